From an optimization exercise on the open Yosys and OpenROAD flow, aimed at small area; shortcuts taken in it are not production practice.
RTL that was checked went through simulation tests only; none was proved equivalent to the original.
The runs stand in the order in which they began. Some may have run side by side, so a run need not build on the results above it, and the first need not be the original design.
The series may have gaps, and a smaller design here may also do less where the tests do not look.
No functional check of the RTL was part of runs 2, 6 to 9, 11, 12, 15, 19, 21, 29 and 30.
No activity file was given, so power comes from the tool's default toggle rates.

==> flow/design.v <==
module rgb565_to_ycbcr422
(
    input   wire                    sys_clk         ,
    input   wire                    sys_rst_n       ,
    input   wire    [15:0]          rgb_data        ,
    output  reg     signed  [7:0]   img_out         ,
    output  reg     [1:0]           state           ,
    output  reg                     start_en        
);
reg             start_1             ;
reg             start               ;
reg     [1:0]   cnt_state           ;
wire    [7:0]   R0_8b               ;
wire    [7:0]   G0_8b               ;
wire    [7:0]   B0_8b               ;
reg     signed  [15:0]  RGB_mul[8:0]        ;
reg     signed  [15:0]  YCrCb_16b[2:0]      ;
reg     signed  [15:0]  Cb_delay            ;
assign R0_8b = {rgb_data[15:11],rgb_data[13:11]};  
assign G0_8b = {rgb_data[10: 5],rgb_data[ 6: 5]};  
assign B0_8b = {rgb_data[ 4: 0],rgb_data[ 2: 0]};  
always@(posedge sys_clk or negedge sys_rst_n)
    if(sys_rst_n==1'b0)
        begin
            RGB_mul[0]<=16'd0;
            RGB_mul[1]<=16'd0;
            RGB_mul[2]<=16'd0;
            RGB_mul[3]<=16'd0;
            RGB_mul[4]<=16'd0;
            RGB_mul[5]<=16'd0;
            RGB_mul[6]<=16'd0;
            RGB_mul[7]<=16'd0;
            RGB_mul[8]<=16'd0;
        end
    else
        begin
            RGB_mul[0]<=16'd77 * R0_8b;
            RGB_mul[1]<=16'd150* G0_8b;
            RGB_mul[2]<=16'd29 * B0_8b;
            RGB_mul[3]<=16'd43 * R0_8b;
            RGB_mul[4]<=16'd85 * G0_8b;
            RGB_mul[5]<=16'd128* B0_8b;
            RGB_mul[6]<=16'd128* R0_8b;
            RGB_mul[7]<=16'd107* G0_8b;
            RGB_mul[8]<=16'd21 * B0_8b;
        end
always@(posedge sys_clk or negedge sys_rst_n)
    if(sys_rst_n==1'b0)
        begin
            YCrCb_16b[0]<=16'd0;
            YCrCb_16b[1]<=16'd0;
            YCrCb_16b[2]<=16'd0;
        end
    else
        begin
            YCrCb_16b[0]<=RGB_mul[0]+RGB_mul[1]+RGB_mul[2]-16'd32768; 
            YCrCb_16b[1]<=RGB_mul[5]-RGB_mul[3]-RGB_mul[4]; 
            YCrCb_16b[2]<=RGB_mul[6]-RGB_mul[7]-RGB_mul[8]; 
        end
always@(posedge sys_clk or negedge sys_rst_n)
    if(sys_rst_n==1'b0)
        Cb_delay<=16'd0;
    else
        Cb_delay<=YCrCb_16b[2];
always@(posedge sys_clk or negedge sys_rst_n)
    if(sys_rst_n==1'b0)
        img_out<=8'd0;
    else if(cnt_state==2'd0 && start_1==1'b1)
        img_out<=YCrCb_16b[0][15:8];
    else if(cnt_state==2'd1 && start_1==1'b1)
        img_out<=YCrCb_16b[1][15:8];
    else if(cnt_state==2'd2 && start_1==1'b1)
        img_out<=Cb_delay[15:8];
    else if(cnt_state==2'd3 && start_1==1'b1)
        img_out<=YCrCb_16b[0][15:8];
    else
        img_out<=img_out;
always@(posedge sys_clk or negedge sys_rst_n)
    if(sys_rst_n==1'b0)
        begin
            start<=1'b0;
            start_1<=1'b0;
            start_en<=1'b0;
        end
    else
        begin
            start<=1'b1;
            start_1<=start;
            start_en<=start_1;
        end
always@(posedge sys_clk or negedge sys_rst_n)
    if(sys_rst_n==1'b0)
        cnt_state<=2'd0;
    else if(cnt_state==2'd3)
        cnt_state<=2'd0;
    else if(start_1==1'b1)
        cnt_state<=cnt_state+1'b1;
    else
        cnt_state<=cnt_state;
always@(posedge sys_clk or negedge sys_rst_n)
    if(sys_rst_n==1'b0)
        state<=2'd0;
    else
        state<=cnt_state;
endmodule
==> flow/run.sh <==
#!/bin/bash
# synth_recipe.tcl (not shown) runs the flow's synth.tcl, then flattens the netlist and writes it again
# the make line also repeats each setting of config.mk as NAME=value (left out here)
make -C /OpenROAD-flow-scripts/flow DESIGN_CONFIG=/design/flow/config.mk WORK_HOME=/design/flow/orfs CLKGATE_MAP_FILE= SYNTH_SCRIPT=/design/flow/synth_recipe.tcl finish
==> flow/config.mk <==
export PLATFORM = sky130hd
export DESIGN_NAME = rgb565_to_ycbcr422
export DESIGN_NICKNAME = rgb565_to_ycbcr422
export VERILOG_FILES = /design/flow/design.v
export SDC_FILE = /design/flow/constraint.sdc
export NUM_CORES = 4
export LEC_CHECK = 0
export CAP_MARGIN = 20
export CORE_MARGIN = 2
export CORE_UTILIZATION = 40
export SLEW_MARGIN = 20
==> flow/constraint.sdc <==
create_clock -name core_clock -period 5.0 [get_ports {sys_clk}]
set_input_delay 1.0000 -clock core_clock [delete_from_list [all_inputs] [get_ports {sys_clk}]]
set_output_delay 1.0000 -clock core_clock [all_outputs]
set_load 0.01 [all_outputs]
==> results of run 1 <==
[registers in the layout, summed over array words and instances, names as in the netlist]
register / flops
RGB_mul: 94
YCrCb_16b: 24
Cb_delay: 8
img_out: 8
cnt_state: 2
state: 2
start: 1
start_1: 1
start_en: 1
[through the flow]
step / hold slack [ps] / cells
after CTS: 345 / 1552
after floorplan: 331 / 1096
after detailed placement: 335 / 1522
after global placement: 332 / 1522
final: 337 / 1552
after global routing: 352 / 1552
[cell families after synthesis]
group	Yosys count
buffers and inverters	178
XOR/XNOR	84
adder cells (fa/ha/maj)	315
flip-flops	141
other	1
AO/OA/AOI/OAI	192
AND/OR/NAND/NOR	185
[cells in the final DEF (no fill, tap or decap), drive strengths merged, types with 4 or more instances in the layout]
master	netlist	routed
a2111oi	5	5
a21o	25	25
a21oi	59	59
a31oi	6	6
and3	6	6
buf	1	22
clkbuf	6	19
clkdlybuf4s50	0	27
clkinv	0	5
clkinvlp	0	5
dfrtp	141	141
fa	68	68
ha	247	247
inv	171	171
nand2	33	33
nand2b	7	7
nand3	15	15
nor2	70	70
nor2b	7	7
nor3	25	25
o211ai	7	7
o21a	8	8
o21ai	25	25
o21bai	6	6
o22ai	8	8
o31ai	16	16
o41ai	5	5
or3	4	4
xnor2	57	57
xor2	27	27
[power groups by stage]
stage / registers (mW) / clock network, mW / logic [mW]
CTS: 1.87 / 1.19 / 4.71
floorplan: 1.82 / 0 / 3.49
global route: 1.91 / 1.25 / 5.34
finish: 1.86 / 1.17 / 4.69
global placement: 1.88 / 0 / 4.60
detailed placement: 1.89 / 0 / 4.65
[final cells by class]
cell class / count / area share
multi-input cells: 777 / 0.567
flip-flops and latches: 141 / 0.271
inverters: 171 / 0.0493
well taps: 384 / 0.0369
clock buffers: 19 / 0.0348
repair buffers: 49 / 0.0337
clock inverters: 11 / 0.00739
[per-layer routing]
metal  share of wire  track usage
met5               0            0
met4           0.022       0.0476
met3           0.022       0.0249
met2            0.48        0.275
met1            0.48        0.221
[how the worst min path moves through the flow]
stage                               startpoint                endpoint  slack [ps]
finish              YCrCb_16b[2][10]$_DFF_PN0_  Cb_delay[10]$_DFF_PN0_         340
global route        YCrCb_16b[2][10]$_DFF_PN0_  Cb_delay[10]$_DFF_PN0_         350
CTS                 YCrCb_16b[2][10]$_DFF_PN0_  Cb_delay[10]$_DFF_PN0_         340
detailed placement  YCrCb_16b[2][12]$_DFF_PN0_  Cb_delay[12]$_DFF_PN0_         330
global placement    YCrCb_16b[2][12]$_DFF_PN0_  Cb_delay[12]$_DFF_PN0_         330
floorplan           YCrCb_16b[2][10]$_DFF_PN0_  Cb_delay[10]$_DFF_PN0_         330
==> flow_summary.toml, run 1 <==
[yosys]
gate_count_after_technology_mapping = 1096
ys.warnings.count = 3
yosys_register_bits = 141
synthXorXnorAreaFrac = 0.0635
synth-compound-area-share = 0.115
combinational_family_with_the_most_area_after_synthesis = "adder cells"
synthDistinctLibCells = 62
synth_fp_nets = 1429
synth_seq_area_share = 0.304
share_of_flip_flops_with_an_asynchronous_set_or_reset = 1.00
post_synth_most_frequent_cells = "sky130_fd_sc_hd__ha_1, sky130_fd_sc_hd__inv_1, sky130_fd_sc_hd__dfrtp_1"
avgSynthCellArea_um2 = 10.6
yosys_most_used_dff = "sky130_fd_sc_hd__dfrtp_1"
synthMostInstantiatedCell = "sky130_fd_sc_hd__ha_1"
netlist.top_cell.by_area = "sky130_fd_sc_hd__dfrtp_1"
synth_top_cells_by_area = "sky130_fd_sc_hd__dfrtp_1, sky130_fd_sc_hd__ha_1, sky130_fd_sc_hd__fa_1"
synth-adder-area-share = 0.384
yosys-mux-area-fraction = 0
simple_gate_share_of_the_synthesized_area = 0.0752
number_of_synthesized_flops_with_an_enable_pin = 0
syn_area_um2 = 11600
synth_top_area_share = 0.304

[clocking]
tritoncts_clock_tree = "done"
cts.reportedPaths.clkPinSlew_ps = 60
cts-htree-levels = 4
clk-insertion-delay-late_ps = 420
post_cts_resize_count = 0
clock_path_buffers = 2
cts_setup_buffers = 0
cts-buffers-inserted = 17
cts_root_buffer = "sky130_fd_sc_hd__clkbuf_16"
post_cts_hold_fix_bufs = 0
cts_sinks = 141

[pwr]
fin_total_pwr_mw = 7.72
power.share.switching = 0.434
logic_pwr_share = 0.608
power_density_nw_per_um2 = 592
power.share.clock = 0.151
seqPwrFrac = 0.241
internal_power_mw = 4.37
power.static_leakage_nw = 6.65
power.ir.vdd_worst_uv = 369
power_switching_mw = 3.35

[detailed_routing]
route.detailed.vias_per_inst = 4.91
wl_per_cell_um = 14.9
wirelength_routed_um = 23100
drt.antenna.violating_nets = 0
drt_drc = 0
routed-via-count = 7620
initial_detailed_routing_violation_count = 439
drt_pre_antenna_iters = 6

[place]
numPortBuffers = 28
placer_congestion = 0.850
detailedPlace.worstSlack_ps = 126
detailedPlacementHpwl_um = 19300
placed_area_um2 = 12500

[setup_path]
critPathMaxStageDelay_ps = 600
cell_by_cell_listing_of_the_critical_path = "clkdlybuf4s50_1, inv_1, ha_1, ha_1, inv_1, fa_1, inv_1, fa_1, ha_1, a21o_1, a21o_1, a2111oi_2, nor3_1, nand3b_1"
required_ps = 5280
setup.worst_path.end = "RGB_mul[7][14]$_DFF_PN0_"
cp_top_family = "adder cells"
timing.rr.start = "RGB_mul[0][1]$_DFF_PN0_"
critPathMaxFanout = 6
crit_slowest_cell = "sky130_fd_sc_hd__clkdlybuf4s50_1"
critical_path_type = "in -> reg"
r2r_setup_slack_ps = 2400
setup.worst_path.start_class = "input port"
critical_path_cell_count = 14
r2r-end = "YCrCb_16b[0][15]$_DFF_PN0_"
crit_path_end_kind = "flop"
rr_worst_depth = 8
worstSetupStartpoint = "rgb_data[6]"
cp_num_buf_inv = 4
cp.arrival_ps = 4720

[grt]
largest_net_degree_at_the_start_of_global_routing = 57
initial_antenna_violation_count = 1
grt.overflow.total = 0
global_route_wire_length_before_repair_um = 39300
first_global_vias = 7816
grt_util_all_layers = 0.164

[floorplanning]
rows = 62
design.die.area_um2 = 30400
io_pins = 29
initial_core_utilization = 0.405
die_height_um = 174
die_width_um = 174
core-area_um2 = 28600

[layout]
filler_cell_count = 2715
multiInputGateArea_um2 = 7390
finish.net_count = 1490
area_growth_pct = 12.4
utilization = 0.455
share_of_final_layout_standard_cells_stronger_than_drive_strength_1 = 0.0582
regArea_um2 = 3530
post-route-cell-area_um2 = 13000
n_antenna_cell = 0

[timing]
layout_min_cycle_time_ps = 4440
final.period_utilization = 0.887
setup-violations-final = 0
fin_worst_skew_ps = 8.83
rsz0062_at_grt = "no"
tightestPinTransition_ps = 632
timing_hold_violations_final = 0
max-slew-margin-rel = 0.578
timing.final.ws_setup_ps = 565
slew_violations = 0
timing.fmax_mhz = 225
final.setup.tns_ps = 0

[job]
drv.max_cap_violation_count = 0

[min_path]
hold_path_class = "reg -> reg"
holdPathStages = 0

[run_status]
run_status = "no timing/DRC/antenna violations"
==> run 2: changes to the inputs <==
==> flow/design.v (replaced) <==
module rgb565_to_ycbcr422
(
    input   wire                    sys_clk         ,
    input   wire                    sys_rst_n       ,
    input   wire    [15:0]          rgb_data        ,
    output  reg     signed  [7:0]   img_out         ,
    output  wire    [1:0]           state           ,
    output  wire                    start_en
);
reg     [1:0]   k       ;
reg             run     ;    
reg     [15:0]  x_q     ;
reg     [7:0]   a_q     ;
wire            sel_y   = ~k[1];
wire            sel_c1  = k[1] & ~k[0];
wire            sel_c2  = k[1] & k[0];
wire    [7:0]   f_top   ;
wire t_0;
wire t_1;
wire t_2;
wire t_3;
wire t_4;
wire t_5;
wire t_6;
wire t_7;
wire t_8;
wire t_9;
wire t_10;
wire t_11;
wire t_12;
wire t_13;
wire t_14;
wire t_15;
wire t_16;
wire t_17;
wire t_18;
wire t_19;
wire t_20;
wire t_21;
wire t_22;
wire t_23;
wire t_24;
wire t_25;
wire t_26;
wire t_27;
wire t_28;
wire t_29;
wire t_30;
wire t_31;
wire t_32;
wire t_33;
wire t_34;
wire t_35;
wire t_36;
wire t_37;
wire t_38;
wire t_39;
wire t_40;
wire t_41;
wire t_42;
wire t_43;
wire t_44;
wire t_45;
wire t_46;
wire t_47;
wire t_48;
wire t_49;
wire t_50;
wire t_51;
wire t_52;
wire t_53;
wire t_54;
wire t_55;
wire t_56;
wire t_57;
wire t_58;
wire t_59;
wire t_60;
wire t_61;
wire t_62;
wire t_63;
wire t_64;
wire t_65;
wire t_66;
wire t_67;
wire t_68;
wire t_69;
wire t_70;
wire t_71;
wire t_72;
wire t_73;
wire t_74;
wire t_75;
wire t_76;
wire t_77;
wire t_78;
wire t_79;
wire t_80;
wire t_81;
wire t_82;
wire t_83;
wire t_84;
wire t_85;
wire t_86;
wire t_87;
wire t_88;
wire t_89;
wire t_90;
wire t_91;
wire t_92;
wire t_93;
wire t_94;
wire t_95;
wire t_96;
wire t_97;
wire t_98;
wire t_99;
wire t_100;
wire t_101;
wire t_102;
wire t_103;
wire t_104;
wire t_105;
wire t_106;
wire t_107;
wire t_108;
wire t_109;
wire t_110;
wire t_111;
wire t_112;
wire t_113;
wire t_114;
wire t_115;
wire t_116;
wire t_117;
wire t_118;
wire t_119;
wire t_120;
wire t_121;
wire t_122;
wire t_123;
wire t_124;
wire t_125;
wire t_126;
wire t_127;
wire t_128;
wire t_129;
wire t_130;
wire t_131;
wire t_132;
wire t_133;
wire t_134;
wire t_135;
wire t_136;
wire t_137;
wire t_138;
wire t_139;
wire t_140;
wire t_141;
wire t_142;
wire t_143;
wire t_144;
wire t_145;
wire t_146;
wire t_147;
wire t_148;
wire t_149;
wire t_150;
wire t_151;
wire t_152;
wire t_153;
wire t_154;
wire t_155;
wire t_156;
wire t_157;
wire t_158;
wire t_159;
wire t_160;
wire t_161;
wire t_162;
wire t_163;
wire t_164;
wire t_165;
wire t_166;
wire t_167;
wire t_168;
wire t_169;
wire t_170;
wire t_171;
wire t_172;
wire t_173;
wire t_174;
wire t_175;
wire t_176;
wire t_177;
wire t_178;
wire t_179;
wire t_180;
wire t_181;
wire t_182;
wire t_183;
wire t_184;
wire t_185;
wire t_186;
wire t_187;
wire t_188;
wire t_189;
wire t_190;
wire t_191;
wire t_192;
wire t_193;
wire t_194;
wire t_195;
wire t_196;
wire t_197;
wire t_198;
wire t_199;
wire t_200;
wire t_201;
wire t_202;
wire t_203;
wire t_204;
wire t_205;
wire t_206;
wire t_207;
wire t_208;
wire t_209;
wire t_210;
wire t_211;
wire t_212;
wire t_213;
wire t_214;
wire t_215;
wire t_216;
wire t_217;
wire t_218;
wire t_219;
wire t_220;
wire t_221;
wire t_222;
wire t_223;
wire t_224;
wire t_225;
wire t_226;
wire t_227;
wire t_228;
wire t_229;
wire t_230;
wire t_231;
wire t_232;
wire t_233;
wire t_234;
wire t_235;
wire t_236;
wire t_237;
wire t_238;
wire t_239;
wire t_240;
wire t_241;
wire t_242;
wire t_243;
wire t_244;
wire t_245;
wire t_246;
wire t_247;
wire t_248;
wire t_249;
wire t_250;
wire t_251;
wire t_252;
wire t_253;
wire t_254;
wire t_255;
wire t_256;
wire t_257;
wire t_258;
wire t_259;
wire t_260;
wire t_261;
wire t_262;
wire t_263;
wire t_264;
wire t_265;
wire t_266;
wire t_267;
wire t_268;
wire t_269;
wire t_270;
wire t_271;
wire t_272;
wire t_273;
wire t_274;
wire t_275;
wire t_276;
wire t_277;
wire t_278;
wire t_279;
wire t_280;
wire t_281;
wire t_282;
wire t_283;
wire t_284;
wire t_285;
wire t_286;
wire t_287;
wire t_288;
wire t_289;
wire t_290;
wire t_291;
assign t_0 = (x_q[11] & (sel_y | sel_c1));
assign t_1 = ((sel_y | sel_c1) & (x_q[11] ^ (sel_y | sel_c1)));
assign t_2 = ((sel_y) & (x_q[11] ^ (sel_y)));
assign t_3 = (x_q[11] & (sel_y));
assign t_4 = ((sel_y | sel_c1) & (x_q[11] ^ (sel_y | sel_c1)));
assign t_5 = (x_q[11] & (sel_y | sel_c2));
assign t_6 = (x_q[12] & (sel_y | sel_c1));
assign t_7 = ((sel_y | sel_c1) & (x_q[12] ^ (sel_y | sel_c1)));
assign t_8 = ((sel_y) & (x_q[12] ^ (sel_y)));
assign t_9 = (x_q[12] & (sel_y));
assign t_10 = ((sel_y | sel_c1) & (x_q[12] ^ (sel_y | sel_c1)));
assign t_11 = (x_q[12] & (sel_y | sel_c2));
assign t_12 = (x_q[13] & (sel_y | sel_c1));
assign t_13 = ((sel_y | sel_c1) & (x_q[13] ^ (sel_y | sel_c1)));
assign t_14 = ((sel_y) & (x_q[13] ^ (sel_y)));
assign t_15 = (x_q[13] & (sel_y));
assign t_16 = ((sel_y | sel_c1) & (x_q[13] ^ (sel_y | sel_c1)));
assign t_17 = (x_q[13] & (sel_y | sel_c2));
assign t_18 = (x_q[14] & (sel_y | sel_c1));
assign t_19 = ((sel_y | sel_c1) & (x_q[14] ^ (sel_y)));
assign t_20 = (x_q[14] & (sel_y | sel_c1));
assign t_21 = ((sel_y | sel_c1) & (x_q[14] ^ (sel_y | sel_c1)));
assign t_22 = (x_q[14] & (sel_y | sel_c2));
assign t_23 = (x_q[15] & (sel_y | sel_c1));
assign t_24 = ((sel_y | sel_c1) & (x_q[15] ^ (sel_y)));
assign t_25 = (x_q[15] & (sel_y | sel_c1));
assign t_26 = ((sel_y | sel_c1) & (x_q[15] ^ (sel_y | sel_c1)));
assign t_27 = (x_q[15] & (sel_y | sel_c2));
assign t_28 = (x_q[5] & (sel_c1 | sel_c2));
assign t_29 = ((sel_y | sel_c1) & (x_q[5] ^ (sel_y | sel_c1)));
assign t_30 = ((sel_c1 | sel_c2) & (x_q[5] ^ (sel_c2)));
assign t_31 = (1'b1 & (x_q[5] ^ (sel_y | sel_c2)));
assign t_32 = (x_q[5] & (sel_c1));
assign t_33 = (x_q[5] & (sel_y));
assign t_34 = (1'b1 & (x_q[5] ^ (sel_c1 | sel_c2)));
assign t_35 = (x_q[6] & (sel_c1 | sel_c2));
assign t_36 = ((sel_y | sel_c1) & (x_q[6] ^ (sel_y | sel_c1)));
assign t_37 = ((sel_c1 | sel_c2) & (x_q[6] ^ (sel_c2)));
assign t_38 = (1'b1 & (x_q[6] ^ (sel_y | sel_c2)));
assign t_39 = (x_q[6] & (sel_c1));
assign t_40 = (x_q[6] & (sel_y));
assign t_41 = (1'b1 & (x_q[6] ^ (sel_c1 | sel_c2)));
assign t_42 = ((sel_c1 | sel_c2) & (x_q[7] ^ (sel_c2)));
assign t_43 = (1'b1 & (x_q[7] ^ (sel_y | sel_c2)));
assign t_44 = (1'b1 & (x_q[7] ^ (sel_y | sel_c2)));
assign t_45 = (1'b1 & (x_q[7] ^ (sel_c1 | sel_c2)));
assign t_46 = ((sel_c1 | sel_c2) & (x_q[8] ^ (sel_c2)));
assign t_47 = (1'b1 & (x_q[8] ^ (sel_y | sel_c2)));
assign t_48 = (1'b1 & (x_q[8] ^ (sel_y | sel_c2)));
assign t_49 = (1'b1 & (x_q[8] ^ (sel_c1 | sel_c2)));
assign t_50 = ((sel_c1 | sel_c2) & (x_q[9] ^ (sel_c2)));
assign t_51 = (1'b1 & (x_q[9] ^ (sel_y | sel_c2)));
assign t_52 = (1'b1 & (x_q[9] ^ (sel_y | sel_c2)));
assign t_53 = (1'b1 & (x_q[9] ^ (sel_c1 | sel_c2)));
assign t_54 = ((sel_c1 | sel_c2) & (x_q[10] ^ (sel_c2)));
assign t_55 = (1'b1 & (x_q[10] ^ (sel_y | sel_c2)));
assign t_56 = (1'b1 & (x_q[10] ^ (sel_y | sel_c2)));
assign t_57 = (1'b1 & (x_q[10] ^ (sel_c1 | sel_c2)));
assign t_58 = ((sel_y | sel_c2) & (x_q[0] ^ (sel_c2)));
assign t_59 = (x_q[0] & (sel_y | sel_c2));
assign t_60 = ((sel_c2) & (x_q[0] ^ (sel_c2)));
assign t_61 = ((sel_c1 | sel_c2) & (x_q[0] ^ (sel_c1 | sel_c2)));
assign t_62 = (x_q[0] & (sel_y | sel_c1));
assign t_63 = (x_q[0] & (sel_c1));
assign t_64 = ((sel_y | sel_c2) & (x_q[1] ^ (sel_c2)));
assign t_65 = (x_q[1] & (sel_y | sel_c2));
assign t_66 = ((sel_c2) & (x_q[1] ^ (sel_c2)));
assign t_67 = ((sel_c1 | sel_c2) & (x_q[1] ^ (sel_c1 | sel_c2)));
assign t_68 = (x_q[1] & (sel_y | sel_c1));
assign t_69 = (x_q[1] & (sel_c1));
assign t_70 = ((sel_y | sel_c2) & (x_q[2] ^ (sel_c2)));
assign t_71 = (x_q[2] & (sel_y | sel_c2));
assign t_72 = ((sel_c2) & (x_q[2] ^ (sel_c2)));
assign t_73 = ((sel_c1 | sel_c2) & (x_q[2] ^ (sel_c1 | sel_c2)));
assign t_74 = (x_q[2] & (sel_y | sel_c1));
assign t_75 = (x_q[2] & (sel_c1));
assign t_76 = ((sel_y | sel_c2) & (x_q[3] ^ (sel_c2)));
assign t_77 = ((sel_y | sel_c2) & (x_q[3] ^ (sel_y | sel_c2)));
assign t_78 = ((sel_c2) & (x_q[3] ^ (sel_c2)));
assign t_79 = (x_q[3] & (sel_y));
assign t_80 = (x_q[3] & (sel_c1));
assign t_81 = ((sel_y | sel_c2) & (x_q[4] ^ (sel_c2)));
assign t_82 = ((sel_y | sel_c2) & (x_q[4] ^ (sel_y | sel_c2)));
assign t_83 = ((sel_c2) & (x_q[4] ^ (sel_c2)));
assign t_84 = (x_q[4] & (sel_y));
assign t_85 = (x_q[4] & (sel_c1));
assign t_86 = (sel_c2);
assign t_87 = (sel_y | sel_c1);
assign t_88 = (sel_y | sel_c1);
assign t_89 = (sel_c1);
assign t_90 = (sel_y | sel_c1);
assign t_91 = (sel_c2);
assign t_92 = (sel_c1 | sel_c2);
assign t_93 = (sel_y | sel_c2);
assign t_94 = (sel_y);
assign t_95 = (sel_y | sel_c2);
assign t_96 = (sel_c1 | sel_c2);
csa_fa u_t_97 (.a(t_86), .b(t_0), .c(t_28), .s(t_97), .co(t_98));
csa_fa u_t_99 (.a(t_87), .b(t_6), .c(t_29), .s(t_99), .co(t_100));
csa_fa u_t_101 (.a(t_35), .b(t_64), .c(t_98), .s(t_101), .co(t_102));
csa_fa u_t_103 (.a(t_88), .b(t_1), .c(t_12), .s(t_103), .co(t_104));
csa_fa u_t_105 (.a(t_36), .b(t_59), .c(t_70), .s(t_105), .co(t_106));
csa_fa u_t_107 (.a(t_100), .b(t_103), .c(t_105), .s(t_107), .co(t_108));
csa_fa u_t_109 (.a(t_89), .b(t_2), .c(t_7), .s(t_109), .co(t_110));
csa_fa u_t_111 (.a(t_30), .b(t_65), .c(t_104), .s(t_111), .co(t_112));
csa_fa u_t_113 (.a(t_106), .b(t_109), .c(t_108), .s(t_113), .co(t_114));
csa_fa u_t_115 (.a(t_90), .b(t_8), .c(t_13), .s(t_115), .co(t_116));
csa_fa u_t_117 (.a(t_31), .b(t_37), .c(t_42), .s(t_117), .co(t_118));
csa_fa u_t_119 (.a(t_71), .b(t_110), .c(t_115), .s(t_119), .co(t_120));
csa_fa u_t_121 (.a(t_117), .b(t_112), .c(t_119), .s(t_121), .co(t_122));
csa_fa u_t_123 (.a(t_91), .b(t_14), .c(t_38), .s(t_123), .co(t_124));
csa_fa u_t_125 (.a(t_43), .b(t_46), .c(t_116), .s(t_125), .co(t_126));
csa_fa u_t_127 (.a(t_118), .b(t_123), .c(t_120), .s(t_127), .co(t_128));
csa_fa u_t_129 (.a(t_125), .b(t_122), .c(t_127), .s(t_129), .co(t_130));
csa_fa u_t_131 (.a(t_92), .b(t_3), .c(t_18), .s(t_131), .co(t_132));
csa_fa u_t_133 (.a(t_32), .b(t_47), .c(t_50), .s(t_133), .co(t_134));
csa_fa u_t_135 (.a(t_60), .b(t_76), .c(t_124), .s(t_135), .co(t_136));
csa_fa u_t_137 (.a(t_131), .b(t_133), .c(t_126), .s(t_137), .co(t_138));
csa_fa u_t_139 (.a(t_135), .b(t_128), .c(t_137), .s(t_139), .co(t_140));
csa_fa u_t_141 (.a(x_q[11]), .b(t_9), .c(t_23), .s(t_141), .co(t_142));
csa_fa u_t_143 (.a(t_39), .b(t_44), .c(t_51), .s(t_143), .co(t_144));
csa_fa u_t_145 (.a(t_54), .b(t_61), .c(t_66), .s(t_145), .co(t_146));
csa_fa u_t_147 (.a(t_81), .b(t_132), .c(t_134), .s(t_147), .co(t_148));
csa_fa u_t_149 (.a(t_141), .b(t_143), .c(t_145), .s(t_149), .co(t_150));
csa_fa u_t_151 (.a(t_136), .b(t_147), .c(t_149), .s(t_151), .co(t_152));
csa_fa u_t_153 (.a(t_138), .b(t_151), .c(t_140), .s(t_153), .co(t_154));
csa_fa u_t_155 (.a(x_q[12]), .b(t_15), .c(t_19), .s(t_155), .co(t_156));
csa_fa u_t_157 (.a(t_33), .b(t_48), .c(t_55), .s(t_157), .co(t_158));
csa_fa u_t_159 (.a(t_62), .b(t_67), .c(t_72), .s(t_159), .co(t_160));
csa_fa u_t_161 (.a(t_77), .b(t_142), .c(t_144), .s(t_161), .co(t_162));
csa_fa u_t_163 (.a(t_146), .b(t_155), .c(t_157), .s(t_163), .co(t_164));
csa_fa u_t_165 (.a(t_159), .b(t_148), .c(t_150), .s(t_165), .co(t_166));
csa_fa u_t_167 (.a(t_161), .b(t_163), .c(t_152), .s(t_167), .co(t_168));
csa_fa u_t_169 (.a(t_165), .b(t_167), .c(t_154), .s(t_169), .co(t_170));
csa_fa u_t_171 (.a(x_q[13]), .b(x_q[7]), .c(t_93), .s(t_171), .co(t_172));
csa_fa u_t_173 (.a(t_4), .b(t_24), .c(t_34), .s(t_173), .co(t_174));
csa_fa u_t_175 (.a(t_40), .b(t_52), .c(t_68), .s(t_175), .co(t_176));
csa_fa u_t_177 (.a(t_73), .b(t_82), .c(t_171), .s(t_177), .co(t_178));
csa_fa u_t_179 (.a(t_156), .b(t_158), .c(t_160), .s(t_179), .co(t_180));
csa_fa u_t_181 (.a(t_173), .b(t_175), .c(t_162), .s(t_181), .co(t_182));
csa_fa u_t_183 (.a(t_177), .b(t_164), .c(t_179), .s(t_183), .co(t_184));
csa_fa u_t_185 (.a(t_166), .b(t_181), .c(t_183), .s(t_185), .co(t_186));
csa_fa u_t_187 (.a(t_168), .b(t_185), .c(t_170), .s(t_187), .co(t_188));
csa_fa u_t_189 (.a(x_q[8]), .b(t_5), .c(t_10), .s(t_189), .co(t_190));
csa_fa u_t_191 (.a(t_20), .b(t_41), .c(t_56), .s(t_191), .co(t_192));
csa_fa u_t_193 (.a(t_63), .b(t_74), .c(t_78), .s(t_193), .co(t_194));
csa_fa u_t_195 (.a(t_172), .b(t_174), .c(t_176), .s(t_195), .co(t_196));
csa_fa u_t_197 (.a(t_189), .b(t_191), .c(t_193), .s(t_197), .co(t_198));
csa_fa u_t_199 (.a(t_178), .b(t_180), .c(t_195), .s(t_199), .co(t_200));
csa_fa u_t_201 (.a(t_197), .b(t_182), .c(t_184), .s(t_201), .co(t_202));
csa_fa u_t_203 (.a(t_199), .b(t_186), .c(t_201), .s(t_203), .co(t_204));
csa_fa u_t_205 (.a(x_q[9]), .b(t_11), .c(t_16), .s(t_205), .co(t_206));
csa_fa u_t_207 (.a(t_25), .b(t_45), .c(t_69), .s(t_207), .co(t_208));
csa_fa u_t_209 (.a(t_79), .b(t_83), .c(t_190), .s(t_209), .co(t_210));
csa_fa u_t_211 (.a(t_192), .b(t_194), .c(t_205), .s(t_211), .co(t_212));
csa_fa u_t_213 (.a(t_207), .b(t_196), .c(t_198), .s(t_213), .co(t_214));
csa_fa u_t_215 (.a(t_209), .b(t_211), .c(t_200), .s(t_215), .co(t_216));
csa_fa u_t_217 (.a(t_213), .b(t_202), .c(t_215), .s(t_217), .co(t_218));
csa_fa u_t_219 (.a(x_q[10]), .b(t_94), .c(t_17), .s(t_219), .co(t_220));
csa_fa u_t_221 (.a(t_21), .b(t_49), .c(t_75), .s(t_221), .co(t_222));
csa_fa u_t_223 (.a(t_84), .b(t_206), .c(t_208), .s(t_223), .co(t_224));
csa_fa u_t_225 (.a(t_219), .b(t_221), .c(t_210), .s(t_225), .co(t_226));
csa_fa u_t_227 (.a(t_212), .b(t_223), .c(t_214), .s(t_227), .co(t_228));
csa_fa u_t_229 (.a(t_225), .b(t_216), .c(t_227), .s(t_229), .co(t_230));
csa_fa u_t_231 (.a(t_95), .b(t_22), .c(t_26), .s(t_231), .co(t_232));
csa_fa u_t_233 (.a(t_53), .b(t_80), .c(t_220), .s(t_233), .co(t_234));
csa_fa u_t_235 (.a(t_222), .b(t_231), .c(t_224), .s(t_235), .co(t_236));
csa_fa u_t_237 (.a(t_233), .b(t_226), .c(t_235), .s(t_237), .co(t_238));
csa_fa u_t_239 (.a(t_228), .b(t_237), .c(t_230), .s(t_239), .co(t_240));
csa_fa u_t_241 (.a(t_96), .b(t_27), .c(t_57), .s(t_241), .co(t_242));
csa_fa u_t_243 (.a(t_85), .b(t_232), .c(t_241), .s(t_243), .co(t_244));
csa_fa u_t_245 (.a(t_234), .b(t_243), .c(t_236), .s(t_245), .co(t_246));
csa_fa u_t_247 (.a(t_238), .b(t_245), .c(t_240), .s(t_247), .co(t_248));
assign t_249 = t_242 ^ t_244 ^ t_246;
csa_ha u_t_250 (.a(t_58), .b(t_97), .s(t_250), .co(t_251));
csa_ha u_t_252 (.a(t_99), .b(t_101), .s(t_252), .co(t_253));
csa_ha u_t_254 (.a(t_102), .b(t_107), .s(t_254), .co(t_255));
csa_ha u_t_256 (.a(t_111), .b(t_113), .s(t_256), .co(t_257));
csa_ha u_t_258 (.a(t_114), .b(t_121), .s(t_258), .co(t_259));
csa_ha u_t_260 (.a(t_130), .b(t_139), .s(t_260), .co(t_261));
csa_ha u_t_262 (.a(t_203), .b(t_188), .s(t_262), .co(t_263));
csa_ha u_t_264 (.a(t_204), .b(t_217), .s(t_264), .co(t_265));
csa_ha u_t_266 (.a(t_218), .b(t_229), .s(t_266), .co(t_267));
csa_ha u_t_268 (.a(t_249), .b(t_248), .s(t_268), .co(t_269));
assign t_270 = t_253 | (t_252 & t_251);
assign t_271 = t_255 | (t_254 & t_270);
assign t_272 = t_257 | (t_256 & t_271);
assign t_273 = t_259 | (t_258 & t_272);
assign t_274 = t_129 & t_273;
assign t_275 = t_261 | (t_260 & t_274);
assign t_276 = t_153 & t_275;
assign t_277 = t_169 & t_276;
assign t_278 = t_187 & t_277;
assign t_279 = t_263 | (t_262 & t_278);
assign t_280 = t_265 | (t_264 & t_279);
assign t_281 = t_267 | (t_266 & t_280);
assign t_282 = t_239 & t_281;
assign t_283 = t_247 & t_282;
assign t_284 = t_169 ^ t_276;
assign t_285 = t_187 ^ t_277;
assign t_286 = t_262 ^ t_278;
assign t_287 = t_264 ^ t_279;
assign t_288 = t_266 ^ t_280;
assign t_289 = t_239 ^ t_281;
assign t_290 = t_247 ^ t_282;
assign t_291 = t_268 ^ t_283;
assign f_top = {t_291, t_290, t_289, t_288, t_287, t_286, t_285, t_284};
always @(posedge sys_clk) begin
    if (k != 2'd2)
        x_q <= rgb_data;
    a_q <= f_top;
end
always @(posedge sys_clk or negedge sys_rst_n)
    if (!sys_rst_n) begin
        k   <= 2'd0;
        run <= 1'b0;
    end else begin
        k   <= k + 2'd1;
        run <= run | (k == 2'd2);
    end
always @(posedge sys_clk or negedge sys_rst_n)
    if (!sys_rst_n)
        img_out <= 8'd0;
    else if (run || k == 2'd2)
        img_out <= a_q;
assign start_en = run;
assign state    = {run & (k[1] ^ k[0]), run & ~k[0]};
endmodule
module csa_fa (input wire a, input wire b, input wire c, output wire s, output wire co);
assign s  = a ^ b ^ c;
assign co = (a & b) | (a & c) | (b & c);
endmodule
module csa_ha (input wire a, input wire b, output wire s, output wire co);
assign s  = a ^ b;
assign co = a & b;
endmodule
--- a/flow/config.mk
+++ b/flow/config.mk
@@ -9,3 +9,4 @@
 export CORE_MARGIN = 2
 export CORE_UTILIZATION = 40
 export SLEW_MARGIN = 20
+export SYNTH_HIERARCHICAL = 1
==> flow_summary.toml, run 2 <==
[run_status]
run_status = "failed layout checks"
layout.failed_checks = "negative setup slack"

[pwr]
logic_pwr_share = 0.596
internal_power_mw = 0.927
power_switching_mw = 0.500
power.ir.vdd_worst_uv = 273
power.share.clock = 0.140
power.share.switching = 0.350
power_density_nw_per_um2 = 310
seqPwrFrac = 0.265
power.static_leakage_nw = 1.98

[clocking]
tritoncts_clock_tree = "done"
cts-htree-levels = 2
cts-buffers-inserted = 5
cts.reportedPaths.clkPinSlew_ps = 70
cts_root_buffer = "sky130_fd_sc_hd__clkbuf_8"
clk-insertion-delay-late_ps = 290
cts_sinks = 35
clock_path_buffers = 2

[setup_path]
setup.worst_path.start_class = "flop"
crit_path_end_kind = "flop"
required_ps = 5180
r2r_setup_slack_ps = -620
critPathMaxFanout = 10
critical_path_type = "reg -> reg"
cp.arrival_ps = 5790

[timing]
tightestPinTransition_ps = 521
timing.fmax_mhz = 178
max-slew-margin-rel = 0.651
final.period_utilization = 1.12
timing.final.ws_setup_ps = -616
rsz0062_at_grt = "yes"
layout_min_cycle_time_ps = 5620
setup-violations-final = 4
timing_hold_violations_final = 0
slew_violations = 0
fin_worst_skew_ps = 6.01

[grt]
first_global_vias = 2500
global_route_wire_length_before_repair_um = 13100
grt.overflow.total = 0
initial_antenna_violation_count = 0
grt_util_all_layers = 0.182
largest_net_degree_at_the_start_of_global_routing = 24

[place]
detailedPlacementHpwl_um = 6510
placer_congestion = 0.910
detailedPlace.worstSlack_ps = -721
numPortBuffers = 28
place.detailed.instances = 431

[min_path]
hold_path_class = "reg -> reg"

[layout]
post_layout_nonfiller_instances = 444
n_antenna_cell = 0
layout.cells.most_common = "sky130_fd_sc_hd__fa_1"
largest_register_ffs = 16
share_of_final_layout_standard_cells_stronger_than_drive_strength_1 = 0.313
layout_common_cells = "sky130_fd_sc_hd__fa_1, sky130_fd_sc_hd__buf_4, sky130_fd_sc_hd__nor2_1"
area_growth_pct = 31.7
finish.net_count = 462
filler_cell_count = 726
multiInputGateArea_um2 = 2700
largest-register = "x_q"
biggestRegsByFlops = "x_q x16, a_q x8, img_out x8"
regArea_um2 = 917

[detailed_routing]
initial_detailed_routing_violation_count = 73
drt.antenna.violating_nets = 0
drt_drc = 0
wirelength_routed_um = 7670
route.detailed.vias_per_inst = 4.72
drt_pre_antenna_iters = 4
wl_per_cell_um = 17.3
routed-via-count = 2097

[floorplanning]
die_width_um = 97.5
design.die.area_um2 = 9500
initial_core_utilization = 0.407
die_height_um = 97.5
core-area_um2 = 8590
io_pins = 29
rows = 34

[yosys]
syn_area_um2 = 3490
synth_top_cells_by_area = "sky130_fd_sc_hd__fa_1, sky130_fd_sc_hd__edfxtp_1, sky130_fd_sc_hd__ha_1"
post_synth_most_frequent_cells = "sky130_fd_sc_hd__fa_1, sky130_fd_sc_hd__ha_1, sky130_fd_sc_hd__nor2_1"
avgSynthCellArea_um2 = 13.9
synth_seq_area_share = 0.262
gate_count_after_technology_mapping = 252
yosys_most_used_dff = "sky130_fd_sc_hd__edfxtp_1"
synth_fp_nets = 379
number_of_synthesized_flops_with_an_enable_pin = 16
yosys_register_bits = 35
share_of_flip_flops_with_an_asynchronous_set_or_reset = 0.314
synth_top_area_share = 0.436
ys.warnings.count = 7
netlist.top_cell.by_area = "sky130_fd_sc_hd__fa_1"
synthMostInstantiatedCell = "sky130_fd_sc_hd__fa_1"
synthDistinctLibCells = 21

[job]
drv.max_cap_violation_count = 0
-- run 2: cell count changes after synthesis, moves of 24 or more --
cell	before	now
sky130_fd_sc_hd__a21oi_1	58	2
sky130_fd_sc_hd__o21ai_0	24	0
sky130_fd_sc_hd__nor2_1	70	33
sky130_fd_sc_hd__nor3_1	25	0
sky130_fd_sc_hd__inv_1	171	17
sky130_fd_sc_hd__dfrtp_1	141	11
sky130_fd_sc_hd__xor2_1	27	3
sky130_fd_sc_hd__ha_1	247	33
sky130_fd_sc_hd__xnor2_1	57	10
sky130_fd_sc_hd__a21o_1	25	0
sky130_fd_sc_hd__nand2_1	33	0
-- run 2: repair_timing --
action,CTS,global route
endpoints found under the setup margin,4,4
hold buffers,0,0
pin swaps,1,6
hold endpoints to repair,0,0
setup buffers,5,0
gates resized for setup,4,9
-- run 2: final cells by class --
class / instances / area share
Sequential cell: 35 / 0.199
Clock inverter: 2 / 0.00245
Timing Repair Buffer: 81 / 0.151
Tap cell: 108 / 0.0294
Clock buffer: 6 / 0.0158
Multi-Input combinational cell: 195 / 0.587
Inverter: 17 / 0.0152
-- run 2: stage by stage --
step	util	power [mW]	setup TNS (ps)	hold WS (ps)	cell area, um2
3_5_place_dp	0.513	1.26	-1990	448	4410
6_report	0.535	1.43	-1560	460	4600
2_1_floorplan	-	1.02	-2690	440	3650
4_1_cts	0.529	1.47	-1790	466	4540
5_1_grt	0.535	1.60	-2090	480	4600
3_3_place_gp	0.513	1.24	-1800	447	4410
-- run 2: cells by family (layout without fill, tap and decap cells) --
kind of cell / count (synthesis) / after routing / synth area share
multiplexers: 12 / 12 / 0.0387
AO/OA/AOI/OAI: 4 / 4 / 0.00752
XOR/XNOR: 13 / 13 / 0.0326
adder cells (fa/ha/maj): 109 / 109 / 0.554
buffers and inverters: 22 / 106 / 0.0265
AND/OR/NAND/NOR: 57 / 57 / 0.0788
flip-flops: 35 / 35 / 0.262
-- run 2: worst max-delay path, stage by stage (launching register included) --
cell	delay, ps
sky130_fd_sc_hd__dfrtp_1	440
sky130_fd_sc_hd__inv_2	80
sky130_fd_sc_hd__ha_4	180
sky130_fd_sc_hd__buf_12	150
sky130_fd_sc_hd__xnor2_4	150
sky130_fd_sc_hd__fa_1	600
sky130_fd_sc_hd__fa_1	460
sky130_fd_sc_hd__fa_2	380
sky130_fd_sc_hd__fa_1	480
sky130_fd_sc_hd__fa_2	350
sky130_fd_sc_hd__fa_2	440
sky130_fd_sc_hd__ha_4	180
sky130_fd_sc_hd__ha_4	140
sky130_fd_sc_hd__or2_4	230
sky130_fd_sc_hd__ha_4	150
sky130_fd_sc_hd__or2_4	250
sky130_fd_sc_hd__ha_4	150
sky130_fd_sc_hd__or2_4	230
sky130_fd_sc_hd__ha_4	170
sky130_fd_sc_hd__ha_4	150
sky130_fd_sc_hd__xor2_1	130
-- run 2: path summary, 6_finish.rpt --
check	startpoint	endpoint	cells after the start
max	k[0]$_DFF_PN0_	a_q[7]$_DFF_P_	20
min	a_q[5]$_DFF_P_	img_out[5]$_DFFE_PN0P_	1
max reg2reg	k[0]$_DFF_PN0_	a_q[7]$_DFF_P_	20
min reg2reg	a_q[5]$_DFF_P_	img_out[5]$_DFFE_PN0P_	1
max in group asynchronous	sys_rst_n	k[1]$_DFF_PN0_	1
min in group asynchronous	sys_rst_n	img_out[3]$_DFFE_PN0P_	1
-- run 2: modules after synthesis (local to each module, per instance) --
module / flip-flops and latches / cells / cell area [um2] / copies in the design
csa_ha: 0 / 1 / 12.5 / 10
csa_fa: 0 / 1 / 20.0 / 76
rgb565_to_ycbcr422: 35 / 166 / 1850 / 1
-- run 2: per-layer routing --
layer	track usage	vias to the layer above	wire length [um]
met1	0.243	1061	3300
met5	0	-	0
met4	0.0534	0	134
li1	-	974	-
met3	0.0302	11	276
met2	0.308	51	3960
-- run 2: power groups by stage --
stage               clock network, mW  registers (mW)  logic [mW]
floorplan                           0           0.379       0.643
global placement                    0           0.384       0.859
detailed placement                  0           0.383       0.880
CTS                             0.209           0.378       0.884
global route                    0.224           0.381       0.998
finish                          0.199           0.378       0.851
==> run 3: changes to the inputs <==
--- a/flow/design.v
+++ b/flow/design.v
@@ -307,6 +307,15 @@
 wire t_289;
 wire t_290;
 wire t_291;
+wire t_292;
+wire t_293;
+wire t_294;
+wire t_295;
+wire t_296;
+wire t_297;
+wire t_298;
+wire t_299;
+wire t_300;
 assign t_0 = (x_q[11] & (sel_y | sel_c1));
 assign t_1 = ((sel_y | sel_c1) & (x_q[11] ^ (sel_y | sel_c1)));
 assign t_2 = ((sel_y) & (x_q[11] ^ (sel_y)));
@@ -499,21 +508,30 @@
 assign t_275 = t_261 | (t_260 & t_274);
 assign t_276 = t_153 & t_275;
 assign t_277 = t_169 & t_276;
-assign t_278 = t_187 & t_277;
-assign t_279 = t_263 | (t_262 & t_278);
-assign t_280 = t_265 | (t_264 & t_279);
-assign t_281 = t_267 | (t_266 & t_280);
-assign t_282 = t_239 & t_281;
-assign t_283 = t_247 & t_282;
-assign t_284 = t_169 ^ t_276;
-assign t_285 = t_187 ^ t_277;
-assign t_286 = t_262 ^ t_278;
-assign t_287 = t_264 ^ t_279;
-assign t_288 = t_266 ^ t_280;
-assign t_289 = t_239 ^ t_281;
-assign t_290 = t_247 ^ t_282;
-assign t_291 = t_268 ^ t_283;
-assign f_top = {t_291, t_290, t_289, t_288, t_287, t_286, t_285, t_284};
+assign t_278 = t_262 & t_187;
+assign t_279 = t_267 | (t_266 & t_265);
+assign t_280 = t_266 & t_264;
+assign t_281 = t_247 & t_239;
+assign t_282 = t_187 & t_277;
+assign t_283 = t_263 | (t_278 & t_277);
+assign t_284 = t_239 & t_279;
+assign t_285 = t_239 & t_280;
+assign t_286 = t_281 & t_279;
+assign t_287 = t_281 & t_280;
+assign t_288 = t_265 | (t_264 & t_283);
+assign t_289 = t_279 | (t_280 & t_283);
+assign t_290 = t_284 | (t_285 & t_283);
+assign t_291 = t_286 | (t_287 & t_283);
+assign t_292 = t_269 | (t_268 & t_291);
+assign t_293 = t_169 ^ t_276;
+assign t_294 = t_187 ^ t_277;
+assign t_295 = t_262 ^ t_282;
+assign t_296 = t_264 ^ t_283;
+assign t_297 = t_266 ^ t_288;
+assign t_298 = t_239 ^ t_289;
+assign t_299 = t_247 ^ t_290;
+assign t_300 = t_268 ^ t_291;
+assign f_top = {t_300, t_299, t_298, t_297, t_296, t_295, t_294, t_293};
 always @(posedge sys_clk) begin
     if (k != 2'd2)
         x_q <= rgb_data;
==> flow_summary.toml, run 3 <==
[run_status]
run_status = "no timing/DRC/antenna violations"

[pwr]
power.static_leakage_nw = 1.79
power.share.clock = 0.151
power.share.switching = 0.377
power_density_nw_per_um2 = 353
logic_pwr_share = 0.596
internal_power_mw = 0.936
seqPwrFrac = 0.252
power_switching_mw = 0.566
power.ir.vdd_worst_uv = 325

[detailed_routing]
drt.antenna.violating_nets = 0
wl_per_cell_um = 17.0
routed-via-count = 2025
drt_drc = 0
initial_detailed_routing_violation_count = 56
drt_pre_antenna_iters = 4
wirelength_routed_um = 7000
route.detailed.vias_per_inst = 4.90

[clocking]
clock_path_buffers = 2
cts-htree-levels = 2
cts_setup_buffers = 0
tritoncts_clock_tree = "done"
post_cts_resize_count = 0
cts_root_buffer = "sky130_fd_sc_hd__clkbuf_8"
cts-buffers-inserted = 5
clk-insertion-delay-late_ps = 290
post_cts_hold_fix_bufs = 0
cts.reportedPaths.clkPinSlew_ps = 70
cts_sinks = 35

[yosys]
synthMostInstantiatedCell = "sky130_fd_sc_hd__fa_1"
avgSynthCellArea_um2 = 13.7
number_of_synthesized_flops_with_an_enable_pin = 16
synth_top_area_share = 0.428
gate_count_after_technology_mapping = 260
synth_fp_nets = 383
synthXorXnorAreaFrac = 0.0419
synthDistinctLibCells = 27
synth-compound-area-share = 0.0201
netlist.top_cell.by_area = "sky130_fd_sc_hd__fa_1"
share_of_flip_flops_with_an_asynchronous_set_or_reset = 0.314
combinational_family_with_the_most_area_after_synthesis = "adder cells"
syn_area_um2 = 3550
synth_top_cells_by_area = "sky130_fd_sc_hd__fa_1, sky130_fd_sc_hd__edfxtp_1, sky130_fd_sc_hd__ha_1"
synth-adder-area-share = 0.530
ys.warnings.count = 7
yosys_most_used_dff = "sky130_fd_sc_hd__edfxtp_1"
simple_gate_share_of_the_synthesized_area = 0.0859
post_synth_most_frequent_cells = "sky130_fd_sc_hd__fa_1, sky130_fd_sc_hd__nor2_1, sky130_fd_sc_hd__ha_1"
yosys_register_bits = 35
yosys-mux-area-fraction = 0.0380
synth_seq_area_share = 0.258

[job]
drv.max_cap_violation_count = 0

[grt]
largest_net_degree_at_the_start_of_global_routing = 23
initial_antenna_violation_count = 0
first_global_vias = 2312
global_route_wire_length_before_repair_um = 11800
grt.overflow.total = 0
grt_util_all_layers = 0.160

[timing]
max-slew-margin-rel = 0.664
timing_hold_violations_final = 0
timing.fmax_mhz = 208
final.setup.tns_ps = 0
slew_violations = 0
final.period_utilization = 0.960
fin_worst_skew_ps = 10.9
setup-violations-final = 0
layout_min_cycle_time_ps = 4800
rsz0062_at_grt = "no"
tightestPinTransition_ps = 502

[setup_path]
r2r-end = "a_q[6]$_DFF_P_"
worstSetupStartpoint = "k[1]$_DFF_PN0_"
rr_worst_depth = 13
critPathMaxFanout = 10
crit_path_end_kind = "flop"
cp.arrival_ps = 5020
required_ps = 5220
setup.worst_path.start_class = "flop"
r2r_setup_slack_ps = 200
timing.rr.start = "k[1]$_DFF_PN0_"
critical_path_type = "reg -> reg"

[layout]
share_of_final_layout_standard_cells_stronger_than_drive_strength_1 = 0.170
area_growth_pct = 19.6
largest-register = "x_q"
utilization = 0.490
largest_register_ffs = 16
n_antenna_cell = 0
layout.cells.most_common = "sky130_fd_sc_hd__fa_1"
layout_common_cells = "sky130_fd_sc_hd__fa_1, sky130_fd_sc_hd__nor2_1, sky130_fd_sc_hd__clkdlybuf4s50_1"
finish.net_count = 427
biggestRegsByFlops = "x_q x16, a_q x8, img_out x8"

[floorplanning]
die_height_um = 98.3
die_width_um = 98.3
initial_core_utilization = 0.409
io_pins = 29
design.die.area_um2 = 9650
core-area_um2 = 8680
rows = 34

[min_path]
hold_path_class = "reg -> reg"
worst_hold_startpoint = "a_q[5]$_DFF_P_"
holdPathStages = 1
worst_hold_endpoint = "img_out[5]$_DFFE_PN0P_"

[place]
placer_congestion = 0.915
numPortBuffers = 28
detailedPlacementHpwl_um = 5930
-- run 3: cell count changes after synthesis, sizes merged, moves of 2 or more --
cell / previous run / this run
nor2: 35 / 37
a2111oi: 0 / 2
xnor2: 10 / 12
ha: 33 / 29
nor3: 0 / 2
xor2: 3 / 5
or2: 3 / 0
-- run 3: stage by stage --
step / instances / worst slack, ps / power [mW] / hold slack (ps) / area [um2]
5_1_grt: 413 / 6.09 / 1.66 / 481 / 4250
3_5_place_dp: 405 / 37.3 / 1.20 / 448 / 4070
2_1_floorplan: 260 / 9.48 / 1.02 / 440 / 3580
3_3_place_gp: 405 / 120 / 1.18 / 447 / 4070
6_report: 413 / 201 / 1.50 / 463 / 4250
4_1_cts: 413 / 39.7 / 1.44 / 468 / 4170
-- run 3: power by group through the flow --
stage                     sequential (mW)  combinational [mW]  clock (mW)
after floorplan                     0.379               0.643           0
after global placement              0.387               0.794           0
after detailed placement            0.386               0.816           0
after CTS                           0.380               0.818       0.238
after global routing                0.383                1.02       0.252
final                               0.379               0.896       0.227
-- run 3: worst max path at each step --
stage	endpoint	slack [ps]	cells after the start
after floorplan	a_q[6]$_DFF_P_	9	16
after global placement	a_q[6]$_DFF_P_	120	15
after detailed placement	a_q[6]$_DFF_P_	40	14
after CTS	a_q[6]$_DFF_P_	40	14
after global routing	a_q[6]$_DFF_P_	6	14
final	a_q[6]$_DFF_P_	200	13
-- run 3: cells by family (layout without fill, tap and decap cells) --
| family | after synthesis | after routing |
|---|---|---|
| muxes | 12 | 12 |
| AOI/OAI and AO/OA | 8 | 8 |
| and+or+nand+nor | 60 | 60 |
| DFF | 35 | 35 |
| xor gates and xnor gates | 17 | 17 |
| adders and majority gates | 105 | 105 |
| buffers and inverters | 23 | 68 |
-- run 3: per-module statistics from Yosys (local to each module, per instance) --
module | flip-flops and latches | times used
rgb565_to_ycbcr422 | 35 | 1
csa_ha | 0 | 10
csa_fa | 0 | 76
-- run 3: worst max-delay path: stages, from the launching register on --
cell and delay, ps:
sky130_fd_sc_hd__dfrtp_2 450, sky130_fd_sc_hd__ha_4 220, sky130_fd_sc_hd__buf_4 190, sky130_fd_sc_hd__nor2b_1 270, sky130_fd_sc_hd__fa_1 500, sky130_fd_sc_hd__fa_1 580, sky130_fd_sc_hd__fa_2 460, sky130_fd_sc_hd__fa_1 410
sky130_fd_sc_hd__fa_1 390, sky130_fd_sc_hd__fa_2 360, sky130_fd_sc_hd__ha_4 290, sky130_fd_sc_hd__nand3_4 90, sky130_fd_sc_hd__a2111oi_4 370, sky130_fd_sc_hd__xor2_1 170
-- run 3: final cells by class --
| cell class | instances | area, um2 |
|---|---|---|
| clock buffers | 8 | 101 |
| fillers | 792 | 4430 |
| inverters | 18 | 73.8 |
| multi-input cells | 202 | 2640 |
| flip-flops and latches | 35 | 917 |
| well taps | 108 | 135 |
| repair buffers | 42 | 389 |
-- run 3: per-layer routing --
layer	vias up	track usage	wire [um]
li1	921	-	-
met1	1053	0.216	2960
met2	42	0.272	3660
met3	9	0.0215	269
met4	0	0.0443	110
met5	-	0	0
==> run 4: changes to the inputs <==
==> flow/flow/run.sh (new file) <==
#!/bin/bash
# Standard layout, but the port buffers are the smallest buffer cell.
set -euo pipefail
export BUFFER_PORTS_ARGS="-buffer_cell sky130_fd_sc_hd__buf_1"
bash standard.sh > standard_flow.log 2>&1
==> flow/standard.sh (new file) <==
#!/bin/bash
# synth_recipe.tcl (not shown) runs the flow's synth.tcl, then flattens the netlist and writes it again
# the make line also repeats each setting of config.mk as NAME=value (left out here)
make -C /OpenROAD-flow-scripts/flow DESIGN_CONFIG=/design/flow/config.mk WORK_HOME=/design/flow/orfs CLKGATE_MAP_FILE= SYNTH_SCRIPT=/design/flow/synth_recipe.tcl "${@:-finish}"
removed: flow/run.sh
==> flow_summary.toml, run 4 <==
[place]
numPortBuffers = 28
placer_congestion = 0.858
detailedPlacementHpwl_um = 5930
place.detailed.instances = 403

[timing]
tightestPinTransition_ps = 569
fin_worst_skew_ps = 6.04
whs_ps = 464
layout_min_cycle_time_ps = 4830
timing_hold_violations_final = 0
max-slew-margin-rel = 0.621
timing.fmax_mhz = 207
slew_violations = 0
final.period_utilization = 0.966
setup-violations-final = 0

[yosys]
synth_seq_area_share = 0.258
number_of_synthesized_flops_with_an_enable_pin = 16
synth_top_cells_by_area = "sky130_fd_sc_hd__fa_1, sky130_fd_sc_hd__edfxtp_1, sky130_fd_sc_hd__ha_1"
synthXorXnorAreaFrac = 0.0419
share_of_flip_flops_with_an_asynchronous_set_or_reset = 0.314
synth_fp_nets = 383
simple_gate_share_of_the_synthesized_area = 0.0859
combinational_family_with_the_most_area_after_synthesis = "adder cells"
synthMostInstantiatedCell = "sky130_fd_sc_hd__fa_1"
netlist.top_cell.by_area = "sky130_fd_sc_hd__fa_1"
avgSynthCellArea_um2 = 13.7
synth-adder-area-share = 0.530
synth-compound-area-share = 0.0201
gate_count_after_technology_mapping = 260
synthDistinctLibCells = 27
yosys-mux-area-fraction = 0.0380
syn_area_um2 = 3550
post_synth_most_frequent_cells = "sky130_fd_sc_hd__fa_1, sky130_fd_sc_hd__nor2_1, sky130_fd_sc_hd__ha_1"
synth_top_area_share = 0.428
ys.warnings.count = 7
yosys_register_bits = 35
yosys_most_used_dff = "sky130_fd_sc_hd__edfxtp_1"

[setup_path]
required_ps = 5220
cp.arrival_ps = 5050
crit_path_end_kind = "flop"
setup.worst_path.start_class = "flop"
critPathMaxFanout = 6
critical_path_type = "reg -> reg"

[clocking]
cts-buffers-inserted = 5
post_cts_hold_fix_bufs = 0
cts_sinks = 35
clk-insertion-delay-late_ps = 280
clock_path_buffers = 2
tritoncts_clock_tree = "done"
cts.reportedPaths.clkPinSlew_ps = 80
cts-htree-levels = 2
cts_root_buffer = "sky130_fd_sc_hd__clkbuf_8"

[detailed_routing]
routed-via-count = 2067
wirelength_routed_um = 7020
drt.antenna.violating_nets = 0
route.detailed.vias_per_inst = 4.97
drt_pre_antenna_iters = 4
drt_drc = 0
wl_per_cell_um = 16.9
initial_detailed_routing_violation_count = 123

[floorplanning]
design.die.area_um2 = 9650
die_width_um = 98.3
die_height_um = 98.3
io_pins = 29
core-area_um2 = 8680
initial_core_utilization = 0.409
rows = 34

[job]
drv.max_cap_violation_count = 0

[min_path]
hold_path_class = "reg -> reg"

[layout]
regArea_um2 = 917
filler_cell_count = 820
utilization = 0.476
largest-register = "x_q"
post_layout_nonfiller_instances = 416
biggestRegsByFlops = "x_q x16, a_q x8, img_out x8"
layout.cells.most_common = "sky130_fd_sc_hd__fa_1"
layout_common_cells = "sky130_fd_sc_hd__fa_1, sky130_fd_sc_hd__nor2_1, sky130_fd_sc_hd__buf_1"
n_antenna_cell = 0
largest_register_ffs = 16
share_of_final_layout_standard_cells_stronger_than_drive_strength_1 = 0.188
finish.net_count = 430
multiInputGateArea_um2 = 2640
area_growth_pct = 16.3

[pwr]
fin_total_pwr_mw = 1.49
power.static_leakage_nw = 1.76
power.ir.vdd_worst_uv = 272
power_density_nw_per_um2 = 360

[grt]
met3_usage = 0.0243
initial_antenna_violation_count = 0
first_global_vias = 2288
global_route_wire_length_before_repair_um = 11600
largest_net_degree_at_the_start_of_global_routing = 23
met2_usage = 0.275
grt_use_met1 = 0.203
busiest_layer = "met2"
grt_util_all_layers = 0.157
grt.overflow.total = 0

[run_status]
run_status = "no timing/DRC/antenna violations"
## run 4: cell count changes in the layout (fill, tap and decap cells not counted), sizes merged
cell | previous run | this run
buf | 14 | 44
clkdlybuf4s50 | 28 | 0
clkinv | 0 | 2
clkbuf | 8 | 7
## run 4: through the flow
stage / TNS (ps) / setup slack [ps] / instance area, um2
2_1_floorplan: 0 / 9.48 / 3580
3_3_place_gp: 0 / 93.2 / 3890
3_5_place_dp: -14.0 / -9.25 / 3890
4_1_cts: 0 / 22.1 / 4020
5_1_grt: -15.8 / -8.34 / 4130
6_report: 0 / 168 / 4130
## run 4: repair_timing
item | in CTS | in global routing
buffers inserted | 0 | 5
hold endpoints to repair | 0 | 0
pin swaps | 0 | 3
endpoints found under the setup margin | 2 | 4
gates resized for setup | 2 | 10
cloned | 0 | 0
## run 4: where the power goes
part | internal [mW] | total, mW | switching (mW)
Sequential | 0.361 | 0.380 | 0.0188
Clock | 0.128 | 0.232 | 0.104
Combinational | 0.435 | 0.877 | 0.442
## run 4: cells by family (layout without fill, tap and decap cells)
| kind of cell | Yosys count | after routing |
|---|---|---|
| buffers and inverters | 23 | 71 |
| XOR/XNOR | 17 | 17 |
| flip-flops | 35 | 35 |
| adder cells (fa/ha/maj) | 105 | 105 |
| AND/OR/NAND/NOR | 60 | 60 |
| multiplexers | 12 | 12 |
| AO/OA/AOI/OAI | 8 | 8 |
## run 4: critical path: stages (launching register included)
cell,delay [ps]
sky130_fd_sc_hd__dfrtp_2,450
sky130_fd_sc_hd__ha_4,180
sky130_fd_sc_hd__buf_12,140
sky130_fd_sc_hd__nor2_2,230
sky130_fd_sc_hd__fa_1,480
sky130_fd_sc_hd__fa_1,390
sky130_fd_sc_hd__fa_1,400
sky130_fd_sc_hd__fa_1,420
sky130_fd_sc_hd__fa_1,380
sky130_fd_sc_hd__fa_1,390
sky130_fd_sc_hd__fa_2,370
sky130_fd_sc_hd__ha_4,290
sky130_fd_sc_hd__nand3_4,90
sky130_fd_sc_hd__a2111oi_4,370
sky130_fd_sc_hd__xor2_1,170
## run 4: area by class of cell
class | instances | area share
multi-input cells | 202 | 0.639
flip-flops and latches | 35 | 0.222
repair buffers | 45 | 0.0623
well taps | 108 | 0.0327
clock buffers | 6 | 0.0227
inverters | 18 | 0.0179
clock inverters | 2 | 0.00333
## run 4: layer usage
layer  vias up  share of wire
met1      1080           0.43
li1        933              -
met4         0          0.015
met3        11          0.032
met5         -              0
met2        43           0.53
## run 4: modules after synthesis (local to each module, per instance)
module	copies in the design	area (um2)
csa_fa	76	20.0
rgb565_to_ycbcr422	1	1910
csa_ha	10	12.5
## run 4: worst paths after layout
kind	startpoint	endpoint	slack, ps	cells past startpoint
worst min-delay path	a_q[5]$_DFF_P_	img_out[5]$_DFFE_PN0P_	460	1
min in group asynchronous	sys_rst_n	img_out[3]$_DFFE_PN0P_	680	1
worst max-delay path	k[1]$_DFF_PN0_	a_q[6]$_DFF_P_	170	14
worst max register to register	k[1]$_DFF_PN0_	a_q[6]$_DFF_P_	170	14
worst min register to register	a_q[5]$_DFF_P_	img_out[5]$_DFFE_PN0P_	460	1
max in group asynchronous	sys_rst_n	k[1]$_DFF_PN0_	3920	1
==> run 5: changes to the inputs <==
==> flow/run.sh (new file) <==
#!/bin/bash
# synth_recipe.tcl (not shown) runs the flow's synth.tcl, then flattens the netlist and writes it again
# the make line also repeats each setting of config.mk as NAME=value (left out here)
make -C /OpenROAD-flow-scripts/flow DESIGN_CONFIG=/design/flow/config.mk WORK_HOME=/design/flow/orfs CLKGATE_MAP_FILE= SYNTH_SCRIPT=/design/flow/synth_recipe.tcl finish
--- a/flow/config.mk
+++ b/flow/config.mk
@@ -8,5 +8,6 @@
 export CAP_MARGIN = 20
 export CORE_MARGIN = 2
 export CORE_UTILIZATION = 40
+export CTS_BUF_LIST = sky130_fd_sc_hd__clkbuf_2 sky130_fd_sc_hd__clkbuf_4
 export SLEW_MARGIN = 20
 export SYNTH_HIERARCHICAL = 1
removed: flow/flow/run.sh
removed: flow/standard.sh
==> flow_summary.toml, run 5 <==
[layout]
finish.net_count = 427
post_layout_nonfiller_instances = 414
largest-register = "x_q"
biggestRegsByFlops = "x_q x16, a_q x8, img_out x8"
utilization = 0.488
layout_common_cells = "sky130_fd_sc_hd__fa_1, sky130_fd_sc_hd__nor2_1, sky130_fd_sc_hd__clkdlybuf4s50_1"
layout.cells.most_common = "sky130_fd_sc_hd__fa_1"
area_growth_pct = 19.2
post-route-cell-area_um2 = 4240
share_of_final_layout_standard_cells_stronger_than_drive_strength_1 = 0.177
largest_register_ffs = 16

[pwr]
fin_total_pwr_mw = 1.48
power.ir.vdd_worst_uv = 296
seqPwrFrac = 0.256
power_density_nw_per_um2 = 350
power.static_leakage_nw = 1.79
logic_pwr_share = 0.603
power.share.clock = 0.142
power_switching_mw = 0.559
internal_power_mw = 0.923
power.share.switching = 0.377

[timing]
layout_min_cycle_time_ps = 4800
slew_violations = 0
setup-violations-final = 0
max-slew-margin-rel = 0.665
fin_worst_skew_ps = 17.5
rsz0062_at_grt = "no"
final.period_utilization = 0.959
timing.fmax_mhz = 208
timing_hold_violations_final = 0
tightestPinTransition_ps = 501
final.setup.tns_ps = 0

[clocking]
clock_path_buffers = 2
cts-htree-levels = 2
cts-buffers-inserted = 5
post_cts_resize_count = 0
cts.reportedPaths.clkPinSlew_ps = 120
tritoncts_clock_tree = "done"
cts_sinks = 35
cts_root_buffer = "sky130_fd_sc_hd__clkbuf_4"
clk-insertion-delay-late_ps = 340
cts_setup_buffers = 0
post_cts_hold_fix_bufs = 0

[yosys]
share_of_flip_flops_with_an_asynchronous_set_or_reset = 0.314
ys.warnings.count = 7
number_of_synthesized_flops_with_an_enable_pin = 16
synth_top_cells_by_area = "sky130_fd_sc_hd__fa_1, sky130_fd_sc_hd__edfxtp_1, sky130_fd_sc_hd__ha_1"
synthMostInstantiatedCell = "sky130_fd_sc_hd__fa_1"
gate_count_after_technology_mapping = 260
post_synth_most_frequent_cells = "sky130_fd_sc_hd__fa_1, sky130_fd_sc_hd__nor2_1, sky130_fd_sc_hd__ha_1"
yosys_register_bits = 35
yosys_most_used_dff = "sky130_fd_sc_hd__edfxtp_1"
syn_area_um2 = 3550
synth_fp_nets = 383
avgSynthCellArea_um2 = 13.7
netlist.top_cell.by_area = "sky130_fd_sc_hd__fa_1"
synthDistinctLibCells = 27
synth_top_area_share = 0.428
synth_seq_area_share = 0.258

[grt]
met2_usage = 0.273
global_route_wire_length_before_repair_um = 11800
met3_usage = 0.0172
largest_net_degree_at_the_start_of_global_routing = 23
grt_util_all_layers = 0.159
busiest_layer = "met2"
grt_use_met1 = 0.217
initial_antenna_violation_count = 1
first_global_vias = 2313
grt.overflow.total = 0

[job]
drv.max_cap_violation_count = 0

[setup_path]
crit_slowest_cell = "sky130_fd_sc_hd__dfrtp_1"
critPathMaxFanout = 12
cell_by_cell_listing_of_the_critical_path = "ha_4, buf_4, nor2_1, fa_1, fa_1, fa_1, fa_1, fa_1, fa_1, fa_2, ha_4, nand3_4, a2111oi_4, xor2_1"
critical_path_type = "reg -> reg"
timing.critical_path.mode_cell = "sky130_fd_sc_hd__fa_1"
required_ps = 5280
rr_worst_depth = 14
crit_path_end_kind = "flop"
cp.arrival_ps = 5080
setup.worst_path.start_class = "flop"
critPathMaxStageDelay_ps = 430

[place]
detailedPlacementHpwl_um = 5930
placed_area_um2 = 4070
placer_congestion = 0.915
place.detailed.instances = 405
numPortBuffers = 28

[floorplanning]
rows = 34
io_pins = 29
core-area_um2 = 8680
die_width_um = 98.3
die_height_um = 98.3
design.die.area_um2 = 9650
initial_core_utilization = 0.409

[detailed_routing]
route.detailed.vias_per_inst = 4.87
wirelength_routed_um = 6990
routed-via-count = 2015
wl_per_cell_um = 16.9
drt_drc = 0
initial_detailed_routing_violation_count = 69
drt_pre_antenna_iters = 4
drt.antenna.violating_nets = 0

[min_path]
hold_path_class = "reg -> reg"
holdPathStages = 1

[run_status]
run_status = "no timing/DRC/antenna violations"
==> run 5: cell counts after synthesis <==
Identical to the previous run, type by type.
==> run 5: final timing paths <==
check / start / to / slack (ps)
setup / recovery: k[0]$_DFF_PN0_ / a_q[6]$_DFF_P_ / 200
hold / removal: a_q[5]$_DFF_P_ / img_out[5]$_DFFE_PN0P_ / 470
setup reg to reg: k[0]$_DFF_PN0_ / a_q[6]$_DFF_P_ / 200
hold reg to reg: a_q[5]$_DFF_P_ / img_out[5]$_DFFE_PN0P_ / 470
max in group asynchronous: sys_rst_n / k[1]$_DFF_PN0_ / 3640
min in group asynchronous: sys_rst_n / img_out[6]$_DFFE_PN0P_ / 980
==> run 5: metrics by stage <==
step / hold slack (ps) / setup WS (ps)
floorplan: 440 / 9.48
global placement: 447 / 120
detailed placement: 448 / 37.3
CTS: 476 / 47.6
global route: 492 / 3.66
finish: 473 / 203
==> run 5: metal layers <==
metal	vias up	part of all wire
met3	4	0.029
li1	926	-
met2	40	0.52
met4	0	0.012
met5	-	0
met1	1045	0.43
==> run 5: cells by family after synthesis <==
logic type               Yosys count  share of synthesized area
AND/OR/NAND/NOR                   60                     0.0859
AO/OA/AOI/OAI                      8                     0.0201
buffers and inverters             23                     0.0261
flip-flops                        35                      0.258
adder cells (fa/ha/maj)          105                      0.530
XOR/XNOR                          17                     0.0419
multiplexers                      12                     0.0380
==> run 5: power by group through the flow <==
stage          Combinational (mW)  Sequential [mW]  Clock [mW]
2_1_floorplan               0.643            0.379           0
3_3_place_gp                0.794            0.387           0
3_5_place_dp                0.816            0.386           0
4_1_cts                     0.818            0.379       0.221
5_1_grt                      1.02            0.383       0.234
6_report                    0.893            0.379       0.210
==> run 5: worst max-delay path, delay by kind of cell (launching register included) <==
kind                       cells  cell delay [ps]
and+or+nand+nor                2              210
buffers and inverters          1              220
xor gates and xnor gates       1              160
AOI/OAI and AO/OA              1              370
DFF                            1              430
adders and majority gates      9             3350
==> run 5: cell type report <==
| cell class | count | area (um2) |
|---|---|---|
| fillers | 798 | 4440 |
| multi-input cells | 202 | 2640 |
| flip-flops and latches | 35 | 917 |
| repair buffers | 42 | 389 |
| well taps | 108 | 135 |
| inverters | 18 | 73.8 |
| clock buffers | 7 | 52.6 |
| clock inverters | 1 | 30.0 |
| diodes | 1 | 2.50 |
==> run 5: Yosys stat by module, one instance, submodules excluded <==
module | cell area [um2] | times used | cells | flops+latches
csa_fa | 20.0 | 76 | 1 | 0
csa_ha | 12.5 | 10 | 1 | 0
rgb565_to_ycbcr422 | 1910 | 1 | 174 | 35
==> run 6: changes to the inputs <==
--- a/flow/design.v
+++ b/flow/design.v
@@ -317,89 +317,89 @@
 wire t_299;
 wire t_300;
 assign t_0 = (x_q[11] & (sel_y | sel_c1));
-assign t_1 = ((sel_y | sel_c1) & (x_q[11] ^ (sel_y | sel_c1)));
-assign t_2 = ((sel_y) & (x_q[11] ^ (sel_y)));
+assign t_1 = (x_q[11] ? 1'b0 : (sel_y | sel_c1));
+assign t_2 = (x_q[11] ? 1'b0 : (sel_y));
 assign t_3 = (x_q[11] & (sel_y));
-assign t_4 = ((sel_y | sel_c1) & (x_q[11] ^ (sel_y | sel_c1)));
+assign t_4 = (x_q[11] ? 1'b0 : (sel_y | sel_c1));
 assign t_5 = (x_q[11] & (sel_y | sel_c2));
 assign t_6 = (x_q[12] & (sel_y | sel_c1));
-assign t_7 = ((sel_y | sel_c1) & (x_q[12] ^ (sel_y | sel_c1)));
-assign t_8 = ((sel_y) & (x_q[12] ^ (sel_y)));
+assign t_7 = (x_q[12] ? 1'b0 : (sel_y | sel_c1));
+assign t_8 = (x_q[12] ? 1'b0 : (sel_y));
 assign t_9 = (x_q[12] & (sel_y));
-assign t_10 = ((sel_y | sel_c1) & (x_q[12] ^ (sel_y | sel_c1)));
+assign t_10 = (x_q[12] ? 1'b0 : (sel_y | sel_c1));
 assign t_11 = (x_q[12] & (sel_y | sel_c2));
 assign t_12 = (x_q[13] & (sel_y | sel_c1));
-assign t_13 = ((sel_y | sel_c1) & (x_q[13] ^ (sel_y | sel_c1)));
-assign t_14 = ((sel_y) & (x_q[13] ^ (sel_y)));
+assign t_13 = (x_q[13] ? 1'b0 : (sel_y | sel_c1));
+assign t_14 = (x_q[13] ? 1'b0 : (sel_y));
 assign t_15 = (x_q[13] & (sel_y));
-assign t_16 = ((sel_y | sel_c1) & (x_q[13] ^ (sel_y | sel_c1)));
+assign t_16 = (x_q[13] ? 1'b0 : (sel_y | sel_c1));
 assign t_17 = (x_q[13] & (sel_y | sel_c2));
 assign t_18 = (x_q[14] & (sel_y | sel_c1));
-assign t_19 = ((sel_y | sel_c1) & (x_q[14] ^ (sel_y)));
+assign t_19 = (x_q[14] ? (sel_c1) : (sel_y));
 assign t_20 = (x_q[14] & (sel_y | sel_c1));
-assign t_21 = ((sel_y | sel_c1) & (x_q[14] ^ (sel_y | sel_c1)));
+assign t_21 = (x_q[14] ? 1'b0 : (sel_y | sel_c1));
 assign t_22 = (x_q[14] & (sel_y | sel_c2));
 assign t_23 = (x_q[15] & (sel_y | sel_c1));
-assign t_24 = ((sel_y | sel_c1) & (x_q[15] ^ (sel_y)));
+assign t_24 = (x_q[15] ? (sel_c1) : (sel_y));
 assign t_25 = (x_q[15] & (sel_y | sel_c1));
-assign t_26 = ((sel_y | sel_c1) & (x_q[15] ^ (sel_y | sel_c1)));
+assign t_26 = (x_q[15] ? 1'b0 : (sel_y | sel_c1));
 assign t_27 = (x_q[15] & (sel_y | sel_c2));
 assign t_28 = (x_q[5] & (sel_c1 | sel_c2));
-assign t_29 = ((sel_y | sel_c1) & (x_q[5] ^ (sel_y | sel_c1)));
-assign t_30 = ((sel_c1 | sel_c2) & (x_q[5] ^ (sel_c2)));
-assign t_31 = (1'b1 & (x_q[5] ^ (sel_y | sel_c2)));
+assign t_29 = (x_q[5] ? 1'b0 : (sel_y | sel_c1));
+assign t_30 = (x_q[5] ? (sel_c1) : (sel_c2));
+assign t_31 = (x_q[5] ? (sel_c1) : (sel_y | sel_c2));
 assign t_32 = (x_q[5] & (sel_c1));
 assign t_33 = (x_q[5] & (sel_y));
-assign t_34 = (1'b1 & (x_q[5] ^ (sel_c1 | sel_c2)));
+assign t_34 = (x_q[5] ? (sel_y) : (sel_c1 | sel_c2));
 assign t_35 = (x_q[6] & (sel_c1 | sel_c2));
-assign t_36 = ((sel_y | sel_c1) & (x_q[6] ^ (sel_y | sel_c1)));
-assign t_37 = ((sel_c1 | sel_c2) & (x_q[6] ^ (sel_c2)));
-assign t_38 = (1'b1 & (x_q[6] ^ (sel_y | sel_c2)));
+assign t_36 = (x_q[6] ? 1'b0 : (sel_y | sel_c1));
+assign t_37 = (x_q[6] ? (sel_c1) : (sel_c2));
+assign t_38 = (x_q[6] ? (sel_c1) : (sel_y | sel_c2));
 assign t_39 = (x_q[6] & (sel_c1));
 assign t_40 = (x_q[6] & (sel_y));
-assign t_41 = (1'b1 & (x_q[6] ^ (sel_c1 | sel_c2)));
-assign t_42 = ((sel_c1 | sel_c2) & (x_q[7] ^ (sel_c2)));
-assign t_43 = (1'b1 & (x_q[7] ^ (sel_y | sel_c2)));
-assign t_44 = (1'b1 & (x_q[7] ^ (sel_y | sel_c2)));
-assign t_45 = (1'b1 & (x_q[7] ^ (sel_c1 | sel_c2)));
-assign t_46 = ((sel_c1 | sel_c2) & (x_q[8] ^ (sel_c2)));
-assign t_47 = (1'b1 & (x_q[8] ^ (sel_y | sel_c2)));
-assign t_48 = (1'b1 & (x_q[8] ^ (sel_y | sel_c2)));
-assign t_49 = (1'b1 & (x_q[8] ^ (sel_c1 | sel_c2)));
-assign t_50 = ((sel_c1 | sel_c2) & (x_q[9] ^ (sel_c2)));
-assign t_51 = (1'b1 & (x_q[9] ^ (sel_y | sel_c2)));
-assign t_52 = (1'b1 & (x_q[9] ^ (sel_y | sel_c2)));
-assign t_53 = (1'b1 & (x_q[9] ^ (sel_c1 | sel_c2)));
-assign t_54 = ((sel_c1 | sel_c2) & (x_q[10] ^ (sel_c2)));
-assign t_55 = (1'b1 & (x_q[10] ^ (sel_y | sel_c2)));
-assign t_56 = (1'b1 & (x_q[10] ^ (sel_y | sel_c2)));
-assign t_57 = (1'b1 & (x_q[10] ^ (sel_c1 | sel_c2)));
-assign t_58 = ((sel_y | sel_c2) & (x_q[0] ^ (sel_c2)));
+assign t_41 = (x_q[6] ? (sel_y) : (sel_c1 | sel_c2));
+assign t_42 = (x_q[7] ? (sel_c1) : (sel_c2));
+assign t_43 = (x_q[7] ? (sel_c1) : (sel_y | sel_c2));
+assign t_44 = (x_q[7] ? (sel_c1) : (sel_y | sel_c2));
+assign t_45 = (x_q[7] ? (sel_y) : (sel_c1 | sel_c2));
+assign t_46 = (x_q[8] ? (sel_c1) : (sel_c2));
+assign t_47 = (x_q[8] ? (sel_c1) : (sel_y | sel_c2));
+assign t_48 = (x_q[8] ? (sel_c1) : (sel_y | sel_c2));
+assign t_49 = (x_q[8] ? (sel_y) : (sel_c1 | sel_c2));
+assign t_50 = (x_q[9] ? (sel_c1) : (sel_c2));
+assign t_51 = (x_q[9] ? (sel_c1) : (sel_y | sel_c2));
+assign t_52 = (x_q[9] ? (sel_c1) : (sel_y | sel_c2));
+assign t_53 = (x_q[9] ? (sel_y) : (sel_c1 | sel_c2));
+assign t_54 = (x_q[10] ? (sel_c1) : (sel_c2));
+assign t_55 = (x_q[10] ? (sel_c1) : (sel_y | sel_c2));
+assign t_56 = (x_q[10] ? (sel_c1) : (sel_y | sel_c2));
+assign t_57 = (x_q[10] ? (sel_y) : (sel_c1 | sel_c2));
+assign t_58 = (x_q[0] ? (sel_y) : (sel_c2));
 assign t_59 = (x_q[0] & (sel_y | sel_c2));
-assign t_60 = ((sel_c2) & (x_q[0] ^ (sel_c2)));
-assign t_61 = ((sel_c1 | sel_c2) & (x_q[0] ^ (sel_c1 | sel_c2)));
+assign t_60 = (x_q[0] ? 1'b0 : (sel_c2));
+assign t_61 = (x_q[0] ? 1'b0 : (sel_c1 | sel_c2));
 assign t_62 = (x_q[0] & (sel_y | sel_c1));
 assign t_63 = (x_q[0] & (sel_c1));
-assign t_64 = ((sel_y | sel_c2) & (x_q[1] ^ (sel_c2)));
+assign t_64 = (x_q[1] ? (sel_y) : (sel_c2));
 assign t_65 = (x_q[1] & (sel_y | sel_c2));
-assign t_66 = ((sel_c2) & (x_q[1] ^ (sel_c2)));
-assign t_67 = ((sel_c1 | sel_c2) & (x_q[1] ^ (sel_c1 | sel_c2)));
+assign t_66 = (x_q[1] ? 1'b0 : (sel_c2));
+assign t_67 = (x_q[1] ? 1'b0 : (sel_c1 | sel_c2));
 assign t_68 = (x_q[1] & (sel_y | sel_c1));
 assign t_69 = (x_q[1] & (sel_c1));
-assign t_70 = ((sel_y | sel_c2) & (x_q[2] ^ (sel_c2)));
+assign t_70 = (x_q[2] ? (sel_y) : (sel_c2));
 assign t_71 = (x_q[2] & (sel_y | sel_c2));
-assign t_72 = ((sel_c2) & (x_q[2] ^ (sel_c2)));
-assign t_73 = ((sel_c1 | sel_c2) & (x_q[2] ^ (sel_c1 | sel_c2)));
+assign t_72 = (x_q[2] ? 1'b0 : (sel_c2));
+assign t_73 = (x_q[2] ? 1'b0 : (sel_c1 | sel_c2));
 assign t_74 = (x_q[2] & (sel_y | sel_c1));
 assign t_75 = (x_q[2] & (sel_c1));
-assign t_76 = ((sel_y | sel_c2) & (x_q[3] ^ (sel_c2)));
-assign t_77 = ((sel_y | sel_c2) & (x_q[3] ^ (sel_y | sel_c2)));
-assign t_78 = ((sel_c2) & (x_q[3] ^ (sel_c2)));
+assign t_76 = (x_q[3] ? (sel_y) : (sel_c2));
+assign t_77 = (x_q[3] ? 1'b0 : (sel_y | sel_c2));
+assign t_78 = (x_q[3] ? 1'b0 : (sel_c2));
 assign t_79 = (x_q[3] & (sel_y));
 assign t_80 = (x_q[3] & (sel_c1));
-assign t_81 = ((sel_y | sel_c2) & (x_q[4] ^ (sel_c2)));
-assign t_82 = ((sel_y | sel_c2) & (x_q[4] ^ (sel_y | sel_c2)));
-assign t_83 = ((sel_c2) & (x_q[4] ^ (sel_c2)));
+assign t_81 = (x_q[4] ? (sel_y) : (sel_c2));
+assign t_82 = (x_q[4] ? 1'b0 : (sel_y | sel_c2));
+assign t_83 = (x_q[4] ? 1'b0 : (sel_c2));
 assign t_84 = (x_q[4] & (sel_y));
 assign t_85 = (x_q[4] & (sel_c1));
 assign t_86 = (sel_c2);
@@ -548,8 +548,8 @@
 always @(posedge sys_clk or negedge sys_rst_n)
     if (!sys_rst_n)
         img_out <= 8'd0;
-    else if (run || k == 2'd2)
-        img_out <= a_q;
+    else
+        img_out <= a_q & {8{run | (k == 2'd2)}};
 assign start_en = run;
 assign state    = {run & (k[1] ^ k[0]), run & ~k[0]};
 endmodule
==> flow/flow/run.sh (new file) <==
#!/bin/bash
# Standard layout, but the port buffers are the smallest buffer cell.
set -euo pipefail
export BUFFER_PORTS_ARGS="-buffer_cell sky130_fd_sc_hd__buf_1"
bash standard.sh > standard_flow.log 2>&1
==> flow/standard.sh (new file) <==
#!/bin/bash
# synth_recipe.tcl (not shown) runs the flow's synth.tcl, then flattens the netlist and writes it again
# the make line also repeats each setting of config.mk as NAME=value (left out here)
make -C /OpenROAD-flow-scripts/flow DESIGN_CONFIG=/design/flow/config.mk WORK_HOME=/design/flow/orfs CLKGATE_MAP_FILE= SYNTH_SCRIPT=/design/flow/synth_recipe.tcl "${@:-finish}"
--- a/flow/config.mk
+++ b/flow/config.mk
@@ -8,6 +8,5 @@
 export CAP_MARGIN = 20
 export CORE_MARGIN = 2
 export CORE_UTILIZATION = 40
-export CTS_BUF_LIST = sky130_fd_sc_hd__clkbuf_2 sky130_fd_sc_hd__clkbuf_4
 export SLEW_MARGIN = 20
 export SYNTH_HIERARCHICAL = 1
removed: flow/run.sh
==> flow_summary.toml, run 6 <==
[clocking]
cts-buffers-inserted = 5
cts.reportedPaths.clkPinSlew_ps = 80
post_cts_hold_fix_bufs = 0
cts_sinks = 35
cts_setup_buffers = 0
tritoncts_clock_tree = "done"
cts-htree-levels = 2
clk-insertion-delay-late_ps = 290
clock_path_buffers = 2
post_cts_resize_count = 0
cts_root_buffer = "sky130_fd_sc_hd__clkbuf_8"

[run_status]
run_status = "no timing/DRC/antenna violations"

[pwr]
power.ir.vdd_worst_uv = 311
power.static_leakage_nw = 1.64
power_density_nw_per_um2 = 377
fin_total_pwr_mw = 1.50

[layout]
post_layout_nonfiller_instances = 419
area_growth_pct = 15.8
n_antenna_cell = 0
post-route-cell-area_um2 = 3970
share_of_final_layout_standard_cells_stronger_than_drive_strength_1 = 0.131
finish.net_count = 422
layout_common_cells = "sky130_fd_sc_hd__fa_1, sky130_fd_sc_hd__nor2_1, sky130_fd_sc_hd__nor2b_1"
biggestRegsByFlops = "x_q x16, a_q x8, img_out x8"
largest_register_ffs = 16
layout.cells.most_common = "sky130_fd_sc_hd__fa_1"
largest-register = "x_q"

[grt]
first_global_vias = 2192
grt_util_all_layers = 0.170
grt.overflow.total = 0
initial_antenna_violation_count = 0
global_route_wire_length_before_repair_um = 11200
largest_net_degree_at_the_start_of_global_routing = 20

[yosys]
yosys_most_used_dff = "sky130_fd_sc_hd__edfxtp_1"
yosys_register_bits = 35
ys.warnings.count = 7
share_of_flip_flops_with_an_asynchronous_set_or_reset = 0.314
synthMostInstantiatedCell = "sky130_fd_sc_hd__fa_1"
netlist.top_cell.by_area = "sky130_fd_sc_hd__fa_1"
avgSynthCellArea_um2 = 12.8
synth_top_cells_by_area = "sky130_fd_sc_hd__fa_1, sky130_fd_sc_hd__edfxtp_1, sky130_fd_sc_hd__dfrtp_1"
synth_fp_nets = 377
syn_area_um2 = 3430
gate_count_after_technology_mapping = 268
synth_seq_area_share = 0.267
number_of_synthesized_flops_with_an_enable_pin = 16
post_synth_most_frequent_cells = "sky130_fd_sc_hd__fa_1, sky130_fd_sc_hd__nor2_1, sky130_fd_sc_hd__nor2b_1"
synthDistinctLibCells = 28
synth_top_area_share = 0.444

[place]
placed_area_um2 = 3770
numPortBuffers = 28
detailedPlace.worstSlack_ps = 28.5
place.detailed.instances = 411
detailedPlacementHpwl_um = 5780
placer_congestion = 0.883

[detailed_routing]
initial_detailed_routing_violation_count = 149
wl_per_cell_um = 16.5
route.detailed.vias_per_inst = 5.02
drt_drc = 0
wirelength_routed_um = 6900
drt_pre_antenna_iters = 4
routed-via-count = 2104
drt.antenna.violating_nets = 0

[setup_path]
required_ps = 5220
cp.arrival_ps = 5040
setup.worst_path.start_class = "flop"
crit_path_end_kind = "flop"
critPathMaxFanout = 5
critical_path_type = "reg -> reg"

[timing]
timing_hold_violations_final = 0
final.setup.tns_ps = 0
fin_worst_skew_ps = 6.79
timing.fmax_mhz = 207
final.period_utilization = 0.964
timing.final.ws_setup_ps = 180
tightestPinTransition_ps = 573
layout_min_cycle_time_ps = 4820
setup-violations-final = 0
slew_violations = 0
max-slew-margin-rel = 0.617

[floorplanning]
io_pins = 29
design.die.area_um2 = 9320
initial_core_utilization = 0.415
die_width_um = 96.5
core-area_um2 = 8260
rows = 33
die_height_um = 96.5

[min_path]
hold_path_class = "reg -> reg"

[job]
drv.max_cap_violation_count = 0
==> run 6: cell types whose count changed after synthesis, moves of 3 or more <==
cell / previous run / this run
sky130_fd_sc_hd__nand2_1: 1 / 5
sky130_fd_sc_hd__inv_1: 17 / 10
sky130_fd_sc_hd__and2_1: 0 / 9
sky130_fd_sc_hd__clkbuf_1: 2 / 5
sky130_fd_sc_hd__o21ai_0: 0 / 4
sky130_fd_sc_hd__a21o_1: 1 / 4
sky130_fd_sc_hd__ha_1: 29 / 15
sky130_fd_sc_hd__mux2_2: 12 / 0
sky130_fd_sc_hd__nor2b_1: 17 / 29
sky130_fd_sc_hd__a21oi_1: 2 / 10
==> run 6: power breakdown <==
group	switching, mW	internal [mW]
Combinational	0.441	0.418
Sequential	0.0175	0.361
Clock	0.109	0.148
Total	0.568	0.928
==> run 6: final timing paths <==
check                                from              endpoint  slack (ps)  depth (start not counted)
setup / recovery           k[0]$_DFF_PN0_        a_q[7]$_DFF_P_         180                         16
hold / removal             a_q[5]$_DFF_P_  img_out[5]$_DFF_PN0_         440                          1
setup reg to reg           k[0]$_DFF_PN0_        a_q[7]$_DFF_P_         180                         16
hold reg to reg            a_q[5]$_DFF_P_  img_out[5]$_DFF_PN0_         440                          1
max in group asynchronous       sys_rst_n        k[1]$_DFF_PN0_        3960                          1
min in group asynchronous       sys_rst_n  img_out[6]$_DFF_PN0_         660                          1
==> run 6: stage by stage <==
step,util,hold slack (ps)
6_report,0.480,440
5_1_grt,0.480,460
4_1_cts,0.470,442
3_5_place_dp,0.456,431
3_3_place_gp,0.456,432
2_1_floorplan,-,423
==> run 6: logic make-up (layout without fill, tap and decap cells) <==
logic type / count (synthesis) / in the layout / share of synthesized area
fa+ha+maj: 91 / 91 / 0.499
simple gates: 84 / 84 / 0.128
buf+inv: 20 / 66 / 0.0234
compound gates: 25 / 25 / 0.0493
xor+xnor: 13 / 13 / 0.0332
flops: 35 / 35 / 0.267
==> run 6: area by class of cell <==
cell class / count / area [um2]
clock inverters: 3 / 43.8
clock buffers: 5 / 68.8
multi-input cells: 213 / 2510
flip-flops and latches: 35 / 916
repair buffers: 47 / 251
fillers: 758 / 4290
well taps: 105 / 131
inverters: 11 / 41.3
==> run 6: routing by layer <==
metal,up-vias,GRT usage,share of wire
met1,1097,0.234,0.42
met2,52,0.273,0.51
met5,-,0,0
li1,946,-,-
met3,9,0.0341,0.053
met4,0,0.0528,0.012
==> run 6: worst max-delay path: stages, from the launching register on <==
cell	delay (ps)
sky130_fd_sc_hd__dfrtp_1	420
sky130_fd_sc_hd__inv_1	110
sky130_fd_sc_hd__ha_4	200
sky130_fd_sc_hd__nor2_2	200
sky130_fd_sc_hd__inv_2	90
sky130_fd_sc_hd__nor2_1	110
sky130_fd_sc_hd__a21oi_1	70
sky130_fd_sc_hd__fa_1	490
sky130_fd_sc_hd__fa_1	420
sky130_fd_sc_hd__fa_1	390
sky130_fd_sc_hd__fa_1	460
sky130_fd_sc_hd__fa_1	390
sky130_fd_sc_hd__fa_1	390
sky130_fd_sc_hd__fa_1	530
sky130_fd_sc_hd__nand2_1	100
sky130_fd_sc_hd__a2111oi_4	210
sky130_fd_sc_hd__xor2_1	190
==> run 6: modules after synthesis, one instance, submodules excluded <==
module | cell area (um2) | copies in the design
rgb565_to_ycbcr422 | 1780 | 1
csa_fa | 20.0 | 76
csa_ha | 12.5 | 10
==> run 7: changes to the inputs <==
--- a/flow/design.v
+++ b/flow/design.v
@@ -11,9 +11,9 @@
 reg             run     ;    
 reg     [15:0]  x_q     ;
 reg     [7:0]   a_q     ;
-wire            sel_y   = ~k[1];
-wire            sel_c1  = k[1] & ~k[0];
-wire            sel_c2  = k[1] & k[0];
+reg             sel_y   ;
+reg             sel_c1  ;
+reg             sel_c2  ;
 wire    [7:0]   f_top   ;
 wire t_0;
 wire t_1;
@@ -533,17 +533,23 @@
 assign t_300 = t_268 ^ t_291;
 assign f_top = {t_300, t_299, t_298, t_297, t_296, t_295, t_294, t_293};
 always @(posedge sys_clk) begin
-    if (k != 2'd2)
+    if (!sel_c1)
         x_q <= rgb_data;
     a_q <= f_top;
 end
 always @(posedge sys_clk or negedge sys_rst_n)
     if (!sys_rst_n) begin
-        k   <= 2'd0;
-        run <= 1'b0;
+        k      <= 2'd0;
+        run    <= 1'b0;
+        sel_y  <= 1'b1;
+        sel_c1 <= 1'b0;
+        sel_c2 <= 1'b0;
     end else begin
-        k   <= k + 2'd1;
-        run <= run | (k == 2'd2);
+        k      <= k + 2'd1;
+        run    <= run | (k == 2'd2);
+        sel_y  <= k[1] == k[0];
+        sel_c1 <= k == 2'd1;
+        sel_c2 <= k == 2'd2;
     end
 always @(posedge sys_clk or negedge sys_rst_n)
     if (!sys_rst_n)
==> flow_summary.toml, run 7 <==
[run_status]
run_status = "no timing/DRC/antenna violations"

[setup_path]
cp.arrival_ps = 5040
crit_path_end_kind = "flop"
r2r-end = "a_q[7]$_DFF_P_"
rr_worst_depth = 14
timing.rr.start = "sel_y$_DFF_PN1_"
critPathMaxFanout = 9
required_ps = 5230
setup.worst_path.start_class = "flop"
r2r_setup_slack_ps = 190
critical_path_type = "reg -> reg"

[yosys]
synthDistinctLibCells = 29
gate_count_after_technology_mapping = 270
yosys_most_used_dff = "sky130_fd_sc_hd__edfxtp_1"
post_synth_most_frequent_cells = "sky130_fd_sc_hd__fa_1, sky130_fd_sc_hd__nor2_1, sky130_fd_sc_hd__nor2b_1"
synthMostInstantiatedCell = "sky130_fd_sc_hd__fa_1"
synth_seq_area_share = 0.281
avgSynthCellArea_um2 = 13.1
netlist.top_cell.by_area = "sky130_fd_sc_hd__fa_1"
synth_top_cells_by_area = "sky130_fd_sc_hd__fa_1, sky130_fd_sc_hd__edfxtp_1, sky130_fd_sc_hd__dfrtp_1"
synth_fp_nets = 379
number_of_synthesized_flops_with_an_enable_pin = 16
syn_area_um2 = 3530
ys.warnings.count = 7
yosys_register_bits = 38
synth_top_area_share = 0.430
share_of_flip_flops_with_an_asynchronous_set_or_reset = 0.368

[layout]
multiInputGateArea_um2 = 2530
finish.net_count = 427
post-route-cell-area_um2 = 4090
n_antenna_cell = 0
filler_cell_count = 787
layout.cells.most_common = "sky130_fd_sc_hd__fa_1"
biggestRegsByFlops = "x_q x16, a_q x8, img_out x8"
largest-register = "x_q"
layout_common_cells = "sky130_fd_sc_hd__fa_1, sky130_fd_sc_hd__buf_1, sky130_fd_sc_hd__nor2_1"
area_growth_pct = 15.6
regArea_um2 = 992
largest_register_ffs = 16
share_of_final_layout_standard_cells_stronger_than_drive_strength_1 = 0.163

[detailed_routing]
wirelength_routed_um = 7360
route.detailed.vias_per_inst = 4.98
wl_per_cell_um = 17.2
drt_pre_antenna_iters = 4
routed-via-count = 2128
initial_detailed_routing_violation_count = 149
drt_drc = 0
drt.antenna.violating_nets = 0

[pwr]
power_density_nw_per_um2 = 388
power.static_leakage_nw = 1.69
fin_total_pwr_mw = 1.59
power.ir.vdd_worst_uv = 253

[clocking]
clock_path_buffers = 2
clk-insertion-delay-late_ps = 290
cts.reportedPaths.clkPinSlew_ps = 90
tritoncts_clock_tree = "done"
cts_root_buffer = "sky130_fd_sc_hd__clkbuf_8"
cts_sinks = 38
post_cts_hold_fix_bufs = 0
cts-buffers-inserted = 5
cts-htree-levels = 2

[timing]
max-slew-margin-rel = 0.511
timing.fmax_mhz = 208
slew_violations = 0
setup-violations-final = 0
final.period_utilization = 0.962
tightestPinTransition_ps = 733
layout_min_cycle_time_ps = 4810
whs_ps = 444
timing_hold_violations_final = 0
fin_worst_skew_ps = 8.75

[grt]
initial_antenna_violation_count = 0
grt_util_all_layers = 0.162
first_global_vias = 2330
largest_net_degree_at_the_start_of_global_routing = 17
grt.overflow.total = 0
global_route_wire_length_before_repair_um = 11900

[floorplanning]
rows = 34
initial_core_utilization = 0.409
die_width_um = 98.0
io_pins = 29
die_height_um = 98.0
design.die.area_um2 = 9600
core-area_um2 = 8640

[place]
detailedPlacementHpwl_um = 6090
placer_congestion = 0.949
placed_area_um2 = 3870
numPortBuffers = 28

[min_path]
worst_hold_endpoint = "img_out[4]$_DFF_PN0_"
hold_path_class = "reg -> reg"
holdPathStages = 1
worst_hold_startpoint = "a_q[4]$_DFF_P_"

[job]
drv.max_cap_violation_count = 0
run 7: changes by cell type after synthesis, moves of 4 or more:
cell / previous run / this run
sky130_fd_sc_hd__and2_1: 9 / 20
sky130_fd_sc_hd__mux2_2: 0 / 8
sky130_fd_sc_hd__nor2_1: 34 / 26
sky130_fd_sc_hd__nor2b_1: 29 / 23
sky130_fd_sc_hd__xnor2_1: 10 / 4
sky130_fd_sc_hd__a21oi_1: 10 / 6
sky130_fd_sc_hd__o21ai_0: 4 / 8
run 7: worst max path at each step:
stage	startpoint	depth (start not counted)	endpoint	slack, ps
floorplan	sel_c1$_DFF_PN0_	14	a_q[6]$_DFF_P_	120
global placement	sel_c1$_DFF_PN0_	13	a_q[6]$_DFF_P_	120
detailed placement	sel_c1$_DFF_PN0_	13	a_q[7]$_DFF_P_	90
CTS	sel_y$_DFF_PN1_	14	a_q[7]$_DFF_P_	50
global route	sel_c1$_DFF_PN0_	15	a_q[7]$_DFF_P_	-50
finish	sel_y$_DFF_PN1_	14	a_q[7]$_DFF_P_	190
run 7: where the power goes:
part | switching, mW | leakage, nW | total, mW | internal (mW)
Combinational | 0.469 | 1.23 | 0.880 | 0.410
Sequential | 0.0205 | 0.401 | 0.406 | 0.385
Clock | 0.122 | 0.0665 | 0.302 | 0.180
Total | 0.611 | 1.69 | 1.59 | 0.976
run 7: through the flow:
stage               utilization  instances  worst slack, ps  TNS, ps
floorplan                     -        270              122        0
global placement          0.448        416              120        0
detailed placement        0.448        416             94.2        0
CTS                       0.463        424             46.1        0
global route              0.473        427            -51.4    -90.9
finish                    0.473        427              188        0
run 7: cell families (layout without fill, tap and decap cells):
kind of cell | after synthesis | count (layout) | synth area share
adder cells (fa/ha/maj) | 91 | 91 | 0.484
AND/OR/NAND/NOR | 84 | 84 | 0.128
multiplexers | 8 | 8 | 0.0255
AO/OA/AOI/OAI | 23 | 23 | 0.0435
flip-flops | 38 | 38 | 0.281
XOR/XNOR | 7 | 7 | 0.0173
buffers and inverters | 19 | 68 | 0.0212
run 7: final cells by class:
type / count / share of cell area
Timing Repair Buffer: 47 / 0.0609
Clock inverter: 2 / 0.00949
Multi-Input combinational cell: 213 / 0.619
Sequential cell: 38 / 0.243
Tap cell: 108 / 0.0331
Inverter: 13 / 0.0119
Clock buffer: 6 / 0.0230
run 7: per-layer routing:
layer / GRT usage / routed length, um / vias to the layer above
li1: - / - / 965
met1: 0.215 / 3060 / 1082
met5: 0 / 0 / -
met4: 0.0491 / 192 / 0
met2: 0.271 / 3750 / 62
met3: 0.0293 / 344 / 19
run 7: what timing repair did:
action                                  in CTS  in global routing
setup buffers                                0                  3
gates resized for setup                      0                 14
endpoints found under the setup margin       0                  5
run 7: modules after synthesis, one instance, submodules excluded:
module / copies in the design / area, um2
rgb565_to_ycbcr422: 1 / 1890
csa_fa: 76 / 20.0
csa_ha: 10 / 12.5
run 7: worst max-delay path, stage by stage (launching register included):
cell and delay, ps:
sky130_fd_sc_hd__dfstp_2 610, sky130_fd_sc_hd__nor2_1 90, sky130_fd_sc_hd__inv_2 150, sky130_fd_sc_hd__nor2_1 60, sky130_fd_sc_hd__a21oi_1 270, sky130_fd_sc_hd__fa_1 490
sky130_fd_sc_hd__fa_1 420, sky130_fd_sc_hd__fa_1 390, sky130_fd_sc_hd__fa_1 460, sky130_fd_sc_hd__fa_1 390, sky130_fd_sc_hd__fa_1 400, sky130_fd_sc_hd__fa_1 540
sky130_fd_sc_hd__nand2_1 100, sky130_fd_sc_hd__a2111oi_4 210, sky130_fd_sc_hd__xor2_1 170
==> run 8: changes to the inputs <==
--- a/flow/design.v
+++ b/flow/design.v
@@ -11,9 +11,9 @@
 reg             run     ;    
 reg     [15:0]  x_q     ;
 reg     [7:0]   a_q     ;
-reg             sel_y   ;
-reg             sel_c1  ;
-reg             sel_c2  ;
+wire            sel_y   = ~k[1];
+wire            sel_c1  = k[1] & ~k[0];
+wire            sel_c2  = k[1] & k[0];
 wire    [7:0]   f_top   ;
 wire t_0;
 wire t_1;
@@ -533,23 +533,17 @@
 assign t_300 = t_268 ^ t_291;
 assign f_top = {t_300, t_299, t_298, t_297, t_296, t_295, t_294, t_293};
 always @(posedge sys_clk) begin
-    if (!sel_c1)
+    if (k != 2'd2)
         x_q <= rgb_data;
     a_q <= f_top;
 end
 always @(posedge sys_clk or negedge sys_rst_n)
     if (!sys_rst_n) begin
-        k      <= 2'd0;
-        run    <= 1'b0;
-        sel_y  <= 1'b1;
-        sel_c1 <= 1'b0;
-        sel_c2 <= 1'b0;
+        k   <= 2'd0;
+        run <= 1'b0;
     end else begin
-        k      <= k + 2'd1;
-        run    <= run | (k == 2'd2);
-        sel_y  <= k[1] == k[0];
-        sel_c1 <= k == 2'd1;
-        sel_c2 <= k == 2'd2;
+        k   <= k + 2'd1;
+        run <= run | (k == 2'd2);
     end
 always @(posedge sys_clk or negedge sys_rst_n)
     if (!sys_rst_n)
--- a/flow/config.mk
+++ b/flow/config.mk
@@ -7,6 +7,7 @@
 export LEC_CHECK = 0
 export CAP_MARGIN = 20
 export CORE_MARGIN = 2
-export CORE_UTILIZATION = 40
+export CORE_UTILIZATION = 65
+export GPL_TIMING_DRIVEN = 0
 export SLEW_MARGIN = 20
 export SYNTH_HIERARCHICAL = 1
==> flow_summary.toml, run 8 <==
[setup_path]
r2r_setup_slack_ps = 150
worstSetupStartpoint = "k[0]$_DFF_PN0_"
required_ps = 5220
timing.rr.start = "k[0]$_DFF_PN0_"
cell_by_cell_listing_of_the_critical_path = "inv_2, ha_4, buf_12, clkbuf_8, nand2_1, o21ai_2, fa_1, fa_1, fa_2, fa_1, fa_2, fa_2, ha_4, nand3_4, a2111oi_4, xor2_1"
setup.worst_path.start_class = "flop"
critPathMaxStageDelay_ps = 520
critPathMaxFanout = 11
critical_path_type = "reg -> reg"
cp.arrival_ps = 5070
crit_path_end_kind = "flop"
crit_slowest_cell = "sky130_fd_sc_hd__fa_1"
cp_num_buf_inv = 3
cp_top_family = "adder cells"

[place]
place.detailed.instances = 366
placed_area_um2 = 3620
numPortBuffers = 28
detailedPlacementHpwl_um = 5410
placer_congestion = 0.905
detailedPlace.worstSlack_ps = -591

[floorplanning]
die_height_um = 76.6
rows = 26
core-area_um2 = 5110
io_pins = 29
die_width_um = 76.6
initial_core_utilization = 0.671
design.die.area_um2 = 5870

[detailed_routing]
drt_drc = 0
wirelength_routed_um = 6990
drt.antenna.violating_nets = 0
routed-via-count = 2160
initial_detailed_routing_violation_count = 170
wl_per_cell_um = 18.3
route.detailed.vias_per_inst = 5.65
drt_pre_antenna_iters = 4

[yosys]
synth_top_cells_by_area = "sky130_fd_sc_hd__fa_1, sky130_fd_sc_hd__edfxtp_1, sky130_fd_sc_hd__dfrtp_1"
syn_area_um2 = 3430
synth_seq_area_share = 0.267
netlist.top_cell.by_area = "sky130_fd_sc_hd__fa_1"
synth_top_area_share = 0.444
share_of_flip_flops_with_an_asynchronous_set_or_reset = 0.314
synthDistinctLibCells = 28
synth_fp_nets = 377
yosys_register_bits = 35
ys.warnings.count = 7
yosys_most_used_dff = "sky130_fd_sc_hd__edfxtp_1"
gate_count_after_technology_mapping = 268
post_synth_most_frequent_cells = "sky130_fd_sc_hd__fa_1, sky130_fd_sc_hd__nor2_1, sky130_fd_sc_hd__nor2b_1"
synthMostInstantiatedCell = "sky130_fd_sc_hd__fa_1"
number_of_synthesized_flops_with_an_enable_pin = 16
avgSynthCellArea_um2 = 12.8

[clocking]
cts_root_buffer = "sky130_fd_sc_hd__clkbuf_8"
cts.reportedPaths.clkPinSlew_ps = 70
cts-buffers-inserted = 5
cts_sinks = 35
tritoncts_clock_tree = "done"
clock_path_buffers = 2
post_cts_hold_fix_bufs = 0
cts-htree-levels = 2
clk-insertion-delay-late_ps = 290

[layout]
layout_common_cells = "sky130_fd_sc_hd__fa_1, sky130_fd_sc_hd__nor2b_1, sky130_fd_sc_hd__buf_1"
largest-register = "x_q"
finish.net_count = 420
area_growth_pct = 17.6
biggestRegsByFlops = "x_q x16, a_q x8, img_out x8"
layout.cells.most_common = "sky130_fd_sc_hd__fa_1"
largest_register_ffs = 16
n_antenna_cell = 0
post_layout_nonfiller_instances = 382
share_of_final_layout_standard_cells_stronger_than_drive_strength_1 = 0.167
post-route-cell-area_um2 = 4030
utilization = 0.789

[min_path]
worst_hold_startpoint = "a_q[4]$_DFF_P_"
hold_path_class = "reg -> reg"

[timing]
timing.final.ws_setup_ps = 154
max-slew-margin-rel = 0.593
timing.fmax_mhz = 206
layout_min_cycle_time_ps = 4850
tightestPinTransition_ps = 608
fin_worst_skew_ps = 6.02
timing_hold_violations_final = 0
final.period_utilization = 0.969
setup-violations-final = 0
slew_violations = 0

[grt]
grt.overflow.total = 0
initial_antenna_violation_count = 0
grt_util_all_layers = 0.273
global_route_wire_length_before_repair_um = 11900
largest_net_degree_at_the_start_of_global_routing = 18
first_global_vias = 2347

[pwr]
power_density_nw_per_um2 = 372
power.static_leakage_nw = 1.63
power.ir.vdd_worst_uv = 546
fin_total_pwr_mw = 1.50

[run_status]
run_status = "no timing/DRC/antenna violations"

[job]
drv.max_cap_violation_count = 0
## run 8: cell count changes after synthesis, sizes merged, moves of 2 or more
cell	before	now
a21oi	6	10
and2	20	9
clkbuf	3	5
dfrtp	13	11
inv	13	11
mux2	8	0
nand2	7	5
nor2	27	34
nor2b	23	29
o21ai	8	4
o21bai	0	2
xnor2	4	10
## run 8: cell type report
type / instances / area (um2)
Buffer: 9 / 91.3
Clock buffer: 6 / 72.6
Clock inverter: 2 / 11.3
Fill cell: 332 / 1080
Inverter: 11 / 47.5
Multi-Input combinational cell: 213 / 2620
Sequential cell: 35 / 918
Tap cell: 70 / 87.6
Timing Repair Buffer: 36 / 183
## run 8: worst register-to-register path: stages, from the launching register on
cell and delay (ps):
sky130_fd_sc_hd__dfrtp_2 440, sky130_fd_sc_hd__inv_2 90, sky130_fd_sc_hd__ha_4 190, sky130_fd_sc_hd__buf_12 150, sky130_fd_sc_hd__clkbuf_8 180, sky130_fd_sc_hd__nand2_1 80
sky130_fd_sc_hd__o21ai_2 100, sky130_fd_sc_hd__fa_1 470, sky130_fd_sc_hd__fa_1 520, sky130_fd_sc_hd__fa_2 420, sky130_fd_sc_hd__fa_1 470, sky130_fd_sc_hd__fa_2 370
sky130_fd_sc_hd__fa_2 360, sky130_fd_sc_hd__ha_4 300, sky130_fd_sc_hd__nand3_4 100, sky130_fd_sc_hd__a2111oi_4 370, sky130_fd_sc_hd__xor2_1 180
## run 8: power by group
part	internal, mW	leakage, nW	total (mW)	switching [mW]
clock network	0.0975	0.0455	0.199	0.101
registers	0.361	0.361	0.380	0.0185
logic	0.444	1.23	0.920	0.476
total	0.903	1.63	1.50	0.596
## run 8: final timing paths
kind                                             end  cells after the start
worst max-delay path                  a_q[6]$_DFF_P_                     16
worst min-delay path            img_out[4]$_DFF_PN0_                      1
worst max register to register        a_q[6]$_DFF_P_                     16
worst min register to register  img_out[4]$_DFF_PN0_                      1
max in group asynchronous             k[1]$_DFF_PN0_                      1
min in group asynchronous       img_out[6]$_DFF_PN0_                      1
## run 8: logic make-up (layout without fill, tap and decap cells)
family / Yosys count / after routing / synth area share
AOI/OAI and AO/OA: 25 / 25 / 0.0493
xor gates and xnor gates: 13 / 13 / 0.0332
adders and majority gates: 91 / 91 / 0.499
buffers and inverters: 20 / 64 / 0.0234
DFF: 35 / 35 / 0.267
and+or+nand+nor: 84 / 84 / 0.128
## run 8: layer usage
| metal | vias to the layer above | share of wire | routed length [um] | GRT usage |
|---|---|---|---|---|
| met4 | 0 | 0.022 | 153 | 0.100 |
| li1 | 946 | - | - | - |
| met5 | - | 0 | 0 | 0 |
| met3 | 15 | 0.060 | 417 | 0.0486 |
| met2 | 86 | 0.51 | 3580 | 0.434 |
| met1 | 1113 | 0.41 | 2840 | 0.385 |
## run 8: repair_timing
item,4_1_cts,5_1_grt
pin swaps,1,6
buffers inserted,4,3
resized for setup,33,23
endpoints found under the setup margin,5,4
gates cloned,0,1
## run 8: Yosys stat by module, one instance, submodules excluded
module | cell area, um2 | copies in the design
csa_ha | 12.5 | 10
rgb565_to_ycbcr422 | 1780 | 1
csa_fa | 20.0 | 76
## run 8: metrics by stage
stage,TNS [ps],hold slack [ps]
after global placement,-2020,427
final,0,440
after floorplan,0,423
after CTS,0,442
after global routing,-2.53,455
after detailed placement,-2140,432
==> run 9: changes to the inputs <==
--- a/flow/config.mk
+++ b/flow/config.mk
@@ -7,7 +7,7 @@
 export LEC_CHECK = 0
 export CAP_MARGIN = 20
 export CORE_MARGIN = 2
-export CORE_UTILIZATION = 65
+export CORE_UTILIZATION = 40
 export GPL_TIMING_DRIVEN = 0
 export SLEW_MARGIN = 20
 export SYNTH_HIERARCHICAL = 1
==> flow_summary.toml, run 9 <==
[grt]
initial_antenna_violation_count = 0
global_route_wire_length_before_repair_um = 11200
grt.overflow.total = 0
largest_net_degree_at_the_start_of_global_routing = 18
grt_util_all_layers = 0.166
first_global_vias = 2318

[place]
detailedPlace.worstSlack_ps = -610
detailedPlacementHpwl_um = 5650
place.detailed.instances = 401
placer_congestion = 0.868
placed_area_um2 = 3660
numPortBuffers = 28

[pwr]
power_switching_mw = 0.608
seqPwrFrac = 0.243
power.ir.vdd_worst_uv = 326
power.static_leakage_nw = 1.62
power.share.clock = 0.151
power.share.switching = 0.390
logic_pwr_share = 0.606
power_density_nw_per_um2 = 385
internal_power_mw = 0.952

[min_path]
hold_path_class = "reg -> reg"

[layout]
post-route-cell-area_um2 = 4060
share_of_final_layout_standard_cells_stronger_than_drive_strength_1 = 0.161
finish.net_count = 418
largest_register_ffs = 16
utilization = 0.492
n_antenna_cell = 0
layout_common_cells = "sky130_fd_sc_hd__fa_1, sky130_fd_sc_hd__nor2b_1, sky130_fd_sc_hd__nor2_1, sky130_fd_sc_hd__buf_1, sky130_fd_sc_hd__edfxtp_1"
layout.cells.most_common = "sky130_fd_sc_hd__fa_1"
area_growth_pct = 18.5
largest-register = "x_q"
biggestRegsByFlops = "x_q x16, a_q x8, img_out x8"
post_layout_nonfiller_instances = 415

[yosys]
yosys_most_used_dff = "sky130_fd_sc_hd__edfxtp_1"
number_of_synthesized_flops_with_an_enable_pin = 16
synth_seq_area_share = 0.267
synth_top_cells_by_area = "sky130_fd_sc_hd__fa_1, sky130_fd_sc_hd__edfxtp_1, sky130_fd_sc_hd__dfrtp_1"
synthDistinctLibCells = 28
netlist.top_cell.by_area = "sky130_fd_sc_hd__fa_1"
simple_gate_share_of_the_synthesized_area = 0.128
synth-adder-area-share = 0.499
combinational_family_with_the_most_area_after_synthesis = "adder cells"
synth_fp_nets = 377
synthMostInstantiatedCell = "sky130_fd_sc_hd__fa_1"
synthXorXnorAreaFrac = 0.0332
post_synth_most_frequent_cells = "sky130_fd_sc_hd__fa_1, sky130_fd_sc_hd__nor2_1, sky130_fd_sc_hd__nor2b_1"
synth_top_area_share = 0.444
yosys-mux-area-fraction = 0
ys.warnings.count = 7
avgSynthCellArea_um2 = 12.8
syn_area_um2 = 3430
share_of_flip_flops_with_an_asynchronous_set_or_reset = 0.314
yosys_register_bits = 35
gate_count_after_technology_mapping = 268
synth-compound-area-share = 0.0493

[detailed_routing]
drt_drc = 0
wirelength_routed_um = 6900
route.met3.wl_um = 383
wl_per_cell_um = 16.6
route.detailed.vias_per_inst = 4.98
dr.max_layer_used = "met4"
wl_met1_um = 2760
drt_pre_antenna_iters = 4
drt.antenna.violating_nets = 0
initial_detailed_routing_violation_count = 94
routed-via-count = 2068
met2RoutedLength_um = 3610

[setup_path]
cp.arrival_ps = 5050
crit_path_end_kind = "flop"
cp_num_buf_inv = 4
critPathMaxFanout = 10
cp_top_family = "adder cells"
setup.worst_path.start_class = "flop"
timing.critical_path.mode_cell = "sky130_fd_sc_hd__fa_1"
cell_by_cell_listing_of_the_critical_path = "inv_2, ha_4, buf_8, buf_12, buf_4, xnor2_1, fa_1, fa_1, fa_1, fa_2, fa_1, fa_2, ha_4, nand3_4, a2111oi_4, xor2_1"
required_ps = 5230
critical_path_type = "reg -> reg"
critPathMaxStageDelay_ps = 470
crit_slowest_cell = "sky130_fd_sc_hd__fa_1"

[timing]
max-slew-margin-rel = 0.627
timing_hold_violations_final = 0
final.period_utilization = 0.964
slew_violations = 0
timing.fmax_mhz = 207
final.setup.tns_ps = 0
tightestPinTransition_ps = 560
layout_min_cycle_time_ps = 4820
fin_worst_skew_ps = 7.92
timing.final.ws_setup_ps = 180
setup-violations-final = 0

[floorplanning]
io_pins = 29
rows = 33
die_height_um = 96.5
initial_core_utilization = 0.415
core-area_um2 = 8260
design.die.area_um2 = 9320
die_width_um = 96.5

[clocking]
cts_root_buffer = "sky130_fd_sc_hd__clkbuf_8"
clk-insertion-delay-late_ps = 290
cts.reportedPaths.clkPinSlew_ps = 80
cts-buffers-inserted = 5
post_cts_hold_fix_bufs = 0
tritoncts_clock_tree = "done"
cts-htree-levels = 2
cts_sinks = 35
clock_path_buffers = 2

[job]
drv.max_cap_violation_count = 0

[run_status]
run_status = "no timing/DRC/antenna violations"
-- run 9: cell counts after synthesis --
No cell type changed its count.
-- run 9: path summary, 6_finish.rpt --
kind                                             end  cells after the start  slack [ps]      startpoint
worst max-delay path                  a_q[6]$_DFF_P_                     16         180  k[0]$_DFF_PN0_
worst min-delay path            img_out[1]$_DFF_PN0_                      1         440  a_q[1]$_DFF_P_
worst max register to register        a_q[6]$_DFF_P_                     16         180  k[0]$_DFF_PN0_
worst min register to register  img_out[1]$_DFF_PN0_                      1         440  a_q[1]$_DFF_P_
max in group asynchronous             k[1]$_DFF_PN0_                      1        3940       sys_rst_n
min in group asynchronous       img_out[6]$_DFF_PN0_                      1         660       sys_rst_n
-- run 9: final cells by class --
cell class              count  area (um2)
fillers                   746        4200
inverters                  11        47.5
clock buffers               6        93.8
clock inverters             2        13.8
well taps                 105         131
plain buffers               8        83.8
flip-flops and latches     35         917
repair buffers             35         158
multi-input cells         213        2610
-- run 9: metal layers --
metal  GRT usage  vias up
met4      0.0669        0
met2       0.269       58
met1       0.221     1056
met3      0.0318       10
li1            -      944
met5           0        -
-- run 9: modules after synthesis, one instance, submodules excluded --
module,cells inside,copies in the design
rgb565_to_ycbcr422,182,1
csa_fa,1,76
csa_ha,1,10
-- run 9: timing repair --
item	in CTS	in global routing
endpoints found under the setup margin	6	5
pin swaps	1	10
setup buffers	2	5
resized for setup	30	25
-- run 9: power groups by stage --
| stage | logic (mW) | registers, mW | clock network, mW |
|---|---|---|---|
| after floorplan | 0.635 | 0.377 | 0 |
| after global placement | 0.763 | 0.383 | 0 |
| after detailed placement | 0.781 | 0.384 | 0 |
| after CTS | 0.927 | 0.379 | 0.245 |
| after global routing | 1.07 | 0.386 | 0.259 |
| final | 0.945 | 0.379 | 0.236 |
-- run 9: worst reg2reg max path: cells and delay by family (launching register included) --
family / cells / cell delay (ps)
compound gates: 1 / 380
fa+ha+maj: 8 / 2950
buf+inv: 4 / 530
xor+xnor: 2 / 370
simple gates: 1 / 100
flops: 1 / 420
-- run 9: kinds of logic (layout without fill, tap and decap cells) --
logic type,count (synthesis),count (layout)
buffers and inverters,20,62
flip-flops,35,35
AO/OA/AOI/OAI,25,25
XOR/XNOR,13,13
AND/OR/NAND/NOR,84,84
adder cells (fa/ha/maj),91,91
-- run 9: per-stage QoR --
step,power [mW],hold slack (ps)
after floorplan,1.01,423
after global placement,1.15,432
after detailed placement,1.17,434
after CTS,1.55,444
after global routing,1.72,461
final,1.56,440
==> run 10: changes to the inputs <==
==> flow/design.v (replaced) <==
module rgb565_to_ycbcr422
(
    input   wire                    sys_clk         ,
    input   wire                    sys_rst_n       ,
    input   wire    [15:0]          rgb_data        ,
    output  reg     signed  [7:0]   img_out         ,
    output  wire    [1:0]           state           ,
    output  wire                    start_en
);
reg     [1:0]   k       ;
reg             run     ;    
reg     [15:0]  x_q     ;
reg     [7:0]   a_q     ;
wire            sel_y   = ~k[1];
wire            sel_c1  = k[1] & ~k[0];
wire            sel_c2  = k[1] & k[0];
wire    [7:0]   f_top   ;
wire t_0;
wire t_1;
wire t_2;
wire t_3;
wire t_4;
wire t_5;
wire t_6;
wire t_7;
wire t_8;
wire t_9;
wire t_10;
wire t_11;
wire t_12;
wire t_13;
wire t_14;
wire t_15;
wire t_16;
wire t_17;
wire t_18;
wire t_19;
wire t_20;
wire t_21;
wire t_22;
wire t_23;
wire t_24;
wire t_25;
wire t_26;
wire t_27;
wire t_28;
wire t_29;
wire t_30;
wire t_31;
wire t_32;
wire t_33;
wire t_34;
wire t_35;
wire t_36;
wire t_37;
wire t_38;
wire t_39;
wire t_40;
wire t_41;
wire t_42;
wire t_43;
wire t_44;
wire t_45;
wire t_46;
wire t_47;
wire t_48;
wire t_49;
wire t_50;
wire t_51;
wire t_52;
wire t_53;
wire t_54;
wire t_55;
wire t_56;
wire t_57;
wire t_58;
wire t_59;
wire t_60;
wire t_61;
wire t_62;
wire t_63;
wire t_64;
wire t_65;
wire t_66;
wire t_67;
wire t_68;
wire t_69;
wire t_70;
wire t_71;
wire t_72;
wire t_73;
wire t_74;
wire t_75;
wire t_76;
wire t_77;
wire t_78;
wire t_79;
wire t_80;
wire t_81;
wire t_82;
wire t_83;
wire t_84;
wire t_85;
wire t_86;
wire t_87;
wire t_88;
wire t_89;
wire t_90;
wire t_91;
wire t_92;
wire t_93;
wire t_94;
wire t_95;
wire t_96;
wire t_97;
wire t_98;
wire t_99;
wire t_100;
wire t_101;
wire t_102;
wire t_103;
wire t_104;
wire t_105;
wire t_106;
wire t_107;
wire t_108;
wire t_109;
wire t_110;
wire t_111;
wire t_112;
wire t_113;
wire t_114;
wire t_115;
wire t_116;
wire t_117;
wire t_118;
wire t_119;
wire t_120;
wire t_121;
wire t_122;
wire t_123;
wire t_124;
wire t_125;
wire t_126;
wire t_127;
wire t_128;
wire t_129;
wire t_130;
wire t_131;
wire t_132;
wire t_133;
wire t_134;
wire t_135;
wire t_136;
wire t_137;
wire t_138;
wire t_139;
wire t_140;
wire t_141;
wire t_142;
wire t_143;
wire t_144;
wire t_145;
wire t_146;
wire t_147;
wire t_148;
wire t_149;
wire t_150;
wire t_151;
wire t_152;
wire t_153;
wire t_154;
wire t_155;
wire t_156;
wire t_157;
wire t_158;
wire t_159;
wire t_160;
wire t_161;
wire t_162;
wire t_163;
wire t_164;
wire t_165;
wire t_166;
wire t_167;
wire t_168;
wire t_169;
wire t_170;
wire t_171;
wire t_172;
wire t_173;
wire t_174;
wire t_175;
wire t_176;
wire t_177;
wire t_178;
wire t_179;
wire t_180;
wire t_181;
wire t_182;
wire t_183;
wire t_184;
wire t_185;
wire t_186;
wire t_187;
wire t_188;
wire t_189;
wire t_190;
wire t_191;
wire t_192;
wire t_193;
wire t_194;
wire t_195;
wire t_196;
wire t_197;
wire t_198;
wire t_199;
wire t_200;
wire t_201;
wire t_202;
wire t_203;
wire t_204;
wire t_205;
wire t_206;
wire t_207;
wire t_208;
wire t_209;
wire t_210;
wire t_211;
wire t_212;
wire t_213;
wire t_214;
wire t_215;
wire t_216;
wire t_217;
wire t_218;
wire t_219;
wire t_220;
wire t_221;
wire t_222;
wire t_223;
wire t_224;
wire t_225;
wire t_226;
wire t_227;
wire t_228;
wire t_229;
wire t_230;
wire t_231;
wire t_232;
wire t_233;
wire t_234;
wire t_235;
wire t_236;
wire t_237;
wire t_238;
wire t_239;
wire t_240;
wire t_241;
wire t_242;
wire t_243;
wire t_244;
wire t_245;
wire t_246;
wire t_247;
wire t_248;
wire t_249;
wire t_250;
wire t_251;
wire t_252;
wire t_253;
wire t_254;
wire t_255;
wire t_256;
wire t_257;
wire t_258;
wire t_259;
wire t_260;
wire t_261;
wire t_262;
wire t_263;
wire t_264;
wire t_265;
wire t_266;
wire t_267;
wire t_268;
wire t_269;
wire t_270;
wire t_271;
wire t_272;
wire t_273;
wire t_274;
wire t_275;
wire t_276;
wire t_277;
wire t_278;
wire t_279;
wire t_280;
wire t_281;
wire t_282;
assign t_0 = (x_q[11] & (sel_y | sel_c1));
assign t_1 = (x_q[11] ? (sel_y) : (sel_c1));
assign t_2 = (x_q[11] ? 1'b0 : (sel_y));
assign t_3 = (x_q[11] & (sel_y));
assign t_4 = (x_q[11] ? 1'b0 : (sel_y | sel_c1));
assign t_5 = (x_q[11] & (sel_y | sel_c2));
assign t_6 = (x_q[12] & (sel_y | sel_c1));
assign t_7 = (x_q[12] ? (sel_y) : (sel_c1));
assign t_8 = (x_q[12] ? 1'b0 : (sel_y));
assign t_9 = (x_q[12] & (sel_y));
assign t_10 = (x_q[12] ? 1'b0 : (sel_y | sel_c1));
assign t_11 = (x_q[12] & (sel_y | sel_c2));
assign t_12 = (x_q[13] & (sel_y | sel_c1));
assign t_13 = (x_q[13] ? 1'b0 : (sel_y | sel_c1));
assign t_14 = (x_q[13] ? 1'b0 : (sel_y));
assign t_15 = (x_q[13] & (sel_y));
assign t_16 = (x_q[13] ? 1'b0 : (sel_y | sel_c1));
assign t_17 = (x_q[13] & (sel_y | sel_c2));
assign t_18 = (x_q[14] & (sel_y | sel_c1));
assign t_19 = (x_q[14] ? (sel_c1) : (sel_y));
assign t_20 = (x_q[14] & (sel_y | sel_c1));
assign t_21 = (x_q[14] ? (sel_y) : (sel_c1));
assign t_22 = (x_q[14] & (sel_c2));
assign t_23 = (x_q[15] & (sel_y | sel_c1));
assign t_24 = (x_q[15] ? (sel_c1) : (sel_y));
assign t_25 = (x_q[15] & (sel_y | sel_c1));
assign t_26 = (x_q[15] ? 1'b0 : (sel_y | sel_c1));
assign t_27 = (x_q[15] & (sel_y | sel_c2));
assign t_28 = (x_q[5] ? (sel_c1) : (sel_c2));
assign t_29 = (x_q[5] ? (sel_y | sel_c1) : (sel_c2));
assign t_30 = (x_q[5] ? (sel_c1) : (sel_y | sel_c2));
assign t_31 = (x_q[5] ? (sel_c1) : (sel_y | sel_c2));
assign t_32 = (x_q[5] & (sel_c1));
assign t_33 = (x_q[5] & (sel_y));
assign t_34 = (x_q[5] ? (sel_y) : (sel_c1 | sel_c2));
assign t_35 = (x_q[6] ? (sel_c1) : (sel_c2));
assign t_36 = (x_q[6] ? (sel_y | sel_c1) : (sel_c2));
assign t_37 = (x_q[6] ? (sel_c1) : (sel_y | sel_c2));
assign t_38 = (x_q[6] ? (sel_c1) : (sel_y | sel_c2));
assign t_39 = (x_q[6] & (sel_c1));
assign t_40 = (x_q[6] & (sel_y));
assign t_41 = (x_q[6] ? (sel_y) : (sel_c1 | sel_c2));
assign t_42 = (x_q[7] ? (sel_c1) : (sel_c2));
assign t_43 = (x_q[7] ? (sel_y | sel_c1) : (sel_c2));
assign t_44 = (x_q[7] ? 1'b0 : (sel_y));
assign t_45 = (x_q[7] ? (sel_c1) : (sel_y | sel_c2));
assign t_46 = (x_q[7] ? (sel_y) : (sel_c1 | sel_c2));
assign t_47 = (x_q[8] ? (sel_c1) : (sel_c2));
assign t_48 = (x_q[8] ? (sel_c1) : (sel_y | sel_c2));
assign t_49 = (x_q[8] ? (sel_c1) : (sel_y | sel_c2));
assign t_50 = (x_q[8] ? (sel_y) : (sel_c1 | sel_c2));
assign t_51 = (x_q[9] & (sel_c1 | sel_c2));
assign t_52 = (x_q[9] & (sel_y | sel_c1));
assign t_53 = (x_q[9] ? 1'b0 : (sel_y | sel_c2));
assign t_54 = (x_q[9] ? (sel_c1) : (sel_y | sel_c2));
assign t_55 = (x_q[9] ? (sel_y) : (sel_c1 | sel_c2));
assign t_56 = (x_q[10] ? (sel_c1) : (sel_c2));
assign t_57 = (x_q[10] ? (sel_c1) : (sel_y | sel_c2));
assign t_58 = (x_q[10] ? (sel_c1) : (sel_y | sel_c2));
assign t_59 = (x_q[10] ? (sel_y) : (sel_c1 | sel_c2));
assign t_60 = (x_q[0] ? (sel_y) : (sel_c2));
assign t_61 = (x_q[0] & (sel_y | sel_c2));
assign t_62 = (x_q[0] & (sel_c2));
assign t_63 = (x_q[0] ? 1'b0 : (sel_c1));
assign t_64 = (x_q[0] ? (sel_y | sel_c1) : (sel_c2));
assign t_65 = (x_q[0] & (sel_c1));
assign t_66 = (x_q[1] ? (sel_y) : (sel_c2));
assign t_67 = (x_q[1] & (sel_y | sel_c2));
assign t_68 = (x_q[1] & (sel_c2));
assign t_69 = (x_q[1] & (sel_c1));
assign t_70 = (x_q[1] ? (sel_y) : (sel_c2));
assign t_71 = (x_q[1] & (sel_c1));
assign t_72 = (x_q[2] ? (sel_y) : (sel_c2));
assign t_73 = (x_q[2] & (sel_y | sel_c2));
assign t_74 = (x_q[2] ? 1'b0 : (sel_c2));
assign t_75 = (x_q[2] ? 1'b0 : (sel_c1 | sel_c2));
assign t_76 = (x_q[2] & (sel_y | sel_c1));
assign t_77 = (x_q[2] & (sel_c1));
assign t_78 = (x_q[3] ? (sel_y) : (sel_c2));
assign t_79 = (x_q[3] ? 1'b0 : (sel_y | sel_c2));
assign t_80 = (x_q[3] ? 1'b0 : (sel_c2));
assign t_81 = (x_q[3] & (sel_y));
assign t_82 = (x_q[3] & (sel_c1));
assign t_83 = (x_q[4] ? (sel_y) : (sel_c2));
assign t_84 = (x_q[4] ? 1'b0 : (sel_y | sel_c2));
assign t_85 = (x_q[4] ? 1'b0 : (sel_c2));
assign t_86 = (x_q[4] & (sel_y));
assign t_87 = (x_q[4] & (sel_c1));
assign t_88 = (sel_c2);
csa_fa u_t_89 (.a(t_0), .b(t_28), .c(t_60), .s(t_89), .co(t_90));
csa_fa u_t_91 (.a(t_6), .b(t_29), .c(t_35), .s(t_91), .co(t_92));
csa_fa u_t_93 (.a(t_66), .b(t_90), .c(t_91), .s(t_93), .co(t_94));
assign t_95 = ~(t_1 ^ t_12);
assign t_96 = t_1 | t_12;
csa_fa u_t_97 (.a(t_30), .b(t_36), .c(t_61), .s(t_97), .co(t_98));
csa_fa u_t_99 (.a(t_72), .b(t_92), .c(t_95), .s(t_99), .co(t_100));
csa_fa u_t_101 (.a(t_97), .b(t_94), .c(t_99), .s(t_101), .co(t_102));
csa_fa u_t_103 (.a(t_7), .b(t_37), .c(t_67), .s(t_103), .co(t_104));
csa_fa u_t_105 (.a(t_96), .b(t_98), .c(t_103), .s(t_105), .co(t_106));
csa_fa u_t_107 (.a(t_100), .b(t_105), .c(t_102), .s(t_107), .co(t_108));
csa_fa u_t_109 (.a(t_2), .b(t_13), .c(t_31), .s(t_109), .co(t_110));
csa_fa u_t_111 (.a(t_42), .b(t_73), .c(t_104), .s(t_111), .co(t_112));
csa_fa u_t_113 (.a(t_109), .b(t_106), .c(t_111), .s(t_113), .co(t_114));
assign t_115 = ~(t_8 ^ t_14);
assign t_116 = t_8 | t_14;
csa_fa u_t_117 (.a(t_38), .b(t_43), .c(t_47), .s(t_117), .co(t_118));
csa_fa u_t_119 (.a(t_110), .b(t_115), .c(t_117), .s(t_119), .co(t_120));
csa_fa u_t_121 (.a(t_112), .b(t_119), .c(t_114), .s(t_121), .co(t_122));
assign t_123 = ~(t_3 ^ t_18);
assign t_124 = t_3 | t_18;
csa_fa u_t_125 (.a(t_32), .b(t_44), .c(t_48), .s(t_125), .co(t_126));
csa_fa u_t_127 (.a(t_51), .b(t_62), .c(t_78), .s(t_127), .co(t_128));
csa_fa u_t_129 (.a(t_116), .b(t_118), .c(t_123), .s(t_129), .co(t_130));
csa_fa u_t_131 (.a(t_125), .b(t_127), .c(t_120), .s(t_131), .co(t_132));
csa_fa u_t_133 (.a(t_129), .b(t_131), .c(t_122), .s(t_133), .co(t_134));
csa_fa u_t_135 (.a(x_q[11]), .b(t_9), .c(t_23), .s(t_135), .co(t_136));
csa_fa u_t_137 (.a(t_39), .b(t_45), .c(t_52), .s(t_137), .co(t_138));
csa_fa u_t_139 (.a(t_56), .b(t_63), .c(t_68), .s(t_139), .co(t_140));
csa_fa u_t_141 (.a(t_83), .b(t_124), .c(t_126), .s(t_141), .co(t_142));
csa_fa u_t_143 (.a(t_128), .b(t_135), .c(t_137), .s(t_143), .co(t_144));
csa_fa u_t_145 (.a(t_139), .b(t_130), .c(t_141), .s(t_145), .co(t_146));
csa_fa u_t_147 (.a(t_143), .b(t_132), .c(t_145), .s(t_147), .co(t_148));
assign t_149 = ~(x_q[12] ^ t_15);
assign t_150 = x_q[12] | t_15;
csa_fa u_t_151 (.a(t_19), .b(t_33), .c(t_49), .s(t_151), .co(t_152));
csa_fa u_t_153 (.a(t_53), .b(t_57), .c(t_64), .s(t_153), .co(t_154));
csa_fa u_t_155 (.a(t_69), .b(t_74), .c(t_79), .s(t_155), .co(t_156));
csa_fa u_t_157 (.a(t_136), .b(t_138), .c(t_140), .s(t_157), .co(t_158));
csa_fa u_t_159 (.a(t_149), .b(t_151), .c(t_153), .s(t_159), .co(t_160));
csa_fa u_t_161 (.a(t_155), .b(t_142), .c(t_144), .s(t_161), .co(t_162));
csa_fa u_t_163 (.a(t_157), .b(t_159), .c(t_146), .s(t_163), .co(t_164));
csa_fa u_t_165 (.a(t_161), .b(t_148), .c(t_163), .s(t_165), .co(t_166));
csa_fa u_t_167 (.a(x_q[13]), .b(x_q[7]), .c(t_4), .s(t_167), .co(t_168));
csa_fa u_t_169 (.a(t_24), .b(t_34), .c(t_40), .s(t_169), .co(t_170));
csa_fa u_t_171 (.a(t_54), .b(t_70), .c(t_75), .s(t_171), .co(t_172));
csa_fa u_t_173 (.a(t_84), .b(t_150), .c(t_152), .s(t_173), .co(t_174));
csa_fa u_t_175 (.a(t_154), .b(t_156), .c(t_167), .s(t_175), .co(t_176));
csa_fa u_t_177 (.a(t_169), .b(t_171), .c(t_158), .s(t_177), .co(t_178));
csa_fa u_t_179 (.a(t_160), .b(t_173), .c(t_175), .s(t_179), .co(t_180));
csa_fa u_t_181 (.a(t_162), .b(t_177), .c(t_179), .s(t_181), .co(t_182));
csa_fa u_t_183 (.a(t_164), .b(t_181), .c(t_166), .s(t_183), .co(t_184));
csa_fa u_t_185 (.a(x_q[8]), .b(t_5), .c(t_10), .s(t_185), .co(t_186));
csa_fa u_t_187 (.a(t_20), .b(t_41), .c(t_58), .s(t_187), .co(t_188));
csa_fa u_t_189 (.a(t_65), .b(t_76), .c(t_80), .s(t_189), .co(t_190));
csa_fa u_t_191 (.a(t_168), .b(t_170), .c(t_172), .s(t_191), .co(t_192));
csa_fa u_t_193 (.a(t_185), .b(t_187), .c(t_189), .s(t_193), .co(t_194));
csa_fa u_t_195 (.a(t_174), .b(t_176), .c(t_191), .s(t_195), .co(t_196));
csa_fa u_t_197 (.a(t_193), .b(t_178), .c(t_180), .s(t_197), .co(t_198));
csa_fa u_t_199 (.a(t_195), .b(t_182), .c(t_197), .s(t_199), .co(t_200));
csa_fa u_t_201 (.a(x_q[9]), .b(t_11), .c(t_16), .s(t_201), .co(t_202));
csa_fa u_t_203 (.a(t_25), .b(t_46), .c(t_71), .s(t_203), .co(t_204));
csa_fa u_t_205 (.a(t_81), .b(t_85), .c(t_186), .s(t_205), .co(t_206));
csa_fa u_t_207 (.a(t_188), .b(t_190), .c(t_201), .s(t_207), .co(t_208));
csa_fa u_t_209 (.a(t_203), .b(t_192), .c(t_194), .s(t_209), .co(t_210));
csa_fa u_t_211 (.a(t_205), .b(t_207), .c(t_196), .s(t_211), .co(t_212));
csa_fa u_t_213 (.a(t_209), .b(t_198), .c(t_211), .s(t_213), .co(t_214));
csa_fa u_t_215 (.a(x_q[10]), .b(t_17), .c(t_21), .s(t_215), .co(t_216));
csa_fa u_t_217 (.a(t_50), .b(t_77), .c(t_86), .s(t_217), .co(t_218));
csa_fa u_t_219 (.a(t_202), .b(t_204), .c(t_215), .s(t_219), .co(t_220));
csa_fa u_t_221 (.a(t_217), .b(t_206), .c(t_208), .s(t_221), .co(t_222));
csa_fa u_t_223 (.a(t_219), .b(t_210), .c(t_221), .s(t_223), .co(t_224));
csa_fa u_t_225 (.a(t_212), .b(t_223), .c(t_214), .s(t_225), .co(t_226));
csa_fa u_t_227 (.a(t_88), .b(t_22), .c(t_26), .s(t_227), .co(t_228));
csa_fa u_t_229 (.a(t_55), .b(t_82), .c(t_216), .s(t_229), .co(t_230));
csa_fa u_t_231 (.a(t_218), .b(t_227), .c(t_220), .s(t_231), .co(t_232));
csa_fa u_t_233 (.a(t_229), .b(t_222), .c(t_231), .s(t_233), .co(t_234));
csa_fa u_t_235 (.a(t_224), .b(t_233), .c(t_226), .s(t_235), .co(t_236));
assign t_237 = ~(t_27 ^ t_59);
assign t_238 = t_27 | t_59;
csa_fa u_t_239 (.a(t_87), .b(t_228), .c(t_237), .s(t_239), .co(t_240));
csa_fa u_t_241 (.a(t_230), .b(t_239), .c(t_232), .s(t_241), .co(t_242));
csa_fa u_t_243 (.a(t_234), .b(t_241), .c(t_236), .s(t_243), .co(t_244));
assign t_245 = t_238 ^ t_240 ^ t_242;
csa_ha u_t_246 (.a(t_113), .b(t_108), .s(t_246), .co(t_247));
csa_ha u_t_248 (.a(t_147), .b(t_134), .s(t_248), .co(t_249));
csa_ha u_t_250 (.a(t_199), .b(t_184), .s(t_250), .co(t_251));
csa_ha u_t_252 (.a(t_200), .b(t_213), .s(t_252), .co(t_253));
csa_ha u_t_254 (.a(t_245), .b(t_244), .s(t_254), .co(t_255));
assign t_256 = t_121 & t_247;
assign t_257 = t_133 & t_256;
assign t_258 = t_249 | (t_248 & t_257);
assign t_259 = t_165 & t_258;
assign t_260 = t_250 & t_183;
assign t_261 = t_225 & t_253;
assign t_262 = t_225 & t_252;
assign t_263 = t_243 & t_235;
assign t_264 = t_183 & t_259;
assign t_265 = t_251 | (t_260 & t_259);
assign t_266 = t_235 & t_261;
assign t_267 = t_235 & t_262;
assign t_268 = t_263 & t_261;
assign t_269 = t_263 & t_262;
assign t_270 = t_253 | (t_252 & t_265);
assign t_271 = t_261 | (t_262 & t_265);
assign t_272 = t_266 | (t_267 & t_265);
assign t_273 = t_268 | (t_269 & t_265);
assign t_274 = t_255 | (t_254 & t_273);
assign t_275 = t_165 ^ t_258;
assign t_276 = t_183 ^ t_259;
assign t_277 = t_250 ^ t_264;
assign t_278 = t_252 ^ t_265;
assign t_279 = t_225 ^ t_270;
assign t_280 = t_235 ^ t_271;
assign t_281 = t_243 ^ t_272;
assign t_282 = t_254 ^ t_273;
assign f_top = {t_282, t_281, t_280, t_279, t_278, t_277, t_276, t_275};
always @(posedge sys_clk) begin
    if (k != 2'd2)
        x_q <= rgb_data;
    a_q <= f_top;
end
always @(posedge sys_clk or negedge sys_rst_n)
    if (!sys_rst_n) begin
        k   <= 2'd0;
        run <= 1'b0;
    end else begin
        k   <= k + 2'd1;
        run <= run | (k == 2'd2);
    end
always @(posedge sys_clk or negedge sys_rst_n)
    if (!sys_rst_n)
        img_out <= 8'd0;
    else
        img_out <= a_q & {8{run | (k == 2'd2)}};
assign start_en = run;
assign state    = {run & (k[1] ^ k[0]), run & ~k[0]};
endmodule
module csa_fa (input wire a, input wire b, input wire c, output wire s, output wire co);
assign s  = a ^ b ^ c;
assign co = (a & b) | (a & c) | (b & c);
endmodule
module csa_ha (input wire a, input wire b, output wire s, output wire co);
assign s  = a ^ b;
assign co = a & b;
endmodule
--- a/flow/config.mk
+++ b/flow/config.mk
@@ -8,6 +8,5 @@
 export CAP_MARGIN = 20
 export CORE_MARGIN = 2
 export CORE_UTILIZATION = 40
-export GPL_TIMING_DRIVEN = 0
 export SLEW_MARGIN = 20
 export SYNTH_HIERARCHICAL = 1
==> flow_summary.toml, run 10 <==
[run_status]
run_status = "no timing/DRC/antenna violations"

[grt]
largest_net_degree_at_the_start_of_global_routing = 24
grt_util_all_layers = 0.164
grt.overflow.total = 0
global_route_wire_length_before_repair_um = 11200
initial_antenna_violation_count = 0
first_global_vias = 2289

[timing]
slew_violations = 0
rsz0062_at_grt = "yes"
timing.fmax_mhz = 208
timing.final.ws_setup_ps = 201
fin_worst_skew_ps = 7.73
tightestPinTransition_ps = 652
max-slew-margin-rel = 0.565
setup-violations-final = 0
timing_hold_violations_final = 0
whs_ps = 438
layout_min_cycle_time_ps = 4800
final.period_utilization = 0.960
final.setup.tns_ps = 0

[place]
numPortBuffers = 28
placed_area_um2 = 3710
place.detailed.instances = 406
placer_congestion = 0.948
detailedPlace.worstSlack_ps = 23.4
detailedPlacementHpwl_um = 5630

[setup_path]
worstSetupStartpoint = "k[0]$_DFF_PN0_"
cp.arrival_ps = 5020
rr_worst_depth = 16
required_ps = 5220
timing.rr.start = "k[0]$_DFF_PN0_"
setup.worst_path.start_class = "flop"
r2r-end = "a_q[7]$_DFF_P_"
critPathMaxFanout = 8
critical_path_type = "reg -> reg"
r2r_setup_slack_ps = 200
setup.worst_path.end = "a_q[7]$_DFF_P_"
crit_path_end_kind = "flop"

[layout]
share_of_final_layout_standard_cells_stronger_than_drive_strength_1 = 0.126
largest_register_ffs = 16
area_growth_pct = 12.2
biggestRegsByFlops = "x_q x16, a_q x8, img_out x8"
layout.cells.most_common = "sky130_fd_sc_hd__fa_1"
n_antenna_cell = 0
post_layout_nonfiller_instances = 415
layout_common_cells = "sky130_fd_sc_hd__fa_1, sky130_fd_sc_hd__buf_1, sky130_fd_sc_hd__nor2_1"
post-route-cell-area_um2 = 3840
largest-register = "x_q"
utilization = 0.465
finish.net_count = 415

[pwr]
power.share.switching = 0.371
power_switching_mw = 0.502
internal_power_mw = 0.850
fin_total_pwr_mw = 1.35
power_density_nw_per_um2 = 352
power.ir.vdd_worst_uv = 295
seqPwrFrac = 0.284
power.share.clock = 0.146
power.static_leakage_nw = 1.61
logic_pwr_share = 0.570

[yosys]
synth_seq_area_share = 0.268
synth_fp_nets = 378
synth_top_cells_by_area = "sky130_fd_sc_hd__fa_1, sky130_fd_sc_hd__edfxtp_1, sky130_fd_sc_hd__dfrtp_1"
avgSynthCellArea_um2 = 12.6
post_synth_most_frequent_cells = "sky130_fd_sc_hd__fa_1, sky130_fd_sc_hd__nor2_1, sky130_fd_sc_hd__nor2b_1"
synthDistinctLibCells = 32
synth_top_area_share = 0.427
syn_area_um2 = 3420
number_of_synthesized_flops_with_an_enable_pin = 16
synthMostInstantiatedCell = "sky130_fd_sc_hd__fa_1"
ys.warnings.count = 7
netlist.top_cell.by_area = "sky130_fd_sc_hd__fa_1"
yosys_most_used_dff = "sky130_fd_sc_hd__edfxtp_1"
share_of_flip_flops_with_an_asynchronous_set_or_reset = 0.314
yosys_register_bits = 35
gate_count_after_technology_mapping = 272

[min_path]
hold_path_class = "reg -> reg"
holdPathStages = 1

[detailed_routing]
wirelength_routed_um = 6820
wl_per_cell_um = 16.4
routed-via-count = 2011
initial_detailed_routing_violation_count = 80
route.detailed.vias_per_inst = 4.85
drt_drc = 0
drt.antenna.violating_nets = 0
drt_pre_antenna_iters = 4

[clocking]
cts_root_buffer = "sky130_fd_sc_hd__clkbuf_8"
cts-htree-levels = 2
cts.reportedPaths.clkPinSlew_ps = 70
tritoncts_clock_tree = "done"
cts-buffers-inserted = 5
cts_sinks = 35
clk-insertion-delay-late_ps = 290
clock_path_buffers = 2

[floorplanning]
die_height_um = 96.5
design.die.area_um2 = 9310
die_width_um = 96.5
initial_core_utilization = 0.414
rows = 33
core-area_um2 = 8260
io_pins = 29

[job]
drv.max_cap_violation_count = 0
run 10: cell count changes in the layout (fill, tap and decap cells not counted), moves of 5 or more:
cell and delta:
sky130_fd_sc_hd__buf_4 +6, sky130_fd_sc_hd__inv_1 +6, sky130_fd_sc_hd__fa_1 -5, sky130_fd_sc_hd__and2b_1 +5, sky130_fd_sc_hd__nor2b_1 -11, sky130_fd_sc_hd__xor2_1 +6
run 10: timing repair:
item | 4_1_cts | 5_1_grt
hold buffers | 0 | 0
pin swaps | 0 | 0
setup endpoints to repair | 1 | 3
buffers inserted | 0 | 1
gates resized for setup | 2 | 8
run 10: modules after synthesis, one instance, submodules excluded:
module              cells inside  flops+latches  copies in the design
csa_fa                         1              0                    73
csa_ha                         1              0                     5
rgb565_to_ycbcr422           194             35                     1
run 10: kinds of logic after synthesis:
logic type / synth area share
adder cells (fa/ha/maj): 0.482
multiplexers: 0.00585
AND/OR/NAND/NOR: 0.118
flip-flops: 0.268
buffers and inverters: 0.0413
AO/OA/AOI/OAI: 0.0413
XOR/XNOR: 0.0435
run 10: cell type report:
type / count / area (um2)
fillers: 779 / 4420
multi-input cells: 209 / 2420
flip-flops and latches: 35 / 916
repair buffers: 42 / 223
well taps: 105 / 131
clock buffers: 7 / 76.3
inverters: 16 / 63.8
clock inverters: 1 / 5.00
run 10: worst max-delay path, cell delays in order (launching register included):
cell	delay [ps]
sky130_fd_sc_hd__dfrtp_1	430
sky130_fd_sc_hd__inv_2	80
sky130_fd_sc_hd__ha_4	210
sky130_fd_sc_hd__or2_1	250
sky130_fd_sc_hd__buf_4	170
sky130_fd_sc_hd__nor2_1	80
sky130_fd_sc_hd__a21oi_1	70
sky130_fd_sc_hd__fa_1	440
sky130_fd_sc_hd__fa_1	450
sky130_fd_sc_hd__fa_1	500
sky130_fd_sc_hd__fa_1	450
sky130_fd_sc_hd__fa_2	380
sky130_fd_sc_hd__fa_2	350
sky130_fd_sc_hd__fa_1	530
sky130_fd_sc_hd__nand3_1	90
sky130_fd_sc_hd__a21oi_2	130
sky130_fd_sc_hd__xor2_1	150
run 10: per-layer routing:
metal / global-route usage / up-vias / share of wire
li1: - / 923 / -
met4: 0.0458 / 0 / 0.014
met2: 0.295 / 43 / 0.54
met5: 0 / - / 0
met1: 0.209 / 1037 / 0.41
met3: 0.0225 / 8 / 0.036
run 10: worst min-delay path by stage:
| stage | start | to | slack, ps |
|---|---|---|---|
| final | a_q[1]$_DFF_P_ | img_out[1]$_DFF_PN0_ | 440 |
| after floorplan | a_q[2]$_DFF_P_ | img_out[2]$_DFF_PN0_ | 420 |
| after global placement | a_q[5]$_DFF_P_ | img_out[5]$_DFF_PN0_ | 420 |
| after detailed placement | a_q[4]$_DFF_P_ | img_out[4]$_DFF_PN0_ | 430 |
| after global routing | a_q[2]$_DFF_P_ | img_out[2]$_DFF_PN0_ | 450 |
| after CTS | a_q[1]$_DFF_P_ | img_out[1]$_DFF_PN0_ | 440 |
run 10: power groups by stage:
stage | combinational (mW) | clock, mW | sequential (mW)
2_1_floorplan | 0.618 | 0 | 0.379
3_3_place_gp | 0.769 | 0 | 0.390
3_5_place_dp | 0.780 | 0 | 0.390
4_1_cts | 0.787 | 0.205 | 0.384
5_1_grt | 0.895 | 0.218 | 0.387
6_report | 0.770 | 0.197 | 0.384
==> run 11: changes to the inputs <==
--- a/flow/design.v
+++ b/flow/design.v
@@ -11,9 +11,9 @@
 reg             run     ;    
 reg     [15:0]  x_q     ;
 reg     [7:0]   a_q     ;
+reg             sel_c1  ;    
+reg             sel_c2  ;    
 wire            sel_y   = ~k[1];
-wire            sel_c1  = k[1] & ~k[0];
-wire            sel_c2  = k[1] & k[0];
 wire    [7:0]   f_top   ;
 wire t_0;
 wire t_1;
@@ -298,91 +298,91 @@
 wire t_280;
 wire t_281;
 wire t_282;
-assign t_0 = (x_q[11] & (sel_y | sel_c1));
+assign t_0 = (x_q[11] & ~sel_c2);
 assign t_1 = (x_q[11] ? (sel_y) : (sel_c1));
 assign t_2 = (x_q[11] ? 1'b0 : (sel_y));
 assign t_3 = (x_q[11] & (sel_y));
-assign t_4 = (x_q[11] ? 1'b0 : (sel_y | sel_c1));
-assign t_5 = (x_q[11] & (sel_y | sel_c2));
-assign t_6 = (x_q[12] & (sel_y | sel_c1));
+assign t_4 = (x_q[11] ? 1'b0 : ~sel_c2);
+assign t_5 = (x_q[11] & ~sel_c1);
+assign t_6 = (x_q[12] & ~sel_c2);
 assign t_7 = (x_q[12] ? (sel_y) : (sel_c1));
 assign t_8 = (x_q[12] ? 1'b0 : (sel_y));
 assign t_9 = (x_q[12] & (sel_y));
-assign t_10 = (x_q[12] ? 1'b0 : (sel_y | sel_c1));
-assign t_11 = (x_q[12] & (sel_y | sel_c2));
-assign t_12 = (x_q[13] & (sel_y | sel_c1));
-assign t_13 = (x_q[13] ? 1'b0 : (sel_y | sel_c1));
+assign t_10 = (x_q[12] ? 1'b0 : ~sel_c2);
+assign t_11 = (x_q[12] & ~sel_c1);
+assign t_12 = (x_q[13] & ~sel_c2);
+assign t_13 = (x_q[13] ? 1'b0 : ~sel_c2);
 assign t_14 = (x_q[13] ? 1'b0 : (sel_y));
 assign t_15 = (x_q[13] & (sel_y));
-assign t_16 = (x_q[13] ? 1'b0 : (sel_y | sel_c1));
-assign t_17 = (x_q[13] & (sel_y | sel_c2));
-assign t_18 = (x_q[14] & (sel_y | sel_c1));
+assign t_16 = (x_q[13] ? 1'b0 : ~sel_c2);
+assign t_17 = (x_q[13] & ~sel_c1);
+assign t_18 = (x_q[14] & ~sel_c2);
 assign t_19 = (x_q[14] ? (sel_c1) : (sel_y));
-assign t_20 = (x_q[14] & (sel_y | sel_c1));
+assign t_20 = (x_q[14] & ~sel_c2);
 assign t_21 = (x_q[14] ? (sel_y) : (sel_c1));
 assign t_22 = (x_q[14] & (sel_c2));
-assign t_23 = (x_q[15] & (sel_y | sel_c1));
+assign t_23 = (x_q[15] & ~sel_c2);
 assign t_24 = (x_q[15] ? (sel_c1) : (sel_y));
-assign t_25 = (x_q[15] & (sel_y | sel_c1));
-assign t_26 = (x_q[15] ? 1'b0 : (sel_y | sel_c1));
-assign t_27 = (x_q[15] & (sel_y | sel_c2));
+assign t_25 = (x_q[15] & ~sel_c2);
+assign t_26 = (x_q[15] ? 1'b0 : ~sel_c2);
+assign t_27 = (x_q[15] & ~sel_c1);
 assign t_28 = (x_q[5] ? (sel_c1) : (sel_c2));
-assign t_29 = (x_q[5] ? (sel_y | sel_c1) : (sel_c2));
-assign t_30 = (x_q[5] ? (sel_c1) : (sel_y | sel_c2));
-assign t_31 = (x_q[5] ? (sel_c1) : (sel_y | sel_c2));
+assign t_29 = (x_q[5] ? ~sel_c2 : (sel_c2));
+assign t_30 = (x_q[5] ? (sel_c1) : ~sel_c1);
+assign t_31 = (x_q[5] ? (sel_c1) : ~sel_c1);
 assign t_32 = (x_q[5] & (sel_c1));
 assign t_33 = (x_q[5] & (sel_y));
-assign t_34 = (x_q[5] ? (sel_y) : (sel_c1 | sel_c2));
+assign t_34 = (x_q[5] ? (sel_y) : k[1]);
 assign t_35 = (x_q[6] ? (sel_c1) : (sel_c2));
-assign t_36 = (x_q[6] ? (sel_y | sel_c1) : (sel_c2));
-assign t_37 = (x_q[6] ? (sel_c1) : (sel_y | sel_c2));
-assign t_38 = (x_q[6] ? (sel_c1) : (sel_y | sel_c2));
+assign t_36 = (x_q[6] ? ~sel_c2 : (sel_c2));
+assign t_37 = (x_q[6] ? (sel_c1) : ~sel_c1);
+assign t_38 = (x_q[6] ? (sel_c1) : ~sel_c1);
 assign t_39 = (x_q[6] & (sel_c1));
 assign t_40 = (x_q[6] & (sel_y));
-assign t_41 = (x_q[6] ? (sel_y) : (sel_c1 | sel_c2));
+assign t_41 = (x_q[6] ? (sel_y) : k[1]);
 assign t_42 = (x_q[7] ? (sel_c1) : (sel_c2));
-assign t_43 = (x_q[7] ? (sel_y | sel_c1) : (sel_c2));
+assign t_43 = (x_q[7] ? ~sel_c2 : (sel_c2));
 assign t_44 = (x_q[7] ? 1'b0 : (sel_y));
-assign t_45 = (x_q[7] ? (sel_c1) : (sel_y | sel_c2));
-assign t_46 = (x_q[7] ? (sel_y) : (sel_c1 | sel_c2));
+assign t_45 = (x_q[7] ? (sel_c1) : ~sel_c1);
+assign t_46 = (x_q[7] ? (sel_y) : k[1]);
 assign t_47 = (x_q[8] ? (sel_c1) : (sel_c2));
-assign t_48 = (x_q[8] ? (sel_c1) : (sel_y | sel_c2));
-assign t_49 = (x_q[8] ? (sel_c1) : (sel_y | sel_c2));
-assign t_50 = (x_q[8] ? (sel_y) : (sel_c1 | sel_c2));
-assign t_51 = (x_q[9] & (sel_c1 | sel_c2));
-assign t_52 = (x_q[9] & (sel_y | sel_c1));
-assign t_53 = (x_q[9] ? 1'b0 : (sel_y | sel_c2));
-assign t_54 = (x_q[9] ? (sel_c1) : (sel_y | sel_c2));
-assign t_55 = (x_q[9] ? (sel_y) : (sel_c1 | sel_c2));
+assign t_48 = (x_q[8] ? (sel_c1) : ~sel_c1);
+assign t_49 = (x_q[8] ? (sel_c1) : ~sel_c1);
+assign t_50 = (x_q[8] ? (sel_y) : k[1]);
+assign t_51 = (x_q[9] & k[1]);
+assign t_52 = (x_q[9] & ~sel_c2);
+assign t_53 = (x_q[9] ? 1'b0 : ~sel_c1);
+assign t_54 = (x_q[9] ? (sel_c1) : ~sel_c1);
+assign t_55 = (x_q[9] ? (sel_y) : k[1]);
 assign t_56 = (x_q[10] ? (sel_c1) : (sel_c2));
-assign t_57 = (x_q[10] ? (sel_c1) : (sel_y | sel_c2));
-assign t_58 = (x_q[10] ? (sel_c1) : (sel_y | sel_c2));
-assign t_59 = (x_q[10] ? (sel_y) : (sel_c1 | sel_c2));
+assign t_57 = (x_q[10] ? (sel_c1) : ~sel_c1);
+assign t_58 = (x_q[10] ? (sel_c1) : ~sel_c1);
+assign t_59 = (x_q[10] ? (sel_y) : k[1]);
 assign t_60 = (x_q[0] ? (sel_y) : (sel_c2));
-assign t_61 = (x_q[0] & (sel_y | sel_c2));
+assign t_61 = (x_q[0] & ~sel_c1);
 assign t_62 = (x_q[0] & (sel_c2));
 assign t_63 = (x_q[0] ? 1'b0 : (sel_c1));
-assign t_64 = (x_q[0] ? (sel_y | sel_c1) : (sel_c2));
+assign t_64 = (x_q[0] ? ~sel_c2 : (sel_c2));
 assign t_65 = (x_q[0] & (sel_c1));
 assign t_66 = (x_q[1] ? (sel_y) : (sel_c2));
-assign t_67 = (x_q[1] & (sel_y | sel_c2));
+assign t_67 = (x_q[1] & ~sel_c1);
 assign t_68 = (x_q[1] & (sel_c2));
 assign t_69 = (x_q[1] & (sel_c1));
 assign t_70 = (x_q[1] ? (sel_y) : (sel_c2));
 assign t_71 = (x_q[1] & (sel_c1));
 assign t_72 = (x_q[2] ? (sel_y) : (sel_c2));
-assign t_73 = (x_q[2] & (sel_y | sel_c2));
+assign t_73 = (x_q[2] & ~sel_c1);
 assign t_74 = (x_q[2] ? 1'b0 : (sel_c2));
-assign t_75 = (x_q[2] ? 1'b0 : (sel_c1 | sel_c2));
-assign t_76 = (x_q[2] & (sel_y | sel_c1));
+assign t_75 = (x_q[2] ? 1'b0 : k[1]);
+assign t_76 = (x_q[2] & ~sel_c2);
 assign t_77 = (x_q[2] & (sel_c1));
 assign t_78 = (x_q[3] ? (sel_y) : (sel_c2));
-assign t_79 = (x_q[3] ? 1'b0 : (sel_y | sel_c2));
+assign t_79 = (x_q[3] ? 1'b0 : ~sel_c1);
 assign t_80 = (x_q[3] ? 1'b0 : (sel_c2));
 assign t_81 = (x_q[3] & (sel_y));
 assign t_82 = (x_q[3] & (sel_c1));
 assign t_83 = (x_q[4] ? (sel_y) : (sel_c2));
-assign t_84 = (x_q[4] ? 1'b0 : (sel_y | sel_c2));
+assign t_84 = (x_q[4] ? 1'b0 : ~sel_c1);
 assign t_85 = (x_q[4] ? 1'b0 : (sel_c2));
 assign t_86 = (x_q[4] & (sel_y));
 assign t_87 = (x_q[4] & (sel_c1));
@@ -505,23 +505,27 @@
 assign t_282 = t_254 ^ t_273;
 assign f_top = {t_282, t_281, t_280, t_279, t_278, t_277, t_276, t_275};
 always @(posedge sys_clk) begin
-    if (k != 2'd2)
+    if (!sel_c1)
         x_q <= rgb_data;
     a_q <= f_top;
 end
 always @(posedge sys_clk or negedge sys_rst_n)
     if (!sys_rst_n) begin
-        k   <= 2'd0;
-        run <= 1'b0;
+        k      <= 2'd0;
+        run    <= 1'b0;
+        sel_c1 <= 1'b0;
+        sel_c2 <= 1'b0;
     end else begin
-        k   <= k + 2'd1;
-        run <= run | (k == 2'd2);
+        k      <= k + 2'd1;
+        run    <= run | (k == 2'd2);
+        sel_c1 <= k == 2'd1;
+        sel_c2 <= k == 2'd2;
     end
 always @(posedge sys_clk or negedge sys_rst_n)
     if (!sys_rst_n)
         img_out <= 8'd0;
     else
-        img_out <= a_q & {8{run | (k == 2'd2)}};
+        img_out <= a_q & {8{run | sel_c1}};
 assign start_en = run;
 assign state    = {run & (k[1] ^ k[0]), run & ~k[0]};
 endmodule
==> flow_summary.toml, run 11 <==
[run_status]
run_status = "no timing/DRC/antenna violations"

[layout]
post-route-cell-area_um2 = 3900
filler_cell_count = 763
largest-register = "x_q"
biggestRegsByFlops = "x_q x16, a_q x8, img_out x8"
largest_register_ffs = 16
utilization = 0.472
share_of_final_layout_standard_cells_stronger_than_drive_strength_1 = 0.104
finish.net_count = 420
area_growth_pct = 13.9
n_antenna_cell = 0
layout_common_cells = "sky130_fd_sc_hd__fa_1, sky130_fd_sc_hd__buf_1, sky130_fd_sc_hd__ha_1"
layout.cells.most_common = "sky130_fd_sc_hd__fa_1"

[pwr]
power.static_leakage_nw = 1.72
power_density_nw_per_um2 = 358
fin_total_pwr_mw = 1.40
power.ir.vdd_worst_uv = 175

[timing]
layout_min_cycle_time_ps = 4750
fin_worst_skew_ps = 4.02
final.setup.tns_ps = 0
rsz0062_at_grt = "no"
max-slew-margin-rel = 0.511
timing_hold_violations_final = 0
tightestPinTransition_ps = 734
timing.fmax_mhz = 210
final.period_utilization = 0.950
timing.final.ws_setup_ps = 249
slew_violations = 0
setup-violations-final = 0

[grt]
global_route_wire_length_before_repair_um = 11600
grt_util_all_layers = 0.174
initial_antenna_violation_count = 0
first_global_vias = 2205
largest_net_degree_at_the_start_of_global_routing = 17
grt.overflow.total = 0

[floorplanning]
design.die.area_um2 = 9320
die_height_um = 96.5
rows = 33
initial_core_utilization = 0.415
die_width_um = 96.5
core-area_um2 = 8260
io_pins = 29

[place]
detailedPlacementHpwl_um = 5930
numPortBuffers = 28
placed_area_um2 = 3730
placer_congestion = 0.969
detailedPlace.worstSlack_ps = 152

[detailed_routing]
route.detailed.vias_per_inst = 4.72
drt_pre_antenna_iters = 4
wl_per_cell_um = 16.9
drt_drc = 0
routed-via-count = 1944
initial_detailed_routing_violation_count = 58
wirelength_routed_um = 6980
drt.antenna.violating_nets = 0

[yosys]
synth_top_area_share = 0.427
synth_top_cells_by_area = "sky130_fd_sc_hd__fa_1, sky130_fd_sc_hd__edfxtp_1, sky130_fd_sc_hd__dfrtp_1"
avgSynthCellArea_um2 = 13.1
synth_seq_area_share = 0.282
yosys_most_used_dff = "sky130_fd_sc_hd__edfxtp_1"
gate_count_after_technology_mapping = 261
synth_fp_nets = 375
synthDistinctLibCells = 28
syn_area_um2 = 3430
number_of_synthesized_flops_with_an_enable_pin = 16
synthMostInstantiatedCell = "sky130_fd_sc_hd__fa_1"
ys.warnings.count = 7
netlist.top_cell.by_area = "sky130_fd_sc_hd__fa_1"
post_synth_most_frequent_cells = "sky130_fd_sc_hd__fa_1, sky130_fd_sc_hd__ha_1, sky130_fd_sc_hd__inv_1"
share_of_flip_flops_with_an_asynchronous_set_or_reset = 0.351
yosys_register_bits = 37

[clocking]
cts-htree-levels = 2
cts_root_buffer = "sky130_fd_sc_hd__clkbuf_8"
clk-insertion-delay-late_ps = 290
cts-buffers-inserted = 5
cts_sinks = 37
clock_path_buffers = 2
cts.reportedPaths.clkPinSlew_ps = 70
tritoncts_clock_tree = "done"

[setup_path]
required_ps = 5220
critPathMaxFanout = 12
setup.worst_path.start_class = "flop"
critical_path_type = "reg -> reg"
crit_path_end_kind = "flop"
cp.arrival_ps = 4980

[job]
drv.max_cap_violation_count = 0

[min_path]
hold_path_class = "reg -> reg"
## run 11: cell types whose count changed after synthesis, moves of 3 or more
| cell | delta |
|---|---|
| sky130_fd_sc_hd__inv_1 | +6 |
| sky130_fd_sc_hd__and2_1 | -4 |
| sky130_fd_sc_hd__a21oi_1 | -7 |
| sky130_fd_sc_hd__nor2_1 | -6 |
| sky130_fd_sc_hd__buf_2 | -3 |
| sky130_fd_sc_hd__and2b_1 | +3 |
| sky130_fd_sc_hd__nor2b_1 | -6 |
| sky130_fd_sc_hd__ha_1 | +8 |
| sky130_fd_sc_hd__nand2_1 | +4 |
## run 11: area by class of cell
class                           count  area [um2]  share of cell area
Inverter                           23        88.8              0.0228
Sequential cell                    37         967               0.248
Timing Repair Buffer               43         218              0.0558
Clock buffer                        8         111              0.0285
Tap cell                          105         131              0.0337
Multi-Input combinational cell    196        2380               0.611
## run 11: final timing paths
path                                              to  slack (ps)              from  cells after the start
worst max-delay path                  a_q[7]$_DFF_P_         250  sel_c1$_DFF_PN0_                     13
worst min-delay path            img_out[7]$_DFF_PN0_         440    a_q[7]$_DFF_P_                      1
worst max register to register        a_q[7]$_DFF_P_         250  sel_c1$_DFF_PN0_                     13
worst min register to register  img_out[7]$_DFF_PN0_         440    a_q[7]$_DFF_P_                      1
max in group asynchronous           sel_c2$_DFF_PN0_        3760         sys_rst_n                      1
min in group asynchronous              run$_DFF_PN0_         740         sys_rst_n                      1
## run 11: timing repair
action                     4_1_cts  5_1_grt
hold endpoints to repair         0        0
setup endpoints to repair        0        1
buffers inserted                 0        1
gates resized for setup          0        9
hold buffers                     0        0
## run 11: metal layers
layer	vias to the layer above	GRT usage	wire, um
li1	908	-	-
met1	987	0.241	2970
met2	43	0.291	3600
met3	6	0.0248	330
met4	0	0.0446	70
met5	-	0	0
## run 11: power breakdown
part / switching [mW] / internal, mW
combinational: 0.385 / 0.365
clock: 0.109 / 0.143
sequential: 0.0173 / 0.379
total: 0.511 / 0.886
## run 11: metrics by stage
step	instances	hold slack [ps]
after global placement	403	421
after global routing	412	455
after floorplan	261	418
final	412	439
after CTS	411	441
after detailed placement	403	427
## run 11: kinds of logic (layout without fill, tap and decap cells)
kind of cell	after synthesis	in the layout	synth area share
fa+ha+maj	96	96	0.511
simple gates	66	66	0.0990
flops	37	37	0.282
buf+inv	28	74	0.0347
compound gates	18	18	0.0325
xor+xnor	15	15	0.0384
mux	1	1	0.00292
## run 11: worst max-delay path: stages (launching register included)
cell and delay [ps]:
sky130_fd_sc_hd__dfrtp_1 410, sky130_fd_sc_hd__buf_4 220, sky130_fd_sc_hd__and2_1 200, sky130_fd_sc_hd__fa_1 480, sky130_fd_sc_hd__fa_1 430, sky130_fd_sc_hd__fa_1 420, sky130_fd_sc_hd__fa_1 460, sky130_fd_sc_hd__fa_1 380
sky130_fd_sc_hd__fa_1 380, sky130_fd_sc_hd__fa_1 400, sky130_fd_sc_hd__fa_1 530, sky130_fd_sc_hd__nand3_1 100, sky130_fd_sc_hd__a21oi_2 130, sky130_fd_sc_hd__xor2_1 140
## run 11: Yosys stat by module, one instance, submodules excluded
module	cells	flops+latches
rgb565_to_ycbcr422	183	37
csa_fa	1	0
csa_ha	1	0
==> run 12: changes to the inputs <==
--- a/flow/design.v
+++ b/flow/design.v
@@ -11,9 +11,9 @@
 reg             run     ;    
 reg     [15:0]  x_q     ;
 reg     [7:0]   a_q     ;
-reg             sel_c1  ;    
-reg             sel_c2  ;    
 wire            sel_y   = ~k[1];
+wire            sel_c1  = k[1] & ~k[0];
+wire            sel_c2  = k[1] & k[0];
 wire    [7:0]   f_top   ;
 wire t_0;
 wire t_1;
@@ -289,100 +289,91 @@
 wire t_271;
 wire t_272;
 wire t_273;
-wire t_274;
-wire t_275;
-wire t_276;
-wire t_277;
-wire t_278;
-wire t_279;
-wire t_280;
-wire t_281;
-wire t_282;
-assign t_0 = (x_q[11] & ~sel_c2);
+assign t_0 = (x_q[11] & (sel_y | sel_c1));
 assign t_1 = (x_q[11] ? (sel_y) : (sel_c1));
 assign t_2 = (x_q[11] ? 1'b0 : (sel_y));
 assign t_3 = (x_q[11] & (sel_y));
-assign t_4 = (x_q[11] ? 1'b0 : ~sel_c2);
-assign t_5 = (x_q[11] & ~sel_c1);
-assign t_6 = (x_q[12] & ~sel_c2);
+assign t_4 = (x_q[11] ? 1'b0 : (sel_y | sel_c1));
+assign t_5 = (x_q[11] & (sel_y | sel_c2));
+assign t_6 = (x_q[12] & (sel_y | sel_c1));
 assign t_7 = (x_q[12] ? (sel_y) : (sel_c1));
 assign t_8 = (x_q[12] ? 1'b0 : (sel_y));
 assign t_9 = (x_q[12] & (sel_y));
-assign t_10 = (x_q[12] ? 1'b0 : ~sel_c2);
-assign t_11 = (x_q[12] & ~sel_c1);
-assign t_12 = (x_q[13] & ~sel_c2);
-assign t_13 = (x_q[13] ? 1'b0 : ~sel_c2);
+assign t_10 = (x_q[12] ? 1'b0 : (sel_y | sel_c1));
+assign t_11 = (x_q[12] & (sel_y | sel_c2));
+assign t_12 = (x_q[13] & (sel_y | sel_c1));
+assign t_13 = (x_q[13] ? 1'b0 : (sel_y | sel_c1));
 assign t_14 = (x_q[13] ? 1'b0 : (sel_y));
 assign t_15 = (x_q[13] & (sel_y));
-assign t_16 = (x_q[13] ? 1'b0 : ~sel_c2);
-assign t_17 = (x_q[13] & ~sel_c1);
-assign t_18 = (x_q[14] & ~sel_c2);
+assign t_16 = (x_q[13] ? 1'b0 : (sel_y | sel_c1));
+assign t_17 = (x_q[13] & (sel_y | sel_c2));
+assign t_18 = (x_q[14] & (sel_y | sel_c1));
 assign t_19 = (x_q[14] ? (sel_c1) : (sel_y));
-assign t_20 = (x_q[14] & ~sel_c2);
+assign t_20 = (x_q[14] & (sel_y | sel_c1));
 assign t_21 = (x_q[14] ? (sel_y) : (sel_c1));
 assign t_22 = (x_q[14] & (sel_c2));
-assign t_23 = (x_q[15] & ~sel_c2);
+assign t_23 = (x_q[15] & (sel_y | sel_c1));
 assign t_24 = (x_q[15] ? (sel_c1) : (sel_y));
-assign t_25 = (x_q[15] & ~sel_c2);
-assign t_26 = (x_q[15] ? 1'b0 : ~sel_c2);
-assign t_27 = (x_q[15] & ~sel_c1);
+assign t_25 = (x_q[15] & (sel_y | sel_c1));
+assign t_26 = (x_q[15] ? 1'b0 : (sel_y | sel_c1));
+assign t_27 = (x_q[15] & (sel_y | sel_c2));
 assign t_28 = (x_q[5] ? (sel_c1) : (sel_c2));
-assign t_29 = (x_q[5] ? ~sel_c2 : (sel_c2));
-assign t_30 = (x_q[5] ? (sel_c1) : ~sel_c1);
-assign t_31 = (x_q[5] ? (sel_c1) : ~sel_c1);
+assign t_29 = (x_q[5] ? (sel_y | sel_c1) : (sel_c2));
+assign t_30 = (x_q[5] ? (sel_c1) : (sel_y | sel_c2));
+assign t_31 = (x_q[5] ? (sel_c1) : (sel_y | sel_c2));
 assign t_32 = (x_q[5] & (sel_c1));
 assign t_33 = (x_q[5] & (sel_y));
-assign t_34 = (x_q[5] ? (sel_y) : k[1]);
+assign t_34 = (x_q[5] ? (sel_y) : (sel_c1 | sel_c2));
 assign t_35 = (x_q[6] ? (sel_c1) : (sel_c2));
-assign t_36 = (x_q[6] ? ~sel_c2 : (sel_c2));
-assign t_37 = (x_q[6] ? (sel_c1) : ~sel_c1);
-assign t_38 = (x_q[6] ? (sel_c1) : ~sel_c1);
+assign t_36 = (x_q[6] ? (sel_y | sel_c1) : (sel_c2));
+assign t_37 = (x_q[6] ? (sel_c1) : (sel_y | sel_c2));
+assign t_38 = (x_q[6] ? (sel_c1) : (sel_y | sel_c2));
 assign t_39 = (x_q[6] & (sel_c1));
 assign t_40 = (x_q[6] & (sel_y));
-assign t_41 = (x_q[6] ? (sel_y) : k[1]);
+assign t_41 = (x_q[6] ? (sel_y) : (sel_c1 | sel_c2));
 assign t_42 = (x_q[7] ? (sel_c1) : (sel_c2));
-assign t_43 = (x_q[7] ? ~sel_c2 : (sel_c2));
+assign t_43 = (x_q[7] ? (sel_y | sel_c1) : (sel_c2));
 assign t_44 = (x_q[7] ? 1'b0 : (sel_y));
-assign t_45 = (x_q[7] ? (sel_c1) : ~sel_c1);
-assign t_46 = (x_q[7] ? (sel_y) : k[1]);
+assign t_45 = (x_q[7] ? (sel_c1) : (sel_y | sel_c2));
+assign t_46 = (x_q[7] ? (sel_y) : (sel_c1 | sel_c2));
 assign t_47 = (x_q[8] ? (sel_c1) : (sel_c2));
-assign t_48 = (x_q[8] ? (sel_c1) : ~sel_c1);
-assign t_49 = (x_q[8] ? (sel_c1) : ~sel_c1);
-assign t_50 = (x_q[8] ? (sel_y) : k[1]);
-assign t_51 = (x_q[9] & k[1]);
-assign t_52 = (x_q[9] & ~sel_c2);
-assign t_53 = (x_q[9] ? 1'b0 : ~sel_c1);
-assign t_54 = (x_q[9] ? (sel_c1) : ~sel_c1);
-assign t_55 = (x_q[9] ? (sel_y) : k[1]);
+assign t_48 = (x_q[8] ? (sel_c1) : (sel_y | sel_c2));
+assign t_49 = (x_q[8] ? (sel_c1) : (sel_y | sel_c2));
+assign t_50 = (x_q[8] ? (sel_y) : (sel_c1 | sel_c2));
+assign t_51 = (x_q[9] & (sel_c1 | sel_c2));
+assign t_52 = (x_q[9] & (sel_y | sel_c1));
+assign t_53 = (x_q[9] ? 1'b0 : (sel_y | sel_c2));
+assign t_54 = (x_q[9] ? (sel_c1) : (sel_y | sel_c2));
+assign t_55 = (x_q[9] ? (sel_y) : (sel_c1 | sel_c2));
 assign t_56 = (x_q[10] ? (sel_c1) : (sel_c2));
-assign t_57 = (x_q[10] ? (sel_c1) : ~sel_c1);
-assign t_58 = (x_q[10] ? (sel_c1) : ~sel_c1);
-assign t_59 = (x_q[10] ? (sel_y) : k[1]);
+assign t_57 = (x_q[10] ? (sel_c1) : (sel_y | sel_c2));
+assign t_58 = (x_q[10] ? (sel_c1) : (sel_y | sel_c2));
+assign t_59 = (x_q[10] ? (sel_y) : (sel_c1 | sel_c2));
 assign t_60 = (x_q[0] ? (sel_y) : (sel_c2));
-assign t_61 = (x_q[0] & ~sel_c1);
+assign t_61 = (x_q[0] & (sel_y | sel_c2));
 assign t_62 = (x_q[0] & (sel_c2));
 assign t_63 = (x_q[0] ? 1'b0 : (sel_c1));
-assign t_64 = (x_q[0] ? ~sel_c2 : (sel_c2));
+assign t_64 = (x_q[0] ? (sel_y | sel_c1) : (sel_c2));
 assign t_65 = (x_q[0] & (sel_c1));
 assign t_66 = (x_q[1] ? (sel_y) : (sel_c2));
-assign t_67 = (x_q[1] & ~sel_c1);
+assign t_67 = (x_q[1] & (sel_y | sel_c2));
 assign t_68 = (x_q[1] & (sel_c2));
 assign t_69 = (x_q[1] & (sel_c1));
 assign t_70 = (x_q[1] ? (sel_y) : (sel_c2));
 assign t_71 = (x_q[1] & (sel_c1));
 assign t_72 = (x_q[2] ? (sel_y) : (sel_c2));
-assign t_73 = (x_q[2] & ~sel_c1);
+assign t_73 = (x_q[2] & (sel_y | sel_c2));
 assign t_74 = (x_q[2] ? 1'b0 : (sel_c2));
-assign t_75 = (x_q[2] ? 1'b0 : k[1]);
-assign t_76 = (x_q[2] & ~sel_c2);
+assign t_75 = (x_q[2] ? 1'b0 : (sel_c1 | sel_c2));
+assign t_76 = (x_q[2] & (sel_y | sel_c1));
 assign t_77 = (x_q[2] & (sel_c1));
 assign t_78 = (x_q[3] ? (sel_y) : (sel_c2));
-assign t_79 = (x_q[3] ? 1'b0 : ~sel_c1);
+assign t_79 = (x_q[3] ? 1'b0 : (sel_y | sel_c2));
 assign t_80 = (x_q[3] ? 1'b0 : (sel_c2));
 assign t_81 = (x_q[3] & (sel_y));
 assign t_82 = (x_q[3] & (sel_c1));
 assign t_83 = (x_q[4] ? (sel_y) : (sel_c2));
-assign t_84 = (x_q[4] ? 1'b0 : ~sel_c1);
+assign t_84 = (x_q[4] ? 1'b0 : (sel_y | sel_c2));
 assign t_85 = (x_q[4] ? 1'b0 : (sel_c2));
 assign t_86 = (x_q[4] & (sel_y));
 assign t_87 = (x_q[4] & (sel_c1));
@@ -480,52 +471,39 @@
 assign t_257 = t_133 & t_256;
 assign t_258 = t_249 | (t_248 & t_257);
 assign t_259 = t_165 & t_258;
-assign t_260 = t_250 & t_183;
-assign t_261 = t_225 & t_253;
-assign t_262 = t_225 & t_252;
-assign t_263 = t_243 & t_235;
-assign t_264 = t_183 & t_259;
-assign t_265 = t_251 | (t_260 & t_259);
-assign t_266 = t_235 & t_261;
-assign t_267 = t_235 & t_262;
-assign t_268 = t_263 & t_261;
-assign t_269 = t_263 & t_262;
-assign t_270 = t_253 | (t_252 & t_265);
-assign t_271 = t_261 | (t_262 & t_265);
-assign t_272 = t_266 | (t_267 & t_265);
-assign t_273 = t_268 | (t_269 & t_265);
-assign t_274 = t_255 | (t_254 & t_273);
-assign t_275 = t_165 ^ t_258;
-assign t_276 = t_183 ^ t_259;
-assign t_277 = t_250 ^ t_264;
-assign t_278 = t_252 ^ t_265;
-assign t_279 = t_225 ^ t_270;
-assign t_280 = t_235 ^ t_271;
-assign t_281 = t_243 ^ t_272;
-assign t_282 = t_254 ^ t_273;
-assign f_top = {t_282, t_281, t_280, t_279, t_278, t_277, t_276, t_275};
+assign t_260 = t_183 & t_259;
+assign t_261 = t_251 | (t_250 & t_260);
+assign t_262 = t_253 | (t_252 & t_261);
+assign t_263 = t_225 & t_262;
+assign t_264 = t_235 & t_263;
+assign t_265 = t_243 & t_264;
+assign t_266 = t_165 ^ t_258;
+assign t_267 = t_183 ^ t_259;
+assign t_268 = t_250 ^ t_260;
+assign t_269 = t_252 ^ t_261;
+assign t_270 = t_225 ^ t_262;
+assign t_271 = t_235 ^ t_263;
+assign t_272 = t_243 ^ t_264;
+assign t_273 = t_254 ^ t_265;
+assign f_top = {t_273, t_272, t_271, t_270, t_269, t_268, t_267, t_266};
 always @(posedge sys_clk) begin
-    if (!sel_c1)
+    if (k != 2'd2)
         x_q <= rgb_data;
     a_q <= f_top;
 end
 always @(posedge sys_clk or negedge sys_rst_n)
     if (!sys_rst_n) begin
-        k      <= 2'd0;
-        run    <= 1'b0;
-        sel_c1 <= 1'b0;
-        sel_c2 <= 1'b0;
+        k   <= 2'd0;
+        run <= 1'b0;
     end else begin
-        k      <= k + 2'd1;
-        run    <= run | (k == 2'd2);
-        sel_c1 <= k == 2'd1;
-        sel_c2 <= k == 2'd2;
+        k   <= k + 2'd1;
+        run <= run | (k == 2'd2);
     end
 always @(posedge sys_clk or negedge sys_rst_n)
     if (!sys_rst_n)
         img_out <= 8'd0;
     else
-        img_out <= a_q & {8{run | sel_c1}};
+        img_out <= a_q & {8{run | (k == 2'd2)}};
 assign start_en = run;
 assign state    = {run & (k[1] ^ k[0]), run & ~k[0]};
 endmodule
==> flow_summary.toml, run 12 <==
[floorplanning]
rows = 34
die_width_um = 97.4
initial_core_utilization = 0.406
die_height_um = 97.4
core-area_um2 = 8590
design.die.area_um2 = 9480
io_pins = 29

[layout]
area_growth_pct = 24.0
largest-register = "x_q"
largest_register_ffs = 16
biggestRegsByFlops = "x_q x16, a_q x8, img_out x8"
layout.cells.most_common = "sky130_fd_sc_hd__fa_1"
post_layout_nonfiller_instances = 438
finish.net_count = 439
n_antenna_cell = 0
filler_cell_count = 778
share_of_final_layout_standard_cells_stronger_than_drive_strength_1 = 0.324
post-route-cell-area_um2 = 4320
layout_common_cells = "sky130_fd_sc_hd__fa_1, sky130_fd_sc_hd__buf_4, sky130_fd_sc_hd__buf_1"

[yosys]
synth_top_cells_by_area = "sky130_fd_sc_hd__fa_1, sky130_fd_sc_hd__edfxtp_1, sky130_fd_sc_hd__dfrtp_1"
syn_area_um2 = 3490
gate_count_after_technology_mapping = 261
yosys_most_used_dff = "sky130_fd_sc_hd__edfxtp_1"
avgSynthCellArea_um2 = 13.4
netlist.top_cell.by_area = "sky130_fd_sc_hd__fa_1"
number_of_synthesized_flops_with_an_enable_pin = 16
post_synth_most_frequent_cells = "sky130_fd_sc_hd__fa_1, sky130_fd_sc_hd__nor2b_1, sky130_fd_sc_hd__ha_1"
synthMostInstantiatedCell = "sky130_fd_sc_hd__fa_1"
synthDistinctLibCells = 28
synth_fp_nets = 371
ys.warnings.count = 7
share_of_flip_flops_with_an_asynchronous_set_or_reset = 0.314
yosys_register_bits = 35
synth_seq_area_share = 0.263
synth_top_area_share = 0.419

[setup_path]
critPathMaxFanout = 6
cp.arrival_ps = 5390
critical_path_type = "reg -> reg"
critPathMaxStageDelay_ps = 480
cell_by_cell_listing_of_the_critical_path = "buf_6, ha_4, buf_6, mux2_4, fa_2, fa_2, fa_2, fa_2, fa_2, fa_2, ha_4, ha_4, or2_4, ha_4, or2_4, ha_4, ha_4, ha_4, xor2_1"
timing.rr.start = "k[1]$_DFF_PN0_"
crit_path_end_kind = "flop"
rr_worst_depth = 19
r2r_setup_slack_ps = -210
required_ps = 5180
r2r-end = "a_q[7]$_DFF_P_"
crit_slowest_cell = "sky130_fd_sc_hd__fa_2"
setup.worst_path.start_class = "flop"
timing.critical_path.mode_cell = "sky130_fd_sc_hd__ha_4"

[detailed_routing]
drt_drc = 0
drt.antenna.violating_nets = 0
routed-via-count = 2073
route.detailed.vias_per_inst = 4.73
drt_pre_antenna_iters = 4
wirelength_routed_um = 7280
initial_detailed_routing_violation_count = 88
wl_per_cell_um = 16.6

[clocking]
cts_root_buffer = "sky130_fd_sc_hd__clkbuf_8"
clk-insertion-delay-late_ps = 290
cts.reportedPaths.clkPinSlew_ps = 70
cts-buffers-inserted = 5
cts_sinks = 35
cts-htree-levels = 2
clock_path_buffers = 2
tritoncts_clock_tree = "done"

[grt]
initial_antenna_violation_count = 0
grt_util_all_layers = 0.175
global_route_wire_length_before_repair_um = 12500
first_global_vias = 2465
grt.overflow.total = 0
largest_net_degree_at_the_start_of_global_routing = 19

[place]
placer_congestion = 0.854
placed_area_um2 = 4130
place.detailed.instances = 427
detailedPlacementHpwl_um = 6140
numPortBuffers = 28

[timing]
whs_ps = 441
timing.fmax_mhz = 192
layout_min_cycle_time_ps = 5210
fin_worst_skew_ps = 6.33
tightestPinTransition_ps = 650
max-slew-margin-rel = 0.567
rsz0062_at_grt = "yes"
setup-violations-final = 2
timing.final.ws_setup_ps = -210
slew_violations = 0
final.period_utilization = 1.04
timing_hold_violations_final = 0

[min_path]
worst_hold_endpoint = "img_out[6]$_DFF_PN0_"
worst_hold_startpoint = "a_q[6]$_DFF_P_"
hold_path_class = "reg -> reg"
holdPathStages = 1

[job]
drv.max_cap_violation_count = 0

[pwr]
fin_total_pwr_mw = 1.46
power.ir.vdd_worst_uv = 235
power_density_nw_per_um2 = 337
power.static_leakage_nw = 1.81

[run_status]
layout.failed_checks = "negative setup slack"
run_status = "failed layout checks"
==> run 12: cell count changes after synthesis, moves of 5 or more <==
| cell | previous run | this run |
|---|---|---|
| sky130_fd_sc_hd__mux2_4 | 0 | 5 |
| sky130_fd_sc_hd__nand2_1 | 12 | 1 |
| sky130_fd_sc_hd__inv_1 | 22 | 15 |
| sky130_fd_sc_hd__and2b_1 | 8 | 0 |
| sky130_fd_sc_hd__nor2b_1 | 12 | 28 |
| sky130_fd_sc_hd__o21ai_0 | 5 | 0 |
| sky130_fd_sc_hd__buf_6 | 0 | 7 |
==> run 12: what timing repair did <==
action                                  CTS  global route
hold buffers                              0             0
gates resized for setup                  21             1
endpoints found under the setup margin    3             3
pin swaps                                15             0
buffers inserted                          3             0
==> run 12: final cells by class <==
cell class | count | area [um2] | share of cell area
Clock buffer | 7 | 86.3 | 0.0200
Clock inverter | 1 | 5.00 | 0.00116
Inverter | 15 | 60.1 | 0.0139
Multi-Input combinational cell | 198 | 2650 | 0.612
Sequential cell | 35 | 916 | 0.212
Tap cell | 108 | 135 | 0.0313
Timing Repair Buffer | 74 | 474 | 0.110
==> run 12: stage by stage <==
| step | utilization | setup TNS (ps) | worst slack [ps] |
|---|---|---|---|
| 3_3_place_gp | 0.480 | -638 | -303 |
| 6_report | 0.503 | -360 | -210 |
| 4_1_cts | 0.502 | -433 | -241 |
| 5_1_grt | 0.503 | -770 | -349 |
| 3_5_place_dp | 0.480 | -726 | -336 |
| 2_1_floorplan | - | -520 | -261 |
==> run 12: how the worst max path moves through the flow <==
| stage | startpoint | endpoint | cells after the start |
|---|---|---|---|
| 2_1_floorplan | k[1]$_DFF_PN0_ | a_q[7]$_DFF_P_ | 21 |
| 3_3_place_gp | k[1]$_DFF_PN0_ | a_q[7]$_DFF_P_ | 18 |
| 4_1_cts | k[1]$_DFF_PN0_ | a_q[7]$_DFF_P_ | 19 |
| 5_1_grt | k[1]$_DFF_PN0_ | a_q[7]$_DFF_P_ | 19 |
| 6_report | k[1]$_DFF_PN0_ | a_q[7]$_DFF_P_ | 19 |
| 3_5_place_dp | k[1]$_DFF_PN0_ | a_q[7]$_DFF_P_ | 18 |
==> run 12: where the power goes <==
part / internal [mW] / total [mW] / switching [mW]
logic: 0.467 / 0.858 / 0.391
clock network: 0.111 / 0.214 / 0.103
registers: 0.363 / 0.383 / 0.0202
total: 0.941 / 1.46 / 0.514
==> run 12: cell families (layout without fill, tap and decap cells) <==
family / after synthesis / in the layout / share of synthesized area
compound gates: 12 / 12 / 0.0201
xor+xnor: 13 / 13 / 0.0327
fa+ha+maj: 92 / 92 / 0.487
buf+inv: 28 / 97 / 0.0481
flops: 35 / 35 / 0.263
mux: 8 / 8 / 0.0305
simple gates: 73 / 73 / 0.118
==> run 12: routing by layer <==
| layer | wire, um | GRT usage | vias to the layer above |
|---|---|---|---|
| met4 | 161 | 0.0684 | 0 |
| met1 | 2900 | 0.216 | 1074 |
| met5 | 0 | 0 | - |
| li1 | - | - | 952 |
| met3 | 221 | 0.0245 | 10 |
| met2 | 4000 | 0.311 | 37 |
==> run 12: worst max-delay path: cells and delay by family (launching register included) <==
family | cells | cell delay, ps
adders and majority gates | 13 | 3500
and+or+nand+nor | 2 | 470
DFF | 1 | 420
buffers and inverters | 2 | 290
muxes | 1 | 280
xor gates and xnor gates | 1 | 130
==> run 12: modules after synthesis (local to each module, per instance) <==
module	times used	cells inside	area, um2
csa_ha	5	1	12.5
rgb565_to_ycbcr422	1	183	1960
csa_fa	73	1	20.0
==> run 13: changes to the inputs <==
--- a/flow/design.v
+++ b/flow/design.v
@@ -289,6 +289,15 @@
 wire t_271;
 wire t_272;
 wire t_273;
+wire t_274;
+wire t_275;
+wire t_276;
+wire t_277;
+wire t_278;
+wire t_279;
+wire t_280;
+wire t_281;
+wire t_282;
 assign t_0 = (x_q[11] & (sel_y | sel_c1));
 assign t_1 = (x_q[11] ? (sel_y) : (sel_c1));
 assign t_2 = (x_q[11] ? 1'b0 : (sel_y));
@@ -471,21 +480,30 @@
 assign t_257 = t_133 & t_256;
 assign t_258 = t_249 | (t_248 & t_257);
 assign t_259 = t_165 & t_258;
-assign t_260 = t_183 & t_259;
-assign t_261 = t_251 | (t_250 & t_260);
-assign t_262 = t_253 | (t_252 & t_261);
-assign t_263 = t_225 & t_262;
-assign t_264 = t_235 & t_263;
-assign t_265 = t_243 & t_264;
-assign t_266 = t_165 ^ t_258;
-assign t_267 = t_183 ^ t_259;
-assign t_268 = t_250 ^ t_260;
-assign t_269 = t_252 ^ t_261;
-assign t_270 = t_225 ^ t_262;
-assign t_271 = t_235 ^ t_263;
-assign t_272 = t_243 ^ t_264;
-assign t_273 = t_254 ^ t_265;
-assign f_top = {t_273, t_272, t_271, t_270, t_269, t_268, t_267, t_266};
+assign t_260 = t_250 & t_183;
+assign t_261 = t_225 & t_253;
+assign t_262 = t_225 & t_252;
+assign t_263 = t_243 & t_235;
+assign t_264 = t_183 & t_259;
+assign t_265 = t_251 | (t_260 & t_259);
+assign t_266 = t_235 & t_261;
+assign t_267 = t_235 & t_262;
+assign t_268 = t_263 & t_261;
+assign t_269 = t_263 & t_262;
+assign t_270 = t_253 | (t_252 & t_265);
+assign t_271 = t_261 | (t_262 & t_265);
+assign t_272 = t_266 | (t_267 & t_265);
+assign t_273 = t_268 | (t_269 & t_265);
+assign t_274 = t_255 | (t_254 & t_273);
+assign t_275 = t_165 ^ t_258;
+assign t_276 = t_183 ^ t_259;
+assign t_277 = t_250 ^ t_264;
+assign t_278 = t_252 ^ t_265;
+assign t_279 = t_225 ^ t_270;
+assign t_280 = t_235 ^ t_271;
+assign t_281 = t_243 ^ t_272;
+assign t_282 = t_254 ^ t_273;
+assign f_top = {t_282, t_281, t_280, t_279, t_278, t_277, t_276, t_275};
 always @(posedge sys_clk) begin
     if (k != 2'd2)
         x_q <= rgb_data;
--- a/flow/config.mk
+++ b/flow/config.mk
@@ -8,5 +8,7 @@
 export CAP_MARGIN = 20
 export CORE_MARGIN = 2
 export CORE_UTILIZATION = 40
+export CTS_CLUSTER_DIAMETER = 150
+export CTS_CLUSTER_SIZE = 50
 export SLEW_MARGIN = 20
 export SYNTH_HIERARCHICAL = 1
==> flow_summary.toml, run 13 <==
[place]
placer_congestion = 0.948
placed_area_um2 = 3710
detailedPlacementHpwl_um = 5630
detailedPlace.worstSlack_ps = 23.4
numPortBuffers = 28

[setup_path]
crit_path_end_kind = "flop"
cp.arrival_ps = 5020
critPathMaxFanout = 8
critical_path_type = "reg -> reg"
setup.worst_path.start_class = "flop"
required_ps = 5220

[grt]
first_global_vias = 2289
grt.overflow.total = 0
global_route_wire_length_before_repair_um = 11200
largest_net_degree_at_the_start_of_global_routing = 24
grt_util_all_layers = 0.164
initial_antenna_violation_count = 0

[yosys]
gate_count_after_technology_mapping = 272
number_of_synthesized_flops_with_an_enable_pin = 16
synthDistinctLibCells = 32
synth_seq_area_share = 0.268
share_of_flip_flops_with_an_asynchronous_set_or_reset = 0.314
ys.warnings.count = 7
post_synth_most_frequent_cells = "sky130_fd_sc_hd__fa_1, sky130_fd_sc_hd__nor2_1, sky130_fd_sc_hd__nor2b_1"
synth_top_cells_by_area = "sky130_fd_sc_hd__fa_1, sky130_fd_sc_hd__edfxtp_1, sky130_fd_sc_hd__dfrtp_1"
synthMostInstantiatedCell = "sky130_fd_sc_hd__fa_1"
netlist.top_cell.by_area = "sky130_fd_sc_hd__fa_1"
synth_top_area_share = 0.427
avgSynthCellArea_um2 = 12.6
synth_fp_nets = 378
yosys_most_used_dff = "sky130_fd_sc_hd__edfxtp_1"
yosys_register_bits = 35
syn_area_um2 = 3420

[layout]
layout_common_cells = "sky130_fd_sc_hd__fa_1, sky130_fd_sc_hd__buf_1, sky130_fd_sc_hd__nor2_1"
largest_register_ffs = 16
biggestRegsByFlops = "x_q x16, a_q x8, img_out x8"
share_of_final_layout_standard_cells_stronger_than_drive_strength_1 = 0.126
n_antenna_cell = 0
layout.cells.most_common = "sky130_fd_sc_hd__fa_1"
largest-register = "x_q"
post-route-cell-area_um2 = 3840
area_growth_pct = 12.2
finish.net_count = 415

[detailed_routing]
drt.antenna.violating_nets = 0
initial_detailed_routing_violation_count = 80
wl_per_cell_um = 16.4
drt_pre_antenna_iters = 4
routed-via-count = 2011
route.detailed.vias_per_inst = 4.85
drt_drc = 0
wirelength_routed_um = 6820

[timing]
whs_ps = 438
max-slew-margin-rel = 0.565
tightestPinTransition_ps = 652
final.setup.tns_ps = 0
rsz0062_at_grt = "yes"
fin_worst_skew_ps = 7.73
timing.fmax_mhz = 208
final.period_utilization = 0.960
setup-violations-final = 0
timing_hold_violations_final = 0
slew_violations = 0
timing.final.ws_setup_ps = 201
layout_min_cycle_time_ps = 4800

[floorplanning]
design.die.area_um2 = 9310
die_height_um = 96.5
io_pins = 29
initial_core_utilization = 0.414
core-area_um2 = 8260
rows = 33
die_width_um = 96.5

[clocking]
cts-buffers-inserted = 5
cts_sinks = 35
cts_root_buffer = "sky130_fd_sc_hd__clkbuf_8"
cts.reportedPaths.clkPinSlew_ps = 70
tritoncts_clock_tree = "done"
clock_path_buffers = 2
post_cts_hold_fix_bufs = 0
clk-insertion-delay-late_ps = 290
cts-htree-levels = 2

[pwr]
power_density_nw_per_um2 = 352
fin_total_pwr_mw = 1.35
power.ir.vdd_worst_uv = 295
power.static_leakage_nw = 1.61

[min_path]
hold_path_class = "reg -> reg"

[run_status]
run_status = "no timing/DRC/antenna violations"

[job]
drv.max_cap_violation_count = 0
run 13: cell count changes in the layout (fill, tap and decap cells not counted), sizes merged, moves of 5 or more:
cell   before  now
and2b       0    5
mux2        6    0
nand2       1    8
nor3        5    0
nor2       19   27
nor2b      28   18
buf        74   42
run 13: through the flow:
step | utilization | cells
floorplan | - | 272
global placement | 0.449 | 406
detailed placement | 0.449 | 406
CTS | 0.460 | 414
global route | 0.465 | 415
finish | 0.465 | 415
run 13: critical path: stages (launching register included):
cell and delay (ps):
sky130_fd_sc_hd__dfrtp_1 430, sky130_fd_sc_hd__inv_2 80, sky130_fd_sc_hd__ha_4 210, sky130_fd_sc_hd__or2_1 250
sky130_fd_sc_hd__buf_4 170, sky130_fd_sc_hd__nor2_1 80, sky130_fd_sc_hd__a21oi_1 70, sky130_fd_sc_hd__fa_1 440
sky130_fd_sc_hd__fa_1 450, sky130_fd_sc_hd__fa_1 500, sky130_fd_sc_hd__fa_1 450, sky130_fd_sc_hd__fa_2 380
sky130_fd_sc_hd__fa_2 350, sky130_fd_sc_hd__fa_1 530, sky130_fd_sc_hd__nand3_1 90, sky130_fd_sc_hd__a21oi_2 130
sky130_fd_sc_hd__xor2_1 150
run 13: what timing repair did:
item | in CTS | in global routing
gates resized for setup | 2 | 8
setup buffers | 0 | 1
pin swaps | 0 | 0
endpoints found under the setup margin | 1 | 3
run 13: routing by layer:
metal / global-route usage / vias to the layer above / part of all wire
met3: 0.0225 / 8 / 0.036
met2: 0.295 / 43 / 0.54
met1: 0.209 / 1037 / 0.41
met4: 0.0458 / 0 / 0.014
met5: 0 / - / 0
li1: - / 923 / -
run 13: cell type report:
| cell class | count | area (um2) |
|---|---|---|
| inverters | 16 | 63.8 |
| repair buffers | 42 | 223 |
| multi-input cells | 209 | 2420 |
| clock inverters | 1 | 5.00 |
| flip-flops and latches | 35 | 916 |
| fillers | 779 | 4420 |
| clock buffers | 7 | 76.3 |
| well taps | 105 | 131 |
run 13: worst paths after layout:
path | startpoint | to | slack (ps) | cells after the start
setup reg to reg | k[0]$_DFF_PN0_ | a_q[7]$_DFF_P_ | 200 | 16
hold reg to reg | a_q[1]$_DFF_P_ | img_out[1]$_DFF_PN0_ | 440 | 1
max in group asynchronous | sys_rst_n | img_out[3]$_DFF_PN0_ | 3870 | 1
hold / removal | a_q[1]$_DFF_P_ | img_out[1]$_DFF_PN0_ | 440 | 1
setup / recovery | k[0]$_DFF_PN0_ | a_q[7]$_DFF_P_ | 200 | 16
min in group asynchronous | sys_rst_n | img_out[7]$_DFF_PN0_ | 700 | 1
run 13: modules after synthesis (local to each module, per instance):
module | cells | flops+latches | area (um2) | times used
rgb565_to_ycbcr422 | 194 | 35 | 1900 | 1
csa_fa | 1 | 0 | 20.0 | 73
csa_ha | 1 | 0 | 12.5 | 5
run 13: cell families after synthesis:
kind of cell / Yosys count / share of synthesized area
fa+ha+maj: 88 / 0.482
simple gates: 78 / 0.118
flops: 35 / 0.268
buf+inv: 28 / 0.0413
compound gates: 24 / 0.0413
xor+xnor: 17 / 0.0435
mux: 2 / 0.00585
run 13: power breakdown:
group | internal (mW) | switching, mW
combinational | 0.389 | 0.381
clock | 0.0977 | 0.0995
sequential | 0.363 | 0.0211
total | 0.850 | 0.502
==> run 14: changes to the inputs <==
--- a/flow/config.mk
+++ b/flow/config.mk
@@ -8,6 +8,7 @@
 export CAP_MARGIN = 20
 export CORE_MARGIN = 2
 export CORE_UTILIZATION = 40
+export CTS_BUF_LIST = sky130_fd_sc_hd__clkbuf_4 sky130_fd_sc_hd__clkbuf_8
 export CTS_CLUSTER_DIAMETER = 150
 export CTS_CLUSTER_SIZE = 50
 export SLEW_MARGIN = 20
==> flow_summary.toml, run 14 <==
[run_status]
run_status = "no timing/DRC/antenna violations"

[job]
drv.max_cap_violation_count = 0

[detailed_routing]
drt.antenna.violating_nets = 0
initial_detailed_routing_violation_count = 79
wl_per_cell_um = 16.4
routed-via-count = 1998
wirelength_routed_um = 6810
drt_drc = 0
drt_pre_antenna_iters = 4
route.detailed.vias_per_inst = 4.81

[timing]
final.setup.tns_ps = 0
rsz0062_at_grt = "yes"
setup-violations-final = 0
final.period_utilization = 0.961
tightestPinTransition_ps = 652
layout_min_cycle_time_ps = 4800
max-slew-margin-rel = 0.565
slew_violations = 0
timing.final.ws_setup_ps = 197
fin_worst_skew_ps = 7.87
timing.fmax_mhz = 208
timing_hold_violations_final = 0

[grt]
initial_antenna_violation_count = 0
grt_util_all_layers = 0.165
largest_net_degree_at_the_start_of_global_routing = 24
grt.overflow.total = 0
first_global_vias = 2289
global_route_wire_length_before_repair_um = 11200

[clocking]
clock_path_buffers = 2
cts.reportedPaths.clkPinSlew_ps = 70
cts-buffers-inserted = 5
cts_sinks = 35
tritoncts_clock_tree = "done"
cts-htree-levels = 2
cts_root_buffer = "sky130_fd_sc_hd__clkbuf_8"
clk-insertion-delay-late_ps = 290

[pwr]
fin_total_pwr_mw = 1.36
power_density_nw_per_um2 = 354
power.ir.vdd_worst_uv = 295
power.static_leakage_nw = 1.61

[yosys]
number_of_synthesized_flops_with_an_enable_pin = 16
ys.warnings.count = 7
synth_fp_nets = 378
gate_count_after_technology_mapping = 272
netlist.top_cell.by_area = "sky130_fd_sc_hd__fa_1"
synth_seq_area_share = 0.268
yosys_most_used_dff = "sky130_fd_sc_hd__edfxtp_1"
avgSynthCellArea_um2 = 12.6
yosys_register_bits = 35
synthMostInstantiatedCell = "sky130_fd_sc_hd__fa_1"
synth_top_cells_by_area = "sky130_fd_sc_hd__fa_1, sky130_fd_sc_hd__edfxtp_1, sky130_fd_sc_hd__dfrtp_1"
post_synth_most_frequent_cells = "sky130_fd_sc_hd__fa_1, sky130_fd_sc_hd__nor2_1, sky130_fd_sc_hd__nor2b_1"
synthDistinctLibCells = 32
share_of_flip_flops_with_an_asynchronous_set_or_reset = 0.314
synth_top_area_share = 0.427
syn_area_um2 = 3420

[layout]
largest_register_ffs = 16
n_antenna_cell = 0
layout_common_cells = "sky130_fd_sc_hd__fa_1, sky130_fd_sc_hd__buf_1, sky130_fd_sc_hd__nor2_1"
area_growth_pct = 12.4
share_of_final_layout_standard_cells_stronger_than_drive_strength_1 = 0.132
filler_cell_count = 778
largest-register = "x_q"
layout.cells.most_common = "sky130_fd_sc_hd__fa_1"
biggestRegsByFlops = "x_q x16, a_q x8, img_out x8"
finish.net_count = 415

[setup_path]
critical_path_type = "reg -> reg"
timing.critical_path.mode_cell = "sky130_fd_sc_hd__fa_1"
crit_path_end_kind = "flop"
cp.arrival_ps = 5030
required_ps = 5230
setup.worst_path.start_class = "flop"
crit_slowest_cell = "sky130_fd_sc_hd__fa_1"
critPathMaxFanout = 8
cell_by_cell_listing_of_the_critical_path = "inv_2, ha_4, or2_1, buf_4, nor2_1, a21oi_1, fa_1, fa_1, fa_1, fa_1, fa_2, fa_2, fa_1, nand3_1, a21oi_2, xor2_1"
cp_num_buf_inv = 2
critPathMaxStageDelay_ps = 530
cp_top_family = "adder cells"

[floorplanning]
io_pins = 29
core-area_um2 = 8260
die_height_um = 96.5
rows = 33
initial_core_utilization = 0.414
die_width_um = 96.5
design.die.area_um2 = 9310

[place]
numPortBuffers = 28
detailedPlace.worstSlack_ps = 23.4
placer_congestion = 0.948
detailedPlacementHpwl_um = 5630

[min_path]
hold_path_class = "reg -> reg"
run 14: cell counts after synthesis:
No cell type changed its count.
run 14: cell type report:
type | instances | area [um2] | share of cell area
Inverter | 16 | 63.8 | 0.0166
Timing Repair Buffer | 42 | 223 | 0.0579
Clock inverter | 1 | 5.00 | 0.00130
Multi-Input combinational cell | 209 | 2420 | 0.630
Sequential cell | 35 | 916 | 0.238
Tap cell | 105 | 131 | 0.0341
Clock buffer | 7 | 83.8 | 0.0218
run 14: stage by stage:
stage          area (um2)  hold slack, ps  instances  utilization
3_5_place_dp         3710             428        406        0.449
2_1_floorplan        3450             418        272            -
6_report             3850             438        415        0.466
3_3_place_gp         3710             422        406        0.449
4_1_cts              3810             442        414        0.461
5_1_grt              3850             454        415        0.466
run 14: final timing paths:
| check | depth (start not counted) | startpoint | slack [ps] | to |
|---|---|---|---|---|
| max | 16 | k[0]$_DFF_PN0_ | 200 | a_q[7]$_DFF_P_ |
| min | 1 | a_q[1]$_DFF_P_ | 440 | img_out[1]$_DFF_PN0_ |
| max reg2reg | 16 | k[0]$_DFF_PN0_ | 200 | a_q[7]$_DFF_P_ |
| min reg2reg | 1 | a_q[1]$_DFF_P_ | 440 | img_out[1]$_DFF_PN0_ |
| max in group asynchronous | 1 | sys_rst_n | 3870 | img_out[3]$_DFF_PN0_ |
| min in group asynchronous | 1 | sys_rst_n | 700 | img_out[7]$_DFF_PN0_ |
run 14: metal layers:
layer  vias to the layer above  part of all wire  routed length, um  global-route usage
met3                         8             0.026                179              0.0248
met5                         -                 0                  0                   0
met2                        35              0.54               3670               0.296
li1                        923                 -                  -                   -
met1                      1032              0.42               2870               0.209
met4                         0             0.014                 93              0.0458
run 14: report_power, final:
group          switching [mW]  total [mW]  internal [mW]
clock                   0.100       0.209          0.109
sequential             0.0211       0.384          0.363
combinational           0.381       0.771          0.389
run 14: cells by family after synthesis:
group / synth area share
simple gates: 0.118
buf+inv: 0.0413
xor+xnor: 0.0435
flops: 0.268
mux: 0.00585
compound gates: 0.0413
fa+ha+maj: 0.482
run 14: Yosys stat by module, one instance, submodules excluded:
module,cells inside,flip-flops and latches
rgb565_to_ycbcr422,194,35
csa_fa,1,0
csa_ha,1,0
run 14: worst reg2reg max path, stage by stage, from the launching register on:
cell and delay, ps:
sky130_fd_sc_hd__dfrtp_1 430, sky130_fd_sc_hd__inv_2 80, sky130_fd_sc_hd__ha_4 210, sky130_fd_sc_hd__or2_1 250, sky130_fd_sc_hd__buf_4 170, sky130_fd_sc_hd__nor2_1 80
sky130_fd_sc_hd__a21oi_1 70, sky130_fd_sc_hd__fa_1 440, sky130_fd_sc_hd__fa_1 450, sky130_fd_sc_hd__fa_1 500, sky130_fd_sc_hd__fa_1 450, sky130_fd_sc_hd__fa_2 380
sky130_fd_sc_hd__fa_2 350, sky130_fd_sc_hd__fa_1 530, sky130_fd_sc_hd__nand3_1 90, sky130_fd_sc_hd__a21oi_2 130, sky130_fd_sc_hd__xor2_1 150
run 14: repair_timing:
item,4_1_cts,5_1_grt
gates cloned,0,0
setup endpoints to repair,1,3
gates resized for setup,2,8
hold buffers,0,0
buffers inserted,0,1
==> run 15: changes to the inputs <==
==> flow/design.v: back to that of run 11 <==
==> flow/flow/run.sh (replaced) <==
#!/bin/bash
# Standard layout, but the port buffers are the smallest buffer cell and
# non-critical cells are downsized after global routing.
set -euo pipefail
export BUFFER_PORTS_ARGS="-buffer_cell sky130_fd_sc_hd__buf_1"
export RECOVER_POWER=100
bash standard.sh > standard_flow.log 2>&1
--- a/flow/config.mk
+++ b/flow/config.mk
@@ -8,8 +8,5 @@
 export CAP_MARGIN = 20
 export CORE_MARGIN = 2
 export CORE_UTILIZATION = 40
-export CTS_BUF_LIST = sky130_fd_sc_hd__clkbuf_4 sky130_fd_sc_hd__clkbuf_8
-export CTS_CLUSTER_DIAMETER = 150
-export CTS_CLUSTER_SIZE = 50
 export SLEW_MARGIN = 20
 export SYNTH_HIERARCHICAL = 1
==> flow_summary.toml, run 15 <==
[run_status]
run_status = "no timing/DRC/antenna violations"

[layout]
layout.cells.most_common = "sky130_fd_sc_hd__fa_1"
finish.net_count = 420
share_of_final_layout_standard_cells_stronger_than_drive_strength_1 = 0.101
biggestRegsByFlops = "x_q x16, a_q x8, img_out x8"
largest-register = "x_q"
area_growth_pct = 13.8
layout_common_cells = "sky130_fd_sc_hd__fa_1, sky130_fd_sc_hd__buf_1, sky130_fd_sc_hd__ha_1"
n_antenna_cell = 0
largest_register_ffs = 16

[place]
detailedPlace.worstSlack_ps = 152
detailedPlacementHpwl_um = 5930
numPortBuffers = 28
placer_congestion = 0.969

[yosys]
synth_fp_nets = 375
netlist.top_cell.by_area = "sky130_fd_sc_hd__fa_1"
yosys_most_used_dff = "sky130_fd_sc_hd__edfxtp_1"
synthMostInstantiatedCell = "sky130_fd_sc_hd__fa_1"
post_synth_most_frequent_cells = "sky130_fd_sc_hd__fa_1, sky130_fd_sc_hd__ha_1, sky130_fd_sc_hd__inv_1"
gate_count_after_technology_mapping = 261
synth_seq_area_share = 0.282
ys.warnings.count = 7
avgSynthCellArea_um2 = 13.1
yosys_register_bits = 37
synthDistinctLibCells = 28
share_of_flip_flops_with_an_asynchronous_set_or_reset = 0.351
synth_top_area_share = 0.427
synth_top_cells_by_area = "sky130_fd_sc_hd__fa_1, sky130_fd_sc_hd__edfxtp_1, sky130_fd_sc_hd__dfrtp_1"
syn_area_um2 = 3430
number_of_synthesized_flops_with_an_enable_pin = 16

[pwr]
fin_total_pwr_mw = 1.39
power_switching_mw = 0.507
power.static_leakage_nw = 1.72
power.ir.vdd_worst_uv = 174
internal_power_mw = 0.884
logic_pwr_share = 0.535
seqPwrFrac = 0.285
power_density_nw_per_um2 = 357
power.share.switching = 0.364
power.share.clock = 0.180

[timing]
fin_worst_skew_ps = 4.20
whs_ps = 439
rsz0062_at_grt = "no"
slew_violations = 0
tightestPinTransition_ps = 887
timing.final.ws_setup_ps = 260
final.period_utilization = 0.948
max-slew-margin-rel = 0.409
timing_hold_violations_final = 0
setup-violations-final = 0
layout_min_cycle_time_ps = 4740
timing.fmax_mhz = 211
final.setup.tns_ps = 0

[detailed_routing]
routed-via-count = 1954
initial_detailed_routing_violation_count = 70
drt.antenna.violating_nets = 0
wl_per_cell_um = 16.9
drt_pre_antenna_iters = 4
drt_drc = 0
wirelength_routed_um = 6960
route.detailed.vias_per_inst = 4.74

[clocking]
clock_path_buffers = 2
cts.reportedPaths.clkPinSlew_ps = 70
cts_sinks = 37
cts-buffers-inserted = 5
tritoncts_clock_tree = "done"
cts_root_buffer = "sky130_fd_sc_hd__clkbuf_8"
cts-htree-levels = 2
clk-insertion-delay-late_ps = 290

[floorplanning]
core-area_um2 = 8260
io_pins = 29
rows = 33
die_width_um = 96.5
die_height_um = 96.5
initial_core_utilization = 0.415
design.die.area_um2 = 9320

[setup_path]
crit_path_end_kind = "flop"
timing.rr.start = "sel_c1$_DFF_PN0_"
worstSetupStartpoint = "sel_c1$_DFF_PN0_"
critical_path_type = "reg -> reg"
required_ps = 5220
critPathMaxFanout = 12
setup.worst_path.start_class = "flop"
cp.arrival_ps = 4960

[grt]
grt.overflow.total = 0
initial_antenna_violation_count = 0
global_route_wire_length_before_repair_um = 11600
grt_util_all_layers = 0.174
first_global_vias = 2205
largest_net_degree_at_the_start_of_global_routing = 17

[min_path]
hold_path_class = "reg -> reg"
worst_hold_startpoint = "a_q[7]$_DFF_P_"

[job]
drv.max_cap_violation_count = 0
[run 15: area by class of cell]
class / count / area [um2]
Clock buffer: 8 / 111
Fill cell: 763 / 4360
Inverter: 23 / 88.8
Multi-Input combinational cell: 196 / 2380
Sequential cell: 37 / 967
Tap cell: 105 / 131
Timing Repair Buffer: 43 / 214
[run 15: power by group through the flow]
stage / Clock, mW / Sequential, mW / Combinational (mW)
finish: 0.250 / 0.396 / 0.745
global route: 0.271 / 0.401 / 0.899
CTS: 0.259 / 0.396 / 0.757
detailed placement: 0 / 0.402 / 0.755
global placement: 0 / 0.402 / 0.733
floorplan: 0 / 0.397 / 0.596
[run 15: what timing repair did]
| action | CTS | global route |
|---|---|---|
| endpoints found under the hold margin | 0 | 0 |
| hold buffers | 0 | 0 |
| endpoints found under the setup margin | 0 | 1 |
| setup buffers | 0 | 1 |
| gates resized for setup | 0 | 9 |
[run 15: path summary, 6_finish.rpt]
path	to	slack (ps)	depth (start not counted)
setup / recovery	a_q[7]$_DFF_P_	260	13
hold / removal	img_out[7]$_DFF_PN0_	440	1
setup reg to reg	a_q[7]$_DFF_P_	260	13
hold reg to reg	img_out[7]$_DFF_PN0_	440	1
max in group asynchronous	sel_c2$_DFF_PN0_	3750	1
min in group asynchronous	run$_DFF_PN0_	740	1
[run 15: kinds of logic after synthesis]
kind of cell,share of synthesized area
AND/OR/NAND/NOR,0.0990
AO/OA/AOI/OAI,0.0325
adder cells (fa/ha/maj),0.511
buffers and inverters,0.0347
flip-flops,0.282
multiplexers,0.00292
XOR/XNOR,0.0384
[run 15: stage by stage]
step | cell area, um2 | utilization | cells
2_1_floorplan | 3430 | - | 261
3_3_place_gp | 3730 | 0.452 | 403
3_5_place_dp | 3730 | 0.452 | 403
4_1_cts | 3850 | 0.466 | 411
5_1_grt | 3900 | 0.472 | 412
6_report | 3900 | 0.472 | 412
[run 15: per-module statistics from Yosys (local to each module, per instance)]
module              cell area (um2)  cells
rgb565_to_ycbcr422             1900    183
csa_fa                         20.0      1
csa_ha                         12.5      1
[run 15: metal layers]
layer  up-vias  part of all wire  global-route usage
li1        907                 -                   -
met1       991              0.43               0.241
met2        46              0.51               0.291
met3        10             0.048              0.0248
met4         0             0.014              0.0446
met5         -                 0                   0
[run 15: critical path: stages, from the launching register on]
cell and delay, ps:
sky130_fd_sc_hd__dfrtp_1 410, sky130_fd_sc_hd__buf_4 220, sky130_fd_sc_hd__and2_1 200, sky130_fd_sc_hd__fa_1 470, sky130_fd_sc_hd__fa_1 430, sky130_fd_sc_hd__fa_1 420, sky130_fd_sc_hd__fa_1 460, sky130_fd_sc_hd__fa_1 380
sky130_fd_sc_hd__fa_1 380, sky130_fd_sc_hd__fa_1 400, sky130_fd_sc_hd__fa_1 530, sky130_fd_sc_hd__nand3_1 100, sky130_fd_sc_hd__a21oi_2 130, sky130_fd_sc_hd__xor2_1 140
==> run 16: changes to the inputs <==
==> flow/design.v: back to that of run 10 <==
==> flow_summary.toml, run 16 <==
[setup_path]
setup.worst_path.start_class = "flop"
crit_path_end_kind = "flop"
critPathMaxFanout = 8
cp.arrival_ps = 5030
critical_path_type = "reg -> reg"
timing.critical_path.mode_cell = "sky130_fd_sc_hd__fa_1"
required_ps = 5220
crit_slowest_cell = "sky130_fd_sc_hd__fa_1"
worstSetupStartpoint = "k[0]$_DFF_PN0_"
cell_by_cell_listing_of_the_critical_path = "inv_2, ha_4, or2_1, buf_4, nor2_1, a21oi_1, fa_1, fa_1, fa_1, fa_1, fa_2, fa_2, fa_1, nand3_1, a21oi_2, xor2_1"
critPathMaxStageDelay_ps = 530
timing.rr.start = "k[0]$_DFF_PN0_"

[floorplanning]
core-area_um2 = 8260
rows = 33
initial_core_utilization = 0.414
design.die.area_um2 = 9310
die_height_um = 96.5
die_width_um = 96.5
io_pins = 29

[yosys]
synthXorXnorAreaFrac = 0.0435
avgSynthCellArea_um2 = 12.6
gate_count_after_technology_mapping = 272
share_of_flip_flops_with_an_asynchronous_set_or_reset = 0.314
combinational_family_with_the_most_area_after_synthesis = "adder cells"
synth-adder-area-share = 0.482
number_of_synthesized_flops_with_an_enable_pin = 16
synth_fp_nets = 378
ys.warnings.count = 7
synth_top_area_share = 0.427
syn_area_um2 = 3420
yosys_register_bits = 35
synth_top_cells_by_area = "sky130_fd_sc_hd__fa_1, sky130_fd_sc_hd__edfxtp_1, sky130_fd_sc_hd__dfrtp_1"
synth_seq_area_share = 0.268
synth-compound-area-share = 0.0413
post_synth_most_frequent_cells = "sky130_fd_sc_hd__fa_1, sky130_fd_sc_hd__nor2_1, sky130_fd_sc_hd__nor2b_1"
yosys_most_used_dff = "sky130_fd_sc_hd__edfxtp_1"
synthMostInstantiatedCell = "sky130_fd_sc_hd__fa_1"
simple_gate_share_of_the_synthesized_area = 0.118
synthDistinctLibCells = 32
netlist.top_cell.by_area = "sky130_fd_sc_hd__fa_1"
yosys-mux-area-fraction = 0.00585

[timing]
fin_worst_skew_ps = 7.87
timing_hold_violations_final = 0
tightestPinTransition_ps = 929
timing.fmax_mhz = 208
final.setup.tns_ps = 0
final.period_utilization = 0.961
timing.final.ws_setup_ps = 197
setup-violations-final = 0
whs_ps = 438
max-slew-margin-rel = 0.381
layout_min_cycle_time_ps = 4800
rsz0062_at_grt = "yes"
slew_violations = 0

[layout]
biggestRegsByFlops = "x_q x16, a_q x8, img_out x8"
utilization = 0.464
post_layout_nonfiller_instances = 415
multiInputGateArea_um2 = 2420
layout_common_cells = "sky130_fd_sc_hd__fa_1, sky130_fd_sc_hd__nor2_1, sky130_fd_sc_hd__buf_1"
regArea_um2 = 916
area_growth_pct = 12.0
share_of_final_layout_standard_cells_stronger_than_drive_strength_1 = 0.119
filler_cell_count = 780
largest_register_ffs = 16
largest-register = "x_q"
post-route-cell-area_um2 = 3830
n_antenna_cell = 0
layout.cells.most_common = "sky130_fd_sc_hd__fa_1"
finish.net_count = 415

[min_path]
worst_hold_startpoint = "a_q[1]$_DFF_P_"
hold_path_class = "reg -> reg"

[detailed_routing]
routed-via-count = 2008
drt.antenna.violating_nets = 0
route.detailed.vias_per_inst = 4.84
drt_drc = 0
wl_per_cell_um = 16.4
initial_detailed_routing_violation_count = 77
wirelength_routed_um = 6790
drt_pre_antenna_iters = 4

[pwr]
power.static_leakage_nw = 1.60
power_density_nw_per_um2 = 351
fin_total_pwr_mw = 1.35
power.ir.vdd_worst_uv = 294

[place]
numPortBuffers = 28
detailedPlacementHpwl_um = 5630
placed_area_um2 = 3710
detailedPlace.worstSlack_ps = 23.4
place.detailed.instances = 406
placer_congestion = 0.948

[grt]
grt.overflow.total = 0
first_global_vias = 2289
initial_antenna_violation_count = 0
global_route_wire_length_before_repair_um = 11200
grt_util_all_layers = 0.164
largest_net_degree_at_the_start_of_global_routing = 24

[clocking]
cts-buffers-inserted = 5
clock_path_buffers = 2
cts.reportedPaths.clkPinSlew_ps = 70
clk-insertion-delay-late_ps = 290
cts_root_buffer = "sky130_fd_sc_hd__clkbuf_8"
cts-htree-levels = 2
cts_sinks = 35
tritoncts_clock_tree = "done"

[run_status]
run_status = "no timing/DRC/antenna violations"

[job]
drv.max_cap_violation_count = 0
run 16: cell types whose count changed after synthesis, moves of 3 or more:
cell,change
sky130_fd_sc_hd__a21oi_1,+7
sky130_fd_sc_hd__nand2_1,-4
sky130_fd_sc_hd__and2b_1,-3
sky130_fd_sc_hd__nor2b_1,+6
sky130_fd_sc_hd__buf_2,+3
sky130_fd_sc_hd__and2_1,+4
sky130_fd_sc_hd__inv_1,-6
sky130_fd_sc_hd__nor2_1,+6
sky130_fd_sc_hd__ha_1,-8
run 16: kinds of logic after synthesis:
family | after synthesis
fa+ha+maj | 88
flops | 35
xor+xnor | 17
simple gates | 78
compound gates | 24
mux | 2
buf+inv | 28
run 16: cell type report:
type	count	share of cell area
Clock inverter	1	0.00131
Timing Repair Buffer	42	0.0562
Sequential cell	35	0.239
Tap cell	105	0.0343
Inverter	16	0.0167
Clock buffer	7	0.0199
Multi-Input combinational cell	209	0.633
run 16: what timing repair did:
action / 4_1_cts / 5_1_grt
setup endpoints to repair: 1 / 3
hold buffers: 0 / 0
pin swaps: 0 / 0
buffers inserted: 0 / 1
gates resized for setup: 2 / 8
hold endpoints to repair: 0 / 0
run 16: metal layers:
layer | GRT usage | vias up | part of all wire
li1 | - | 924 | -
met1 | 0.209 | 1044 | 0.42
met2 | 0.295 | 30 | 0.53
met3 | 0.0225 | 10 | 0.027
met4 | 0.0458 | 0 | 0.016
met5 | 0 | - | 0
run 16: final timing paths:
kind                                              to  slack (ps)  cells past startpoint
max in group asynchronous       img_out[3]$_DFF_PN0_        3880                      1
worst max register to register        a_q[7]$_DFF_P_         200                     16
worst min register to register  img_out[1]$_DFF_PN0_         440                      1
min in group asynchronous       img_out[7]$_DFF_PN0_         700                      1
worst min-delay path            img_out[1]$_DFF_PN0_         440                      1
worst max-delay path                  a_q[7]$_DFF_P_         200                     16
run 16: report_power, final:
part / switching [mW] / leakage (nW) / internal, mW
clock network: 0.0997 / 0.0422 / 0.0977
registers: 0.0211 / 0.363 / 0.363
logic: 0.379 / 1.20 / 0.385
total: 0.500 / 1.60 / 0.846
run 16: modules after synthesis (local to each module, per instance):
| module | cells inside | flops+latches | cell area [um2] | times used |
|---|---|---|---|---|
| csa_ha | 1 | 0 | 12.5 | 5 |
| rgb565_to_ycbcr422 | 194 | 35 | 1900 | 1 |
| csa_fa | 1 | 0 | 20.0 | 73 |
run 16: critical path: cells and delay by family, from the launching register on:
family,cells,cell delay (ps)
DFF,1,430
buffers and inverters,2,250
AOI/OAI and AO/OA,2,200
and+or+nand+nor,3,420
adders and majority gates,8,3310
xor gates and xnor gates,1,150
==> run 17: changes to the inputs <==
==> flow/flow/run.sh (replaced) <==
#!/bin/bash
# Standard layout, but the port buffers are the smallest buffer cell.
set -euo pipefail
export BUFFER_PORTS_ARGS="-buffer_cell sky130_fd_sc_hd__buf_1"
bash standard.sh > standard_flow.log 2>&1
--- a/flow/config.mk
+++ b/flow/config.mk
@@ -7,6 +7,6 @@
 export LEC_CHECK = 0
 export CAP_MARGIN = 20
 export CORE_MARGIN = 2
-export CORE_UTILIZATION = 40
+export CORE_UTILIZATION = 60
 export SLEW_MARGIN = 20
 export SYNTH_HIERARCHICAL = 1
==> flow_summary.toml, run 17 <==
[run_status]
run_status = "no timing/DRC/antenna violations"

[setup_path]
timing.rr.start = "k[0]$_DFF_PN0_"
rr_worst_depth = 16
r2r-end = "a_q[7]$_DFF_P_"
crit_path_end_kind = "flop"
setup.worst_path.start_class = "flop"
cp.arrival_ps = 5070
critical_path_type = "reg -> reg"
r2r_setup_slack_ps = 160
required_ps = 5220
critPathMaxFanout = 7

[clocking]
clk-insertion-delay-late_ps = 290
clock_path_buffers = 2
cts.reportedPaths.clkPinSlew_ps = 70
cts_sinks = 35
cts-htree-levels = 2
post_cts_hold_fix_bufs = 0
tritoncts_clock_tree = "done"
cts_root_buffer = "sky130_fd_sc_hd__clkbuf_8"
cts-buffers-inserted = 5

[layout]
layout.cells.most_common = "sky130_fd_sc_hd__fa_1"
finish.net_count = 414
filler_cell_count = 410
utilization = 0.698
n_antenna_cell = 0
area_growth_pct = 12.2
largest-register = "x_q"
post_layout_nonfiller_instances = 381
biggestRegsByFlops = "x_q x16, a_q x8, img_out x8"
layout_common_cells = "sky130_fd_sc_hd__fa_1, sky130_fd_sc_hd__buf_1, sky130_fd_sc_hd__nor2_1"
post-route-cell-area_um2 = 3840
share_of_final_layout_standard_cells_stronger_than_drive_strength_1 = 0.146
largest_register_ffs = 16

[yosys]
synthXorXnorAreaFrac = 0.0435
synthDistinctLibCells = 32
synth-adder-area-share = 0.482
number_of_synthesized_flops_with_an_enable_pin = 16
yosys-mux-area-fraction = 0.00585
gate_count_after_technology_mapping = 272
synth_top_area_share = 0.427
combinational_family_with_the_most_area_after_synthesis = "adder cells"
yosys_register_bits = 35
synth_seq_area_share = 0.268
post_synth_most_frequent_cells = "sky130_fd_sc_hd__fa_1, sky130_fd_sc_hd__nor2_1, sky130_fd_sc_hd__nor2b_1"
netlist.top_cell.by_area = "sky130_fd_sc_hd__fa_1"
yosys_most_used_dff = "sky130_fd_sc_hd__edfxtp_1"
synth_top_cells_by_area = "sky130_fd_sc_hd__fa_1, sky130_fd_sc_hd__edfxtp_1, sky130_fd_sc_hd__dfrtp_1"
ys.warnings.count = 7
simple_gate_share_of_the_synthesized_area = 0.118
share_of_flip_flops_with_an_asynchronous_set_or_reset = 0.314
avgSynthCellArea_um2 = 12.6
synth_fp_nets = 378
syn_area_um2 = 3420
synthMostInstantiatedCell = "sky130_fd_sc_hd__fa_1"
synth-compound-area-share = 0.0413

[min_path]
hold_path_class = "reg -> reg"
holdPathStages = 1
worst_hold_endpoint = "img_out[4]$_DFF_PN0_"
worst_hold_startpoint = "a_q[4]$_DFF_P_"

[timing]
fin_worst_skew_ps = 6.24
whs_ps = 442
max-slew-margin-rel = 0.581
timing.fmax_mhz = 206
slew_violations = 0
timing.final.ws_setup_ps = 155
layout_min_cycle_time_ps = 4840
timing_hold_violations_final = 0
final.period_utilization = 0.969
final.setup.tns_ps = 0
tightestPinTransition_ps = 628
setup-violations-final = 0

[place]
numPortBuffers = 28
placer_congestion = 0.887
detailedPlace.worstSlack_ps = -24.9
detailedPlacementHpwl_um = 5300
placed_area_um2 = 3650
place.detailed.instances = 371

[pwr]
power.static_leakage_nw = 1.62
power_density_nw_per_um2 = 367
fin_total_pwr_mw = 1.41
power.ir.vdd_worst_uv = 315

[detailed_routing]
wl_per_cell_um = 16.9
route.detailed.vias_per_inst = 5.35
drt_drc = 0
wirelength_routed_um = 6450
drt.antenna.violating_nets = 0
drt_pre_antenna_iters = 4
routed-via-count = 2038
initial_detailed_routing_violation_count = 101

[floorplanning]
io_pins = 29
die_width_um = 79.5
design.die.area_um2 = 6320
die_height_um = 79.5
core-area_um2 = 5510
rows = 27
initial_core_utilization = 0.621

[grt]
grt_util_all_layers = 0.232
global_route_wire_length_before_repair_um = 10700
initial_antenna_violation_count = 0
largest_net_degree_at_the_start_of_global_routing = 24
first_global_vias = 2209
grt.overflow.total = 0

[job]
drv.max_cap_violation_count = 0
-- run 17: cell counts after synthesis --
No cell type changed its count.
-- run 17: logic make-up (layout without fill, tap and decap cells) --
| family | Yosys count | in the layout |
|---|---|---|
| XOR/XNOR | 17 | 17 |
| buffers and inverters | 28 | 65 |
| multiplexers | 2 | 2 |
| AND/OR/NAND/NOR | 78 | 78 |
| AO/OA/AOI/OAI | 24 | 24 |
| adder cells (fa/ha/maj) | 88 | 88 |
| flip-flops | 35 | 35 |
-- run 17: repair_timing --
item | CTS | global route
cloned | 0 | 0
endpoints found under the setup margin | 1 | 3
setup buffers | 2 | 0
resized for setup | 2 | 13
pin swaps | 1 | 2
-- run 17: cell type report --
type	count	area [um2]	share of cell area
Tap cell	72	90.1	0.0235
Inverter	16	67.6	0.0176
Clock inverter	1	5.00	0.00130
Clock buffer	7	108	0.0280
Multi-Input combinational cell	209	2440	0.635
Timing Repair Buffer	41	215	0.0560
Sequential cell	35	917	0.239
-- run 17: worst max path at each step --
stage	startpoint	endpoint	slack [ps]	cells after the start
2_1_floorplan	k[0]$_DFF_PN0_	a_q[7]$_DFF_P_	10	15
3_3_place_gp	k[0]$_DFF_PN0_	a_q[7]$_DFF_P_	30	14
3_5_place_dp	k[0]$_DFF_PN0_	a_q[7]$_DFF_P_	-20	15
4_1_cts	k[1]$_DFF_PN0_	a_q[7]$_DFF_P_	2	15
5_1_grt	k[0]$_DFF_PN0_	a_q[7]$_DFF_P_	-4	16
6_report	k[0]$_DFF_PN0_	a_q[7]$_DFF_P_	160	16
-- run 17: worst max-delay path: stages, from the launching register on --
cell	delay (ps)
sky130_fd_sc_hd__dfrtp_1	420
sky130_fd_sc_hd__inv_2	80
sky130_fd_sc_hd__ha_4	190
sky130_fd_sc_hd__or2_1	260
sky130_fd_sc_hd__buf_4	170
sky130_fd_sc_hd__nor2_1	80
sky130_fd_sc_hd__a21oi_1	70
sky130_fd_sc_hd__fa_1	450
sky130_fd_sc_hd__fa_1	480
sky130_fd_sc_hd__fa_1	510
sky130_fd_sc_hd__fa_1	440
sky130_fd_sc_hd__fa_2	370
sky130_fd_sc_hd__fa_2	350
sky130_fd_sc_hd__fa_1	530
sky130_fd_sc_hd__nand3_1	90
sky130_fd_sc_hd__a21oi_2	130
sky130_fd_sc_hd__xor2_1	140
-- run 17: routing by layer --
layer,vias to the layer above,part of all wire,global-route usage
met5,-,0,0
met4,0,0.028,0.0776
met3,19,0.040,0.0317
met2,63,0.50,0.375
met1,1035,0.43,0.328
li1,921,-,-
-- run 17: where the power goes --
group	internal, mW	switching (mW)
Sequential	0.363	0.0213
Clock	0.141	0.103
Combinational	0.389	0.392
-- run 17: per-module statistics from Yosys (local to each module, per instance) --
module	times used	cells inside
csa_fa	73	1
csa_ha	5	1
rgb565_to_ycbcr422	1	194
==> run 18: changes to the inputs <==
--- a/flow/config.mk
+++ b/flow/config.mk
@@ -7,6 +7,7 @@
 export LEC_CHECK = 0
 export CAP_MARGIN = 20
 export CORE_MARGIN = 2
-export CORE_UTILIZATION = 60
+export CORE_UTILIZATION = 40
+export PLACE_DENSITY = 0.8
 export SLEW_MARGIN = 20
 export SYNTH_HIERARCHICAL = 1
==> flow_summary.toml, run 18 <==
[min_path]
worst_hold_startpoint = "a_q[2]$_DFF_P_"
hold_path_class = "reg -> reg"

[grt]
grt_util_all_layers = 0.168
first_global_vias = 2338
met2_usage = 0.301
grt_use_met1 = 0.213
met3_usage = 0.0209
grt.overflow.total = 0
global_route_wire_length_before_repair_um = 11500
initial_antenna_violation_count = 0
busiest_layer = "met2"
largest_net_degree_at_the_start_of_global_routing = 24

[setup_path]
critPathMaxFanout = 14
critical_path_type = "reg -> reg"
cell_by_cell_listing_of_the_critical_path = "ha_2, buf_4, nor2_1, a21oi_1, fa_1, fa_1, fa_1, fa_1, fa_2, fa_2, fa_2, fa_1, nand3_1, a21oi_2, xor2_1"
setup.worst_path.start_class = "flop"
worstSetupStartpoint = "k[1]$_DFF_PN0_"
timing.critical_path.mode_cell = "sky130_fd_sc_hd__fa_1"
critPathMaxStageDelay_ps = 550
timing.rr.start = "k[1]$_DFF_PN0_"
crit_slowest_cell = "sky130_fd_sc_hd__fa_1"
required_ps = 5220
cp_top_family = "adder cells"
cp_num_buf_inv = 1
cp.arrival_ps = 5150
crit_path_end_kind = "flop"

[layout]
finish.net_count = 413
layout_common_cells = "sky130_fd_sc_hd__fa_1, sky130_fd_sc_hd__buf_1, sky130_fd_sc_hd__nor2_1"
layout.cells.most_common = "sky130_fd_sc_hd__fa_1"
n_antenna_cell = 0
filler_cell_count = 747
area_growth_pct = 12.5
largest_register_ffs = 16
share_of_final_layout_standard_cells_stronger_than_drive_strength_1 = 0.120
largest-register = "x_q"
biggestRegsByFlops = "x_q x16, a_q x8, img_out x8"

[yosys]
synth_top_area_share = 0.427
share_of_flip_flops_with_an_asynchronous_set_or_reset = 0.314
synthDistinctLibCells = 32
yosys_register_bits = 35
yosys_most_used_dff = "sky130_fd_sc_hd__edfxtp_1"
avgSynthCellArea_um2 = 12.6
netlist.top_cell.by_area = "sky130_fd_sc_hd__fa_1"
gate_count_after_technology_mapping = 272
synthMostInstantiatedCell = "sky130_fd_sc_hd__fa_1"
number_of_synthesized_flops_with_an_enable_pin = 16
post_synth_most_frequent_cells = "sky130_fd_sc_hd__fa_1, sky130_fd_sc_hd__nor2_1, sky130_fd_sc_hd__nor2b_1"
synth_seq_area_share = 0.268
synth_top_cells_by_area = "sky130_fd_sc_hd__fa_1, sky130_fd_sc_hd__edfxtp_1, sky130_fd_sc_hd__dfrtp_1"
ys.warnings.count = 7
synth_fp_nets = 378
syn_area_um2 = 3420

[clocking]
cts-buffers-inserted = 5
cts_sinks = 35
cts-htree-levels = 2
clk-insertion-delay-late_ps = 290
cts_root_buffer = "sky130_fd_sc_hd__clkbuf_8"
cts_setup_buffers = 0
post_cts_hold_fix_bufs = 0
cts.reportedPaths.clkPinSlew_ps = 70
clock_path_buffers = 2
tritoncts_clock_tree = "done"

[timing]
fin_worst_skew_ps = 2.29
slew_violations = 0
timing_hold_violations_final = 0
setup-violations-final = 0
timing.fmax_mhz = 203
final.setup.tns_ps = 0
final.period_utilization = 0.987
tightestPinTransition_ps = 574
max-slew-margin-rel = 0.617
timing.final.ws_setup_ps = 65.8
layout_min_cycle_time_ps = 4930
rsz0062_at_grt = "yes"

[pwr]
power_density_nw_per_um2 = 371
power.static_leakage_nw = 1.62
power.ir.vdd_worst_uv = 272

[detailed_routing]
routed-via-count = 2046
initial_detailed_routing_violation_count = 147
drt.antenna.violating_nets = 0
drt_drc = 0
wirelength_routed_um = 6940
route.detailed.vias_per_inst = 4.95
drt_pre_antenna_iters = 4
wl_per_cell_um = 16.8

[floorplanning]
io_pins = 29
die_width_um = 96.5
design.die.area_um2 = 9310
rows = 33
die_height_um = 96.5
core-area_um2 = 8260
initial_core_utilization = 0.414

[place]
placer_congestion = 0.904
numPortBuffers = 28
detailedPlacementHpwl_um = 5770
detailedPlace.worstSlack_ps = 11.4

[run_status]
run_status = "no timing/DRC/antenna violations"

[job]
drv.max_cap_violation_count = 0
-- run 18: cell types whose count changed in the layout (fill, tap and decap cells not counted), sizes merged --
cell,change
buf,-1
clkinvlp,-1
inv,+1
-- run 18: worst paths after layout --
kind                                             end  slack, ps  depth (start not counted)
worst max-delay path                  a_q[7]$_DFF_P_         70                         15
worst min-delay path            img_out[2]$_DFF_PN0_        440                          1
worst max register to register        a_q[7]$_DFF_P_         70                         15
worst min register to register  img_out[2]$_DFF_PN0_        440                          1
max in group asynchronous             k[0]$_DFF_PN0_       3950                          1
min in group asynchronous       img_out[3]$_DFF_PN0_        670                          1
-- run 18: power by group --
part	total (mW)	switching, mW	internal, mW	leakage, nW
registers	0.385	0.0223	0.363	0.363
clock network	0.249	0.108	0.141	0.0594
logic	0.794	0.403	0.391	1.20
total	1.43	0.533	0.896	1.62
-- run 18: final cells by class --
class / instances / area (um2) / area share
inverters: 16 / 63.8 / 0.0166
clock buffers: 7 / 108 / 0.0280
flip-flops and latches: 35 / 916 / 0.238
repair buffers: 40 / 208 / 0.0540
well taps: 105 / 131 / 0.0341
multi-input cells: 209 / 2420 / 0.628
clock inverters: 1 / 5.00 / 0.00130
-- run 18: cells by family after synthesis --
logic type | after synthesis | synth area share
adders and majority gates | 88 | 0.482
and+or+nand+nor | 78 | 0.118
DFF | 35 | 0.268
buffers and inverters | 28 | 0.0413
AOI/OAI and AO/OA | 24 | 0.0413
xor gates and xnor gates | 17 | 0.0435
muxes | 2 | 0.00585
-- run 18: modules after synthesis (local to each module, per instance) --
module | flip-flops and latches | cells inside
csa_fa | 0 | 1
rgb565_to_ycbcr422 | 35 | 194
csa_ha | 0 | 1
-- run 18: worst register-to-register path: stages, from the launching register on --
cell and delay [ps]:
sky130_fd_sc_hd__dfrtp_1 430, sky130_fd_sc_hd__ha_2 240, sky130_fd_sc_hd__buf_4 200, sky130_fd_sc_hd__nor2_1 120
sky130_fd_sc_hd__a21oi_1 80, sky130_fd_sc_hd__fa_1 440, sky130_fd_sc_hd__fa_1 460, sky130_fd_sc_hd__fa_1 390
sky130_fd_sc_hd__fa_1 470, sky130_fd_sc_hd__fa_2 360, sky130_fd_sc_hd__fa_2 360, sky130_fd_sc_hd__fa_2 350
sky130_fd_sc_hd__fa_1 550, sky130_fd_sc_hd__nand3_1 100, sky130_fd_sc_hd__a21oi_2 140, sky130_fd_sc_hd__xor2_1 170
-- run 18: repair_timing --
action                     in CTS  in global routing
gates resized for setup         2                  5
setup endpoints to repair       1                  3
gates cloned                    0                  0
-- run 18: routing by layer --
layer / routed length (um) / vias to the layer above
met5: 0 / -
met4: 146 / 0
met3: 288 / 19
met2: 3780 / 58
met1: 2730 / 1049
li1: - / 920
-- run 18: metrics by stage --
stage / hold WS [ps] / utilization / cell area, um2 / cells / power (mW)
after floorplan: 418 / - / 3450 / 272 / 0.997
after global placement: 427 / 0.448 / 3700 / 405 / 1.14
after detailed placement: 434 / 0.448 / 3700 / 405 / 1.19
after CTS: 450 / 0.462 / 3820 / 413 / 1.44
after global routing: 464 / 0.466 / 3850 / 413 / 1.57
final: 444 / 0.466 / 3850 / 413 / 1.43
==> run 19: changes to the inputs <==
==> flow/design.v (replaced) <==
module rgb565_to_ycbcr422
(
    input   wire                    sys_clk         ,
    input   wire                    sys_rst_n       ,
    input   wire    [15:0]          rgb_data        ,
    output  reg     signed  [7:0]   img_out         ,
    output  wire    [1:0]           state           ,
    output  wire                    start_en
);
reg     [1:0]   k       ;
reg             run     ;    
reg     [15:0]  x_q     ;
reg     [7:0]   a_q     ;
reg             sel_c1  ;    
reg             sel_c2  ;    
wire            sel_y   = ~k[1];
wire    [7:0]   f_top   ;
wire t_0;
wire t_1;
wire t_2;
wire t_3;
wire t_4;
wire t_5;
wire t_6;
wire t_7;
wire t_8;
wire t_9;
wire t_10;
wire t_11;
wire t_12;
wire t_13;
wire t_14;
wire t_15;
wire t_16;
wire t_17;
wire t_18;
wire t_19;
wire t_20;
wire t_21;
wire t_22;
wire t_23;
wire t_24;
wire t_25;
wire t_26;
wire t_27;
wire t_28;
wire t_29;
wire t_30;
wire t_31;
wire t_32;
wire t_33;
wire t_34;
wire t_35;
wire t_36;
wire t_37;
wire t_38;
wire t_39;
wire t_40;
wire t_41;
wire t_42;
wire t_43;
wire t_44;
wire t_45;
wire t_46;
wire t_47;
wire t_48;
wire t_49;
wire t_50;
wire t_51;
wire t_52;
wire t_53;
wire t_54;
wire t_55;
wire t_56;
wire t_57;
wire t_58;
wire t_59;
wire t_60;
wire t_61;
wire t_62;
wire t_63;
wire t_64;
wire t_65;
wire t_66;
wire t_67;
wire t_68;
wire t_69;
wire t_70;
wire t_71;
wire t_72;
wire t_73;
wire t_74;
wire t_75;
wire t_76;
wire t_77;
wire t_78;
wire t_79;
wire t_80;
wire t_81;
wire t_82;
wire t_83;
wire t_84;
wire t_85;
wire t_86;
wire t_87;
wire t_88;
wire t_89;
wire t_90;
wire t_91;
wire t_92;
wire t_93;
wire t_94;
wire t_95;
wire t_96;
wire t_97;
wire t_98;
wire t_99;
wire t_100;
wire t_101;
wire t_102;
wire t_103;
wire t_104;
wire t_105;
wire t_106;
wire t_107;
wire t_108;
wire t_109;
wire t_110;
wire t_111;
wire t_112;
wire t_113;
wire t_114;
wire t_115;
wire t_116;
wire t_117;
wire t_118;
wire t_119;
wire t_120;
wire t_121;
wire t_122;
wire t_123;
wire t_124;
wire t_125;
wire t_126;
wire t_127;
wire t_128;
wire t_129;
wire t_130;
wire t_131;
wire t_132;
wire t_133;
wire t_134;
wire t_135;
wire t_136;
wire t_137;
wire t_138;
wire t_139;
wire t_140;
wire t_141;
wire t_142;
wire t_143;
wire t_144;
wire t_145;
wire t_146;
wire t_147;
wire t_148;
wire t_149;
wire t_150;
wire t_151;
wire t_152;
wire t_153;
wire t_154;
wire t_155;
wire t_156;
wire t_157;
wire t_158;
wire t_159;
wire t_160;
wire t_161;
wire t_162;
wire t_163;
wire t_164;
wire t_165;
wire t_166;
wire t_167;
wire t_168;
wire t_169;
wire t_170;
wire t_171;
wire t_172;
wire t_173;
wire t_174;
wire t_175;
wire t_176;
wire t_177;
wire t_178;
wire t_179;
wire t_180;
wire t_181;
wire t_182;
wire t_183;
wire t_184;
wire t_185;
wire t_186;
wire t_187;
wire t_188;
wire t_189;
wire t_190;
wire t_191;
wire t_192;
wire t_193;
wire t_194;
wire t_195;
wire t_196;
wire t_197;
wire t_198;
wire t_199;
wire t_200;
wire t_201;
wire t_202;
wire t_203;
wire t_204;
wire t_205;
wire t_206;
wire t_207;
wire t_208;
wire t_209;
wire t_210;
wire t_211;
wire t_212;
wire t_213;
wire t_214;
wire t_215;
wire t_216;
wire t_217;
wire t_218;
wire t_219;
wire t_220;
wire t_221;
wire t_222;
wire t_223;
wire t_224;
wire t_225;
wire t_226;
wire t_227;
wire t_228;
wire t_229;
wire t_230;
wire t_231;
wire t_232;
wire t_233;
wire t_234;
wire t_235;
wire t_236;
wire t_237;
wire t_238;
wire t_239;
wire t_240;
wire t_241;
wire t_242;
wire t_243;
wire t_244;
wire t_245;
wire t_246;
wire t_247;
wire t_248;
wire t_249;
wire t_250;
wire t_251;
wire t_252;
wire t_253;
wire t_254;
wire t_255;
wire t_256;
wire t_257;
wire t_258;
wire t_259;
wire t_260;
wire t_261;
wire t_262;
wire t_263;
wire t_264;
wire t_265;
wire t_266;
wire t_267;
wire t_268;
wire t_269;
wire t_270;
wire t_271;
wire t_272;
wire t_273;
wire t_274;
wire t_275;
wire t_276;
wire t_277;
wire t_278;
wire t_279;
wire t_280;
wire t_281;
wire t_282;
wire t_283;
wire t_284;
wire t_285;
wire t_286;
wire t_287;
assign t_0 = (x_q[11] & ~sel_c2);
assign t_1 = (x_q[11] ? (sel_y) : (sel_c1));
assign t_2 = (x_q[11] ? 1'b0 : (sel_y));
assign t_3 = (x_q[11] & (sel_y));
assign t_4 = (x_q[11] ? 1'b0 : ~sel_c2);
assign t_5 = (x_q[11] & ~sel_c1);
assign t_6 = (x_q[12] & ~sel_c2);
assign t_7 = (x_q[12] ? 1'b0 : ~sel_c2);
assign t_8 = (x_q[12] ? 1'b0 : (sel_y));
assign t_9 = (x_q[12] ? 1'b0 : (sel_y));
assign t_10 = (x_q[12] ? 1'b0 : k[1]);
assign t_11 = (x_q[12] ? (sel_c2) : ~sel_c2);
assign t_12 = (x_q[12] & ~sel_c1);
assign t_13 = (x_q[13] & ~sel_c2);
assign t_14 = (x_q[13] ? 1'b0 : ~sel_c2);
assign t_15 = (x_q[13] ? 1'b0 : (sel_y));
assign t_16 = (x_q[13] & (sel_y));
assign t_17 = (x_q[13] ? (sel_c2) : ~sel_c2);
assign t_18 = (x_q[13] ? 1'b0 : ~sel_c2);
assign t_19 = (x_q[13] & ~sel_c1);
assign t_20 = (x_q[14] & ~sel_c2);
assign t_21 = (x_q[14] ? (sel_c1) : (sel_y));
assign t_22 = (x_q[14] & ~sel_c2);
assign t_23 = (x_q[14] ? 1'b0 : ~sel_c2);
assign t_24 = (x_q[14] & ~sel_c1);
assign t_25 = (x_q[15] & ~sel_c2);
assign t_26 = (x_q[15] ? (sel_c1) : (sel_y));
assign t_27 = (x_q[15] & ~sel_c2);
assign t_28 = (x_q[15] ? (sel_y) : (sel_c1));
assign t_29 = (x_q[15] & (sel_c2));
assign t_30 = (x_q[5] ? (sel_c1) : (sel_c2));
assign t_31 = (x_q[5] ? (sel_c1) : ~sel_c1);
assign t_32 = (x_q[5] ? (sel_c1) : (sel_c2));
assign t_33 = (x_q[5] ? (sel_c1) : ~sel_c1);
assign t_34 = (x_q[5] & (sel_c1));
assign t_35 = (x_q[5] & (sel_y));
assign t_36 = (x_q[5] ? (sel_y) : k[1]);
assign t_37 = (x_q[6] ? (sel_c2) : (sel_c1));
assign t_38 = (x_q[6] ? 1'b0 : (sel_y));
assign t_39 = (x_q[6] ? (sel_c2) : (sel_c1));
assign t_40 = (x_q[6] ? 1'b0 : (sel_y));
assign t_41 = (x_q[6] ? 1'b0 : k[1]);
assign t_42 = (x_q[6] ? 1'b0 : (sel_c1));
assign t_43 = (x_q[6] & ~sel_c2);
assign t_44 = (x_q[6] ? (sel_y) : k[1]);
assign t_45 = (x_q[7] ? (sel_c1) : (sel_c2));
assign t_46 = (x_q[7] ? (sel_c1) : ~sel_c1);
assign t_47 = (x_q[7] ? (sel_c1) : ~sel_c1);
assign t_48 = (x_q[7] ? (sel_y) : k[1]);
assign t_49 = (x_q[8] ? (sel_c1) : (sel_c2));
assign t_50 = (x_q[8] ? (sel_c1) : ~sel_c1);
assign t_51 = (x_q[8] ? (sel_c1) : ~sel_c1);
assign t_52 = (x_q[8] ? (sel_y) : k[1]);
assign t_53 = (x_q[9] ? (sel_c1) : (sel_c2));
assign t_54 = (x_q[9] ? (sel_c1) : ~sel_c1);
assign t_55 = (x_q[9] ? (sel_c1) : ~sel_c1);
assign t_56 = (x_q[9] ? (sel_y) : k[1]);
assign t_57 = (x_q[10] ? (sel_c1) : (sel_c2));
assign t_58 = (x_q[10] ? (sel_c1) : ~sel_c1);
assign t_59 = (x_q[10] ? (sel_c1) : ~sel_c1);
assign t_60 = (x_q[10] ? (sel_y) : k[1]);
assign t_61 = (x_q[0] ? (sel_y) : (sel_c2));
assign t_62 = (x_q[0] & ~sel_c1);
assign t_63 = (x_q[0] & (sel_c2));
assign t_64 = (x_q[0] & (sel_c1));
assign t_65 = (x_q[0] ? (sel_y) : (sel_c2));
assign t_66 = (x_q[0] & (sel_c1));
assign t_67 = (x_q[1] ? (sel_y) : (sel_c2));
assign t_68 = (x_q[1] & ~sel_c1);
assign t_69 = (x_q[1] & (sel_c2));
assign t_70 = (x_q[1] & (sel_c1));
assign t_71 = (x_q[1] ? (sel_y) : (sel_c2));
assign t_72 = (x_q[1] & (sel_c1));
assign t_73 = (x_q[2] ? (sel_y) : (sel_c2));
assign t_74 = (x_q[2] & ~sel_c1);
assign t_75 = (x_q[2] & (sel_c2));
assign t_76 = (x_q[2] & (sel_c1));
assign t_77 = (x_q[2] ? (sel_y) : (sel_c2));
assign t_78 = (x_q[2] & (sel_c1));
assign t_79 = (x_q[3] ? (sel_y) : (sel_c2));
assign t_80 = (x_q[3] ? 1'b0 : ~sel_c1);
assign t_81 = (x_q[3] & (sel_c2));
assign t_82 = (x_q[3] ? (sel_y) : (sel_c2));
assign t_83 = (x_q[3] & (sel_c1));
assign t_84 = (x_q[4] ? (sel_y) : (sel_c2));
assign t_85 = (x_q[4] ? (sel_c2) : (sel_y));
assign t_86 = (x_q[4] & (sel_c2));
assign t_87 = (x_q[4] ? (sel_y) : (sel_c2));
assign t_88 = (x_q[4] & (sel_c1));
assign t_89 = ~sel_c1;
csa_fa u_t_90 (.a(t_0), .b(t_30), .c(t_61), .s(t_90), .co(t_91));
assign t_92 = ~(t_6 ^ t_31);
assign t_93 = t_6 | t_31;
csa_fa u_t_94 (.a(t_37), .b(t_67), .c(t_91), .s(t_94), .co(t_95));
csa_fa u_t_96 (.a(t_1), .b(t_13), .c(t_32), .s(t_96), .co(t_97));
csa_fa u_t_98 (.a(t_38), .b(t_62), .c(t_73), .s(t_98), .co(t_99));
csa_fa u_t_100 (.a(t_93), .b(t_96), .c(t_98), .s(t_100), .co(t_101));
csa_fa u_t_102 (.a(t_7), .b(t_68), .c(t_97), .s(t_102), .co(t_103));
csa_fa u_t_104 (.a(t_99), .b(t_101), .c(t_102), .s(t_104), .co(t_105));
assign t_106 = ~(t_2 ^ t_8);
assign t_107 = t_2 | t_8;
csa_fa u_t_108 (.a(t_14), .b(t_33), .c(t_39), .s(t_108), .co(t_109));
csa_fa u_t_110 (.a(t_45), .b(t_74), .c(t_106), .s(t_110), .co(t_111));
csa_fa u_t_112 (.a(t_108), .b(t_103), .c(t_110), .s(t_112), .co(t_113));
csa_fa u_t_114 (.a(t_15), .b(t_40), .c(t_46), .s(t_114), .co(t_115));
csa_fa u_t_116 (.a(t_49), .b(t_107), .c(t_109), .s(t_116), .co(t_117));
csa_fa u_t_118 (.a(t_114), .b(t_111), .c(t_116), .s(t_118), .co(t_119));
csa_fa u_t_120 (.a(t_3), .b(t_20), .c(t_34), .s(t_120), .co(t_121));
csa_fa u_t_122 (.a(t_41), .b(t_50), .c(t_53), .s(t_122), .co(t_123));
csa_fa u_t_124 (.a(t_63), .b(t_79), .c(t_115), .s(t_124), .co(t_125));
csa_fa u_t_126 (.a(t_120), .b(t_122), .c(t_117), .s(t_126), .co(t_127));
csa_fa u_t_128 (.a(t_124), .b(t_119), .c(t_126), .s(t_128), .co(t_129));
assign t_130 = ~(x_q[11] ^ t_9);
assign t_131 = x_q[11] | t_9;
csa_fa u_t_132 (.a(t_25), .b(t_47), .c(t_54), .s(t_132), .co(t_133));
csa_fa u_t_134 (.a(t_57), .b(t_64), .c(t_69), .s(t_134), .co(t_135));
csa_fa u_t_136 (.a(t_84), .b(t_121), .c(t_123), .s(t_136), .co(t_137));
csa_fa u_t_138 (.a(t_130), .b(t_132), .c(t_134), .s(t_138), .co(t_139));
csa_fa u_t_140 (.a(t_125), .b(t_136), .c(t_138), .s(t_140), .co(t_141));
csa_fa u_t_142 (.a(t_127), .b(t_140), .c(t_129), .s(t_142), .co(t_143));
assign t_144 = ~(t_10 ^ t_16);
assign t_145 = t_10 | t_16;
csa_fa u_t_146 (.a(t_21), .b(t_35), .c(t_42), .s(t_146), .co(t_147));
csa_fa u_t_148 (.a(t_51), .b(t_58), .c(t_65), .s(t_148), .co(t_149));
csa_fa u_t_150 (.a(t_70), .b(t_75), .c(t_80), .s(t_150), .co(t_151));
csa_fa u_t_152 (.a(t_131), .b(t_133), .c(t_135), .s(t_152), .co(t_153));
csa_fa u_t_154 (.a(t_144), .b(t_146), .c(t_148), .s(t_154), .co(t_155));
csa_fa u_t_156 (.a(t_150), .b(t_137), .c(t_139), .s(t_156), .co(t_157));
csa_fa u_t_158 (.a(t_152), .b(t_154), .c(t_141), .s(t_158), .co(t_159));
csa_fa u_t_160 (.a(t_156), .b(t_158), .c(t_143), .s(t_160), .co(t_161));
csa_fa u_t_162 (.a(x_q[7]), .b(t_4), .c(t_11), .s(t_162), .co(t_163));
csa_fa u_t_164 (.a(t_17), .b(t_26), .c(t_36), .s(t_164), .co(t_165));
csa_fa u_t_166 (.a(t_43), .b(t_55), .c(t_71), .s(t_166), .co(t_167));
csa_fa u_t_168 (.a(t_76), .b(t_85), .c(t_145), .s(t_168), .co(t_169));
csa_fa u_t_170 (.a(t_147), .b(t_149), .c(t_151), .s(t_170), .co(t_171));
csa_fa u_t_172 (.a(t_162), .b(t_164), .c(t_166), .s(t_172), .co(t_173));
csa_fa u_t_174 (.a(t_153), .b(t_155), .c(t_168), .s(t_174), .co(t_175));
csa_fa u_t_176 (.a(t_170), .b(t_172), .c(t_157), .s(t_176), .co(t_177));
csa_fa u_t_178 (.a(t_174), .b(t_159), .c(t_176), .s(t_178), .co(t_179));
assign t_180 = ~(x_q[8] ^ t_5);
assign t_181 = x_q[8] | t_5;
csa_fa u_t_182 (.a(t_18), .b(t_22), .c(t_44), .s(t_182), .co(t_183));
csa_fa u_t_184 (.a(t_59), .b(t_66), .c(t_77), .s(t_184), .co(t_185));
csa_fa u_t_186 (.a(t_81), .b(t_86), .c(t_163), .s(t_186), .co(t_187));
csa_fa u_t_188 (.a(t_165), .b(t_167), .c(t_180), .s(t_188), .co(t_189));
csa_fa u_t_190 (.a(t_182), .b(t_184), .c(t_169), .s(t_190), .co(t_191));
csa_fa u_t_192 (.a(t_171), .b(t_173), .c(t_186), .s(t_192), .co(t_193));
csa_fa u_t_194 (.a(t_188), .b(t_175), .c(t_190), .s(t_194), .co(t_195));
csa_fa u_t_196 (.a(t_192), .b(t_177), .c(t_194), .s(t_196), .co(t_197));
csa_fa u_t_198 (.a(x_q[9]), .b(t_12), .c(t_27), .s(t_198), .co(t_199));
csa_fa u_t_200 (.a(t_48), .b(t_72), .c(t_82), .s(t_200), .co(t_201));
csa_fa u_t_202 (.a(t_181), .b(t_183), .c(t_185), .s(t_202), .co(t_203));
csa_fa u_t_204 (.a(t_198), .b(t_200), .c(t_187), .s(t_204), .co(t_205));
csa_fa u_t_206 (.a(t_189), .b(t_202), .c(t_191), .s(t_206), .co(t_207));
csa_fa u_t_208 (.a(t_193), .b(t_204), .c(t_195), .s(t_208), .co(t_209));
csa_fa u_t_210 (.a(t_206), .b(t_197), .c(t_208), .s(t_210), .co(t_211));
csa_fa u_t_212 (.a(x_q[10]), .b(t_89), .c(t_19), .s(t_212), .co(t_213));
csa_fa u_t_214 (.a(t_23), .b(t_52), .c(t_78), .s(t_214), .co(t_215));
csa_fa u_t_216 (.a(t_87), .b(t_199), .c(t_201), .s(t_216), .co(t_217));
csa_fa u_t_218 (.a(t_212), .b(t_214), .c(t_203), .s(t_218), .co(t_219));
csa_fa u_t_220 (.a(t_216), .b(t_205), .c(t_218), .s(t_220), .co(t_221));
csa_fa u_t_222 (.a(t_207), .b(t_220), .c(t_209), .s(t_222), .co(t_223));
csa_fa u_t_224 (.a(t_24), .b(t_28), .c(t_56), .s(t_224), .co(t_225));
csa_fa u_t_226 (.a(t_83), .b(t_213), .c(t_215), .s(t_226), .co(t_227));
csa_fa u_t_228 (.a(t_224), .b(t_217), .c(t_226), .s(t_228), .co(t_229));
csa_fa u_t_230 (.a(t_219), .b(t_228), .c(t_221), .s(t_230), .co(t_231));
assign t_232 = ~(t_29 ^ t_60);
assign t_233 = t_29 | t_60;
csa_fa u_t_234 (.a(t_88), .b(t_225), .c(t_232), .s(t_234), .co(t_235));
csa_fa u_t_236 (.a(t_227), .b(t_234), .c(t_229), .s(t_236), .co(t_237));
assign t_238 = t_233 ^ t_235 ^ t_237;
csa_ha u_t_239 (.a(t_92), .b(t_94), .s(t_239), .co(t_240));
csa_ha u_t_241 (.a(t_95), .b(t_100), .s(t_241), .co(t_242));
csa_ha u_t_243 (.a(t_105), .b(t_112), .s(t_243), .co(t_244));
csa_ha u_t_245 (.a(t_113), .b(t_118), .s(t_245), .co(t_246));
csa_ha u_t_247 (.a(t_178), .b(t_161), .s(t_247), .co(t_248));
csa_ha u_t_249 (.a(t_179), .b(t_196), .s(t_249), .co(t_250));
csa_ha u_t_251 (.a(t_211), .b(t_222), .s(t_251), .co(t_252));
csa_ha u_t_253 (.a(t_230), .b(t_223), .s(t_253), .co(t_254));
csa_ha u_t_255 (.a(t_236), .b(t_231), .s(t_255), .co(t_256));
assign t_257 = t_242 | (t_241 & t_240);
assign t_258 = t_104 & t_257;
assign t_259 = t_244 | (t_243 & t_258);
assign t_260 = t_246 | (t_245 & t_259);
assign t_261 = t_128 & t_260;
assign t_262 = t_142 & t_261;
assign t_263 = t_160 & t_262;
assign t_264 = t_250 | (t_249 & t_248);
assign t_265 = t_249 & t_247;
assign t_266 = t_251 & t_210;
assign t_267 = t_256 | (t_255 & t_254);
assign t_268 = t_255 & t_253;
assign t_269 = t_248 | (t_247 & t_263);
assign t_270 = t_264 | (t_265 & t_263);
assign t_271 = t_254 | (t_253 & t_252);
assign t_272 = t_253 & t_266;
assign t_273 = t_267 | (t_268 & t_252);
assign t_274 = t_268 & t_266;
assign t_275 = t_210 & t_270;
assign t_276 = t_252 | (t_266 & t_270);
assign t_277 = t_271 | (t_272 & t_270);
assign t_278 = t_273 | (t_274 & t_270);
assign t_279 = t_238 & t_278;
assign t_280 = t_160 ^ t_262;
assign t_281 = t_247 ^ t_263;
assign t_282 = t_249 ^ t_269;
assign t_283 = t_210 ^ t_270;
assign t_284 = t_251 ^ t_275;
assign t_285 = t_253 ^ t_276;
assign t_286 = t_255 ^ t_277;
assign t_287 = t_238 ^ t_278;
assign f_top = {t_287, t_286, t_285, t_284, t_283, t_282, t_281, t_280};
always @(posedge sys_clk) begin
    if (!sel_c1)
        x_q <= rgb_data;
    a_q <= f_top;
end
always @(posedge sys_clk or negedge sys_rst_n)
    if (!sys_rst_n) begin
        k      <= 2'd0;
        run    <= 1'b0;
        sel_c1 <= 1'b0;
        sel_c2 <= 1'b0;
    end else begin
        k      <= k + 2'd1;
        run    <= run | (k == 2'd2);
        sel_c1 <= k == 2'd1;
        sel_c2 <= k == 2'd2;
    end
always @(posedge sys_clk or negedge sys_rst_n)
    if (!sys_rst_n)
        img_out <= 8'd0;
    else
        img_out <= a_q & {8{run | sel_c1}};
assign start_en = run;
assign state    = {run & (k[1] ^ k[0]), run & ~k[0]};
endmodule
module csa_fa (input wire a, input wire b, input wire c, output wire s, output wire co);
assign s  = a ^ b ^ c;
assign co = (a & b) | (a & c) | (b & c);
endmodule
module csa_ha (input wire a, input wire b, output wire s, output wire co);
assign s  = a ^ b;
assign co = a & b;
endmodule
--- a/flow/config.mk
+++ b/flow/config.mk
@@ -8,6 +8,5 @@
 export CAP_MARGIN = 20
 export CORE_MARGIN = 2
 export CORE_UTILIZATION = 40
-export PLACE_DENSITY = 0.8
 export SLEW_MARGIN = 20
 export SYNTH_HIERARCHICAL = 1
==> flow_summary.toml, run 19 <==
[run_status]
run_status = "no timing/DRC/antenna violations"

[pwr]
logic_pwr_share = 0.519
seqPwrFrac = 0.282
power_switching_mw = 0.493
power.share.switching = 0.353
fin_total_pwr_mw = 1.40
internal_power_mw = 0.903
power.share.clock = 0.199
power.ir.vdd_worst_uv = 252
power.static_leakage_nw = 1.68
power_density_nw_per_um2 = 370

[grt]
first_global_vias = 2145
initial_antenna_violation_count = 0
largest_net_degree_at_the_start_of_global_routing = 20
grt.overflow.total = 0
global_route_wire_length_before_repair_um = 11000
grt_util_all_layers = 0.165

[detailed_routing]
drt_drc = 0
initial_detailed_routing_violation_count = 147
routed-via-count = 1943
drt_pre_antenna_iters = 4
route.detailed.vias_per_inst = 4.77
drt.antenna.violating_nets = 0
wirelength_routed_um = 6630
wl_per_cell_um = 16.3

[setup_path]
critPathMaxStageDelay_ps = 500
cp.arrival_ps = 4900
critical_path_type = "reg -> reg"
setup.worst_path.start_class = "flop"
timing.critical_path.mode_cell = "sky130_fd_sc_hd__fa_1"
crit_path_end_kind = "flop"
crit_slowest_cell = "sky130_fd_sc_hd__fa_1"
required_ps = 5190
critPathMaxFanout = 14
cell_by_cell_listing_of_the_critical_path = "buf_4, xnor2_1, fa_1, fa_1, fa_1, fa_1, fa_1, fa_1, ha_1, o211ai_1, o21bai_2, a21oi_1, xnor2_1"

[floorplanning]
design.die.area_um2 = 9240
core-area_um2 = 8220
rows = 33
io_pins = 29
die_width_um = 96.1
initial_core_utilization = 0.413
die_height_um = 96.1

[yosys]
synth_seq_area_share = 0.284
yosys_register_bits = 37
avgSynthCellArea_um2 = 12.8
gate_count_after_technology_mapping = 265
share_of_flip_flops_with_an_asynchronous_set_or_reset = 0.351
synth_top_area_share = 0.401
yosys_most_used_dff = "sky130_fd_sc_hd__edfxtp_1"
ys.warnings.count = 7
post_synth_most_frequent_cells = "sky130_fd_sc_hd__fa_1, sky130_fd_sc_hd__ha_1, sky130_fd_sc_hd__inv_1"
synthDistinctLibCells = 27
syn_area_um2 = 3400
synth_top_cells_by_area = "sky130_fd_sc_hd__fa_1, sky130_fd_sc_hd__edfxtp_1, sky130_fd_sc_hd__ha_1"
number_of_synthesized_flops_with_an_enable_pin = 16
netlist.top_cell.by_area = "sky130_fd_sc_hd__fa_1"
synthMostInstantiatedCell = "sky130_fd_sc_hd__fa_1"
synth_fp_nets = 378

[layout]
layout.cells.most_common = "sky130_fd_sc_hd__fa_1"
biggestRegsByFlops = "x_q x16, a_q x8, img_out x8"
finish.net_count = 414
post_layout_nonfiller_instances = 407
share_of_final_layout_standard_cells_stronger_than_drive_strength_1 = 0.0662
layout_common_cells = "sky130_fd_sc_hd__fa_1, sky130_fd_sc_hd__buf_1, sky130_fd_sc_hd__ha_1"
post-route-cell-area_um2 = 3780
largest_register_ffs = 16
area_growth_pct = 11.2
filler_cell_count = 774
largest-register = "x_q"
n_antenna_cell = 0

[timing]
final.period_utilization = 0.942
fin_worst_skew_ps = 5.09
layout_min_cycle_time_ps = 4710
slew_violations = 0
rsz0062_at_grt = "no"
timing.fmax_mhz = 212
max-slew-margin-rel = 0.513
tightestPinTransition_ps = 730
timing.final.ws_setup_ps = 289
setup-violations-final = 0
final.setup.tns_ps = 0
timing_hold_violations_final = 0

[clocking]
post_cts_resize_count = 0
cts_root_buffer = "sky130_fd_sc_hd__clkbuf_8"
cts_sinks = 37
cts.reportedPaths.clkPinSlew_ps = 80
tritoncts_clock_tree = "done"
cts_setup_buffers = 0
post_cts_hold_fix_bufs = 0
clock_path_buffers = 2
clk-insertion-delay-late_ps = 290
cts-htree-levels = 2
cts-buffers-inserted = 5

[place]
placed_area_um2 = 3660
placer_congestion = 0.898
detailedPlacementHpwl_um = 5650
detailedPlace.worstSlack_ps = 293
numPortBuffers = 28
place.detailed.instances = 399

[min_path]
hold_path_class = "reg -> reg"

[job]
drv.max_cap_violation_count = 0
run 19: cell count changes after synthesis, moves of 4 or more:
cell / before / now
sky130_fd_sc_hd__nor2b_1: 18 / 14
sky130_fd_sc_hd__fa_1: 73 / 68
sky130_fd_sc_hd__buf_4: 4 / 0
sky130_fd_sc_hd__and2b_1: 5 / 0
sky130_fd_sc_hd__ha_1: 15 / 27
sky130_fd_sc_hd__inv_1: 16 / 26
sky130_fd_sc_hd__nor2_1: 27 / 21
run 19: logic make-up after synthesis:
family,synth area share
flops,0.284
fa+ha+maj,0.500
mux,0.00884
simple gates,0.0833
compound gates,0.0479
xor+xnor,0.0387
buf+inv,0.0365
run 19: Yosys stat by module (local to each module, per instance):
| module | cells inside | times used | cell area, um2 | flip-flops and latches |
|---|---|---|---|---|
| rgb565_to_ycbcr422 | 188 | 1 | 1920 | 37 |
| csa_ha | 1 | 9 | 12.5 | 0 |
| csa_fa | 1 | 68 | 20.0 | 0 |
run 19: routing by layer:
| metal | global-route usage | part of all wire | up-vias |
|---|---|---|---|
| li1 | - | - | 907 |
| met2 | 0.273 | 0.51 | 47 |
| met3 | 0.0321 | 0.039 | 14 |
| met1 | 0.218 | 0.43 | 975 |
| met5 | 0 | 0 | - |
| met4 | 0.0560 | 0.025 | 0 |
run 19: power groups by stage:
| stage | registers (mW) | logic [mW] | clock network [mW] |
|---|---|---|---|
| after floorplan | 0.394 | 0.599 | 0 |
| after global placement | 0.400 | 0.729 | 0 |
| after detailed placement | 0.401 | 0.738 | 0 |
| after CTS | 0.394 | 0.745 | 0.289 |
| after global routing | 0.397 | 0.845 | 0.297 |
| final | 0.393 | 0.725 | 0.278 |
run 19: layout make-up:
cell class | instances | area [um2] | area share
multi-input combinational | 196 | 2310 | 0.610
timing repair buffer | 35 | 158 | 0.0417
clock buffer | 6 | 82.6 | 0.0219
inverter | 26 | 97.6 | 0.0258
clock inverter | 2 | 36.3 | 0.00961
tap | 105 | 131 | 0.0348
sequential | 37 | 966 | 0.256
run 19: final timing paths:
| path | from | endpoint | slack (ps) | cells after the start |
|---|---|---|---|---|
| max in group asynchronous | sys_rst_n | img_out[7]$_DFF_PN0_ | 3810 | 1 |
| hold reg to reg | a_q[3]$_DFF_P_ | img_out[3]$_DFF_PN0_ | 440 | 1 |
| hold / removal | a_q[3]$_DFF_P_ | img_out[3]$_DFF_PN0_ | 440 | 1 |
| setup / recovery | sel_c1$_DFF_PN0_ | a_q[6]$_DFF_P_ | 290 | 13 |
| setup reg to reg | sel_c1$_DFF_PN0_ | a_q[6]$_DFF_P_ | 290 | 13 |
| min in group asynchronous | sys_rst_n | img_out[3]$_DFF_PN0_ | 730 | 1 |
run 19: critical path, delay by kind of cell, from the launching register on:
| kind | cells | cell delay (ps) |
|---|---|---|
| buffers and inverters | 1 | 240 |
| adder cells (fa/ha/maj) | 7 | 2970 |
| AO/OA/AOI/OAI | 3 | 450 |
| flip-flops | 1 | 480 |
| XOR/XNOR | 2 | 480 |
run 19: through the flow:
step                      utilization  hold WS (ps)
after detailed placement        0.445           432
after global routing            0.460           450
final                           0.460           438
after global placement          0.445           428
after floorplan                     -           423
after CTS                       0.460           441
==> run 20: changes to the inputs <==
--- a/flow/design.v
+++ b/flow/design.v
@@ -11,9 +11,9 @@
 reg             run     ;    
 reg     [15:0]  x_q     ;
 reg     [7:0]   a_q     ;
-reg             sel_c1  ;    
-reg             sel_c2  ;    
 wire            sel_y   = ~k[1];
+wire            sel_c1  = k[1] & ~k[0];
+wire            sel_c2  = k[1] & k[0];
 wire    [7:0]   f_top   ;
 wire t_0;
 wire t_1;
@@ -303,87 +303,87 @@
 wire t_285;
 wire t_286;
 wire t_287;
-assign t_0 = (x_q[11] & ~sel_c2);
+assign t_0 = (x_q[11] & (sel_y | sel_c1));
 assign t_1 = (x_q[11] ? (sel_y) : (sel_c1));
 assign t_2 = (x_q[11] ? 1'b0 : (sel_y));
 assign t_3 = (x_q[11] & (sel_y));
-assign t_4 = (x_q[11] ? 1'b0 : ~sel_c2);
-assign t_5 = (x_q[11] & ~sel_c1);
-assign t_6 = (x_q[12] & ~sel_c2);
-assign t_7 = (x_q[12] ? 1'b0 : ~sel_c2);
+assign t_4 = (x_q[11] ? 1'b0 : (sel_y | sel_c1));
+assign t_5 = (x_q[11] & (sel_y | sel_c2));
+assign t_6 = (x_q[12] & (sel_y | sel_c1));
+assign t_7 = (x_q[12] ? 1'b0 : (sel_y | sel_c1));
 assign t_8 = (x_q[12] ? 1'b0 : (sel_y));
 assign t_9 = (x_q[12] ? 1'b0 : (sel_y));
-assign t_10 = (x_q[12] ? 1'b0 : k[1]);
-assign t_11 = (x_q[12] ? (sel_c2) : ~sel_c2);
-assign t_12 = (x_q[12] & ~sel_c1);
-assign t_13 = (x_q[13] & ~sel_c2);
-assign t_14 = (x_q[13] ? 1'b0 : ~sel_c2);
+assign t_10 = (x_q[12] ? 1'b0 : (sel_c1 | sel_c2));
+assign t_11 = (x_q[12] ? (sel_c2) : (sel_y | sel_c1));
+assign t_12 = (x_q[12] & (sel_y | sel_c2));
+assign t_13 = (x_q[13] & (sel_y | sel_c1));
+assign t_14 = (x_q[13] ? 1'b0 : (sel_y | sel_c1));
 assign t_15 = (x_q[13] ? 1'b0 : (sel_y));
 assign t_16 = (x_q[13] & (sel_y));
-assign t_17 = (x_q[13] ? (sel_c2) : ~sel_c2);
-assign t_18 = (x_q[13] ? 1'b0 : ~sel_c2);
-assign t_19 = (x_q[13] & ~sel_c1);
-assign t_20 = (x_q[14] & ~sel_c2);
+assign t_17 = (x_q[13] ? (sel_c2) : (sel_y | sel_c1));
+assign t_18 = (x_q[13] ? 1'b0 : (sel_y | sel_c1));
+assign t_19 = (x_q[13] & (sel_y | sel_c2));
+assign t_20 = (x_q[14] & (sel_y | sel_c1));
 assign t_21 = (x_q[14] ? (sel_c1) : (sel_y));
-assign t_22 = (x_q[14] & ~sel_c2);
-assign t_23 = (x_q[14] ? 1'b0 : ~sel_c2);
-assign t_24 = (x_q[14] & ~sel_c1);
-assign t_25 = (x_q[15] & ~sel_c2);
+assign t_22 = (x_q[14] & (sel_y | sel_c1));
+assign t_23 = (x_q[14] ? 1'b0 : (sel_y | sel_c1));
+assign t_24 = (x_q[14] & (sel_y | sel_c2));
+assign t_25 = (x_q[15] & (sel_y | sel_c1));
 assign t_26 = (x_q[15] ? (sel_c1) : (sel_y));
-assign t_27 = (x_q[15] & ~sel_c2);
+assign t_27 = (x_q[15] & (sel_y | sel_c1));
 assign t_28 = (x_q[15] ? (sel_y) : (sel_c1));
 assign t_29 = (x_q[15] & (sel_c2));
 assign t_30 = (x_q[5] ? (sel_c1) : (sel_c2));
-assign t_31 = (x_q[5] ? (sel_c1) : ~sel_c1);
+assign t_31 = (x_q[5] ? (sel_c1) : (sel_y | sel_c2));
 assign t_32 = (x_q[5] ? (sel_c1) : (sel_c2));
-assign t_33 = (x_q[5] ? (sel_c1) : ~sel_c1);
+assign t_33 = (x_q[5] ? (sel_c1) : (sel_y | sel_c2));
 assign t_34 = (x_q[5] & (sel_c1));
 assign t_35 = (x_q[5] & (sel_y));
-assign t_36 = (x_q[5] ? (sel_y) : k[1]);
+assign t_36 = (x_q[5] ? (sel_y) : (sel_c1 | sel_c2));
 assign t_37 = (x_q[6] ? (sel_c2) : (sel_c1));
 assign t_38 = (x_q[6] ? 1'b0 : (sel_y));
 assign t_39 = (x_q[6] ? (sel_c2) : (sel_c1));
 assign t_40 = (x_q[6] ? 1'b0 : (sel_y));
-assign t_41 = (x_q[6] ? 1'b0 : k[1]);
+assign t_41 = (x_q[6] ? 1'b0 : (sel_c1 | sel_c2));
 assign t_42 = (x_q[6] ? 1'b0 : (sel_c1));
-assign t_43 = (x_q[6] & ~sel_c2);
-assign t_44 = (x_q[6] ? (sel_y) : k[1]);
+assign t_43 = (x_q[6] & (sel_y | sel_c1));
+assign t_44 = (x_q[6] ? (sel_y) : (sel_c1 | sel_c2));
 assign t_45 = (x_q[7] ? (sel_c1) : (sel_c2));
-assign t_46 = (x_q[7] ? (sel_c1) : ~sel_c1);
-assign t_47 = (x_q[7] ? (sel_c1) : ~sel_c1);
-assign t_48 = (x_q[7] ? (sel_y) : k[1]);
+assign t_46 = (x_q[7] ? (sel_c1) : (sel_y | sel_c2));
+assign t_47 = (x_q[7] ? (sel_c1) : (sel_y | sel_c2));
+assign t_48 = (x_q[7] ? (sel_y) : (sel_c1 | sel_c2));
 assign t_49 = (x_q[8] ? (sel_c1) : (sel_c2));
-assign t_50 = (x_q[8] ? (sel_c1) : ~sel_c1);
-assign t_51 = (x_q[8] ? (sel_c1) : ~sel_c1);
-assign t_52 = (x_q[8] ? (sel_y) : k[1]);
+assign t_50 = (x_q[8] ? (sel_c1) : (sel_y | sel_c2));
+assign t_51 = (x_q[8] ? (sel_c1) : (sel_y | sel_c2));
+assign t_52 = (x_q[8] ? (sel_y) : (sel_c1 | sel_c2));
 assign t_53 = (x_q[9] ? (sel_c1) : (sel_c2));
-assign t_54 = (x_q[9] ? (sel_c1) : ~sel_c1);
-assign t_55 = (x_q[9] ? (sel_c1) : ~sel_c1);
-assign t_56 = (x_q[9] ? (sel_y) : k[1]);
+assign t_54 = (x_q[9] ? (sel_c1) : (sel_y | sel_c2));
+assign t_55 = (x_q[9] ? (sel_c1) : (sel_y | sel_c2));
+assign t_56 = (x_q[9] ? (sel_y) : (sel_c1 | sel_c2));
 assign t_57 = (x_q[10] ? (sel_c1) : (sel_c2));
-assign t_58 = (x_q[10] ? (sel_c1) : ~sel_c1);
-assign t_59 = (x_q[10] ? (sel_c1) : ~sel_c1);
-assign t_60 = (x_q[10] ? (sel_y) : k[1]);
+assign t_58 = (x_q[10] ? (sel_c1) : (sel_y | sel_c2));
+assign t_59 = (x_q[10] ? (sel_c1) : (sel_y | sel_c2));
+assign t_60 = (x_q[10] ? (sel_y) : (sel_c1 | sel_c2));
 assign t_61 = (x_q[0] ? (sel_y) : (sel_c2));
-assign t_62 = (x_q[0] & ~sel_c1);
+assign t_62 = (x_q[0] & (sel_y | sel_c2));
 assign t_63 = (x_q[0] & (sel_c2));
 assign t_64 = (x_q[0] & (sel_c1));
 assign t_65 = (x_q[0] ? (sel_y) : (sel_c2));
 assign t_66 = (x_q[0] & (sel_c1));
 assign t_67 = (x_q[1] ? (sel_y) : (sel_c2));
-assign t_68 = (x_q[1] & ~sel_c1);
+assign t_68 = (x_q[1] & (sel_y | sel_c2));
 assign t_69 = (x_q[1] & (sel_c2));
 assign t_70 = (x_q[1] & (sel_c1));
 assign t_71 = (x_q[1] ? (sel_y) : (sel_c2));
 assign t_72 = (x_q[1] & (sel_c1));
 assign t_73 = (x_q[2] ? (sel_y) : (sel_c2));
-assign t_74 = (x_q[2] & ~sel_c1);
+assign t_74 = (x_q[2] & (sel_y | sel_c2));
 assign t_75 = (x_q[2] & (sel_c2));
 assign t_76 = (x_q[2] & (sel_c1));
 assign t_77 = (x_q[2] ? (sel_y) : (sel_c2));
 assign t_78 = (x_q[2] & (sel_c1));
 assign t_79 = (x_q[3] ? (sel_y) : (sel_c2));
-assign t_80 = (x_q[3] ? 1'b0 : ~sel_c1);
+assign t_80 = (x_q[3] ? 1'b0 : (sel_y | sel_c2));
 assign t_81 = (x_q[3] & (sel_c2));
 assign t_82 = (x_q[3] ? (sel_y) : (sel_c2));
 assign t_83 = (x_q[3] & (sel_c1));
@@ -392,7 +392,7 @@
 assign t_86 = (x_q[4] & (sel_c2));
 assign t_87 = (x_q[4] ? (sel_y) : (sel_c2));
 assign t_88 = (x_q[4] & (sel_c1));
-assign t_89 = ~sel_c1;
+assign t_89 = (sel_y | sel_c2);
 csa_fa u_t_90 (.a(t_0), .b(t_30), .c(t_61), .s(t_90), .co(t_91));
 assign t_92 = ~(t_6 ^ t_31);
 assign t_93 = t_6 | t_31;
@@ -516,27 +516,23 @@
 assign t_287 = t_238 ^ t_278;
 assign f_top = {t_287, t_286, t_285, t_284, t_283, t_282, t_281, t_280};
 always @(posedge sys_clk) begin
-    if (!sel_c1)
+    if (k != 2'd2)
         x_q <= rgb_data;
     a_q <= f_top;
 end
 always @(posedge sys_clk or negedge sys_rst_n)
     if (!sys_rst_n) begin
-        k      <= 2'd0;
-        run    <= 1'b0;
-        sel_c1 <= 1'b0;
-        sel_c2 <= 1'b0;
+        k   <= 2'd0;
+        run <= 1'b0;
     end else begin
-        k      <= k + 2'd1;
-        run    <= run | (k == 2'd2);
-        sel_c1 <= k == 2'd1;
-        sel_c2 <= k == 2'd2;
+        k   <= k + 2'd1;
+        run <= run | (k == 2'd2);
     end
 always @(posedge sys_clk or negedge sys_rst_n)
     if (!sys_rst_n)
         img_out <= 8'd0;
     else
-        img_out <= a_q & {8{run | sel_c1}};
+        img_out <= a_q & {8{run | (k == 2'd2)}};
 assign start_en = run;
 assign state    = {run & (k[1] ^ k[0]), run & ~k[0]};
 endmodule
==> flow_summary.toml, run 20 <==
[run_status]
run_status = "no timing/DRC/antenna violations"

[grt]
largest_net_degree_at_the_start_of_global_routing = 25
grt.overflow.total = 0
first_global_vias = 2196
grt_util_all_layers = 0.162
global_route_wire_length_before_repair_um = 10800
initial_antenna_violation_count = 0

[clocking]
cts-htree-levels = 2
cts.reportedPaths.clkPinSlew_ps = 70
clock_path_buffers = 2
cts-buffers-inserted = 5
cts_root_buffer = "sky130_fd_sc_hd__clkbuf_8"
tritoncts_clock_tree = "done"
post_cts_hold_fix_bufs = 0
clk-insertion-delay-late_ps = 290
cts_sinks = 35

[detailed_routing]
initial_detailed_routing_violation_count = 109
route.detailed.vias_per_inst = 4.78
drt_pre_antenna_iters = 4
wirelength_routed_um = 6440
drt.antenna.violating_nets = 0
wl_per_cell_um = 15.5
routed-via-count = 1984
drt_drc = 0

[yosys]
synth_top_cells_by_area = "sky130_fd_sc_hd__fa_1, sky130_fd_sc_hd__edfxtp_1, sky130_fd_sc_hd__dfrtp_1"
syn_area_um2 = 3330
synthMostInstantiatedCell = "sky130_fd_sc_hd__fa_1"
synth-adder-area-share = 0.483
synth_top_area_share = 0.408
yosys-mux-area-fraction = 0.00601
synthXorXnorAreaFrac = 0.0368
synth_fp_nets = 376
netlist.top_cell.by_area = "sky130_fd_sc_hd__fa_1"
number_of_synthesized_flops_with_an_enable_pin = 16
post_synth_most_frequent_cells = "sky130_fd_sc_hd__fa_1, sky130_fd_sc_hd__nor2_1, sky130_fd_sc_hd__ha_1, sky130_fd_sc_hd__inv_1, sky130_fd_sc_hd__nor2b_1"
avgSynthCellArea_um2 = 12.3
yosys_most_used_dff = "sky130_fd_sc_hd__edfxtp_1"
combinational_family_with_the_most_area_after_synthesis = "adder cells"
gate_count_after_technology_mapping = 270
synthDistinctLibCells = 26
synth-compound-area-share = 0.0601
ys.warnings.count = 7
share_of_flip_flops_with_an_asynchronous_set_or_reset = 0.314
synth_seq_area_share = 0.275
yosys_register_bits = 35
simple_gate_share_of_the_synthesized_area = 0.107

[min_path]
hold_path_class = "reg -> reg"
holdPathStages = 1
worst_hold_endpoint = "img_out[6]$_DFF_PN0_"
worst_hold_startpoint = "a_q[6]$_DFF_P_"

[place]
detailedPlacementHpwl_um = 5580
numPortBuffers = 28
placed_area_um2 = 3620
detailedPlace.worstSlack_ps = 51.4
placer_congestion = 0.916

[layout]
post-route-cell-area_um2 = 3770
finish.net_count = 415
share_of_final_layout_standard_cells_stronger_than_drive_strength_1 = 0.113
largest_register_ffs = 16
area_growth_pct = 13.0
n_antenna_cell = 0
layout_common_cells = "sky130_fd_sc_hd__fa_1, sky130_fd_sc_hd__buf_1, sky130_fd_sc_hd__nor2_1"
layout.cells.most_common = "sky130_fd_sc_hd__fa_1"
filler_cell_count = 753
biggestRegsByFlops = "x_q x16, a_q x8, img_out x8"
largest-register = "x_q"

[floorplanning]
die_height_um = 95.3
rows = 33
io_pins = 29
initial_core_utilization = 0.410
design.die.area_um2 = 9080
die_width_um = 95.3
core-area_um2 = 8130

[setup_path]
critPathMaxFanout = 5
timing.critical_path.mode_cell = "sky130_fd_sc_hd__fa_1"
setup.worst_path.start_class = "flop"
r2r-end = "a_q[7]$_DFF_P_"
crit_slowest_cell = "sky130_fd_sc_hd__fa_1"
critPathMaxStageDelay_ps = 460
cp.arrival_ps = 4950
required_ps = 5170
rr_worst_depth = 16
cell_by_cell_listing_of_the_critical_path = "inv_1, ha_2, clkinvlp_4, nor2_2, a21o_1, fa_1, fa_1, fa_1, fa_1, fa_1, fa_1, ha_1, a211oi_2, o21bai_2, o31ai_2, xnor2_1"
crit_path_end_kind = "flop"
timing.rr.start = "k[0]$_DFF_PN0_"
r2r_setup_slack_ps = 230
critical_path_type = "reg -> reg"

[timing]
whs_ps = 439
fin_worst_skew_ps = 3.13
setup-violations-final = 0
final.setup.tns_ps = 0
layout_min_cycle_time_ps = 4770
tightestPinTransition_ps = 601
timing_hold_violations_final = 0
max-slew-margin-rel = 0.599
rsz0062_at_grt = "no"
final.period_utilization = 0.955
timing.fmax_mhz = 209
timing.final.ws_setup_ps = 227
slew_violations = 0

[pwr]
power_density_nw_per_um2 = 349
power.static_leakage_nw = 1.61
power.ir.vdd_worst_uv = 247
fin_total_pwr_mw = 1.31

[job]
drv.max_cap_violation_count = 0
==> run 20: changes by cell type after synthesis, moves of 3 or more <==
cell and delta:
sky130_fd_sc_hd__xor2_1 -3, sky130_fd_sc_hd__a21oi_1 +6, sky130_fd_sc_hd__nor2_1 +5, sky130_fd_sc_hd__nor2b_1 +5, sky130_fd_sc_hd__inv_1 -6, sky130_fd_sc_hd__ha_1 -7
==> run 20: cell type report <==
type / count / area, um2 / share of cell area
clock buffers: 5 / 68.8 / 0.0183
inverters: 20 / 78.8 / 0.0209
multi-input cells: 208 / 2360 / 0.626
flip-flops and latches: 35 / 916 / 0.243
clock inverters: 3 / 15.0 / 0.00399
repair buffers: 39 / 200 / 0.0532
well taps: 105 / 131 / 0.0349
==> run 20: modules after synthesis, one instance, submodules excluded <==
module,copies in the design,cells
csa_fa,68,1
csa_ha,9,1
rgb565_to_ycbcr422,1,193
==> run 20: power breakdown <==
part | switching (mW) | internal, mW
combinational | 0.370 | 0.366
sequential | 0.0172 | 0.362
clock | 0.104 | 0.0953
total | 0.491 | 0.823
==> run 20: per-layer routing <==
layer	share of wire	GRT usage
met5	0	0
met2	0.50	0.265
met1	0.44	0.227
met3	0.037	0.0206
met4	0.022	0.0495
==> run 20: cells by family (layout without fill, tap and decap cells) <==
logic type               Yosys count  in the layout
AO/OA/AOI/OAI                     32             32
XOR/XNOR                          14             14
adder cells (fa/ha/maj)           88             88
buffers and inverters             27             67
flip-flops                        35             35
multiplexers                       2              2
AND/OR/NAND/NOR                   72             72
==> run 20: how the worst max path moves through the flow <==
stage	startpoint	to	slack [ps]	depth (start not counted)
after floorplan	k[0]$_DFF_PN0_	a_q[7]$_DFF_P_	180	16
after global placement	k[0]$_DFF_PN0_	a_q[6]$_DFF_P_	190	15
after detailed placement	k[0]$_DFF_PN0_	a_q[6]$_DFF_P_	50	15
after CTS	k[0]$_DFF_PN0_	a_q[7]$_DFF_P_	40	15
after global routing	k[0]$_DFF_PN0_	a_q[7]$_DFF_P_	40	17
final	k[0]$_DFF_PN0_	a_q[7]$_DFF_P_	230	16
==> run 20: critical path, delay by kind of cell, from the launching register on <==
| family | cells | cell delay (ps) |
|---|---|---|
| fa+ha+maj | 8 | 3040 |
| compound gates | 4 | 850 |
| flops | 1 | 390 |
| buf+inv | 2 | 220 |
| xor+xnor | 1 | 100 |
| simple gates | 1 | 70 |
==> run 20: timing repair <==
| item | in CTS | in global routing |
|---|---|---|
| setup buffers | 0 | 2 |
| endpoints found under the setup margin | 0 | 5 |
| gates resized for setup | 0 | 10 |
==> run 20: per-stage QoR <==
| stage | utilization | cells |
|---|---|---|
| 2_1_floorplan | - | 270 |
| 3_3_place_gp | 0.445 | 405 |
| 3_5_place_dp | 0.445 | 405 |
| 4_1_cts | 0.456 | 413 |
| 5_1_grt | 0.463 | 415 |
| 6_report | 0.463 | 415 |
==> run 21: changes to the inputs <==
==> flow/design.v (replaced) <==
module rgb565_to_ycbcr422
(
    input   wire                    sys_clk         ,
    input   wire                    sys_rst_n       ,
    input   wire    [15:0]          rgb_data        ,
    output  reg     signed  [7:0]   img_out         ,
    output  wire    [1:0]           state           ,
    output  wire                    start_en
);
reg     [1:0]   k       ;
reg             run     ;    
reg     [15:0]  x_q     ;
reg     [7:0]   a_q     ;
wire            sel_y   = ~k[1];
wire            sel_c1  = k[1] & ~k[0];
wire            sel_c2  = k[1] & k[0];
wire    [7:0]   f_top   ;
wire t_0;
wire t_1;
wire t_2;
wire t_3;
wire t_4;
wire t_5;
wire t_6;
wire t_7;
wire t_8;
wire t_9;
wire t_10;
wire t_11;
wire t_12;
wire t_13;
wire t_14;
wire t_15;
wire t_16;
wire t_17;
wire t_18;
wire t_19;
wire t_20;
wire t_21;
wire t_22;
wire t_23;
wire t_24;
wire t_25;
wire t_26;
wire t_27;
wire t_28;
wire t_29;
wire t_30;
wire t_31;
wire t_32;
wire t_33;
wire t_34;
wire t_35;
wire t_36;
wire t_37;
wire t_38;
wire t_39;
wire t_40;
wire t_41;
wire t_42;
wire t_43;
wire t_44;
wire t_45;
wire t_46;
wire t_47;
wire t_48;
wire t_49;
wire t_50;
wire t_51;
wire t_52;
wire t_53;
wire t_54;
wire t_55;
wire t_56;
wire t_57;
wire t_58;
wire t_59;
wire t_60;
wire t_61;
wire t_62;
wire t_63;
wire t_64;
wire t_65;
wire t_66;
wire t_67;
wire t_68;
wire t_69;
wire t_70;
wire t_71;
wire t_72;
wire t_73;
wire t_74;
wire t_75;
wire t_76;
wire t_77;
wire t_78;
wire t_79;
wire t_80;
wire t_81;
wire t_82;
wire t_83;
wire t_84;
wire t_85;
wire t_86;
wire t_87;
wire t_88;
wire t_89;
wire t_90;
wire t_91;
wire t_92;
wire t_93;
wire t_94;
wire t_95;
wire t_96;
wire t_97;
wire t_98;
wire t_99;
wire t_100;
wire t_101;
wire t_102;
wire t_103;
wire t_104;
wire t_105;
wire t_106;
wire t_107;
wire t_108;
wire t_109;
wire t_110;
wire t_111;
wire t_112;
wire t_113;
wire t_114;
wire t_115;
wire t_116;
wire t_117;
wire t_118;
wire t_119;
wire t_120;
wire t_121;
wire t_122;
wire t_123;
wire t_124;
wire t_125;
wire t_126;
wire t_127;
wire t_128;
wire t_129;
wire t_130;
wire t_131;
wire t_132;
wire t_133;
wire t_134;
wire t_135;
wire t_136;
wire t_137;
wire t_138;
wire t_139;
wire t_140;
wire t_141;
wire t_142;
wire t_143;
wire t_144;
wire t_145;
wire t_146;
wire t_147;
wire t_148;
wire t_149;
wire t_150;
wire t_151;
wire t_152;
wire t_153;
wire t_154;
wire t_155;
wire t_156;
wire t_157;
wire t_158;
wire t_159;
wire t_160;
wire t_161;
wire t_162;
wire t_163;
wire t_164;
wire t_165;
wire t_166;
wire t_167;
wire t_168;
wire t_169;
wire t_170;
wire t_171;
wire t_172;
wire t_173;
wire t_174;
wire t_175;
wire t_176;
wire t_177;
wire t_178;
wire t_179;
wire t_180;
wire t_181;
wire t_182;
wire t_183;
wire t_184;
wire t_185;
wire t_186;
wire t_187;
wire t_188;
wire t_189;
wire t_190;
wire t_191;
wire t_192;
wire t_193;
wire t_194;
wire t_195;
wire t_196;
wire t_197;
wire t_198;
wire t_199;
wire t_200;
wire t_201;
wire t_202;
wire t_203;
wire t_204;
wire t_205;
wire t_206;
wire t_207;
wire t_208;
wire t_209;
wire t_210;
wire t_211;
wire t_212;
wire t_213;
wire t_214;
wire t_215;
wire t_216;
wire t_217;
wire t_218;
wire t_219;
wire t_220;
wire t_221;
wire t_222;
wire t_223;
wire t_224;
wire t_225;
wire t_226;
wire t_227;
wire t_228;
wire t_229;
wire t_230;
wire t_231;
wire t_232;
wire t_233;
wire t_234;
wire t_235;
wire t_236;
wire t_237;
wire t_238;
wire t_239;
wire t_240;
wire t_241;
wire t_242;
wire t_243;
wire t_244;
wire t_245;
wire t_246;
wire t_247;
wire t_248;
wire t_249;
wire t_250;
wire t_251;
wire t_252;
wire t_253;
wire t_254;
wire t_255;
wire t_256;
wire t_257;
wire t_258;
wire t_259;
wire t_260;
wire t_261;
wire t_262;
wire t_263;
wire t_264;
wire t_265;
wire t_266;
wire t_267;
wire t_268;
wire t_269;
wire t_270;
wire t_271;
wire t_272;
wire t_273;
wire t_274;
wire t_275;
wire t_276;
wire t_277;
wire t_278;
wire t_279;
wire t_280;
wire t_281;
wire t_282;
wire t_283;
wire t_284;
wire t_285;
wire t_286;
wire t_287;
assign t_0 = (x_q[11] & (sel_y | sel_c1));
assign t_1 = (x_q[11] ? (sel_y) : (sel_c1));
assign t_2 = (x_q[11] ? 1'b0 : (sel_y));
assign t_3 = (x_q[11] & (sel_y));
assign t_4 = (x_q[11] ? 1'b0 : (sel_y | sel_c1));
assign t_5 = (x_q[11] & (sel_y | sel_c2));
assign t_6 = (x_q[12] ? 1'b0 : (sel_y | sel_c1));
assign t_7 = (x_q[12] ? 1'b0 : (sel_y | sel_c1));
assign t_8 = (x_q[12] ? 1'b0 : (sel_y));
assign t_9 = (x_q[12] & (sel_y));
assign t_10 = (x_q[12] ? 1'b0 : (sel_y | sel_c1));
assign t_11 = (x_q[12] & (sel_y | sel_c2));
assign t_12 = (x_q[13] & (sel_y | sel_c1));
assign t_13 = (x_q[13] ? (sel_y) : (sel_c1));
assign t_14 = (x_q[13] & (sel_y));
assign t_15 = (x_q[13] & (sel_y));
assign t_16 = (x_q[13] ? (sel_c1) : (sel_y));
assign t_17 = (x_q[13] ? (sel_y | sel_c2) : (sel_c1));
assign t_18 = (x_q[14] & (sel_y | sel_c1));
assign t_19 = (x_q[14] ? (sel_c1) : (sel_y));
assign t_20 = (x_q[14] & (sel_y | sel_c1));
assign t_21 = (x_q[14] ? 1'b0 : (sel_y | sel_c1));
assign t_22 = (x_q[14] & (sel_y | sel_c2));
assign t_23 = (x_q[15] & (sel_y | sel_c1));
assign t_24 = (x_q[15] ? (sel_c1) : (sel_y));
assign t_25 = (x_q[15] ? 1'b0 : (sel_y | sel_c1));
assign t_26 = (x_q[15] ? 1'b0 : (sel_y | sel_c1));
assign t_27 = (x_q[15] & (sel_y | sel_c2));
assign t_28 = (x_q[5] ? (sel_c1) : (sel_c2));
assign t_29 = (x_q[5] ? (sel_c2) : (sel_y | sel_c1));
assign t_30 = (x_q[5] ? (sel_c1) : (sel_c2));
assign t_31 = (x_q[5] ? (sel_c1) : (sel_y | sel_c2));
assign t_32 = (x_q[5] & (sel_c1));
assign t_33 = (x_q[5] & (sel_y));
assign t_34 = (x_q[5] ? (sel_y) : (sel_c1 | sel_c2));
assign t_35 = (x_q[6] & (sel_c1 | sel_c2));
assign t_36 = (x_q[6] ? 1'b0 : (sel_y | sel_c1));
assign t_37 = (x_q[6] ? 1'b0 : (sel_c1 | sel_c2));
assign t_38 = (x_q[6] ? (sel_y) : (sel_c2));
assign t_39 = (x_q[6] ? 1'b0 : (sel_y | sel_c1));
assign t_40 = (x_q[6] ? 1'b0 : (sel_c1));
assign t_41 = (x_q[6] ? (sel_y) : (sel_c1));
assign t_42 = (x_q[6] ? (sel_y) : (sel_c2));
assign t_43 = (x_q[7] ? 1'b0 : (sel_c1 | sel_c2));
assign t_44 = (x_q[7] & (sel_y | sel_c2));
assign t_45 = (x_q[7] ? (sel_y | sel_c2) : (sel_c1));
assign t_46 = (x_q[7] ? (sel_y | sel_c2) : (sel_c1));
assign t_47 = (x_q[7] & (sel_c1));
assign t_48 = (x_q[7] ? (sel_y) : (sel_c1 | sel_c2));
assign t_49 = (x_q[8] ? (sel_c1) : (sel_c2));
assign t_50 = (x_q[8] ? (sel_c1) : (sel_y | sel_c2));
assign t_51 = (x_q[8] ? (sel_c1) : (sel_y | sel_c2));
assign t_52 = (x_q[8] ? (sel_y) : (sel_c1 | sel_c2));
assign t_53 = (x_q[9] ? (sel_c1) : (sel_c2));
assign t_54 = (x_q[9] ? (sel_c1) : (sel_y | sel_c2));
assign t_55 = (x_q[9] ? (sel_c1) : (sel_y | sel_c2));
assign t_56 = (x_q[9] ? (sel_y) : (sel_c1 | sel_c2));
assign t_57 = (x_q[10] ? (sel_c1) : (sel_c2));
assign t_58 = (x_q[10] ? (sel_c1) : (sel_y | sel_c2));
assign t_59 = (x_q[10] & (sel_y | sel_c2));
assign t_60 = (x_q[10] & (sel_c1));
assign t_61 = (x_q[10] ? (sel_y) : (sel_c1 | sel_c2));
assign t_62 = (x_q[0] ? (sel_y) : (sel_c2));
assign t_63 = (x_q[0] & (sel_y | sel_c2));
assign t_64 = (x_q[0] & (sel_c2));
assign t_65 = (x_q[0] & (sel_c1));
assign t_66 = (x_q[0] ? (sel_y) : (sel_c2));
assign t_67 = (x_q[0] & (sel_c1));
assign t_68 = (x_q[1] ? (sel_y) : (sel_c2));
assign t_69 = (x_q[1] & (sel_y | sel_c2));
assign t_70 = (x_q[1] ? 1'b0 : (sel_c2));
assign t_71 = (x_q[1] ? 1'b0 : (sel_c1 | sel_c2));
assign t_72 = (x_q[1] & (sel_y | sel_c1));
assign t_73 = (x_q[1] & (sel_c1));
assign t_74 = (x_q[2] ? 1'b0 : (sel_y | sel_c2));
assign t_75 = (x_q[2] & (sel_y));
assign t_76 = (x_q[2] & (sel_y | sel_c2));
assign t_77 = (x_q[2] & (sel_c2));
assign t_78 = (x_q[2] ? 1'b0 : (sel_c1));
assign t_79 = (x_q[2] ? (sel_y | sel_c1) : (sel_c2));
assign t_80 = (x_q[2] & (sel_c1));
assign t_81 = (x_q[3] ? (sel_y) : (sel_c2));
assign t_82 = (x_q[3] ? (sel_y) : (sel_c2));
assign t_83 = (x_q[3] & (sel_y));
assign t_84 = (x_q[3] ? (sel_y) : (sel_c2));
assign t_85 = (x_q[3] & (sel_c1));
assign t_86 = (x_q[4] ? (sel_c2) : (sel_y));
assign t_87 = (x_q[4] ? (sel_c2) : (sel_y));
assign t_88 = (x_q[4] & (sel_c2));
assign t_89 = (x_q[4] ? (sel_y) : (sel_c2));
assign t_90 = (x_q[4] & (sel_c1));
assign t_91 = (sel_c2);
csa_fa u_t_92 (.a(t_0), .b(t_28), .c(t_62), .s(t_92), .co(t_93));
csa_fa u_t_94 (.a(t_6), .b(t_29), .c(t_35), .s(t_94), .co(t_95));
csa_fa u_t_96 (.a(t_68), .b(t_93), .c(t_94), .s(t_96), .co(t_97));
csa_fa u_t_98 (.a(t_1), .b(t_7), .c(t_12), .s(t_98), .co(t_99));
csa_fa u_t_100 (.a(t_36), .b(t_63), .c(t_74), .s(t_100), .co(t_101));
csa_fa u_t_102 (.a(t_95), .b(t_98), .c(t_100), .s(t_102), .co(t_103));
csa_fa u_t_104 (.a(t_30), .b(t_69), .c(t_75), .s(t_104), .co(t_105));
csa_fa u_t_106 (.a(t_99), .b(t_101), .c(t_104), .s(t_106), .co(t_107));
csa_fa u_t_108 (.a(t_2), .b(t_8), .c(t_13), .s(t_108), .co(t_109));
csa_fa u_t_110 (.a(t_31), .b(t_37), .c(t_43), .s(t_110), .co(t_111));
csa_fa u_t_112 (.a(t_76), .b(t_105), .c(t_108), .s(t_112), .co(t_113));
csa_fa u_t_114 (.a(t_110), .b(t_107), .c(t_112), .s(t_114), .co(t_115));
csa_fa u_t_116 (.a(t_38), .b(t_44), .c(t_49), .s(t_116), .co(t_117));
csa_fa u_t_118 (.a(t_109), .b(t_111), .c(t_116), .s(t_118), .co(t_119));
csa_fa u_t_120 (.a(t_113), .b(t_118), .c(t_115), .s(t_120), .co(t_121));
assign t_122 = ~(t_3 ^ t_14);
assign t_123 = t_3 | t_14;
csa_fa u_t_124 (.a(t_18), .b(t_32), .c(t_39), .s(t_124), .co(t_125));
csa_fa u_t_126 (.a(t_45), .b(t_50), .c(t_53), .s(t_126), .co(t_127));
csa_fa u_t_128 (.a(t_64), .b(t_81), .c(t_117), .s(t_128), .co(t_129));
csa_fa u_t_130 (.a(t_122), .b(t_124), .c(t_126), .s(t_130), .co(t_131));
csa_fa u_t_132 (.a(t_119), .b(t_128), .c(t_130), .s(t_132), .co(t_133));
csa_fa u_t_134 (.a(x_q[11]), .b(t_9), .c(t_15), .s(t_134), .co(t_135));
csa_fa u_t_136 (.a(t_23), .b(t_54), .c(t_57), .s(t_136), .co(t_137));
csa_fa u_t_138 (.a(t_65), .b(t_70), .c(t_86), .s(t_138), .co(t_139));
csa_fa u_t_140 (.a(t_123), .b(t_125), .c(t_127), .s(t_140), .co(t_141));
csa_fa u_t_142 (.a(t_134), .b(t_136), .c(t_138), .s(t_142), .co(t_143));
csa_fa u_t_144 (.a(t_129), .b(t_131), .c(t_140), .s(t_144), .co(t_145));
csa_fa u_t_146 (.a(t_142), .b(t_133), .c(t_144), .s(t_146), .co(t_147));
csa_fa u_t_148 (.a(x_q[12]), .b(t_19), .c(t_33), .s(t_148), .co(t_149));
csa_fa u_t_150 (.a(t_40), .b(t_46), .c(t_51), .s(t_150), .co(t_151));
csa_fa u_t_152 (.a(t_58), .b(t_66), .c(t_71), .s(t_152), .co(t_153));
csa_fa u_t_154 (.a(t_77), .b(t_82), .c(t_87), .s(t_154), .co(t_155));
csa_fa u_t_156 (.a(t_135), .b(t_137), .c(t_139), .s(t_156), .co(t_157));
csa_fa u_t_158 (.a(t_148), .b(t_150), .c(t_152), .s(t_158), .co(t_159));
csa_fa u_t_160 (.a(t_154), .b(t_141), .c(t_143), .s(t_160), .co(t_161));
csa_fa u_t_162 (.a(t_156), .b(t_158), .c(t_145), .s(t_162), .co(t_163));
csa_fa u_t_164 (.a(t_160), .b(t_147), .c(t_162), .s(t_164), .co(t_165));
csa_fa u_t_166 (.a(x_q[13]), .b(t_4), .c(t_24), .s(t_166), .co(t_167));
csa_fa u_t_168 (.a(t_34), .b(t_41), .c(t_55), .s(t_168), .co(t_169));
csa_fa u_t_170 (.a(t_72), .b(t_78), .c(t_83), .s(t_170), .co(t_171));
csa_fa u_t_172 (.a(t_149), .b(t_151), .c(t_153), .s(t_172), .co(t_173));
csa_fa u_t_174 (.a(t_155), .b(t_166), .c(t_168), .s(t_174), .co(t_175));
csa_fa u_t_176 (.a(t_170), .b(t_157), .c(t_159), .s(t_176), .co(t_177));
csa_fa u_t_178 (.a(t_172), .b(t_174), .c(t_161), .s(t_178), .co(t_179));
csa_fa u_t_180 (.a(t_176), .b(t_163), .c(t_178), .s(t_180), .co(t_181));
csa_fa u_t_182 (.a(x_q[8]), .b(x_q[10]), .c(t_5), .s(t_182), .co(t_183));
csa_fa u_t_184 (.a(t_10), .b(t_20), .c(t_42), .s(t_184), .co(t_185));
csa_fa u_t_186 (.a(t_47), .b(t_67), .c(t_79), .s(t_186), .co(t_187));
csa_fa u_t_188 (.a(t_84), .b(t_88), .c(t_167), .s(t_188), .co(t_189));
csa_fa u_t_190 (.a(t_169), .b(t_171), .c(t_182), .s(t_190), .co(t_191));
csa_fa u_t_192 (.a(t_184), .b(t_186), .c(t_173), .s(t_192), .co(t_193));
csa_fa u_t_194 (.a(t_175), .b(t_188), .c(t_190), .s(t_194), .co(t_195));
csa_fa u_t_196 (.a(t_177), .b(t_192), .c(t_194), .s(t_196), .co(t_197));
csa_fa u_t_198 (.a(t_179), .b(t_196), .c(t_181), .s(t_198), .co(t_199));
csa_fa u_t_200 (.a(x_q[9]), .b(t_11), .c(t_16), .s(t_200), .co(t_201));
csa_fa u_t_202 (.a(t_25), .b(t_48), .c(t_59), .s(t_202), .co(t_203));
csa_fa u_t_204 (.a(t_73), .b(t_183), .c(t_185), .s(t_204), .co(t_205));
csa_fa u_t_206 (.a(t_187), .b(t_200), .c(t_202), .s(t_206), .co(t_207));
csa_fa u_t_208 (.a(t_189), .b(t_191), .c(t_204), .s(t_208), .co(t_209));
csa_fa u_t_210 (.a(t_206), .b(t_193), .c(t_195), .s(t_210), .co(t_211));
csa_fa u_t_212 (.a(t_208), .b(t_197), .c(t_210), .s(t_212), .co(t_213));
csa_fa u_t_214 (.a(t_17), .b(t_21), .c(t_26), .s(t_214), .co(t_215));
csa_fa u_t_216 (.a(t_52), .b(t_60), .c(t_80), .s(t_216), .co(t_217));
csa_fa u_t_218 (.a(t_89), .b(t_201), .c(t_203), .s(t_218), .co(t_219));
csa_fa u_t_220 (.a(t_214), .b(t_216), .c(t_205), .s(t_220), .co(t_221));
csa_fa u_t_222 (.a(t_207), .b(t_218), .c(t_209), .s(t_222), .co(t_223));
csa_fa u_t_224 (.a(t_220), .b(t_211), .c(t_222), .s(t_224), .co(t_225));
csa_fa u_t_226 (.a(t_91), .b(t_22), .c(t_56), .s(t_226), .co(t_227));
csa_fa u_t_228 (.a(t_85), .b(t_215), .c(t_217), .s(t_228), .co(t_229));
csa_fa u_t_230 (.a(t_226), .b(t_219), .c(t_228), .s(t_230), .co(t_231));
csa_fa u_t_232 (.a(t_221), .b(t_230), .c(t_223), .s(t_232), .co(t_233));
assign t_234 = ~(t_27 ^ t_61);
assign t_235 = t_27 | t_61;
csa_fa u_t_236 (.a(t_90), .b(t_227), .c(t_234), .s(t_236), .co(t_237));
csa_fa u_t_238 (.a(t_229), .b(t_236), .c(t_231), .s(t_238), .co(t_239));
assign t_240 = t_235 ^ t_237 ^ t_239;
csa_ha u_t_241 (.a(t_97), .b(t_102), .s(t_241), .co(t_242));
csa_ha u_t_243 (.a(t_103), .b(t_106), .s(t_243), .co(t_244));
csa_ha u_t_245 (.a(t_132), .b(t_121), .s(t_245), .co(t_246));
csa_ha u_t_247 (.a(t_165), .b(t_180), .s(t_247), .co(t_248));
csa_ha u_t_249 (.a(t_212), .b(t_199), .s(t_249), .co(t_250));
csa_ha u_t_251 (.a(t_213), .b(t_224), .s(t_251), .co(t_252));
csa_ha u_t_253 (.a(t_225), .b(t_232), .s(t_253), .co(t_254));
csa_ha u_t_255 (.a(t_238), .b(t_233), .s(t_255), .co(t_256));
assign t_257 = t_244 | (t_243 & t_242);
assign t_258 = t_114 & t_257;
assign t_259 = t_120 & t_258;
assign t_260 = t_246 | (t_245 & t_259);
assign t_261 = t_146 & t_260;
assign t_262 = t_164 & t_261;
assign t_263 = t_198 & t_248;
assign t_264 = t_198 & t_247;
assign t_265 = t_252 | (t_251 & t_250);
assign t_266 = t_251 & t_249;
assign t_267 = t_256 | (t_255 & t_254);
assign t_268 = t_255 & t_253;
assign t_269 = t_248 | (t_247 & t_262);
assign t_270 = t_263 | (t_264 & t_262);
assign t_271 = t_254 | (t_253 & t_265);
assign t_272 = t_253 & t_266;
assign t_273 = t_267 | (t_268 & t_265);
assign t_274 = t_268 & t_266;
assign t_275 = t_250 | (t_249 & t_270);
assign t_276 = t_265 | (t_266 & t_270);
assign t_277 = t_271 | (t_272 & t_270);
assign t_278 = t_273 | (t_274 & t_270);
assign t_279 = t_240 & t_278;
assign t_280 = t_164 ^ t_261;
assign t_281 = t_247 ^ t_262;
assign t_282 = t_198 ^ t_269;
assign t_283 = t_249 ^ t_270;
assign t_284 = t_251 ^ t_275;
assign t_285 = t_253 ^ t_276;
assign t_286 = t_255 ^ t_277;
assign t_287 = t_240 ^ t_278;
assign f_top = {t_287, t_286, t_285, t_284, t_283, t_282, t_281, t_280};
always @(posedge sys_clk) begin
    if (k != 2'd2)
        x_q <= rgb_data;
    a_q <= f_top;
end
always @(posedge sys_clk or negedge sys_rst_n)
    if (!sys_rst_n) begin
        k   <= 2'd0;
        run <= 1'b0;
    end else begin
        k   <= k + 2'd1;
        run <= run | (k == 2'd2);
    end
always @(posedge sys_clk or negedge sys_rst_n)
    if (!sys_rst_n)
        img_out <= 8'd0;
    else
        img_out <= a_q & {8{run | (k == 2'd2)}};
assign start_en = run;
assign state    = {run & (k[1] ^ k[0]), run & ~k[0]};
endmodule
module csa_fa (input wire a, input wire b, input wire c, output wire s, output wire co);
assign s  = a ^ b ^ c;
assign co = (a & b) | (a & c) | (b & c);
endmodule
module csa_ha (input wire a, input wire b, output wire s, output wire co);
assign s  = a ^ b;
assign co = a & b;
endmodule
==> flow_summary.toml, run 21 <==
[layout]
area_growth_pct = 11.1
biggestRegsByFlops = "x_q x16, a_q x8, img_out x8"
n_antenna_cell = 0
share_of_final_layout_standard_cells_stronger_than_drive_strength_1 = 0.0676
layout_common_cells = "sky130_fd_sc_hd__fa_1, sky130_fd_sc_hd__nor2_1, sky130_fd_sc_hd__buf_1"
layout.cells.most_common = "sky130_fd_sc_hd__fa_1"
finish.net_count = 400
largest-register = "x_q"
largest_register_ffs = 16

[clocking]
clk-insertion-delay-late_ps = 280
cts-htree-levels = 2
cts_sinks = 35
cts.reportedPaths.clkPinSlew_ps = 70
clock_path_buffers = 2
cts_root_buffer = "sky130_fd_sc_hd__clkbuf_8"
post_cts_hold_fix_bufs = 0
tritoncts_clock_tree = "done"
cts-buffers-inserted = 5

[yosys]
avgSynthCellArea_um2 = 12.8
ys.warnings.count = 7
gate_count_after_technology_mapping = 262
number_of_synthesized_flops_with_an_enable_pin = 16
yosys_register_bits = 35
synthDistinctLibCells = 28
share_of_flip_flops_with_an_asynchronous_set_or_reset = 0.314
syn_area_um2 = 3350
netlist.top_cell.by_area = "sky130_fd_sc_hd__fa_1"
post_synth_most_frequent_cells = "sky130_fd_sc_hd__fa_1, sky130_fd_sc_hd__nor2_1, sky130_fd_sc_hd__nor2b_1"
yosys_most_used_dff = "sky130_fd_sc_hd__edfxtp_1"
synth_fp_nets = 367
synth_top_area_share = 0.430
synthMostInstantiatedCell = "sky130_fd_sc_hd__fa_1"
synth_top_cells_by_area = "sky130_fd_sc_hd__fa_1, sky130_fd_sc_hd__edfxtp_1, sky130_fd_sc_hd__dfrtp_1"
synth_seq_area_share = 0.273

[setup_path]
timing.rr.start = "k[0]$_DFF_PN0_"
required_ps = 5170
r2r_setup_slack_ps = 280
critical_path_type = "reg -> reg"
rr_worst_depth = 16
setup.worst_path.start_class = "flop"
r2r-end = "a_q[7]$_DFF_P_"
crit_path_end_kind = "flop"
critPathMaxFanout = 28
cp.arrival_ps = 4890

[timing]
layout_min_cycle_time_ps = 4720
fin_worst_skew_ps = 4.32
rsz0062_at_grt = "no"
final.setup.tns_ps = 0
timing.fmax_mhz = 212
setup-violations-final = 0
slew_violations = 0
final.period_utilization = 0.944
max-slew-margin-rel = 0.605
tightestPinTransition_ps = 593
timing_hold_violations_final = 0

[job]
drv.max_cap_violation_count = 0

[floorplanning]
die_height_um = 95.5
core-area_um2 = 8180
rows = 33
io_pins = 29
initial_core_utilization = 0.410
design.die.area_um2 = 9130
die_width_um = 95.5

[detailed_routing]
initial_detailed_routing_violation_count = 60
route.detailed.vias_per_inst = 4.95
drt_drc = 0
routed-via-count = 1984
wl_per_cell_um = 15.9
drt_pre_antenna_iters = 4
wirelength_routed_um = 6400
drt.antenna.violating_nets = 0

[grt]
first_global_vias = 2190
largest_net_degree_at_the_start_of_global_routing = 29
global_route_wire_length_before_repair_um = 10600
grt_use_met1 = 0.210
busiest_layer = "met2"
met3_usage = 0.0221
grt_util_all_layers = 0.158
met2_usage = 0.256
grt.overflow.total = 0
initial_antenna_violation_count = 0

[min_path]
hold_path_class = "reg -> reg"
worst_hold_endpoint = "img_out[4]$_DFF_PN0_"
worst_hold_startpoint = "a_q[4]$_DFF_P_"
holdPathStages = 1

[pwr]
power.ir.vdd_worst_uv = 246
fin_total_pwr_mw = 1.42
power.static_leakage_nw = 1.54
power_density_nw_per_um2 = 381

[place]
numPortBuffers = 28
detailedPlacementHpwl_um = 5290
placer_congestion = 0.871

[run_status]
run_status = "no timing/DRC/antenna violations"
-- run 21: cell count changes after synthesis, moves of 4 or more --
| cell | previous run | this run |
|---|---|---|
| sky130_fd_sc_hd__a21oi_1 | 16 | 12 |
| sky130_fd_sc_hd__fa_1 | 68 | 72 |
| sky130_fd_sc_hd__ha_1 | 20 | 15 |
| sky130_fd_sc_hd__inv_1 | 20 | 10 |
| sky130_fd_sc_hd__nand2_1 | 11 | 5 |
| sky130_fd_sc_hd__nor2b_1 | 19 | 27 |
-- run 21: cell families after synthesis --
| group | share of synthesized area |
|---|---|
| fa+ha+maj | 0.486 |
| simple gates | 0.117 |
| flops | 0.273 |
| compound gates | 0.0530 |
| buf+inv | 0.0254 |
| xor+xnor | 0.0366 |
| mux | 0.00896 |
-- run 21: metal layers --
layer  share of wire  vias to the layer above
met1            0.41                     1013
met3           0.037                       18
met2            0.52                       57
met5               0                        -
li1                -                      896
met4           0.034                        0
-- run 21: worst max-delay path, cell delays in order (launching register included) --
cell and delay [ps]:
sky130_fd_sc_hd__dfrtp_1 400, sky130_fd_sc_hd__inv_1 80, sky130_fd_sc_hd__ha_1 230, sky130_fd_sc_hd__buf_12 200
sky130_fd_sc_hd__and2_1 200, sky130_fd_sc_hd__o21bai_1 150, sky130_fd_sc_hd__fa_1 480, sky130_fd_sc_hd__fa_1 420
sky130_fd_sc_hd__fa_1 390, sky130_fd_sc_hd__fa_1 450, sky130_fd_sc_hd__fa_1 380, sky130_fd_sc_hd__fa_1 370
sky130_fd_sc_hd__ha_1 310, sky130_fd_sc_hd__nand3_1 130, sky130_fd_sc_hd__o211ai_2 200, sky130_fd_sc_hd__a21oi_2 80
sky130_fd_sc_hd__xnor2_1 120
-- run 21: per-module statistics from Yosys, one instance, submodules excluded --
module	cells	area [um2]	times used
csa_fa	1	20.0	72
csa_ha	1	12.5	8
rgb565_to_ycbcr422	182	1810	1
-- run 21: power breakdown --
part	switching, mW	internal, mW	leakage (nW)
combinational	0.407	0.383	1.11
sequential	0.0212	0.362	0.362
clock	0.101	0.141	0.0594
total	0.530	0.886	1.54
-- run 21: through the flow --
| stage | cell area, um2 | util | instances | setup WS, ps | hold slack [ps] |
|---|---|---|---|---|---|
| detailed placement | 3600 | 0.440 | 393 | 281 | 433 |
| CTS | 3710 | 0.454 | 401 | 247 | 438 |
| floorplan | 3350 | - | 262 | 338 | 423 |
| global route | 3720 | 0.455 | 401 | 24.9 | 456 |
| finish | 3720 | 0.455 | 401 | 282 | 437 |
| global placement | 3600 | 0.440 | 393 | 308 | 432 |
-- run 21: worst max-delay path by stage --
| stage | slack [ps] | from | endpoint | cells past startpoint |
|---|---|---|---|---|
| global placement | 310 | k[0]$_DFF_PN0_ | a_q[7]$_DFF_P_ | 16 |
| detailed placement | 280 | k[0]$_DFF_PN0_ | a_q[7]$_DFF_P_ | 16 |
| CTS | 250 | k[0]$_DFF_PN0_ | a_q[4]$_DFF_P_ | 19 |
| global route | 20 | k[0]$_DFF_PN0_ | a_q[4]$_DFF_P_ | 19 |
| finish | 280 | k[0]$_DFF_PN0_ | a_q[7]$_DFF_P_ | 16 |
| floorplan | 340 | k[0]$_DFF_PN0_ | a_q[6]$_DFF_P_ | 16 |
-- run 21: cell type report --
class	count	area [um2]
repair buffers	34	163
fillers	763	4450
inverters	11	41.3
well taps	105	131
clock inverters	1	5.00
multi-input cells	208	2360
clock buffers	7	108
flip-flops and latches	35	916
-- run 21: what timing repair did --
action	CTS	global route
resized for setup	0	1
endpoints found under the setup margin	0	1
buffers inserted	0	0
==> run 22: changes to the inputs <==
==> flow/design.v (replaced) <==
module rgb565_to_ycbcr422
(
    input   wire                    sys_clk         ,
    input   wire                    sys_rst_n       ,
    input   wire    [15:0]          rgb_data        ,
    output  reg     signed  [7:0]   img_out         ,
    output  wire    [1:0]           state           ,
    output  wire                    start_en
);
reg     [1:0]   k       ;
reg             run     ;    
reg     [15:0]  x_q     ;
reg     [7:0]   a_q     ;
wire            sel_y   = ~k[1];
wire            sel_c1  = k[1] & ~k[0];
wire            sel_c2  = k[1] & k[0];
wire    [7:0]   f_top   ;
wire t_0;
wire t_1;
wire t_2;
wire t_3;
wire t_4;
wire t_5;
wire t_6;
wire t_7;
wire t_8;
wire t_9;
wire t_10;
wire t_11;
wire t_12;
wire t_13;
wire t_14;
wire t_15;
wire t_16;
wire t_17;
wire t_18;
wire t_19;
wire t_20;
wire t_21;
wire t_22;
wire t_23;
wire t_24;
wire t_25;
wire t_26;
wire t_27;
wire t_28;
wire t_29;
wire t_30;
wire t_31;
wire t_32;
wire t_33;
wire t_34;
wire t_35;
wire t_36;
wire t_37;
wire t_38;
wire t_39;
wire t_40;
wire t_41;
wire t_42;
wire t_43;
wire t_44;
wire t_45;
wire t_46;
wire t_47;
wire t_48;
wire t_49;
wire t_50;
wire t_51;
wire t_52;
wire t_53;
wire t_54;
wire t_55;
wire t_56;
wire t_57;
wire t_58;
wire t_59;
wire t_60;
wire t_61;
wire t_62;
wire t_63;
wire t_64;
wire t_65;
wire t_66;
wire t_67;
wire t_68;
wire t_69;
wire t_70;
wire t_71;
wire t_72;
wire t_73;
wire t_74;
wire t_75;
wire t_76;
wire t_77;
wire t_78;
wire t_79;
wire t_80;
wire t_81;
wire t_82;
wire t_83;
wire t_84;
wire t_85;
wire t_86;
wire t_87;
wire t_88;
wire t_89;
wire t_90;
wire t_91;
wire t_92;
wire t_93;
wire t_94;
wire t_95;
wire t_96;
wire t_97;
wire t_98;
wire t_99;
wire t_100;
wire t_101;
wire t_102;
wire t_103;
wire t_104;
wire t_105;
wire t_106;
wire t_107;
wire t_108;
wire t_109;
wire t_110;
wire t_111;
wire t_112;
wire t_113;
wire t_114;
wire t_115;
wire t_116;
wire t_117;
wire t_118;
wire t_119;
wire t_120;
wire t_121;
wire t_122;
wire t_123;
wire t_124;
wire t_125;
wire t_126;
wire t_127;
wire t_128;
wire t_129;
wire t_130;
wire t_131;
wire t_132;
wire t_133;
wire t_134;
wire t_135;
wire t_136;
wire t_137;
wire t_138;
wire t_139;
wire t_140;
wire t_141;
wire t_142;
wire t_143;
wire t_144;
wire t_145;
wire t_146;
wire t_147;
wire t_148;
wire t_149;
wire t_150;
wire t_151;
wire t_152;
wire t_153;
wire t_154;
wire t_155;
wire t_156;
wire t_157;
wire t_158;
wire t_159;
wire t_160;
wire t_161;
wire t_162;
wire t_163;
wire t_164;
wire t_165;
wire t_166;
wire t_167;
wire t_168;
wire t_169;
wire t_170;
wire t_171;
wire t_172;
wire t_173;
wire t_174;
wire t_175;
wire t_176;
wire t_177;
wire t_178;
wire t_179;
wire t_180;
wire t_181;
wire t_182;
wire t_183;
wire t_184;
wire t_185;
wire t_186;
wire t_187;
wire t_188;
wire t_189;
wire t_190;
wire t_191;
wire t_192;
wire t_193;
wire t_194;
wire t_195;
wire t_196;
wire t_197;
wire t_198;
wire t_199;
wire t_200;
wire t_201;
wire t_202;
wire t_203;
wire t_204;
wire t_205;
wire t_206;
wire t_207;
wire t_208;
wire t_209;
wire t_210;
wire t_211;
wire t_212;
wire t_213;
wire t_214;
wire t_215;
wire t_216;
wire t_217;
wire t_218;
wire t_219;
wire t_220;
wire t_221;
wire t_222;
wire t_223;
wire t_224;
wire t_225;
wire t_226;
wire t_227;
wire t_228;
wire t_229;
wire t_230;
wire t_231;
wire t_232;
wire t_233;
wire t_234;
wire t_235;
wire t_236;
wire t_237;
wire t_238;
wire t_239;
wire t_240;
wire t_241;
wire t_242;
wire t_243;
wire t_244;
wire t_245;
wire t_246;
wire t_247;
wire t_248;
wire t_249;
wire t_250;
wire t_251;
wire t_252;
wire t_253;
wire t_254;
wire t_255;
wire t_256;
wire t_257;
wire t_258;
wire t_259;
wire t_260;
wire t_261;
wire t_262;
wire t_263;
wire t_264;
wire t_265;
wire t_266;
wire t_267;
wire t_268;
wire t_269;
wire t_270;
wire t_271;
wire t_272;
wire t_273;
wire t_274;
wire t_275;
wire t_276;
wire t_277;
wire t_278;
wire t_279;
wire t_280;
assign t_0 = (x_q[11] & (sel_y | sel_c1));
assign t_1 = (x_q[11] ? (sel_y) : (sel_c1));
assign t_2 = (x_q[11] & (sel_y));
assign t_3 = (x_q[11] & (sel_y));
assign t_4 = (x_q[11] ? 1'b0 : (sel_y | sel_c1));
assign t_5 = (x_q[11] & (sel_y | sel_c2));
assign t_6 = (x_q[12] & (sel_y | sel_c1));
assign t_7 = (x_q[12] ? 1'b0 : (sel_y | sel_c1));
assign t_8 = (x_q[12] ? 1'b0 : (sel_y));
assign t_9 = (x_q[12] & (sel_y));
assign t_10 = (x_q[12] & (sel_y | sel_c1));
assign t_11 = (x_q[12] ? (sel_c2) : (sel_c1));
assign t_12 = (x_q[13] & (sel_y | sel_c1));
assign t_13 = (x_q[13] ? 1'b0 : (sel_y | sel_c1));
assign t_14 = (x_q[13] ? 1'b0 : (sel_y));
assign t_15 = (x_q[13] & (sel_y));
assign t_16 = (x_q[13] ? (sel_y) : (sel_c1));
assign t_17 = (x_q[13] & (sel_c2));
assign t_18 = (x_q[14] & (sel_y | sel_c1));
assign t_19 = (x_q[14] ? (sel_c1) : (sel_y));
assign t_20 = (x_q[14] ? 1'b0 : (sel_y | sel_c1));
assign t_21 = (x_q[14] ? 1'b0 : (sel_y | sel_c1));
assign t_22 = (x_q[14] & (sel_y | sel_c2));
assign t_23 = (x_q[15] & (sel_y | sel_c1));
assign t_24 = (x_q[15] ? (sel_c1) : (sel_y));
assign t_25 = (x_q[15] & (sel_y | sel_c1));
assign t_26 = (x_q[15] ? 1'b0 : (sel_y | sel_c1));
assign t_27 = (x_q[15] & (sel_y | sel_c2));
assign t_28 = (x_q[5] ? (sel_c1) : (sel_c2));
assign t_29 = (x_q[5] ? (sel_y | sel_c1) : (sel_c2));
assign t_30 = (x_q[5] ? (sel_c1) : (sel_y | sel_c2));
assign t_31 = (x_q[5] ? (sel_c1) : (sel_y | sel_c2));
assign t_32 = (x_q[5] & (sel_c1));
assign t_33 = (x_q[5] & (sel_y));
assign t_34 = (x_q[5] ? (sel_y) : (sel_c1 | sel_c2));
assign t_35 = (x_q[6] ? (sel_c1) : (sel_c2));
assign t_36 = (x_q[6] ? (sel_c2) : (sel_y | sel_c1));
assign t_37 = (x_q[6] ? (sel_c1) : (sel_c2));
assign t_38 = (x_q[6] ? (sel_c1) : (sel_y | sel_c2));
assign t_39 = (x_q[6] & (sel_c1));
assign t_40 = (x_q[6] & (sel_y));
assign t_41 = (x_q[6] ? (sel_y) : (sel_c1 | sel_c2));
assign t_42 = (x_q[7] ? (sel_c1) : (sel_c2));
assign t_43 = (x_q[7] ? (sel_c1) : (sel_y | sel_c2));
assign t_44 = (x_q[7] ? (sel_c1) : (sel_y | sel_c2));
assign t_45 = (x_q[7] ? (sel_y) : (sel_c1 | sel_c2));
assign t_46 = (x_q[8] ? (sel_c1) : (sel_c2));
assign t_47 = (x_q[8] ? (sel_c1) : (sel_y | sel_c2));
assign t_48 = (x_q[8] ? (sel_c1) : (sel_y | sel_c2));
assign t_49 = (x_q[8] ? (sel_y) : (sel_c1 | sel_c2));
assign t_50 = (x_q[9] ? (sel_c2) : (sel_c1));
assign t_51 = (x_q[9] ? 1'b0 : (sel_y));
assign t_52 = (x_q[9] ? (sel_c1) : (sel_c2));
assign t_53 = (x_q[9] ? (sel_c1) : (sel_y | sel_c2));
assign t_54 = (x_q[9] ? (sel_y) : (sel_c1 | sel_c2));
assign t_55 = (x_q[10] ? (sel_c1) : (sel_c2));
assign t_56 = (x_q[10] ? (sel_c1) : (sel_y | sel_c2));
assign t_57 = (x_q[10] ? (sel_c1) : (sel_y | sel_c2));
assign t_58 = (x_q[10] ? (sel_y) : (sel_c1 | sel_c2));
assign t_59 = (x_q[0] ? (sel_y) : (sel_c2));
assign t_60 = (x_q[0] & (sel_y | sel_c2));
assign t_61 = (x_q[0] ? 1'b0 : (sel_c2));
assign t_62 = (x_q[0] ? 1'b0 : (sel_c1 | sel_c2));
assign t_63 = (x_q[0] & (sel_y | sel_c1));
assign t_64 = (x_q[0] & (sel_c1));
assign t_65 = (x_q[1] ? (sel_y) : (sel_c2));
assign t_66 = (x_q[1] & (sel_y | sel_c2));
assign t_67 = (x_q[1] ? 1'b0 : (sel_c2));
assign t_68 = (x_q[1] ? 1'b0 : (sel_c1 | sel_c2));
assign t_69 = (x_q[1] & (sel_y | sel_c1));
assign t_70 = (x_q[1] & (sel_c1));
assign t_71 = (x_q[2] ? (sel_y) : (sel_c2));
assign t_72 = (x_q[2] & (sel_y | sel_c2));
assign t_73 = (x_q[2] ? 1'b0 : (sel_c2));
assign t_74 = (x_q[2] ? (sel_c2) : (sel_c1));
assign t_75 = (x_q[2] ? (sel_c1) : (sel_y | sel_c2));
assign t_76 = (x_q[2] & (sel_y));
assign t_77 = (x_q[2] & (sel_c1));
assign t_78 = (x_q[3] ? (sel_y) : (sel_c2));
assign t_79 = (x_q[3] ? 1'b0 : (sel_y | sel_c2));
assign t_80 = (x_q[3] ? 1'b0 : (sel_c2));
assign t_81 = (x_q[3] & (sel_y));
assign t_82 = (x_q[3] & (sel_c1));
assign t_83 = (x_q[4] ? (sel_y) : (sel_c2));
assign t_84 = (x_q[4] ? (sel_y) : (sel_c2));
assign t_85 = (x_q[4] & (sel_y));
assign t_86 = (x_q[4] ? (sel_y) : (sel_c2));
assign t_87 = (x_q[4] & (sel_c1));
assign t_88 = (sel_c2);
csa_fa u_t_89 (.a(t_0), .b(t_28), .c(t_59), .s(t_89), .co(t_90));
csa_fa u_t_91 (.a(t_6), .b(t_29), .c(t_35), .s(t_91), .co(t_92));
csa_fa u_t_93 (.a(t_65), .b(t_90), .c(t_91), .s(t_93), .co(t_94));
csa_fa u_t_95 (.a(t_1), .b(t_12), .c(t_30), .s(t_95), .co(t_96));
csa_fa u_t_97 (.a(t_36), .b(t_60), .c(t_71), .s(t_97), .co(t_98));
csa_fa u_t_99 (.a(t_92), .b(t_95), .c(t_97), .s(t_99), .co(t_100));
csa_fa u_t_101 (.a(t_7), .b(t_66), .c(t_96), .s(t_101), .co(t_102));
csa_fa u_t_103 (.a(t_98), .b(t_100), .c(t_101), .s(t_103), .co(t_104));
csa_fa u_t_105 (.a(t_2), .b(t_8), .c(t_13), .s(t_105), .co(t_106));
csa_fa u_t_107 (.a(t_31), .b(t_37), .c(t_42), .s(t_107), .co(t_108));
csa_fa u_t_109 (.a(t_72), .b(t_105), .c(t_107), .s(t_109), .co(t_110));
csa_fa u_t_111 (.a(t_102), .b(t_109), .c(t_104), .s(t_111), .co(t_112));
assign t_113 = ~(t_3 ^ t_14);
assign t_114 = t_3 | t_14;
csa_fa u_t_115 (.a(t_38), .b(t_43), .c(t_46), .s(t_115), .co(t_116));
csa_fa u_t_117 (.a(t_106), .b(t_108), .c(t_113), .s(t_117), .co(t_118));
csa_fa u_t_119 (.a(t_115), .b(t_110), .c(t_117), .s(t_119), .co(t_120));
csa_fa u_t_121 (.a(t_18), .b(t_32), .c(t_47), .s(t_121), .co(t_122));
csa_fa u_t_123 (.a(t_50), .b(t_61), .c(t_78), .s(t_123), .co(t_124));
csa_fa u_t_125 (.a(t_114), .b(t_116), .c(t_121), .s(t_125), .co(t_126));
csa_fa u_t_127 (.a(t_123), .b(t_118), .c(t_125), .s(t_127), .co(t_128));
csa_fa u_t_129 (.a(x_q[11]), .b(t_9), .c(t_23), .s(t_129), .co(t_130));
csa_fa u_t_131 (.a(t_39), .b(t_44), .c(t_51), .s(t_131), .co(t_132));
csa_fa u_t_133 (.a(t_55), .b(t_62), .c(t_67), .s(t_133), .co(t_134));
csa_fa u_t_135 (.a(t_83), .b(t_122), .c(t_124), .s(t_135), .co(t_136));
csa_fa u_t_137 (.a(t_129), .b(t_131), .c(t_133), .s(t_137), .co(t_138));
csa_fa u_t_139 (.a(t_126), .b(t_135), .c(t_137), .s(t_139), .co(t_140));
csa_fa u_t_141 (.a(x_q[12]), .b(t_15), .c(t_19), .s(t_141), .co(t_142));
csa_fa u_t_143 (.a(t_33), .b(t_48), .c(t_52), .s(t_143), .co(t_144));
csa_fa u_t_145 (.a(t_56), .b(t_63), .c(t_68), .s(t_145), .co(t_146));
csa_fa u_t_147 (.a(t_73), .b(t_79), .c(t_130), .s(t_147), .co(t_148));
csa_fa u_t_149 (.a(t_132), .b(t_134), .c(t_141), .s(t_149), .co(t_150));
csa_fa u_t_151 (.a(t_143), .b(t_145), .c(t_136), .s(t_151), .co(t_152));
csa_fa u_t_153 (.a(t_138), .b(t_147), .c(t_149), .s(t_153), .co(t_154));
csa_fa u_t_155 (.a(t_151), .b(t_140), .c(t_153), .s(t_155), .co(t_156));
csa_fa u_t_157 (.a(x_q[13]), .b(x_q[7]), .c(t_4), .s(t_157), .co(t_158));
csa_fa u_t_159 (.a(t_24), .b(t_34), .c(t_40), .s(t_159), .co(t_160));
csa_fa u_t_161 (.a(t_53), .b(t_69), .c(t_74), .s(t_161), .co(t_162));
csa_fa u_t_163 (.a(t_84), .b(t_142), .c(t_144), .s(t_163), .co(t_164));
csa_fa u_t_165 (.a(t_146), .b(t_157), .c(t_159), .s(t_165), .co(t_166));
csa_fa u_t_167 (.a(t_161), .b(t_148), .c(t_150), .s(t_167), .co(t_168));
csa_fa u_t_169 (.a(t_163), .b(t_165), .c(t_152), .s(t_169), .co(t_170));
csa_fa u_t_171 (.a(t_154), .b(t_167), .c(t_169), .s(t_171), .co(t_172));
csa_fa u_t_173 (.a(x_q[8]), .b(t_5), .c(t_10), .s(t_173), .co(t_174));
csa_fa u_t_175 (.a(t_20), .b(t_41), .c(t_57), .s(t_175), .co(t_176));
csa_fa u_t_177 (.a(t_64), .b(t_75), .c(t_80), .s(t_177), .co(t_178));
csa_fa u_t_179 (.a(t_85), .b(t_158), .c(t_160), .s(t_179), .co(t_180));
csa_fa u_t_181 (.a(t_162), .b(t_173), .c(t_175), .s(t_181), .co(t_182));
csa_fa u_t_183 (.a(t_177), .b(t_164), .c(t_166), .s(t_183), .co(t_184));
csa_fa u_t_185 (.a(t_179), .b(t_181), .c(t_168), .s(t_185), .co(t_186));
csa_fa u_t_187 (.a(t_183), .b(t_170), .c(t_185), .s(t_187), .co(t_188));
csa_fa u_t_189 (.a(x_q[9]), .b(t_11), .c(t_16), .s(t_189), .co(t_190));
csa_fa u_t_191 (.a(t_21), .b(t_25), .c(t_45), .s(t_191), .co(t_192));
csa_fa u_t_193 (.a(t_70), .b(t_76), .c(t_81), .s(t_193), .co(t_194));
csa_fa u_t_195 (.a(t_86), .b(t_174), .c(t_176), .s(t_195), .co(t_196));
csa_fa u_t_197 (.a(t_178), .b(t_189), .c(t_191), .s(t_197), .co(t_198));
csa_fa u_t_199 (.a(t_193), .b(t_180), .c(t_182), .s(t_199), .co(t_200));
csa_fa u_t_201 (.a(t_195), .b(t_197), .c(t_184), .s(t_201), .co(t_202));
csa_fa u_t_203 (.a(t_199), .b(t_186), .c(t_201), .s(t_203), .co(t_204));
csa_fa u_t_205 (.a(x_q[10]), .b(t_17), .c(t_49), .s(t_205), .co(t_206));
csa_fa u_t_207 (.a(t_77), .b(t_190), .c(t_192), .s(t_207), .co(t_208));
csa_fa u_t_209 (.a(t_194), .b(t_205), .c(t_196), .s(t_209), .co(t_210));
csa_fa u_t_211 (.a(t_198), .b(t_207), .c(t_200), .s(t_211), .co(t_212));
csa_fa u_t_213 (.a(t_209), .b(t_202), .c(t_211), .s(t_213), .co(t_214));
csa_fa u_t_215 (.a(t_88), .b(t_22), .c(t_26), .s(t_215), .co(t_216));
csa_fa u_t_217 (.a(t_54), .b(t_82), .c(t_206), .s(t_217), .co(t_218));
csa_fa u_t_219 (.a(t_215), .b(t_208), .c(t_217), .s(t_219), .co(t_220));
csa_fa u_t_221 (.a(t_210), .b(t_219), .c(t_212), .s(t_221), .co(t_222));
assign t_223 = ~(t_27 ^ t_58);
assign t_224 = t_27 | t_58;
csa_fa u_t_225 (.a(t_87), .b(t_216), .c(t_223), .s(t_225), .co(t_226));
csa_fa u_t_227 (.a(t_218), .b(t_225), .c(t_220), .s(t_227), .co(t_228));
assign t_229 = t_224 ^ t_226 ^ t_228;
csa_ha u_t_230 (.a(t_94), .b(t_99), .s(t_230), .co(t_231));
csa_ha u_t_232 (.a(t_119), .b(t_112), .s(t_232), .co(t_233));
csa_ha u_t_234 (.a(t_120), .b(t_127), .s(t_234), .co(t_235));
csa_ha u_t_236 (.a(t_128), .b(t_139), .s(t_236), .co(t_237));
csa_ha u_t_238 (.a(t_156), .b(t_171), .s(t_238), .co(t_239));
csa_ha u_t_240 (.a(t_172), .b(t_187), .s(t_240), .co(t_241));
csa_ha u_t_242 (.a(t_188), .b(t_203), .s(t_242), .co(t_243));
csa_ha u_t_244 (.a(t_204), .b(t_213), .s(t_244), .co(t_245));
csa_ha u_t_246 (.a(t_214), .b(t_221), .s(t_246), .co(t_247));
csa_ha u_t_248 (.a(t_227), .b(t_222), .s(t_248), .co(t_249));
assign t_250 = t_103 & t_231;
assign t_251 = t_111 & t_250;
assign t_252 = t_233 | (t_232 & t_251);
assign t_253 = t_235 | (t_234 & t_252);
assign t_254 = t_237 | (t_236 & t_253);
assign t_255 = t_155 & t_254;
assign t_256 = t_241 | (t_240 & t_239);
assign t_257 = t_240 & t_238;
assign t_258 = t_245 | (t_244 & t_243);
assign t_259 = t_244 & t_242;
assign t_260 = t_249 | (t_248 & t_247);
assign t_261 = t_248 & t_246;
assign t_262 = t_239 | (t_238 & t_255);
assign t_263 = t_256 | (t_257 & t_255);
assign t_264 = t_247 | (t_246 & t_258);
assign t_265 = t_246 & t_259;
assign t_266 = t_260 | (t_261 & t_258);
assign t_267 = t_261 & t_259;
assign t_268 = t_243 | (t_242 & t_263);
assign t_269 = t_258 | (t_259 & t_263);
assign t_270 = t_264 | (t_265 & t_263);
assign t_271 = t_266 | (t_267 & t_263);
assign t_272 = t_229 & t_271;
assign t_273 = t_155 ^ t_254;
assign t_274 = t_238 ^ t_255;
assign t_275 = t_240 ^ t_262;
assign t_276 = t_242 ^ t_263;
assign t_277 = t_244 ^ t_268;
assign t_278 = t_246 ^ t_269;
assign t_279 = t_248 ^ t_270;
assign t_280 = t_229 ^ t_271;
assign f_top = {t_280, t_279, t_278, t_277, t_276, t_275, t_274, t_273};
always @(posedge sys_clk) begin
    if (k != 2'd2)
        x_q <= rgb_data;
    a_q <= f_top;
end
always @(posedge sys_clk or negedge sys_rst_n)
    if (!sys_rst_n) begin
        k   <= 2'd0;
        run <= 1'b0;
    end else begin
        k   <= k + 2'd1;
        run <= run | (k == 2'd2);
    end
always @(posedge sys_clk or negedge sys_rst_n)
    if (!sys_rst_n)
        img_out <= 8'd0;
    else
        img_out <= a_q & {8{run | (k == 2'd2)}};
assign start_en = run;
assign state    = {run & (k[1] ^ k[0]), run & ~k[0]};
endmodule
module csa_fa (input wire a, input wire b, input wire c, output wire s, output wire co);
assign s  = a ^ b ^ c;
assign co = (a & b) | (a & c) | (b & c);
endmodule
module csa_ha (input wire a, input wire b, output wire s, output wire co);
assign s  = a ^ b;
assign co = a & b;
endmodule
==> flow_summary.toml, run 22 <==
[run_status]
run_status = "no timing/DRC/antenna violations"

[floorplanning]
rows = 33
die_width_um = 95.3
initial_core_utilization = 0.410
die_height_um = 95.3
io_pins = 29
core-area_um2 = 8130
design.die.area_um2 = 9080

[yosys]
syn_area_um2 = 3330
yosys_most_used_dff = "sky130_fd_sc_hd__edfxtp_1"
netlist.top_cell.by_area = "sky130_fd_sc_hd__fa_1"
post_synth_most_frequent_cells = "sky130_fd_sc_hd__fa_1, sky130_fd_sc_hd__nor2_1, sky130_fd_sc_hd__nor2b_1"
synth_top_cells_by_area = "sky130_fd_sc_hd__fa_1, sky130_fd_sc_hd__edfxtp_1, sky130_fd_sc_hd__dfrtp_1"
share_of_flip_flops_with_an_asynchronous_set_or_reset = 0.314
synth_fp_nets = 371
synth-compound-area-share = 0.0653
synthMostInstantiatedCell = "sky130_fd_sc_hd__fa_1"
avgSynthCellArea_um2 = 12.4
synthDistinctLibCells = 30
synth-adder-area-share = 0.472
synth_seq_area_share = 0.275
yosys-mux-area-fraction = 0.00300
synthXorXnorAreaFrac = 0.0420
yosys_register_bits = 35
synth_top_area_share = 0.408
ys.warnings.count = 7
gate_count_after_technology_mapping = 268
number_of_synthesized_flops_with_an_enable_pin = 16
simple_gate_share_of_the_synthesized_area = 0.117
combinational_family_with_the_most_area_after_synthesis = "adder cells"

[timing]
whs_ps = 438
timing.final.ws_setup_ps = 272
fin_worst_skew_ps = 9.24
tightestPinTransition_ps = 570
timing.fmax_mhz = 212
slew_violations = 0
final.setup.tns_ps = 0
timing_hold_violations_final = 0
rsz0062_at_grt = "no"
layout_min_cycle_time_ps = 4730
setup-violations-final = 0
final.period_utilization = 0.946
max-slew-margin-rel = 0.620

[job]
drv.max_cap_violation_count = 0

[grt]
grt.overflow.total = 0
initial_antenna_violation_count = 0
met3_usage = 0.0348
largest_net_degree_at_the_start_of_global_routing = 23
global_route_wire_length_before_repair_um = 11000
first_global_vias = 2185
met2_usage = 0.271
grt_util_all_layers = 0.166
busiest_layer = "met2"
grt_use_met1 = 0.219

[place]
detailedPlace.worstSlack_ps = 179
place.detailed.instances = 400
placed_area_um2 = 3600
numPortBuffers = 28
placer_congestion = 0.914
detailedPlacementHpwl_um = 5560

[pwr]
power.ir.vdd_worst_uv = 224
fin_total_pwr_mw = 1.34
power_density_nw_per_um2 = 362
power.static_leakage_nw = 1.55

[detailed_routing]
route.detailed.vias_per_inst = 5.00
drt_pre_antenna_iters = 4
routed-via-count = 2041
wirelength_routed_um = 6680
wl_per_cell_um = 16.4
drt.antenna.violating_nets = 0
initial_detailed_routing_violation_count = 128
drt_drc = 0

[setup_path]
r2r_setup_slack_ps = 270
required_ps = 5230
r2r-end = "a_q[4]$_DFF_P_"
cell_by_cell_listing_of_the_critical_path = "ha_1, buf_4, nor2b_2, fa_1, fa_1, fa_1, fa_1, ha_1, a41o_1, a21o_1, a21o_1, ha_1, a21o_2, a21o_1, ha_1, nor2_1, xnor2_1"
timing.rr.start = "k[0]$_DFF_PN0_"
crit_path_end_kind = "flop"
crit_slowest_cell = "sky130_fd_sc_hd__fa_1"
critPathMaxStageDelay_ps = 470
rr_worst_depth = 17
setup.worst_path.start_class = "flop"
cp.arrival_ps = 4960
critical_path_type = "reg -> reg"
critPathMaxFanout = 22

[min_path]
hold_path_class = "reg -> reg"
worst_hold_startpoint = "a_q[3]$_DFF_P_"
worst_hold_endpoint = "img_out[3]$_DFF_PN0_"
holdPathStages = 1

[clocking]
tritoncts_clock_tree = "done"
cts.reportedPaths.clkPinSlew_ps = 80
cts-htree-levels = 2
post_cts_hold_fix_bufs = 0
cts-buffers-inserted = 5
post_cts_resize_count = 0
clock_path_buffers = 2
cts_root_buffer = "sky130_fd_sc_hd__clkbuf_8"
cts_sinks = 35
cts_setup_buffers = 0
clk-insertion-delay-late_ps = 290

[layout]
largest_register_ffs = 16
share_of_final_layout_standard_cells_stronger_than_drive_strength_1 = 0.0924
largest-register = "x_q"
utilization = 0.456
post-route-cell-area_um2 = 3710
filler_cell_count = 739
area_growth_pct = 11.3
post_layout_nonfiller_instances = 408
finish.net_count = 405
biggestRegsByFlops = "x_q x16, a_q x8, img_out x8"
layout.cells.most_common = "sky130_fd_sc_hd__fa_1"
layout_common_cells = "sky130_fd_sc_hd__fa_1, sky130_fd_sc_hd__buf_1, sky130_fd_sc_hd__nor2_1"
n_antenna_cell = 0
-- run 22: changes by cell type in the layout (fill, tap and decap cells not counted), sizes merged, moves of 3 or more --
cell / previous run / this run
fa: 72 / 68
a21o: 0 / 4
buf: 34 / 38
a21oi: 15 / 10
o21ai: 6 / 11
or2: 0 / 3
and2: 11 / 8
nand2: 5 / 10
xnor2: 9 / 13
-- run 22: cell families after synthesis --
group,after synthesis
AOI/OAI and AO/OA,33
DFF,35
adders and majority gates,85
xor gates and xnor gates,16
and+or+nand+nor,77
buffers and inverters,21
muxes,1
-- run 22: modules after synthesis, one instance, submodules excluded --
module	cell area, um2	cells inside	flops+latches	times used
csa_fa	20.0	1	0	68
csa_ha	12.5	1	0	10
rgb565_to_ycbcr422	1850	190	35	1
-- run 22: layer usage --
metal,vias to the layer above,wire [um]
met5,-,0
met4,0,160
met3,13,377
met2,63,3420
met1,1044,2730
li1,921,-
-- run 22: how the worst max path moves through the flow --
stage              startpoint              to  slack, ps
5_1_grt        k[1]$_DFF_PN0_  a_q[4]$_DFF_P_         40
2_1_floorplan  k[0]$_DFF_PN0_  a_q[4]$_DFF_P_        240
3_5_place_dp   k[0]$_DFF_PN0_  a_q[4]$_DFF_P_        180
6_report       k[0]$_DFF_PN0_  a_q[4]$_DFF_P_        270
3_3_place_gp   k[1]$_DFF_PN0_  a_q[4]$_DFF_P_        260
4_1_cts        k[0]$_DFF_PN0_  a_q[4]$_DFF_P_        150
-- run 22: layout make-up --
type	instances	area, um2	share of cell area
timing repair buffer	38	180	0.0486
clock buffer	6	93.8	0.0253
clock inverter	2	13.8	0.00371
multi-input combinational	212	2340	0.630
inverter	10	37.5	0.0101
tap	105	131	0.0354
sequential	35	916	0.247
-- run 22: power by group --
group / switching, mW / internal (mW) / total (mW)
clock network: 0.110 / 0.128 / 0.238
logic: 0.362 / 0.364 / 0.726
registers: 0.0183 / 0.360 / 0.379
-- run 22: critical path: cells and delay by family (launching register included) --
kind                       cells  cell delay, ps
xor gates and xnor gates       1             120
AOI/OAI and AO/OA              5             970
buffers and inverters          1             230
DFF                            1             400
adders and majority gates      8            2570
and+or+nand+nor                2             360
==> run 23: changes to the inputs <==
==> flow/flow/run.sh (replaced) <==
#!/bin/bash
# Standard layout, with the smallest buffer cell on the ports and a clock
# tree without dummy balancing loads.
set -euo pipefail
export BUFFER_PORTS_ARGS="-buffer_cell sky130_fd_sc_hd__buf_1"
export CTS_ARGS="-sink_clustering_enable -repair_clock_nets -dont_use_dummy_load"
bash standard.sh > standard_flow.log 2>&1
==> flow_summary.toml, run 23 <==
[pwr]
power_density_nw_per_um2 = 350
power.static_leakage_nw = 1.53
seqPwrFrac = 0.295
power.ir.vdd_worst_uv = 215
power.share.clock = 0.141
power.share.switching = 0.366
power_switching_mw = 0.470
logic_pwr_share = 0.564
fin_total_pwr_mw = 1.28
internal_power_mw = 0.814

[setup_path]
crit_path_end_kind = "flop"
cp.arrival_ps = 4970
required_ps = 5230
r2r-end = "a_q[4]$_DFF_P_"
r2r_setup_slack_ps = 260
timing.rr.start = "k[0]$_DFF_PN0_"
rr_worst_depth = 17
critPathMaxFanout = 22
setup.worst_path.start_class = "flop"
critical_path_type = "reg -> reg"

[grt]
initial_antenna_violation_count = 0
grt.overflow.total = 0
global_route_wire_length_before_repair_um = 11000
first_global_vias = 2174
largest_net_degree_at_the_start_of_global_routing = 23
grt_util_all_layers = 0.166

[detailed_routing]
drt.antenna.violating_nets = 0
drt_pre_antenna_iters = 4
routed-via-count = 2041
initial_detailed_routing_violation_count = 109
wl_per_cell_um = 16.5
drt_drc = 0
wirelength_routed_um = 6680
route.detailed.vias_per_inst = 5.04

[floorplanning]
die_width_um = 95.3
initial_core_utilization = 0.410
io_pins = 29
design.die.area_um2 = 9080
core-area_um2 = 8130
rows = 33
die_height_um = 95.3

[yosys]
yosys_most_used_dff = "sky130_fd_sc_hd__edfxtp_1"
synth_fp_nets = 371
number_of_synthesized_flops_with_an_enable_pin = 16
gate_count_after_technology_mapping = 268
synth_top_cells_by_area = "sky130_fd_sc_hd__fa_1, sky130_fd_sc_hd__edfxtp_1, sky130_fd_sc_hd__dfrtp_1"
synthDistinctLibCells = 30
syn_area_um2 = 3330
synthMostInstantiatedCell = "sky130_fd_sc_hd__fa_1"
avgSynthCellArea_um2 = 12.4
synth_seq_area_share = 0.275
yosys_register_bits = 35
ys.warnings.count = 7
post_synth_most_frequent_cells = "sky130_fd_sc_hd__fa_1, sky130_fd_sc_hd__nor2_1, sky130_fd_sc_hd__nor2b_1"
netlist.top_cell.by_area = "sky130_fd_sc_hd__fa_1"
synth_top_area_share = 0.408
share_of_flip_flops_with_an_asynchronous_set_or_reset = 0.314

[clocking]
cts-htree-levels = 2
tritoncts_clock_tree = "done"
cts_root_buffer = "sky130_fd_sc_hd__clkbuf_8"
cts_sinks = 35
cts-buffers-inserted = 5
post_cts_hold_fix_bufs = 0
cts.reportedPaths.clkPinSlew_ps = 80
clk-insertion-delay-late_ps = 290
cts_setup_buffers = 0
clock_path_buffers = 2

[layout]
n_antenna_cell = 0
finish.net_count = 405
share_of_final_layout_standard_cells_stronger_than_drive_strength_1 = 0.0833
largest-register = "x_q"
post_layout_nonfiller_instances = 405
biggestRegsByFlops = "x_q x16, a_q x8, img_out x8"
filler_cell_count = 742
area_growth_pct = 10.1
layout_common_cells = "sky130_fd_sc_hd__fa_1, sky130_fd_sc_hd__buf_1, sky130_fd_sc_hd__nor2_1"
largest_register_ffs = 16
layout.cells.most_common = "sky130_fd_sc_hd__fa_1"

[place]
placer_congestion = 0.914
numPortBuffers = 28
detailedPlace.worstSlack_ps = 179
place.detailed.instances = 400
detailedPlacementHpwl_um = 5560

[timing]
final.period_utilization = 0.948
timing.fmax_mhz = 211
final.setup.tns_ps = 0
max-slew-margin-rel = 0.619
tightestPinTransition_ps = 571
timing.final.ws_setup_ps = 261
timing_hold_violations_final = 0
whs_ps = 427
slew_violations = 0
rsz0062_at_grt = "no"
layout_min_cycle_time_ps = 4740
fin_worst_skew_ps = 26.6
setup-violations-final = 0

[min_path]
worst_hold_endpoint = "img_out[3]$_DFF_PN0_"
worst_hold_startpoint = "a_q[3]$_DFF_P_"
holdPathStages = 1
hold_path_class = "reg -> reg"

[run_status]
run_status = "no timing/DRC/antenna violations"

[job]
drv.max_cap_violation_count = 0
-- run 23: cell types whose count changed in the layout (fill, tap and decap cells not counted) --
cell and delta:
sky130_fd_sc_hd__clkinv_2 -1, sky130_fd_sc_hd__clkbuf_16 -1, sky130_fd_sc_hd__clkinv_4 -1
-- run 23: worst max path at each step --
stage | from | end | slack (ps) | depth (start not counted)
2_1_floorplan | k[0]$_DFF_PN0_ | a_q[4]$_DFF_P_ | 240 | 19
3_3_place_gp | k[1]$_DFF_PN0_ | a_q[4]$_DFF_P_ | 260 | 17
3_5_place_dp | k[0]$_DFF_PN0_ | a_q[4]$_DFF_P_ | 180 | 17
4_1_cts | k[0]$_DFF_PN0_ | a_q[4]$_DFF_P_ | 150 | 17
5_1_grt | k[1]$_DFF_PN0_ | a_q[4]$_DFF_P_ | 40 | 17
6_report | k[0]$_DFF_PN0_ | a_q[4]$_DFF_P_ | 260 | 17
-- run 23: logic make-up after synthesis --
| logic type | Yosys count | share of synthesized area |
|---|---|---|
| mux | 1 | 0.00300 |
| fa+ha+maj | 85 | 0.472 |
| compound gates | 33 | 0.0653 |
| xor+xnor | 16 | 0.0420 |
| simple gates | 77 | 0.117 |
| flops | 35 | 0.275 |
| buf+inv | 21 | 0.0255 |
-- run 23: worst max-delay path: stages (launching register included) --
cell	delay (ps)
sky130_fd_sc_hd__dfrtp_1	400
sky130_fd_sc_hd__ha_1	230
sky130_fd_sc_hd__buf_4	230
sky130_fd_sc_hd__nor2b_2	240
sky130_fd_sc_hd__fa_1	470
sky130_fd_sc_hd__fa_1	430
sky130_fd_sc_hd__fa_1	410
sky130_fd_sc_hd__fa_1	370
sky130_fd_sc_hd__ha_1	280
sky130_fd_sc_hd__a41o_1	240
sky130_fd_sc_hd__a21o_1	170
sky130_fd_sc_hd__a21o_1	170
sky130_fd_sc_hd__ha_1	210
sky130_fd_sc_hd__a21o_2	220
sky130_fd_sc_hd__a21o_1	170
sky130_fd_sc_hd__ha_1	170
sky130_fd_sc_hd__nor2_1	130
sky130_fd_sc_hd__xnor2_1	120
-- run 23: metal layers --
layer | GRT usage | routed length (um) | vias up | share of wire
li1 | - | - | 917 | -
met1 | 0.218 | 2730 | 1048 | 0.41
met2 | 0.270 | 3440 | 65 | 0.51
met3 | 0.0348 | 372 | 11 | 0.056
met4 | 0.0616 | 146 | 0 | 0.022
met5 | 0 | 0 | - | 0
-- run 23: per-stage QoR --
stage | instance area, um2 | util
floorplan | 3330 | -
global placement | 3600 | 0.442
detailed placement | 3600 | 0.442
CTS | 3670 | 0.451
global route | 3670 | 0.451
finish | 3670 | 0.451
-- run 23: what timing repair did --
item                                   4_1_cts  5_1_grt
endpoints found under the hold margin        0        0
setup endpoints to repair                    0        3
gates resized for setup                      0        3
-- run 23: per-module statistics from Yosys (local to each module, per instance) --
module	cells inside	area, um2
csa_fa	1	20.0
csa_ha	1	12.5
rgb565_to_ycbcr422	190	1850
-- run 23: area by class of cell --
| type | count | area [um2] | share of cell area |
|---|---|---|---|
| multi-input combinational | 212 | 2340 | 0.637 |
| sequential | 35 | 916 | 0.249 |
| clock buffer | 5 | 68.8 | 0.0187 |
| tap | 105 | 131 | 0.0358 |
| timing repair buffer | 38 | 180 | 0.0491 |
| inverter | 10 | 37.5 | 0.0102 |
-- run 23: power by group through the flow --
stage | clock network, mW | logic [mW] | registers, mW
after floorplan | 0 | 0.597 | 0.377
after global placement | 0 | 0.727 | 0.385
after detailed placement | 0 | 0.736 | 0.386
after CTS | 0.191 | 0.740 | 0.380
after global routing | 0.202 | 0.838 | 0.383
final | 0.181 | 0.724 | 0.379
==> run 24: changes to the inputs <==
==> flow/flow/run.sh (replaced) <==
#!/bin/bash
# Standard layout, with the smallest buffer cell on the ports and a clock
# tree without dummy balancing loads.
set -euo pipefail
export BUFFER_PORTS_ARGS="-buffer_cell sky130_fd_sc_hd__buf_1"
export CTS_ARGS="-sink_clustering_enable -repair_clock_nets -dont_use_dummy_load -buf_list sky130_fd_sc_hd__clkbuf_8 -root_buf sky130_fd_sc_hd__clkbuf_4"
bash standard.sh > standard_flow.log 2>&1
==> flow_summary.toml, run 24 <==
[yosys]
gate_count_after_technology_mapping = 268
netlist.top_cell.by_area = "sky130_fd_sc_hd__fa_1"
synthDistinctLibCells = 30
avgSynthCellArea_um2 = 12.4
synth_top_cells_by_area = "sky130_fd_sc_hd__fa_1, sky130_fd_sc_hd__edfxtp_1, sky130_fd_sc_hd__dfrtp_1"
yosys_most_used_dff = "sky130_fd_sc_hd__edfxtp_1"
number_of_synthesized_flops_with_an_enable_pin = 16
syn_area_um2 = 3330
post_synth_most_frequent_cells = "sky130_fd_sc_hd__fa_1, sky130_fd_sc_hd__nor2_1, sky130_fd_sc_hd__nor2b_1"
ys.warnings.count = 7
synth_fp_nets = 371
synth_seq_area_share = 0.275
yosys_register_bits = 35
synthMostInstantiatedCell = "sky130_fd_sc_hd__fa_1"
share_of_flip_flops_with_an_asynchronous_set_or_reset = 0.314
synth_top_area_share = 0.408

[layout]
area_growth_pct = 9.19
largest_register_ffs = 16
share_of_final_layout_standard_cells_stronger_than_drive_strength_1 = 0.0833
biggestRegsByFlops = "x_q x16, a_q x8, img_out x8"
filler_cell_count = 739
regArea_um2 = 916
utilization = 0.448
n_antenna_cell = 0
finish.net_count = 405
layout.cells.most_common = "sky130_fd_sc_hd__fa_1"
layout_common_cells = "sky130_fd_sc_hd__fa_1, sky130_fd_sc_hd__buf_1, sky130_fd_sc_hd__nor2_1"
multiInputGateArea_um2 = 2340
largest-register = "x_q"

[grt]
first_global_vias = 2153
global_route_wire_length_before_repair_um = 10900
grt_util_all_layers = 0.164
initial_antenna_violation_count = 0
grt.overflow.total = 0
largest_net_degree_at_the_start_of_global_routing = 23

[pwr]
fin_total_pwr_mw = 1.23
power.static_leakage_nw = 1.52
power_density_nw_per_um2 = 339
power.ir.vdd_worst_uv = 199

[run_status]
run_status = "no timing/DRC/antenna violations"

[setup_path]
cp.arrival_ps = 5030
critical_path_type = "reg -> reg"
critPathMaxFanout = 22
required_ps = 5290
rr_worst_depth = 17
r2r-end = "a_q[4]$_DFF_P_"
r2r_setup_slack_ps = 260
timing.rr.start = "k[0]$_DFF_PN0_"
setup.worst_path.start_class = "flop"
crit_path_end_kind = "flop"

[timing]
final.period_utilization = 0.948
setup-violations-final = 0
max-slew-margin-rel = 0.621
timing_hold_violations_final = 0
layout_min_cycle_time_ps = 4740
rsz0062_at_grt = "no"
fin_worst_skew_ps = 36.4
timing.fmax_mhz = 211
slew_violations = 0
final.setup.tns_ps = 0
tightestPinTransition_ps = 569

[clocking]
clock_path_buffers = 2
post_cts_resize_count = 0
post_cts_hold_fix_bufs = 0
clk-insertion-delay-late_ps = 350
tritoncts_clock_tree = "done"
cts_sinks = 35
cts-htree-levels = 2
cts_root_buffer = "sky130_fd_sc_hd__clkbuf_4"
cts.reportedPaths.clkPinSlew_ps = 120
cts-buffers-inserted = 5
cts_setup_buffers = 0

[job]
drv.max_cap_violation_count = 0

[detailed_routing]
routed-via-count = 2037
wl_per_cell_um = 16.3
route.detailed.vias_per_inst = 5.03
initial_detailed_routing_violation_count = 134
drt.antenna.violating_nets = 0
drt_drc = 0
wirelength_routed_um = 6590
drt_pre_antenna_iters = 4

[min_path]
hold_path_class = "reg -> reg"
worst_hold_endpoint = "img_out[3]$_DFF_PN0_"
holdPathStages = 1
worst_hold_startpoint = "a_q[3]$_DFF_P_"

[floorplanning]
die_width_um = 95.3
core-area_um2 = 8130
die_height_um = 95.3
rows = 33
io_pins = 29
initial_core_utilization = 0.410
design.die.area_um2 = 9080

[place]
detailedPlacementHpwl_um = 5560
numPortBuffers = 28
placer_congestion = 0.914
## run 24: cell counts after synthesis
No cell type changed its count.
## run 24: critical path, stage by stage, from the launching register on
cell and delay, ps:
sky130_fd_sc_hd__dfrtp_1 420, sky130_fd_sc_hd__ha_1 240, sky130_fd_sc_hd__buf_4 230, sky130_fd_sc_hd__nor2b_2 230, sky130_fd_sc_hd__fa_1 470, sky130_fd_sc_hd__fa_1 430, sky130_fd_sc_hd__fa_1 410, sky130_fd_sc_hd__fa_1 370
sky130_fd_sc_hd__ha_1 280, sky130_fd_sc_hd__a41o_1 240, sky130_fd_sc_hd__a21o_1 170, sky130_fd_sc_hd__a21o_1 170, sky130_fd_sc_hd__ha_1 210, sky130_fd_sc_hd__a21o_2 220, sky130_fd_sc_hd__a21o_1 170, sky130_fd_sc_hd__ha_1 170
sky130_fd_sc_hd__nor2_1 130, sky130_fd_sc_hd__xnor2_1 120
## run 24: how the worst max path moves through the flow
stage                        start              to  slack, ps  depth (start not counted)
floorplan           k[0]$_DFF_PN0_  a_q[4]$_DFF_P_        240                         19
global placement    k[1]$_DFF_PN0_  a_q[4]$_DFF_P_        260                         17
detailed placement  k[0]$_DFF_PN0_  a_q[4]$_DFF_P_        180                         17
CTS                 k[0]$_DFF_PN0_  a_q[4]$_DFF_P_        140                         17
global route        k[1]$_DFF_PN0_  a_q[4]$_DFF_P_         30                         17
finish              k[0]$_DFF_PN0_  a_q[4]$_DFF_P_        260                         17
## run 24: Yosys stat by module (local to each module, per instance)
module	cell area [um2]	flops+latches
csa_fa	20.0	0
csa_ha	12.5	0
rgb565_to_ycbcr422	1850	35
## run 24: where the power goes
group	internal (mW)	total (mW)	leakage, nW	switching [mW]
sequential	0.360	0.379	0.363	0.0183
combinational	0.362	0.720	1.13	0.358
clock	0.0470	0.134	0.0230	0.0867
## run 24: area by class of cell
type / instances / share of cell area
Inverter: 10 / 0.0103
Multi-Input combinational cell: 212 / 0.642
Clock buffer: 5 / 0.0103
Tap cell: 105 / 0.0361
Sequential cell: 35 / 0.252
Timing Repair Buffer: 38 / 0.0495
## run 24: logic make-up after synthesis
family | share of synthesized area
AO/OA/AOI/OAI | 0.0653
XOR/XNOR | 0.0420
adder cells (fa/ha/maj) | 0.472
buffers and inverters | 0.0255
flip-flops | 0.275
multiplexers | 0.00300
AND/OR/NAND/NOR | 0.117
## run 24: metrics by stage
step | cell area [um2] | hold slack, ps | instances | worst slack [ps]
after floorplan | 3330 | 423 | 268 | 242
after global placement | 3600 | 431 | 400 | 260
after detailed placement | 3600 | 434 | 400 | 179
after CTS | 3640 | 425 | 405 | 137
after global routing | 3640 | 438 | 405 | 28.7
final | 3640 | 428 | 405 | 259
## run 24: metal layers
| layer | part of all wire | global-route usage | vias up |
|---|---|---|---|
| met4 | 0.023 | 0.0495 | 0 |
| met2 | 0.51 | 0.268 | 67 |
| met5 | 0 | 0 | - |
| li1 | - | - | 917 |
| met1 | 0.40 | 0.215 | 1041 |
| met3 | 0.067 | 0.0411 | 12 |
==> run 25: changes to the inputs <==
==> flow/flow/run.sh (replaced) <==
#!/bin/bash
# Standard layout, with the smallest buffer cell on the ports and a clock
# tree without dummy balancing loads.
set -euo pipefail
export BUFFER_PORTS_ARGS="-buffer_cell sky130_fd_sc_hd__buf_1"
export CTS_ARGS="-sink_clustering_enable -repair_clock_nets -dont_use_dummy_load -buf_list sky130_fd_sc_hd__clkbuf_4 -root_buf sky130_fd_sc_hd__clkbuf_8"
bash standard.sh > standard_flow.log 2>&1
==> flow_summary.toml, run 25 <==
[run_status]
run_status = "no timing/DRC/antenna violations"

[job]
drv.max_cap_violation_count = 0

[grt]
grt.overflow.total = 0
grt_util_all_layers = 0.166
first_global_vias = 2174
global_route_wire_length_before_repair_um = 11000
largest_net_degree_at_the_start_of_global_routing = 23
initial_antenna_violation_count = 0

[pwr]
power.share.switching = 0.366
power.share.clock = 0.141
logic_pwr_share = 0.564
power.ir.vdd_worst_uv = 215
internal_power_mw = 0.814
fin_total_pwr_mw = 1.28
power_switching_mw = 0.470
seqPwrFrac = 0.295
power.static_leakage_nw = 1.53
power_density_nw_per_um2 = 350

[yosys]
combinational_family_with_the_most_area_after_synthesis = "adder cells"
number_of_synthesized_flops_with_an_enable_pin = 16
yosys_register_bits = 35
yosys-mux-area-fraction = 0.00300
simple_gate_share_of_the_synthesized_area = 0.117
synth-compound-area-share = 0.0653
synth_fp_nets = 371
synth_seq_area_share = 0.275
synthXorXnorAreaFrac = 0.0420
gate_count_after_technology_mapping = 268
yosys_most_used_dff = "sky130_fd_sc_hd__edfxtp_1"
synthMostInstantiatedCell = "sky130_fd_sc_hd__fa_1"
netlist.top_cell.by_area = "sky130_fd_sc_hd__fa_1"
synth_top_cells_by_area = "sky130_fd_sc_hd__fa_1, sky130_fd_sc_hd__edfxtp_1, sky130_fd_sc_hd__dfrtp_1"
avgSynthCellArea_um2 = 12.4
synthDistinctLibCells = 30
synth_top_area_share = 0.408
synth-adder-area-share = 0.472
post_synth_most_frequent_cells = "sky130_fd_sc_hd__fa_1, sky130_fd_sc_hd__nor2_1, sky130_fd_sc_hd__nor2b_1"
ys.warnings.count = 7
share_of_flip_flops_with_an_asynchronous_set_or_reset = 0.314
syn_area_um2 = 3330

[layout]
n_antenna_cell = 0
finish.net_count = 405
filler_cell_count = 742
largest-register = "x_q"
area_growth_pct = 10.1
utilization = 0.451
post-route-cell-area_um2 = 3670
layout_common_cells = "sky130_fd_sc_hd__fa_1, sky130_fd_sc_hd__buf_1, sky130_fd_sc_hd__nor2_1"
share_of_final_layout_standard_cells_stronger_than_drive_strength_1 = 0.0833
biggestRegsByFlops = "x_q x16, a_q x8, img_out x8"
largest_register_ffs = 16
layout.cells.most_common = "sky130_fd_sc_hd__fa_1"

[timing]
tightestPinTransition_ps = 571
slew_violations = 0
layout_min_cycle_time_ps = 4740
max-slew-margin-rel = 0.619
timing_hold_violations_final = 0
setup-violations-final = 0
timing.fmax_mhz = 211
final.period_utilization = 0.948
final.setup.tns_ps = 0
rsz0062_at_grt = "no"
fin_worst_skew_ps = 26.6

[setup_path]
r2r_setup_slack_ps = 260
worstSetupStartpoint = "k[0]$_DFF_PN0_"
setup.worst_path.end = "a_q[4]$_DFF_P_"
setup.worst_path.start_class = "flop"
crit_path_end_kind = "flop"
critPathMaxFanout = 22
rr_worst_depth = 17
critical_path_type = "reg -> reg"
cp.arrival_ps = 4970
timing.rr.start = "k[0]$_DFF_PN0_"
required_ps = 5230
r2r-end = "a_q[4]$_DFF_P_"

[floorplanning]
die_height_um = 95.3
io_pins = 29
rows = 33
initial_core_utilization = 0.410
die_width_um = 95.3
core-area_um2 = 8130
design.die.area_um2 = 9080

[place]
placed_area_um2 = 3600
detailedPlacementHpwl_um = 5560
numPortBuffers = 28
placer_congestion = 0.914

[clocking]
clock_path_buffers = 2
cts.reportedPaths.clkPinSlew_ps = 80
cts_setup_buffers = 0
cts_root_buffer = "sky130_fd_sc_hd__clkbuf_8"
cts-htree-levels = 2
cts_sinks = 35
tritoncts_clock_tree = "done"
clk-insertion-delay-late_ps = 290
cts-buffers-inserted = 5

[min_path]
hold_path_class = "reg -> reg"

[detailed_routing]
drt_drc = 0
drt_pre_antenna_iters = 4
routed-via-count = 2041
wl_per_cell_um = 16.5
drt.antenna.violating_nets = 0
initial_detailed_routing_violation_count = 109
wirelength_routed_um = 6680
route.detailed.vias_per_inst = 5.04
## run 25: worst min-delay path by stage
stage | startpoint | depth (start not counted) | endpoint | slack (ps)
floorplan | a_q[0]$_DFF_P_ | 1 | img_out[0]$_DFF_PN0_ | 420
global placement | a_q[0]$_DFF_P_ | 1 | img_out[0]$_DFF_PN0_ | 430
detailed placement | a_q[3]$_DFF_P_ | 1 | img_out[3]$_DFF_PN0_ | 430
CTS | a_q[3]$_DFF_P_ | 1 | img_out[3]$_DFF_PN0_ | 430
global route | a_q[3]$_DFF_P_ | 1 | img_out[3]$_DFF_PN0_ | 450
finish | a_q[3]$_DFF_P_ | 1 | img_out[3]$_DFF_PN0_ | 430
## run 25: area by class of cell
type                    instances  area, um2  area share
clock buffers                   5       68.8      0.0187
inverters                      10       37.5      0.0102
multi-input cells             212       2340       0.637
flip-flops and latches         35        916       0.249
well taps                     105        131      0.0358
repair buffers                 38        180      0.0491
## run 25: what timing repair did
item | CTS | global route
hold buffers | 0 | 0
setup endpoints to repair | 0 | 3
gates resized for setup | 0 | 3
## run 25: per-module statistics from Yosys (local to each module, per instance)
module,cell area (um2),cells inside,flip-flops and latches,copies in the design
csa_ha,12.5,1,0,10
rgb565_to_ycbcr422,1850,190,35,1
csa_fa,20.0,1,0,68
## run 25: logic make-up after synthesis
| logic type | after synthesis |
|---|---|
| simple gates | 77 |
| compound gates | 33 |
| mux | 1 |
| flops | 35 |
| fa+ha+maj | 85 |
| buf+inv | 21 |
| xor+xnor | 16 |
## run 25: routing by layer
metal,up-vias,GRT usage,wire [um]
li1,917,-,-
met1,1048,0.218,2730
met2,65,0.270,3440
met3,11,0.0348,372
met4,0,0.0616,146
met5,-,0,0
## run 25: through the flow
stage	setup slack, ps	hold WS (ps)	cells
after floorplan	242	423	268
after global placement	260	431	400
after detailed placement	179	434	400
after CTS	149	432	405
after global routing	41.5	445	405
final	261	427	405
## run 25: power by group through the flow
stage	Combinational [mW]	Clock (mW)	Sequential, mW
2_1_floorplan	0.597	0	0.377
3_3_place_gp	0.727	0	0.385
3_5_place_dp	0.736	0	0.386
4_1_cts	0.740	0.191	0.380
5_1_grt	0.838	0.202	0.383
6_report	0.724	0.181	0.379
## run 25: critical path, stage by stage (launching register included)
cell and delay [ps]:
sky130_fd_sc_hd__dfrtp_1 400, sky130_fd_sc_hd__ha_1 230, sky130_fd_sc_hd__buf_4 230, sky130_fd_sc_hd__nor2b_2 240, sky130_fd_sc_hd__fa_1 470, sky130_fd_sc_hd__fa_1 430, sky130_fd_sc_hd__fa_1 410, sky130_fd_sc_hd__fa_1 370
sky130_fd_sc_hd__ha_1 280, sky130_fd_sc_hd__a41o_1 240, sky130_fd_sc_hd__a21o_1 170, sky130_fd_sc_hd__a21o_1 170, sky130_fd_sc_hd__ha_1 210, sky130_fd_sc_hd__a21o_2 220, sky130_fd_sc_hd__a21o_1 170, sky130_fd_sc_hd__ha_1 170
sky130_fd_sc_hd__nor2_1 130, sky130_fd_sc_hd__xnor2_1 120
==> run 26: changes to the inputs <==
==> flow/flow/run.sh (replaced) <==
#!/bin/bash
# Standard layout, with the smallest buffer cell on the ports and a clock
# tree without dummy balancing loads.
set -euo pipefail
export BUFFER_PORTS_ARGS="-buffer_cell sky130_fd_sc_hd__buf_1"
export CTS_ARGS="-sink_clustering_enable -repair_clock_nets -dont_use_dummy_load -buf_list sky130_fd_sc_hd__clkbuf_4 -root_buf sky130_fd_sc_hd__clkbuf_4"
bash standard.sh > standard_flow.log 2>&1
==> flow_summary.toml, run 26 <==
[setup_path]
cp.arrival_ps = 5030
critical_path_type = "reg -> reg"
rr_worst_depth = 17
r2r_setup_slack_ps = 260
cell_by_cell_listing_of_the_critical_path = "ha_1, buf_4, nor2b_2, fa_1, fa_1, fa_1, fa_1, ha_1, a41o_1, a21o_1, a21o_1, ha_1, a21o_2, a21o_1, ha_1, nor2_1, xnor2_1"
worstSetupStartpoint = "k[0]$_DFF_PN0_"
critical_path_cell_count = 17
timing.rr.start = "k[0]$_DFF_PN0_"
setup.worst_path.end = "a_q[4]$_DFF_P_"
crit_path_end_kind = "flop"
cp_top_family = "adder cells"
cp_num_buf_inv = 1
r2r-end = "a_q[4]$_DFF_P_"
critPathMaxFanout = 22
required_ps = 5290
crit_slowest_cell = "sky130_fd_sc_hd__fa_1"
critPathMaxStageDelay_ps = 470
setup.worst_path.start_class = "flop"

[pwr]
power.share.clock = 0.108
logic_pwr_share = 0.584
internal_power_mw = 0.769
seqPwrFrac = 0.307
power.ir.vdd_worst_uv = 199
power.share.switching = 0.376
power_switching_mw = 0.463
power_density_nw_per_um2 = 339
power.static_leakage_nw = 1.52

[timing]
timing.fmax_mhz = 211
timing.final.ws_setup_ps = 259
setup-violations-final = 0
rsz0062_at_grt = "no"
max-slew-margin-rel = 0.621
layout_min_cycle_time_ps = 4740
slew_violations = 0
final.period_utilization = 0.948
final.setup.tns_ps = 0
fin_worst_skew_ps = 36.4
timing_hold_violations_final = 0
tightestPinTransition_ps = 569

[layout]
layout_common_cells = "sky130_fd_sc_hd__fa_1, sky130_fd_sc_hd__buf_1, sky130_fd_sc_hd__nor2_1"
largest_register_ffs = 16
area_growth_pct = 9.19
biggestRegsByFlops = "x_q x16, a_q x8, img_out x8"
post_layout_nonfiller_instances = 405
share_of_final_layout_standard_cells_stronger_than_drive_strength_1 = 0.0833
finish.net_count = 405
n_antenna_cell = 0
layout.cells.most_common = "sky130_fd_sc_hd__fa_1"
largest-register = "x_q"

[detailed_routing]
wirelength_routed_um = 6590
drt_drc = 0
initial_detailed_routing_violation_count = 134
wl_per_cell_um = 16.3
routed-via-count = 2037
route.detailed.vias_per_inst = 5.03
drt_pre_antenna_iters = 4
drt.antenna.violating_nets = 0

[clocking]
tritoncts_clock_tree = "done"
post_cts_hold_fix_bufs = 0
clk-insertion-delay-late_ps = 350
clock_path_buffers = 2
cts_root_buffer = "sky130_fd_sc_hd__clkbuf_4"
cts_sinks = 35
cts-buffers-inserted = 5
cts-htree-levels = 2
cts.reportedPaths.clkPinSlew_ps = 120

[floorplanning]
design.die.area_um2 = 9080
core-area_um2 = 8130
die_width_um = 95.3
die_height_um = 95.3
rows = 33
io_pins = 29
initial_core_utilization = 0.410

[run_status]
run_status = "no timing/DRC/antenna violations"

[place]
numPortBuffers = 28
place.detailed.instances = 400
detailedPlacementHpwl_um = 5560
detailedPlace.worstSlack_ps = 179
placer_congestion = 0.914

[grt]
grt_util_all_layers = 0.164
largest_net_degree_at_the_start_of_global_routing = 23
initial_antenna_violation_count = 0
first_global_vias = 2153
grt.overflow.total = 0
global_route_wire_length_before_repair_um = 10900

[min_path]
worst_hold_startpoint = "a_q[3]$_DFF_P_"
hold_path_class = "reg -> reg"

[yosys]
post_synth_most_frequent_cells = "sky130_fd_sc_hd__fa_1, sky130_fd_sc_hd__nor2_1, sky130_fd_sc_hd__nor2b_1"
netlist.top_cell.by_area = "sky130_fd_sc_hd__fa_1"
synth_seq_area_share = 0.275
number_of_synthesized_flops_with_an_enable_pin = 16
syn_area_um2 = 3330
yosys_most_used_dff = "sky130_fd_sc_hd__edfxtp_1"
synth_top_cells_by_area = "sky130_fd_sc_hd__fa_1, sky130_fd_sc_hd__edfxtp_1, sky130_fd_sc_hd__dfrtp_1"
share_of_flip_flops_with_an_asynchronous_set_or_reset = 0.314
yosys_register_bits = 35
synth_top_area_share = 0.408
gate_count_after_technology_mapping = 268
synthMostInstantiatedCell = "sky130_fd_sc_hd__fa_1"
avgSynthCellArea_um2 = 12.4
ys.warnings.count = 7
synth_fp_nets = 371
synthDistinctLibCells = 30

[job]
drv.max_cap_violation_count = 0
[run 26: what timing repair did]
item / 4_1_cts / 5_1_grt
hold endpoints to repair: 0 / 0
endpoints found under the setup margin: 0 / 3
resized for setup: 0 / 3
setup buffers: 0 / 0
[run 26: worst reg2reg max path: cells and delay by family, from the launching register on]
kind	cells	cell delay, ps
flip-flops	1	420
adder cells (fa/ha/maj)	8	2580
buffers and inverters	1	230
AO/OA/AOI/OAI	5	970
AND/OR/NAND/NOR	2	370
XOR/XNOR	1	120
[run 26: metal layers]
metal / part of all wire / vias to the layer above / GRT usage / routed length, um
met2: 0.51 / 67 / 0.268 / 3370
met5: 0 / - / 0 / 0
li1: - / 917 / - / -
met3: 0.067 / 12 / 0.0411 / 442
met4: 0.023 / 0 / 0.0495 / 154
met1: 0.40 / 1041 / 0.215 / 2620
[run 26: kinds of logic after synthesis]
group | share of synthesized area
compound gates | 0.0653
xor+xnor | 0.0420
fa+ha+maj | 0.472
buf+inv | 0.0255
flops | 0.275
mux | 0.00300
simple gates | 0.117
[run 26: area by class of cell]
cell class	instances	area, um2
clock buffers	5	37.5
fillers	739	4490
inverters	10	37.5
multi-input cells	212	2340
flip-flops and latches	35	916
well taps	105	131
repair buffers	38	180
[run 26: worst min-delay path by stage]
stage | end | cells after the start | slack [ps]
detailed placement | img_out[3]$_DFF_PN0_ | 1 | 430
global route | img_out[3]$_DFF_PN0_ | 1 | 440
CTS | img_out[3]$_DFF_PN0_ | 1 | 420
global placement | img_out[0]$_DFF_PN0_ | 1 | 430
floorplan | img_out[0]$_DFF_PN0_ | 1 | 420
finish | img_out[3]$_DFF_PN0_ | 1 | 430
[run 26: power by group through the flow]
stage	clock network (mW)	registers, mW	logic [mW]
floorplan	0	0.377	0.597
global placement	0	0.385	0.727
detailed placement	0	0.386	0.736
finish	0.134	0.379	0.720
CTS	0.144	0.379	0.739
global route	0.156	0.383	0.838
[run 26: metrics by stage]
stage / power, mW / util / area, um2 / hold slack, ps
floorplan: 0.974 / - / 3330 / 423
global placement: 1.11 / 0.442 / 3600 / 431
detailed placement: 1.12 / 0.442 / 3600 / 434
CTS: 1.26 / 0.447 / 3640 / 425
global route: 1.38 / 0.448 / 3640 / 438
finish: 1.23 / 0.448 / 3640 / 428
[run 26: per-module statistics from Yosys, one instance, submodules excluded]
module,flip-flops and latches,area (um2),copies in the design
rgb565_to_ycbcr422,35,1850,1
csa_fa,0,20.0,68
csa_ha,0,12.5,10
==> run 27: changes to the inputs <==
--- a/flow/config.mk
+++ b/flow/config.mk
@@ -7,6 +7,6 @@
 export LEC_CHECK = 0
 export CAP_MARGIN = 20
 export CORE_MARGIN = 2
-export CORE_UTILIZATION = 40
+export CORE_UTILIZATION = 50
 export SLEW_MARGIN = 20
 export SYNTH_HIERARCHICAL = 1
==> flow_summary.toml, run 27 <==
[yosys]
netlist.top_cell.by_area = "sky130_fd_sc_hd__fa_1"
yosys_register_bits = 35
syn_area_um2 = 3330
synthDistinctLibCells = 30
synth_top_area_share = 0.408
share_of_flip_flops_with_an_asynchronous_set_or_reset = 0.314
number_of_synthesized_flops_with_an_enable_pin = 16
gate_count_after_technology_mapping = 268
synth_top_cells_by_area = "sky130_fd_sc_hd__fa_1, sky130_fd_sc_hd__edfxtp_1, sky130_fd_sc_hd__dfrtp_1"
synthMostInstantiatedCell = "sky130_fd_sc_hd__fa_1"
yosys_most_used_dff = "sky130_fd_sc_hd__edfxtp_1"
synth_seq_area_share = 0.275
avgSynthCellArea_um2 = 12.4
ys.warnings.count = 7
synth_fp_nets = 371
post_synth_most_frequent_cells = "sky130_fd_sc_hd__fa_1, sky130_fd_sc_hd__nor2_1, sky130_fd_sc_hd__nor2b_1"

[setup_path]
cell_by_cell_listing_of_the_critical_path = "buf_4, ha_1, inv_1, nor2_2, or2_1, fa_1, fa_1, fa_1, fa_1, ha_1, a41o_1, a21o_1, a21o_1, ha_1, a21o_2, a21o_1, ha_1, nor2_2, xnor2_1"
critPathMaxFanout = 6
crit_path_end_kind = "flop"
required_ps = 5270
cp_num_buf_inv = 2
crit_slowest_cell = "sky130_fd_sc_hd__fa_1"
critical_path_cell_count = 19
cp.arrival_ps = 5070
critPathMaxStageDelay_ps = 450
rr_worst_depth = 19
setup.worst_path.start_class = "flop"
critical_path_type = "reg -> reg"
cp_top_family = "adder cells"

[place]
numPortBuffers = 28
place.detailed.instances = 374
detailedPlace.worstSlack_ps = 185
placer_congestion = 0.886
detailedPlacementHpwl_um = 5560
placed_area_um2 = 3580

[layout]
finish.net_count = 407
biggestRegsByFlops = "x_q x16, a_q x8, img_out x8"
largest-register = "x_q"
layout_common_cells = "sky130_fd_sc_hd__fa_1, sky130_fd_sc_hd__buf_1, sky130_fd_sc_hd__nor2b_1"
post-route-cell-area_um2 = 3650
area_growth_pct = 9.42
largest_register_ffs = 16
layout.cells.most_common = "sky130_fd_sc_hd__fa_1"
utilization = 0.571
share_of_final_layout_standard_cells_stronger_than_drive_strength_1 = 0.113
post_layout_nonfiller_instances = 379
n_antenna_cell = 0

[timing]
max-slew-margin-rel = 0.580
whs_ps = 444
layout_min_cycle_time_ps = 4800
final.period_utilization = 0.960
slew_violations = 0
setup-violations-final = 0
tightestPinTransition_ps = 630
timing.fmax_mhz = 208
timing.final.ws_setup_ps = 201
rsz0062_at_grt = "yes"
fin_worst_skew_ps = 34.7
timing_hold_violations_final = 0
final.setup.tns_ps = 0

[grt]
largest_net_degree_at_the_start_of_global_routing = 21
grt_util_all_layers = 0.206
global_route_wire_length_before_repair_um = 11200
initial_antenna_violation_count = 0
grt.overflow.total = 0
first_global_vias = 2175

[min_path]
holdPathStages = 1
hold_path_class = "reg -> reg"

[detailed_routing]
routed-via-count = 2003
wirelength_routed_um = 6640
initial_detailed_routing_violation_count = 117
drt.antenna.violating_nets = 0
route.detailed.vias_per_inst = 5.28
drt_drc = 0
drt_pre_antenna_iters = 4
wl_per_cell_um = 17.5

[clocking]
cts-htree-levels = 2
cts_root_buffer = "sky130_fd_sc_hd__clkbuf_4"
clock_path_buffers = 2
clk-insertion-delay-late_ps = 330
cts-buffers-inserted = 5
cts_sinks = 35
cts.reportedPaths.clkPinSlew_ps = 120
tritoncts_clock_tree = "done"

[floorplanning]
die_height_um = 85.7
core-area_um2 = 6390
die_width_um = 85.7
rows = 29
design.die.area_um2 = 7340
initial_core_utilization = 0.522
io_pins = 29

[job]
drv.max_cap_violation_count = 0

[pwr]
power.ir.vdd_worst_uv = 338
power_density_nw_per_um2 = 341
fin_total_pwr_mw = 1.25
power.static_leakage_nw = 1.53

[run_status]
run_status = "no timing/DRC/antenna violations"
[run 27: cell types whose count changed in the layout (fill, tap and decap cells not counted), moves of 2 or more]
cell and delta:
sky130_fd_sc_hd__a21oi_2 +2, sky130_fd_sc_hd__nor2_1 -3, sky130_fd_sc_hd__a21oi_1 -2, sky130_fd_sc_hd__fa_2 +2, sky130_fd_sc_hd__fa_1 -2, sky130_fd_sc_hd__nor2_2 +3
sky130_fd_sc_hd__buf_4 +2
[run 27: cell type report]
type,count,area [um2]
sequential,35,916
tap,77,96.3
timing repair buffer,40,195
inverter,10,37.5
fill,537,2740
multi-input combinational,212,2370
clock buffer,5,37.5
[run 27: per-module statistics from Yosys (local to each module, per instance)]
module | cells inside | times used | flops+latches
rgb565_to_ycbcr422 | 190 | 1 | 35
csa_fa | 1 | 68 | 0
csa_ha | 1 | 10 | 0
[run 27: cells by family after synthesis]
family,count (synthesis),synth area share
buf+inv,21,0.0255
simple gates,77,0.117
mux,1,0.00300
xor+xnor,16,0.0420
compound gates,33,0.0653
fa+ha+maj,85,0.472
flops,35,0.275
[run 27: layer usage]
layer / GRT usage / up-vias / routed length (um)
li1: - / 926 / -
met1: 0.296 / 1004 / 2850
met2: 0.329 / 61 / 3380
met3: 0.0318 / 12 / 291
met4: 0.0620 / 0 / 117
met5: 0 / - / 0
[run 27: where the power goes]
| group | total [mW] | switching [mW] | internal [mW] |
|---|---|---|---|
| Clock | 0.130 | 0.0830 | 0.0470 |
| Combinational | 0.736 | 0.370 | 0.367 |
| Sequential | 0.379 | 0.0185 | 0.360 |
[run 27: what timing repair did]
action | CTS | global route
setup buffers | 0 | 0
gates resized for setup | 0 | 10
hold buffers | 0 | 0
endpoints found under the setup margin | 0 | 4
[run 27: path summary, 6_finish.rpt]
| check | to | slack (ps) | from |
|---|---|---|---|
| min | img_out[5]$_DFF_PN0_ | 440 | a_q[5]$_DFF_P_ |
| max in group asynchronous | img_out[3]$_DFF_PN0_ | 3930 | sys_rst_n |
| max reg2reg | a_q[4]$_DFF_P_ | 200 | k[1]$_DFF_PN0_ |
| min reg2reg | img_out[5]$_DFF_PN0_ | 440 | a_q[5]$_DFF_P_ |
| min in group asynchronous | img_out[4]$_DFF_PN0_ | 640 | sys_rst_n |
| max | a_q[4]$_DFF_P_ | 200 | k[1]$_DFF_PN0_ |
==> run 28: changes to the inputs <==
--- a/flow/config.mk
+++ b/flow/config.mk
@@ -7,6 +7,7 @@
 export LEC_CHECK = 0
 export CAP_MARGIN = 20
 export CORE_MARGIN = 2
-export CORE_UTILIZATION = 50
+export CORE_UTILIZATION = 40
+export PLACE_DENSITY = 0.5
 export SLEW_MARGIN = 20
 export SYNTH_HIERARCHICAL = 1
==> flow_summary.toml, run 28 <==
[layout]
post-route-cell-area_um2 = 3690
post_layout_nonfiller_instances = 411
area_growth_pct = 10.7
finish.net_count = 411
utilization = 0.454
largest_register_ffs = 16
n_antenna_cell = 0
share_of_final_layout_standard_cells_stronger_than_drive_strength_1 = 0.0948
layout.cells.most_common = "sky130_fd_sc_hd__fa_1"
biggestRegsByFlops = "x_q x16, a_q x8, img_out x8"
largest-register = "x_q"
layout_common_cells = "sky130_fd_sc_hd__fa_1, sky130_fd_sc_hd__buf_1, sky130_fd_sc_hd__nor2_1, sky130_fd_sc_hd__nor2b_1"
filler_cell_count = 759

[timing]
max-slew-margin-rel = 0.611
timing.fmax_mhz = 212
layout_min_cycle_time_ps = 4720
setup-violations-final = 0
final.setup.tns_ps = 0
tightestPinTransition_ps = 584
final.period_utilization = 0.944
timing_hold_violations_final = 0
fin_worst_skew_ps = 45.1
slew_violations = 0

[grt]
first_global_vias = 2156
grt.overflow.total = 0
global_route_wire_length_before_repair_um = 11300
largest_net_degree_at_the_start_of_global_routing = 22
grt_util_all_layers = 0.173
initial_antenna_violation_count = 0

[setup_path]
critical_path_type = "reg -> reg"
critPathMaxFanout = 4
crit_path_end_kind = "flop"
cp.arrival_ps = 5000
r2r_setup_slack_ps = 280
required_ps = 5280
setup.worst_path.start_class = "flop"

[detailed_routing]
wl_per_cell_um = 16.7
drt.antenna.violating_nets = 0
route.detailed.vias_per_inst = 4.82
drt_pre_antenna_iters = 4
wirelength_routed_um = 6850
drt_drc = 0
routed-via-count = 1983
initial_detailed_routing_violation_count = 106

[clocking]
cts_sinks = 35
clk-insertion-delay-late_ps = 340
post_cts_resize_count = 0
cts.reportedPaths.clkPinSlew_ps = 120
cts-htree-levels = 2
clock_path_buffers = 2
post_cts_hold_fix_bufs = 0
cts-buffers-inserted = 5
tritoncts_clock_tree = "done"
cts_root_buffer = "sky130_fd_sc_hd__clkbuf_4"
cts_setup_buffers = 0

[pwr]
power.share.switching = 0.376
power.static_leakage_nw = 1.55
logic_pwr_share = 0.586
power_switching_mw = 0.465
seqPwrFrac = 0.304
internal_power_mw = 0.771
power.ir.vdd_worst_uv = 235
power.share.clock = 0.110
fin_total_pwr_mw = 1.24
power_density_nw_per_um2 = 335

[floorplanning]
die_height_um = 95.3
rows = 33
initial_core_utilization = 0.410
die_width_um = 95.3
io_pins = 29
core-area_um2 = 8130
design.die.area_um2 = 9080

[yosys]
synth_top_area_share = 0.408
syn_area_um2 = 3330
gate_count_after_technology_mapping = 268
synth_seq_area_share = 0.275
synthMostInstantiatedCell = "sky130_fd_sc_hd__fa_1"
avgSynthCellArea_um2 = 12.4
ys.warnings.count = 7
number_of_synthesized_flops_with_an_enable_pin = 16
post_synth_most_frequent_cells = "sky130_fd_sc_hd__fa_1, sky130_fd_sc_hd__nor2_1, sky130_fd_sc_hd__nor2b_1"
synth_top_cells_by_area = "sky130_fd_sc_hd__fa_1, sky130_fd_sc_hd__edfxtp_1, sky130_fd_sc_hd__dfrtp_1"
netlist.top_cell.by_area = "sky130_fd_sc_hd__fa_1"
yosys_register_bits = 35
share_of_flip_flops_with_an_asynchronous_set_or_reset = 0.314
yosys_most_used_dff = "sky130_fd_sc_hd__edfxtp_1"
synth_fp_nets = 371
synthDistinctLibCells = 30

[place]
placer_congestion = 0.815
placed_area_um2 = 3640
detailedPlacementHpwl_um = 5850
place.detailed.instances = 406
numPortBuffers = 28

[min_path]
hold_path_class = "reg -> reg"

[run_status]
run_status = "no timing/DRC/antenna violations"

[job]
drv.max_cap_violation_count = 0
==> run 28: changes by cell type in the layout (fill, tap and decap cells not counted), sizes merged <==
cell / before / now
buf: 40 / 44
==> run 28: worst max-delay path, cell delays in order (launching register included) <==
cell and delay (ps):
sky130_fd_sc_hd__dfrtp_1 440, sky130_fd_sc_hd__ha_1 220, sky130_fd_sc_hd__inv_1 110, sky130_fd_sc_hd__nor2_1 90, sky130_fd_sc_hd__or2_1 250, sky130_fd_sc_hd__fa_1 470, sky130_fd_sc_hd__fa_1 400, sky130_fd_sc_hd__fa_1 420
sky130_fd_sc_hd__fa_1 370, sky130_fd_sc_hd__ha_1 280, sky130_fd_sc_hd__a41o_1 240, sky130_fd_sc_hd__a21o_1 170, sky130_fd_sc_hd__a21o_1 170, sky130_fd_sc_hd__ha_1 220, sky130_fd_sc_hd__a21o_2 220, sky130_fd_sc_hd__a21o_1 170
sky130_fd_sc_hd__ha_1 170, sky130_fd_sc_hd__nor2_1 120, sky130_fd_sc_hd__xnor2_1 120
==> run 28: metrics by stage <==
step	hold slack (ps)	worst slack, ps
floorplan	423	242
global placement	430	297
detailed placement	431	222
CTS	430	186
global route	425	-2.45
finish	427	282
==> run 28: modules after synthesis, one instance, submodules excluded <==
module / times used / flops+latches / area, um2
csa_fa: 68 / 0 / 20.0
csa_ha: 10 / 0 / 12.5
rgb565_to_ycbcr422: 1 / 35 / 1850
==> run 28: logic make-up (layout without fill, tap and decap cells) <==
kind of cell    Yosys count  after routing  share of synthesized area
simple gates             77             77                      0.117
fa+ha+maj                85             85                      0.472
flops                    35             35                      0.275
xor+xnor                 16             16                     0.0420
buf+inv                  21             59                     0.0255
mux                       1              1                    0.00300
compound gates           33             33                     0.0653
==> run 28: power by group through the flow <==
| stage | Sequential, mW | Clock, mW | Combinational (mW) |
|---|---|---|---|
| floorplan | 0.377 | 0 | 0.597 |
| global placement | 0.383 | 0 | 0.751 |
| detailed placement | 0.383 | 0 | 0.745 |
| CTS | 0.377 | 0.143 | 0.750 |
| global route | 0.381 | 0.151 | 0.849 |
| finish | 0.376 | 0.135 | 0.725 |
==> run 28: cell type report <==
type                            count  area [um2]  share of cell area
Multi-Input combinational cell    212        2340               0.633
Sequential cell                    35         916               0.248
Timing Repair Buffer               44         233              0.0631
Tap cell                          105         131              0.0356
Clock buffer                        5        37.5              0.0102
Inverter                           10        37.5              0.0102
==> run 28: final timing paths <==
check	from	to	cells past startpoint
setup / recovery	k[1]$_DFF_PN0_	a_q[4]$_DFF_P_	18
hold / removal	a_q[3]$_DFF_P_	img_out[3]$_DFF_PN0_	1
setup reg to reg	k[1]$_DFF_PN0_	a_q[4]$_DFF_P_	18
hold reg to reg	a_q[3]$_DFF_P_	img_out[3]$_DFF_PN0_	1
max in group asynchronous	sys_rst_n	img_out[6]$_DFF_PN0_	1
min in group asynchronous	sys_rst_n	img_out[3]$_DFF_PN0_	1
==> run 28: routing by layer <==
| metal | track usage | wire (um) |
|---|---|---|
| met1 | 0.250 | 3200 |
| met2 | 0.271 | 3370 |
| met3 | 0.0229 | 150 |
| met4 | 0.0543 | 129 |
| met5 | 0 | 0 |
==> run 29: changes to the inputs <==
==> flow/design.v (replaced) <==
module rgb565_to_ycbcr422
(
    input   wire                    sys_clk         ,
    input   wire                    sys_rst_n       ,
    input   wire    [15:0]          rgb_data        ,
    output  reg     signed  [7:0]   img_out         ,
    output  wire    [1:0]           state           ,
    output  wire                    start_en
);
reg     [1:0]   k       ;
reg             run     ;    
reg     [15:0]  x_q     ;
reg     [7:0]   a_q     ;
wire            sel_y   = ~k[1];
wire            sel_c1  = k[1] & ~k[0];
wire            sel_c2  = k[1] & k[0];
wire    [7:0]   f_top   ;
wire t_0;
wire t_1;
wire t_2;
wire t_3;
wire t_4;
wire t_5;
wire t_6;
wire t_7;
wire t_8;
wire t_9;
wire t_10;
wire t_11;
wire t_12;
wire t_13;
wire t_14;
wire t_15;
wire t_16;
wire t_17;
wire t_18;
wire t_19;
wire t_20;
wire t_21;
wire t_22;
wire t_23;
wire t_24;
wire t_25;
wire t_26;
wire t_27;
wire t_28;
wire t_29;
wire t_30;
wire t_31;
wire t_32;
wire t_33;
wire t_34;
wire t_35;
wire t_36;
wire t_37;
wire t_38;
wire t_39;
wire t_40;
wire t_41;
wire t_42;
wire t_43;
wire t_44;
wire t_45;
wire t_46;
wire t_47;
wire t_48;
wire t_49;
wire t_50;
wire t_51;
wire t_52;
wire t_53;
wire t_54;
wire t_55;
wire t_56;
wire t_57;
wire t_58;
wire t_59;
wire t_60;
wire t_61;
wire t_62;
wire t_63;
wire t_64;
wire t_65;
wire t_66;
wire t_67;
wire t_68;
wire t_69;
wire t_70;
wire t_71;
wire t_72;
wire t_73;
wire t_74;
wire t_75;
wire t_76;
wire t_77;
wire t_78;
wire t_79;
wire t_80;
wire t_81;
wire t_82;
wire t_83;
wire t_84;
wire t_85;
wire t_86;
wire t_87;
wire t_88;
wire t_89;
wire t_90;
wire t_91;
wire t_92;
wire t_93;
wire t_94;
wire t_95;
wire t_96;
wire t_97;
wire t_98;
wire t_99;
wire t_100;
wire t_101;
wire t_102;
wire t_103;
wire t_104;
wire t_105;
wire t_106;
wire t_107;
wire t_108;
wire t_109;
wire t_110;
wire t_111;
wire t_112;
wire t_113;
wire t_114;
wire t_115;
wire t_116;
wire t_117;
wire t_118;
wire t_119;
wire t_120;
wire t_121;
wire t_122;
wire t_123;
wire t_124;
wire t_125;
wire t_126;
wire t_127;
wire t_128;
wire t_129;
wire t_130;
wire t_131;
wire t_132;
wire t_133;
wire t_134;
wire t_135;
wire t_136;
wire t_137;
wire t_138;
wire t_139;
wire t_140;
wire t_141;
wire t_142;
wire t_143;
wire t_144;
wire t_145;
wire t_146;
wire t_147;
wire t_148;
wire t_149;
wire t_150;
wire t_151;
wire t_152;
wire t_153;
wire t_154;
wire t_155;
wire t_156;
wire t_157;
wire t_158;
wire t_159;
wire t_160;
wire t_161;
wire t_162;
wire t_163;
wire t_164;
wire t_165;
wire t_166;
wire t_167;
wire t_168;
wire t_169;
wire t_170;
wire t_171;
wire t_172;
wire t_173;
wire t_174;
wire t_175;
wire t_176;
wire t_177;
wire t_178;
wire t_179;
wire t_180;
wire t_181;
wire t_182;
wire t_183;
wire t_184;
wire t_185;
wire t_186;
wire t_187;
wire t_188;
wire t_189;
wire t_190;
wire t_191;
wire t_192;
wire t_193;
wire t_194;
wire t_195;
wire t_196;
wire t_197;
wire t_198;
wire t_199;
wire t_200;
wire t_201;
wire t_202;
wire t_203;
wire t_204;
wire t_205;
wire t_206;
wire t_207;
wire t_208;
wire t_209;
wire t_210;
wire t_211;
wire t_212;
wire t_213;
wire t_214;
wire t_215;
wire t_216;
wire t_217;
wire t_218;
wire t_219;
wire t_220;
wire t_221;
wire t_222;
wire t_223;
wire t_224;
wire t_225;
wire t_226;
wire t_227;
wire t_228;
wire t_229;
wire t_230;
wire t_231;
wire t_232;
wire t_233;
wire t_234;
wire t_235;
wire t_236;
wire t_237;
wire t_238;
wire t_239;
wire t_240;
wire t_241;
wire t_242;
wire t_243;
wire t_244;
wire t_245;
wire t_246;
wire t_247;
wire t_248;
wire t_249;
wire t_250;
wire t_251;
wire t_252;
wire t_253;
wire t_254;
wire t_255;
wire t_256;
wire t_257;
wire t_258;
wire t_259;
wire t_260;
wire t_261;
wire t_262;
wire t_263;
wire t_264;
wire t_265;
wire t_266;
wire t_267;
wire t_268;
wire t_269;
wire t_270;
wire t_271;
wire t_272;
wire t_273;
wire t_274;
wire t_275;
wire t_276;
wire t_277;
wire t_278;
wire t_279;
wire t_280;
wire t_281;
wire t_282;
wire t_283;
wire t_284;
wire t_285;
wire t_286;
wire t_287;
wire t_288;
wire t_289;
assign t_0 = (x_q[11] & (sel_y | sel_c1));
assign t_1 = (x_q[11] ? (sel_y) : (sel_c1));
assign t_2 = (x_q[11] & (sel_y));
assign t_3 = (x_q[11] & (sel_y));
assign t_4 = (x_q[11] & (sel_y | sel_c1));
assign t_5 = (x_q[11] ? (sel_c2) : (sel_c1));
assign t_6 = (x_q[12] & (sel_y | sel_c1));
assign t_7 = (x_q[12] ? 1'b0 : (sel_y | sel_c1));
assign t_8 = (x_q[12] ? 1'b0 : (sel_y));
assign t_9 = (x_q[12] & (sel_y));
assign t_10 = (x_q[12] ? 1'b0 : (sel_y | sel_c1));
assign t_11 = (x_q[12] & (sel_y | sel_c2));
assign t_12 = (x_q[13] & (sel_y | sel_c1));
assign t_13 = (x_q[13] ? (sel_c1) : (sel_y));
assign t_14 = (x_q[13] ? 1'b0 : (sel_y | sel_c1));
assign t_15 = (x_q[13] ? 1'b0 : (sel_y));
assign t_16 = (x_q[13] ? 1'b0 : (sel_c1 | sel_c2));
assign t_17 = (x_q[13] ? (sel_c2) : (sel_y | sel_c1));
assign t_18 = (x_q[13] & (sel_y | sel_c2));
assign t_19 = (x_q[14] & (sel_y | sel_c1));
assign t_20 = (x_q[14] ? (sel_c1) : (sel_y));
assign t_21 = (x_q[14] & (sel_y | sel_c1));
assign t_22 = (x_q[14] ? 1'b0 : (sel_y | sel_c1));
assign t_23 = (x_q[14] & (sel_y | sel_c2));
assign t_24 = (x_q[15] & (sel_y | sel_c1));
assign t_25 = (x_q[15] ? (sel_c1) : (sel_y));
assign t_26 = (x_q[15] ? 1'b0 : (sel_y | sel_c1));
assign t_27 = (x_q[15] ? 1'b0 : (sel_y | sel_c1));
assign t_28 = (x_q[15] & (sel_y | sel_c2));
assign t_29 = (x_q[5] ? (sel_c1) : (sel_c2));
assign t_30 = (x_q[5] ? (sel_c1) : (sel_y | sel_c2));
assign t_31 = (x_q[5] ? (sel_c1) : (sel_c2));
assign t_32 = (x_q[5] ? (sel_c1) : (sel_y | sel_c2));
assign t_33 = (x_q[5] & (sel_c1));
assign t_34 = (x_q[5] & (sel_y));
assign t_35 = (x_q[5] ? (sel_y) : (sel_c1 | sel_c2));
assign t_36 = (x_q[6] ? (sel_c2) : (sel_c1));
assign t_37 = (x_q[6] ? 1'b0 : (sel_y));
assign t_38 = (x_q[6] ? 1'b0 : (sel_c1 | sel_c2));
assign t_39 = (x_q[6] & (sel_y | sel_c2));
assign t_40 = ~x_q[6];
assign t_41 = (x_q[6] & (sel_c1));
assign t_42 = (x_q[6] & (sel_y));
assign t_43 = (x_q[6] ? (sel_y) : (sel_c1 | sel_c2));
assign t_44 = (x_q[7] ? (sel_c1) : (sel_c2));
assign t_45 = (x_q[7] ? (sel_c1) : (sel_y | sel_c2));
assign t_46 = (x_q[7] ? (sel_c1) : (sel_y | sel_c2));
assign t_47 = (x_q[7] ? 1'b0 : (sel_c1 | sel_c2));
assign t_48 = (x_q[8] ? (sel_c1) : (sel_c2));
assign t_49 = (x_q[8] ? (sel_c1) : (sel_y | sel_c2));
assign t_50 = (x_q[8] ? (sel_c1) : (sel_y | sel_c2));
assign t_51 = (x_q[8] ? (sel_y) : (sel_c1 | sel_c2));
assign t_52 = (x_q[9] ? (sel_c1) : (sel_c2));
assign t_53 = (x_q[9] ? (sel_c1) : (sel_y | sel_c2));
assign t_54 = (x_q[9] ? (sel_c1) : (sel_y | sel_c2));
assign t_55 = (x_q[9] ? (sel_y) : (sel_c1 | sel_c2));
assign t_56 = (x_q[10] ? (sel_c1) : (sel_c2));
assign t_57 = (x_q[10] ? (sel_c1) : (sel_y | sel_c2));
assign t_58 = (x_q[10] ? (sel_c1) : (sel_y | sel_c2));
assign t_59 = (x_q[10] ? (sel_y) : (sel_c1 | sel_c2));
assign t_60 = (x_q[0] ? (sel_y) : (sel_c2));
assign t_61 = (x_q[0] & (sel_y | sel_c2));
assign t_62 = (x_q[0] & (sel_c2));
assign t_63 = (x_q[0] & (sel_c1));
assign t_64 = (x_q[0] ? (sel_y) : (sel_c2));
assign t_65 = (x_q[0] & (sel_c1));
assign t_66 = (x_q[1] ? (sel_y) : (sel_c2));
assign t_67 = (x_q[1] & (sel_y | sel_c2));
assign t_68 = (x_q[1] ? 1'b0 : (sel_c2));
assign t_69 = (x_q[1] ? 1'b0 : (sel_c1 | sel_c2));
assign t_70 = (x_q[1] & (sel_y | sel_c1));
assign t_71 = (x_q[1] & (sel_c1));
assign t_72 = (x_q[2] ? (sel_y) : (sel_c2));
assign t_73 = (x_q[2] & (sel_y | sel_c2));
assign t_74 = (x_q[2] & (sel_c2));
assign t_75 = (x_q[2] ? 1'b0 : (sel_c1));
assign t_76 = (x_q[2] ? (sel_y | sel_c1) : (sel_c2));
assign t_77 = (x_q[2] & (sel_c1));
assign t_78 = (x_q[3] ? (sel_y) : (sel_c2));
assign t_79 = (x_q[3] & (sel_y | sel_c2));
assign t_80 = (x_q[3] ? (sel_y) : (sel_c2));
assign t_81 = (x_q[3] ? (sel_y) : (sel_c2));
assign t_82 = (x_q[3] & (sel_c1));
assign t_83 = (x_q[4] ? (sel_c2) : (sel_y));
assign t_84 = (x_q[4] ? (sel_c2) : (sel_y));
assign t_85 = (x_q[4] & (sel_c2));
assign t_86 = (x_q[4] & (sel_y | sel_c2));
assign t_87 = (x_q[4] ? 1'b0 : (sel_c2));
assign t_88 = (x_q[4] & (sel_c1));
csa_fa u_t_89 (.a(t_0), .b(t_29), .c(t_60), .s(t_89), .co(t_90));
assign t_91 = ~(t_6 ^ t_30);
assign t_92 = t_6 | t_30;
csa_fa u_t_93 (.a(t_36), .b(t_66), .c(t_90), .s(t_93), .co(t_94));
csa_fa u_t_95 (.a(t_1), .b(t_12), .c(t_31), .s(t_95), .co(t_96));
csa_fa u_t_97 (.a(t_37), .b(t_61), .c(t_72), .s(t_97), .co(t_98));
csa_fa u_t_99 (.a(t_92), .b(t_95), .c(t_97), .s(t_99), .co(t_100));
csa_fa u_t_101 (.a(t_7), .b(t_67), .c(t_96), .s(t_101), .co(t_102));
csa_fa u_t_103 (.a(t_98), .b(t_100), .c(t_101), .s(t_103), .co(t_104));
csa_fa u_t_105 (.a(t_2), .b(t_8), .c(t_13), .s(t_105), .co(t_106));
csa_fa u_t_107 (.a(t_32), .b(t_38), .c(t_44), .s(t_107), .co(t_108));
csa_fa u_t_109 (.a(t_73), .b(t_105), .c(t_107), .s(t_109), .co(t_110));
csa_ha u_t_111 (.a(t_102), .b(t_109), .s(t_111), .co(t_112));
csa_fa u_t_113 (.a(t_3), .b(t_14), .c(t_39), .s(t_113), .co(t_114));
csa_fa u_t_115 (.a(t_45), .b(t_48), .c(t_106), .s(t_115), .co(t_116));
csa_fa u_t_117 (.a(t_108), .b(t_113), .c(t_110), .s(t_117), .co(t_118));
csa_fa u_t_119 (.a(t_115), .b(t_112), .c(t_117), .s(t_119), .co(t_120));
csa_fa u_t_121 (.a(t_19), .b(t_33), .c(t_40), .s(t_121), .co(t_122));
csa_fa u_t_123 (.a(t_49), .b(t_52), .c(t_62), .s(t_123), .co(t_124));
csa_fa u_t_125 (.a(t_78), .b(t_114), .c(t_121), .s(t_125), .co(t_126));
csa_fa u_t_127 (.a(t_123), .b(t_116), .c(t_125), .s(t_127), .co(t_128));
csa_ha u_t_129 (.a(t_118), .b(t_127), .s(t_129), .co(t_130));
assign t_131 = ~(x_q[11] ^ t_9);
assign t_132 = x_q[11] | t_9;
csa_fa u_t_133 (.a(t_24), .b(t_46), .c(t_53), .s(t_133), .co(t_134));
csa_fa u_t_135 (.a(t_56), .b(t_63), .c(t_68), .s(t_135), .co(t_136));
csa_fa u_t_137 (.a(t_83), .b(t_122), .c(t_124), .s(t_137), .co(t_138));
csa_fa u_t_139 (.a(t_131), .b(t_133), .c(t_135), .s(t_139), .co(t_140));
csa_fa u_t_141 (.a(t_126), .b(t_137), .c(t_139), .s(t_141), .co(t_142));
csa_fa u_t_143 (.a(t_128), .b(t_141), .c(t_130), .s(t_143), .co(t_144));
csa_fa u_t_145 (.a(x_q[12]), .b(t_15), .c(t_20), .s(t_145), .co(t_146));
csa_fa u_t_147 (.a(t_34), .b(t_41), .c(t_50), .s(t_147), .co(t_148));
csa_fa u_t_149 (.a(t_57), .b(t_64), .c(t_69), .s(t_149), .co(t_150));
csa_fa u_t_151 (.a(t_74), .b(t_79), .c(t_84), .s(t_151), .co(t_152));
csa_fa u_t_153 (.a(t_132), .b(t_134), .c(t_136), .s(t_153), .co(t_154));
csa_fa u_t_155 (.a(t_145), .b(t_147), .c(t_149), .s(t_155), .co(t_156));
csa_fa u_t_157 (.a(t_151), .b(t_138), .c(t_140), .s(t_157), .co(t_158));
csa_fa u_t_159 (.a(t_153), .b(t_155), .c(t_142), .s(t_159), .co(t_160));
csa_fa u_t_161 (.a(t_157), .b(t_159), .c(t_144), .s(t_161), .co(t_162));
csa_fa u_t_163 (.a(x_q[7]), .b(t_4), .c(t_16), .s(t_163), .co(t_164));
csa_fa u_t_165 (.a(t_25), .b(t_35), .c(t_42), .s(t_165), .co(t_166));
csa_fa u_t_167 (.a(t_54), .b(t_70), .c(t_75), .s(t_167), .co(t_168));
csa_fa u_t_169 (.a(t_80), .b(t_146), .c(t_148), .s(t_169), .co(t_170));
csa_fa u_t_171 (.a(t_150), .b(t_152), .c(t_163), .s(t_171), .co(t_172));
csa_fa u_t_173 (.a(t_165), .b(t_167), .c(t_154), .s(t_173), .co(t_174));
csa_fa u_t_175 (.a(t_156), .b(t_169), .c(t_171), .s(t_175), .co(t_176));
csa_fa u_t_177 (.a(t_158), .b(t_173), .c(t_175), .s(t_177), .co(t_178));
csa_ha u_t_179 (.a(t_160), .b(t_177), .s(t_179), .co(t_180));
csa_fa u_t_181 (.a(x_q[8]), .b(t_5), .c(t_10), .s(t_181), .co(t_182));
csa_fa u_t_183 (.a(t_17), .b(t_21), .c(t_43), .s(t_183), .co(t_184));
csa_fa u_t_185 (.a(t_58), .b(t_65), .c(t_76), .s(t_185), .co(t_186));
csa_fa u_t_187 (.a(t_81), .b(t_85), .c(t_164), .s(t_187), .co(t_188));
csa_fa u_t_189 (.a(t_166), .b(t_168), .c(t_181), .s(t_189), .co(t_190));
csa_fa u_t_191 (.a(t_183), .b(t_185), .c(t_170), .s(t_191), .co(t_192));
csa_fa u_t_193 (.a(t_172), .b(t_187), .c(t_189), .s(t_193), .co(t_194));
csa_fa u_t_195 (.a(t_174), .b(t_191), .c(t_176), .s(t_195), .co(t_196));
csa_fa u_t_197 (.a(t_193), .b(t_178), .c(t_195), .s(t_197), .co(t_198));
csa_fa u_t_199 (.a(x_q[7]), .b(x_q[9]), .c(t_11), .s(t_199), .co(t_200));
csa_fa u_t_201 (.a(t_26), .b(t_71), .c(t_182), .s(t_201), .co(t_202));
csa_fa u_t_203 (.a(t_184), .b(t_186), .c(t_199), .s(t_203), .co(t_204));
csa_fa u_t_205 (.a(t_188), .b(t_190), .c(t_201), .s(t_205), .co(t_206));
csa_fa u_t_207 (.a(t_203), .b(t_192), .c(t_194), .s(t_207), .co(t_208));
csa_fa u_t_209 (.a(t_205), .b(t_196), .c(t_207), .s(t_209), .co(t_210));
csa_fa u_t_211 (.a(x_q[10]), .b(t_18), .c(t_22), .s(t_211), .co(t_212));
csa_fa u_t_213 (.a(t_27), .b(t_47), .c(t_51), .s(t_213), .co(t_214));
csa_fa u_t_215 (.a(t_77), .b(t_86), .c(t_200), .s(t_215), .co(t_216));
csa_fa u_t_217 (.a(t_211), .b(t_213), .c(t_202), .s(t_217), .co(t_218));
csa_fa u_t_219 (.a(t_204), .b(t_215), .c(t_206), .s(t_219), .co(t_220));
csa_fa u_t_221 (.a(t_217), .b(t_208), .c(t_219), .s(t_221), .co(t_222));
csa_fa u_t_223 (.a(t_23), .b(t_55), .c(t_82), .s(t_223), .co(t_224));
csa_fa u_t_225 (.a(t_87), .b(t_212), .c(t_214), .s(t_225), .co(t_226));
csa_fa u_t_227 (.a(t_223), .b(t_216), .c(t_225), .s(t_227), .co(t_228));
csa_fa u_t_229 (.a(t_218), .b(t_227), .c(t_220), .s(t_229), .co(t_230));
assign t_231 = ~(t_28 ^ t_59);
assign t_232 = t_28 | t_59;
csa_fa u_t_233 (.a(t_88), .b(t_224), .c(t_231), .s(t_233), .co(t_234));
csa_fa u_t_235 (.a(t_226), .b(t_233), .c(t_228), .s(t_235), .co(t_236));
assign t_237 = t_232 ^ t_234 ^ t_236;
csa_ha u_t_238 (.a(t_91), .b(t_93), .s(t_238), .co(t_239));
csa_ha u_t_240 (.a(t_94), .b(t_99), .s(t_240), .co(t_241));
csa_ha u_t_242 (.a(t_111), .b(t_104), .s(t_242), .co(t_243));
csa_ha u_t_244 (.a(t_129), .b(t_120), .s(t_244), .co(t_245));
csa_ha u_t_246 (.a(t_179), .b(t_162), .s(t_246), .co(t_247));
csa_ha u_t_248 (.a(t_180), .b(t_197), .s(t_248), .co(t_249));
csa_ha u_t_250 (.a(t_198), .b(t_209), .s(t_250), .co(t_251));
csa_ha u_t_252 (.a(t_210), .b(t_221), .s(t_252), .co(t_253));
csa_ha u_t_254 (.a(t_222), .b(t_229), .s(t_254), .co(t_255));
csa_ha u_t_256 (.a(t_235), .b(t_230), .s(t_256), .co(t_257));
assign t_258 = t_241 | (t_240 & t_239);
assign t_259 = t_103 & t_258;
assign t_260 = t_243 | (t_242 & t_259);
assign t_261 = t_119 & t_260;
assign t_262 = t_245 | (t_244 & t_261);
assign t_263 = t_143 & t_262;
assign t_264 = t_161 & t_263;
assign t_265 = t_249 | (t_248 & t_247);
assign t_266 = t_248 & t_246;
assign t_267 = t_253 | (t_252 & t_251);
assign t_268 = t_252 & t_250;
assign t_269 = t_257 | (t_256 & t_255);
assign t_270 = t_256 & t_254;
assign t_271 = t_247 | (t_246 & t_264);
assign t_272 = t_265 | (t_266 & t_264);
assign t_273 = t_255 | (t_254 & t_267);
assign t_274 = t_254 & t_268;
assign t_275 = t_269 | (t_270 & t_267);
assign t_276 = t_270 & t_268;
assign t_277 = t_251 | (t_250 & t_272);
assign t_278 = t_267 | (t_268 & t_272);
assign t_279 = t_273 | (t_274 & t_272);
assign t_280 = t_275 | (t_276 & t_272);
assign t_281 = t_237 & t_280;
assign t_282 = t_161 ^ t_263;
assign t_283 = t_246 ^ t_264;
assign t_284 = t_248 ^ t_271;
assign t_285 = t_250 ^ t_272;
assign t_286 = t_252 ^ t_277;
assign t_287 = t_254 ^ t_278;
assign t_288 = t_256 ^ t_279;
assign t_289 = t_237 ^ t_280;
assign f_top = {t_289, t_288, t_287, t_286, t_285, t_284, t_283, t_282};
always @(posedge sys_clk) begin
    if (k != 2'd2)
        x_q <= rgb_data;
    a_q <= f_top;
end
always @(posedge sys_clk or negedge sys_rst_n)
    if (!sys_rst_n) begin
        k   <= 2'd0;
        run <= 1'b0;
    end else begin
        k   <= k + 2'd1;
        run <= run | (k == 2'd2);
    end
always @(posedge sys_clk or negedge sys_rst_n)
    if (!sys_rst_n)
        img_out <= 8'd0;
    else
        img_out <= a_q & {8{run | (k == 2'd2)}};
assign start_en = run;
assign state    = {run & (k[1] ^ k[0]), run & ~k[0]};
endmodule
module csa_fa (input wire a, input wire b, input wire c, output wire s, output wire co);
assign s  = a ^ b ^ c;
assign co = (a & b) | (a & c) | (b & c);
endmodule
module csa_ha (input wire a, input wire b, output wire s, output wire co);
assign s  = a ^ b;
assign co = a & b;
endmodule
--- a/flow/config.mk
+++ b/flow/config.mk
@@ -8,6 +8,5 @@
 export CAP_MARGIN = 20
 export CORE_MARGIN = 2
 export CORE_UTILIZATION = 40
-export PLACE_DENSITY = 0.5
 export SLEW_MARGIN = 20
 export SYNTH_HIERARCHICAL = 1
==> flow_summary.toml, run 29 <==
[timing]
fin_worst_skew_ps = 33.2
timing_hold_violations_final = 0
final.period_utilization = 0.946
tightestPinTransition_ps = 660
whs_ps = 407
max-slew-margin-rel = 0.548
timing.fmax_mhz = 212
setup-violations-final = 0
layout_min_cycle_time_ps = 4730
final.setup.tns_ps = 0
rsz0062_at_grt = "no"
slew_violations = 0

[detailed_routing]
drt.antenna.violating_nets = 0
drt_drc = 0
wirelength_routed_um = 6450
drt_pre_antenna_iters = 4
wl_per_cell_um = 16.0
route.detailed.vias_per_inst = 4.94
initial_detailed_routing_violation_count = 118
routed-via-count = 1996

[yosys]
syn_area_um2 = 3350
simple_gate_share_of_the_synthesized_area = 0.111
synth_seq_area_share = 0.273
synthMostInstantiatedCell = "sky130_fd_sc_hd__fa_1"
synth-compound-area-share = 0.0467
yosys-mux-area-fraction = 0.0183
synthXorXnorAreaFrac = 0.0366
synth_top_cells_by_area = "sky130_fd_sc_hd__fa_1, sky130_fd_sc_hd__edfxtp_1, sky130_fd_sc_hd__dfrtp_1"
share_of_flip_flops_with_an_asynchronous_set_or_reset = 0.314
synth_top_area_share = 0.406
gate_count_after_technology_mapping = 268
post_synth_most_frequent_cells = "sky130_fd_sc_hd__fa_1, sky130_fd_sc_hd__nor2_1, sky130_fd_sc_hd__ha_1"
ys.warnings.count = 7
yosys_most_used_dff = "sky130_fd_sc_hd__edfxtp_1"
yosys_register_bits = 35
netlist.top_cell.by_area = "sky130_fd_sc_hd__fa_1"
avgSynthCellArea_um2 = 12.5
synth-adder-area-share = 0.485
number_of_synthesized_flops_with_an_enable_pin = 16
synthDistinctLibCells = 29
synth_fp_nets = 375
combinational_family_with_the_most_area_after_synthesis = "adder cells"

[layout]
utilization = 0.446
regArea_um2 = 916
post_layout_nonfiller_instances = 404
layout.cells.most_common = "sky130_fd_sc_hd__fa_1"
filler_cell_count = 765
largest_register_ffs = 16
layout_common_cells = "sky130_fd_sc_hd__fa_1, sky130_fd_sc_hd__nor2_1, sky130_fd_sc_hd__buf_1"
biggestRegsByFlops = "x_q x16, a_q x8, img_out x8"
largest-register = "x_q"
finish.net_count = 408
n_antenna_cell = 0
multiInputGateArea_um2 = 2340
area_growth_pct = 8.88
share_of_final_layout_standard_cells_stronger_than_drive_strength_1 = 0.0602

[grt]
grt_util_all_layers = 0.161
grt.overflow.total = 0
global_route_wire_length_before_repair_um = 10900
largest_net_degree_at_the_start_of_global_routing = 30
initial_antenna_violation_count = 0
first_global_vias = 2135

[run_status]
run_status = "no timing/DRC/antenna violations"

[floorplanning]
io_pins = 29
design.die.area_um2 = 9130
core-area_um2 = 8180
die_width_um = 95.5
initial_core_utilization = 0.410
die_height_um = 95.5
rows = 33

[setup_path]
setup.worst_path.start_class = "flop"
cp.arrival_ps = 4980
critPathMaxFanout = 20
critical_path_type = "reg -> reg"
crit_path_end_kind = "flop"
required_ps = 5250

[pwr]
power.static_leakage_nw = 1.55
power_density_nw_per_um2 = 355
power.ir.vdd_worst_uv = 241

[clocking]
cts_setup_buffers = 0
tritoncts_clock_tree = "done"
cts-htree-levels = 2
post_cts_hold_fix_bufs = 0
cts_sinks = 35
clk-insertion-delay-late_ps = 350
cts.reportedPaths.clkPinSlew_ps = 120
cts-buffers-inserted = 5
clock_path_buffers = 2
cts_root_buffer = "sky130_fd_sc_hd__clkbuf_4"

[min_path]
hold_path_class = "reg -> reg"

[job]
drv.max_cap_violation_count = 0

[place]
placer_congestion = 0.892
detailedPlacementHpwl_um = 5450
place.detailed.instances = 399
numPortBuffers = 28
==> run 29: metal layers <==
metal  global-route usage  part of all wire  wire, um
met1                0.226              0.42      2730
met2                0.253              0.50      3230
met3               0.0237             0.050       324
met4               0.0619             0.026       165
met5                    0                 0         0
==> run 29: cell families (layout without fill, tap and decap cells) <==
| family | after synthesis | in the layout |
|---|---|---|
| simple gates | 76 | 76 |
| mux | 6 | 6 |
| buf+inv | 24 | 55 |
| compound gates | 24 | 24 |
| xor+xnor | 14 | 14 |
| flops | 35 | 35 |
| fa+ha+maj | 89 | 89 |
==> run 29: through the flow <==
step | power, mW | area (um2) | worst slack [ps]
global route | 1.46 | 3650 | 4.38
global placement | 1.17 | 3610 | 315
CTS | 1.33 | 3640 | 207
finish | 1.29 | 3650 | 272
floorplan | 1.03 | 3350 | 327
detailed placement | 1.19 | 3610 | 272
==> run 29: per-module statistics from Yosys (local to each module, per instance) <==
| module | flip-flops and latches | cells inside | times used | cell area [um2] |
|---|---|---|---|---|
| csa_fa | 0 | 1 | 68 | 20.0 |
| csa_ha | 0 | 1 | 13 | 12.5 |
| rgb565_to_ycbcr422 | 35 | 187 | 1 | 1830 |
==> run 29: layout make-up <==
type                    instances  area share
multi-input cells             209       0.642
flip-flops and latches         35       0.251
repair buffers                 34      0.0446
well taps                     105      0.0360
inverters                      16      0.0165
clock buffers                   5      0.0103
==> run 29: final timing paths <==
path,start,cells after the start,slack [ps],endpoint
min in group asynchronous,sys_rst_n,1,610,run$_DFF_PN0_
worst max-delay path,k[1]$_DFF_PN0_,15,270,a_q[4]$_DFF_P_
worst max register to register,k[1]$_DFF_PN0_,15,270,a_q[4]$_DFF_P_
max in group asynchronous,sys_rst_n,1,3960,img_out[7]$_DFF_PN0_
worst min register to register,a_q[4]$_DFF_P_,1,410,img_out[4]$_DFF_PN0_
worst min-delay path,a_q[4]$_DFF_P_,1,410,img_out[4]$_DFF_PN0_
==> run 29: power breakdown <==
| group | switching (mW) | internal [mW] |
|---|---|---|
| sequential | 0.0183 | 0.362 |
| clock | 0.0864 | 0.0470 |
| combinational | 0.387 | 0.394 |
==> run 29: what timing repair did <==
item,CTS,global route
resized for setup,0,2
hold endpoints to repair,0,0
setup endpoints to repair,0,4
==> run 29: worst max-delay path, cell delays in order (launching register included) <==
cell	delay [ps]
sky130_fd_sc_hd__dfrtp_1	430
sky130_fd_sc_hd__ha_1	220
sky130_fd_sc_hd__buf_4	220
sky130_fd_sc_hd__nor2_1	340
sky130_fd_sc_hd__fa_1	480
sky130_fd_sc_hd__fa_1	510
sky130_fd_sc_hd__fa_1	410
sky130_fd_sc_hd__ha_1	210
sky130_fd_sc_hd__fa_1	390
sky130_fd_sc_hd__fa_1	440
sky130_fd_sc_hd__ha_1	240
sky130_fd_sc_hd__a21oi_2	210
sky130_fd_sc_hd__o21bai_1	90
sky130_fd_sc_hd__ha_1	180
sky130_fd_sc_hd__nor2_1	130
sky130_fd_sc_hd__xnor2_1	120
==> run 30: changes to the inputs <==
--- a/flow/design.v
+++ b/flow/design.v
@@ -300,11 +300,6 @@
 wire t_282;
 wire t_283;
 wire t_284;
-wire t_285;
-wire t_286;
-wire t_287;
-wire t_288;
-wire t_289;
 assign t_0 = (x_q[11] & (sel_y | sel_c1));
 assign t_1 = (x_q[11] ? (sel_y) : (sel_c1));
 assign t_2 = (x_q[11] & (sel_y));
@@ -406,11 +401,11 @@
 csa_fa u_t_105 (.a(t_2), .b(t_8), .c(t_13), .s(t_105), .co(t_106));
 csa_fa u_t_107 (.a(t_32), .b(t_38), .c(t_44), .s(t_107), .co(t_108));
 csa_fa u_t_109 (.a(t_73), .b(t_105), .c(t_107), .s(t_109), .co(t_110));
-csa_ha u_t_111 (.a(t_102), .b(t_109), .s(t_111), .co(t_112));
+csa_fa u_t_111 (.a(t_102), .b(t_109), .c(t_104), .s(t_111), .co(t_112));
 csa_fa u_t_113 (.a(t_3), .b(t_14), .c(t_39), .s(t_113), .co(t_114));
 csa_fa u_t_115 (.a(t_45), .b(t_48), .c(t_106), .s(t_115), .co(t_116));
 csa_fa u_t_117 (.a(t_108), .b(t_113), .c(t_110), .s(t_117), .co(t_118));
-csa_fa u_t_119 (.a(t_115), .b(t_112), .c(t_117), .s(t_119), .co(t_120));
+csa_fa u_t_119 (.a(t_115), .b(t_117), .c(t_112), .s(t_119), .co(t_120));
 csa_fa u_t_121 (.a(t_19), .b(t_33), .c(t_40), .s(t_121), .co(t_122));
 csa_fa u_t_123 (.a(t_49), .b(t_52), .c(t_62), .s(t_123), .co(t_124));
 csa_fa u_t_125 (.a(t_78), .b(t_114), .c(t_121), .s(t_125), .co(t_126));
@@ -441,7 +436,7 @@
 csa_fa u_t_173 (.a(t_165), .b(t_167), .c(t_154), .s(t_173), .co(t_174));
 csa_fa u_t_175 (.a(t_156), .b(t_169), .c(t_171), .s(t_175), .co(t_176));
 csa_fa u_t_177 (.a(t_158), .b(t_173), .c(t_175), .s(t_177), .co(t_178));
-csa_ha u_t_179 (.a(t_160), .b(t_177), .s(t_179), .co(t_180));
+csa_fa u_t_179 (.a(t_160), .b(t_177), .c(t_162), .s(t_179), .co(t_180));
 csa_fa u_t_181 (.a(x_q[8]), .b(t_5), .c(t_10), .s(t_181), .co(t_182));
 csa_fa u_t_183 (.a(t_17), .b(t_21), .c(t_43), .s(t_183), .co(t_184));
 csa_fa u_t_185 (.a(t_58), .b(t_65), .c(t_76), .s(t_185), .co(t_186));
@@ -474,47 +469,44 @@
 assign t_237 = t_232 ^ t_234 ^ t_236;
 csa_ha u_t_238 (.a(t_91), .b(t_93), .s(t_238), .co(t_239));
 csa_ha u_t_240 (.a(t_94), .b(t_99), .s(t_240), .co(t_241));
-csa_ha u_t_242 (.a(t_111), .b(t_104), .s(t_242), .co(t_243));
-csa_ha u_t_244 (.a(t_129), .b(t_120), .s(t_244), .co(t_245));
-csa_ha u_t_246 (.a(t_179), .b(t_162), .s(t_246), .co(t_247));
-csa_ha u_t_248 (.a(t_180), .b(t_197), .s(t_248), .co(t_249));
-csa_ha u_t_250 (.a(t_198), .b(t_209), .s(t_250), .co(t_251));
-csa_ha u_t_252 (.a(t_210), .b(t_221), .s(t_252), .co(t_253));
-csa_ha u_t_254 (.a(t_222), .b(t_229), .s(t_254), .co(t_255));
-csa_ha u_t_256 (.a(t_235), .b(t_230), .s(t_256), .co(t_257));
-assign t_258 = t_241 | (t_240 & t_239);
-assign t_259 = t_103 & t_258;
-assign t_260 = t_243 | (t_242 & t_259);
-assign t_261 = t_119 & t_260;
-assign t_262 = t_245 | (t_244 & t_261);
-assign t_263 = t_143 & t_262;
-assign t_264 = t_161 & t_263;
-assign t_265 = t_249 | (t_248 & t_247);
-assign t_266 = t_248 & t_246;
-assign t_267 = t_253 | (t_252 & t_251);
-assign t_268 = t_252 & t_250;
-assign t_269 = t_257 | (t_256 & t_255);
-assign t_270 = t_256 & t_254;
-assign t_271 = t_247 | (t_246 & t_264);
-assign t_272 = t_265 | (t_266 & t_264);
-assign t_273 = t_255 | (t_254 & t_267);
-assign t_274 = t_254 & t_268;
-assign t_275 = t_269 | (t_270 & t_267);
-assign t_276 = t_270 & t_268;
-assign t_277 = t_251 | (t_250 & t_272);
-assign t_278 = t_267 | (t_268 & t_272);
-assign t_279 = t_273 | (t_274 & t_272);
-assign t_280 = t_275 | (t_276 & t_272);
-assign t_281 = t_237 & t_280;
-assign t_282 = t_161 ^ t_263;
-assign t_283 = t_246 ^ t_264;
-assign t_284 = t_248 ^ t_271;
-assign t_285 = t_250 ^ t_272;
-assign t_286 = t_252 ^ t_277;
-assign t_287 = t_254 ^ t_278;
-assign t_288 = t_256 ^ t_279;
-assign t_289 = t_237 ^ t_280;
-assign f_top = {t_289, t_288, t_287, t_286, t_285, t_284, t_283, t_282};
+csa_ha u_t_242 (.a(t_129), .b(t_120), .s(t_242), .co(t_243));
+csa_ha u_t_244 (.a(t_197), .b(t_180), .s(t_244), .co(t_245));
+csa_ha u_t_246 (.a(t_198), .b(t_209), .s(t_246), .co(t_247));
+csa_ha u_t_248 (.a(t_210), .b(t_221), .s(t_248), .co(t_249));
+csa_ha u_t_250 (.a(t_222), .b(t_229), .s(t_250), .co(t_251));
+csa_ha u_t_252 (.a(t_235), .b(t_230), .s(t_252), .co(t_253));
+assign t_254 = t_241 | (t_240 & t_239);
+assign t_255 = t_103 & t_254;
+assign t_256 = t_111 & t_255;
+assign t_257 = t_119 & t_256;
+assign t_258 = t_243 | (t_242 & t_257);
+assign t_259 = t_143 & t_258;
+assign t_260 = t_161 & t_259;
+assign t_261 = t_244 & t_179;
+assign t_262 = t_249 | (t_248 & t_247);
+assign t_263 = t_248 & t_246;
+assign t_264 = t_253 | (t_252 & t_251);
+assign t_265 = t_252 & t_250;
+assign t_266 = t_179 & t_260;
+assign t_267 = t_245 | (t_261 & t_260);
+assign t_268 = t_251 | (t_250 & t_262);
+assign t_269 = t_250 & t_263;
+assign t_270 = t_264 | (t_265 & t_262);
+assign t_271 = t_265 & t_263;
+assign t_272 = t_247 | (t_246 & t_267);
+assign t_273 = t_262 | (t_263 & t_267);
+assign t_274 = t_268 | (t_269 & t_267);
+assign t_275 = t_270 | (t_271 & t_267);
+assign t_276 = t_237 & t_275;
+assign t_277 = t_161 ^ t_259;
+assign t_278 = t_179 ^ t_260;
+assign t_279 = t_244 ^ t_266;
+assign t_280 = t_246 ^ t_267;
+assign t_281 = t_248 ^ t_272;
+assign t_282 = t_250 ^ t_273;
+assign t_283 = t_252 ^ t_274;
+assign t_284 = t_237 ^ t_275;
+assign f_top = {t_284, t_283, t_282, t_281, t_280, t_279, t_278, t_277};
 always @(posedge sys_clk) begin
     if (k != 2'd2)
         x_q <= rgb_data;
==> flow_summary.toml, run 30 <==
[clocking]
tritoncts_clock_tree = "done"
cts-htree-levels = 2
cts_sinks = 35
clock_path_buffers = 2
cts-buffers-inserted = 5
cts.reportedPaths.clkPinSlew_ps = 110
cts_root_buffer = "sky130_fd_sc_hd__clkbuf_4"
clk-insertion-delay-late_ps = 340

[place]
placed_area_um2 = 3710
detailedPlace.worstSlack_ps = -12.0
detailedPlacementHpwl_um = 5770
placer_congestion = 0.922
numPortBuffers = 28

[setup_path]
critical_path_cell_count = 15
setup.worst_path.start_class = "flop"
cp_num_buf_inv = 2
crit_slowest_cell = "sky130_fd_sc_hd__fa_1"
required_ps = 5220
cp.arrival_ps = 5040
cp_top_family = "adder cells"
timing.critical_path.mode_cell = "sky130_fd_sc_hd__fa_1"
cell_by_cell_listing_of_the_critical_path = "ha_2, buf_4, buf_4, and2_1, o21bai_2, fa_2, fa_1, fa_1, fa_1, fa_1, ha_4, a31o_1, o22a_2, a31oi_4, xnor2_1"
critical_path_type = "reg -> reg"
timing.rr.start = "k[1]$_DFF_PN0_"
critPathMaxFanout = 12
worstSetupStartpoint = "k[1]$_DFF_PN0_"
crit_path_end_kind = "flop"
critPathMaxStageDelay_ps = 580
rr_worst_depth = 15

[timing]
fin_worst_skew_ps = 22.2
slew_violations = 0
max-slew-margin-rel = 0.599
timing.final.ws_setup_ps = 178
final.period_utilization = 0.964
final.setup.tns_ps = 0
timing.fmax_mhz = 207
setup-violations-final = 0
tightestPinTransition_ps = 600
whs_ps = 421
layout_min_cycle_time_ps = 4820
timing_hold_violations_final = 0
rsz0062_at_grt = "no"

[layout]
largest_register_ffs = 16
share_of_final_layout_standard_cells_stronger_than_drive_strength_1 = 0.190
utilization = 0.477
layout.cells.most_common = "sky130_fd_sc_hd__fa_1"
layout_common_cells = "sky130_fd_sc_hd__fa_1, sky130_fd_sc_hd__buf_1, sky130_fd_sc_hd__buf_4"
largest-register = "x_q"
area_growth_pct = 16.9
n_antenna_cell = 0
biggestRegsByFlops = "x_q x16, a_q x8, img_out x8"
finish.net_count = 417
post-route-cell-area_um2 = 3860

[yosys]
synth_seq_area_share = 0.277
share_of_flip_flops_with_an_asynchronous_set_or_reset = 0.314
synth_top_cells_by_area = "sky130_fd_sc_hd__fa_1, sky130_fd_sc_hd__edfxtp_1, sky130_fd_sc_hd__dfrtp_1"
netlist.top_cell.by_area = "sky130_fd_sc_hd__fa_1"
post_synth_most_frequent_cells = "sky130_fd_sc_hd__fa_1, sky130_fd_sc_hd__nor2_1, sky130_fd_sc_hd__nor2b_1"
synthDistinctLibCells = 29
synthMostInstantiatedCell = "sky130_fd_sc_hd__fa_1"
number_of_synthesized_flops_with_an_enable_pin = 16
yosys_register_bits = 35
yosys_most_used_dff = "sky130_fd_sc_hd__edfxtp_1"
synth_top_area_share = 0.425
syn_area_um2 = 3300
avgSynthCellArea_um2 = 12.8
gate_count_after_technology_mapping = 257
synth_fp_nets = 362
ys.warnings.count = 7

[pwr]
power.ir.vdd_worst_uv = 259
power.static_leakage_nw = 1.64
power_density_nw_per_um2 = 347

[grt]
first_global_vias = 2173
grt.overflow.total = 0
global_route_wire_length_before_repair_um = 11100
initial_antenna_violation_count = 0
grt_util_all_layers = 0.170
largest_net_degree_at_the_start_of_global_routing = 19

[min_path]
worst_hold_startpoint = "a_q[3]$_DFF_P_"
holdPathStages = 1
hold_path_class = "reg -> reg"

[floorplanning]
io_pins = 29
initial_core_utilization = 0.408
die_width_um = 94.8
rows = 33
design.die.area_um2 = 8990
core-area_um2 = 8090
die_height_um = 94.8

[detailed_routing]
drt_pre_antenna_iters = 4
drt_drc = 0
drt.antenna.violating_nets = 0
wirelength_routed_um = 6680
initial_detailed_routing_violation_count = 102
route.detailed.vias_per_inst = 4.84
routed-via-count = 2010
wl_per_cell_um = 16.1

[run_status]
run_status = "no timing/DRC/antenna violations"

[job]
drv.max_cap_violation_count = 0
[run 30: per-module statistics from Yosys, one instance, submodules excluded]
module,cells,times used,flops+latches,cell area [um2]
csa_ha,1,9,0,12.5
csa_fa,1,70,0,20.0
rgb565_to_ycbcr422,178,1,35,1790
[run 30: through the flow]
step,instances,total power [mW]
2_1_floorplan,257,0.965
3_3_place_gp,410,1.16
3_5_place_dp,410,1.18
4_1_cts,415,1.33
5_1_grt,415,1.49
6_report,415,1.34
[run 30: power breakdown]
group | internal (mW) | leakage, nW | switching (mW)
Sequential | 0.361 | 0.363 | 0.0152
Clock | 0.0470 | 0.0230 | 0.0859
Combinational | 0.440 | 1.25 | 0.391
[run 30: timing repair]
action | 4_1_cts | 5_1_grt
endpoints found under the hold margin | 0 | 0
pin swaps | 0 | 7
hold buffers | 0 | 0
endpoints found under the setup margin | 2 | 5
buffers inserted | 0 | 0
resized for setup | 7 | 21
[run 30: cells by family after synthesis]
| family | synth area share |
|---|---|
| adders and majority gates | 0.489 |
| buffers and inverters | 0.0273 |
| muxes | 0.0186 |
| and+or+nand+nor | 0.105 |
| DFF | 0.277 |
| xor gates and xnor gates | 0.0371 |
| AOI/OAI and AO/OA | 0.0455 |
[run 30: worst register-to-register path: cells and delay by family, from the launching register on]
| family | cells | cell delay (ps) |
|---|---|---|
| fa+ha+maj | 7 | 2690 |
| compound gates | 4 | 950 |
| flops | 1 | 440 |
| buf+inv | 2 | 380 |
| simple gates | 1 | 170 |
| xor+xnor | 1 | 80 |
[run 30: layout make-up]
class                           count  area [um2]
Sequential cell                    35         916
Fill cell                         775        4240
Multi-Input combinational cell    199        2390
Inverter                           15        56.3
Tap cell                          105         131
Timing Repair Buffer               56         327
Clock buffer                        5        37.5
[run 30: final timing paths]
check,endpoint,slack [ps]
setup / recovery,a_q[7]$_DFF_P_,180
hold / removal,img_out[3]$_DFF_PN0_,420
setup reg to reg,a_q[7]$_DFF_P_,180
hold reg to reg,img_out[3]$_DFF_PN0_,420
max in group asynchronous,run$_DFF_PN0_,3970
min in group asynchronous,img_out[1]$_DFF_PN0_,620
[run 30: layer usage]
layer | track usage | wire [um]
met5 | 0 | 0
met4 | 0.0737 | 219
met3 | 0.0239 | 297
met2 | 0.282 | 3530
met1 | 0.223 | 2630
==> run 31: changes to the inputs <==
==> flow/design.v (replaced) <==
module rgb565_to_ycbcr422
(
    input   wire                    sys_clk         ,
    input   wire                    sys_rst_n       ,
    input   wire    [15:0]          rgb_data        ,
    output  reg     signed  [7:0]   img_out         ,
    output  wire    [1:0]           state           ,
    output  wire                    start_en
);
reg     [1:0]   k       ;
reg             run     ;    
reg     [15:0]  x_q     ;
reg     [7:0]   a_q     ;
reg             sel_c1  ;    
reg             sel_c2  ;    
wire            sel_y   = ~k[1];
wire    [7:0]   f_top   ;
wire t_0;
wire t_1;
wire t_2;
wire t_3;
wire t_4;
wire t_5;
wire t_6;
wire t_7;
wire t_8;
wire t_9;
wire t_10;
wire t_11;
wire t_12;
wire t_13;
wire t_14;
wire t_15;
wire t_16;
wire t_17;
wire t_18;
wire t_19;
wire t_20;
wire t_21;
wire t_22;
wire t_23;
wire t_24;
wire t_25;
wire t_26;
wire t_27;
wire t_28;
wire t_29;
wire t_30;
wire t_31;
wire t_32;
wire t_33;
wire t_34;
wire t_35;
wire t_36;
wire t_37;
wire t_38;
wire t_39;
wire t_40;
wire t_41;
wire t_42;
wire t_43;
wire t_44;
wire t_45;
wire t_46;
wire t_47;
wire t_48;
wire t_49;
wire t_50;
wire t_51;
wire t_52;
wire t_53;
wire t_54;
wire t_55;
wire t_56;
wire t_57;
wire t_58;
wire t_59;
wire t_60;
wire t_61;
wire t_62;
wire t_63;
wire t_64;
wire t_65;
wire t_66;
wire t_67;
wire t_68;
wire t_69;
wire t_70;
wire t_71;
wire t_72;
wire t_73;
wire t_74;
wire t_75;
wire t_76;
wire t_77;
wire t_78;
wire t_79;
wire t_80;
wire t_81;
wire t_82;
wire t_83;
wire t_84;
wire t_85;
wire t_86;
wire t_87;
wire t_88;
wire t_89;
wire t_90;
wire t_91;
wire t_92;
wire t_93;
wire t_94;
wire t_95;
wire t_96;
wire t_97;
wire t_98;
wire t_99;
wire t_100;
wire t_101;
wire t_102;
wire t_103;
wire t_104;
wire t_105;
wire t_106;
wire t_107;
wire t_108;
wire t_109;
wire t_110;
wire t_111;
wire t_112;
wire t_113;
wire t_114;
wire t_115;
wire t_116;
wire t_117;
wire t_118;
wire t_119;
wire t_120;
wire t_121;
wire t_122;
wire t_123;
wire t_124;
wire t_125;
wire t_126;
wire t_127;
wire t_128;
wire t_129;
wire t_130;
wire t_131;
wire t_132;
wire t_133;
wire t_134;
wire t_135;
wire t_136;
wire t_137;
wire t_138;
wire t_139;
wire t_140;
wire t_141;
wire t_142;
wire t_143;
wire t_144;
wire t_145;
wire t_146;
wire t_147;
wire t_148;
wire t_149;
wire t_150;
wire t_151;
wire t_152;
wire t_153;
wire t_154;
wire t_155;
wire t_156;
wire t_157;
wire t_158;
wire t_159;
wire t_160;
wire t_161;
wire t_162;
wire t_163;
wire t_164;
wire t_165;
wire t_166;
wire t_167;
wire t_168;
wire t_169;
wire t_170;
wire t_171;
wire t_172;
wire t_173;
wire t_174;
wire t_175;
wire t_176;
wire t_177;
wire t_178;
wire t_179;
wire t_180;
wire t_181;
wire t_182;
wire t_183;
wire t_184;
wire t_185;
wire t_186;
wire t_187;
wire t_188;
wire t_189;
wire t_190;
wire t_191;
wire t_192;
wire t_193;
wire t_194;
wire t_195;
wire t_196;
wire t_197;
wire t_198;
wire t_199;
wire t_200;
wire t_201;
wire t_202;
wire t_203;
wire t_204;
wire t_205;
wire t_206;
wire t_207;
wire t_208;
wire t_209;
wire t_210;
wire t_211;
wire t_212;
wire t_213;
wire t_214;
wire t_215;
wire t_216;
wire t_217;
wire t_218;
wire t_219;
wire t_220;
wire t_221;
wire t_222;
wire t_223;
wire t_224;
wire t_225;
wire t_226;
wire t_227;
wire t_228;
wire t_229;
wire t_230;
wire t_231;
wire t_232;
wire t_233;
wire t_234;
wire t_235;
wire t_236;
wire t_237;
wire t_238;
wire t_239;
wire t_240;
wire t_241;
wire t_242;
wire t_243;
wire t_244;
wire t_245;
wire t_246;
wire t_247;
wire t_248;
wire t_249;
wire t_250;
wire t_251;
wire t_252;
wire t_253;
wire t_254;
wire t_255;
wire t_256;
wire t_257;
wire t_258;
wire t_259;
wire t_260;
wire t_261;
wire t_262;
wire t_263;
wire t_264;
wire t_265;
wire t_266;
wire t_267;
wire t_268;
wire t_269;
wire t_270;
wire t_271;
wire t_272;
wire t_273;
wire t_274;
wire t_275;
wire t_276;
wire t_277;
wire t_278;
wire t_279;
wire t_280;
assign t_0 = (x_q[11] & ~sel_c2);
assign t_1 = (x_q[11] ? (sel_y) : (sel_c1));
assign t_2 = (x_q[11] & (sel_y));
assign t_3 = (x_q[11] & (sel_y));
assign t_4 = (x_q[11] ? 1'b0 : ~sel_c2);
assign t_5 = (x_q[11] & ~sel_c1);
assign t_6 = (x_q[12] & ~sel_c2);
assign t_7 = (x_q[12] ? 1'b0 : ~sel_c2);
assign t_8 = (x_q[12] ? 1'b0 : (sel_y));
assign t_9 = (x_q[12] & (sel_y));
assign t_10 = (x_q[12] & ~sel_c2);
assign t_11 = (x_q[12] ? (sel_c2) : (sel_c1));
assign t_12 = (x_q[13] & ~sel_c2);
assign t_13 = (x_q[13] ? 1'b0 : ~sel_c2);
assign t_14 = (x_q[13] ? 1'b0 : (sel_y));
assign t_15 = (x_q[13] & (sel_y));
assign t_16 = (x_q[13] ? (sel_y) : (sel_c1));
assign t_17 = (x_q[13] & (sel_c2));
assign t_18 = (x_q[14] & ~sel_c2);
assign t_19 = (x_q[14] ? (sel_c1) : (sel_y));
assign t_20 = (x_q[14] ? 1'b0 : ~sel_c2);
assign t_21 = (x_q[14] ? 1'b0 : ~sel_c2);
assign t_22 = (x_q[14] & ~sel_c1);
assign t_23 = (x_q[15] & ~sel_c2);
assign t_24 = (x_q[15] ? (sel_c1) : (sel_y));
assign t_25 = (x_q[15] & ~sel_c2);
assign t_26 = (x_q[15] ? 1'b0 : ~sel_c2);
assign t_27 = (x_q[15] & ~sel_c1);
assign t_28 = (x_q[5] ? (sel_c1) : (sel_c2));
assign t_29 = (x_q[5] ? ~sel_c2 : (sel_c2));
assign t_30 = (x_q[5] ? (sel_c1) : ~sel_c1);
assign t_31 = (x_q[5] ? (sel_c1) : ~sel_c1);
assign t_32 = (x_q[5] & (sel_c1));
assign t_33 = (x_q[5] & (sel_y));
assign t_34 = (x_q[5] ? (sel_y) : k[1]);
assign t_35 = (x_q[6] ? (sel_c1) : (sel_c2));
assign t_36 = (x_q[6] ? (sel_c2) : ~sel_c2);
assign t_37 = (x_q[6] ? (sel_c1) : (sel_c2));
assign t_38 = (x_q[6] ? (sel_c1) : ~sel_c1);
assign t_39 = (x_q[6] & (sel_c1));
assign t_40 = (x_q[6] & (sel_y));
assign t_41 = (x_q[6] ? (sel_y) : k[1]);
assign t_42 = (x_q[7] ? (sel_c1) : (sel_c2));
assign t_43 = (x_q[7] ? (sel_c1) : ~sel_c1);
assign t_44 = (x_q[7] ? (sel_c1) : ~sel_c1);
assign t_45 = (x_q[7] ? (sel_y) : k[1]);
assign t_46 = (x_q[8] ? (sel_c1) : (sel_c2));
assign t_47 = (x_q[8] ? (sel_c1) : ~sel_c1);
assign t_48 = (x_q[8] ? (sel_c1) : ~sel_c1);
assign t_49 = (x_q[8] ? (sel_y) : k[1]);
assign t_50 = (x_q[9] ? (sel_c2) : (sel_c1));
assign t_51 = (x_q[9] ? 1'b0 : (sel_y));
assign t_52 = (x_q[9] ? (sel_c1) : (sel_c2));
assign t_53 = (x_q[9] ? (sel_c1) : ~sel_c1);
assign t_54 = (x_q[9] ? (sel_y) : k[1]);
assign t_55 = (x_q[10] ? (sel_c1) : (sel_c2));
assign t_56 = (x_q[10] ? (sel_c1) : ~sel_c1);
assign t_57 = (x_q[10] ? (sel_c1) : ~sel_c1);
assign t_58 = (x_q[10] ? (sel_y) : k[1]);
assign t_59 = (x_q[0] ? (sel_y) : (sel_c2));
assign t_60 = (x_q[0] & ~sel_c1);
assign t_61 = (x_q[0] ? 1'b0 : (sel_c2));
assign t_62 = (x_q[0] ? 1'b0 : k[1]);
assign t_63 = (x_q[0] & ~sel_c2);
assign t_64 = (x_q[0] & (sel_c1));
assign t_65 = (x_q[1] ? (sel_y) : (sel_c2));
assign t_66 = (x_q[1] & ~sel_c1);
assign t_67 = (x_q[1] ? 1'b0 : (sel_c2));
assign t_68 = (x_q[1] ? 1'b0 : k[1]);
assign t_69 = (x_q[1] & ~sel_c2);
assign t_70 = (x_q[1] & (sel_c1));
assign t_71 = (x_q[2] ? (sel_y) : (sel_c2));
assign t_72 = (x_q[2] & ~sel_c1);
assign t_73 = (x_q[2] ? 1'b0 : (sel_c2));
assign t_74 = (x_q[2] ? (sel_c2) : (sel_c1));
assign t_75 = (x_q[2] ? (sel_c1) : ~sel_c1);
assign t_76 = (x_q[2] & (sel_y));
assign t_77 = (x_q[2] & (sel_c1));
assign t_78 = (x_q[3] ? (sel_y) : (sel_c2));
assign t_79 = (x_q[3] ? 1'b0 : ~sel_c1);
assign t_80 = (x_q[3] ? 1'b0 : (sel_c2));
assign t_81 = (x_q[3] & (sel_y));
assign t_82 = (x_q[3] & (sel_c1));
assign t_83 = (x_q[4] ? (sel_y) : (sel_c2));
assign t_84 = (x_q[4] ? (sel_y) : (sel_c2));
assign t_85 = (x_q[4] & (sel_y));
assign t_86 = (x_q[4] ? (sel_y) : (sel_c2));
assign t_87 = (x_q[4] & (sel_c1));
assign t_88 = (sel_c2);
csa_fa u_t_89 (.a(t_0), .b(t_28), .c(t_59), .s(t_89), .co(t_90));
csa_fa u_t_91 (.a(t_6), .b(t_29), .c(t_35), .s(t_91), .co(t_92));
csa_fa u_t_93 (.a(t_65), .b(t_90), .c(t_91), .s(t_93), .co(t_94));
csa_fa u_t_95 (.a(t_1), .b(t_12), .c(t_30), .s(t_95), .co(t_96));
csa_fa u_t_97 (.a(t_36), .b(t_60), .c(t_71), .s(t_97), .co(t_98));
csa_fa u_t_99 (.a(t_92), .b(t_95), .c(t_97), .s(t_99), .co(t_100));
csa_fa u_t_101 (.a(t_7), .b(t_66), .c(t_96), .s(t_101), .co(t_102));
csa_fa u_t_103 (.a(t_98), .b(t_100), .c(t_101), .s(t_103), .co(t_104));
csa_fa u_t_105 (.a(t_2), .b(t_8), .c(t_13), .s(t_105), .co(t_106));
csa_fa u_t_107 (.a(t_31), .b(t_37), .c(t_42), .s(t_107), .co(t_108));
csa_fa u_t_109 (.a(t_72), .b(t_105), .c(t_107), .s(t_109), .co(t_110));
csa_fa u_t_111 (.a(t_102), .b(t_109), .c(t_104), .s(t_111), .co(t_112));
assign t_113 = ~(t_3 ^ t_14);
assign t_114 = t_3 | t_14;
csa_fa u_t_115 (.a(t_38), .b(t_43), .c(t_46), .s(t_115), .co(t_116));
csa_fa u_t_117 (.a(t_106), .b(t_108), .c(t_113), .s(t_117), .co(t_118));
csa_fa u_t_119 (.a(t_115), .b(t_110), .c(t_117), .s(t_119), .co(t_120));
csa_fa u_t_121 (.a(t_18), .b(t_32), .c(t_47), .s(t_121), .co(t_122));
csa_fa u_t_123 (.a(t_50), .b(t_61), .c(t_78), .s(t_123), .co(t_124));
csa_fa u_t_125 (.a(t_114), .b(t_116), .c(t_121), .s(t_125), .co(t_126));
csa_fa u_t_127 (.a(t_123), .b(t_118), .c(t_125), .s(t_127), .co(t_128));
csa_fa u_t_129 (.a(x_q[11]), .b(t_9), .c(t_23), .s(t_129), .co(t_130));
csa_fa u_t_131 (.a(t_39), .b(t_44), .c(t_51), .s(t_131), .co(t_132));
csa_fa u_t_133 (.a(t_55), .b(t_62), .c(t_67), .s(t_133), .co(t_134));
csa_fa u_t_135 (.a(t_83), .b(t_122), .c(t_124), .s(t_135), .co(t_136));
csa_fa u_t_137 (.a(t_129), .b(t_131), .c(t_133), .s(t_137), .co(t_138));
csa_fa u_t_139 (.a(t_126), .b(t_135), .c(t_137), .s(t_139), .co(t_140));
csa_fa u_t_141 (.a(x_q[12]), .b(t_15), .c(t_19), .s(t_141), .co(t_142));
csa_fa u_t_143 (.a(t_33), .b(t_48), .c(t_52), .s(t_143), .co(t_144));
csa_fa u_t_145 (.a(t_56), .b(t_63), .c(t_68), .s(t_145), .co(t_146));
csa_fa u_t_147 (.a(t_73), .b(t_79), .c(t_130), .s(t_147), .co(t_148));
csa_fa u_t_149 (.a(t_132), .b(t_134), .c(t_141), .s(t_149), .co(t_150));
csa_fa u_t_151 (.a(t_143), .b(t_145), .c(t_136), .s(t_151), .co(t_152));
csa_fa u_t_153 (.a(t_138), .b(t_147), .c(t_149), .s(t_153), .co(t_154));
csa_fa u_t_155 (.a(t_151), .b(t_140), .c(t_153), .s(t_155), .co(t_156));
csa_fa u_t_157 (.a(x_q[13]), .b(x_q[7]), .c(t_4), .s(t_157), .co(t_158));
csa_fa u_t_159 (.a(t_24), .b(t_34), .c(t_40), .s(t_159), .co(t_160));
csa_fa u_t_161 (.a(t_53), .b(t_69), .c(t_74), .s(t_161), .co(t_162));
csa_fa u_t_163 (.a(t_84), .b(t_142), .c(t_144), .s(t_163), .co(t_164));
csa_fa u_t_165 (.a(t_146), .b(t_157), .c(t_159), .s(t_165), .co(t_166));
csa_fa u_t_167 (.a(t_161), .b(t_148), .c(t_150), .s(t_167), .co(t_168));
csa_fa u_t_169 (.a(t_163), .b(t_165), .c(t_152), .s(t_169), .co(t_170));
csa_fa u_t_171 (.a(t_154), .b(t_167), .c(t_169), .s(t_171), .co(t_172));
csa_fa u_t_173 (.a(x_q[8]), .b(t_5), .c(t_10), .s(t_173), .co(t_174));
csa_fa u_t_175 (.a(t_20), .b(t_41), .c(t_57), .s(t_175), .co(t_176));
csa_fa u_t_177 (.a(t_64), .b(t_75), .c(t_80), .s(t_177), .co(t_178));
csa_fa u_t_179 (.a(t_85), .b(t_158), .c(t_160), .s(t_179), .co(t_180));
csa_fa u_t_181 (.a(t_162), .b(t_173), .c(t_175), .s(t_181), .co(t_182));
csa_fa u_t_183 (.a(t_177), .b(t_164), .c(t_166), .s(t_183), .co(t_184));
csa_fa u_t_185 (.a(t_179), .b(t_181), .c(t_168), .s(t_185), .co(t_186));
csa_fa u_t_187 (.a(t_183), .b(t_170), .c(t_185), .s(t_187), .co(t_188));
csa_fa u_t_189 (.a(x_q[9]), .b(t_11), .c(t_16), .s(t_189), .co(t_190));
csa_fa u_t_191 (.a(t_21), .b(t_25), .c(t_45), .s(t_191), .co(t_192));
csa_fa u_t_193 (.a(t_70), .b(t_76), .c(t_81), .s(t_193), .co(t_194));
csa_fa u_t_195 (.a(t_86), .b(t_174), .c(t_176), .s(t_195), .co(t_196));
csa_fa u_t_197 (.a(t_178), .b(t_189), .c(t_191), .s(t_197), .co(t_198));
csa_fa u_t_199 (.a(t_193), .b(t_180), .c(t_182), .s(t_199), .co(t_200));
csa_fa u_t_201 (.a(t_195), .b(t_197), .c(t_184), .s(t_201), .co(t_202));
csa_fa u_t_203 (.a(t_199), .b(t_186), .c(t_201), .s(t_203), .co(t_204));
csa_fa u_t_205 (.a(x_q[10]), .b(t_17), .c(t_49), .s(t_205), .co(t_206));
csa_fa u_t_207 (.a(t_77), .b(t_190), .c(t_192), .s(t_207), .co(t_208));
csa_fa u_t_209 (.a(t_194), .b(t_205), .c(t_196), .s(t_209), .co(t_210));
csa_fa u_t_211 (.a(t_198), .b(t_207), .c(t_200), .s(t_211), .co(t_212));
csa_fa u_t_213 (.a(t_209), .b(t_202), .c(t_211), .s(t_213), .co(t_214));
csa_fa u_t_215 (.a(t_88), .b(t_22), .c(t_26), .s(t_215), .co(t_216));
csa_fa u_t_217 (.a(t_54), .b(t_82), .c(t_206), .s(t_217), .co(t_218));
csa_fa u_t_219 (.a(t_215), .b(t_208), .c(t_217), .s(t_219), .co(t_220));
csa_fa u_t_221 (.a(t_210), .b(t_219), .c(t_212), .s(t_221), .co(t_222));
assign t_223 = ~(t_27 ^ t_58);
assign t_224 = t_27 | t_58;
csa_fa u_t_225 (.a(t_87), .b(t_216), .c(t_223), .s(t_225), .co(t_226));
csa_fa u_t_227 (.a(t_218), .b(t_225), .c(t_220), .s(t_227), .co(t_228));
assign t_229 = t_224 ^ t_226 ^ t_228;
csa_ha u_t_230 (.a(t_94), .b(t_99), .s(t_230), .co(t_231));
csa_ha u_t_232 (.a(t_119), .b(t_112), .s(t_232), .co(t_233));
csa_ha u_t_234 (.a(t_120), .b(t_127), .s(t_234), .co(t_235));
csa_ha u_t_236 (.a(t_128), .b(t_139), .s(t_236), .co(t_237));
csa_ha u_t_238 (.a(t_156), .b(t_171), .s(t_238), .co(t_239));
csa_ha u_t_240 (.a(t_172), .b(t_187), .s(t_240), .co(t_241));
csa_ha u_t_242 (.a(t_188), .b(t_203), .s(t_242), .co(t_243));
csa_ha u_t_244 (.a(t_204), .b(t_213), .s(t_244), .co(t_245));
csa_ha u_t_246 (.a(t_214), .b(t_221), .s(t_246), .co(t_247));
csa_ha u_t_248 (.a(t_227), .b(t_222), .s(t_248), .co(t_249));
assign t_250 = t_103 & t_231;
assign t_251 = t_111 & t_250;
assign t_252 = t_233 | (t_232 & t_251);
assign t_253 = t_235 | (t_234 & t_252);
assign t_254 = t_237 | (t_236 & t_253);
assign t_255 = t_155 & t_254;
assign t_256 = t_241 | (t_240 & t_239);
assign t_257 = t_240 & t_238;
assign t_258 = t_245 | (t_244 & t_243);
assign t_259 = t_244 & t_242;
assign t_260 = t_249 | (t_248 & t_247);
assign t_261 = t_248 & t_246;
assign t_262 = t_239 | (t_238 & t_255);
assign t_263 = t_256 | (t_257 & t_255);
assign t_264 = t_247 | (t_246 & t_258);
assign t_265 = t_246 & t_259;
assign t_266 = t_260 | (t_261 & t_258);
assign t_267 = t_261 & t_259;
assign t_268 = t_243 | (t_242 & t_263);
assign t_269 = t_258 | (t_259 & t_263);
assign t_270 = t_264 | (t_265 & t_263);
assign t_271 = t_266 | (t_267 & t_263);
assign t_272 = t_229 & t_271;
assign t_273 = t_155 ^ t_254;
assign t_274 = t_238 ^ t_255;
assign t_275 = t_240 ^ t_262;
assign t_276 = t_242 ^ t_263;
assign t_277 = t_244 ^ t_268;
assign t_278 = t_246 ^ t_269;
assign t_279 = t_248 ^ t_270;
assign t_280 = t_229 ^ t_271;
assign f_top = {t_280, t_279, t_278, t_277, t_276, t_275, t_274, t_273};
always @(posedge sys_clk) begin
    if (!sel_c1)
        x_q <= rgb_data;
    a_q <= f_top;
end
always @(posedge sys_clk or negedge sys_rst_n)
    if (!sys_rst_n) begin
        k      <= 2'd0;
        run    <= 1'b0;
        sel_c1 <= 1'b0;
        sel_c2 <= 1'b0;
    end else begin
        k      <= k + 2'd1;
        run    <= run | (k == 2'd2);
        sel_c1 <= k == 2'd1;
        sel_c2 <= k == 2'd2;
    end
always @(posedge sys_clk or negedge sys_rst_n)
    if (!sys_rst_n)
        img_out <= 8'd0;
    else
        img_out <= a_q & {8{run | sel_c1}};
assign start_en = run;
assign state    = {run & (k[1] ^ k[0]), run & ~k[0]};
endmodule
module csa_fa (input wire a, input wire b, input wire c, output wire s, output wire co);
assign s  = a ^ b ^ c;
assign co = (a & b) | (a & c) | (b & c);
endmodule
module csa_ha (input wire a, input wire b, output wire s, output wire co);
assign s  = a ^ b;
assign co = a & b;
endmodule
==> flow_summary.toml, run 31 <==
[setup_path]
crit_path_end_kind = "flop"
crit_slowest_cell = "sky130_fd_sc_hd__dfrtp_1"
cp_num_buf_inv = 0
worstSetupStartpoint = "k[1]$_DFF_PN0_"
critPathMaxFanout = 13
cp.arrival_ps = 5000
required_ps = 5270
cp_top_family = "adder cells"
timing.critical_path.mode_cell = "sky130_fd_sc_hd__fa_1"
timing.rr.start = "k[1]$_DFF_PN0_"
setup.worst_path.start_class = "flop"
cell_by_cell_listing_of_the_critical_path = "nor2b_1, or2_1, fa_1, fa_1, fa_1, fa_1, ha_1, a41o_1, a21o_1, a21o_1, ha_1, a21o_2, a21o_1, ha_1, nor2_1, xnor2_1"
critical_path_type = "reg -> reg"
critPathMaxStageDelay_ps = 670

[yosys]
synth_fp_nets = 367
avgSynthCellArea_um2 = 13.1
yosys_register_bits = 37
number_of_synthesized_flops_with_an_enable_pin = 16
share_of_flip_flops_with_an_asynchronous_set_or_reset = 0.351
netlist.top_cell.by_area = "sky130_fd_sc_hd__fa_1"
synthMostInstantiatedCell = "sky130_fd_sc_hd__fa_1"
synth_top_cells_by_area = "sky130_fd_sc_hd__fa_1, sky130_fd_sc_hd__edfxtp_1, sky130_fd_sc_hd__dfrtp_1"
synth_top_area_share = 0.404
syn_area_um2 = 3370
post_synth_most_frequent_cells = "sky130_fd_sc_hd__fa_1, sky130_fd_sc_hd__ha_1, sky130_fd_sc_hd__nor2b_1"
synth_seq_area_share = 0.286
ys.warnings.count = 7
gate_count_after_technology_mapping = 257
synthDistinctLibCells = 29
yosys_most_used_dff = "sky130_fd_sc_hd__edfxtp_1"

[timing]
final.setup.tns_ps = 0
slew_violations = 0
fin_worst_skew_ps = 14.3
layout_min_cycle_time_ps = 4720
setup-violations-final = 0
timing_hold_violations_final = 0
final.period_utilization = 0.944
tightestPinTransition_ps = 754
max-slew-margin-rel = 0.497
timing.fmax_mhz = 212
rsz0062_at_grt = "no"
timing.final.ws_setup_ps = 280

[clocking]
cts_setup_buffers = 0
cts-buffers-inserted = 5
cts-htree-levels = 2
clk-insertion-delay-late_ps = 330
clock_path_buffers = 2
cts_root_buffer = "sky130_fd_sc_hd__clkbuf_4"
cts_sinks = 37
tritoncts_clock_tree = "done"
post_cts_resize_count = 0
cts.reportedPaths.clkPinSlew_ps = 110
post_cts_hold_fix_bufs = 0

[layout]
largest-register = "x_q"
largest_register_ffs = 16
layout_common_cells = "sky130_fd_sc_hd__fa_1, sky130_fd_sc_hd__buf_1, sky130_fd_sc_hd__nor2b_1, sky130_fd_sc_hd__ha_1, sky130_fd_sc_hd__nor2_1"
finish.net_count = 400
biggestRegsByFlops = "x_q x16, a_q x8, img_out x8"
share_of_final_layout_standard_cells_stronger_than_drive_strength_1 = 0.0660
layout.cells.most_common = "sky130_fd_sc_hd__fa_1"
utilization = 0.446
area_growth_pct = 8.12
n_antenna_cell = 0
post-route-cell-area_um2 = 3650

[floorplanning]
initial_core_utilization = 0.413
rows = 33
io_pins = 29
die_height_um = 95.8
die_width_um = 95.8
design.die.area_um2 = 9180
core-area_um2 = 8180

[min_path]
hold_path_class = "reg -> reg"
worst_hold_startpoint = "a_q[6]$_DFF_P_"

[grt]
first_global_vias = 2126
largest_net_degree_at_the_start_of_global_routing = 23
initial_antenna_violation_count = 0
global_route_wire_length_before_repair_um = 10800
grt_util_all_layers = 0.161
grt.overflow.total = 0

[detailed_routing]
drt_drc = 0
drt.antenna.violating_nets = 0
drt_pre_antenna_iters = 4
routed-via-count = 1933
route.detailed.vias_per_inst = 4.92
wirelength_routed_um = 6600
initial_detailed_routing_violation_count = 93
wl_per_cell_um = 16.8

[place]
detailedPlace.worstSlack_ps = 305
numPortBuffers = 28
detailedPlacementHpwl_um = 5450
placed_area_um2 = 3610
placer_congestion = 0.921

[pwr]
power_density_nw_per_um2 = 343
power.ir.vdd_worst_uv = 211
power.static_leakage_nw = 1.56

[run_status]
run_status = "no timing/DRC/antenna violations"

[job]
drv.max_cap_violation_count = 0
run 31: final timing paths:
kind	cells past startpoint	slack (ps)	endpoint
min	1	440	img_out[6]$_DFF_PN0_
max	16	280	a_q[4]$_DFF_P_
max in group asynchronous	1	3820	k[1]$_DFF_PN0_
max reg2reg	16	280	a_q[4]$_DFF_P_
min reg2reg	1	440	img_out[6]$_DFF_PN0_
min in group asynchronous	1	690	img_out[4]$_DFF_PN0_
run 31: stage by stage:
step	total power, mW	hold WS (ps)	instances
6_report	1.25	444	393
5_1_grt	1.39	458	393
4_1_cts	1.28	448	393
3_5_place_dp	1.13	432	388
3_3_place_gp	1.12	428	388
2_1_floorplan	0.989	423	257
run 31: power by group:
| group | internal, mW | switching [mW] | total, mW |
|---|---|---|---|
| clock | 0.0471 | 0.0901 | 0.137 |
| combinational | 0.359 | 0.361 | 0.720 |
| sequential | 0.376 | 0.0191 | 0.396 |
run 31: modules after synthesis (local to each module, per instance):
module              cells inside  copies in the design  area [um2]  flip-flops and latches
rgb565_to_ycbcr422           179                     1        1890                      37
csa_fa                         1                    68        20.0                       0
csa_ha                         1                    10        12.5                       0
run 31: per-layer routing:
layer  vias up  share of wire  track usage
met2        52           0.52        0.279
met4         0          0.015       0.0536
met5         -              0            0
met1       991           0.44        0.212
met3         7          0.033       0.0164
li1        883              -            -
run 31: cell families after synthesis:
| family | synth area share |
|---|---|
| AO/OA/AOI/OAI | 0.0579 |
| XOR/XNOR | 0.0415 |
| adder cells (fa/ha/maj) | 0.493 |
| buffers and inverters | 0.0256 |
| flip-flops | 0.286 |
| AND/OR/NAND/NOR | 0.0961 |
run 31: final cells by class:
cell class,instances,area (um2)
Inverter,15,56.3
Tap cell,105,131
Multi-Input combinational cell,199,2320
Timing Repair Buffer,32,135
Fill cell,774,4530
Sequential cell,37,966
Clock buffer,5,37.5
==> run 32: changes to the inputs <==
==> flow/design.v: back to that of run 22 <==
==> flow/flow/run.sh (replaced) <==
#!/bin/bash
# Standard layout, with the smallest buffer cell on the ports and a clock
# tree without dummy balancing loads.
set -euo pipefail
export BUFFER_PORTS_ARGS="-buffer_cell sky130_fd_sc_hd__buf_1"
export CTS_ARGS="-repair_clock_nets -dont_use_dummy_load -buf_list sky130_fd_sc_hd__clkbuf_4 -root_buf sky130_fd_sc_hd__clkbuf_4"
bash standard.sh > standard_flow.log 2>&1
==> flow_summary.toml, run 32 <==
[timing]
max-slew-margin-rel = 0.621
timing.fmax_mhz = 211
rsz0062_at_grt = "no"
setup-violations-final = 0
layout_min_cycle_time_ps = 4740
final.period_utilization = 0.948
final.setup.tns_ps = 0
timing_hold_violations_final = 0
tightestPinTransition_ps = 569
slew_violations = 0
fin_worst_skew_ps = 36.4

[yosys]
synth_top_cells_by_area = "sky130_fd_sc_hd__fa_1, sky130_fd_sc_hd__edfxtp_1, sky130_fd_sc_hd__dfrtp_1"
gate_count_after_technology_mapping = 268
synthDistinctLibCells = 30
synth_top_area_share = 0.408
syn_area_um2 = 3330
number_of_synthesized_flops_with_an_enable_pin = 16
synth_fp_nets = 371
ys.warnings.count = 7
share_of_flip_flops_with_an_asynchronous_set_or_reset = 0.314
yosys_register_bits = 35
synthMostInstantiatedCell = "sky130_fd_sc_hd__fa_1"
yosys_most_used_dff = "sky130_fd_sc_hd__edfxtp_1"
synth_seq_area_share = 0.275
netlist.top_cell.by_area = "sky130_fd_sc_hd__fa_1"
post_synth_most_frequent_cells = "sky130_fd_sc_hd__fa_1, sky130_fd_sc_hd__nor2_1, sky130_fd_sc_hd__nor2b_1"
avgSynthCellArea_um2 = 12.4

[floorplanning]
rows = 33
io_pins = 29
die_width_um = 95.3
core-area_um2 = 8130
design.die.area_um2 = 9080
die_height_um = 95.3
initial_core_utilization = 0.410

[setup_path]
critPathMaxStageDelay_ps = 470
critical_path_type = "reg -> reg"
rr_worst_depth = 17
critical_path_cell_count = 17
cp_num_buf_inv = 1
required_ps = 5290
cell_by_cell_listing_of_the_critical_path = "ha_1, buf_4, nor2b_2, fa_1, fa_1, fa_1, fa_1, ha_1, a41o_1, a21o_1, a21o_1, ha_1, a21o_2, a21o_1, ha_1, nor2_1, xnor2_1"
critPathMaxFanout = 22
cp.arrival_ps = 5030
crit_slowest_cell = "sky130_fd_sc_hd__fa_1"
setup.worst_path.start_class = "flop"
crit_path_end_kind = "flop"
cp_top_family = "adder cells"

[detailed_routing]
wirelength_routed_um = 6590
wl_per_cell_um = 16.3
route.detailed.vias_per_inst = 5.03
drt_drc = 0
initial_detailed_routing_violation_count = 134
routed-via-count = 2037
drt_pre_antenna_iters = 4
drt.antenna.violating_nets = 0

[clocking]
clk-insertion-delay-late_ps = 350
cts.reportedPaths.clkPinSlew_ps = 120
clock_path_buffers = 2
cts-buffers-inserted = 5
tritoncts_clock_tree = "done"
cts-htree-levels = 2
cts_root_buffer = "sky130_fd_sc_hd__clkbuf_4"
cts_sinks = 35

[layout]
share_of_final_layout_standard_cells_stronger_than_drive_strength_1 = 0.0833
biggestRegsByFlops = "x_q x16, a_q x8, img_out x8"
layout.cells.most_common = "sky130_fd_sc_hd__fa_1"
multiInputGateArea_um2 = 2340
post-route-cell-area_um2 = 3640
filler_cell_count = 739
layout_common_cells = "sky130_fd_sc_hd__fa_1, sky130_fd_sc_hd__buf_1, sky130_fd_sc_hd__nor2_1"
largest-register = "x_q"
n_antenna_cell = 0
regArea_um2 = 916
finish.net_count = 405
area_growth_pct = 9.19
largest_register_ffs = 16

[grt]
initial_antenna_violation_count = 0
first_global_vias = 2153
grt_util_all_layers = 0.164
global_route_wire_length_before_repair_um = 10900
grt.overflow.total = 0
largest_net_degree_at_the_start_of_global_routing = 23

[pwr]
power.ir.vdd_worst_uv = 199
logic_pwr_share = 0.584
power.share.switching = 0.376
power_switching_mw = 0.463
internal_power_mw = 0.769
power.share.clock = 0.108
power.static_leakage_nw = 1.52
power_density_nw_per_um2 = 339
seqPwrFrac = 0.307

[place]
detailedPlacementHpwl_um = 5560
numPortBuffers = 28
placer_congestion = 0.914
placed_area_um2 = 3600

[min_path]
hold_path_class = "reg -> reg"
holdPathStages = 1

[run_status]
run_status = "no timing/DRC/antenna violations"

[job]
drv.max_cap_violation_count = 0
==> run 32: final timing paths <==
path,from,to,slack (ps)
max,k[0]$_DFF_PN0_,a_q[4]$_DFF_P_,260
min,a_q[3]$_DFF_P_,img_out[3]$_DFF_PN0_,430
max reg2reg,k[0]$_DFF_PN0_,a_q[4]$_DFF_P_,260
min reg2reg,a_q[3]$_DFF_P_,img_out[3]$_DFF_PN0_,430
max in group asynchronous,sys_rst_n,img_out[7]$_DFF_PN0_,4010
min in group asynchronous,sys_rst_n,img_out[3]$_DFF_PN0_,600
==> run 32: per-stage QoR <==
stage | hold WS, ps | total power [mW] | std cells | utilization | setup WS (ps)
2_1_floorplan | 423 | 0.974 | 268 | - | 242
3_3_place_gp | 431 | 1.11 | 400 | 0.442 | 260
3_5_place_dp | 434 | 1.12 | 400 | 0.442 | 179
4_1_cts | 425 | 1.26 | 405 | 0.447 | 137
5_1_grt | 438 | 1.38 | 405 | 0.448 | 28.7
6_report | 428 | 1.23 | 405 | 0.448 | 259
==> run 32: power groups by stage <==
stage | registers (mW) | logic (mW) | clock network [mW]
6_report | 0.379 | 0.720 | 0.134
5_1_grt | 0.383 | 0.838 | 0.156
4_1_cts | 0.379 | 0.739 | 0.144
3_5_place_dp | 0.386 | 0.736 | 0
3_3_place_gp | 0.385 | 0.727 | 0
2_1_floorplan | 0.377 | 0.597 | 0
==> run 32: timing repair <==
| item | in CTS | in global routing |
|---|---|---|
| setup endpoints to repair | 0 | 3 |
| gates resized for setup | 0 | 3 |
| setup buffers | 0 | 0 |
| hold buffers | 0 | 0 |
==> run 32: area by class of cell <==
class	count	share of cell area
clock buffers	5	0.0103
inverters	10	0.0103
multi-input cells	212	0.642
flip-flops and latches	35	0.252
well taps	105	0.0361
repair buffers	38	0.0495
==> run 32: logic make-up after synthesis <==
group	count (synthesis)	share of synthesized area
AOI/OAI and AO/OA	33	0.0653
buffers and inverters	21	0.0255
and+or+nand+nor	77	0.117
DFF	35	0.275
muxes	1	0.00300
xor gates and xnor gates	16	0.0420
adders and majority gates	85	0.472
==> run 32: Yosys stat by module, one instance, submodules excluded <==
module,area (um2),flip-flops and latches
rgb565_to_ycbcr422,1850,35
csa_fa,20.0,0
csa_ha,12.5,0
==> run 32: per-layer routing <==
layer / up-vias / part of all wire / track usage
met1: 1041 / 0.40 / 0.215
met3: 12 / 0.067 / 0.0411
met4: 0 / 0.023 / 0.0495
li1: 917 / - / -
met5: - / 0 / 0
met2: 67 / 0.51 / 0.268
==> run 33: changes to the inputs <==
==> flow/flow/run.sh (replaced) <==
#!/bin/bash
# Standard layout, with the smallest buffer cell on the ports and a clock
# tree without dummy balancing loads.
set -euo pipefail
export BUFFER_PORTS_ARGS="-buffer_cell sky130_fd_sc_hd__buf_1"
export CTS_ARGS="-sink_clustering_enable -sink_clustering_size 40 -sink_clustering_max_diameter 200 -repair_clock_nets -dont_use_dummy_load -buf_list sky130_fd_sc_hd__clkbuf_8 -root_buf sky130_fd_sc_hd__clkbuf_8"
bash standard.sh > standard_flow.log 2>&1
==> flow_summary.toml, run 33 <==
[run_status]
run_status = "no timing/DRC/antenna violations"

[clocking]
tritoncts_clock_tree = "done"
cts_setup_buffers = 0
clock_path_buffers = 2
clk-insertion-delay-late_ps = 290
cts_sinks = 35
cts-htree-levels = 2
cts.reportedPaths.clkPinSlew_ps = 80
cts-buffers-inserted = 5
cts_root_buffer = "sky130_fd_sc_hd__clkbuf_8"

[place]
placer_congestion = 0.914
placed_area_um2 = 3600
detailedPlacementHpwl_um = 5560
detailedPlace.worstSlack_ps = 179
numPortBuffers = 28
place.detailed.instances = 400

[setup_path]
r2r-end = "a_q[4]$_DFF_P_"
critPathMaxFanout = 22
r2r_setup_slack_ps = 260
setup.worst_path.start_class = "flop"
required_ps = 5230
crit_path_end_kind = "flop"
rr_worst_depth = 17
critical_path_type = "reg -> reg"
cp.arrival_ps = 4970
timing.rr.start = "k[0]$_DFF_PN0_"

[layout]
largest-register = "x_q"
post-route-cell-area_um2 = 3670
layout.cells.most_common = "sky130_fd_sc_hd__fa_1"
finish.net_count = 405
filler_cell_count = 742
post_layout_nonfiller_instances = 405
regArea_um2 = 916
largest_register_ffs = 16
multiInputGateArea_um2 = 2340
share_of_final_layout_standard_cells_stronger_than_drive_strength_1 = 0.0833
biggestRegsByFlops = "x_q x16, a_q x8, img_out x8"
n_antenna_cell = 0
area_growth_pct = 10.1
layout_common_cells = "sky130_fd_sc_hd__fa_1, sky130_fd_sc_hd__buf_1, sky130_fd_sc_hd__nor2_1"

[timing]
timing.fmax_mhz = 211
timing.final.ws_setup_ps = 261
final.setup.tns_ps = 0
fin_worst_skew_ps = 26.6
final.period_utilization = 0.948
layout_min_cycle_time_ps = 4740
setup-violations-final = 0
slew_violations = 0
tightestPinTransition_ps = 571
max-slew-margin-rel = 0.619
timing_hold_violations_final = 0
rsz0062_at_grt = "no"
whs_ps = 427

[pwr]
power.static_leakage_nw = 1.53
power.ir.vdd_worst_uv = 215
power_density_nw_per_um2 = 350

[yosys]
gate_count_after_technology_mapping = 268
number_of_synthesized_flops_with_an_enable_pin = 16
yosys_most_used_dff = "sky130_fd_sc_hd__edfxtp_1"
syn_area_um2 = 3330
synth_top_cells_by_area = "sky130_fd_sc_hd__fa_1, sky130_fd_sc_hd__edfxtp_1, sky130_fd_sc_hd__dfrtp_1"
synth_fp_nets = 371
synth_seq_area_share = 0.275
synthMostInstantiatedCell = "sky130_fd_sc_hd__fa_1"
synth_top_area_share = 0.408
yosys_register_bits = 35
share_of_flip_flops_with_an_asynchronous_set_or_reset = 0.314
ys.warnings.count = 7
netlist.top_cell.by_area = "sky130_fd_sc_hd__fa_1"
avgSynthCellArea_um2 = 12.4
post_synth_most_frequent_cells = "sky130_fd_sc_hd__fa_1, sky130_fd_sc_hd__nor2_1, sky130_fd_sc_hd__nor2b_1"
synthDistinctLibCells = 30

[detailed_routing]
route.detailed.vias_per_inst = 5.04
drt.antenna.violating_nets = 0
drt_drc = 0
drt_pre_antenna_iters = 4
routed-via-count = 2041
wirelength_routed_um = 6680
initial_detailed_routing_violation_count = 109
wl_per_cell_um = 16.5

[grt]
largest_net_degree_at_the_start_of_global_routing = 23
global_route_wire_length_before_repair_um = 11000
first_global_vias = 2174
grt_util_all_layers = 0.166
initial_antenna_violation_count = 0
grt.overflow.total = 0

[min_path]
holdPathStages = 1
hold_path_class = "reg -> reg"
worst_hold_endpoint = "img_out[3]$_DFF_PN0_"
worst_hold_startpoint = "a_q[3]$_DFF_P_"

[floorplanning]
rows = 33
io_pins = 29
die_width_um = 95.3
die_height_um = 95.3
core-area_um2 = 8130
initial_core_utilization = 0.410
design.die.area_um2 = 9080

[job]
drv.max_cap_violation_count = 0
[run 33: cell counts after synthesis]
No cell type changed its count.
[run 33: final cells by class]
| cell class | count | share of cell area |
|---|---|---|
| multi-input combinational | 212 | 0.637 |
| sequential | 35 | 0.249 |
| timing repair buffer | 38 | 0.0491 |
| tap | 105 | 0.0358 |
| clock buffer | 5 | 0.0187 |
| inverter | 10 | 0.0102 |
[run 33: worst max-delay path by stage]
| stage | start | end | slack (ps) |
|---|---|---|---|
| after floorplan | k[0]$_DFF_PN0_ | a_q[4]$_DFF_P_ | 240 |
| after global placement | k[1]$_DFF_PN0_ | a_q[4]$_DFF_P_ | 260 |
| after detailed placement | k[0]$_DFF_PN0_ | a_q[4]$_DFF_P_ | 180 |
| after CTS | k[0]$_DFF_PN0_ | a_q[4]$_DFF_P_ | 150 |
| after global routing | k[1]$_DFF_PN0_ | a_q[4]$_DFF_P_ | 40 |
| final | k[0]$_DFF_PN0_ | a_q[4]$_DFF_P_ | 260 |
[run 33: critical path, cell delays in order (launching register included)]
cell                      delay (ps)
sky130_fd_sc_hd__dfrtp_1         400
sky130_fd_sc_hd__ha_1            230
sky130_fd_sc_hd__buf_4           230
sky130_fd_sc_hd__nor2b_2         240
sky130_fd_sc_hd__fa_1            470
sky130_fd_sc_hd__fa_1            430
sky130_fd_sc_hd__fa_1            410
sky130_fd_sc_hd__fa_1            370
sky130_fd_sc_hd__ha_1            280
sky130_fd_sc_hd__a41o_1          240
sky130_fd_sc_hd__a21o_1          170
sky130_fd_sc_hd__a21o_1          170
sky130_fd_sc_hd__ha_1            210
sky130_fd_sc_hd__a21o_2          220
sky130_fd_sc_hd__a21o_1          170
sky130_fd_sc_hd__ha_1            170
sky130_fd_sc_hd__nor2_1          130
sky130_fd_sc_hd__xnor2_1         120
[run 33: logic make-up (layout without fill, tap and decap cells)]
family / after synthesis / after routing / synth area share
adders and majority gates: 85 / 85 / 0.472
and+or+nand+nor: 77 / 77 / 0.117
muxes: 1 / 1 / 0.00300
DFF: 35 / 35 / 0.275
xor gates and xnor gates: 16 / 16 / 0.0420
buffers and inverters: 21 / 53 / 0.0255
AOI/OAI and AO/OA: 33 / 33 / 0.0653
[run 33: Yosys stat by module (local to each module, per instance)]
module,area (um2),flip-flops and latches,cells inside
rgb565_to_ycbcr422,1850,35,190
csa_ha,12.5,0,1
csa_fa,20.0,0,1
[run 33: per-stage QoR]
step / power [mW] / utilization
floorplan: 0.974 / -
global placement: 1.11 / 0.442
detailed placement: 1.12 / 0.442
CTS: 1.31 / 0.451
global route: 1.42 / 0.451
finish: 1.28 / 0.451
[run 33: per-layer routing]
metal  GRT usage  wire, um  up-vias
met5           0         0        -
met4      0.0616       146        0
met3      0.0348       372       11
met2       0.270      3440       65
met1       0.218      2730     1048
li1            -         -      917
[run 33: repair_timing]
item,4_1_cts,5_1_grt
hold buffers,0,0
setup endpoints to repair,0,3
resized for setup,0,3
[run 33: where the power goes]
| group | internal, mW | switching [mW] | total (mW) |
|---|---|---|---|
| logic | 0.364 | 0.361 | 0.724 |
| clock network | 0.0895 | 0.0913 | 0.181 |
| registers | 0.361 | 0.0183 | 0.379 |

==> static timing again, ports no longer ideal <==
Ports are ideal in the flow. The routed layouts listed here were re-timed in OpenROAD. Step 1, drivers: a clkbuf_16 drives sys_clk and a buf_2 each remaining input, both assumed. Step 2 also shifts input and output timing later by t, the mid clock arrival at the registers, as if the neighbouring blocks saw the same clock. Three values: ideal, step 1, step 2; two values: the first two.
| run | shift t [ns] | setup slack, ns | worst setup path at the end | slew at the worst register clock pin (ns) |
|---|---|---|---|---|
| run 1 | 0.459 | 0.565 / 0.581 / 0.122 | input to register | 0.06 / 0.06 |
| run 2 | 0.313 | -0.616 / -0.616 / -0.616 | register to register | 0.07 / 0.07 |
| run 3 | 0.315 | 0.201 / 0.201 / 0.201 | register to register | 0.07 / 0.07 |
| run 4 | 0.307 | 0.168 / 0.168 / 0.168 | register to register | 0.08 / 0.08 |
| run 5 | 0.362 | 0.203 / 0.203 / 0.203 | register to register | 0.12 / 0.12 |
| run 6 | 0.322 | 0.180 / 0.180 / 0.180 | register to register | 0.08 / 0.08 |
| run 7 | 0.321 | 0.188 / 0.188 / 0.188 | register to register | 0.09 / 0.09 |
| run 8 | 0.317 | 0.154 / 0.154 / 0.154 | register to register | 0.07 / 0.07 |
| run 9 | 0.318 | 0.180 / 0.180 / 0.180 | register to register | 0.08 / 0.08 |
| run 10 | 0.315 | 0.201 / 0.201 / 0.201 | register to register | 0.07 / 0.07 |
| run 11 | 0.320 | 0.249 / 0.249 / 0.249 | register to register | 0.08 / 0.08 |
| run 12 | 0.318 | -0.210 / -0.210 / -0.210 | register to register | 0.07 / 0.07 |
| run 13 | 0.315 | 0.201 / 0.201 / 0.201 | register to register | 0.07 / 0.07 |
| run 14 | 0.316 | 0.197 / 0.197 / 0.197 | register to register | 0.07 / 0.07 |
| run 15 | 0.318 | 0.260 / 0.260 / 0.260 | register to register | 0.08 / 0.08 |
| run 16 | 0.315 | 0.197 / 0.197 / 0.197 | register to register | 0.07 / 0.07 |
| run 17 | 0.311 | 0.155 / 0.155 / 0.155 | register to register | 0.07 / 0.07 |
| run 18 | 0.314 | 0.066 / 0.066 / 0.066 | register to register | 0.07 / 0.07 |
| run 19 | 0.322 | 0.289 / 0.289 / 0.289 | register to register | 0.08 / 0.08 |
| run 20 | 0.316 | 0.227 / 0.227 / 0.227 | register to register | 0.07 / 0.07 |
| run 21 | 0.311 | 0.282 / 0.282 / 0.282 | register to register | 0.07 / 0.07 |
| run 22 | 0.319 | 0.272 / 0.272 / 0.272 | register to register | 0.08 / 0.08 |
| run 23 | 0.310 | 0.261 / 0.261 / 0.261 | register to register | 0.08 / 0.08 |
| run 24 | 0.356 | 0.259 / 0.259 / 0.259 | register to register | 0.12 / 0.12 |
| run 25 | 0.310 | 0.261 / 0.261 / 0.261 | register to register | 0.08 / 0.08 |
| run 26 | 0.356 | 0.259 / 0.259 / 0.259 | register to register | 0.12 / 0.12 |
| run 27 | 0.344 | 0.201 / 0.201 / 0.201 | register to register | 0.12 / 0.12 |
| run 28 | 0.346 | 0.282 / 0.282 / 0.282 | register to register | 0.12 / 0.12 |
| run 29 | 0.359 | 0.272 / 0.272 / 0.272 | register to register | 0.12 / 0.12 |
| run 30 | 0.358 | 0.178 / 0.178 / 0.178 | register to register | 0.11 / 0.11 |
| run 31 | 0.354 | 0.280 / 0.280 / 0.280 | register to register | 0.11 / 0.11 |
| run 32 | 0.356 | 0.259 / 0.259 / 0.259 | register to register | 0.12 / 0.12 |
| run 33 | 0.310 | 0.261 / 0.261 / 0.261 | register to register | 0.08 / 0.08 |
The setup slack of run 1, which loses most, moves by +0.016 ns with the drivers and by -0.443 ns with both steps.
